Context: an optimization exercise on an open-source flow, tuned for small area, a short achievable clock period and few clock cycles. The choices shown serve that exercise and are no tape-out recipe.
At most, simulation tests tie the RTL to the original design; equivalence was not proved.
The runs stand in the order in which they began. Some may have run side by side, so a run need not build on the results above it, and the first need not be the original design.
The series may have gaps, and a smaller design here may also do less where the tests do not look.
Only the layout flow was run in runs 6 to 9, 12 to 15 and 20; the RTL was not checked for function there.
Power and IR drop assume default switching activity.

==> flow/design.v <==
`timescale 1ns / 1ns
module source_64bit_mod3(s, f, x, e, clk);
output reg [1:0] s;
output reg f;
input wire [63:0] x;
input wire e;
input wire clk;
always @(posedge clk) begin
	f <= e;
	s <= x % 3;
end
endmodule
==> flow/run.sh <==
#!/bin/bash
# synth_recipe.tcl (not shown) runs the flow's synth.tcl, then flattens the netlist and writes it again
# the make line also repeats each setting of config.mk as NAME=value (left out here)
make -C /OpenROAD-flow-scripts/flow DESIGN_CONFIG=/design/flow/config.mk WORK_HOME=/design/flow/orfs CLKGATE_MAP_FILE= SYNTH_SCRIPT=/design/flow/synth_recipe.tcl finish
==> flow/config.mk <==
export PLATFORM = sky130hd
export DESIGN_NAME = source_64bit_mod3
export DESIGN_NICKNAME = source_64bit_mod3
export VERILOG_FILES = /design/flow/design.v
export SDC_FILE = /design/flow/constraint.sdc
export NUM_CORES = 4
export LEC_CHECK = 0
export CAP_MARGIN = 20
export CORE_AREA = 5 5 85 85
export DIE_AREA = 0 0 90 90
export SLEW_MARGIN = 20
==> flow/constraint.sdc <==
create_clock -name core_clock -period 4.5 [get_ports {clk}]
set_input_delay 0.9000 -clock core_clock [delete_from_list [all_inputs] [get_ports {clk}]]
set_output_delay 0.9000 -clock core_clock [all_outputs]
set_load 0.01 [all_outputs]
==> flow_summary.ini, run 1 <==
[synthesis]
yosysMostFrequentCell = nand2_1
synthDistinctLibCells = 121
yosys.area.top_type_share_pct = 5.624
syn_area_sq_um = 5072
synth_flop_cell = dfxtp_1
synth-seq-area-share_pct = 1.184
synth_simple_gate_area_share_pct = 40.53
synth_xor_area_share_pct = 3.799
syn_nets = 823
yosys.area_share.adder_pct = 0.4933
syn_area_per_cell_sq_um = 6.718
ys_ff_latch = 3
synth_edf_count = 0
ys_warn_count = 1
ys_top_cells_by_area = nand2_1 5.6%, nor2_1 5.1%, nand3_1 3.7%, mux2i_1 3.4%, a21oi_1 3.2%
synth_compound_area_share_pct = 41.66
yosys.area.top_type = nand2_1
synth_top_family_by_area = compound AO/OA/AOI/OAI gates
synthCells = 755
synthMuxAreaShare_pct = 4.835
async_reset_ff_share_pct = 0
ys_top_cells_by_count = 76 x nand2_1, 69 x nor2_1, 38 x nand3_1

[die]
die_w_microns = 90
core.rowCount = 29
start_util_pct = 80.81
io_pins = 69
die_h_microns = 90

[status]
status = stopped before the end
stop_stage = global placement
tool.error = [ERROR GPL-0301] Utilization 104.265 % exceeds 100%.

[placement]
io_buffer_count = 68
-- cell families after synthesis --
family,count (synthesis)
AND/OR/NAND/NOR,378
AO/OA/AOI/OAI,254
buffers and inverters,73
multiplexers,23
XOR/XNOR,22
flip-flops,3
adder cells (fa/ha/maj),2
Testbench counts, summed over its fixed seeds: cycles 1,600.
==> run 2, diff against run 1 <==
==> flow/design.v (replaced) <==
module source_64bit_mod3(s, f, x, e, clk);
output reg [1:0] s;
output reg f;
input wire [63:0] x;
input wire e;
input wire clk;
function [2:0] oh;
  input [1:0] d;
  oh = {d==2'b10, d==2'b01, d[0]==d[1]};
endfunction
function [2:0] ohc;
  input [2:0] a, b;
  ohc = {(a[0]&b[2])|(a[1]&b[1])|(a[2]&b[0]), (a[0]&b[1])|(a[1]&b[0])|(a[2]&b[2]), (a[0]&b[0])|(a[1]&b[2])|(a[2]&b[1])};
endfunction
wire [2:0] w0 = ohc(oh(x[1:0]), oh(x[3:2]));
wire [2:0] w1 = ohc(oh(x[5:4]), oh(x[7:6]));
wire [2:0] w2 = ohc(oh(x[9:8]), oh(x[11:10]));
wire [2:0] w3 = ohc(oh(x[13:12]), oh(x[15:14]));
wire [2:0] w4 = ohc(oh(x[17:16]), oh(x[19:18]));
wire [2:0] w5 = ohc(oh(x[21:20]), oh(x[23:22]));
wire [2:0] w6 = ohc(oh(x[25:24]), oh(x[27:26]));
wire [2:0] w7 = ohc(oh(x[29:28]), oh(x[31:30]));
wire [2:0] w8 = ohc(oh(x[33:32]), oh(x[35:34]));
wire [2:0] w9 = ohc(oh(x[37:36]), oh(x[39:38]));
wire [2:0] w10 = ohc(oh(x[41:40]), oh(x[43:42]));
wire [2:0] w11 = ohc(oh(x[45:44]), oh(x[47:46]));
wire [2:0] w12 = ohc(oh(x[49:48]), oh(x[51:50]));
wire [2:0] w13 = ohc(oh(x[53:52]), oh(x[55:54]));
wire [2:0] w14 = ohc(oh(x[57:56]), oh(x[59:58]));
wire [2:0] w15 = ohc(oh(x[61:60]), oh(x[63:62]));
wire [2:0] w16 = ohc(w0, w1);
wire [2:0] w17 = ohc(w2, w3);
wire [2:0] w18 = ohc(w4, w5);
wire [2:0] w19 = ohc(w6, w7);
wire [2:0] w20 = ohc(w8, w9);
wire [2:0] w21 = ohc(w10, w11);
wire [2:0] w22 = ohc(w12, w13);
wire [2:0] w23 = ohc(w14, w15);
wire [2:0] w24 = ohc(w16, w17);
wire [2:0] w25 = ohc(w18, w19);
wire [2:0] w26 = ohc(w20, w21);
wire [2:0] w27 = ohc(w22, w23);
wire [2:0] w28 = ohc(w24, w25);
wire [2:0] w29 = ohc(w26, w27);
wire [2:0] w30 = ohc(w28, w29);
always @(posedge clk) begin f <= e; s <= {w30[2], w30[1]}; end
endmodule
==> flow_summary.ini, run 2 <==
[critical_path]
crit_fanout = 3
start_kind = input pin
end_kind = register
critPathRequiredTime_ns = 4.59
path_class = input pin to register
arrival_ns = 3.68

[pwr]
finalPower_uw = 458.5
power.density_nw_per_um2 = 151.4
p_leak_uw = 0.001441
irDropWorstVdd_mv = 0.1323

[routing]
drt_iter0_markers = 262
drc = 0
via_count = 2560
viasPerCell = 5.845
first_pass_iters = 8
ant_nets = 0
wire_per_inst_microns = 12.07
drt-total-wl_mm = 5.287

[timing]
min_period_over_period_pct = 79.64
min_period_ns = 3.584
rsz0062_at_grt = no
finalMaxSlewViolations = 0
tightestPinTransition_ns = 0.5141
hold_viol_final = 0
tns_ns = 0
hold-worst-slack_ns = 1.144
setup_viol = 0
max_freq_mhz = 279.0
slew-limit-headroom_pct = 65.73

[die]
core-area_sq_um = 6277
die_area_sq_um = 8100
die_h_microns = 90
die_w_microns = 90
start_util_pct = 35.16
io_pins = 69
core.rowCount = 29

[global_route]
use_met3_pct = 2.671
top_usage_layer = met2
grt_pass1_vias = 2155
grt_start_max_net_pins = 4
grtUsageMet1_pct = 15.34
grt.overflow.total = 0
use_met2_pct = 19.45
antenna_found_initial = 0
grt_first_pass_wirelength_mm = 8.493
grt_usage_pct = 11.39

[clock_tree]
cts.clk_slew.worst_paths_ns = 0.03
root_buffer = clkbuf_8
cts_buffers = 3
htree_num_levels = 1
post_cts_resized = 0
cts_buffer_depth = 2
cts_tree = built
cts_hold_buffers = 0
postCtsSetupBuffers = 0
cts.sinks = 3

[synthesis]
yosys.area.top_type = ha_1
syn_area_per_cell_sq_um = 7.637
yosysMostFrequentCell = inv_1
ys_warn_count = 1
synth_edf_count = 0
synth_xor_area_share_pct = 0
synth_flop_cell = dfxtp_1
synthCells = 289
ys_top_cells_by_area = ha_1 36%, a222oi_1 23%, inv_1 11%, o22ai_1 9.9%, nor2_1 7.3%
synth_simple_gate_area_share_pct = 9.184
synthMuxAreaShare_pct = 0
ys_ff_latch = 3
synth-seq-area-share_pct = 2.721
syn_nets = 419
syn_area_sq_um = 2207
ys_top_cells_by_count = 66 x inv_1, 64 x ha_1, 51 x a222oi_1
yosys.area_share.adder_pct = 36.28
synth_compound_area_share_pct = 40.59
yosys.area.top_type_share_pct = 36.28
synthDistinctLibCells = 13
synth_top_family_by_area = compound AO/OA/AOI/OAI gates
async_reset_ff_share_pct = 0

[run]
drv_cap = 0

[placement]
dpl.hpwl_mm = 4.607
gp_congestion = 0.7296
io_buffer_count = 68

[cells_and_area]
syn2layout_area_growth_pct = 37.25
top_register = s
most-common-layout-cells = 68 x clkdlybuf4s50_1, 66 x inv_1, 64 x ha_1
final_layout_size_suffix_gt1_share_pct = 2.216
finalNetCount = 492
largest_register_ffs = 2
diodes = 0
largestRegisters = s x2, f x1
mostFrequentLayoutCell = clkdlybuf4s50_1

[status]
status = complete, no violations

[hold_path]
hold_depth = 1
hold_class = input pin to register
-- run 2: cell count changes after synthesis, moves of 30 or more --
cell | before | now
nand2_1 | 76 | 6
a21oi_1 | 32 | 0
ha_1 | 2 | 64
nand3_1 | 38 | 0
o21ai_0 | 30 | 0
a222oi_1 | 0 | 51
inv_1 | 28 | 66
nor3_1 | 32 | 0
-- run 2: layer usage --
| layer | vias to the layer above | part of all wire (%) | wire length, microns |
|---|---|---|---|
| met5 | - | 0 | 0 |
| met4 | 0 | 0 | 0 |
| met3 | 0 | 5.2 | 275 |
| met2 | 74 | 47 | 2485 |
| met1 | 1169 | 48 | 2526 |
| li1 | 1317 | - | - |
-- run 2: layout make-up --
type,instances,area [sq um]
fill,619,3248
multi-input combinational,220,1899
clock buffer,4,45.04
tap,77,96.34
sequential,3,60.06
timing repair buffer,68,680.7
inverter,66,247.7
-- run 2: power by group --
| part | internal (uW) | switching [uW] | total (uW) |
|---|---|---|---|
| Combinational | 171 | 181 | 352 |
| Sequential | 29.4 | 0.526 | 29.9 |
| Clock | 60.2 | 16.2 | 76.4 |
| Total | 261 | 198 | 459 |
-- run 2: final timing paths --
path	startpoint	endpoint	slack (ns)
setup / recovery	x[12]	s[0]	0.92
hold / removal	e	f	1.14
-- run 2: cell families after synthesis --
logic type               after synthesis
AND/OR/NAND/NOR                       52
adder cells (fa/ha/maj)               64
buffers and inverters                 66
AO/OA/AOI/OAI                        104
flip-flops                             3
-- run 2: stage by stage --
stage	setup slack (ns)	std cells	util, %	area, sq um
finish	0.9162	438	48.26	3029
global route	0.6821	438	48.26	3029
CTS	0.9239	438	48.26	3029
detailed placement	0.6982	434	47.54	2984
global placement	0.7825	434	47.54	2984
floorplan	1.464	289	-	2207
-- run 2: critical path: stages --
cell and delay [ns]:
clkdlybuf4s50_1 0.48, inv_1 0.05, ha_1 0.31, a222oi_1 0.51
o22ai_1 0.19, o22ai_1 0.19, o221ai_1 0.19, a222oi_1 0.43
inv_1 0.07, a221o_1 0.34
Testbench counts for the RTL of run 2, summed over its fixed seeds: cycles 1,600.
==> run 3, diff against run 2 <==
==> flow/design.v (replaced) <==
module g_nand2(input a,b, output y);
assign y = ~(a & b);
endmodule
module g_nand3(input a,b,c, output y);
assign y = ~(a & b & c);
endmodule
module g_nor2(input a,b, output y);
assign y = ~(a | b);
endmodule
module m_digit(input a1, a0, output h, l);
assign h = a1 & ~a0; assign l = a0 & ~a1;
endmodule
module source_64bit_mod3(s, f, x, e, clk);
output reg [1:0] s;
output reg f;
input wire [63:0] x;
input wire e;
input wire clk;
wire m1_h, m1_l; m_digit u1 (.a1(x[1]), .a0(x[0]), .h(m1_h), .l(m1_l));
wire m2_h, m2_l; m_digit u2 (.a1(x[3]), .a0(x[2]), .h(m2_h), .l(m2_l));
wire m3_h, m3_l; m_digit u3 (.a1(x[5]), .a0(x[4]), .h(m3_h), .l(m3_l));
wire m4_h, m4_l; m_digit u4 (.a1(x[7]), .a0(x[6]), .h(m4_h), .l(m4_l));
wire m5_h, m5_l; m_digit u5 (.a1(x[9]), .a0(x[8]), .h(m5_h), .l(m5_l));
wire m6_h, m6_l; m_digit u6 (.a1(x[11]), .a0(x[10]), .h(m6_h), .l(m6_l));
wire m7_h, m7_l; m_digit u7 (.a1(x[13]), .a0(x[12]), .h(m7_h), .l(m7_l));
wire m8_h, m8_l; m_digit u8 (.a1(x[15]), .a0(x[14]), .h(m8_h), .l(m8_l));
wire m9_h, m9_l; m_digit u9 (.a1(x[17]), .a0(x[16]), .h(m9_h), .l(m9_l));
wire m10_h, m10_l; m_digit u10 (.a1(x[19]), .a0(x[18]), .h(m10_h), .l(m10_l));
wire m11_h, m11_l; m_digit u11 (.a1(x[21]), .a0(x[20]), .h(m11_h), .l(m11_l));
wire m12_h, m12_l; m_digit u12 (.a1(x[23]), .a0(x[22]), .h(m12_h), .l(m12_l));
wire m13_h, m13_l; m_digit u13 (.a1(x[25]), .a0(x[24]), .h(m13_h), .l(m13_l));
wire m14_h, m14_l; m_digit u14 (.a1(x[27]), .a0(x[26]), .h(m14_h), .l(m14_l));
wire m15_h, m15_l; m_digit u15 (.a1(x[29]), .a0(x[28]), .h(m15_h), .l(m15_l));
wire m16_h, m16_l; m_digit u16 (.a1(x[31]), .a0(x[30]), .h(m16_h), .l(m16_l));
wire m17_h, m17_l; m_digit u17 (.a1(x[33]), .a0(x[32]), .h(m17_h), .l(m17_l));
wire m18_h, m18_l; m_digit u18 (.a1(x[35]), .a0(x[34]), .h(m18_h), .l(m18_l));
wire m19_h, m19_l; m_digit u19 (.a1(x[37]), .a0(x[36]), .h(m19_h), .l(m19_l));
wire m20_h, m20_l; m_digit u20 (.a1(x[39]), .a0(x[38]), .h(m20_h), .l(m20_l));
wire m21_h, m21_l; m_digit u21 (.a1(x[41]), .a0(x[40]), .h(m21_h), .l(m21_l));
wire m22_h, m22_l; m_digit u22 (.a1(x[43]), .a0(x[42]), .h(m22_h), .l(m22_l));
wire m23_h, m23_l; m_digit u23 (.a1(x[45]), .a0(x[44]), .h(m23_h), .l(m23_l));
wire m24_h, m24_l; m_digit u24 (.a1(x[47]), .a0(x[46]), .h(m24_h), .l(m24_l));
wire m25_h, m25_l; m_digit u25 (.a1(x[49]), .a0(x[48]), .h(m25_h), .l(m25_l));
wire m26_h, m26_l; m_digit u26 (.a1(x[51]), .a0(x[50]), .h(m26_h), .l(m26_l));
wire m27_h, m27_l; m_digit u27 (.a1(x[53]), .a0(x[52]), .h(m27_h), .l(m27_l));
wire m28_h, m28_l; m_digit u28 (.a1(x[55]), .a0(x[54]), .h(m28_h), .l(m28_l));
wire m29_h, m29_l; m_digit u29 (.a1(x[57]), .a0(x[56]), .h(m29_h), .l(m29_l));
wire m30_h, m30_l; m_digit u30 (.a1(x[59]), .a0(x[58]), .h(m30_h), .l(m30_l));
wire m31_h, m31_l; m_digit u31 (.a1(x[61]), .a0(x[60]), .h(m31_h), .l(m31_l));
wire m32_h, m32_l; m_digit u32 (.a1(x[63]), .a0(x[62]), .h(m32_h), .l(m32_l));
wire n33; g_nor2 u33 (.a(m1_h), .b(m1_l), .y(n33));
wire n34; g_nor2 u34 (.a(m2_h), .b(m2_l), .y(n34));
wire n35; g_nand2 u35 (.a(n33), .b(m2_l), .y(n35));
wire n36; g_nand2 u36 (.a(m1_l), .b(n34), .y(n36));
wire n37; g_nand2 u37 (.a(m1_h), .b(m2_h), .y(n37));
wire n38; g_nand3 u38 (.a(n35), .b(n36), .c(n37), .y(n38));
wire n39; g_nand2 u39 (.a(n33), .b(m2_h), .y(n39));
wire n40; g_nand2 u40 (.a(m1_l), .b(m2_l), .y(n40));
wire n41; g_nand2 u41 (.a(m1_h), .b(n34), .y(n41));
wire n42; g_nand3 u42 (.a(n39), .b(n40), .c(n41), .y(n42));
wire n43; g_nor2 u43 (.a(m3_h), .b(m3_l), .y(n43));
wire n44; g_nor2 u44 (.a(m4_h), .b(m4_l), .y(n44));
wire n45; g_nand2 u45 (.a(n43), .b(m4_l), .y(n45));
wire n46; g_nand2 u46 (.a(m3_l), .b(n44), .y(n46));
wire n47; g_nand2 u47 (.a(m3_h), .b(m4_h), .y(n47));
wire n48; g_nand3 u48 (.a(n45), .b(n46), .c(n47), .y(n48));
wire n49; g_nand2 u49 (.a(n43), .b(m4_h), .y(n49));
wire n50; g_nand2 u50 (.a(m3_l), .b(m4_l), .y(n50));
wire n51; g_nand2 u51 (.a(m3_h), .b(n44), .y(n51));
wire n52; g_nand3 u52 (.a(n49), .b(n50), .c(n51), .y(n52));
wire n53; g_nor2 u53 (.a(m5_h), .b(m5_l), .y(n53));
wire n54; g_nor2 u54 (.a(m6_h), .b(m6_l), .y(n54));
wire n55; g_nand2 u55 (.a(n53), .b(m6_l), .y(n55));
wire n56; g_nand2 u56 (.a(m5_l), .b(n54), .y(n56));
wire n57; g_nand2 u57 (.a(m5_h), .b(m6_h), .y(n57));
wire n58; g_nand3 u58 (.a(n55), .b(n56), .c(n57), .y(n58));
wire n59; g_nand2 u59 (.a(n53), .b(m6_h), .y(n59));
wire n60; g_nand2 u60 (.a(m5_l), .b(m6_l), .y(n60));
wire n61; g_nand2 u61 (.a(m5_h), .b(n54), .y(n61));
wire n62; g_nand3 u62 (.a(n59), .b(n60), .c(n61), .y(n62));
wire n63; g_nor2 u63 (.a(m7_h), .b(m7_l), .y(n63));
wire n64; g_nor2 u64 (.a(m8_h), .b(m8_l), .y(n64));
wire n65; g_nand2 u65 (.a(n63), .b(m8_l), .y(n65));
wire n66; g_nand2 u66 (.a(m7_l), .b(n64), .y(n66));
wire n67; g_nand2 u67 (.a(m7_h), .b(m8_h), .y(n67));
wire n68; g_nand3 u68 (.a(n65), .b(n66), .c(n67), .y(n68));
wire n69; g_nand2 u69 (.a(n63), .b(m8_h), .y(n69));
wire n70; g_nand2 u70 (.a(m7_l), .b(m8_l), .y(n70));
wire n71; g_nand2 u71 (.a(m7_h), .b(n64), .y(n71));
wire n72; g_nand3 u72 (.a(n69), .b(n70), .c(n71), .y(n72));
wire n73; g_nor2 u73 (.a(m9_h), .b(m9_l), .y(n73));
wire n74; g_nor2 u74 (.a(m10_h), .b(m10_l), .y(n74));
wire n75; g_nand2 u75 (.a(n73), .b(m10_l), .y(n75));
wire n76; g_nand2 u76 (.a(m9_l), .b(n74), .y(n76));
wire n77; g_nand2 u77 (.a(m9_h), .b(m10_h), .y(n77));
wire n78; g_nand3 u78 (.a(n75), .b(n76), .c(n77), .y(n78));
wire n79; g_nand2 u79 (.a(n73), .b(m10_h), .y(n79));
wire n80; g_nand2 u80 (.a(m9_l), .b(m10_l), .y(n80));
wire n81; g_nand2 u81 (.a(m9_h), .b(n74), .y(n81));
wire n82; g_nand3 u82 (.a(n79), .b(n80), .c(n81), .y(n82));
wire n83; g_nor2 u83 (.a(m11_h), .b(m11_l), .y(n83));
wire n84; g_nor2 u84 (.a(m12_h), .b(m12_l), .y(n84));
wire n85; g_nand2 u85 (.a(n83), .b(m12_l), .y(n85));
wire n86; g_nand2 u86 (.a(m11_l), .b(n84), .y(n86));
wire n87; g_nand2 u87 (.a(m11_h), .b(m12_h), .y(n87));
wire n88; g_nand3 u88 (.a(n85), .b(n86), .c(n87), .y(n88));
wire n89; g_nand2 u89 (.a(n83), .b(m12_h), .y(n89));
wire n90; g_nand2 u90 (.a(m11_l), .b(m12_l), .y(n90));
wire n91; g_nand2 u91 (.a(m11_h), .b(n84), .y(n91));
wire n92; g_nand3 u92 (.a(n89), .b(n90), .c(n91), .y(n92));
wire n93; g_nor2 u93 (.a(m13_h), .b(m13_l), .y(n93));
wire n94; g_nor2 u94 (.a(m14_h), .b(m14_l), .y(n94));
wire n95; g_nand2 u95 (.a(n93), .b(m14_l), .y(n95));
wire n96; g_nand2 u96 (.a(m13_l), .b(n94), .y(n96));
wire n97; g_nand2 u97 (.a(m13_h), .b(m14_h), .y(n97));
wire n98; g_nand3 u98 (.a(n95), .b(n96), .c(n97), .y(n98));
wire n99; g_nand2 u99 (.a(n93), .b(m14_h), .y(n99));
wire n100; g_nand2 u100 (.a(m13_l), .b(m14_l), .y(n100));
wire n101; g_nand2 u101 (.a(m13_h), .b(n94), .y(n101));
wire n102; g_nand3 u102 (.a(n99), .b(n100), .c(n101), .y(n102));
wire n103; g_nor2 u103 (.a(m15_h), .b(m15_l), .y(n103));
wire n104; g_nor2 u104 (.a(m16_h), .b(m16_l), .y(n104));
wire n105; g_nand2 u105 (.a(n103), .b(m16_l), .y(n105));
wire n106; g_nand2 u106 (.a(m15_l), .b(n104), .y(n106));
wire n107; g_nand2 u107 (.a(m15_h), .b(m16_h), .y(n107));
wire n108; g_nand3 u108 (.a(n105), .b(n106), .c(n107), .y(n108));
wire n109; g_nand2 u109 (.a(n103), .b(m16_h), .y(n109));
wire n110; g_nand2 u110 (.a(m15_l), .b(m16_l), .y(n110));
wire n111; g_nand2 u111 (.a(m15_h), .b(n104), .y(n111));
wire n112; g_nand3 u112 (.a(n109), .b(n110), .c(n111), .y(n112));
wire n113; g_nor2 u113 (.a(m17_h), .b(m17_l), .y(n113));
wire n114; g_nor2 u114 (.a(m18_h), .b(m18_l), .y(n114));
wire n115; g_nand2 u115 (.a(n113), .b(m18_l), .y(n115));
wire n116; g_nand2 u116 (.a(m17_l), .b(n114), .y(n116));
wire n117; g_nand2 u117 (.a(m17_h), .b(m18_h), .y(n117));
wire n118; g_nand3 u118 (.a(n115), .b(n116), .c(n117), .y(n118));
wire n119; g_nand2 u119 (.a(n113), .b(m18_h), .y(n119));
wire n120; g_nand2 u120 (.a(m17_l), .b(m18_l), .y(n120));
wire n121; g_nand2 u121 (.a(m17_h), .b(n114), .y(n121));
wire n122; g_nand3 u122 (.a(n119), .b(n120), .c(n121), .y(n122));
wire n123; g_nor2 u123 (.a(m19_h), .b(m19_l), .y(n123));
wire n124; g_nor2 u124 (.a(m20_h), .b(m20_l), .y(n124));
wire n125; g_nand2 u125 (.a(n123), .b(m20_l), .y(n125));
wire n126; g_nand2 u126 (.a(m19_l), .b(n124), .y(n126));
wire n127; g_nand2 u127 (.a(m19_h), .b(m20_h), .y(n127));
wire n128; g_nand3 u128 (.a(n125), .b(n126), .c(n127), .y(n128));
wire n129; g_nand2 u129 (.a(n123), .b(m20_h), .y(n129));
wire n130; g_nand2 u130 (.a(m19_l), .b(m20_l), .y(n130));
wire n131; g_nand2 u131 (.a(m19_h), .b(n124), .y(n131));
wire n132; g_nand3 u132 (.a(n129), .b(n130), .c(n131), .y(n132));
wire n133; g_nor2 u133 (.a(m21_h), .b(m21_l), .y(n133));
wire n134; g_nor2 u134 (.a(m22_h), .b(m22_l), .y(n134));
wire n135; g_nand2 u135 (.a(n133), .b(m22_l), .y(n135));
wire n136; g_nand2 u136 (.a(m21_l), .b(n134), .y(n136));
wire n137; g_nand2 u137 (.a(m21_h), .b(m22_h), .y(n137));
wire n138; g_nand3 u138 (.a(n135), .b(n136), .c(n137), .y(n138));
wire n139; g_nand2 u139 (.a(n133), .b(m22_h), .y(n139));
wire n140; g_nand2 u140 (.a(m21_l), .b(m22_l), .y(n140));
wire n141; g_nand2 u141 (.a(m21_h), .b(n134), .y(n141));
wire n142; g_nand3 u142 (.a(n139), .b(n140), .c(n141), .y(n142));
wire n143; g_nor2 u143 (.a(m23_h), .b(m23_l), .y(n143));
wire n144; g_nor2 u144 (.a(m24_h), .b(m24_l), .y(n144));
wire n145; g_nand2 u145 (.a(n143), .b(m24_l), .y(n145));
wire n146; g_nand2 u146 (.a(m23_l), .b(n144), .y(n146));
wire n147; g_nand2 u147 (.a(m23_h), .b(m24_h), .y(n147));
wire n148; g_nand3 u148 (.a(n145), .b(n146), .c(n147), .y(n148));
wire n149; g_nand2 u149 (.a(n143), .b(m24_h), .y(n149));
wire n150; g_nand2 u150 (.a(m23_l), .b(m24_l), .y(n150));
wire n151; g_nand2 u151 (.a(m23_h), .b(n144), .y(n151));
wire n152; g_nand3 u152 (.a(n149), .b(n150), .c(n151), .y(n152));
wire n153; g_nor2 u153 (.a(m25_h), .b(m25_l), .y(n153));
wire n154; g_nor2 u154 (.a(m26_h), .b(m26_l), .y(n154));
wire n155; g_nand2 u155 (.a(n153), .b(m26_l), .y(n155));
wire n156; g_nand2 u156 (.a(m25_l), .b(n154), .y(n156));
wire n157; g_nand2 u157 (.a(m25_h), .b(m26_h), .y(n157));
wire n158; g_nand3 u158 (.a(n155), .b(n156), .c(n157), .y(n158));
wire n159; g_nand2 u159 (.a(n153), .b(m26_h), .y(n159));
wire n160; g_nand2 u160 (.a(m25_l), .b(m26_l), .y(n160));
wire n161; g_nand2 u161 (.a(m25_h), .b(n154), .y(n161));
wire n162; g_nand3 u162 (.a(n159), .b(n160), .c(n161), .y(n162));
wire n163; g_nor2 u163 (.a(m27_h), .b(m27_l), .y(n163));
wire n164; g_nor2 u164 (.a(m28_h), .b(m28_l), .y(n164));
wire n165; g_nand2 u165 (.a(n163), .b(m28_l), .y(n165));
wire n166; g_nand2 u166 (.a(m27_l), .b(n164), .y(n166));
wire n167; g_nand2 u167 (.a(m27_h), .b(m28_h), .y(n167));
wire n168; g_nand3 u168 (.a(n165), .b(n166), .c(n167), .y(n168));
wire n169; g_nand2 u169 (.a(n163), .b(m28_h), .y(n169));
wire n170; g_nand2 u170 (.a(m27_l), .b(m28_l), .y(n170));
wire n171; g_nand2 u171 (.a(m27_h), .b(n164), .y(n171));
wire n172; g_nand3 u172 (.a(n169), .b(n170), .c(n171), .y(n172));
wire n173; g_nor2 u173 (.a(m29_h), .b(m29_l), .y(n173));
wire n174; g_nor2 u174 (.a(m30_h), .b(m30_l), .y(n174));
wire n175; g_nand2 u175 (.a(n173), .b(m30_l), .y(n175));
wire n176; g_nand2 u176 (.a(m29_l), .b(n174), .y(n176));
wire n177; g_nand2 u177 (.a(m29_h), .b(m30_h), .y(n177));
wire n178; g_nand3 u178 (.a(n175), .b(n176), .c(n177), .y(n178));
wire n179; g_nand2 u179 (.a(n173), .b(m30_h), .y(n179));
wire n180; g_nand2 u180 (.a(m29_l), .b(m30_l), .y(n180));
wire n181; g_nand2 u181 (.a(m29_h), .b(n174), .y(n181));
wire n182; g_nand3 u182 (.a(n179), .b(n180), .c(n181), .y(n182));
wire n183; g_nor2 u183 (.a(m31_h), .b(m31_l), .y(n183));
wire n184; g_nor2 u184 (.a(m32_h), .b(m32_l), .y(n184));
wire n185; g_nand2 u185 (.a(n183), .b(m32_l), .y(n185));
wire n186; g_nand2 u186 (.a(m31_l), .b(n184), .y(n186));
wire n187; g_nand2 u187 (.a(m31_h), .b(m32_h), .y(n187));
wire n188; g_nand3 u188 (.a(n185), .b(n186), .c(n187), .y(n188));
wire n189; g_nand2 u189 (.a(n183), .b(m32_h), .y(n189));
wire n190; g_nand2 u190 (.a(m31_l), .b(m32_l), .y(n190));
wire n191; g_nand2 u191 (.a(m31_h), .b(n184), .y(n191));
wire n192; g_nand3 u192 (.a(n189), .b(n190), .c(n191), .y(n192));
wire n193; g_nor2 u193 (.a(n42), .b(n38), .y(n193));
wire n194; g_nor2 u194 (.a(n52), .b(n48), .y(n194));
wire n195; g_nand2 u195 (.a(n193), .b(n48), .y(n195));
wire n196; g_nand2 u196 (.a(n38), .b(n194), .y(n196));
wire n197; g_nand2 u197 (.a(n42), .b(n52), .y(n197));
wire n198; g_nand3 u198 (.a(n195), .b(n196), .c(n197), .y(n198));
wire n199; g_nand2 u199 (.a(n193), .b(n52), .y(n199));
wire n200; g_nand2 u200 (.a(n38), .b(n48), .y(n200));
wire n201; g_nand2 u201 (.a(n42), .b(n194), .y(n201));
wire n202; g_nand3 u202 (.a(n199), .b(n200), .c(n201), .y(n202));
wire n203; g_nor2 u203 (.a(n62), .b(n58), .y(n203));
wire n204; g_nor2 u204 (.a(n72), .b(n68), .y(n204));
wire n205; g_nand2 u205 (.a(n203), .b(n68), .y(n205));
wire n206; g_nand2 u206 (.a(n58), .b(n204), .y(n206));
wire n207; g_nand2 u207 (.a(n62), .b(n72), .y(n207));
wire n208; g_nand3 u208 (.a(n205), .b(n206), .c(n207), .y(n208));
wire n209; g_nand2 u209 (.a(n203), .b(n72), .y(n209));
wire n210; g_nand2 u210 (.a(n58), .b(n68), .y(n210));
wire n211; g_nand2 u211 (.a(n62), .b(n204), .y(n211));
wire n212; g_nand3 u212 (.a(n209), .b(n210), .c(n211), .y(n212));
wire n213; g_nor2 u213 (.a(n82), .b(n78), .y(n213));
wire n214; g_nor2 u214 (.a(n92), .b(n88), .y(n214));
wire n215; g_nand2 u215 (.a(n213), .b(n88), .y(n215));
wire n216; g_nand2 u216 (.a(n78), .b(n214), .y(n216));
wire n217; g_nand2 u217 (.a(n82), .b(n92), .y(n217));
wire n218; g_nand3 u218 (.a(n215), .b(n216), .c(n217), .y(n218));
wire n219; g_nand2 u219 (.a(n213), .b(n92), .y(n219));
wire n220; g_nand2 u220 (.a(n78), .b(n88), .y(n220));
wire n221; g_nand2 u221 (.a(n82), .b(n214), .y(n221));
wire n222; g_nand3 u222 (.a(n219), .b(n220), .c(n221), .y(n222));
wire n223; g_nor2 u223 (.a(n102), .b(n98), .y(n223));
wire n224; g_nor2 u224 (.a(n112), .b(n108), .y(n224));
wire n225; g_nand2 u225 (.a(n223), .b(n108), .y(n225));
wire n226; g_nand2 u226 (.a(n98), .b(n224), .y(n226));
wire n227; g_nand2 u227 (.a(n102), .b(n112), .y(n227));
wire n228; g_nand3 u228 (.a(n225), .b(n226), .c(n227), .y(n228));
wire n229; g_nand2 u229 (.a(n223), .b(n112), .y(n229));
wire n230; g_nand2 u230 (.a(n98), .b(n108), .y(n230));
wire n231; g_nand2 u231 (.a(n102), .b(n224), .y(n231));
wire n232; g_nand3 u232 (.a(n229), .b(n230), .c(n231), .y(n232));
wire n233; g_nor2 u233 (.a(n122), .b(n118), .y(n233));
wire n234; g_nor2 u234 (.a(n132), .b(n128), .y(n234));
wire n235; g_nand2 u235 (.a(n233), .b(n128), .y(n235));
wire n236; g_nand2 u236 (.a(n118), .b(n234), .y(n236));
wire n237; g_nand2 u237 (.a(n122), .b(n132), .y(n237));
wire n238; g_nand3 u238 (.a(n235), .b(n236), .c(n237), .y(n238));
wire n239; g_nand2 u239 (.a(n233), .b(n132), .y(n239));
wire n240; g_nand2 u240 (.a(n118), .b(n128), .y(n240));
wire n241; g_nand2 u241 (.a(n122), .b(n234), .y(n241));
wire n242; g_nand3 u242 (.a(n239), .b(n240), .c(n241), .y(n242));
wire n243; g_nor2 u243 (.a(n142), .b(n138), .y(n243));
wire n244; g_nor2 u244 (.a(n152), .b(n148), .y(n244));
wire n245; g_nand2 u245 (.a(n243), .b(n148), .y(n245));
wire n246; g_nand2 u246 (.a(n138), .b(n244), .y(n246));
wire n247; g_nand2 u247 (.a(n142), .b(n152), .y(n247));
wire n248; g_nand3 u248 (.a(n245), .b(n246), .c(n247), .y(n248));
wire n249; g_nand2 u249 (.a(n243), .b(n152), .y(n249));
wire n250; g_nand2 u250 (.a(n138), .b(n148), .y(n250));
wire n251; g_nand2 u251 (.a(n142), .b(n244), .y(n251));
wire n252; g_nand3 u252 (.a(n249), .b(n250), .c(n251), .y(n252));
wire n253; g_nor2 u253 (.a(n162), .b(n158), .y(n253));
wire n254; g_nor2 u254 (.a(n172), .b(n168), .y(n254));
wire n255; g_nand2 u255 (.a(n253), .b(n168), .y(n255));
wire n256; g_nand2 u256 (.a(n158), .b(n254), .y(n256));
wire n257; g_nand2 u257 (.a(n162), .b(n172), .y(n257));
wire n258; g_nand3 u258 (.a(n255), .b(n256), .c(n257), .y(n258));
wire n259; g_nand2 u259 (.a(n253), .b(n172), .y(n259));
wire n260; g_nand2 u260 (.a(n158), .b(n168), .y(n260));
wire n261; g_nand2 u261 (.a(n162), .b(n254), .y(n261));
wire n262; g_nand3 u262 (.a(n259), .b(n260), .c(n261), .y(n262));
wire n263; g_nor2 u263 (.a(n182), .b(n178), .y(n263));
wire n264; g_nor2 u264 (.a(n192), .b(n188), .y(n264));
wire n265; g_nand2 u265 (.a(n263), .b(n188), .y(n265));
wire n266; g_nand2 u266 (.a(n178), .b(n264), .y(n266));
wire n267; g_nand2 u267 (.a(n182), .b(n192), .y(n267));
wire n268; g_nand3 u268 (.a(n265), .b(n266), .c(n267), .y(n268));
wire n269; g_nand2 u269 (.a(n263), .b(n192), .y(n269));
wire n270; g_nand2 u270 (.a(n178), .b(n188), .y(n270));
wire n271; g_nand2 u271 (.a(n182), .b(n264), .y(n271));
wire n272; g_nand3 u272 (.a(n269), .b(n270), .c(n271), .y(n272));
wire n273; g_nor2 u273 (.a(n202), .b(n198), .y(n273));
wire n274; g_nor2 u274 (.a(n212), .b(n208), .y(n274));
wire n275; g_nand2 u275 (.a(n273), .b(n208), .y(n275));
wire n276; g_nand2 u276 (.a(n198), .b(n274), .y(n276));
wire n277; g_nand2 u277 (.a(n202), .b(n212), .y(n277));
wire n278; g_nand3 u278 (.a(n275), .b(n276), .c(n277), .y(n278));
wire n279; g_nand2 u279 (.a(n273), .b(n212), .y(n279));
wire n280; g_nand2 u280 (.a(n198), .b(n208), .y(n280));
wire n281; g_nand2 u281 (.a(n202), .b(n274), .y(n281));
wire n282; g_nand3 u282 (.a(n279), .b(n280), .c(n281), .y(n282));
wire n283; g_nor2 u283 (.a(n222), .b(n218), .y(n283));
wire n284; g_nor2 u284 (.a(n232), .b(n228), .y(n284));
wire n285; g_nand2 u285 (.a(n283), .b(n228), .y(n285));
wire n286; g_nand2 u286 (.a(n218), .b(n284), .y(n286));
wire n287; g_nand2 u287 (.a(n222), .b(n232), .y(n287));
wire n288; g_nand3 u288 (.a(n285), .b(n286), .c(n287), .y(n288));
wire n289; g_nand2 u289 (.a(n283), .b(n232), .y(n289));
wire n290; g_nand2 u290 (.a(n218), .b(n228), .y(n290));
wire n291; g_nand2 u291 (.a(n222), .b(n284), .y(n291));
wire n292; g_nand3 u292 (.a(n289), .b(n290), .c(n291), .y(n292));
wire n293; g_nor2 u293 (.a(n242), .b(n238), .y(n293));
wire n294; g_nor2 u294 (.a(n252), .b(n248), .y(n294));
wire n295; g_nand2 u295 (.a(n293), .b(n248), .y(n295));
wire n296; g_nand2 u296 (.a(n238), .b(n294), .y(n296));
wire n297; g_nand2 u297 (.a(n242), .b(n252), .y(n297));
wire n298; g_nand3 u298 (.a(n295), .b(n296), .c(n297), .y(n298));
wire n299; g_nand2 u299 (.a(n293), .b(n252), .y(n299));
wire n300; g_nand2 u300 (.a(n238), .b(n248), .y(n300));
wire n301; g_nand2 u301 (.a(n242), .b(n294), .y(n301));
wire n302; g_nand3 u302 (.a(n299), .b(n300), .c(n301), .y(n302));
wire n303; g_nor2 u303 (.a(n262), .b(n258), .y(n303));
wire n304; g_nor2 u304 (.a(n272), .b(n268), .y(n304));
wire n305; g_nand2 u305 (.a(n303), .b(n268), .y(n305));
wire n306; g_nand2 u306 (.a(n258), .b(n304), .y(n306));
wire n307; g_nand2 u307 (.a(n262), .b(n272), .y(n307));
wire n308; g_nand3 u308 (.a(n305), .b(n306), .c(n307), .y(n308));
wire n309; g_nand2 u309 (.a(n303), .b(n272), .y(n309));
wire n310; g_nand2 u310 (.a(n258), .b(n268), .y(n310));
wire n311; g_nand2 u311 (.a(n262), .b(n304), .y(n311));
wire n312; g_nand3 u312 (.a(n309), .b(n310), .c(n311), .y(n312));
wire n313; g_nor2 u313 (.a(n282), .b(n278), .y(n313));
wire n314; g_nor2 u314 (.a(n292), .b(n288), .y(n314));
wire n315; g_nand2 u315 (.a(n313), .b(n288), .y(n315));
wire n316; g_nand2 u316 (.a(n278), .b(n314), .y(n316));
wire n317; g_nand2 u317 (.a(n282), .b(n292), .y(n317));
wire n318; g_nand3 u318 (.a(n315), .b(n316), .c(n317), .y(n318));
wire n319; g_nand2 u319 (.a(n313), .b(n292), .y(n319));
wire n320; g_nand2 u320 (.a(n278), .b(n288), .y(n320));
wire n321; g_nand2 u321 (.a(n282), .b(n314), .y(n321));
wire n322; g_nand3 u322 (.a(n319), .b(n320), .c(n321), .y(n322));
wire n323; g_nor2 u323 (.a(n302), .b(n298), .y(n323));
wire n324; g_nor2 u324 (.a(n312), .b(n308), .y(n324));
wire n325; g_nand2 u325 (.a(n323), .b(n308), .y(n325));
wire n326; g_nand2 u326 (.a(n298), .b(n324), .y(n326));
wire n327; g_nand2 u327 (.a(n302), .b(n312), .y(n327));
wire n328; g_nand3 u328 (.a(n325), .b(n326), .c(n327), .y(n328));
wire n329; g_nand2 u329 (.a(n323), .b(n312), .y(n329));
wire n330; g_nand2 u330 (.a(n298), .b(n308), .y(n330));
wire n331; g_nand2 u331 (.a(n302), .b(n324), .y(n331));
wire n332; g_nand3 u332 (.a(n329), .b(n330), .c(n331), .y(n332));
wire n333; g_nor2 u333 (.a(n322), .b(n318), .y(n333));
wire n334; g_nor2 u334 (.a(n332), .b(n328), .y(n334));
wire n335; g_nand2 u335 (.a(n333), .b(n328), .y(n335));
wire n336; g_nand2 u336 (.a(n318), .b(n334), .y(n336));
wire n337; g_nand2 u337 (.a(n322), .b(n332), .y(n337));
wire n338; g_nand3 u338 (.a(n335), .b(n336), .c(n337), .y(n338));
wire n339; g_nand2 u339 (.a(n333), .b(n332), .y(n339));
wire n340; g_nand2 u340 (.a(n318), .b(n328), .y(n340));
wire n341; g_nand2 u341 (.a(n322), .b(n334), .y(n341));
wire n342; g_nand3 u342 (.a(n339), .b(n340), .c(n341), .y(n342));
always @(posedge clk) begin
  f <= e;
  s <= {n342, n338};
end
endmodule
==> flow/flow/run.sh (new file) <==
#!/bin/bash
cat >> config.mk <<'EOC'
export BUFFER_PORTS_ARGS = -buffer_cell sky130_fd_sc_hd__buf_1
EOC
bash standard.sh > standard.log 2>&1
==> flow/standard.sh (new file) <==
#!/bin/bash
# synth_recipe.tcl (not shown) runs the flow's synth.tcl, then flattens the netlist and writes it again
# the make line also repeats each setting of config.mk as NAME=value (left out here)
make -C /OpenROAD-flow-scripts/flow DESIGN_CONFIG=/design/flow/config.mk WORK_HOME=/design/flow/orfs CLKGATE_MAP_FILE= SYNTH_SCRIPT=/design/flow/synth_recipe.tcl "${@:-finish}"
--- a/flow/config.mk
+++ b/flow/config.mk
@@ -9,3 +9,6 @@
 export CORE_AREA = 5 5 85 85
+export CTS_BUF_LIST = sky130_fd_sc_hd__clkbuf_2
 export DIE_AREA = 0 0 90 90
 export SLEW_MARGIN = 20
+export SYNTH_HIERARCHICAL = 1
+export BUFFER_PORTS_ARGS = -buffer_cell sky130_fd_sc_hd__buf_1
removed: flow/run.sh
==> flow_summary.ini, run 3 <==
[die]
start_util_pct = 28.38
die_h_microns = 90
core.rowCount = 29
die_area_sq_um = 8100
die_w_microns = 90
core-area_sq_um = 6277
io_pins = 69

[timing]
setup_viol = 0
slew-limit-headroom_pct = 85.55
tns_ns = 0
finalMaxSlewViolations = 0
tightestPinTransition_ns = 0.2163
min_period_ns = 2.560
rsz0062_at_grt = no
max_freq_mhz = 390.6
min_period_over_period_pct = 56.90
hold_viol_final = 0

[clock_tree]
root_buffer = clkbuf_2
postCtsSetupBuffers = 0
cts_buffer_depth = 2
cts_hold_buffers = 0
cts.sinks = 3
post_cts_resized = 0
htree_num_levels = 1
cts.clk_slew.worst_paths_ns = 0.04
cts_buffers = 3
cts_tree = built

[synthesis]
ys_ff_latch = 3
yosys.area_share.adder_pct = 0
synthMuxAreaShare_pct = 0
ys_warn_count = 7
synth_flop_cell = dfxtp_1
syn_area_per_cell_sq_um = 4.726
async_reset_ff_share_pct = 0
synth_compound_area_share_pct = 0
syn_nets = 443
ys_top_cells_by_area = nand2_1 39%, nand3_1 17%, and2b_2 16%, nor2_1 13%, nor2b_1 11%
ys_top_cells_by_count = 186 x nand2_1, 62 x nand3_1, 62 x nor2_1
syn_area_sq_um = 1782
synth-seq-area-share_pct = 3.371
synth_xor_area_share_pct = 0
yosys.area.top_type = nand2_1
yosys.area.top_type_share_pct = 39.19
synth_edf_count = 0
yosysMostFrequentCell = nand2_1
synthDistinctLibCells = 6
synth_top_family_by_area = simple AND/OR/NAND/NOR gates
synth_simple_gate_area_share_pct = 96.63
synthCells = 377

[cells_and_area]
syn2layout_area_growth_pct = 20.86
diodes = 0
multi_input_area_sq_um = 1722
most-common-layout-cells = 186 x nand2_1, 68 x buf_1, 62 x nand3_1, 62 x nor2_1
largest_register_ffs = 2
final_cells = 526
largestRegisters = s x2, f x1
final_layout_size_suffix_gt1_share_pct = 8.018
mostFrequentLayoutCell = nand2_1
seq_area_sq_um = 60.06
finalNetCount = 516
fillers = 732
top_register = s
fin_area_sq_um = 2153

[routing]
ant_nets = 0
drc = 0
first_pass_iters = 4
drt_iter0_markers = 52
viasPerCell = 4.574
wire_per_inst_microns = 7.772
via_count = 2406
drt-total-wl_mm = 4.088

[pwr]
finalPower_uw = 391.0
power.density_nw_per_um2 = 181.6
p_leak_uw = 0.0009725
irDropWorstVdd_mv = 0.06637

[global_route]
antenna_found_initial = 0
grt_first_pass_wirelength_mm = 7.755
grt_usage_pct = 10.17
grt_pass1_vias = 2186
grt.overflow.total = 0
grt_start_max_net_pins = 4

[critical_path]
end_kind = register
start_kind = input pin
path_delay_family = simple AND/OR/NAND/NOR gates
crit_fanout = 3
path_class = input pin to register
arrival_ns = 2.64
cp_num_buf_inv = 1
slowest_delay_ns = 0.23
critPathRequiredTime_ns = 4.58
path_cells = buf_1 > nor2b_1 > nor2_1 > nand2_1 > nand3_1 > nor2_1 > nand2_1 > nand3_1 > nor2_1 > nand2_1 > nand3_1 > nor2_1 > nand2_1 > nand3_1 > nor2_1 > nand2_1 > nand3_1
crit_slowest_cell = nor2b_1

[placement]
dpl.hpwl_mm = 3.814
dpl_cell_area_sq_um = 2133
io_buffer_count = 68
gp_congestion = 0.6980
placed_cells = 522

[hold_path]
hold_class = input pin to register

[status]
status = complete, no violations

[run]
drv_cap = 0
-- run 3: changes by cell type after synthesis, moves of 35 or more --
cell      previous run  this run
ha_1                64         0
inv_1               66         0
o22ai_1             35         0
nand2_1              6       186
a222oi_1            51         0
nand3_1              0        62
-- run 3: where the power goes --
group | internal [uW] | switching (uW)
Clock | 23.4 | 11.9
Combinational | 121 | 193
Sequential | 37.5 | 3.66
Total | 182 | 209
-- run 3: per-stage QoR --
stage          util (%)  hold slack (ns)  worst slack (ns)
6_report          34.30           0.7969             1.940
3_3_place_gp      33.98           0.9907             1.811
4_1_cts           34.30           0.7832             1.948
3_5_place_dp      33.98           0.9935             1.744
2_1_floorplan         -           0.9277             2.049
5_1_grt           34.30           0.7737             1.538
-- run 3: area by class of cell --
type                       instances  share of cell area, %
clock buffer                       4                 0.9297
multi-input combinational        374                  79.95
sequential                         3                  2.789
timing repair buffer              68                  11.85
tap                               77                  4.474
-- run 3: worst paths after layout --
check | start | endpoint | slack, ns | depth (start not counted)
max | x[53] | s[1] | 1.94 | 17
min | e | f | 0.80 | 1
-- run 3: routing by layer --
layer | up-vias | GRT usage [%] | routed length (microns)
met1 | 1029 | 11.05 | 1726
li1 | 1342 | - | -
met5 | - | 0 | 0
met2 | 35 | 20.24 | 2135
met4 | 0 | 1.985 | 0
met3 | 0 | 1.753 | 226
-- run 3: kinds of logic after synthesis --
| logic type | count (synthesis) |
|---|---|
| and+or+nand+nor | 374 |
| DFF | 3 |
-- run 3: Yosys stat by module, one instance, submodules excluded --
module	times used	cell area (sq um)	cells	flops+latches
m_digit	32	15.01	2	0
g_nor2	62	3.754	1	0
g_nand3	62	5.005	1	0
g_nand2	186	3.754	1	0
source_64bit_mod3	1	60.06	3	3
Testbench counts for the RTL of run 3, summed over its fixed seeds: cycles 1,600.
==> run 4, diff against run 3 <==
==> flow/design.v (replaced) <==
module g_nand2(input a,b, output y);
assign y = ~(a & b);
endmodule
module g_nand3(input a,b,c, output y);
assign y = ~(a & b & c);
endmodule
module g_nor2(input a,b, output y);
assign y = ~(a | b);
endmodule
module g_xor2(input a,b, output y);
assign y = a ^ b;
endmodule
module source_64bit_mod3(s, f, x, e, clk);
output reg [1:0] s;
output reg f;
input wire [63:0] x;
input wire e;
input wire clk;
wire n1; g_xor2 u1 (.a(x[0]), .b(x[2]), .y(n1));
wire n2; g_xor2 u2 (.a(x[1]), .b(x[3]), .y(n2));
wire n3; g_nor2 u3 (.a(x[0]), .b(x[2]), .y(n3));
wire n4; g_nor2 u4 (.a(x[1]), .b(x[3]), .y(n4));
wire n5; g_nand2 u5 (.a(n1), .b(n4), .y(n5));
wire n6; g_nand3 u6 (.a(x[0]), .b(x[2]), .c(n2), .y(n6));
wire n7; g_nand3 u7 (.a(n3), .b(x[1]), .c(x[3]), .y(n7));
wire n8; g_nand3 u8 (.a(n5), .b(n6), .c(n7), .y(n8));
wire n9; g_nand2 u9 (.a(n3), .b(n2), .y(n9));
wire n10; g_nand3 u10 (.a(n1), .b(x[1]), .c(x[3]), .y(n10));
wire n11; g_nand3 u11 (.a(x[0]), .b(x[2]), .c(n4), .y(n11));
wire n12; g_nand3 u12 (.a(n9), .b(n10), .c(n11), .y(n12));
wire n13; g_xor2 u13 (.a(x[4]), .b(x[6]), .y(n13));
wire n14; g_xor2 u14 (.a(x[5]), .b(x[7]), .y(n14));
wire n15; g_nor2 u15 (.a(x[4]), .b(x[6]), .y(n15));
wire n16; g_nor2 u16 (.a(x[5]), .b(x[7]), .y(n16));
wire n17; g_nand2 u17 (.a(n13), .b(n16), .y(n17));
wire n18; g_nand3 u18 (.a(x[4]), .b(x[6]), .c(n14), .y(n18));
wire n19; g_nand3 u19 (.a(n15), .b(x[5]), .c(x[7]), .y(n19));
wire n20; g_nand3 u20 (.a(n17), .b(n18), .c(n19), .y(n20));
wire n21; g_nand2 u21 (.a(n15), .b(n14), .y(n21));
wire n22; g_nand3 u22 (.a(n13), .b(x[5]), .c(x[7]), .y(n22));
wire n23; g_nand3 u23 (.a(x[4]), .b(x[6]), .c(n16), .y(n23));
wire n24; g_nand3 u24 (.a(n21), .b(n22), .c(n23), .y(n24));
wire n25; g_xor2 u25 (.a(x[8]), .b(x[10]), .y(n25));
wire n26; g_xor2 u26 (.a(x[9]), .b(x[11]), .y(n26));
wire n27; g_nor2 u27 (.a(x[8]), .b(x[10]), .y(n27));
wire n28; g_nor2 u28 (.a(x[9]), .b(x[11]), .y(n28));
wire n29; g_nand2 u29 (.a(n25), .b(n28), .y(n29));
wire n30; g_nand3 u30 (.a(x[8]), .b(x[10]), .c(n26), .y(n30));
wire n31; g_nand3 u31 (.a(n27), .b(x[9]), .c(x[11]), .y(n31));
wire n32; g_nand3 u32 (.a(n29), .b(n30), .c(n31), .y(n32));
wire n33; g_nand2 u33 (.a(n27), .b(n26), .y(n33));
wire n34; g_nand3 u34 (.a(n25), .b(x[9]), .c(x[11]), .y(n34));
wire n35; g_nand3 u35 (.a(x[8]), .b(x[10]), .c(n28), .y(n35));
wire n36; g_nand3 u36 (.a(n33), .b(n34), .c(n35), .y(n36));
wire n37; g_xor2 u37 (.a(x[12]), .b(x[14]), .y(n37));
wire n38; g_xor2 u38 (.a(x[13]), .b(x[15]), .y(n38));
wire n39; g_nor2 u39 (.a(x[12]), .b(x[14]), .y(n39));
wire n40; g_nor2 u40 (.a(x[13]), .b(x[15]), .y(n40));
wire n41; g_nand2 u41 (.a(n37), .b(n40), .y(n41));
wire n42; g_nand3 u42 (.a(x[12]), .b(x[14]), .c(n38), .y(n42));
wire n43; g_nand3 u43 (.a(n39), .b(x[13]), .c(x[15]), .y(n43));
wire n44; g_nand3 u44 (.a(n41), .b(n42), .c(n43), .y(n44));
wire n45; g_nand2 u45 (.a(n39), .b(n38), .y(n45));
wire n46; g_nand3 u46 (.a(n37), .b(x[13]), .c(x[15]), .y(n46));
wire n47; g_nand3 u47 (.a(x[12]), .b(x[14]), .c(n40), .y(n47));
wire n48; g_nand3 u48 (.a(n45), .b(n46), .c(n47), .y(n48));
wire n49; g_xor2 u49 (.a(x[16]), .b(x[18]), .y(n49));
wire n50; g_xor2 u50 (.a(x[17]), .b(x[19]), .y(n50));
wire n51; g_nor2 u51 (.a(x[16]), .b(x[18]), .y(n51));
wire n52; g_nor2 u52 (.a(x[17]), .b(x[19]), .y(n52));
wire n53; g_nand2 u53 (.a(n49), .b(n52), .y(n53));
wire n54; g_nand3 u54 (.a(x[16]), .b(x[18]), .c(n50), .y(n54));
wire n55; g_nand3 u55 (.a(n51), .b(x[17]), .c(x[19]), .y(n55));
wire n56; g_nand3 u56 (.a(n53), .b(n54), .c(n55), .y(n56));
wire n57; g_nand2 u57 (.a(n51), .b(n50), .y(n57));
wire n58; g_nand3 u58 (.a(n49), .b(x[17]), .c(x[19]), .y(n58));
wire n59; g_nand3 u59 (.a(x[16]), .b(x[18]), .c(n52), .y(n59));
wire n60; g_nand3 u60 (.a(n57), .b(n58), .c(n59), .y(n60));
wire n61; g_xor2 u61 (.a(x[20]), .b(x[22]), .y(n61));
wire n62; g_xor2 u62 (.a(x[21]), .b(x[23]), .y(n62));
wire n63; g_nor2 u63 (.a(x[20]), .b(x[22]), .y(n63));
wire n64; g_nor2 u64 (.a(x[21]), .b(x[23]), .y(n64));
wire n65; g_nand2 u65 (.a(n61), .b(n64), .y(n65));
wire n66; g_nand3 u66 (.a(x[20]), .b(x[22]), .c(n62), .y(n66));
wire n67; g_nand3 u67 (.a(n63), .b(x[21]), .c(x[23]), .y(n67));
wire n68; g_nand3 u68 (.a(n65), .b(n66), .c(n67), .y(n68));
wire n69; g_nand2 u69 (.a(n63), .b(n62), .y(n69));
wire n70; g_nand3 u70 (.a(n61), .b(x[21]), .c(x[23]), .y(n70));
wire n71; g_nand3 u71 (.a(x[20]), .b(x[22]), .c(n64), .y(n71));
wire n72; g_nand3 u72 (.a(n69), .b(n70), .c(n71), .y(n72));
wire n73; g_xor2 u73 (.a(x[24]), .b(x[26]), .y(n73));
wire n74; g_xor2 u74 (.a(x[25]), .b(x[27]), .y(n74));
wire n75; g_nor2 u75 (.a(x[24]), .b(x[26]), .y(n75));
wire n76; g_nor2 u76 (.a(x[25]), .b(x[27]), .y(n76));
wire n77; g_nand2 u77 (.a(n73), .b(n76), .y(n77));
wire n78; g_nand3 u78 (.a(x[24]), .b(x[26]), .c(n74), .y(n78));
wire n79; g_nand3 u79 (.a(n75), .b(x[25]), .c(x[27]), .y(n79));
wire n80; g_nand3 u80 (.a(n77), .b(n78), .c(n79), .y(n80));
wire n81; g_nand2 u81 (.a(n75), .b(n74), .y(n81));
wire n82; g_nand3 u82 (.a(n73), .b(x[25]), .c(x[27]), .y(n82));
wire n83; g_nand3 u83 (.a(x[24]), .b(x[26]), .c(n76), .y(n83));
wire n84; g_nand3 u84 (.a(n81), .b(n82), .c(n83), .y(n84));
wire n85; g_xor2 u85 (.a(x[28]), .b(x[30]), .y(n85));
wire n86; g_xor2 u86 (.a(x[29]), .b(x[31]), .y(n86));
wire n87; g_nor2 u87 (.a(x[28]), .b(x[30]), .y(n87));
wire n88; g_nor2 u88 (.a(x[29]), .b(x[31]), .y(n88));
wire n89; g_nand2 u89 (.a(n85), .b(n88), .y(n89));
wire n90; g_nand3 u90 (.a(x[28]), .b(x[30]), .c(n86), .y(n90));
wire n91; g_nand3 u91 (.a(n87), .b(x[29]), .c(x[31]), .y(n91));
wire n92; g_nand3 u92 (.a(n89), .b(n90), .c(n91), .y(n92));
wire n93; g_nand2 u93 (.a(n87), .b(n86), .y(n93));
wire n94; g_nand3 u94 (.a(n85), .b(x[29]), .c(x[31]), .y(n94));
wire n95; g_nand3 u95 (.a(x[28]), .b(x[30]), .c(n88), .y(n95));
wire n96; g_nand3 u96 (.a(n93), .b(n94), .c(n95), .y(n96));
wire n97; g_xor2 u97 (.a(x[32]), .b(x[34]), .y(n97));
wire n98; g_xor2 u98 (.a(x[33]), .b(x[35]), .y(n98));
wire n99; g_nor2 u99 (.a(x[32]), .b(x[34]), .y(n99));
wire n100; g_nor2 u100 (.a(x[33]), .b(x[35]), .y(n100));
wire n101; g_nand2 u101 (.a(n97), .b(n100), .y(n101));
wire n102; g_nand3 u102 (.a(x[32]), .b(x[34]), .c(n98), .y(n102));
wire n103; g_nand3 u103 (.a(n99), .b(x[33]), .c(x[35]), .y(n103));
wire n104; g_nand3 u104 (.a(n101), .b(n102), .c(n103), .y(n104));
wire n105; g_nand2 u105 (.a(n99), .b(n98), .y(n105));
wire n106; g_nand3 u106 (.a(n97), .b(x[33]), .c(x[35]), .y(n106));
wire n107; g_nand3 u107 (.a(x[32]), .b(x[34]), .c(n100), .y(n107));
wire n108; g_nand3 u108 (.a(n105), .b(n106), .c(n107), .y(n108));
wire n109; g_xor2 u109 (.a(x[36]), .b(x[38]), .y(n109));
wire n110; g_xor2 u110 (.a(x[37]), .b(x[39]), .y(n110));
wire n111; g_nor2 u111 (.a(x[36]), .b(x[38]), .y(n111));
wire n112; g_nor2 u112 (.a(x[37]), .b(x[39]), .y(n112));
wire n113; g_nand2 u113 (.a(n109), .b(n112), .y(n113));
wire n114; g_nand3 u114 (.a(x[36]), .b(x[38]), .c(n110), .y(n114));
wire n115; g_nand3 u115 (.a(n111), .b(x[37]), .c(x[39]), .y(n115));
wire n116; g_nand3 u116 (.a(n113), .b(n114), .c(n115), .y(n116));
wire n117; g_nand2 u117 (.a(n111), .b(n110), .y(n117));
wire n118; g_nand3 u118 (.a(n109), .b(x[37]), .c(x[39]), .y(n118));
wire n119; g_nand3 u119 (.a(x[36]), .b(x[38]), .c(n112), .y(n119));
wire n120; g_nand3 u120 (.a(n117), .b(n118), .c(n119), .y(n120));
wire n121; g_xor2 u121 (.a(x[40]), .b(x[42]), .y(n121));
wire n122; g_xor2 u122 (.a(x[41]), .b(x[43]), .y(n122));
wire n123; g_nor2 u123 (.a(x[40]), .b(x[42]), .y(n123));
wire n124; g_nor2 u124 (.a(x[41]), .b(x[43]), .y(n124));
wire n125; g_nand2 u125 (.a(n121), .b(n124), .y(n125));
wire n126; g_nand3 u126 (.a(x[40]), .b(x[42]), .c(n122), .y(n126));
wire n127; g_nand3 u127 (.a(n123), .b(x[41]), .c(x[43]), .y(n127));
wire n128; g_nand3 u128 (.a(n125), .b(n126), .c(n127), .y(n128));
wire n129; g_nand2 u129 (.a(n123), .b(n122), .y(n129));
wire n130; g_nand3 u130 (.a(n121), .b(x[41]), .c(x[43]), .y(n130));
wire n131; g_nand3 u131 (.a(x[40]), .b(x[42]), .c(n124), .y(n131));
wire n132; g_nand3 u132 (.a(n129), .b(n130), .c(n131), .y(n132));
wire n133; g_xor2 u133 (.a(x[44]), .b(x[46]), .y(n133));
wire n134; g_xor2 u134 (.a(x[45]), .b(x[47]), .y(n134));
wire n135; g_nor2 u135 (.a(x[44]), .b(x[46]), .y(n135));
wire n136; g_nor2 u136 (.a(x[45]), .b(x[47]), .y(n136));
wire n137; g_nand2 u137 (.a(n133), .b(n136), .y(n137));
wire n138; g_nand3 u138 (.a(x[44]), .b(x[46]), .c(n134), .y(n138));
wire n139; g_nand3 u139 (.a(n135), .b(x[45]), .c(x[47]), .y(n139));
wire n140; g_nand3 u140 (.a(n137), .b(n138), .c(n139), .y(n140));
wire n141; g_nand2 u141 (.a(n135), .b(n134), .y(n141));
wire n142; g_nand3 u142 (.a(n133), .b(x[45]), .c(x[47]), .y(n142));
wire n143; g_nand3 u143 (.a(x[44]), .b(x[46]), .c(n136), .y(n143));
wire n144; g_nand3 u144 (.a(n141), .b(n142), .c(n143), .y(n144));
wire n145; g_xor2 u145 (.a(x[48]), .b(x[50]), .y(n145));
wire n146; g_xor2 u146 (.a(x[49]), .b(x[51]), .y(n146));
wire n147; g_nor2 u147 (.a(x[48]), .b(x[50]), .y(n147));
wire n148; g_nor2 u148 (.a(x[49]), .b(x[51]), .y(n148));
wire n149; g_nand2 u149 (.a(n145), .b(n148), .y(n149));
wire n150; g_nand3 u150 (.a(x[48]), .b(x[50]), .c(n146), .y(n150));
wire n151; g_nand3 u151 (.a(n147), .b(x[49]), .c(x[51]), .y(n151));
wire n152; g_nand3 u152 (.a(n149), .b(n150), .c(n151), .y(n152));
wire n153; g_nand2 u153 (.a(n147), .b(n146), .y(n153));
wire n154; g_nand3 u154 (.a(n145), .b(x[49]), .c(x[51]), .y(n154));
wire n155; g_nand3 u155 (.a(x[48]), .b(x[50]), .c(n148), .y(n155));
wire n156; g_nand3 u156 (.a(n153), .b(n154), .c(n155), .y(n156));
wire n157; g_xor2 u157 (.a(x[52]), .b(x[54]), .y(n157));
wire n158; g_xor2 u158 (.a(x[53]), .b(x[55]), .y(n158));
wire n159; g_nor2 u159 (.a(x[52]), .b(x[54]), .y(n159));
wire n160; g_nor2 u160 (.a(x[53]), .b(x[55]), .y(n160));
wire n161; g_nand2 u161 (.a(n157), .b(n160), .y(n161));
wire n162; g_nand3 u162 (.a(x[52]), .b(x[54]), .c(n158), .y(n162));
wire n163; g_nand3 u163 (.a(n159), .b(x[53]), .c(x[55]), .y(n163));
wire n164; g_nand3 u164 (.a(n161), .b(n162), .c(n163), .y(n164));
wire n165; g_nand2 u165 (.a(n159), .b(n158), .y(n165));
wire n166; g_nand3 u166 (.a(n157), .b(x[53]), .c(x[55]), .y(n166));
wire n167; g_nand3 u167 (.a(x[52]), .b(x[54]), .c(n160), .y(n167));
wire n168; g_nand3 u168 (.a(n165), .b(n166), .c(n167), .y(n168));
wire n169; g_xor2 u169 (.a(x[56]), .b(x[58]), .y(n169));
wire n170; g_xor2 u170 (.a(x[57]), .b(x[59]), .y(n170));
wire n171; g_nor2 u171 (.a(x[56]), .b(x[58]), .y(n171));
wire n172; g_nor2 u172 (.a(x[57]), .b(x[59]), .y(n172));
wire n173; g_nand2 u173 (.a(n169), .b(n172), .y(n173));
wire n174; g_nand3 u174 (.a(x[56]), .b(x[58]), .c(n170), .y(n174));
wire n175; g_nand3 u175 (.a(n171), .b(x[57]), .c(x[59]), .y(n175));
wire n176; g_nand3 u176 (.a(n173), .b(n174), .c(n175), .y(n176));
wire n177; g_nand2 u177 (.a(n171), .b(n170), .y(n177));
wire n178; g_nand3 u178 (.a(n169), .b(x[57]), .c(x[59]), .y(n178));
wire n179; g_nand3 u179 (.a(x[56]), .b(x[58]), .c(n172), .y(n179));
wire n180; g_nand3 u180 (.a(n177), .b(n178), .c(n179), .y(n180));
wire n181; g_xor2 u181 (.a(x[60]), .b(x[62]), .y(n181));
wire n182; g_xor2 u182 (.a(x[61]), .b(x[63]), .y(n182));
wire n183; g_nor2 u183 (.a(x[60]), .b(x[62]), .y(n183));
wire n184; g_nor2 u184 (.a(x[61]), .b(x[63]), .y(n184));
wire n185; g_nand2 u185 (.a(n181), .b(n184), .y(n185));
wire n186; g_nand3 u186 (.a(x[60]), .b(x[62]), .c(n182), .y(n186));
wire n187; g_nand3 u187 (.a(n183), .b(x[61]), .c(x[63]), .y(n187));
wire n188; g_nand3 u188 (.a(n185), .b(n186), .c(n187), .y(n188));
wire n189; g_nand2 u189 (.a(n183), .b(n182), .y(n189));
wire n190; g_nand3 u190 (.a(n181), .b(x[61]), .c(x[63]), .y(n190));
wire n191; g_nand3 u191 (.a(x[60]), .b(x[62]), .c(n184), .y(n191));
wire n192; g_nand3 u192 (.a(n189), .b(n190), .c(n191), .y(n192));
wire n193; g_nor2 u193 (.a(n12), .b(n8), .y(n193));
wire n194; g_nor2 u194 (.a(n24), .b(n20), .y(n194));
wire n195; g_nand2 u195 (.a(n193), .b(n20), .y(n195));
wire n196; g_nand2 u196 (.a(n8), .b(n194), .y(n196));
wire n197; g_nand2 u197 (.a(n12), .b(n24), .y(n197));
wire n198; g_nand3 u198 (.a(n195), .b(n196), .c(n197), .y(n198));
wire n199; g_nand2 u199 (.a(n193), .b(n24), .y(n199));
wire n200; g_nand2 u200 (.a(n8), .b(n20), .y(n200));
wire n201; g_nand2 u201 (.a(n12), .b(n194), .y(n201));
wire n202; g_nand3 u202 (.a(n199), .b(n200), .c(n201), .y(n202));
wire n203; g_nor2 u203 (.a(n36), .b(n32), .y(n203));
wire n204; g_nor2 u204 (.a(n48), .b(n44), .y(n204));
wire n205; g_nand2 u205 (.a(n203), .b(n44), .y(n205));
wire n206; g_nand2 u206 (.a(n32), .b(n204), .y(n206));
wire n207; g_nand2 u207 (.a(n36), .b(n48), .y(n207));
wire n208; g_nand3 u208 (.a(n205), .b(n206), .c(n207), .y(n208));
wire n209; g_nand2 u209 (.a(n203), .b(n48), .y(n209));
wire n210; g_nand2 u210 (.a(n32), .b(n44), .y(n210));
wire n211; g_nand2 u211 (.a(n36), .b(n204), .y(n211));
wire n212; g_nand3 u212 (.a(n209), .b(n210), .c(n211), .y(n212));
wire n213; g_nor2 u213 (.a(n60), .b(n56), .y(n213));
wire n214; g_nor2 u214 (.a(n72), .b(n68), .y(n214));
wire n215; g_nand2 u215 (.a(n213), .b(n68), .y(n215));
wire n216; g_nand2 u216 (.a(n56), .b(n214), .y(n216));
wire n217; g_nand2 u217 (.a(n60), .b(n72), .y(n217));
wire n218; g_nand3 u218 (.a(n215), .b(n216), .c(n217), .y(n218));
wire n219; g_nand2 u219 (.a(n213), .b(n72), .y(n219));
wire n220; g_nand2 u220 (.a(n56), .b(n68), .y(n220));
wire n221; g_nand2 u221 (.a(n60), .b(n214), .y(n221));
wire n222; g_nand3 u222 (.a(n219), .b(n220), .c(n221), .y(n222));
wire n223; g_nor2 u223 (.a(n84), .b(n80), .y(n223));
wire n224; g_nor2 u224 (.a(n96), .b(n92), .y(n224));
wire n225; g_nand2 u225 (.a(n223), .b(n92), .y(n225));
wire n226; g_nand2 u226 (.a(n80), .b(n224), .y(n226));
wire n227; g_nand2 u227 (.a(n84), .b(n96), .y(n227));
wire n228; g_nand3 u228 (.a(n225), .b(n226), .c(n227), .y(n228));
wire n229; g_nand2 u229 (.a(n223), .b(n96), .y(n229));
wire n230; g_nand2 u230 (.a(n80), .b(n92), .y(n230));
wire n231; g_nand2 u231 (.a(n84), .b(n224), .y(n231));
wire n232; g_nand3 u232 (.a(n229), .b(n230), .c(n231), .y(n232));
wire n233; g_nor2 u233 (.a(n108), .b(n104), .y(n233));
wire n234; g_nor2 u234 (.a(n120), .b(n116), .y(n234));
wire n235; g_nand2 u235 (.a(n233), .b(n116), .y(n235));
wire n236; g_nand2 u236 (.a(n104), .b(n234), .y(n236));
wire n237; g_nand2 u237 (.a(n108), .b(n120), .y(n237));
wire n238; g_nand3 u238 (.a(n235), .b(n236), .c(n237), .y(n238));
wire n239; g_nand2 u239 (.a(n233), .b(n120), .y(n239));
wire n240; g_nand2 u240 (.a(n104), .b(n116), .y(n240));
wire n241; g_nand2 u241 (.a(n108), .b(n234), .y(n241));
wire n242; g_nand3 u242 (.a(n239), .b(n240), .c(n241), .y(n242));
wire n243; g_nor2 u243 (.a(n132), .b(n128), .y(n243));
wire n244; g_nor2 u244 (.a(n144), .b(n140), .y(n244));
wire n245; g_nand2 u245 (.a(n243), .b(n140), .y(n245));
wire n246; g_nand2 u246 (.a(n128), .b(n244), .y(n246));
wire n247; g_nand2 u247 (.a(n132), .b(n144), .y(n247));
wire n248; g_nand3 u248 (.a(n245), .b(n246), .c(n247), .y(n248));
wire n249; g_nand2 u249 (.a(n243), .b(n144), .y(n249));
wire n250; g_nand2 u250 (.a(n128), .b(n140), .y(n250));
wire n251; g_nand2 u251 (.a(n132), .b(n244), .y(n251));
wire n252; g_nand3 u252 (.a(n249), .b(n250), .c(n251), .y(n252));
wire n253; g_nor2 u253 (.a(n156), .b(n152), .y(n253));
wire n254; g_nor2 u254 (.a(n168), .b(n164), .y(n254));
wire n255; g_nand2 u255 (.a(n253), .b(n164), .y(n255));
wire n256; g_nand2 u256 (.a(n152), .b(n254), .y(n256));
wire n257; g_nand2 u257 (.a(n156), .b(n168), .y(n257));
wire n258; g_nand3 u258 (.a(n255), .b(n256), .c(n257), .y(n258));
wire n259; g_nand2 u259 (.a(n253), .b(n168), .y(n259));
wire n260; g_nand2 u260 (.a(n152), .b(n164), .y(n260));
wire n261; g_nand2 u261 (.a(n156), .b(n254), .y(n261));
wire n262; g_nand3 u262 (.a(n259), .b(n260), .c(n261), .y(n262));
wire n263; g_nor2 u263 (.a(n180), .b(n176), .y(n263));
wire n264; g_nor2 u264 (.a(n192), .b(n188), .y(n264));
wire n265; g_nand2 u265 (.a(n263), .b(n188), .y(n265));
wire n266; g_nand2 u266 (.a(n176), .b(n264), .y(n266));
wire n267; g_nand2 u267 (.a(n180), .b(n192), .y(n267));
wire n268; g_nand3 u268 (.a(n265), .b(n266), .c(n267), .y(n268));
wire n269; g_nand2 u269 (.a(n263), .b(n192), .y(n269));
wire n270; g_nand2 u270 (.a(n176), .b(n188), .y(n270));
wire n271; g_nand2 u271 (.a(n180), .b(n264), .y(n271));
wire n272; g_nand3 u272 (.a(n269), .b(n270), .c(n271), .y(n272));
wire n273; g_nor2 u273 (.a(n202), .b(n198), .y(n273));
wire n274; g_nor2 u274 (.a(n212), .b(n208), .y(n274));
wire n275; g_nand2 u275 (.a(n273), .b(n274), .y(n275));
wire n276; g_nand2 u276 (.a(n198), .b(n212), .y(n276));
wire n277; g_nand2 u277 (.a(n202), .b(n208), .y(n277));
wire n278; g_nand3 u278 (.a(n275), .b(n276), .c(n277), .y(n278));
wire n279; g_nand2 u279 (.a(n273), .b(n208), .y(n279));
wire n280; g_nand2 u280 (.a(n198), .b(n274), .y(n280));
wire n281; g_nand2 u281 (.a(n202), .b(n212), .y(n281));
wire n282; g_nand3 u282 (.a(n279), .b(n280), .c(n281), .y(n282));
wire n283; g_nand2 u283 (.a(n273), .b(n212), .y(n283));
wire n284; g_nand2 u284 (.a(n198), .b(n208), .y(n284));
wire n285; g_nand2 u285 (.a(n202), .b(n274), .y(n285));
wire n286; g_nand3 u286 (.a(n283), .b(n284), .c(n285), .y(n286));
wire n287; g_nor2 u287 (.a(n222), .b(n218), .y(n287));
wire n288; g_nor2 u288 (.a(n232), .b(n228), .y(n288));
wire n289; g_nand2 u289 (.a(n287), .b(n288), .y(n289));
wire n290; g_nand2 u290 (.a(n218), .b(n232), .y(n290));
wire n291; g_nand2 u291 (.a(n222), .b(n228), .y(n291));
wire n292; g_nand3 u292 (.a(n289), .b(n290), .c(n291), .y(n292));
wire n293; g_nand2 u293 (.a(n287), .b(n228), .y(n293));
wire n294; g_nand2 u294 (.a(n218), .b(n288), .y(n294));
wire n295; g_nand2 u295 (.a(n222), .b(n232), .y(n295));
wire n296; g_nand3 u296 (.a(n293), .b(n294), .c(n295), .y(n296));
wire n297; g_nand2 u297 (.a(n287), .b(n232), .y(n297));
wire n298; g_nand2 u298 (.a(n218), .b(n228), .y(n298));
wire n299; g_nand2 u299 (.a(n222), .b(n288), .y(n299));
wire n300; g_nand3 u300 (.a(n297), .b(n298), .c(n299), .y(n300));
wire n301; g_nor2 u301 (.a(n242), .b(n238), .y(n301));
wire n302; g_nor2 u302 (.a(n252), .b(n248), .y(n302));
wire n303; g_nand2 u303 (.a(n301), .b(n302), .y(n303));
wire n304; g_nand2 u304 (.a(n238), .b(n252), .y(n304));
wire n305; g_nand2 u305 (.a(n242), .b(n248), .y(n305));
wire n306; g_nand3 u306 (.a(n303), .b(n304), .c(n305), .y(n306));
wire n307; g_nand2 u307 (.a(n301), .b(n248), .y(n307));
wire n308; g_nand2 u308 (.a(n238), .b(n302), .y(n308));
wire n309; g_nand2 u309 (.a(n242), .b(n252), .y(n309));
wire n310; g_nand3 u310 (.a(n307), .b(n308), .c(n309), .y(n310));
wire n311; g_nand2 u311 (.a(n301), .b(n252), .y(n311));
wire n312; g_nand2 u312 (.a(n238), .b(n248), .y(n312));
wire n313; g_nand2 u313 (.a(n242), .b(n302), .y(n313));
wire n314; g_nand3 u314 (.a(n311), .b(n312), .c(n313), .y(n314));
wire n315; g_nor2 u315 (.a(n262), .b(n258), .y(n315));
wire n316; g_nor2 u316 (.a(n272), .b(n268), .y(n316));
wire n317; g_nand2 u317 (.a(n315), .b(n316), .y(n317));
wire n318; g_nand2 u318 (.a(n258), .b(n272), .y(n318));
wire n319; g_nand2 u319 (.a(n262), .b(n268), .y(n319));
wire n320; g_nand3 u320 (.a(n317), .b(n318), .c(n319), .y(n320));
wire n321; g_nand2 u321 (.a(n315), .b(n268), .y(n321));
wire n322; g_nand2 u322 (.a(n258), .b(n316), .y(n322));
wire n323; g_nand2 u323 (.a(n262), .b(n272), .y(n323));
wire n324; g_nand3 u324 (.a(n321), .b(n322), .c(n323), .y(n324));
wire n325; g_nand2 u325 (.a(n315), .b(n272), .y(n325));
wire n326; g_nand2 u326 (.a(n258), .b(n268), .y(n326));
wire n327; g_nand2 u327 (.a(n262), .b(n316), .y(n327));
wire n328; g_nand3 u328 (.a(n325), .b(n326), .c(n327), .y(n328));
wire n329; g_nand2 u329 (.a(n278), .b(n292), .y(n329));
wire n330; g_nand2 u330 (.a(n282), .b(n300), .y(n330));
wire n331; g_nand2 u331 (.a(n286), .b(n296), .y(n331));
wire n332; g_nand3 u332 (.a(n329), .b(n330), .c(n331), .y(n332));
wire n333; g_nand2 u333 (.a(n278), .b(n296), .y(n333));
wire n334; g_nand2 u334 (.a(n282), .b(n292), .y(n334));
wire n335; g_nand2 u335 (.a(n286), .b(n300), .y(n335));
wire n336; g_nand3 u336 (.a(n333), .b(n334), .c(n335), .y(n336));
wire n337; g_nand2 u337 (.a(n278), .b(n300), .y(n337));
wire n338; g_nand2 u338 (.a(n282), .b(n296), .y(n338));
wire n339; g_nand2 u339 (.a(n286), .b(n292), .y(n339));
wire n340; g_nand3 u340 (.a(n337), .b(n338), .c(n339), .y(n340));
wire n341; g_nand2 u341 (.a(n306), .b(n320), .y(n341));
wire n342; g_nand2 u342 (.a(n310), .b(n328), .y(n342));
wire n343; g_nand2 u343 (.a(n314), .b(n324), .y(n343));
wire n344; g_nand3 u344 (.a(n341), .b(n342), .c(n343), .y(n344));
wire n345; g_nand2 u345 (.a(n306), .b(n324), .y(n345));
wire n346; g_nand2 u346 (.a(n310), .b(n320), .y(n346));
wire n347; g_nand2 u347 (.a(n314), .b(n328), .y(n347));
wire n348; g_nand3 u348 (.a(n345), .b(n346), .c(n347), .y(n348));
wire n349; g_nand2 u349 (.a(n306), .b(n328), .y(n349));
wire n350; g_nand2 u350 (.a(n310), .b(n324), .y(n350));
wire n351; g_nand2 u351 (.a(n314), .b(n320), .y(n351));
wire n352; g_nand3 u352 (.a(n349), .b(n350), .c(n351), .y(n352));
wire n353; g_nand2 u353 (.a(n332), .b(n348), .y(n353));
wire n354; g_nand2 u354 (.a(n336), .b(n344), .y(n354));
wire n355; g_nand2 u355 (.a(n340), .b(n352), .y(n355));
wire n356; g_nand3 u356 (.a(n353), .b(n354), .c(n355), .y(n356));
wire n357; g_nand2 u357 (.a(n332), .b(n352), .y(n357));
wire n358; g_nand2 u358 (.a(n336), .b(n348), .y(n358));
wire n359; g_nand2 u359 (.a(n340), .b(n344), .y(n359));
wire n360; g_nand3 u360 (.a(n357), .b(n358), .c(n359), .y(n360));
always @(posedge clk) begin
  f <= e;
  s <= {n360, n356};
end
endmodule
--- a/flow/config.mk
+++ b/flow/config.mk
@@ -11,2 +11,3 @@
 export DIE_AREA = 0 0 90 90
+export SETUP_SLACK_MARGIN = 2.5
 export SLEW_MARGIN = 20
==> flow_summary.ini, run 4 <==
[cells_and_area]
largestRegisters = s x2, f x1
top_register = s
fillers = 595
mostFrequentLayoutCell = nand2_2
largest_register_ffs = 2
final_layout_size_suffix_gt1_share_pct = 60.67
seq_area_sq_um = 60.06
diodes = 0
most-common-layout-cells = 69 x nand2_2, 68 x nand2_1, 60 x nand3_1
syn2layout_area_growth_pct = 102.7
multi_input_area_sq_um = 2805
finalNetCount = 512

[placement]
io_buffer_count = 68
gp_congestion = 0.7393
dpl.hpwl_mm = 4.119

[pwr]
finalPower_uw = 750.5
p_leak_uw = 0.001682
power.density_nw_per_um2 = 213.2
irDropWorstVdd_mv = 0.08830

[clock_tree]
cts.sinks = 3
cts.clk_slew.worst_paths_ns = 0.04
htree_num_levels = 1
root_buffer = clkbuf_2
cts_buffers = 3
cts_hold_buffers = 0
cts_buffer_depth = 2
cts_tree = built

[timing]
max_freq_mhz = 452.0
tns_ns = 0
rsz0062_at_grt = yes
hold_viol_final = 0
min_period_over_period_pct = 49.16
setup_viol = 0
tightestPinTransition_ns = 0.1803
finalMaxSlewViolations = 0
slew-limit-headroom_pct = 87.94
min_period_ns = 2.212

[die]
die_area_sq_um = 8100
core-area_sq_um = 6277
io_pins = 69
die_h_microns = 90
start_util_pct = 27.67
core.rowCount = 29
die_w_microns = 90

[synthesis]
synth-seq-area-share_pct = 3.458
async_reset_ff_share_pct = 0
syn_area_sq_um = 1737
yosysMostFrequentCell = nand2_1
ys_warn_count = 7
synth_flop_cell = dfxtp_1
syn_nets = 429
synthDistinctLibCells = 5
yosys.area.top_type = nand3_1
ys_ff_latch = 3
yosys.area.top_type_share_pct = 38.04
synth_edf_count = 0
synthCells = 363
ys_top_cells_by_count = 140 x nand2_1, 132 x nand3_1, 56 x nor2_1
ys_top_cells_by_area = nand3_1 38%, nand2_1 30%, xor2_1 16%, nor2_1 12%, dfxtp_1 3.5%
syn_area_per_cell_sq_um = 4.784

[hold_path]
hold_class = input pin to register
min_to = f
hold_depth = 1
hold_path_startpoint = e

[routing]
wire_per_inst_microns = 10.65
drt_iter0_markers = 70
via_count = 2610
viasPerCell = 5.000
first_pass_iters = 4
drc = 0
ant_nets = 0
drt-total-wl_mm = 5.561

[global_route]
antenna_found_initial = 0
grt_pass1_vias = 2308
grt.overflow.total = 0
grt_first_pass_wirelength_mm = 8.873
grt_start_max_net_pins = 5
grt_usage_pct = 11.61

[critical_path]
arrival_ns = 2.30
start_kind = input pin
path_class = input pin to register
critPathRequiredTime_ns = 4.59
end_kind = register
crit_fanout = 4

[run]
drv_cap = 0

[status]
status = complete, no violations
run 4: cell types whose count changed in the layout (fill, tap and decap cells not counted), moves of 35 or more:
| cell | delta |
|---|---|
| nand2_1 | -118 |
| nand2_2 | +69 |
| buf_2 | +35 |
| nand3_2 | +41 |
| buf_1 | -64 |
run 4: cell families after synthesis:
kind of cell	after synthesis	share of synthesized area (%)
AND/OR/NAND/NOR	328	80.40
XOR/XNOR	32	16.14
flip-flops	3	3.458
run 4: report_power, final:
group	switching [uW]	total, uW	internal, uW
Combinational	401	675	273
Sequential	3.15	39.5	36.4
Clock	13.0	36.4	23.5
Total	417	751	333
run 4: worst max path at each step:
stage / from / endpoint / slack, ns / cells after the start
6_report: x[28] / s[0] / 2.29 / 14
2_1_floorplan: x[46] / s[1] / 2.43 / 13
5_1_grt: x[23] / s[0] / 2.18 / 14
3_5_place_dp: x[63] / s[0] / 2.08 / 14
3_3_place_gp: x[63] / s[0] / 2.10 / 14
4_1_cts: x[52] / s[0] / 2.36 / 14
run 4: cell type report:
type | count | share of cell area (%)
multi-input cells | 360 | 79.67
repair buffers | 78 | 15.32
well taps | 77 | 2.736
flip-flops and latches | 3 | 1.706
clock buffers | 4 | 0.5686
run 4: per-module statistics from Yosys (local to each module, per instance):
module / flip-flops and latches / copies in the design / cell area, sq um
source_64bit_mod3: 3 / 1 / 60.06
g_xor2: 0 / 32 / 8.758
g_nand3: 0 / 132 / 5.005
g_nor2: 0 / 56 / 3.754
g_nand2: 0 / 140 / 3.754
run 4: routing by layer:
metal,GRT usage [%],up-vias,routed length [microns]
met5,0,-,0
met4,1.737,0,23
met3,1.586,2,187
met2,21.71,40,3140
met1,14.21,1194,2209
li1,-,1374,-
run 4: worst max-delay path, cell delays in order:
cell and delay (ns):
buf_2 0.13, xor2_2 0.19, nand3_2 0.10, nand3_4 0.09
nor2_4 0.14, nand2_2 0.09, nand3_4 0.12, nor2_4 0.06
nand2_2 0.08, nand3_4 0.08, nand2_2 0.09, nand3_4 0.08
nand2_2 0.07, nand3_2 0.06
run 4: per-stage QoR:
stage               area (sq um)  std cells  utilization [%]  hold WS, ns  setup slack [ns]
floorplan                   2082        363                -       0.9277             2.428
global placement            2434        508            38.77       0.9927             2.103
detailed placement          2434        508            38.77       0.9948             2.081
CTS                         2644        513            42.12       0.7838             2.362
global route                3521        522            56.09       0.7717             2.179
finish                      3521        522            56.09       0.7937             2.288
run 4: what timing repair did:
item,CTS,global route
setup endpoints to repair,2,2
resized for setup,85,194
pin swaps,67,129
setup buffers,1,9
Testbench counts for the RTL of run 4, summed over its fixed seeds: cycles 1,600.
==> run 5, diff against run 4 <==
--- a/flow/config.mk
+++ b/flow/config.mk
@@ -11,3 +11,2 @@
 export DIE_AREA = 0 0 90 90
-export SETUP_SLACK_MARGIN = 2.5
 export SLEW_MARGIN = 20
==> flow_summary.ini, run 5 <==
[synthesis]
synthDistinctLibCells = 5
syn_area_sq_um = 1737
ys_warn_count = 7
yosys.area.top_type = nand3_1
async_reset_ff_share_pct = 0
yosysMostFrequentCell = nand2_1
synth_simple_gate_area_share_pct = 80.40
synth_compound_area_share_pct = 0
synthMuxAreaShare_pct = 0
synth-seq-area-share_pct = 3.458
synthCells = 363
yosys.area_share.adder_pct = 0
synth_top_family_by_area = simple AND/OR/NAND/NOR gates
synth_edf_count = 0
synth_flop_cell = dfxtp_1
ys_top_cells_by_count = 140 x nand2_1, 132 x nand3_1, 56 x nor2_1
syn_nets = 429
yosys.area.top_type_share_pct = 38.04
synth_xor_area_share_pct = 16.14
ys_top_cells_by_area = nand3_1 38%, nand2_1 30%, xor2_1 16%, nor2_1 12%, dfxtp_1 3.5%
ys_ff_latch = 3
syn_area_per_cell_sq_um = 4.784

[placement]
place_ws_ns = 1.920
gp_congestion = 0.6925
dpl.hpwl_mm = 3.978
dpl_cell_area_sq_um = 2088
io_buffer_count = 68

[routing]
viasPerCell = 4.885
via_count = 2501
first_pass_iters = 5
ant_nets = 0
wire_per_inst_microns = 8.701
drc = 0
drt_iter0_markers = 78
drt-total-wl_mm = 4.455

[pwr]
finalPower_uw = 427.8
power.density_nw_per_um2 = 202.9
p_leak_uw = 0.0009182
irDropWorstVdd_mv = 0.06749

[cells_and_area]
fin_area_sq_um = 2108
largestRegisters = s x2, f x1
finalNetCount = 502
final_layout_size_suffix_gt1_share_pct = 0.9195
seq_area_sq_um = 60.06
syn2layout_area_growth_pct = 21.40
diodes = 0
fillers = 699
post-route-util_pct = 33.59
mostFrequentLayoutCell = nand2_1
multi_input_area_sq_um = 1677
most-common-layout-cells = 140 x nand2_1, 132 x nand3_1, 68 x buf_1
largest_register_ffs = 2
top_register = s

[timing]
min_period_ns = 2.372
min_period_over_period_pct = 52.72
tightestPinTransition_ns = 0.1989
setup_viol = 0
finalMaxSlewViolations = 0
tns_ns = 0
max_freq_mhz = 421.5
rsz0062_at_grt = no
slew-limit-headroom_pct = 86.70
setup_ws_ns = 2.128
hold_viol_final = 0

[clock_tree]
cts_tree = built
cts_buffers = 3
postCtsSetupBuffers = 0
cts.clk_slew.worst_paths_ns = 0.04
root_buffer = clkbuf_2
cts.sinks = 3
cts_hold_buffers = 0
post_cts_resized = 0
cts_buffer_depth = 2
htree_num_levels = 1

[hold_path]
min_to = f
hold_path_startpoint = e
hold_depth = 1
hold_class = input pin to register

[global_route]
antenna_found_initial = 0
grt.overflow.total = 0
grt_start_max_net_pins = 5
grt_first_pass_wirelength_mm = 8.148
grt_usage_pct = 10.69
grt_pass1_vias = 2250

[critical_path]
path_class = input pin to register
critPathLaunch = x[49]
crit_fanout = 4
critPathRequiredTime_ns = 4.64
arrival_ns = 2.51
end_kind = register
start_kind = input pin

[die]
core-area_sq_um = 6277
die_w_microns = 90
die_h_microns = 90
die_area_sq_um = 8100
core.rowCount = 29
start_util_pct = 27.67
io_pins = 69

[run]
drv_cap = 0

[status]
status = complete, no violations
## run 5: cell count changes in the layout (fill, tap and decap cells not counted), sizes merged
cell,before,now
buf,73,68
clkbuf,9,4
## run 5: how the worst max path moves through the flow
| stage | depth (start not counted) | slack, ns | end |
|---|---|---|---|
| after floorplan | 13 | 2.32 | s[0] |
| after global placement | 14 | 2.00 | s[0] |
| after detailed placement | 14 | 1.92 | s[0] |
| after CTS | 14 | 2.13 | s[0] |
| after global routing | 14 | 1.80 | s[1] |
| final | 14 | 2.13 | s[1] |
## run 5: power by group
group	internal, uW	total, uW	switching (uW)
sequential	36.4	39.1	2.79
clock	23.4	36.0	12.6
combinational	122	353	231
total	182	428	246
## run 5: stage by stage
stage	hold WS [ns]	cells
after floorplan	0.9277	363
after global placement	0.9921	508
after detailed placement	0.9968	508
after CTS	0.7824	512
after global routing	0.7837	512
final	0.7940	512
## run 5: cell type report
cell class,instances,share of cell area (%)
Tap cell,77,4.570
Timing Repair Buffer,68,12.11
Multi-Input combinational cell,360,79.53
Clock buffer,4,0.9496
Sequential cell,3,2.849
## run 5: per-layer routing
metal  global-route usage, %  routed length, microns  share of wire, %
met5                       0                       0                 0
met1                   11.64                    1890                42
met2                   21.28                    2339                53
met3                   1.419                     224               5.0
met4                   2.605                       0                 0
## run 5: modules after synthesis, one instance, submodules excluded
module | flip-flops and latches | cells inside
g_nand2 | 0 | 1
g_nand3 | 0 | 1
g_nor2 | 0 | 1
g_xor2 | 0 | 1
source_64bit_mod3 | 3 | 3
## run 5: cells by family (layout without fill, tap and decap cells)
kind of cell              count (synthesis)  count (layout)
DFF                                       3               3
buffers and inverters                     0              72
and+or+nand+nor                         328             328
xor gates and xnor gates                 32              32
## run 5: worst max-delay path, stage by stage
cell and delay (ns):
buf_1 0.17, xor2_1 0.22, nand3_1 0.10, nand3_1 0.12
nor2_1 0.08, nand2_1 0.06, nand3_1 0.13, nor2_1 0.22
nand2_1 0.08, nand3_1 0.13, nand2_1 0.07, nand3_1 0.10
nand2_1 0.06, nand3_1 0.07
==> run 6, diff against run 5 <==
==> flow/design.v (replaced) <==
module g_a22oi(input a1,a2,b1,b2, output y);
assign y = ~((a1 & a2) | (b1 & b2));
endmodule
module g_nand2(input a,b, output y);
assign y = ~(a & b);
endmodule
module g_nand3(input a,b,c, output y);
assign y = ~(a & b & c);
endmodule
module g_nor2(input a,b, output y);
assign y = ~(a | b);
endmodule
module g_o21ai(input a1,a2,b1, output y);
assign y = ~((a1 | a2) & b1);
endmodule
module g_o22ai(input a1,a2,b1,b2, output y);
assign y = ~((a1 | a2) & (b1 | b2));
endmodule
module g_xnor2(input a,b, output y);
assign y = ~(a ^ b);
endmodule
module g_xor2(input a,b, output y);
assign y = a ^ b;
endmodule
module source_64bit_mod3(s, f, x, e, clk);
output reg [1:0] s;
output reg f;
input wire [63:0] x;
input wire e;
input wire clk;
wire n1; g_nand2 u1 (.a(x[3]), .b(x[1]), .y(n1));
wire n2; g_a22oi u2 (.a1(x[3]), .a2(x[1]), .b1(x[2]), .b2(x[0]), .y(n2));
wire n3; g_xnor2 u3 (.a(x[2]), .b(x[0]), .y(n3));
wire n4; g_o21ai u4 (.a1(x[3]), .a2(x[1]), .b1(n3), .y(n4));
wire n5; g_xor2 u5 (.a(n2), .b(n4), .y(n5));
wire n6; g_o22ai u6 (.a1(x[3]), .a2(x[1]), .b1(x[2]), .b2(x[0]), .y(n6));
wire n7; g_nand2 u7 (.a(n1), .b(n3), .y(n7));
wire n8; g_xnor2 u8 (.a(n6), .b(n7), .y(n8));
wire n9; g_nand2 u9 (.a(x[7]), .b(x[5]), .y(n9));
wire n10; g_a22oi u10 (.a1(x[7]), .a2(x[5]), .b1(x[6]), .b2(x[4]), .y(n10));
wire n11; g_xnor2 u11 (.a(x[6]), .b(x[4]), .y(n11));
wire n12; g_o21ai u12 (.a1(x[7]), .a2(x[5]), .b1(n11), .y(n12));
wire n13; g_xor2 u13 (.a(n10), .b(n12), .y(n13));
wire n14; g_o22ai u14 (.a1(x[7]), .a2(x[5]), .b1(x[6]), .b2(x[4]), .y(n14));
wire n15; g_nand2 u15 (.a(n9), .b(n11), .y(n15));
wire n16; g_xnor2 u16 (.a(n14), .b(n15), .y(n16));
wire n17; g_nand2 u17 (.a(x[11]), .b(x[9]), .y(n17));
wire n18; g_a22oi u18 (.a1(x[11]), .a2(x[9]), .b1(x[10]), .b2(x[8]), .y(n18));
wire n19; g_xnor2 u19 (.a(x[10]), .b(x[8]), .y(n19));
wire n20; g_o21ai u20 (.a1(x[11]), .a2(x[9]), .b1(n19), .y(n20));
wire n21; g_xor2 u21 (.a(n18), .b(n20), .y(n21));
wire n22; g_o22ai u22 (.a1(x[11]), .a2(x[9]), .b1(x[10]), .b2(x[8]), .y(n22));
wire n23; g_nand2 u23 (.a(n17), .b(n19), .y(n23));
wire n24; g_xnor2 u24 (.a(n22), .b(n23), .y(n24));
wire n25; g_nand2 u25 (.a(x[15]), .b(x[13]), .y(n25));
wire n26; g_a22oi u26 (.a1(x[15]), .a2(x[13]), .b1(x[14]), .b2(x[12]), .y(n26));
wire n27; g_xnor2 u27 (.a(x[14]), .b(x[12]), .y(n27));
wire n28; g_o21ai u28 (.a1(x[15]), .a2(x[13]), .b1(n27), .y(n28));
wire n29; g_xor2 u29 (.a(n26), .b(n28), .y(n29));
wire n30; g_o22ai u30 (.a1(x[15]), .a2(x[13]), .b1(x[14]), .b2(x[12]), .y(n30));
wire n31; g_nand2 u31 (.a(n25), .b(n27), .y(n31));
wire n32; g_xnor2 u32 (.a(n30), .b(n31), .y(n32));
wire n33; g_nand2 u33 (.a(x[19]), .b(x[17]), .y(n33));
wire n34; g_a22oi u34 (.a1(x[19]), .a2(x[17]), .b1(x[18]), .b2(x[16]), .y(n34));
wire n35; g_xnor2 u35 (.a(x[18]), .b(x[16]), .y(n35));
wire n36; g_o21ai u36 (.a1(x[19]), .a2(x[17]), .b1(n35), .y(n36));
wire n37; g_xor2 u37 (.a(n34), .b(n36), .y(n37));
wire n38; g_o22ai u38 (.a1(x[19]), .a2(x[17]), .b1(x[18]), .b2(x[16]), .y(n38));
wire n39; g_nand2 u39 (.a(n33), .b(n35), .y(n39));
wire n40; g_xnor2 u40 (.a(n38), .b(n39), .y(n40));
wire n41; g_nand2 u41 (.a(x[23]), .b(x[21]), .y(n41));
wire n42; g_a22oi u42 (.a1(x[23]), .a2(x[21]), .b1(x[22]), .b2(x[20]), .y(n42));
wire n43; g_xnor2 u43 (.a(x[22]), .b(x[20]), .y(n43));
wire n44; g_o21ai u44 (.a1(x[23]), .a2(x[21]), .b1(n43), .y(n44));
wire n45; g_xor2 u45 (.a(n42), .b(n44), .y(n45));
wire n46; g_o22ai u46 (.a1(x[23]), .a2(x[21]), .b1(x[22]), .b2(x[20]), .y(n46));
wire n47; g_nand2 u47 (.a(n41), .b(n43), .y(n47));
wire n48; g_xnor2 u48 (.a(n46), .b(n47), .y(n48));
wire n49; g_nand2 u49 (.a(x[27]), .b(x[25]), .y(n49));
wire n50; g_a22oi u50 (.a1(x[27]), .a2(x[25]), .b1(x[26]), .b2(x[24]), .y(n50));
wire n51; g_xnor2 u51 (.a(x[26]), .b(x[24]), .y(n51));
wire n52; g_o21ai u52 (.a1(x[27]), .a2(x[25]), .b1(n51), .y(n52));
wire n53; g_xor2 u53 (.a(n50), .b(n52), .y(n53));
wire n54; g_o22ai u54 (.a1(x[27]), .a2(x[25]), .b1(x[26]), .b2(x[24]), .y(n54));
wire n55; g_nand2 u55 (.a(n49), .b(n51), .y(n55));
wire n56; g_xnor2 u56 (.a(n54), .b(n55), .y(n56));
wire n57; g_nand2 u57 (.a(x[31]), .b(x[29]), .y(n57));
wire n58; g_a22oi u58 (.a1(x[31]), .a2(x[29]), .b1(x[30]), .b2(x[28]), .y(n58));
wire n59; g_xnor2 u59 (.a(x[30]), .b(x[28]), .y(n59));
wire n60; g_o21ai u60 (.a1(x[31]), .a2(x[29]), .b1(n59), .y(n60));
wire n61; g_xor2 u61 (.a(n58), .b(n60), .y(n61));
wire n62; g_o22ai u62 (.a1(x[31]), .a2(x[29]), .b1(x[30]), .b2(x[28]), .y(n62));
wire n63; g_nand2 u63 (.a(n57), .b(n59), .y(n63));
wire n64; g_xnor2 u64 (.a(n62), .b(n63), .y(n64));
wire n65; g_nand2 u65 (.a(x[35]), .b(x[33]), .y(n65));
wire n66; g_a22oi u66 (.a1(x[35]), .a2(x[33]), .b1(x[34]), .b2(x[32]), .y(n66));
wire n67; g_xnor2 u67 (.a(x[34]), .b(x[32]), .y(n67));
wire n68; g_o21ai u68 (.a1(x[35]), .a2(x[33]), .b1(n67), .y(n68));
wire n69; g_xor2 u69 (.a(n66), .b(n68), .y(n69));
wire n70; g_o22ai u70 (.a1(x[35]), .a2(x[33]), .b1(x[34]), .b2(x[32]), .y(n70));
wire n71; g_nand2 u71 (.a(n65), .b(n67), .y(n71));
wire n72; g_xnor2 u72 (.a(n70), .b(n71), .y(n72));
wire n73; g_nand2 u73 (.a(x[39]), .b(x[37]), .y(n73));
wire n74; g_a22oi u74 (.a1(x[39]), .a2(x[37]), .b1(x[38]), .b2(x[36]), .y(n74));
wire n75; g_xnor2 u75 (.a(x[38]), .b(x[36]), .y(n75));
wire n76; g_o21ai u76 (.a1(x[39]), .a2(x[37]), .b1(n75), .y(n76));
wire n77; g_xor2 u77 (.a(n74), .b(n76), .y(n77));
wire n78; g_o22ai u78 (.a1(x[39]), .a2(x[37]), .b1(x[38]), .b2(x[36]), .y(n78));
wire n79; g_nand2 u79 (.a(n73), .b(n75), .y(n79));
wire n80; g_xnor2 u80 (.a(n78), .b(n79), .y(n80));
wire n81; g_nand2 u81 (.a(x[43]), .b(x[41]), .y(n81));
wire n82; g_a22oi u82 (.a1(x[43]), .a2(x[41]), .b1(x[42]), .b2(x[40]), .y(n82));
wire n83; g_xnor2 u83 (.a(x[42]), .b(x[40]), .y(n83));
wire n84; g_o21ai u84 (.a1(x[43]), .a2(x[41]), .b1(n83), .y(n84));
wire n85; g_xor2 u85 (.a(n82), .b(n84), .y(n85));
wire n86; g_o22ai u86 (.a1(x[43]), .a2(x[41]), .b1(x[42]), .b2(x[40]), .y(n86));
wire n87; g_nand2 u87 (.a(n81), .b(n83), .y(n87));
wire n88; g_xnor2 u88 (.a(n86), .b(n87), .y(n88));
wire n89; g_nand2 u89 (.a(x[47]), .b(x[45]), .y(n89));
wire n90; g_a22oi u90 (.a1(x[47]), .a2(x[45]), .b1(x[46]), .b2(x[44]), .y(n90));
wire n91; g_xnor2 u91 (.a(x[46]), .b(x[44]), .y(n91));
wire n92; g_o21ai u92 (.a1(x[47]), .a2(x[45]), .b1(n91), .y(n92));
wire n93; g_xor2 u93 (.a(n90), .b(n92), .y(n93));
wire n94; g_o22ai u94 (.a1(x[47]), .a2(x[45]), .b1(x[46]), .b2(x[44]), .y(n94));
wire n95; g_nand2 u95 (.a(n89), .b(n91), .y(n95));
wire n96; g_xnor2 u96 (.a(n94), .b(n95), .y(n96));
wire n97; g_nand2 u97 (.a(x[51]), .b(x[49]), .y(n97));
wire n98; g_a22oi u98 (.a1(x[51]), .a2(x[49]), .b1(x[50]), .b2(x[48]), .y(n98));
wire n99; g_xnor2 u99 (.a(x[50]), .b(x[48]), .y(n99));
wire n100; g_o21ai u100 (.a1(x[51]), .a2(x[49]), .b1(n99), .y(n100));
wire n101; g_xor2 u101 (.a(n98), .b(n100), .y(n101));
wire n102; g_o22ai u102 (.a1(x[51]), .a2(x[49]), .b1(x[50]), .b2(x[48]), .y(n102));
wire n103; g_nand2 u103 (.a(n97), .b(n99), .y(n103));
wire n104; g_xnor2 u104 (.a(n102), .b(n103), .y(n104));
wire n105; g_nand2 u105 (.a(x[55]), .b(x[53]), .y(n105));
wire n106; g_a22oi u106 (.a1(x[55]), .a2(x[53]), .b1(x[54]), .b2(x[52]), .y(n106));
wire n107; g_xnor2 u107 (.a(x[54]), .b(x[52]), .y(n107));
wire n108; g_o21ai u108 (.a1(x[55]), .a2(x[53]), .b1(n107), .y(n108));
wire n109; g_xor2 u109 (.a(n106), .b(n108), .y(n109));
wire n110; g_o22ai u110 (.a1(x[55]), .a2(x[53]), .b1(x[54]), .b2(x[52]), .y(n110));
wire n111; g_nand2 u111 (.a(n105), .b(n107), .y(n111));
wire n112; g_xnor2 u112 (.a(n110), .b(n111), .y(n112));
wire n113; g_nand2 u113 (.a(x[59]), .b(x[57]), .y(n113));
wire n114; g_a22oi u114 (.a1(x[59]), .a2(x[57]), .b1(x[58]), .b2(x[56]), .y(n114));
wire n115; g_xnor2 u115 (.a(x[58]), .b(x[56]), .y(n115));
wire n116; g_o21ai u116 (.a1(x[59]), .a2(x[57]), .b1(n115), .y(n116));
wire n117; g_xor2 u117 (.a(n114), .b(n116), .y(n117));
wire n118; g_o22ai u118 (.a1(x[59]), .a2(x[57]), .b1(x[58]), .b2(x[56]), .y(n118));
wire n119; g_nand2 u119 (.a(n113), .b(n115), .y(n119));
wire n120; g_xnor2 u120 (.a(n118), .b(n119), .y(n120));
wire n121; g_nand2 u121 (.a(x[63]), .b(x[61]), .y(n121));
wire n122; g_a22oi u122 (.a1(x[63]), .a2(x[61]), .b1(x[62]), .b2(x[60]), .y(n122));
wire n123; g_xnor2 u123 (.a(x[62]), .b(x[60]), .y(n123));
wire n124; g_o21ai u124 (.a1(x[63]), .a2(x[61]), .b1(n123), .y(n124));
wire n125; g_xor2 u125 (.a(n122), .b(n124), .y(n125));
wire n126; g_o22ai u126 (.a1(x[63]), .a2(x[61]), .b1(x[62]), .b2(x[60]), .y(n126));
wire n127; g_nand2 u127 (.a(n121), .b(n123), .y(n127));
wire n128; g_xnor2 u128 (.a(n126), .b(n127), .y(n128));
wire n129; g_nor2 u129 (.a(n5), .b(n8), .y(n129));
wire n130; g_nor2 u130 (.a(n13), .b(n16), .y(n130));
wire n131; g_nand2 u131 (.a(n129), .b(n16), .y(n131));
wire n132; g_nand2 u132 (.a(n8), .b(n130), .y(n132));
wire n133; g_nand2 u133 (.a(n5), .b(n13), .y(n133));
wire n134; g_nand3 u134 (.a(n131), .b(n132), .c(n133), .y(n134));
wire n135; g_nand2 u135 (.a(n129), .b(n13), .y(n135));
wire n136; g_nand2 u136 (.a(n8), .b(n16), .y(n136));
wire n137; g_nand2 u137 (.a(n5), .b(n130), .y(n137));
wire n138; g_nand3 u138 (.a(n135), .b(n136), .c(n137), .y(n138));
wire n139; g_nor2 u139 (.a(n21), .b(n24), .y(n139));
wire n140; g_nor2 u140 (.a(n29), .b(n32), .y(n140));
wire n141; g_nand2 u141 (.a(n139), .b(n32), .y(n141));
wire n142; g_nand2 u142 (.a(n24), .b(n140), .y(n142));
wire n143; g_nand2 u143 (.a(n21), .b(n29), .y(n143));
wire n144; g_nand3 u144 (.a(n141), .b(n142), .c(n143), .y(n144));
wire n145; g_nand2 u145 (.a(n139), .b(n29), .y(n145));
wire n146; g_nand2 u146 (.a(n24), .b(n32), .y(n146));
wire n147; g_nand2 u147 (.a(n21), .b(n140), .y(n147));
wire n148; g_nand3 u148 (.a(n145), .b(n146), .c(n147), .y(n148));
wire n149; g_nor2 u149 (.a(n37), .b(n40), .y(n149));
wire n150; g_nor2 u150 (.a(n45), .b(n48), .y(n150));
wire n151; g_nand2 u151 (.a(n149), .b(n48), .y(n151));
wire n152; g_nand2 u152 (.a(n40), .b(n150), .y(n152));
wire n153; g_nand2 u153 (.a(n37), .b(n45), .y(n153));
wire n154; g_nand3 u154 (.a(n151), .b(n152), .c(n153), .y(n154));
wire n155; g_nand2 u155 (.a(n149), .b(n45), .y(n155));
wire n156; g_nand2 u156 (.a(n40), .b(n48), .y(n156));
wire n157; g_nand2 u157 (.a(n37), .b(n150), .y(n157));
wire n158; g_nand3 u158 (.a(n155), .b(n156), .c(n157), .y(n158));
wire n159; g_nor2 u159 (.a(n53), .b(n56), .y(n159));
wire n160; g_nor2 u160 (.a(n61), .b(n64), .y(n160));
wire n161; g_nand2 u161 (.a(n159), .b(n64), .y(n161));
wire n162; g_nand2 u162 (.a(n56), .b(n160), .y(n162));
wire n163; g_nand2 u163 (.a(n53), .b(n61), .y(n163));
wire n164; g_nand3 u164 (.a(n161), .b(n162), .c(n163), .y(n164));
wire n165; g_nand2 u165 (.a(n159), .b(n61), .y(n165));
wire n166; g_nand2 u166 (.a(n56), .b(n64), .y(n166));
wire n167; g_nand2 u167 (.a(n53), .b(n160), .y(n167));
wire n168; g_nand3 u168 (.a(n165), .b(n166), .c(n167), .y(n168));
wire n169; g_nor2 u169 (.a(n69), .b(n72), .y(n169));
wire n170; g_nor2 u170 (.a(n77), .b(n80), .y(n170));
wire n171; g_nand2 u171 (.a(n169), .b(n80), .y(n171));
wire n172; g_nand2 u172 (.a(n72), .b(n170), .y(n172));
wire n173; g_nand2 u173 (.a(n69), .b(n77), .y(n173));
wire n174; g_nand3 u174 (.a(n171), .b(n172), .c(n173), .y(n174));
wire n175; g_nand2 u175 (.a(n169), .b(n77), .y(n175));
wire n176; g_nand2 u176 (.a(n72), .b(n80), .y(n176));
wire n177; g_nand2 u177 (.a(n69), .b(n170), .y(n177));
wire n178; g_nand3 u178 (.a(n175), .b(n176), .c(n177), .y(n178));
wire n179; g_nor2 u179 (.a(n85), .b(n88), .y(n179));
wire n180; g_nor2 u180 (.a(n93), .b(n96), .y(n180));
wire n181; g_nand2 u181 (.a(n179), .b(n96), .y(n181));
wire n182; g_nand2 u182 (.a(n88), .b(n180), .y(n182));
wire n183; g_nand2 u183 (.a(n85), .b(n93), .y(n183));
wire n184; g_nand3 u184 (.a(n181), .b(n182), .c(n183), .y(n184));
wire n185; g_nand2 u185 (.a(n179), .b(n93), .y(n185));
wire n186; g_nand2 u186 (.a(n88), .b(n96), .y(n186));
wire n187; g_nand2 u187 (.a(n85), .b(n180), .y(n187));
wire n188; g_nand3 u188 (.a(n185), .b(n186), .c(n187), .y(n188));
wire n189; g_nor2 u189 (.a(n101), .b(n104), .y(n189));
wire n190; g_nor2 u190 (.a(n109), .b(n112), .y(n190));
wire n191; g_nand2 u191 (.a(n189), .b(n112), .y(n191));
wire n192; g_nand2 u192 (.a(n104), .b(n190), .y(n192));
wire n193; g_nand2 u193 (.a(n101), .b(n109), .y(n193));
wire n194; g_nand3 u194 (.a(n191), .b(n192), .c(n193), .y(n194));
wire n195; g_nand2 u195 (.a(n189), .b(n109), .y(n195));
wire n196; g_nand2 u196 (.a(n104), .b(n112), .y(n196));
wire n197; g_nand2 u197 (.a(n101), .b(n190), .y(n197));
wire n198; g_nand3 u198 (.a(n195), .b(n196), .c(n197), .y(n198));
wire n199; g_nor2 u199 (.a(n117), .b(n120), .y(n199));
wire n200; g_nor2 u200 (.a(n125), .b(n128), .y(n200));
wire n201; g_nand2 u201 (.a(n199), .b(n128), .y(n201));
wire n202; g_nand2 u202 (.a(n120), .b(n200), .y(n202));
wire n203; g_nand2 u203 (.a(n117), .b(n125), .y(n203));
wire n204; g_nand3 u204 (.a(n201), .b(n202), .c(n203), .y(n204));
wire n205; g_nand2 u205 (.a(n199), .b(n125), .y(n205));
wire n206; g_nand2 u206 (.a(n120), .b(n128), .y(n206));
wire n207; g_nand2 u207 (.a(n117), .b(n200), .y(n207));
wire n208; g_nand3 u208 (.a(n205), .b(n206), .c(n207), .y(n208));
wire n209; g_nor2 u209 (.a(n138), .b(n134), .y(n209));
wire n210; g_nor2 u210 (.a(n148), .b(n144), .y(n210));
wire n211; g_nand2 u211 (.a(n209), .b(n210), .y(n211));
wire n212; g_nand2 u212 (.a(n134), .b(n148), .y(n212));
wire n213; g_nand2 u213 (.a(n138), .b(n144), .y(n213));
wire n214; g_nand3 u214 (.a(n211), .b(n212), .c(n213), .y(n214));
wire n215; g_nand2 u215 (.a(n209), .b(n144), .y(n215));
wire n216; g_nand2 u216 (.a(n134), .b(n210), .y(n216));
wire n217; g_nand2 u217 (.a(n138), .b(n148), .y(n217));
wire n218; g_nand3 u218 (.a(n215), .b(n216), .c(n217), .y(n218));
wire n219; g_nand2 u219 (.a(n209), .b(n148), .y(n219));
wire n220; g_nand2 u220 (.a(n134), .b(n144), .y(n220));
wire n221; g_nand2 u221 (.a(n138), .b(n210), .y(n221));
wire n222; g_nand3 u222 (.a(n219), .b(n220), .c(n221), .y(n222));
wire n223; g_nor2 u223 (.a(n158), .b(n154), .y(n223));
wire n224; g_nor2 u224 (.a(n168), .b(n164), .y(n224));
wire n225; g_nand2 u225 (.a(n223), .b(n224), .y(n225));
wire n226; g_nand2 u226 (.a(n154), .b(n168), .y(n226));
wire n227; g_nand2 u227 (.a(n158), .b(n164), .y(n227));
wire n228; g_nand3 u228 (.a(n225), .b(n226), .c(n227), .y(n228));
wire n229; g_nand2 u229 (.a(n223), .b(n164), .y(n229));
wire n230; g_nand2 u230 (.a(n154), .b(n224), .y(n230));
wire n231; g_nand2 u231 (.a(n158), .b(n168), .y(n231));
wire n232; g_nand3 u232 (.a(n229), .b(n230), .c(n231), .y(n232));
wire n233; g_nand2 u233 (.a(n223), .b(n168), .y(n233));
wire n234; g_nand2 u234 (.a(n154), .b(n164), .y(n234));
wire n235; g_nand2 u235 (.a(n158), .b(n224), .y(n235));
wire n236; g_nand3 u236 (.a(n233), .b(n234), .c(n235), .y(n236));
wire n237; g_nor2 u237 (.a(n178), .b(n174), .y(n237));
wire n238; g_nor2 u238 (.a(n188), .b(n184), .y(n238));
wire n239; g_nand2 u239 (.a(n237), .b(n238), .y(n239));
wire n240; g_nand2 u240 (.a(n174), .b(n188), .y(n240));
wire n241; g_nand2 u241 (.a(n178), .b(n184), .y(n241));
wire n242; g_nand3 u242 (.a(n239), .b(n240), .c(n241), .y(n242));
wire n243; g_nand2 u243 (.a(n237), .b(n184), .y(n243));
wire n244; g_nand2 u244 (.a(n174), .b(n238), .y(n244));
wire n245; g_nand2 u245 (.a(n178), .b(n188), .y(n245));
wire n246; g_nand3 u246 (.a(n243), .b(n244), .c(n245), .y(n246));
wire n247; g_nand2 u247 (.a(n237), .b(n188), .y(n247));
wire n248; g_nand2 u248 (.a(n174), .b(n184), .y(n248));
wire n249; g_nand2 u249 (.a(n178), .b(n238), .y(n249));
wire n250; g_nand3 u250 (.a(n247), .b(n248), .c(n249), .y(n250));
wire n251; g_nor2 u251 (.a(n198), .b(n194), .y(n251));
wire n252; g_nor2 u252 (.a(n208), .b(n204), .y(n252));
wire n253; g_nand2 u253 (.a(n251), .b(n252), .y(n253));
wire n254; g_nand2 u254 (.a(n194), .b(n208), .y(n254));
wire n255; g_nand2 u255 (.a(n198), .b(n204), .y(n255));
wire n256; g_nand3 u256 (.a(n253), .b(n254), .c(n255), .y(n256));
wire n257; g_nand2 u257 (.a(n251), .b(n204), .y(n257));
wire n258; g_nand2 u258 (.a(n194), .b(n252), .y(n258));
wire n259; g_nand2 u259 (.a(n198), .b(n208), .y(n259));
wire n260; g_nand3 u260 (.a(n257), .b(n258), .c(n259), .y(n260));
wire n261; g_nand2 u261 (.a(n251), .b(n208), .y(n261));
wire n262; g_nand2 u262 (.a(n194), .b(n204), .y(n262));
wire n263; g_nand2 u263 (.a(n198), .b(n252), .y(n263));
wire n264; g_nand3 u264 (.a(n261), .b(n262), .c(n263), .y(n264));
wire n265; g_nand2 u265 (.a(n214), .b(n228), .y(n265));
wire n266; g_nand2 u266 (.a(n218), .b(n236), .y(n266));
wire n267; g_nand2 u267 (.a(n222), .b(n232), .y(n267));
wire n268; g_nand3 u268 (.a(n265), .b(n266), .c(n267), .y(n268));
wire n269; g_nand2 u269 (.a(n214), .b(n232), .y(n269));
wire n270; g_nand2 u270 (.a(n218), .b(n228), .y(n270));
wire n271; g_nand2 u271 (.a(n222), .b(n236), .y(n271));
wire n272; g_nand3 u272 (.a(n269), .b(n270), .c(n271), .y(n272));
wire n273; g_nand2 u273 (.a(n214), .b(n236), .y(n273));
wire n274; g_nand2 u274 (.a(n218), .b(n232), .y(n274));
wire n275; g_nand2 u275 (.a(n222), .b(n228), .y(n275));
wire n276; g_nand3 u276 (.a(n273), .b(n274), .c(n275), .y(n276));
wire n277; g_nand2 u277 (.a(n242), .b(n256), .y(n277));
wire n278; g_nand2 u278 (.a(n246), .b(n264), .y(n278));
wire n279; g_nand2 u279 (.a(n250), .b(n260), .y(n279));
wire n280; g_nand3 u280 (.a(n277), .b(n278), .c(n279), .y(n280));
wire n281; g_nand2 u281 (.a(n242), .b(n260), .y(n281));
wire n282; g_nand2 u282 (.a(n246), .b(n256), .y(n282));
wire n283; g_nand2 u283 (.a(n250), .b(n264), .y(n283));
wire n284; g_nand3 u284 (.a(n281), .b(n282), .c(n283), .y(n284));
wire n285; g_nand2 u285 (.a(n242), .b(n264), .y(n285));
wire n286; g_nand2 u286 (.a(n246), .b(n260), .y(n286));
wire n287; g_nand2 u287 (.a(n250), .b(n256), .y(n287));
wire n288; g_nand3 u288 (.a(n285), .b(n286), .c(n287), .y(n288));
wire n289; g_nand2 u289 (.a(n268), .b(n284), .y(n289));
wire n290; g_nand2 u290 (.a(n272), .b(n280), .y(n290));
wire n291; g_nand2 u291 (.a(n276), .b(n288), .y(n291));
wire n292; g_nand3 u292 (.a(n289), .b(n290), .c(n291), .y(n292));
wire n293; g_nand2 u293 (.a(n268), .b(n288), .y(n293));
wire n294; g_nand2 u294 (.a(n272), .b(n284), .y(n294));
wire n295; g_nand2 u295 (.a(n276), .b(n280), .y(n295));
wire n296; g_nand3 u296 (.a(n293), .b(n294), .c(n295), .y(n296));
always @(posedge clk) begin
  f <= e;
  s <= {n296, n292};
end
endmodule
==> flow_summary.ini, run 6 <==
[synthesis]
ys_top_cells_by_count = 140 x nand2_1, 36 x nand3_1, 32 x xnor2_1
ys_top_cells_by_area = nand2_1 32%, xnor2_1 17%, a22oi_2 12%, nand3_1 11%, xor2_1 8.5%
ys_ff_latch = 3
ys_warn_count = 7
synth_edf_count = 0
synth_flop_cell = dfxtp_1
synthCells = 299
synth-seq-area-share_pct = 3.625
synthDistinctLibCells = 9
syn_area_per_cell_sq_um = 5.540
yosys.area.top_type = nand2_1
syn_area_sq_um = 1657
syn_nets = 365
yosys.area.top_type_share_pct = 31.72
async_reset_ff_share_pct = 0
yosysMostFrequentCell = nand2_1

[critical_path]
start_kind = input pin
end_kind = register
crit_cells = 14
arrival_ns = 2.61
cp_num_buf_inv = 1
path_class = input pin to register
critPathCapture = s[0]
critPathLaunch = x[0]
path_delay_family = simple AND/OR/NAND/NOR gates
path_cells = buf_1 > xnor2_1 > nand2_1 > xnor2_1 > nor2_1 > nand2_1 > nand3_1 > nor2_1 > nand2_1 > nand3_1 > nand2_1 > nand3_1 > nand2_1 > nand3_1
critPathRequiredTime_ns = 4.63
crit_slowest_cell = xnor2_1
crit_fanout = 4
crit_path_frequent_cell = nand2_1
slowest_delay_ns = 0.26

[timing]
hold_viol_final = 0
rsz0062_at_grt = no
tightestPinTransition_ns = 0.2738
finalMaxSlewViolations = 0
min_period_over_period_pct = 55.09
tns_ns = 0
slew-limit-headroom_pct = 81.62
setup_viol = 0
max_freq_mhz = 403.4
min_period_ns = 2.479

[pwr]
p_leak_uw = 0.0007694
finalPower_uw = 593.7
clockPowerShare_pct = 6.1
p_int_uw = 253.8
switching_share_pct = 57.26
irDropWorstVdd_mv = 0.1035
power.density_nw_per_um2 = 292.7
switchingPower_uw = 339.9
comb_power_share_pct = 86.9
p_seq_share_pct = 7.0

[cells_and_area]
finalNetCount = 438
fin_area_sq_um = 2028
seq_area_sq_um = 60.06
multi_input_area_sq_um = 1597
largest_register_ffs = 2
largestRegisters = s x2, f x1
syn2layout_area_growth_pct = 22.43
final_layout_size_suffix_gt1_share_pct = 5.391
top_register = s
mostFrequentLayoutCell = nand2_1
fillers = 711
diodes = 0
most-common-layout-cells = 140 x nand2_1, 68 x buf_1, 36 x nand3_1

[placement]
io_buffer_count = 68
dpl_cell_area_sq_um = 2008
gp_congestion = 0.7272
dpl.hpwl_mm = 3.415

[global_route]
grt_first_pass_wirelength_mm = 7.107
grt.overflow.total = 0
grt_usage_pct = 9.398
antenna_found_initial = 0
grt_pass1_vias = 1900
grt_start_max_net_pins = 5

[status]
status = complete, no violations

[die]
start_util_pct = 26.39
core-area_sq_um = 6277
core.rowCount = 29
io_pins = 69
die_w_microns = 90
die_area_sq_um = 8100
die_h_microns = 90

[routing]
first_pass_iters = 4
drt-total-wl_mm = 3.792
viasPerCell = 4.725
drt_iter0_markers = 49
drc = 0
ant_nets = 0
via_count = 2117
wire_per_inst_microns = 8.464

[clock_tree]
post_cts_resized = 0
postCtsSetupBuffers = 0
cts_buffer_depth = 2
htree_num_levels = 1
cts.clk_slew.worst_paths_ns = 0.04
cts_hold_buffers = 0
cts_tree = built
root_buffer = clkbuf_2
cts.sinks = 3
cts_buffers = 3

[hold_path]
hold_class = input pin to register

[run]
drv_cap = 0
==> run 6: cell types whose count changed in the layout (fill, tap and decap cells not counted) <==
cell,before,now
nand3_1,132,36
nor2_1,56,24
xnor2_1,0,32
a22oi_2,0,16
o21ai_1,0,16
o22ai_1,0,16
xor2_1,32,16
==> run 6: metal layers <==
layer  global-route usage (%)  up-vias  routed length (microns)  share of wire, %
met4                    2.233        0                        0                 0
li1                         -     1167                        -                 -
met5                        0        -                        0                 0
met1                    11.31      907                     1711                45
met2                    17.26       43                     1884                50
met3                    1.503        0                      195               5.1
==> run 6: worst min path at each step <==
stage	startpoint	endpoint	cells past startpoint	slack, ns
after floorplan	e	f	0	0.93
after global placement	e	f	1	1.0
after detailed placement	e	f	1	1.0
after CTS	e	f	1	0.78
after global routing	e	f	1	0.77
final	e	f	1	0.80
==> run 6: modules after synthesis (local to each module, per instance), excerpt <==
module             area (sq um)  copies in the design
g_nand2                   3.754                   140
g_o22ai                   6.256                    16
g_nand3                   5.005                    36
source_64bit_mod3         60.06                     1
g_nor2                    3.754                    24
g_xor2                    8.758                    16
g_o21ai                   5.005                    16
g_xnor2                   8.758                    32
==> run 6: kinds of logic (layout without fill, tap and decap cells) <==
group                  after synthesis  count (layout)  synth area share, %
AO/OA/AOI/OAI                       48              48                22.96
XOR/XNOR                            48              48                25.38
buffers and inverters                0              72                    0
flip-flops                           3               3                3.626
AND/OR/NAND/NOR                    200             200                48.04
==> run 6: layout make-up <==
cell class	count	area share [%]
Clock buffer	4	0.9870
Timing Repair Buffer	68	12.58
Tap cell	77	4.750
Multi-Input combinational cell	296	78.72
Sequential cell	3	2.961
==> run 6: power groups by stage <==
| stage | registers, uW | clock network [uW] | logic, uW |
|---|---|---|---|
| 2_1_floorplan | 46.7 | 0 | 397 |
| 3_3_place_gp | 43.3 | 0 | 505 |
| 3_5_place_dp | 42.1 | 0 | 518 |
| 4_1_cts | 41.7 | 38.2 | 520 |
| 5_1_grt | 42.8 | 42.9 | 604 |
| 6_report | 41.5 | 36.0 | 516 |
==> run 6: through the flow <==
stage / util (%) / hold WS (ns) / worst slack, ns / std cells
finish: 32.31 / 0.7981 / 2.021 / 448
floorplan: - / 0.9277 / 2.214 / 299
CTS: 32.31 / 0.7790 / 2.002 / 448
detailed placement: 31.99 / 0.9981 / 1.788 / 444
global route: 32.31 / 0.7714 / 1.679 / 448
global placement: 31.99 / 0.9959 / 1.881 / 444
==> run 7, diff against run 6 <==
==> flow/design.v (replaced) <==
module g_nand2(input a,b, output y);
assign y = ~(a & b);
endmodule
module g_nand3(input a,b,c, output y);
assign y = ~(a & b & c);
endmodule
module g_nor2(input a,b, output y);
assign y = ~(a | b);
endmodule
module g_xor2(input a,b, output y);
assign y = a ^ b;
endmodule
module source_64bit_mod3(s, f, x, e, clk);
output reg [1:0] s;
output reg f;
input wire [63:0] x;
input wire e;
input wire clk;
wire n1; g_xor2 u1 (.a(x[0]), .b(x[2]), .y(n1));
wire n2; g_xor2 u2 (.a(x[1]), .b(x[3]), .y(n2));
wire n3; g_nor2 u3 (.a(x[0]), .b(x[2]), .y(n3));
wire n4; g_nor2 u4 (.a(x[1]), .b(x[3]), .y(n4));
wire n5; g_nand2 u5 (.a(n1), .b(n4), .y(n5));
wire n6; g_nand3 u6 (.a(x[0]), .b(x[2]), .c(n2), .y(n6));
wire n7; g_nand3 u7 (.a(n3), .b(x[1]), .c(x[3]), .y(n7));
wire n8; g_nand3 u8 (.a(n5), .b(n6), .c(n7), .y(n8));
wire n9; g_nand2 u9 (.a(n3), .b(n2), .y(n9));
wire n10; g_nand3 u10 (.a(n1), .b(x[1]), .c(x[3]), .y(n10));
wire n11; g_nand3 u11 (.a(x[0]), .b(x[2]), .c(n4), .y(n11));
wire n12; g_nand3 u12 (.a(n9), .b(n10), .c(n11), .y(n12));
wire n13; g_xor2 u13 (.a(x[4]), .b(x[6]), .y(n13));
wire n14; g_xor2 u14 (.a(x[5]), .b(x[7]), .y(n14));
wire n15; g_nor2 u15 (.a(x[4]), .b(x[6]), .y(n15));
wire n16; g_nor2 u16 (.a(x[5]), .b(x[7]), .y(n16));
wire n17; g_nand2 u17 (.a(n13), .b(n16), .y(n17));
wire n18; g_nand3 u18 (.a(x[4]), .b(x[6]), .c(n14), .y(n18));
wire n19; g_nand3 u19 (.a(n15), .b(x[5]), .c(x[7]), .y(n19));
wire n20; g_nand3 u20 (.a(n17), .b(n18), .c(n19), .y(n20));
wire n21; g_nand2 u21 (.a(n15), .b(n14), .y(n21));
wire n22; g_nand3 u22 (.a(n13), .b(x[5]), .c(x[7]), .y(n22));
wire n23; g_nand3 u23 (.a(x[4]), .b(x[6]), .c(n16), .y(n23));
wire n24; g_nand3 u24 (.a(n21), .b(n22), .c(n23), .y(n24));
wire n25; g_xor2 u25 (.a(x[8]), .b(x[10]), .y(n25));
wire n26; g_xor2 u26 (.a(x[9]), .b(x[11]), .y(n26));
wire n27; g_nor2 u27 (.a(x[8]), .b(x[10]), .y(n27));
wire n28; g_nor2 u28 (.a(x[9]), .b(x[11]), .y(n28));
wire n29; g_nand2 u29 (.a(n25), .b(n28), .y(n29));
wire n30; g_nand3 u30 (.a(x[8]), .b(x[10]), .c(n26), .y(n30));
wire n31; g_nand3 u31 (.a(n27), .b(x[9]), .c(x[11]), .y(n31));
wire n32; g_nand3 u32 (.a(n29), .b(n30), .c(n31), .y(n32));
wire n33; g_nand2 u33 (.a(n27), .b(n26), .y(n33));
wire n34; g_nand3 u34 (.a(n25), .b(x[9]), .c(x[11]), .y(n34));
wire n35; g_nand3 u35 (.a(x[8]), .b(x[10]), .c(n28), .y(n35));
wire n36; g_nand3 u36 (.a(n33), .b(n34), .c(n35), .y(n36));
wire n37; g_xor2 u37 (.a(x[12]), .b(x[14]), .y(n37));
wire n38; g_xor2 u38 (.a(x[13]), .b(x[15]), .y(n38));
wire n39; g_nor2 u39 (.a(x[12]), .b(x[14]), .y(n39));
wire n40; g_nor2 u40 (.a(x[13]), .b(x[15]), .y(n40));
wire n41; g_nand2 u41 (.a(n37), .b(n40), .y(n41));
wire n42; g_nand3 u42 (.a(x[12]), .b(x[14]), .c(n38), .y(n42));
wire n43; g_nand3 u43 (.a(n39), .b(x[13]), .c(x[15]), .y(n43));
wire n44; g_nand3 u44 (.a(n41), .b(n42), .c(n43), .y(n44));
wire n45; g_nand2 u45 (.a(n39), .b(n38), .y(n45));
wire n46; g_nand3 u46 (.a(n37), .b(x[13]), .c(x[15]), .y(n46));
wire n47; g_nand3 u47 (.a(x[12]), .b(x[14]), .c(n40), .y(n47));
wire n48; g_nand3 u48 (.a(n45), .b(n46), .c(n47), .y(n48));
wire n49; g_xor2 u49 (.a(x[16]), .b(x[18]), .y(n49));
wire n50; g_xor2 u50 (.a(x[17]), .b(x[19]), .y(n50));
wire n51; g_nor2 u51 (.a(x[16]), .b(x[18]), .y(n51));
wire n52; g_nor2 u52 (.a(x[17]), .b(x[19]), .y(n52));
wire n53; g_nand2 u53 (.a(n49), .b(n52), .y(n53));
wire n54; g_nand3 u54 (.a(x[16]), .b(x[18]), .c(n50), .y(n54));
wire n55; g_nand3 u55 (.a(n51), .b(x[17]), .c(x[19]), .y(n55));
wire n56; g_nand3 u56 (.a(n53), .b(n54), .c(n55), .y(n56));
wire n57; g_nand2 u57 (.a(n51), .b(n50), .y(n57));
wire n58; g_nand3 u58 (.a(n49), .b(x[17]), .c(x[19]), .y(n58));
wire n59; g_nand3 u59 (.a(x[16]), .b(x[18]), .c(n52), .y(n59));
wire n60; g_nand3 u60 (.a(n57), .b(n58), .c(n59), .y(n60));
wire n61; g_xor2 u61 (.a(x[20]), .b(x[22]), .y(n61));
wire n62; g_xor2 u62 (.a(x[21]), .b(x[23]), .y(n62));
wire n63; g_nor2 u63 (.a(x[20]), .b(x[22]), .y(n63));
wire n64; g_nor2 u64 (.a(x[21]), .b(x[23]), .y(n64));
wire n65; g_nand2 u65 (.a(n61), .b(n64), .y(n65));
wire n66; g_nand3 u66 (.a(x[20]), .b(x[22]), .c(n62), .y(n66));
wire n67; g_nand3 u67 (.a(n63), .b(x[21]), .c(x[23]), .y(n67));
wire n68; g_nand3 u68 (.a(n65), .b(n66), .c(n67), .y(n68));
wire n69; g_nand2 u69 (.a(n63), .b(n62), .y(n69));
wire n70; g_nand3 u70 (.a(n61), .b(x[21]), .c(x[23]), .y(n70));
wire n71; g_nand3 u71 (.a(x[20]), .b(x[22]), .c(n64), .y(n71));
wire n72; g_nand3 u72 (.a(n69), .b(n70), .c(n71), .y(n72));
wire n73; g_xor2 u73 (.a(x[24]), .b(x[26]), .y(n73));
wire n74; g_xor2 u74 (.a(x[25]), .b(x[27]), .y(n74));
wire n75; g_nor2 u75 (.a(x[24]), .b(x[26]), .y(n75));
wire n76; g_nor2 u76 (.a(x[25]), .b(x[27]), .y(n76));
wire n77; g_nand2 u77 (.a(n73), .b(n76), .y(n77));
wire n78; g_nand3 u78 (.a(x[24]), .b(x[26]), .c(n74), .y(n78));
wire n79; g_nand3 u79 (.a(n75), .b(x[25]), .c(x[27]), .y(n79));
wire n80; g_nand3 u80 (.a(n77), .b(n78), .c(n79), .y(n80));
wire n81; g_nand2 u81 (.a(n75), .b(n74), .y(n81));
wire n82; g_nand3 u82 (.a(n73), .b(x[25]), .c(x[27]), .y(n82));
wire n83; g_nand3 u83 (.a(x[24]), .b(x[26]), .c(n76), .y(n83));
wire n84; g_nand3 u84 (.a(n81), .b(n82), .c(n83), .y(n84));
wire n85; g_xor2 u85 (.a(x[28]), .b(x[30]), .y(n85));
wire n86; g_xor2 u86 (.a(x[29]), .b(x[31]), .y(n86));
wire n87; g_nor2 u87 (.a(x[28]), .b(x[30]), .y(n87));
wire n88; g_nor2 u88 (.a(x[29]), .b(x[31]), .y(n88));
wire n89; g_nand2 u89 (.a(n85), .b(n88), .y(n89));
wire n90; g_nand3 u90 (.a(x[28]), .b(x[30]), .c(n86), .y(n90));
wire n91; g_nand3 u91 (.a(n87), .b(x[29]), .c(x[31]), .y(n91));
wire n92; g_nand3 u92 (.a(n89), .b(n90), .c(n91), .y(n92));
wire n93; g_nand2 u93 (.a(n87), .b(n86), .y(n93));
wire n94; g_nand3 u94 (.a(n85), .b(x[29]), .c(x[31]), .y(n94));
wire n95; g_nand3 u95 (.a(x[28]), .b(x[30]), .c(n88), .y(n95));
wire n96; g_nand3 u96 (.a(n93), .b(n94), .c(n95), .y(n96));
wire n97; g_xor2 u97 (.a(x[32]), .b(x[34]), .y(n97));
wire n98; g_xor2 u98 (.a(x[33]), .b(x[35]), .y(n98));
wire n99; g_nor2 u99 (.a(x[32]), .b(x[34]), .y(n99));
wire n100; g_nor2 u100 (.a(x[33]), .b(x[35]), .y(n100));
wire n101; g_nand2 u101 (.a(n97), .b(n100), .y(n101));
wire n102; g_nand3 u102 (.a(x[32]), .b(x[34]), .c(n98), .y(n102));
wire n103; g_nand3 u103 (.a(n99), .b(x[33]), .c(x[35]), .y(n103));
wire n104; g_nand3 u104 (.a(n101), .b(n102), .c(n103), .y(n104));
wire n105; g_nand2 u105 (.a(n99), .b(n98), .y(n105));
wire n106; g_nand3 u106 (.a(n97), .b(x[33]), .c(x[35]), .y(n106));
wire n107; g_nand3 u107 (.a(x[32]), .b(x[34]), .c(n100), .y(n107));
wire n108; g_nand3 u108 (.a(n105), .b(n106), .c(n107), .y(n108));
wire n109; g_xor2 u109 (.a(x[36]), .b(x[38]), .y(n109));
wire n110; g_xor2 u110 (.a(x[37]), .b(x[39]), .y(n110));
wire n111; g_nor2 u111 (.a(x[36]), .b(x[38]), .y(n111));
wire n112; g_nor2 u112 (.a(x[37]), .b(x[39]), .y(n112));
wire n113; g_nand2 u113 (.a(n109), .b(n112), .y(n113));
wire n114; g_nand3 u114 (.a(x[36]), .b(x[38]), .c(n110), .y(n114));
wire n115; g_nand3 u115 (.a(n111), .b(x[37]), .c(x[39]), .y(n115));
wire n116; g_nand3 u116 (.a(n113), .b(n114), .c(n115), .y(n116));
wire n117; g_nand2 u117 (.a(n111), .b(n110), .y(n117));
wire n118; g_nand3 u118 (.a(n109), .b(x[37]), .c(x[39]), .y(n118));
wire n119; g_nand3 u119 (.a(x[36]), .b(x[38]), .c(n112), .y(n119));
wire n120; g_nand3 u120 (.a(n117), .b(n118), .c(n119), .y(n120));
wire n121; g_xor2 u121 (.a(x[40]), .b(x[42]), .y(n121));
wire n122; g_xor2 u122 (.a(x[41]), .b(x[43]), .y(n122));
wire n123; g_nor2 u123 (.a(x[40]), .b(x[42]), .y(n123));
wire n124; g_nor2 u124 (.a(x[41]), .b(x[43]), .y(n124));
wire n125; g_nand2 u125 (.a(n121), .b(n124), .y(n125));
wire n126; g_nand3 u126 (.a(x[40]), .b(x[42]), .c(n122), .y(n126));
wire n127; g_nand3 u127 (.a(n123), .b(x[41]), .c(x[43]), .y(n127));
wire n128; g_nand3 u128 (.a(n125), .b(n126), .c(n127), .y(n128));
wire n129; g_nand2 u129 (.a(n123), .b(n122), .y(n129));
wire n130; g_nand3 u130 (.a(n121), .b(x[41]), .c(x[43]), .y(n130));
wire n131; g_nand3 u131 (.a(x[40]), .b(x[42]), .c(n124), .y(n131));
wire n132; g_nand3 u132 (.a(n129), .b(n130), .c(n131), .y(n132));
wire n133; g_xor2 u133 (.a(x[44]), .b(x[46]), .y(n133));
wire n134; g_xor2 u134 (.a(x[45]), .b(x[47]), .y(n134));
wire n135; g_nor2 u135 (.a(x[44]), .b(x[46]), .y(n135));
wire n136; g_nor2 u136 (.a(x[45]), .b(x[47]), .y(n136));
wire n137; g_nand2 u137 (.a(n133), .b(n136), .y(n137));
wire n138; g_nand3 u138 (.a(x[44]), .b(x[46]), .c(n134), .y(n138));
wire n139; g_nand3 u139 (.a(n135), .b(x[45]), .c(x[47]), .y(n139));
wire n140; g_nand3 u140 (.a(n137), .b(n138), .c(n139), .y(n140));
wire n141; g_nand2 u141 (.a(n135), .b(n134), .y(n141));
wire n142; g_nand3 u142 (.a(n133), .b(x[45]), .c(x[47]), .y(n142));
wire n143; g_nand3 u143 (.a(x[44]), .b(x[46]), .c(n136), .y(n143));
wire n144; g_nand3 u144 (.a(n141), .b(n142), .c(n143), .y(n144));
wire n145; g_xor2 u145 (.a(x[48]), .b(x[50]), .y(n145));
wire n146; g_xor2 u146 (.a(x[49]), .b(x[51]), .y(n146));
wire n147; g_nor2 u147 (.a(x[48]), .b(x[50]), .y(n147));
wire n148; g_nor2 u148 (.a(x[49]), .b(x[51]), .y(n148));
wire n149; g_nand2 u149 (.a(n145), .b(n148), .y(n149));
wire n150; g_nand3 u150 (.a(x[48]), .b(x[50]), .c(n146), .y(n150));
wire n151; g_nand3 u151 (.a(n147), .b(x[49]), .c(x[51]), .y(n151));
wire n152; g_nand3 u152 (.a(n149), .b(n150), .c(n151), .y(n152));
wire n153; g_nand2 u153 (.a(n147), .b(n146), .y(n153));
wire n154; g_nand3 u154 (.a(n145), .b(x[49]), .c(x[51]), .y(n154));
wire n155; g_nand3 u155 (.a(x[48]), .b(x[50]), .c(n148), .y(n155));
wire n156; g_nand3 u156 (.a(n153), .b(n154), .c(n155), .y(n156));
wire n157; g_xor2 u157 (.a(x[52]), .b(x[54]), .y(n157));
wire n158; g_xor2 u158 (.a(x[53]), .b(x[55]), .y(n158));
wire n159; g_nor2 u159 (.a(x[52]), .b(x[54]), .y(n159));
wire n160; g_nor2 u160 (.a(x[53]), .b(x[55]), .y(n160));
wire n161; g_nand2 u161 (.a(n157), .b(n160), .y(n161));
wire n162; g_nand3 u162 (.a(x[52]), .b(x[54]), .c(n158), .y(n162));
wire n163; g_nand3 u163 (.a(n159), .b(x[53]), .c(x[55]), .y(n163));
wire n164; g_nand3 u164 (.a(n161), .b(n162), .c(n163), .y(n164));
wire n165; g_nand2 u165 (.a(n159), .b(n158), .y(n165));
wire n166; g_nand3 u166 (.a(n157), .b(x[53]), .c(x[55]), .y(n166));
wire n167; g_nand3 u167 (.a(x[52]), .b(x[54]), .c(n160), .y(n167));
wire n168; g_nand3 u168 (.a(n165), .b(n166), .c(n167), .y(n168));
wire n169; g_xor2 u169 (.a(x[56]), .b(x[58]), .y(n169));
wire n170; g_xor2 u170 (.a(x[57]), .b(x[59]), .y(n170));
wire n171; g_nor2 u171 (.a(x[56]), .b(x[58]), .y(n171));
wire n172; g_nor2 u172 (.a(x[57]), .b(x[59]), .y(n172));
wire n173; g_nand2 u173 (.a(n169), .b(n172), .y(n173));
wire n174; g_nand3 u174 (.a(x[56]), .b(x[58]), .c(n170), .y(n174));
wire n175; g_nand3 u175 (.a(n171), .b(x[57]), .c(x[59]), .y(n175));
wire n176; g_nand3 u176 (.a(n173), .b(n174), .c(n175), .y(n176));
wire n177; g_nand2 u177 (.a(n171), .b(n170), .y(n177));
wire n178; g_nand3 u178 (.a(n169), .b(x[57]), .c(x[59]), .y(n178));
wire n179; g_nand3 u179 (.a(x[56]), .b(x[58]), .c(n172), .y(n179));
wire n180; g_nand3 u180 (.a(n177), .b(n178), .c(n179), .y(n180));
wire n181; g_xor2 u181 (.a(x[60]), .b(x[62]), .y(n181));
wire n182; g_xor2 u182 (.a(x[61]), .b(x[63]), .y(n182));
wire n183; g_nor2 u183 (.a(x[60]), .b(x[62]), .y(n183));
wire n184; g_nor2 u184 (.a(x[61]), .b(x[63]), .y(n184));
wire n185; g_nand2 u185 (.a(n181), .b(n184), .y(n185));
wire n186; g_nand3 u186 (.a(x[60]), .b(x[62]), .c(n182), .y(n186));
wire n187; g_nand3 u187 (.a(n183), .b(x[61]), .c(x[63]), .y(n187));
wire n188; g_nand3 u188 (.a(n185), .b(n186), .c(n187), .y(n188));
wire n189; g_nand2 u189 (.a(n183), .b(n182), .y(n189));
wire n190; g_nand3 u190 (.a(n181), .b(x[61]), .c(x[63]), .y(n190));
wire n191; g_nand3 u191 (.a(x[60]), .b(x[62]), .c(n184), .y(n191));
wire n192; g_nand3 u192 (.a(n189), .b(n190), .c(n191), .y(n192));
wire n193; g_nor2 u193 (.a(n12), .b(n8), .y(n193));
wire n194; g_nor2 u194 (.a(n24), .b(n20), .y(n194));
wire n195; g_nand2 u195 (.a(n193), .b(n194), .y(n195));
wire n196; g_nand2 u196 (.a(n8), .b(n24), .y(n196));
wire n197; g_nand2 u197 (.a(n12), .b(n20), .y(n197));
wire n198; g_nand3 u198 (.a(n195), .b(n196), .c(n197), .y(n198));
wire n199; g_nand2 u199 (.a(n193), .b(n20), .y(n199));
wire n200; g_nand2 u200 (.a(n8), .b(n194), .y(n200));
wire n201; g_nand2 u201 (.a(n12), .b(n24), .y(n201));
wire n202; g_nand3 u202 (.a(n199), .b(n200), .c(n201), .y(n202));
wire n203; g_nand2 u203 (.a(n193), .b(n24), .y(n203));
wire n204; g_nand2 u204 (.a(n8), .b(n20), .y(n204));
wire n205; g_nand2 u205 (.a(n12), .b(n194), .y(n205));
wire n206; g_nand3 u206 (.a(n203), .b(n204), .c(n205), .y(n206));
wire n207; g_nor2 u207 (.a(n36), .b(n32), .y(n207));
wire n208; g_nor2 u208 (.a(n48), .b(n44), .y(n208));
wire n209; g_nand2 u209 (.a(n207), .b(n208), .y(n209));
wire n210; g_nand2 u210 (.a(n32), .b(n48), .y(n210));
wire n211; g_nand2 u211 (.a(n36), .b(n44), .y(n211));
wire n212; g_nand3 u212 (.a(n209), .b(n210), .c(n211), .y(n212));
wire n213; g_nand2 u213 (.a(n207), .b(n44), .y(n213));
wire n214; g_nand2 u214 (.a(n32), .b(n208), .y(n214));
wire n215; g_nand2 u215 (.a(n36), .b(n48), .y(n215));
wire n216; g_nand3 u216 (.a(n213), .b(n214), .c(n215), .y(n216));
wire n217; g_nand2 u217 (.a(n207), .b(n48), .y(n217));
wire n218; g_nand2 u218 (.a(n32), .b(n44), .y(n218));
wire n219; g_nand2 u219 (.a(n36), .b(n208), .y(n219));
wire n220; g_nand3 u220 (.a(n217), .b(n218), .c(n219), .y(n220));
wire n221; g_nor2 u221 (.a(n60), .b(n56), .y(n221));
wire n222; g_nor2 u222 (.a(n72), .b(n68), .y(n222));
wire n223; g_nand2 u223 (.a(n221), .b(n222), .y(n223));
wire n224; g_nand2 u224 (.a(n56), .b(n72), .y(n224));
wire n225; g_nand2 u225 (.a(n60), .b(n68), .y(n225));
wire n226; g_nand3 u226 (.a(n223), .b(n224), .c(n225), .y(n226));
wire n227; g_nand2 u227 (.a(n221), .b(n68), .y(n227));
wire n228; g_nand2 u228 (.a(n56), .b(n222), .y(n228));
wire n229; g_nand2 u229 (.a(n60), .b(n72), .y(n229));
wire n230; g_nand3 u230 (.a(n227), .b(n228), .c(n229), .y(n230));
wire n231; g_nand2 u231 (.a(n221), .b(n72), .y(n231));
wire n232; g_nand2 u232 (.a(n56), .b(n68), .y(n232));
wire n233; g_nand2 u233 (.a(n60), .b(n222), .y(n233));
wire n234; g_nand3 u234 (.a(n231), .b(n232), .c(n233), .y(n234));
wire n235; g_nor2 u235 (.a(n84), .b(n80), .y(n235));
wire n236; g_nor2 u236 (.a(n96), .b(n92), .y(n236));
wire n237; g_nand2 u237 (.a(n235), .b(n236), .y(n237));
wire n238; g_nand2 u238 (.a(n80), .b(n96), .y(n238));
wire n239; g_nand2 u239 (.a(n84), .b(n92), .y(n239));
wire n240; g_nand3 u240 (.a(n237), .b(n238), .c(n239), .y(n240));
wire n241; g_nand2 u241 (.a(n235), .b(n92), .y(n241));
wire n242; g_nand2 u242 (.a(n80), .b(n236), .y(n242));
wire n243; g_nand2 u243 (.a(n84), .b(n96), .y(n243));
wire n244; g_nand3 u244 (.a(n241), .b(n242), .c(n243), .y(n244));
wire n245; g_nand2 u245 (.a(n235), .b(n96), .y(n245));
wire n246; g_nand2 u246 (.a(n80), .b(n92), .y(n246));
wire n247; g_nand2 u247 (.a(n84), .b(n236), .y(n247));
wire n248; g_nand3 u248 (.a(n245), .b(n246), .c(n247), .y(n248));
wire n249; g_nor2 u249 (.a(n108), .b(n104), .y(n249));
wire n250; g_nor2 u250 (.a(n120), .b(n116), .y(n250));
wire n251; g_nand2 u251 (.a(n249), .b(n250), .y(n251));
wire n252; g_nand2 u252 (.a(n104), .b(n120), .y(n252));
wire n253; g_nand2 u253 (.a(n108), .b(n116), .y(n253));
wire n254; g_nand3 u254 (.a(n251), .b(n252), .c(n253), .y(n254));
wire n255; g_nand2 u255 (.a(n249), .b(n116), .y(n255));
wire n256; g_nand2 u256 (.a(n104), .b(n250), .y(n256));
wire n257; g_nand2 u257 (.a(n108), .b(n120), .y(n257));
wire n258; g_nand3 u258 (.a(n255), .b(n256), .c(n257), .y(n258));
wire n259; g_nand2 u259 (.a(n249), .b(n120), .y(n259));
wire n260; g_nand2 u260 (.a(n104), .b(n116), .y(n260));
wire n261; g_nand2 u261 (.a(n108), .b(n250), .y(n261));
wire n262; g_nand3 u262 (.a(n259), .b(n260), .c(n261), .y(n262));
wire n263; g_nor2 u263 (.a(n132), .b(n128), .y(n263));
wire n264; g_nor2 u264 (.a(n144), .b(n140), .y(n264));
wire n265; g_nand2 u265 (.a(n263), .b(n264), .y(n265));
wire n266; g_nand2 u266 (.a(n128), .b(n144), .y(n266));
wire n267; g_nand2 u267 (.a(n132), .b(n140), .y(n267));
wire n268; g_nand3 u268 (.a(n265), .b(n266), .c(n267), .y(n268));
wire n269; g_nand2 u269 (.a(n263), .b(n140), .y(n269));
wire n270; g_nand2 u270 (.a(n128), .b(n264), .y(n270));
wire n271; g_nand2 u271 (.a(n132), .b(n144), .y(n271));
wire n272; g_nand3 u272 (.a(n269), .b(n270), .c(n271), .y(n272));
wire n273; g_nand2 u273 (.a(n263), .b(n144), .y(n273));
wire n274; g_nand2 u274 (.a(n128), .b(n140), .y(n274));
wire n275; g_nand2 u275 (.a(n132), .b(n264), .y(n275));
wire n276; g_nand3 u276 (.a(n273), .b(n274), .c(n275), .y(n276));
wire n277; g_nor2 u277 (.a(n156), .b(n152), .y(n277));
wire n278; g_nor2 u278 (.a(n168), .b(n164), .y(n278));
wire n279; g_nand2 u279 (.a(n277), .b(n278), .y(n279));
wire n280; g_nand2 u280 (.a(n152), .b(n168), .y(n280));
wire n281; g_nand2 u281 (.a(n156), .b(n164), .y(n281));
wire n282; g_nand3 u282 (.a(n279), .b(n280), .c(n281), .y(n282));
wire n283; g_nand2 u283 (.a(n277), .b(n164), .y(n283));
wire n284; g_nand2 u284 (.a(n152), .b(n278), .y(n284));
wire n285; g_nand2 u285 (.a(n156), .b(n168), .y(n285));
wire n286; g_nand3 u286 (.a(n283), .b(n284), .c(n285), .y(n286));
wire n287; g_nand2 u287 (.a(n277), .b(n168), .y(n287));
wire n288; g_nand2 u288 (.a(n152), .b(n164), .y(n288));
wire n289; g_nand2 u289 (.a(n156), .b(n278), .y(n289));
wire n290; g_nand3 u290 (.a(n287), .b(n288), .c(n289), .y(n290));
wire n291; g_nor2 u291 (.a(n180), .b(n176), .y(n291));
wire n292; g_nor2 u292 (.a(n192), .b(n188), .y(n292));
wire n293; g_nand2 u293 (.a(n291), .b(n292), .y(n293));
wire n294; g_nand2 u294 (.a(n176), .b(n192), .y(n294));
wire n295; g_nand2 u295 (.a(n180), .b(n188), .y(n295));
wire n296; g_nand3 u296 (.a(n293), .b(n294), .c(n295), .y(n296));
wire n297; g_nand2 u297 (.a(n291), .b(n188), .y(n297));
wire n298; g_nand2 u298 (.a(n176), .b(n292), .y(n298));
wire n299; g_nand2 u299 (.a(n180), .b(n192), .y(n299));
wire n300; g_nand3 u300 (.a(n297), .b(n298), .c(n299), .y(n300));
wire n301; g_nand2 u301 (.a(n291), .b(n192), .y(n301));
wire n302; g_nand2 u302 (.a(n176), .b(n188), .y(n302));
wire n303; g_nand2 u303 (.a(n180), .b(n292), .y(n303));
wire n304; g_nand3 u304 (.a(n301), .b(n302), .c(n303), .y(n304));
wire n305; g_nand2 u305 (.a(n198), .b(n212), .y(n305));
wire n306; g_nand2 u306 (.a(n202), .b(n220), .y(n306));
wire n307; g_nand2 u307 (.a(n206), .b(n216), .y(n307));
wire n308; g_nand3 u308 (.a(n305), .b(n306), .c(n307), .y(n308));
wire n309; g_nand2 u309 (.a(n198), .b(n216), .y(n309));
wire n310; g_nand2 u310 (.a(n202), .b(n212), .y(n310));
wire n311; g_nand2 u311 (.a(n206), .b(n220), .y(n311));
wire n312; g_nand3 u312 (.a(n309), .b(n310), .c(n311), .y(n312));
wire n313; g_nand2 u313 (.a(n198), .b(n220), .y(n313));
wire n314; g_nand2 u314 (.a(n202), .b(n216), .y(n314));
wire n315; g_nand2 u315 (.a(n206), .b(n212), .y(n315));
wire n316; g_nand3 u316 (.a(n313), .b(n314), .c(n315), .y(n316));
wire n317; g_nand2 u317 (.a(n226), .b(n240), .y(n317));
wire n318; g_nand2 u318 (.a(n230), .b(n248), .y(n318));
wire n319; g_nand2 u319 (.a(n234), .b(n244), .y(n319));
wire n320; g_nand3 u320 (.a(n317), .b(n318), .c(n319), .y(n320));
wire n321; g_nand2 u321 (.a(n226), .b(n244), .y(n321));
wire n322; g_nand2 u322 (.a(n230), .b(n240), .y(n322));
wire n323; g_nand2 u323 (.a(n234), .b(n248), .y(n323));
wire n324; g_nand3 u324 (.a(n321), .b(n322), .c(n323), .y(n324));
wire n325; g_nand2 u325 (.a(n226), .b(n248), .y(n325));
wire n326; g_nand2 u326 (.a(n230), .b(n244), .y(n326));
wire n327; g_nand2 u327 (.a(n234), .b(n240), .y(n327));
wire n328; g_nand3 u328 (.a(n325), .b(n326), .c(n327), .y(n328));
wire n329; g_nand2 u329 (.a(n254), .b(n268), .y(n329));
wire n330; g_nand2 u330 (.a(n258), .b(n276), .y(n330));
wire n331; g_nand2 u331 (.a(n262), .b(n272), .y(n331));
wire n332; g_nand3 u332 (.a(n329), .b(n330), .c(n331), .y(n332));
wire n333; g_nand2 u333 (.a(n254), .b(n272), .y(n333));
wire n334; g_nand2 u334 (.a(n258), .b(n268), .y(n334));
wire n335; g_nand2 u335 (.a(n262), .b(n276), .y(n335));
wire n336; g_nand3 u336 (.a(n333), .b(n334), .c(n335), .y(n336));
wire n337; g_nand2 u337 (.a(n254), .b(n276), .y(n337));
wire n338; g_nand2 u338 (.a(n258), .b(n272), .y(n338));
wire n339; g_nand2 u339 (.a(n262), .b(n268), .y(n339));
wire n340; g_nand3 u340 (.a(n337), .b(n338), .c(n339), .y(n340));
wire n341; g_nand2 u341 (.a(n282), .b(n296), .y(n341));
wire n342; g_nand2 u342 (.a(n286), .b(n304), .y(n342));
wire n343; g_nand2 u343 (.a(n290), .b(n300), .y(n343));
wire n344; g_nand3 u344 (.a(n341), .b(n342), .c(n343), .y(n344));
wire n345; g_nand2 u345 (.a(n282), .b(n300), .y(n345));
wire n346; g_nand2 u346 (.a(n286), .b(n296), .y(n346));
wire n347; g_nand2 u347 (.a(n290), .b(n304), .y(n347));
wire n348; g_nand3 u348 (.a(n345), .b(n346), .c(n347), .y(n348));
wire n349; g_nand2 u349 (.a(n282), .b(n304), .y(n349));
wire n350; g_nand2 u350 (.a(n286), .b(n300), .y(n350));
wire n351; g_nand2 u351 (.a(n290), .b(n296), .y(n351));
wire n352; g_nand3 u352 (.a(n349), .b(n350), .c(n351), .y(n352));
wire n353; g_nand2 u353 (.a(n308), .b(n320), .y(n353));
wire n354; g_nand2 u354 (.a(n312), .b(n328), .y(n354));
wire n355; g_nand2 u355 (.a(n316), .b(n324), .y(n355));
wire n356; g_nand3 u356 (.a(n353), .b(n354), .c(n355), .y(n356));
wire n357; g_nand2 u357 (.a(n308), .b(n324), .y(n357));
wire n358; g_nand2 u358 (.a(n312), .b(n320), .y(n358));
wire n359; g_nand2 u359 (.a(n316), .b(n328), .y(n359));
wire n360; g_nand3 u360 (.a(n357), .b(n358), .c(n359), .y(n360));
wire n361; g_nand2 u361 (.a(n308), .b(n328), .y(n361));
wire n362; g_nand2 u362 (.a(n312), .b(n324), .y(n362));
wire n363; g_nand2 u363 (.a(n316), .b(n320), .y(n363));
wire n364; g_nand3 u364 (.a(n361), .b(n362), .c(n363), .y(n364));
wire n365; g_nand2 u365 (.a(n332), .b(n344), .y(n365));
wire n366; g_nand2 u366 (.a(n336), .b(n352), .y(n366));
wire n367; g_nand2 u367 (.a(n340), .b(n348), .y(n367));
wire n368; g_nand3 u368 (.a(n365), .b(n366), .c(n367), .y(n368));
wire n369; g_nand2 u369 (.a(n332), .b(n348), .y(n369));
wire n370; g_nand2 u370 (.a(n336), .b(n344), .y(n370));
wire n371; g_nand2 u371 (.a(n340), .b(n352), .y(n371));
wire n372; g_nand3 u372 (.a(n369), .b(n370), .c(n371), .y(n372));
wire n373; g_nand2 u373 (.a(n332), .b(n352), .y(n373));
wire n374; g_nand2 u374 (.a(n336), .b(n348), .y(n374));
wire n375; g_nand2 u375 (.a(n340), .b(n344), .y(n375));
wire n376; g_nand3 u376 (.a(n373), .b(n374), .c(n375), .y(n376));
wire n377; g_nand2 u377 (.a(n356), .b(n372), .y(n377));
wire n378; g_nand2 u378 (.a(n360), .b(n368), .y(n378));
wire n379; g_nand2 u379 (.a(n364), .b(n376), .y(n379));
wire n380; g_nand3 u380 (.a(n377), .b(n378), .c(n379), .y(n380));
wire n381; g_nand2 u381 (.a(n356), .b(n376), .y(n381));
wire n382; g_nand2 u382 (.a(n360), .b(n372), .y(n382));
wire n383; g_nand2 u383 (.a(n364), .b(n368), .y(n383));
wire n384; g_nand3 u384 (.a(n381), .b(n382), .c(n383), .y(n384));
always @(posedge clk) begin
  f <= e;
  s <= {n384, n380};
end
endmodule
==> flow_summary.ini, run 7 <==
[routing]
via_count = 2668
drc = 0
drt_iter0_markers = 118
first_pass_iters = 4
drt-total-wl_mm = 4.890
viasPerCell = 4.978
wire_per_inst_microns = 9.123
ant_nets = 0

[critical_path]
start_kind = input pin
end_kind = register
path_class = input pin to register
crit_fanout = 4
arrival_ns = 2.38
critPathRequiredTime_ns = 4.57

[timing]
hold_viol_final = 0
max_freq_mhz = 432.6
tns_ns = 0
slew-limit-headroom_pct = 85.97
setup_ws_ns = 2.189
setup_viol = 0
tightestPinTransition_ns = 0.2097
min_period_over_period_pct = 51.37
min_period_ns = 2.311
rsz0062_at_grt = no
finalMaxSlewViolations = 0

[clock_tree]
htree_num_levels = 1
cts_hold_buffers = 0
post_cts_resized = 0
cts.sinks = 3
root_buffer = clkbuf_2
cts.clk_slew.worst_paths_ns = 0.04
cts_buffers = 3
cts_buffer_depth = 2
cts_tree = built
postCtsSetupBuffers = 0

[global_route]
grt_first_pass_wirelength_mm = 8.638
grt_pass1_vias = 2325
antenna_found_initial = 0
grt_usage_pct = 11.22
grt.overflow.total = 0
grt_start_max_net_pins = 5

[die]
core-area_sq_um = 6277
start_util_pct = 29.26
io_pins = 69
die_w_microns = 90
core.rowCount = 29
die_area_sq_um = 8100
die_h_microns = 90

[status]
status = complete, no violations

[cells_and_area]
seq_area_sq_um = 60.06
post-route-util_pct = 35.18
mostFrequentLayoutCell = nand2_1
largestRegisters = s x2, f x1
largest_register_ffs = 2
final_layout_size_suffix_gt1_share_pct = 0.8715
multi_input_area_sq_um = 1777
diodes = 0
top_register = s
most-common-layout-cells = 164 x nand2_1, 140 x nand3_1, 68 x buf_1
syn2layout_area_growth_pct = 20.23
fillers = 711
finalNetCount = 526

[synthesis]
ys_top_cells_by_count = 164 x nand2_1, 140 x nand3_1, 48 x nor2_1
syn_nets = 453
synth_edf_count = 0
synth-seq-area-share_pct = 3.270
syn_area_sq_um = 1837
syn_area_per_cell_sq_um = 4.746
ys_top_cells_by_area = nand3_1 38%, nand2_1 34%, xor2_1 15%, nor2_1 9.8%, dfxtp_1 3.3%
synthDistinctLibCells = 5
synthCells = 387
ys_warn_count = 7
yosys.area.top_type = nand3_1
yosysMostFrequentCell = nand2_1
synth_flop_cell = dfxtp_1
async_reset_ff_share_pct = 0
ys_ff_latch = 3
yosys.area.top_type_share_pct = 38.15

[placement]
io_buffer_count = 68
place_ws_ns = 1.991
gp_congestion = 0.7186
dpl.hpwl_mm = 4.328

[hold_path]
min_to = f
hold_path_startpoint = e
hold_class = input pin to register
hold_depth = 1

[run]
drv_cap = 0

[pwr]
finalPower_uw = 416.7
p_leak_uw = 0.0009664
irDropWorstVdd_mv = 0.05869
power.density_nw_per_um2 = 188.7
==> run 7: changes by cell type in the layout (fill, tap and decap cells not counted), moves of 24 or more <==
cell / previous run / this run
xnor2_1: 32 / 0
nand3_1: 36 / 140
nor2_1: 24 / 48
nand2_1: 140 / 164
==> run 7: modules after synthesis (local to each module, per instance) <==
module | flip-flops and latches | times used | area, sq um | cells inside
g_nand2 | 0 | 164 | 3.754 | 1
g_nand3 | 0 | 140 | 5.005 | 1
g_nor2 | 0 | 48 | 3.754 | 1
g_xor2 | 0 | 32 | 8.758 | 1
source_64bit_mod3 | 3 | 1 | 60.06 | 3
==> run 7: area by class of cell <==
cell class | instances | area share [%]
clock buffers | 4 | 0.9065
multi-input cells | 384 | 80.45
repair buffers | 68 | 11.56
well taps | 77 | 4.363
flip-flops and latches | 3 | 2.720
==> run 7: stage by stage <==
step	area (sq um)	cells	hold WS (ns)
finish	2208	536	0.7964
floorplan	1837	387	0.9277
detailed placement	2188	532	0.9935
global placement	2188	532	0.9933
global route	2208	536	0.7763
CTS	2208	536	0.7842
==> run 7: how the worst max path moves through the flow <==
| stage | slack (ns) | startpoint | end | cells after the start |
|---|---|---|---|---|
| after global placement | 2.07 | x[48] | s[0] | 13 |
| after global routing | 1.90 | x[19] | s[1] | 13 |
| after detailed placement | 1.99 | x[17] | s[1] | 13 |
| final | 2.19 | x[35] | s[1] | 13 |
| after floorplan | 2.42 | x[3] | s[0] | 12 |
| after CTS | 2.20 | x[17] | s[1] | 13 |
==> run 7: logic make-up (layout without fill, tap and decap cells) <==
group	after synthesis	after routing	synth area share [%]
flops	3	3	3.270
xor+xnor	32	32	15.26
simple gates	352	352	81.47
buf+inv	0	72	0
==> run 7: power by group <==
| group | internal (uW) | total [uW] | switching (uW) | leakage [uW] |
|---|---|---|---|---|
| logic | 117 | 345 | 228 | 0.000925 |
| clock network | 23.4 | 35.3 | 11.9 | 0.0000166 |
| registers | 34.2 | 36.4 | 2.23 | 0.0000250 |
| total | 175 | 417 | 242 | 0.000966 |
==> run 7: critical path, cell delays in order <==
cell,delay (ns)
buf_1,0.17
xor2_1,0.22
nand3_1,0.11
nand3_1,0.15
nor2_1,0.10
nand2_1,0.07
nand3_1,0.12
nand2_1,0.10
nand3_1,0.11
nand2_1,0.10
nand3_1,0.10
nand2_1,0.07
nand3_1,0.08
==> run 7: routing by layer <==
layer	up-vias	global-route usage, %	share of wire, %
met5	-	0	0
met4	0	1.613	0
met3	0	0.9182	4.1
met2	47	22.13	52
met1	1166	13.20	44
li1	1455	-	-
==> run 8, diff against run 7 <==
--- a/flow/design.v
+++ b/flow/design.v
@@ -212,195 +212,153 @@
 wire n194; g_nor2 u194 (.a(n24), .b(n20), .y(n194));
-wire n195; g_nand2 u195 (.a(n193), .b(n194), .y(n195));
-wire n196; g_nand2 u196 (.a(n8), .b(n24), .y(n196));
-wire n197; g_nand2 u197 (.a(n12), .b(n20), .y(n197));
+wire n195; g_nand2 u195 (.a(n193), .b(n20), .y(n195));
+wire n196; g_nand2 u196 (.a(n8), .b(n194), .y(n196));
+wire n197; g_nand2 u197 (.a(n12), .b(n24), .y(n197));
 wire n198; g_nand3 u198 (.a(n195), .b(n196), .c(n197), .y(n198));
-wire n199; g_nand2 u199 (.a(n193), .b(n20), .y(n199));
-wire n200; g_nand2 u200 (.a(n8), .b(n194), .y(n200));
-wire n201; g_nand2 u201 (.a(n12), .b(n24), .y(n201));
+wire n199; g_nand2 u199 (.a(n193), .b(n24), .y(n199));
+wire n200; g_nand2 u200 (.a(n8), .b(n20), .y(n200));
+wire n201; g_nand2 u201 (.a(n12), .b(n194), .y(n201));
 wire n202; g_nand3 u202 (.a(n199), .b(n200), .c(n201), .y(n202));
-wire n203; g_nand2 u203 (.a(n193), .b(n24), .y(n203));
-wire n204; g_nand2 u204 (.a(n8), .b(n20), .y(n204));
-wire n205; g_nand2 u205 (.a(n12), .b(n194), .y(n205));
-wire n206; g_nand3 u206 (.a(n203), .b(n204), .c(n205), .y(n206));
-wire n207; g_nor2 u207 (.a(n36), .b(n32), .y(n207));
-wire n208; g_nor2 u208 (.a(n48), .b(n44), .y(n208));
-wire n209; g_nand2 u209 (.a(n207), .b(n208), .y(n209));
-wire n210; g_nand2 u210 (.a(n32), .b(n48), .y(n210));
-wire n211; g_nand2 u211 (.a(n36), .b(n44), .y(n211));
+wire n203; g_nor2 u203 (.a(n36), .b(n32), .y(n203));
+wire n204; g_nor2 u204 (.a(n48), .b(n44), .y(n204));
+wire n205; g_nand2 u205 (.a(n203), .b(n44), .y(n205));
+wire n206; g_nand2 u206 (.a(n32), .b(n204), .y(n206));
+wire n207; g_nand2 u207 (.a(n36), .b(n48), .y(n207));
+wire n208; g_nand3 u208 (.a(n205), .b(n206), .c(n207), .y(n208));
+wire n209; g_nand2 u209 (.a(n203), .b(n48), .y(n209));
+wire n210; g_nand2 u210 (.a(n32), .b(n44), .y(n210));
+wire n211; g_nand2 u211 (.a(n36), .b(n204), .y(n211));
 wire n212; g_nand3 u212 (.a(n209), .b(n210), .c(n211), .y(n212));
-wire n213; g_nand2 u213 (.a(n207), .b(n44), .y(n213));
-wire n214; g_nand2 u214 (.a(n32), .b(n208), .y(n214));
-wire n215; g_nand2 u215 (.a(n36), .b(n48), .y(n215));
-wire n216; g_nand3 u216 (.a(n213), .b(n214), .c(n215), .y(n216));
-wire n217; g_nand2 u217 (.a(n207), .b(n48), .y(n217));
-wire n218; g_nand2 u218 (.a(n32), .b(n44), .y(n218));
-wire n219; g_nand2 u219 (.a(n36), .b(n208), .y(n219));
-wire n220; g_nand3 u220 (.a(n217), .b(n218), .c(n219), .y(n220));
-wire n221; g_nor2 u221 (.a(n60), .b(n56), .y(n221));
-wire n222; g_nor2 u222 (.a(n72), .b(n68), .y(n222));
-wire n223; g_nand2 u223 (.a(n221), .b(n222), .y(n223));
-wire n224; g_nand2 u224 (.a(n56), .b(n72), .y(n224));
-wire n225; g_nand2 u225 (.a(n60), .b(n68), .y(n225));
-wire n226; g_nand3 u226 (.a(n223), .b(n224), .c(n225), .y(n226));
-wire n227; g_nand2 u227 (.a(n221), .b(n68), .y(n227));
-wire n228; g_nand2 u228 (.a(n56), .b(n222), .y(n228));
-wire n229; g_nand2 u229 (.a(n60), .b(n72), .y(n229));
-wire n230; g_nand3 u230 (.a(n227), .b(n228), .c(n229), .y(n230));
-wire n231; g_nand2 u231 (.a(n221), .b(n72), .y(n231));
-wire n232; g_nand2 u232 (.a(n56), .b(n68), .y(n232));
-wire n233; g_nand2 u233 (.a(n60), .b(n222), .y(n233));
-wire n234; g_nand3 u234 (.a(n231), .b(n232), .c(n233), .y(n234));
-wire n235; g_nor2 u235 (.a(n84), .b(n80), .y(n235));
-wire n236; g_nor2 u236 (.a(n96), .b(n92), .y(n236));
-wire n237; g_nand2 u237 (.a(n235), .b(n236), .y(n237));
-wire n238; g_nand2 u238 (.a(n80), .b(n96), .y(n238));
-wire n239; g_nand2 u239 (.a(n84), .b(n92), .y(n239));
-wire n240; g_nand3 u240 (.a(n237), .b(n238), .c(n239), .y(n240));
-wire n241; g_nand2 u241 (.a(n235), .b(n92), .y(n241));
-wire n242; g_nand2 u242 (.a(n80), .b(n236), .y(n242));
-wire n243; g_nand2 u243 (.a(n84), .b(n96), .y(n243));
-wire n244; g_nand3 u244 (.a(n241), .b(n242), .c(n243), .y(n244));
-wire n245; g_nand2 u245 (.a(n235), .b(n96), .y(n245));
-wire n246; g_nand2 u246 (.a(n80), .b(n92), .y(n246));
-wire n247; g_nand2 u247 (.a(n84), .b(n236), .y(n247));
+wire n213; g_nor2 u213 (.a(n60), .b(n56), .y(n213));
+wire n214; g_nor2 u214 (.a(n72), .b(n68), .y(n214));
+wire n215; g_nand2 u215 (.a(n213), .b(n68), .y(n215));
+wire n216; g_nand2 u216 (.a(n56), .b(n214), .y(n216));
+wire n217; g_nand2 u217 (.a(n60), .b(n72), .y(n217));
+wire n218; g_nand3 u218 (.a(n215), .b(n216), .c(n217), .y(n218));
+wire n219; g_nand2 u219 (.a(n213), .b(n72), .y(n219));
+wire n220; g_nand2 u220 (.a(n56), .b(n68), .y(n220));
+wire n221; g_nand2 u221 (.a(n60), .b(n214), .y(n221));
+wire n222; g_nand3 u222 (.a(n219), .b(n220), .c(n221), .y(n222));
+wire n223; g_nor2 u223 (.a(n84), .b(n80), .y(n223));
+wire n224; g_nor2 u224 (.a(n96), .b(n92), .y(n224));
+wire n225; g_nand2 u225 (.a(n223), .b(n92), .y(n225));
+wire n226; g_nand2 u226 (.a(n80), .b(n224), .y(n226));
+wire n227; g_nand2 u227 (.a(n84), .b(n96), .y(n227));
+wire n228; g_nand3 u228 (.a(n225), .b(n226), .c(n227), .y(n228));
+wire n229; g_nand2 u229 (.a(n223), .b(n96), .y(n229));
+wire n230; g_nand2 u230 (.a(n80), .b(n92), .y(n230));
+wire n231; g_nand2 u231 (.a(n84), .b(n224), .y(n231));
+wire n232; g_nand3 u232 (.a(n229), .b(n230), .c(n231), .y(n232));
+wire n233; g_nor2 u233 (.a(n108), .b(n104), .y(n233));
+wire n234; g_nor2 u234 (.a(n120), .b(n116), .y(n234));
+wire n235; g_nand2 u235 (.a(n233), .b(n116), .y(n235));
+wire n236; g_nand2 u236 (.a(n104), .b(n234), .y(n236));
+wire n237; g_nand2 u237 (.a(n108), .b(n120), .y(n237));
+wire n238; g_nand3 u238 (.a(n235), .b(n236), .c(n237), .y(n238));
+wire n239; g_nand2 u239 (.a(n233), .b(n120), .y(n239));
+wire n240; g_nand2 u240 (.a(n104), .b(n116), .y(n240));
+wire n241; g_nand2 u241 (.a(n108), .b(n234), .y(n241));
+wire n242; g_nand3 u242 (.a(n239), .b(n240), .c(n241), .y(n242));
+wire n243; g_nor2 u243 (.a(n132), .b(n128), .y(n243));
+wire n244; g_nor2 u244 (.a(n144), .b(n140), .y(n244));
+wire n245; g_nand2 u245 (.a(n243), .b(n140), .y(n245));
+wire n246; g_nand2 u246 (.a(n128), .b(n244), .y(n246));
+wire n247; g_nand2 u247 (.a(n132), .b(n144), .y(n247));
 wire n248; g_nand3 u248 (.a(n245), .b(n246), .c(n247), .y(n248));
-wire n249; g_nor2 u249 (.a(n108), .b(n104), .y(n249));
-wire n250; g_nor2 u250 (.a(n120), .b(n116), .y(n250));
-wire n251; g_nand2 u251 (.a(n249), .b(n250), .y(n251));
-wire n252; g_nand2 u252 (.a(n104), .b(n120), .y(n252));
-wire n253; g_nand2 u253 (.a(n108), .b(n116), .y(n253));
-wire n254; g_nand3 u254 (.a(n251), .b(n252), .c(n253), .y(n254));
-wire n255; g_nand2 u255 (.a(n249), .b(n116), .y(n255));
-wire n256; g_nand2 u256 (.a(n104), .b(n250), .y(n256));
-wire n257; g_nand2 u257 (.a(n108), .b(n120), .y(n257));
+wire n249; g_nand2 u249 (.a(n243), .b(n144), .y(n249));
+wire n250; g_nand2 u250 (.a(n128), .b(n140), .y(n250));
+wire n251; g_nand2 u251 (.a(n132), .b(n244), .y(n251));
+wire n252; g_nand3 u252 (.a(n249), .b(n250), .c(n251), .y(n252));
+wire n253; g_nor2 u253 (.a(n156), .b(n152), .y(n253));
+wire n254; g_nor2 u254 (.a(n168), .b(n164), .y(n254));
+wire n255; g_nand2 u255 (.a(n253), .b(n164), .y(n255));
+wire n256; g_nand2 u256 (.a(n152), .b(n254), .y(n256));
+wire n257; g_nand2 u257 (.a(n156), .b(n168), .y(n257));
 wire n258; g_nand3 u258 (.a(n255), .b(n256), .c(n257), .y(n258));
-wire n259; g_nand2 u259 (.a(n249), .b(n120), .y(n259));
-wire n260; g_nand2 u260 (.a(n104), .b(n116), .y(n260));
-wire n261; g_nand2 u261 (.a(n108), .b(n250), .y(n261));
+wire n259; g_nand2 u259 (.a(n253), .b(n168), .y(n259));
+wire n260; g_nand2 u260 (.a(n152), .b(n164), .y(n260));
+wire n261; g_nand2 u261 (.a(n156), .b(n254), .y(n261));
 wire n262; g_nand3 u262 (.a(n259), .b(n260), .c(n261), .y(n262));
-wire n263; g_nor2 u263 (.a(n132), .b(n128), .y(n263));
-wire n264; g_nor2 u264 (.a(n144), .b(n140), .y(n264));
-wire n265; g_nand2 u265 (.a(n263), .b(n264), .y(n265));
-wire n266; g_nand2 u266 (.a(n128), .b(n144), .y(n266));
-wire n267; g_nand2 u267 (.a(n132), .b(n140), .y(n267));
+wire n263; g_nor2 u263 (.a(n180), .b(n176), .y(n263));
+wire n264; g_nor2 u264 (.a(n192), .b(n188), .y(n264));
+wire n265; g_nand2 u265 (.a(n263), .b(n188), .y(n265));
+wire n266; g_nand2 u266 (.a(n176), .b(n264), .y(n266));
+wire n267; g_nand2 u267 (.a(n180), .b(n192), .y(n267));
 wire n268; g_nand3 u268 (.a(n265), .b(n266), .c(n267), .y(n268));
-wire n269; g_nand2 u269 (.a(n263), .b(n140), .y(n269));
-wire n270; g_nand2 u270 (.a(n128), .b(n264), .y(n270));
-wire n271; g_nand2 u271 (.a(n132), .b(n144), .y(n271));
+wire n269; g_nand2 u269 (.a(n263), .b(n192), .y(n269));
+wire n270; g_nand2 u270 (.a(n176), .b(n188), .y(n270));
+wire n271; g_nand2 u271 (.a(n180), .b(n264), .y(n271));
 wire n272; g_nand3 u272 (.a(n269), .b(n270), .c(n271), .y(n272));
-wire n273; g_nand2 u273 (.a(n263), .b(n144), .y(n273));
-wire n274; g_nand2 u274 (.a(n128), .b(n140), .y(n274));
-wire n275; g_nand2 u275 (.a(n132), .b(n264), .y(n275));
-wire n276; g_nand3 u276 (.a(n273), .b(n274), .c(n275), .y(n276));
-wire n277; g_nor2 u277 (.a(n156), .b(n152), .y(n277));
-wire n278; g_nor2 u278 (.a(n168), .b(n164), .y(n278));
-wire n279; g_nand2 u279 (.a(n277), .b(n278), .y(n279));
-wire n280; g_nand2 u280 (.a(n152), .b(n168), .y(n280));
-wire n281; g_nand2 u281 (.a(n156), .b(n164), .y(n281));
+wire n273; g_nor2 u273 (.a(n202), .b(n198), .y(n273));
+wire n274; g_nor2 u274 (.a(n212), .b(n208), .y(n274));
+wire n275; g_nand2 u275 (.a(n273), .b(n208), .y(n275));
+wire n276; g_nand2 u276 (.a(n198), .b(n274), .y(n276));
+wire n277; g_nand2 u277 (.a(n202), .b(n212), .y(n277));
+wire n278; g_nand3 u278 (.a(n275), .b(n276), .c(n277), .y(n278));
+wire n279; g_nand2 u279 (.a(n273), .b(n212), .y(n279));
+wire n280; g_nand2 u280 (.a(n198), .b(n208), .y(n280));
+wire n281; g_nand2 u281 (.a(n202), .b(n274), .y(n281));
 wire n282; g_nand3 u282 (.a(n279), .b(n280), .c(n281), .y(n282));
-wire n283; g_nand2 u283 (.a(n277), .b(n164), .y(n283));
-wire n284; g_nand2 u284 (.a(n152), .b(n278), .y(n284));
-wire n285; g_nand2 u285 (.a(n156), .b(n168), .y(n285));
-wire n286; g_nand3 u286 (.a(n283), .b(n284), .c(n285), .y(n286));
-wire n287; g_nand2 u287 (.a(n277), .b(n168), .y(n287));
-wire n288; g_nand2 u288 (.a(n152), .b(n164), .y(n288));
-wire n289; g_nand2 u289 (.a(n156), .b(n278), .y(n289));
-wire n290; g_nand3 u290 (.a(n287), .b(n288), .c(n289), .y(n290));
-wire n291; g_nor2 u291 (.a(n180), .b(n176), .y(n291));
-wire n292; g_nor2 u292 (.a(n192), .b(n188), .y(n292));
-wire n293; g_nand2 u293 (.a(n291), .b(n292), .y(n293));
-wire n294; g_nand2 u294 (.a(n176), .b(n192), .y(n294));
-wire n295; g_nand2 u295 (.a(n180), .b(n188), .y(n295));
-wire n296; g_nand3 u296 (.a(n293), .b(n294), .c(n295), .y(n296));
-wire n297; g_nand2 u297 (.a(n291), .b(n188), .y(n297));
-wire n298; g_nand2 u298 (.a(n176), .b(n292), .y(n298));
-wire n299; g_nand2 u299 (.a(n180), .b(n192), .y(n299));
-wire n300; g_nand3 u300 (.a(n297), .b(n298), .c(n299), .y(n300));
-wire n301; g_nand2 u301 (.a(n291), .b(n192), .y(n301));
-wire n302; g_nand2 u302 (.a(n176), .b(n188), .y(n302));
-wire n303; g_nand2 u303 (.a(n180), .b(n292), .y(n303));
-wire n304; g_nand3 u304 (.a(n301), .b(n302), .c(n303), .y(n304));
-wire n305; g_nand2 u305 (.a(n198), .b(n212), .y(n305));
-wire n306; g_nand2 u306 (.a(n202), .b(n220), .y(n306));
-wire n307; g_nand2 u307 (.a(n206), .b(n216), .y(n307));
+wire n283; g_nor2 u283 (.a(n222), .b(n218), .y(n283));
+wire n284; g_nor2 u284 (.a(n232), .b(n228), .y(n284));
+wire n285; g_nand2 u285 (.a(n283), .b(n228), .y(n285));
+wire n286; g_nand2 u286 (.a(n218), .b(n284), .y(n286));
+wire n287; g_nand2 u287 (.a(n222), .b(n232), .y(n287));
+wire n288; g_nand3 u288 (.a(n285), .b(n286), .c(n287), .y(n288));
+wire n289; g_nand2 u289 (.a(n283), .b(n232), .y(n289));
+wire n290; g_nand2 u290 (.a(n218), .b(n228), .y(n290));
+wire n291; g_nand2 u291 (.a(n222), .b(n284), .y(n291));
+wire n292; g_nand3 u292 (.a(n289), .b(n290), .c(n291), .y(n292));
+wire n293; g_nor2 u293 (.a(n242), .b(n238), .y(n293));
+wire n294; g_nor2 u294 (.a(n252), .b(n248), .y(n294));
+wire n295; g_nand2 u295 (.a(n293), .b(n248), .y(n295));
+wire n296; g_nand2 u296 (.a(n238), .b(n294), .y(n296));
+wire n297; g_nand2 u297 (.a(n242), .b(n252), .y(n297));
+wire n298; g_nand3 u298 (.a(n295), .b(n296), .c(n297), .y(n298));
+wire n299; g_nand2 u299 (.a(n293), .b(n252), .y(n299));
+wire n300; g_nand2 u300 (.a(n238), .b(n248), .y(n300));
+wire n301; g_nand2 u301 (.a(n242), .b(n294), .y(n301));
+wire n302; g_nand3 u302 (.a(n299), .b(n300), .c(n301), .y(n302));
+wire n303; g_nor2 u303 (.a(n262), .b(n258), .y(n303));
+wire n304; g_nor2 u304 (.a(n272), .b(n268), .y(n304));
+wire n305; g_nand2 u305 (.a(n303), .b(n268), .y(n305));
+wire n306; g_nand2 u306 (.a(n258), .b(n304), .y(n306));
+wire n307; g_nand2 u307 (.a(n262), .b(n272), .y(n307));
 wire n308; g_nand3 u308 (.a(n305), .b(n306), .c(n307), .y(n308));
-wire n309; g_nand2 u309 (.a(n198), .b(n216), .y(n309));
-wire n310; g_nand2 u310 (.a(n202), .b(n212), .y(n310));
-wire n311; g_nand2 u311 (.a(n206), .b(n220), .y(n311));
+wire n309; g_nand2 u309 (.a(n303), .b(n272), .y(n309));
+wire n310; g_nand2 u310 (.a(n258), .b(n268), .y(n310));
+wire n311; g_nand2 u311 (.a(n262), .b(n304), .y(n311));
 wire n312; g_nand3 u312 (.a(n309), .b(n310), .c(n311), .y(n312));
-wire n313; g_nand2 u313 (.a(n198), .b(n220), .y(n313));
-wire n314; g_nand2 u314 (.a(n202), .b(n216), .y(n314));
-wire n315; g_nand2 u315 (.a(n206), .b(n212), .y(n315));
-wire n316; g_nand3 u316 (.a(n313), .b(n314), .c(n315), .y(n316));
-wire n317; g_nand2 u317 (.a(n226), .b(n240), .y(n317));
-wire n318; g_nand2 u318 (.a(n230), .b(n248), .y(n318));
-wire n319; g_nand2 u319 (.a(n234), .b(n244), .y(n319));
-wire n320; g_nand3 u320 (.a(n317), .b(n318), .c(n319), .y(n320));
-wire n321; g_nand2 u321 (.a(n226), .b(n244), .y(n321));
-wire n322; g_nand2 u322 (.a(n230), .b(n240), .y(n322));
-wire n323; g_nand2 u323 (.a(n234), .b(n248), .y(n323));
-wire n324; g_nand3 u324 (.a(n321), .b(n322), .c(n323), .y(n324));
-wire n325; g_nand2 u325 (.a(n226), .b(n248), .y(n325));
-wire n326; g_nand2 u326 (.a(n230), .b(n244), .y(n326));
-wire n327; g_nand2 u327 (.a(n234), .b(n240), .y(n327));
+wire n313; g_nor2 u313 (.a(n282), .b(n278), .y(n313));
+wire n314; g_nor2 u314 (.a(n292), .b(n288), .y(n314));
+wire n315; g_nand2 u315 (.a(n313), .b(n288), .y(n315));
+wire n316; g_nand2 u316 (.a(n278), .b(n314), .y(n316));
+wire n317; g_nand2 u317 (.a(n282), .b(n292), .y(n317));
+wire n318; g_nand3 u318 (.a(n315), .b(n316), .c(n317), .y(n318));
+wire n319; g_nand2 u319 (.a(n313), .b(n292), .y(n319));
+wire n320; g_nand2 u320 (.a(n278), .b(n288), .y(n320));
+wire n321; g_nand2 u321 (.a(n282), .b(n314), .y(n321));
+wire n322; g_nand3 u322 (.a(n319), .b(n320), .c(n321), .y(n322));
+wire n323; g_nor2 u323 (.a(n302), .b(n298), .y(n323));
+wire n324; g_nor2 u324 (.a(n312), .b(n308), .y(n324));
+wire n325; g_nand2 u325 (.a(n323), .b(n308), .y(n325));
+wire n326; g_nand2 u326 (.a(n298), .b(n324), .y(n326));
+wire n327; g_nand2 u327 (.a(n302), .b(n312), .y(n327));
 wire n328; g_nand3 u328 (.a(n325), .b(n326), .c(n327), .y(n328));
-wire n329; g_nand2 u329 (.a(n254), .b(n268), .y(n329));
-wire n330; g_nand2 u330 (.a(n258), .b(n276), .y(n330));
-wire n331; g_nand2 u331 (.a(n262), .b(n272), .y(n331));
+wire n329; g_nand2 u329 (.a(n323), .b(n312), .y(n329));
+wire n330; g_nand2 u330 (.a(n298), .b(n308), .y(n330));
+wire n331; g_nand2 u331 (.a(n302), .b(n324), .y(n331));
 wire n332; g_nand3 u332 (.a(n329), .b(n330), .c(n331), .y(n332));
-wire n333; g_nand2 u333 (.a(n254), .b(n272), .y(n333));
-wire n334; g_nand2 u334 (.a(n258), .b(n268), .y(n334));
-wire n335; g_nand2 u335 (.a(n262), .b(n276), .y(n335));
-wire n336; g_nand3 u336 (.a(n333), .b(n334), .c(n335), .y(n336));
-wire n337; g_nand2 u337 (.a(n254), .b(n276), .y(n337));
-wire n338; g_nand2 u338 (.a(n258), .b(n272), .y(n338));
-wire n339; g_nand2 u339 (.a(n262), .b(n268), .y(n339));
-wire n340; g_nand3 u340 (.a(n337), .b(n338), .c(n339), .y(n340));
-wire n341; g_nand2 u341 (.a(n282), .b(n296), .y(n341));
-wire n342; g_nand2 u342 (.a(n286), .b(n304), .y(n342));
-wire n343; g_nand2 u343 (.a(n290), .b(n300), .y(n343));
-wire n344; g_nand3 u344 (.a(n341), .b(n342), .c(n343), .y(n344));
-wire n345; g_nand2 u345 (.a(n282), .b(n300), .y(n345));
-wire n346; g_nand2 u346 (.a(n286), .b(n296), .y(n346));
-wire n347; g_nand2 u347 (.a(n290), .b(n304), .y(n347));
-wire n348; g_nand3 u348 (.a(n345), .b(n346), .c(n347), .y(n348));
-wire n349; g_nand2 u349 (.a(n282), .b(n304), .y(n349));
-wire n350; g_nand2 u350 (.a(n286), .b(n300), .y(n350));
-wire n351; g_nand2 u351 (.a(n290), .b(n296), .y(n351));
-wire n352; g_nand3 u352 (.a(n349), .b(n350), .c(n351), .y(n352));
-wire n353; g_nand2 u353 (.a(n308), .b(n320), .y(n353));
-wire n354; g_nand2 u354 (.a(n312), .b(n328), .y(n354));
-wire n355; g_nand2 u355 (.a(n316), .b(n324), .y(n355));
-wire n356; g_nand3 u356 (.a(n353), .b(n354), .c(n355), .y(n356));
-wire n357; g_nand2 u357 (.a(n308), .b(n324), .y(n357));
-wire n358; g_nand2 u358 (.a(n312), .b(n320), .y(n358));
-wire n359; g_nand2 u359 (.a(n316), .b(n328), .y(n359));
-wire n360; g_nand3 u360 (.a(n357), .b(n358), .c(n359), .y(n360));
-wire n361; g_nand2 u361 (.a(n308), .b(n328), .y(n361));
-wire n362; g_nand2 u362 (.a(n312), .b(n324), .y(n362));
-wire n363; g_nand2 u363 (.a(n316), .b(n320), .y(n363));
-wire n364; g_nand3 u364 (.a(n361), .b(n362), .c(n363), .y(n364));
-wire n365; g_nand2 u365 (.a(n332), .b(n344), .y(n365));
-wire n366; g_nand2 u366 (.a(n336), .b(n352), .y(n366));
-wire n367; g_nand2 u367 (.a(n340), .b(n348), .y(n367));
-wire n368; g_nand3 u368 (.a(n365), .b(n366), .c(n367), .y(n368));
-wire n369; g_nand2 u369 (.a(n332), .b(n348), .y(n369));
-wire n370; g_nand2 u370 (.a(n336), .b(n344), .y(n370));
-wire n371; g_nand2 u371 (.a(n340), .b(n352), .y(n371));
-wire n372; g_nand3 u372 (.a(n369), .b(n370), .c(n371), .y(n372));
-wire n373; g_nand2 u373 (.a(n332), .b(n352), .y(n373));
-wire n374; g_nand2 u374 (.a(n336), .b(n348), .y(n374));
-wire n375; g_nand2 u375 (.a(n340), .b(n344), .y(n375));
-wire n376; g_nand3 u376 (.a(n373), .b(n374), .c(n375), .y(n376));
-wire n377; g_nand2 u377 (.a(n356), .b(n372), .y(n377));
-wire n378; g_nand2 u378 (.a(n360), .b(n368), .y(n378));
-wire n379; g_nand2 u379 (.a(n364), .b(n376), .y(n379));
-wire n380; g_nand3 u380 (.a(n377), .b(n378), .c(n379), .y(n380));
-wire n381; g_nand2 u381 (.a(n356), .b(n376), .y(n381));
-wire n382; g_nand2 u382 (.a(n360), .b(n372), .y(n382));
-wire n383; g_nand2 u383 (.a(n364), .b(n368), .y(n383));
-wire n384; g_nand3 u384 (.a(n381), .b(n382), .c(n383), .y(n384));
+wire n333; g_nor2 u333 (.a(n322), .b(n318), .y(n333));
+wire n334; g_nor2 u334 (.a(n332), .b(n328), .y(n334));
+wire n335; g_nand2 u335 (.a(n333), .b(n328), .y(n335));
+wire n336; g_nand2 u336 (.a(n318), .b(n334), .y(n336));
+wire n337; g_nand2 u337 (.a(n322), .b(n332), .y(n337));
+wire n338; g_nand3 u338 (.a(n335), .b(n336), .c(n337), .y(n338));
+wire n339; g_nand2 u339 (.a(n333), .b(n332), .y(n339));
+wire n340; g_nand2 u340 (.a(n318), .b(n328), .y(n340));
+wire n341; g_nand2 u341 (.a(n322), .b(n334), .y(n341));
+wire n342; g_nand3 u342 (.a(n339), .b(n340), .c(n341), .y(n342));
 always @(posedge clk) begin
   f <= e;
-  s <= {n384, n380};
+  s <= {n342, n338};
 end
==> flow_summary.ini, run 8 <==
[status]
status = complete, no violations

[routing]
drc = 0
ant_nets = 0
viasPerCell = 4.844
drt-total-wl_mm = 4.282
wire_per_inst_microns = 8.668
via_count = 2393
drt_iter0_markers = 79
first_pass_iters = 4

[clock_tree]
cts_tree = built
cts_buffers = 3
postCtsSetupBuffers = 0
cts.clk_slew.worst_paths_ns = 0.04
htree_num_levels = 1
cts.sinks = 3
post_cts_resized = 0
root_buffer = clkbuf_2
cts_hold_buffers = 0
cts_buffer_depth = 2

[synthesis]
yosysMostFrequentCell = nand3_1
syn_nets = 411
synthCells = 345
async_reset_ff_share_pct = 0
synth-seq-area-share_pct = 3.614
syn_area_per_cell_sq_um = 4.816
yosys.area.top_type = nand3_1
syn_area_sq_um = 1662
ys_ff_latch = 3
synthDistinctLibCells = 5
yosys.area.top_type_share_pct = 37.95
ys_top_cells_by_area = nand3_1 38%, nand2_1 28%, xor2_1 17%, nor2_1 14%, dfxtp_1 3.6%
ys_warn_count = 7
synth_edf_count = 0
synth_flop_cell = dfxtp_1
ys_top_cells_by_count = 126 x nand3_1, 122 x nand2_1, 62 x nor2_1

[critical_path]
crit_fanout = 4
crit_path_frequent_cell = nand3_1
path_class = input pin to register
end_kind = register
critPathRequiredTime_ns = 4.64
crit_slowest_cell = xor2_1
path_delay_family = simple AND/OR/NAND/NOR gates
arrival_ns = 2.66
slowest_delay_ns = 0.21
start_kind = input pin
path_cells = buf_1 > xor2_1 > nand3_1 > nand3_1 > nor2_1 > nand2_1 > nand3_1 > nor2_1 > nand2_1 > nand3_1 > nor2_1 > nand2_1 > nand3_1 > nor2_1 > nand2_1 > nand3_1
cp_num_buf_inv = 1

[timing]
finalMaxSlewViolations = 0
setup_ws_ns = 1.980
hold_viol_final = 0
max_freq_mhz = 396.9
setup_viol = 0
min_period_ns = 2.520
tns_ns = 0
min_period_over_period_pct = 55.99
rsz0062_at_grt = no
slew-limit-headroom_pct = 86.50
tightestPinTransition_ns = 0.2025

[cells_and_area]
seq_area_sq_um = 60.06
fin_area_sq_um = 2033
finalNetCount = 484
most-common-layout-cells = 126 x nand3_1, 122 x nand2_1, 68 x buf_1
diodes = 0
top_register = s
post-route-util_pct = 32.39
largestRegisters = s x2, f x1
syn2layout_area_growth_pct = 22.36
mostFrequentLayoutCell = nand3_1
largest_register_ffs = 2
final_layout_size_suffix_gt1_share_pct = 0.9592
fillers = 725
multi_input_area_sq_um = 1602

[global_route]
grt_start_max_net_pins = 5
antenna_found_initial = 0
grt_first_pass_wirelength_mm = 7.617
grt_usage_pct = 10.10
grt_pass1_vias = 2129
grt.overflow.total = 0

[run]
drv_cap = 0

[die]
die_h_microns = 90
die_area_sq_um = 8100
core.rowCount = 29
die_w_microns = 90
io_pins = 69
core-area_sq_um = 6277
start_util_pct = 26.47

[placement]
dpl_cell_area_sq_um = 2013
place_ws_ns = 1.752
dpl.hpwl_mm = 3.837
io_buffer_count = 68
gp_congestion = 0.7049

[hold_path]
hold_class = input pin to register

[pwr]
irDropWorstVdd_mv = 0.08399
p_leak_uw = 0.0008803
power.density_nw_per_um2 = 204.7
[run 8: final cells by class]
cell class	instances	area share [%]
Clock buffer	4	0.9846
Timing Repair Buffer	68	12.55
Multi-Input combinational cell	342	78.77
Tap cell	77	4.738
Sequential cell	3	2.954
[run 8: metal layers]
layer  share of wire [%]  wire [microns]  vias up  GRT usage, %
li1                    -               -     1320             -
met1                  44            1895     1029         11.19
met2                  51            2184       40         19.82
met3                 3.8             164        4         1.169
met4                0.89              38        0         2.854
met5                   0               0        -             0
[run 8: final timing paths]
kind	startpoint	endpoint	slack (ns)	cells after the start
min	e	f	0.79	1
max	x[0]	s[0]	1.98	16
[run 8: Yosys stat by module, one instance, submodules excluded]
module | cells inside | flip-flops and latches | copies in the design
g_xor2 | 1 | 0 | 32
g_nor2 | 1 | 0 | 62
source_64bit_mod3 | 3 | 3 | 1
g_nand3 | 1 | 0 | 126
g_nand2 | 1 | 0 | 122
[run 8: power by group]
| group | switching (uW) | internal (uW) |
|---|---|---|
| Clock | 13.4 | 23.4 |
| Sequential | 3.38 | 37.6 |
| Combinational | 219 | 119 |
[run 8: stage by stage]
step	total power (uW)	std cells	hold WS, ns
2_1_floorplan	288.9	345	0.9277
3_3_place_gp	372.2	490	0.9922
3_5_place_dp	383.1	490	1.001
4_1_cts	422.8	494	0.7781
5_1_grt	481.5	494	0.7880
6_report	416.2	494	0.7916
[run 8: logic make-up (layout without fill, tap and decap cells)]
logic type | after synthesis | after routing | share of synthesized area, %
buf+inv | 0 | 72 | 0
flops | 3 | 3 | 3.615
xor+xnor | 32 | 32 | 16.87
simple gates | 310 | 310 | 79.52
==> run 9, diff against run 8 <==
--- a/flow/design.v
+++ b/flow/design.v
@@ -332,33 +332,39 @@
 wire n314; g_nor2 u314 (.a(n292), .b(n288), .y(n314));
-wire n315; g_nand2 u315 (.a(n313), .b(n288), .y(n315));
-wire n316; g_nand2 u316 (.a(n278), .b(n314), .y(n316));
-wire n317; g_nand2 u317 (.a(n282), .b(n292), .y(n317));
+wire n315; g_nand2 u315 (.a(n313), .b(n314), .y(n315));
+wire n316; g_nand2 u316 (.a(n278), .b(n292), .y(n316));
+wire n317; g_nand2 u317 (.a(n282), .b(n288), .y(n317));
 wire n318; g_nand3 u318 (.a(n315), .b(n316), .c(n317), .y(n318));
-wire n319; g_nand2 u319 (.a(n313), .b(n292), .y(n319));
-wire n320; g_nand2 u320 (.a(n278), .b(n288), .y(n320));
-wire n321; g_nand2 u321 (.a(n282), .b(n314), .y(n321));
+wire n319; g_nand2 u319 (.a(n313), .b(n288), .y(n319));
+wire n320; g_nand2 u320 (.a(n278), .b(n314), .y(n320));
+wire n321; g_nand2 u321 (.a(n282), .b(n292), .y(n321));
 wire n322; g_nand3 u322 (.a(n319), .b(n320), .c(n321), .y(n322));
-wire n323; g_nor2 u323 (.a(n302), .b(n298), .y(n323));
-wire n324; g_nor2 u324 (.a(n312), .b(n308), .y(n324));
-wire n325; g_nand2 u325 (.a(n323), .b(n308), .y(n325));
-wire n326; g_nand2 u326 (.a(n298), .b(n324), .y(n326));
-wire n327; g_nand2 u327 (.a(n302), .b(n312), .y(n327));
-wire n328; g_nand3 u328 (.a(n325), .b(n326), .c(n327), .y(n328));
-wire n329; g_nand2 u329 (.a(n323), .b(n312), .y(n329));
-wire n330; g_nand2 u330 (.a(n298), .b(n308), .y(n330));
-wire n331; g_nand2 u331 (.a(n302), .b(n324), .y(n331));
+wire n323; g_nand2 u323 (.a(n313), .b(n292), .y(n323));
+wire n324; g_nand2 u324 (.a(n278), .b(n288), .y(n324));
+wire n325; g_nand2 u325 (.a(n282), .b(n314), .y(n325));
+wire n326; g_nand3 u326 (.a(n323), .b(n324), .c(n325), .y(n326));
+wire n327; g_nor2 u327 (.a(n302), .b(n298), .y(n327));
+wire n328; g_nor2 u328 (.a(n312), .b(n308), .y(n328));
+wire n329; g_nand2 u329 (.a(n327), .b(n328), .y(n329));
+wire n330; g_nand2 u330 (.a(n298), .b(n312), .y(n330));
+wire n331; g_nand2 u331 (.a(n302), .b(n308), .y(n331));
 wire n332; g_nand3 u332 (.a(n329), .b(n330), .c(n331), .y(n332));
-wire n333; g_nor2 u333 (.a(n322), .b(n318), .y(n333));
-wire n334; g_nor2 u334 (.a(n332), .b(n328), .y(n334));
-wire n335; g_nand2 u335 (.a(n333), .b(n328), .y(n335));
-wire n336; g_nand2 u336 (.a(n318), .b(n334), .y(n336));
-wire n337; g_nand2 u337 (.a(n322), .b(n332), .y(n337));
-wire n338; g_nand3 u338 (.a(n335), .b(n336), .c(n337), .y(n338));
-wire n339; g_nand2 u339 (.a(n333), .b(n332), .y(n339));
-wire n340; g_nand2 u340 (.a(n318), .b(n328), .y(n340));
-wire n341; g_nand2 u341 (.a(n322), .b(n334), .y(n341));
-wire n342; g_nand3 u342 (.a(n339), .b(n340), .c(n341), .y(n342));
+wire n333; g_nand2 u333 (.a(n327), .b(n308), .y(n333));
+wire n334; g_nand2 u334 (.a(n298), .b(n328), .y(n334));
+wire n335; g_nand2 u335 (.a(n302), .b(n312), .y(n335));
+wire n336; g_nand3 u336 (.a(n333), .b(n334), .c(n335), .y(n336));
+wire n337; g_nand2 u337 (.a(n327), .b(n312), .y(n337));
+wire n338; g_nand2 u338 (.a(n298), .b(n308), .y(n338));
+wire n339; g_nand2 u339 (.a(n302), .b(n328), .y(n339));
+wire n340; g_nand3 u340 (.a(n337), .b(n338), .c(n339), .y(n340));
+wire n341; g_nand2 u341 (.a(n318), .b(n336), .y(n341));
+wire n342; g_nand2 u342 (.a(n322), .b(n332), .y(n342));
+wire n343; g_nand2 u343 (.a(n326), .b(n340), .y(n343));
+wire n344; g_nand3 u344 (.a(n341), .b(n342), .c(n343), .y(n344));
+wire n345; g_nand2 u345 (.a(n318), .b(n340), .y(n345));
+wire n346; g_nand2 u346 (.a(n322), .b(n336), .y(n346));
+wire n347; g_nand2 u347 (.a(n326), .b(n332), .y(n347));
+wire n348; g_nand3 u348 (.a(n345), .b(n346), .c(n347), .y(n348));
 always @(posedge clk) begin
   f <= e;
-  s <= {n342, n338};
+  s <= {n348, n344};
 end
==> flow_summary.ini, run 9 <==
[clock_tree]
cts.sinks = 3
cts.clk_slew.worst_paths_ns = 0.04
htree_num_levels = 1
root_buffer = clkbuf_2
cts_tree = built
cts_buffer_depth = 2
post_cts_resized = 0
cts_hold_buffers = 0
postCtsSetupBuffers = 0
cts_buffers = 3

[pwr]
p_seq_share_pct = 9.6
p_int_uw = 182.5
switching_share_pct = 57.50
p_leak_uw = 0.0008932
irDropWorstVdd_mv = 0.06466
comb_power_share_pct = 82.0
power.density_nw_per_um2 = 208.6
switchingPower_uw = 246.9
clockPowerShare_pct = 8.4

[die]
core-area_sq_um = 6277
io_pins = 69
core.rowCount = 29
die_h_microns = 90
die_w_microns = 90
die_area_sq_um = 8100
start_util_pct = 26.87

[synthesis]
synth-seq-area-share_pct = 3.561
yosys.area_share.adder_pct = 0
synthDistinctLibCells = 5
ys_ff_latch = 3
ys_warn_count = 7
yosys.area.top_type = nand3_1
synthCells = 351
synth_xor_area_share_pct = 16.62
synth_simple_gate_area_share_pct = 79.82
synthMuxAreaShare_pct = 0
syn_nets = 417
synth_flop_cell = dfxtp_1
syn_area_per_cell_sq_um = 4.805
ys_top_cells_by_count = 128 x nand2_1, 128 x nand3_1, 60 x nor2_1
syn_area_sq_um = 1687
synth_edf_count = 0
async_reset_ff_share_pct = 0
ys_top_cells_by_area = nand3_1 38%, nand2_1 28%, xor2_1 17%, nor2_1 13%, dfxtp_1 3.6%
synth_compound_area_share_pct = 0
synth_top_family_by_area = simple AND/OR/NAND/NOR gates
yosys.area.top_type_share_pct = 37.98

[routing]
wire_per_inst_microns = 8.852
drt-total-wl_mm = 4.426
first_pass_iters = 4
ant_nets = 0
via_count = 2416
drt_iter0_markers = 72
drc = 0
viasPerCell = 4.832

[placement]
gp_congestion = 0.7550
io_buffer_count = 68
dpl.hpwl_mm = 3.921
placed_cells = 496

[cells_and_area]
top_register = s
final_layout_size_suffix_gt1_share_pct = 0.9456
most-common-layout-cells = 128 x nand3_1, 128 x nand2_1, 68 x buf_1
final_cells = 500
syn2layout_area_growth_pct = 22.03
finalNetCount = 490
largest_register_ffs = 2
fillers = 705
largestRegisters = s x2, f x1
diodes = 0

[timing]
min_period_over_period_pct = 55.49
setup_viol = 0
rsz0062_at_grt = no
min_period_ns = 2.497
max_freq_mhz = 400.5
hold_viol_final = 0
slew-limit-headroom_pct = 85.66
finalMaxSlewViolations = 0
tns_ns = 0
tightestPinTransition_ns = 0.2143

[global_route]
grt_first_pass_wirelength_mm = 7.838
grt_usage_pct = 10.31
antenna_found_initial = 0
grt_pass1_vias = 2077
grt.overflow.total = 0
grt_start_max_net_pins = 5

[critical_path]
start_kind = input pin
crit_fanout = 4
path_class = input pin to register
critPathRequiredTime_ns = 4.58
arrival_ns = 2.57
end_kind = register

[hold_path]
hold_class = input pin to register
hold_depth = 1

[status]
status = complete, no violations

[run]
drv_cap = 0
==> run 9: cell count changes after synthesis, sizes merged <==
cell   previous run  this run
nand3           126       128
nand2           122       128
nor2             62        60
==> run 9: cells by family after synthesis <==
group	after synthesis
and+or+nand+nor	316
xor gates and xnor gates	32
DFF	3
==> run 9: metal layers <==
layer  part of all wire (%)  wire (microns)  GRT usage [%]
met4                   0.34              15          2.109
met5                      0               0              0
met2                     48            2134          18.84
met3                    5.3             236          1.252
met1                     46            2039          12.84
==> run 9: area by class of cell <==
| class | count | area [sq um] | area share (%) |
|---|---|---|---|
| timing repair buffer | 68 | 255.2 | 12.40 |
| multi-input combinational | 348 | 1627 | 79.03 |
| sequential | 3 | 60.06 | 2.918 |
| clock buffer | 4 | 20.02 | 0.9726 |
| tap | 77 | 96.34 | 4.681 |
==> run 9: critical path, cell delays in order <==
cell and delay, ns:
buf_1 0.17, xor2_1 0.24, nand3_1 0.10, nand3_1 0.13
nor2_1 0.07, nand2_1 0.06, nand3_1 0.12, nor2_1 0.15
nand2_1 0.07, nand3_1 0.15, nor2_1 0.10, nand2_1 0.08
nand3_1 0.09, nand2_1 0.07, nand3_1 0.08
==> run 9: worst paths after layout <==
check | slack, ns | start | end
min | 0.79 | e | f
max | 2.00 | x[38] | s[1]
==> run 9: power by group through the flow <==
| stage | Clock, uW | Combinational, uW | Sequential [uW] |
|---|---|---|---|
| 2_1_floorplan | 0 | 250 | 44.7 |
| 3_3_place_gp | 0 | 338 | 43.2 |
| 3_5_place_dp | 0 | 352 | 42.5 |
| 4_1_cts | 37.8 | 353 | 42.2 |
| 5_1_grt | 39.5 | 410 | 42.0 |
| 6_report | 36.0 | 352 | 41.2 |
==> run 9: per-stage QoR <==
| stage | setup WS, ns | area (sq um) | power [uW] | util (%) | hold slack (ns) |
|---|---|---|---|---|---|
| 2_1_floorplan | 2.242 | 1687 | 295.2 | - | 0.9277 |
| 3_3_place_gp | 1.902 | 2038 | 380.8 | 32.47 | 0.9908 |
| 3_5_place_dp | 1.812 | 2038 | 394.1 | 32.47 | 0.9935 |
| 4_1_cts | 2.022 | 2058 | 432.7 | 32.79 | 0.7812 |
| 5_1_grt | 1.701 | 2058 | 491.8 | 32.79 | 0.7822 |
| 6_report | 2.003 | 2058 | 429.3 | 32.79 | 0.7937 |
==> run 9: Yosys stat by module, one instance, submodules excluded <==
module | area (sq um) | cells inside | flops+latches
g_nor2 | 3.754 | 1 | 0
g_xor2 | 8.758 | 1 | 0
g_nand3 | 5.005 | 1 | 0
source_64bit_mod3 | 60.06 | 3 | 3
g_nand2 | 3.754 | 1 | 0
==> run 10, diff against run 9 <==
==> flow/design.v (replaced) <==
module g_a211oi(input a1,a2,b1,c1, output y);
assign y = ~((a1 & a2) | b1 | c1);
endmodule
module g_a21oi(input a1,a2,b1, output y);
assign y = ~((a1 & a2) | b1);
endmodule
module g_nand2(input a,b, output y);
assign y = ~(a & b);
endmodule
module g_nand3(input a,b,c, output y);
assign y = ~(a & b & c);
endmodule
module g_nor2(input a,b, output y);
assign y = ~(a | b);
endmodule
module g_o21a(input a1,a2,b1, output y);
assign y = (a1 | a2) & b1;
endmodule
module g_o22ai(input a1,a2,b1,b2, output y);
assign y = ~((a1 | a2) & (b1 | b2));
endmodule
module source_64bit_mod3(s, f, x, e, clk);
output reg [1:0] s;
output reg f;
input wire [63:0] x;
input wire e;
input wire clk;
wire n1; g_nand2 u1 (.a(x[2]), .b(x[0]), .y(n1));
wire n2; g_nor2 u2 (.a(x[3]), .b(n1), .y(n2));
wire n3; g_nor2 u3 (.a(x[2]), .b(x[0]), .y(n3));
wire n4; g_a21oi u4 (.a1(x[3]), .a2(n3), .b1(n2), .y(n4));
wire n5; g_nand2 u5 (.a(x[1]), .b(n4), .y(n5));
wire n6; g_a211oi u6 (.a1(x[3]), .a2(n1), .b1(n2), .c1(n3), .y(n6));
wire n7; g_o22ai u7 (.a1(x[1]), .a2(n4), .b1(n5), .b2(n6), .y(n7));
wire n8; g_o21a u8 (.a1(x[1]), .a2(n6), .b1(n5), .y(n8));
wire n9; g_nand2 u9 (.a(x[6]), .b(x[4]), .y(n9));
wire n10; g_nor2 u10 (.a(x[7]), .b(n9), .y(n10));
wire n11; g_nor2 u11 (.a(x[6]), .b(x[4]), .y(n11));
wire n12; g_a21oi u12 (.a1(x[7]), .a2(n11), .b1(n10), .y(n12));
wire n13; g_nand2 u13 (.a(x[5]), .b(n12), .y(n13));
wire n14; g_a211oi u14 (.a1(x[7]), .a2(n9), .b1(n10), .c1(n11), .y(n14));
wire n15; g_o22ai u15 (.a1(x[5]), .a2(n12), .b1(n13), .b2(n14), .y(n15));
wire n16; g_o21a u16 (.a1(x[5]), .a2(n14), .b1(n13), .y(n16));
wire n17; g_nand2 u17 (.a(x[10]), .b(x[8]), .y(n17));
wire n18; g_nor2 u18 (.a(x[11]), .b(n17), .y(n18));
wire n19; g_nor2 u19 (.a(x[10]), .b(x[8]), .y(n19));
wire n20; g_a21oi u20 (.a1(x[11]), .a2(n19), .b1(n18), .y(n20));
wire n21; g_nand2 u21 (.a(x[9]), .b(n20), .y(n21));
wire n22; g_a211oi u22 (.a1(x[11]), .a2(n17), .b1(n18), .c1(n19), .y(n22));
wire n23; g_o22ai u23 (.a1(x[9]), .a2(n20), .b1(n21), .b2(n22), .y(n23));
wire n24; g_o21a u24 (.a1(x[9]), .a2(n22), .b1(n21), .y(n24));
wire n25; g_nand2 u25 (.a(x[14]), .b(x[12]), .y(n25));
wire n26; g_nor2 u26 (.a(x[15]), .b(n25), .y(n26));
wire n27; g_nor2 u27 (.a(x[14]), .b(x[12]), .y(n27));
wire n28; g_a21oi u28 (.a1(x[15]), .a2(n27), .b1(n26), .y(n28));
wire n29; g_nand2 u29 (.a(x[13]), .b(n28), .y(n29));
wire n30; g_a211oi u30 (.a1(x[15]), .a2(n25), .b1(n26), .c1(n27), .y(n30));
wire n31; g_o22ai u31 (.a1(x[13]), .a2(n28), .b1(n29), .b2(n30), .y(n31));
wire n32; g_o21a u32 (.a1(x[13]), .a2(n30), .b1(n29), .y(n32));
wire n33; g_nand2 u33 (.a(x[18]), .b(x[16]), .y(n33));
wire n34; g_nor2 u34 (.a(x[19]), .b(n33), .y(n34));
wire n35; g_nor2 u35 (.a(x[18]), .b(x[16]), .y(n35));
wire n36; g_a21oi u36 (.a1(x[19]), .a2(n35), .b1(n34), .y(n36));
wire n37; g_nand2 u37 (.a(x[17]), .b(n36), .y(n37));
wire n38; g_a211oi u38 (.a1(x[19]), .a2(n33), .b1(n34), .c1(n35), .y(n38));
wire n39; g_o22ai u39 (.a1(x[17]), .a2(n36), .b1(n37), .b2(n38), .y(n39));
wire n40; g_o21a u40 (.a1(x[17]), .a2(n38), .b1(n37), .y(n40));
wire n41; g_nand2 u41 (.a(x[22]), .b(x[20]), .y(n41));
wire n42; g_nor2 u42 (.a(x[23]), .b(n41), .y(n42));
wire n43; g_nor2 u43 (.a(x[22]), .b(x[20]), .y(n43));
wire n44; g_a21oi u44 (.a1(x[23]), .a2(n43), .b1(n42), .y(n44));
wire n45; g_nand2 u45 (.a(x[21]), .b(n44), .y(n45));
wire n46; g_a211oi u46 (.a1(x[23]), .a2(n41), .b1(n42), .c1(n43), .y(n46));
wire n47; g_o22ai u47 (.a1(x[21]), .a2(n44), .b1(n45), .b2(n46), .y(n47));
wire n48; g_o21a u48 (.a1(x[21]), .a2(n46), .b1(n45), .y(n48));
wire n49; g_nand2 u49 (.a(x[26]), .b(x[24]), .y(n49));
wire n50; g_nor2 u50 (.a(x[27]), .b(n49), .y(n50));
wire n51; g_nor2 u51 (.a(x[26]), .b(x[24]), .y(n51));
wire n52; g_a21oi u52 (.a1(x[27]), .a2(n51), .b1(n50), .y(n52));
wire n53; g_nand2 u53 (.a(x[25]), .b(n52), .y(n53));
wire n54; g_a211oi u54 (.a1(x[27]), .a2(n49), .b1(n50), .c1(n51), .y(n54));
wire n55; g_o22ai u55 (.a1(x[25]), .a2(n52), .b1(n53), .b2(n54), .y(n55));
wire n56; g_o21a u56 (.a1(x[25]), .a2(n54), .b1(n53), .y(n56));
wire n57; g_nand2 u57 (.a(x[30]), .b(x[28]), .y(n57));
wire n58; g_nor2 u58 (.a(x[31]), .b(n57), .y(n58));
wire n59; g_nor2 u59 (.a(x[30]), .b(x[28]), .y(n59));
wire n60; g_a21oi u60 (.a1(x[31]), .a2(n59), .b1(n58), .y(n60));
wire n61; g_nand2 u61 (.a(x[29]), .b(n60), .y(n61));
wire n62; g_a211oi u62 (.a1(x[31]), .a2(n57), .b1(n58), .c1(n59), .y(n62));
wire n63; g_o22ai u63 (.a1(x[29]), .a2(n60), .b1(n61), .b2(n62), .y(n63));
wire n64; g_o21a u64 (.a1(x[29]), .a2(n62), .b1(n61), .y(n64));
wire n65; g_nand2 u65 (.a(x[34]), .b(x[32]), .y(n65));
wire n66; g_nor2 u66 (.a(x[35]), .b(n65), .y(n66));
wire n67; g_nor2 u67 (.a(x[34]), .b(x[32]), .y(n67));
wire n68; g_a21oi u68 (.a1(x[35]), .a2(n67), .b1(n66), .y(n68));
wire n69; g_nand2 u69 (.a(x[33]), .b(n68), .y(n69));
wire n70; g_a211oi u70 (.a1(x[35]), .a2(n65), .b1(n66), .c1(n67), .y(n70));
wire n71; g_o22ai u71 (.a1(x[33]), .a2(n68), .b1(n69), .b2(n70), .y(n71));
wire n72; g_o21a u72 (.a1(x[33]), .a2(n70), .b1(n69), .y(n72));
wire n73; g_nand2 u73 (.a(x[38]), .b(x[36]), .y(n73));
wire n74; g_nor2 u74 (.a(x[39]), .b(n73), .y(n74));
wire n75; g_nor2 u75 (.a(x[38]), .b(x[36]), .y(n75));
wire n76; g_a21oi u76 (.a1(x[39]), .a2(n75), .b1(n74), .y(n76));
wire n77; g_nand2 u77 (.a(x[37]), .b(n76), .y(n77));
wire n78; g_a211oi u78 (.a1(x[39]), .a2(n73), .b1(n74), .c1(n75), .y(n78));
wire n79; g_o22ai u79 (.a1(x[37]), .a2(n76), .b1(n77), .b2(n78), .y(n79));
wire n80; g_o21a u80 (.a1(x[37]), .a2(n78), .b1(n77), .y(n80));
wire n81; g_nand2 u81 (.a(x[42]), .b(x[40]), .y(n81));
wire n82; g_nor2 u82 (.a(x[43]), .b(n81), .y(n82));
wire n83; g_nor2 u83 (.a(x[42]), .b(x[40]), .y(n83));
wire n84; g_a21oi u84 (.a1(x[43]), .a2(n83), .b1(n82), .y(n84));
wire n85; g_nand2 u85 (.a(x[41]), .b(n84), .y(n85));
wire n86; g_a211oi u86 (.a1(x[43]), .a2(n81), .b1(n82), .c1(n83), .y(n86));
wire n87; g_o22ai u87 (.a1(x[41]), .a2(n84), .b1(n85), .b2(n86), .y(n87));
wire n88; g_o21a u88 (.a1(x[41]), .a2(n86), .b1(n85), .y(n88));
wire n89; g_nand2 u89 (.a(x[46]), .b(x[44]), .y(n89));
wire n90; g_nor2 u90 (.a(x[47]), .b(n89), .y(n90));
wire n91; g_nor2 u91 (.a(x[46]), .b(x[44]), .y(n91));
wire n92; g_a21oi u92 (.a1(x[47]), .a2(n91), .b1(n90), .y(n92));
wire n93; g_nand2 u93 (.a(x[45]), .b(n92), .y(n93));
wire n94; g_a211oi u94 (.a1(x[47]), .a2(n89), .b1(n90), .c1(n91), .y(n94));
wire n95; g_o22ai u95 (.a1(x[45]), .a2(n92), .b1(n93), .b2(n94), .y(n95));
wire n96; g_o21a u96 (.a1(x[45]), .a2(n94), .b1(n93), .y(n96));
wire n97; g_nand2 u97 (.a(x[50]), .b(x[48]), .y(n97));
wire n98; g_nor2 u98 (.a(x[51]), .b(n97), .y(n98));
wire n99; g_nor2 u99 (.a(x[50]), .b(x[48]), .y(n99));
wire n100; g_a21oi u100 (.a1(x[51]), .a2(n99), .b1(n98), .y(n100));
wire n101; g_nand2 u101 (.a(x[49]), .b(n100), .y(n101));
wire n102; g_a211oi u102 (.a1(x[51]), .a2(n97), .b1(n98), .c1(n99), .y(n102));
wire n103; g_o22ai u103 (.a1(x[49]), .a2(n100), .b1(n101), .b2(n102), .y(n103));
wire n104; g_o21a u104 (.a1(x[49]), .a2(n102), .b1(n101), .y(n104));
wire n105; g_nand2 u105 (.a(x[54]), .b(x[52]), .y(n105));
wire n106; g_nor2 u106 (.a(x[55]), .b(n105), .y(n106));
wire n107; g_nor2 u107 (.a(x[54]), .b(x[52]), .y(n107));
wire n108; g_a21oi u108 (.a1(x[55]), .a2(n107), .b1(n106), .y(n108));
wire n109; g_nand2 u109 (.a(x[53]), .b(n108), .y(n109));
wire n110; g_a211oi u110 (.a1(x[55]), .a2(n105), .b1(n106), .c1(n107), .y(n110));
wire n111; g_o22ai u111 (.a1(x[53]), .a2(n108), .b1(n109), .b2(n110), .y(n111));
wire n112; g_o21a u112 (.a1(x[53]), .a2(n110), .b1(n109), .y(n112));
wire n113; g_nand2 u113 (.a(x[58]), .b(x[56]), .y(n113));
wire n114; g_nor2 u114 (.a(x[59]), .b(n113), .y(n114));
wire n115; g_nor2 u115 (.a(x[58]), .b(x[56]), .y(n115));
wire n116; g_a21oi u116 (.a1(x[59]), .a2(n115), .b1(n114), .y(n116));
wire n117; g_nand2 u117 (.a(x[57]), .b(n116), .y(n117));
wire n118; g_a211oi u118 (.a1(x[59]), .a2(n113), .b1(n114), .c1(n115), .y(n118));
wire n119; g_o22ai u119 (.a1(x[57]), .a2(n116), .b1(n117), .b2(n118), .y(n119));
wire n120; g_o21a u120 (.a1(x[57]), .a2(n118), .b1(n117), .y(n120));
wire n121; g_nand2 u121 (.a(x[62]), .b(x[60]), .y(n121));
wire n122; g_nor2 u122 (.a(x[63]), .b(n121), .y(n122));
wire n123; g_nor2 u123 (.a(x[62]), .b(x[60]), .y(n123));
wire n124; g_a21oi u124 (.a1(x[63]), .a2(n123), .b1(n122), .y(n124));
wire n125; g_nand2 u125 (.a(x[61]), .b(n124), .y(n125));
wire n126; g_a211oi u126 (.a1(x[63]), .a2(n121), .b1(n122), .c1(n123), .y(n126));
wire n127; g_o22ai u127 (.a1(x[61]), .a2(n124), .b1(n125), .b2(n126), .y(n127));
wire n128; g_o21a u128 (.a1(x[61]), .a2(n126), .b1(n125), .y(n128));
wire n129; g_nor2 u129 (.a(n7), .b(n8), .y(n129));
wire n130; g_nor2 u130 (.a(n15), .b(n16), .y(n130));
wire n131; g_nand2 u131 (.a(n129), .b(n16), .y(n131));
wire n132; g_nand2 u132 (.a(n8), .b(n130), .y(n132));
wire n133; g_nand2 u133 (.a(n7), .b(n15), .y(n133));
wire n134; g_nand3 u134 (.a(n131), .b(n132), .c(n133), .y(n134));
wire n135; g_nand2 u135 (.a(n129), .b(n15), .y(n135));
wire n136; g_nand2 u136 (.a(n8), .b(n16), .y(n136));
wire n137; g_nand2 u137 (.a(n7), .b(n130), .y(n137));
wire n138; g_nand3 u138 (.a(n135), .b(n136), .c(n137), .y(n138));
wire n139; g_nor2 u139 (.a(n23), .b(n24), .y(n139));
wire n140; g_nor2 u140 (.a(n31), .b(n32), .y(n140));
wire n141; g_nand2 u141 (.a(n139), .b(n32), .y(n141));
wire n142; g_nand2 u142 (.a(n24), .b(n140), .y(n142));
wire n143; g_nand2 u143 (.a(n23), .b(n31), .y(n143));
wire n144; g_nand3 u144 (.a(n141), .b(n142), .c(n143), .y(n144));
wire n145; g_nand2 u145 (.a(n139), .b(n31), .y(n145));
wire n146; g_nand2 u146 (.a(n24), .b(n32), .y(n146));
wire n147; g_nand2 u147 (.a(n23), .b(n140), .y(n147));
wire n148; g_nand3 u148 (.a(n145), .b(n146), .c(n147), .y(n148));
wire n149; g_nor2 u149 (.a(n39), .b(n40), .y(n149));
wire n150; g_nor2 u150 (.a(n47), .b(n48), .y(n150));
wire n151; g_nand2 u151 (.a(n149), .b(n48), .y(n151));
wire n152; g_nand2 u152 (.a(n40), .b(n150), .y(n152));
wire n153; g_nand2 u153 (.a(n39), .b(n47), .y(n153));
wire n154; g_nand3 u154 (.a(n151), .b(n152), .c(n153), .y(n154));
wire n155; g_nand2 u155 (.a(n149), .b(n47), .y(n155));
wire n156; g_nand2 u156 (.a(n40), .b(n48), .y(n156));
wire n157; g_nand2 u157 (.a(n39), .b(n150), .y(n157));
wire n158; g_nand3 u158 (.a(n155), .b(n156), .c(n157), .y(n158));
wire n159; g_nor2 u159 (.a(n55), .b(n56), .y(n159));
wire n160; g_nor2 u160 (.a(n63), .b(n64), .y(n160));
wire n161; g_nand2 u161 (.a(n159), .b(n64), .y(n161));
wire n162; g_nand2 u162 (.a(n56), .b(n160), .y(n162));
wire n163; g_nand2 u163 (.a(n55), .b(n63), .y(n163));
wire n164; g_nand3 u164 (.a(n161), .b(n162), .c(n163), .y(n164));
wire n165; g_nand2 u165 (.a(n159), .b(n63), .y(n165));
wire n166; g_nand2 u166 (.a(n56), .b(n64), .y(n166));
wire n167; g_nand2 u167 (.a(n55), .b(n160), .y(n167));
wire n168; g_nand3 u168 (.a(n165), .b(n166), .c(n167), .y(n168));
wire n169; g_nor2 u169 (.a(n71), .b(n72), .y(n169));
wire n170; g_nor2 u170 (.a(n79), .b(n80), .y(n170));
wire n171; g_nand2 u171 (.a(n169), .b(n80), .y(n171));
wire n172; g_nand2 u172 (.a(n72), .b(n170), .y(n172));
wire n173; g_nand2 u173 (.a(n71), .b(n79), .y(n173));
wire n174; g_nand3 u174 (.a(n171), .b(n172), .c(n173), .y(n174));
wire n175; g_nand2 u175 (.a(n169), .b(n79), .y(n175));
wire n176; g_nand2 u176 (.a(n72), .b(n80), .y(n176));
wire n177; g_nand2 u177 (.a(n71), .b(n170), .y(n177));
wire n178; g_nand3 u178 (.a(n175), .b(n176), .c(n177), .y(n178));
wire n179; g_nor2 u179 (.a(n87), .b(n88), .y(n179));
wire n180; g_nor2 u180 (.a(n95), .b(n96), .y(n180));
wire n181; g_nand2 u181 (.a(n179), .b(n96), .y(n181));
wire n182; g_nand2 u182 (.a(n88), .b(n180), .y(n182));
wire n183; g_nand2 u183 (.a(n87), .b(n95), .y(n183));
wire n184; g_nand3 u184 (.a(n181), .b(n182), .c(n183), .y(n184));
wire n185; g_nand2 u185 (.a(n179), .b(n95), .y(n185));
wire n186; g_nand2 u186 (.a(n88), .b(n96), .y(n186));
wire n187; g_nand2 u187 (.a(n87), .b(n180), .y(n187));
wire n188; g_nand3 u188 (.a(n185), .b(n186), .c(n187), .y(n188));
wire n189; g_nor2 u189 (.a(n103), .b(n104), .y(n189));
wire n190; g_nor2 u190 (.a(n111), .b(n112), .y(n190));
wire n191; g_nand2 u191 (.a(n189), .b(n112), .y(n191));
wire n192; g_nand2 u192 (.a(n104), .b(n190), .y(n192));
wire n193; g_nand2 u193 (.a(n103), .b(n111), .y(n193));
wire n194; g_nand3 u194 (.a(n191), .b(n192), .c(n193), .y(n194));
wire n195; g_nand2 u195 (.a(n189), .b(n111), .y(n195));
wire n196; g_nand2 u196 (.a(n104), .b(n112), .y(n196));
wire n197; g_nand2 u197 (.a(n103), .b(n190), .y(n197));
wire n198; g_nand3 u198 (.a(n195), .b(n196), .c(n197), .y(n198));
wire n199; g_nor2 u199 (.a(n119), .b(n120), .y(n199));
wire n200; g_nor2 u200 (.a(n127), .b(n128), .y(n200));
wire n201; g_nand2 u201 (.a(n199), .b(n128), .y(n201));
wire n202; g_nand2 u202 (.a(n120), .b(n200), .y(n202));
wire n203; g_nand2 u203 (.a(n119), .b(n127), .y(n203));
wire n204; g_nand3 u204 (.a(n201), .b(n202), .c(n203), .y(n204));
wire n205; g_nand2 u205 (.a(n199), .b(n127), .y(n205));
wire n206; g_nand2 u206 (.a(n120), .b(n128), .y(n206));
wire n207; g_nand2 u207 (.a(n119), .b(n200), .y(n207));
wire n208; g_nand3 u208 (.a(n205), .b(n206), .c(n207), .y(n208));
wire n209; g_nor2 u209 (.a(n138), .b(n134), .y(n209));
wire n210; g_nor2 u210 (.a(n148), .b(n144), .y(n210));
wire n211; g_nand2 u211 (.a(n209), .b(n210), .y(n211));
wire n212; g_nand2 u212 (.a(n134), .b(n148), .y(n212));
wire n213; g_nand2 u213 (.a(n138), .b(n144), .y(n213));
wire n214; g_nand3 u214 (.a(n211), .b(n212), .c(n213), .y(n214));
wire n215; g_nand2 u215 (.a(n209), .b(n144), .y(n215));
wire n216; g_nand2 u216 (.a(n134), .b(n210), .y(n216));
wire n217; g_nand2 u217 (.a(n138), .b(n148), .y(n217));
wire n218; g_nand3 u218 (.a(n215), .b(n216), .c(n217), .y(n218));
wire n219; g_nand2 u219 (.a(n209), .b(n148), .y(n219));
wire n220; g_nand2 u220 (.a(n134), .b(n144), .y(n220));
wire n221; g_nand2 u221 (.a(n138), .b(n210), .y(n221));
wire n222; g_nand3 u222 (.a(n219), .b(n220), .c(n221), .y(n222));
wire n223; g_nor2 u223 (.a(n158), .b(n154), .y(n223));
wire n224; g_nor2 u224 (.a(n168), .b(n164), .y(n224));
wire n225; g_nand2 u225 (.a(n223), .b(n224), .y(n225));
wire n226; g_nand2 u226 (.a(n154), .b(n168), .y(n226));
wire n227; g_nand2 u227 (.a(n158), .b(n164), .y(n227));
wire n228; g_nand3 u228 (.a(n225), .b(n226), .c(n227), .y(n228));
wire n229; g_nand2 u229 (.a(n223), .b(n164), .y(n229));
wire n230; g_nand2 u230 (.a(n154), .b(n224), .y(n230));
wire n231; g_nand2 u231 (.a(n158), .b(n168), .y(n231));
wire n232; g_nand3 u232 (.a(n229), .b(n230), .c(n231), .y(n232));
wire n233; g_nand2 u233 (.a(n223), .b(n168), .y(n233));
wire n234; g_nand2 u234 (.a(n154), .b(n164), .y(n234));
wire n235; g_nand2 u235 (.a(n158), .b(n224), .y(n235));
wire n236; g_nand3 u236 (.a(n233), .b(n234), .c(n235), .y(n236));
wire n237; g_nor2 u237 (.a(n178), .b(n174), .y(n237));
wire n238; g_nor2 u238 (.a(n188), .b(n184), .y(n238));
wire n239; g_nand2 u239 (.a(n237), .b(n238), .y(n239));
wire n240; g_nand2 u240 (.a(n174), .b(n188), .y(n240));
wire n241; g_nand2 u241 (.a(n178), .b(n184), .y(n241));
wire n242; g_nand3 u242 (.a(n239), .b(n240), .c(n241), .y(n242));
wire n243; g_nand2 u243 (.a(n237), .b(n184), .y(n243));
wire n244; g_nand2 u244 (.a(n174), .b(n238), .y(n244));
wire n245; g_nand2 u245 (.a(n178), .b(n188), .y(n245));
wire n246; g_nand3 u246 (.a(n243), .b(n244), .c(n245), .y(n246));
wire n247; g_nand2 u247 (.a(n237), .b(n188), .y(n247));
wire n248; g_nand2 u248 (.a(n174), .b(n184), .y(n248));
wire n249; g_nand2 u249 (.a(n178), .b(n238), .y(n249));
wire n250; g_nand3 u250 (.a(n247), .b(n248), .c(n249), .y(n250));
wire n251; g_nor2 u251 (.a(n198), .b(n194), .y(n251));
wire n252; g_nor2 u252 (.a(n208), .b(n204), .y(n252));
wire n253; g_nand2 u253 (.a(n251), .b(n252), .y(n253));
wire n254; g_nand2 u254 (.a(n194), .b(n208), .y(n254));
wire n255; g_nand2 u255 (.a(n198), .b(n204), .y(n255));
wire n256; g_nand3 u256 (.a(n253), .b(n254), .c(n255), .y(n256));
wire n257; g_nand2 u257 (.a(n251), .b(n204), .y(n257));
wire n258; g_nand2 u258 (.a(n194), .b(n252), .y(n258));
wire n259; g_nand2 u259 (.a(n198), .b(n208), .y(n259));
wire n260; g_nand3 u260 (.a(n257), .b(n258), .c(n259), .y(n260));
wire n261; g_nand2 u261 (.a(n251), .b(n208), .y(n261));
wire n262; g_nand2 u262 (.a(n194), .b(n204), .y(n262));
wire n263; g_nand2 u263 (.a(n198), .b(n252), .y(n263));
wire n264; g_nand3 u264 (.a(n261), .b(n262), .c(n263), .y(n264));
wire n265; g_nand2 u265 (.a(n214), .b(n228), .y(n265));
wire n266; g_nand2 u266 (.a(n218), .b(n236), .y(n266));
wire n267; g_nand2 u267 (.a(n222), .b(n232), .y(n267));
wire n268; g_nand3 u268 (.a(n265), .b(n266), .c(n267), .y(n268));
wire n269; g_nand2 u269 (.a(n214), .b(n232), .y(n269));
wire n270; g_nand2 u270 (.a(n218), .b(n228), .y(n270));
wire n271; g_nand2 u271 (.a(n222), .b(n236), .y(n271));
wire n272; g_nand3 u272 (.a(n269), .b(n270), .c(n271), .y(n272));
wire n273; g_nand2 u273 (.a(n214), .b(n236), .y(n273));
wire n274; g_nand2 u274 (.a(n218), .b(n232), .y(n274));
wire n275; g_nand2 u275 (.a(n222), .b(n228), .y(n275));
wire n276; g_nand3 u276 (.a(n273), .b(n274), .c(n275), .y(n276));
wire n277; g_nand2 u277 (.a(n242), .b(n256), .y(n277));
wire n278; g_nand2 u278 (.a(n246), .b(n264), .y(n278));
wire n279; g_nand2 u279 (.a(n250), .b(n260), .y(n279));
wire n280; g_nand3 u280 (.a(n277), .b(n278), .c(n279), .y(n280));
wire n281; g_nand2 u281 (.a(n242), .b(n260), .y(n281));
wire n282; g_nand2 u282 (.a(n246), .b(n256), .y(n282));
wire n283; g_nand2 u283 (.a(n250), .b(n264), .y(n283));
wire n284; g_nand3 u284 (.a(n281), .b(n282), .c(n283), .y(n284));
wire n285; g_nand2 u285 (.a(n242), .b(n264), .y(n285));
wire n286; g_nand2 u286 (.a(n246), .b(n260), .y(n286));
wire n287; g_nand2 u287 (.a(n250), .b(n256), .y(n287));
wire n288; g_nand3 u288 (.a(n285), .b(n286), .c(n287), .y(n288));
wire n289; g_nand2 u289 (.a(n268), .b(n284), .y(n289));
wire n290; g_nand2 u290 (.a(n272), .b(n280), .y(n290));
wire n291; g_nand2 u291 (.a(n276), .b(n288), .y(n291));
wire n292; g_nand3 u292 (.a(n289), .b(n290), .c(n291), .y(n292));
wire n293; g_nand2 u293 (.a(n268), .b(n288), .y(n293));
wire n294; g_nand2 u294 (.a(n272), .b(n284), .y(n294));
wire n295; g_nand2 u295 (.a(n276), .b(n280), .y(n295));
wire n296; g_nand3 u296 (.a(n293), .b(n294), .c(n295), .y(n296));
always @(posedge clk) begin
  f <= e;
  s <= {n296, n292};
end
endmodule
==> flow_summary.ini, run 10 <==
[critical_path]
crit_slowest_cell = o22ai_1
end_kind = register
path_delay_family = simple AND/OR/NAND/NOR gates
slowest_delay_ns = 0.27
critPathRequiredTime_ns = 4.63
path_cells = buf_1 > nand2_1 > nor2_1 > a21oi_2 > o22ai_1 > nor2_1 > nand2_1 > nand3_1 > nor2_1 > nand2_1 > nand3_1 > nand2_1 > nand3_1 > nand2_1 > nand3_1
critPathLaunch = x[50]
crit_fanout = 4
critPathCapture = s[1]
crit_cells = 15
cp_num_buf_inv = 1
path_class = input pin to register
start_kind = input pin
arrival_ns = 2.67
crit_path_frequent_cell = nand2_1

[die]
die_h_microns = 90
die_area_sq_um = 8100
io_pins = 69
start_util_pct = 24.48
die_w_microns = 90
core-area_sq_um = 6277
core.rowCount = 29

[routing]
drt_iter0_markers = 65
ant_nets = 0
viasPerCell = 4.864
via_count = 2179
first_pass_iters = 5
drt-total-wl_mm = 3.946
drc = 0
wire_per_inst_microns = 8.808

[clock_tree]
post_cts_resized = 0
cts_hold_buffers = 0
root_buffer = clkbuf_2
htree_num_levels = 1
postCtsSetupBuffers = 0
cts_tree = built
cts.sinks = 3
cts_buffers = 3
cts_buffer_depth = 2
cts.clk_slew.worst_paths_ns = 0.04

[cells_and_area]
finalNetCount = 438
largestRegisters = s x2, f x1
diodes = 0
final_layout_size_suffix_gt1_share_pct = 9.704
largest_register_ffs = 2
post-route-util_pct = 30.40
mostFrequentLayoutCell = nand2_1
top_register = s
most-common-layout-cells = 140 x nand2_1, 68 x buf_1, 56 x nor2_1
fillers = 703
syn2layout_area_growth_pct = 24.19

[synthesis]
yosysMostFrequentCell = nand2_1
async_reset_ff_share_pct = 0
syn_nets = 365
synth_flop_cell = dfxtp_1
ys_ff_latch = 3
syn_area_sq_um = 1536
synth_top_family_by_area = simple AND/OR/NAND/NOR gates
synthCells = 299
synth_compound_area_share_pct = 36.48
yosys.area.top_type = nand2_1
ys_warn_count = 7
ys_top_cells_by_area = nand2_1 34%, nor2_1 14%, a211oi_2 13%, nand3_1 12%, a21oi_2 9.1%
yosys.area.top_type_share_pct = 34.20
syn_area_per_cell_sq_um = 5.139
yosys.area_share.adder_pct = 0
synth-seq-area-share_pct = 3.909
ys_top_cells_by_count = 140 x nand2_1, 56 x nor2_1, 36 x nand3_1
synthDistinctLibCells = 8
synthMuxAreaShare_pct = 0
synth_edf_count = 0
synth_simple_gate_area_share_pct = 59.61
synth_xor_area_share_pct = 0

[timing]
hold_viol_final = 0
tns_ns = 0
setup_viol = 0
max_freq_mhz = 394.8
rsz0062_at_grt = no
min_period_over_period_pct = 56.29
tightestPinTransition_ns = 0.2927
slew-limit-headroom_pct = 80.49
min_period_ns = 2.533
finalMaxSlewViolations = 0

[hold_path]
hold_path_startpoint = e
hold_class = input pin to register

[placement]
io_buffer_count = 68
dpl.hpwl_mm = 3.542
gp_congestion = 0.7290

[global_route]
grt.overflow.total = 0
grt_usage_pct = 9.136
grt_pass1_vias = 1918
grt_first_pass_wirelength_mm = 6.962
antenna_found_initial = 0
grt_start_max_net_pins = 5

[pwr]
power.density_nw_per_um2 = 213.3
irDropWorstVdd_mv = 0.08074
p_leak_uw = 0.0007384

[run]
drv_cap = 0

[status]
status = complete, no violations
run 10: cell types whose count changed in the layout (fill, tap and decap cells not counted), sizes merged:
cell    before  now
a211oi       0   16
a21oi        0   16
nand3      128   36
nor2        60   56
nand2      128  140
xor2        32    0
o22ai        0   16
o21a         0   16
run 10: cells by family after synthesis:
family | count (synthesis)
DFF | 3
AOI/OAI and AO/OA | 64
and+or+nand+nor | 232
run 10: metrics by stage:
step	total power, uW	worst slack [ns]	std cells	area, sq um	hold slack (ns)
6_report	406.9	1.967	448	1908	0.7956
5_1_grt	463.7	1.685	448	1908	0.7848
4_1_cts	409.4	1.994	448	1908	0.7815
3_5_place_dp	371.1	1.789	444	1888	0.9962
3_3_place_gp	356.7	1.881	444	1888	0.9914
2_1_floorplan	288.3	2.143	299	1536	0.9277
run 10: how the worst min path moves through the flow:
stage | slack [ns] | to | depth (start not counted)
CTS | 0.78 | f | 1
floorplan | 0.93 | f | 0
global route | 0.78 | f | 1
global placement | 0.99 | f | 1
detailed placement | 1.0 | f | 1
finish | 0.80 | f | 1
run 10: cell type report:
type                            instances  area [sq um]  share of cell area (%)
Tap cell                               77         96.34                   5.049
Clock buffer                            4         20.02                   1.049
Multi-Input combinational cell        296          1476                   77.38
Sequential cell                         3         60.06                   3.148
Timing Repair Buffer                   68         255.2                   13.38
run 10: power by group:
group / internal (uW) / switching, uW / leakage, uW / total (uW)
logic: 121 / 210 / 0.000697 / 331
registers: 36.9 / 3.62 / 0.0000252 / 40.5
clock network: 23.4 / 12.0 / 0.0000166 / 35.4
total: 181 / 226 / 0.000738 / 407
run 10: Yosys stat by module, one instance, submodules excluded:
module | flops+latches | area [sq um] | cells inside
g_a211oi | 0 | 12.51 | 1
g_nor2 | 0 | 3.754 | 1
g_o22ai | 0 | 6.256 | 1
g_nand2 | 0 | 3.754 | 1
g_nand3 | 0 | 5.005 | 1
g_a21oi | 0 | 8.758 | 1
g_o21a | 0 | 7.507 | 1
source_64bit_mod3 | 3 | 60.06 | 3
run 10: layer usage:
metal  GRT usage (%)  vias up  wire, microns
met2           17.80       51           1981
met4           2.357        0             45
met3          0.5843        8            189
li1                -     1193              -
met1           10.59      927           1729
met5               0        -              0
Testbench counts for the RTL of run 10, summed over its fixed seeds: cycles 1,600.
==> run 11, diff against run 10 <==
==> flow/flow/run.sh (replaced) <==
#!/bin/bash
HERE=$(pwd)
cat >> config.mk <<EOC
export BUFFER_PORTS_ARGS = -buffer_cell sky130_fd_sc_hd__buf_1
export POST_FLOORPLAN_TCL = $HERE/flow/downsize.tcl
EOC
bash standard.sh > standard.log 2>&1
==> flow/flow/downsize.tcl (new file) <==
# After floorplan: put every logic gate that synthesis upsized back to its _1 size.
# Timing repair later in the flow still upsizes whatever it needs to.
set db [ord::get_db]
set block [[$db getChip] getBlock]
set n 0
foreach inst [$block getInsts] {
  set name [[$inst getMaster] getName]
  if {[regexp {^(sky130_fd_sc_hd__(a21oi|a211oi|a22oi|o21ai|o22ai|o21a|nand2|nand3|nor2|nor3|xor2|xnor2))_[248]$} $name -> base]} {
    set new [$db findMaster ${base}_1]
    if {$new ne "NULL" && $new ne ""} {
      $inst swapMaster $new
      incr n
    }
  }
}
puts "downsize.tcl: resized $n instances to drive strength 1"
--- a/flow/config.mk
+++ b/flow/config.mk
@@ -14 +14,2 @@
 export BUFFER_PORTS_ARGS = -buffer_cell sky130_fd_sc_hd__buf_1
+export POST_FLOORPLAN_TCL = /design/flow/flow/downsize.tcl
==> flow_summary.ini, run 11 <==
[synthesis]
ys_top_cells_by_count = 140 x nand2_1, 56 x nor2_1, 36 x nand3_1
synth_xor_area_share_pct = 0
synth_edf_count = 0
yosys.area.top_type_share_pct = 34.20
synth_top_family_by_area = simple AND/OR/NAND/NOR gates
synth_simple_gate_area_share_pct = 59.61
syn_nets = 365
synth_flop_cell = dfxtp_1
yosys.area.top_type = nand2_1
synthCells = 299
syn_area_per_cell_sq_um = 5.139
ys_ff_latch = 3
synth_compound_area_share_pct = 36.48
yosysMostFrequentCell = nand2_1
syn_area_sq_um = 1536
synthDistinctLibCells = 8
ys_warn_count = 7
synth-seq-area-share_pct = 3.909
yosys.area_share.adder_pct = 0
async_reset_ff_share_pct = 0
ys_top_cells_by_area = nand2_1 34%, nor2_1 14%, a211oi_2 13%, nand3_1 12%, a21oi_2 9.1%
synthMuxAreaShare_pct = 0

[routing]
ant_nets = 0
drt-total-wl_mm = 3.707
first_pass_iters = 4
drt_iter0_markers = 44
wire_per_inst_microns = 8.275
via_count = 2121
viasPerCell = 4.734
drc = 0

[cells_and_area]
final_layout_size_suffix_gt1_share_pct = 1.078
syn2layout_area_growth_pct = 15.07
top_register = s
mostFrequentLayoutCell = nand2_1
post-route-util_pct = 28.16
largest_register_ffs = 2
largestRegisters = s x2, f x1
finalNetCount = 438
diodes = 0
most-common-layout-cells = 140 x nand2_1, 68 x buf_1, 56 x nor2_1

[die]
die_w_microns = 90
core.rowCount = 29
die_area_sq_um = 8100
io_pins = 69
core-area_sq_um = 6277
die_h_microns = 90
start_util_pct = 24.48

[placement]
gp_congestion = 0.7296
io_buffer_count = 68
dpl.hpwl_mm = 3.355

[clock_tree]
cts_hold_buffers = 0
postCtsSetupBuffers = 0
cts.sinks = 3
htree_num_levels = 1
cts_buffer_depth = 2
cts_tree = built
root_buffer = clkbuf_2
cts.clk_slew.worst_paths_ns = 0.04
post_cts_resized = 0
cts_buffers = 3

[critical_path]
path_class = input pin to register
path_cells = buf_1 > nand2_1 > nor2_1 > a211oi_1 > o22ai_1 > nor2_1 > nand2_1 > nand3_1 > nor2_1 > nand2_1 > nand3_1 > nand2_1 > nand3_1 > nand2_1 > nand3_1
crit_fanout = 4
crit_path_frequent_cell = nand2_1
start_kind = input pin
crit_slowest_cell = a211oi_1
slowest_delay_ns = 0.26
end_kind = register
arrival_ns = 2.58
critPathRequiredTime_ns = 4.58

[pwr]
p_int_uw = 174.4
p_seq_share_pct = 9.9
clockPowerShare_pct = 9.3
switching_share_pct = 55.22
power.density_nw_per_um2 = 220.3
switchingPower_uw = 215.1
p_leak_uw = 0.0007079
comb_power_share_pct = 80.8
irDropWorstVdd_mv = 0.06545

[timing]
max_freq_mhz = 400.0
hold_viol_final = 0
slew-limit-headroom_pct = 79.50
finalMaxSlewViolations = 0
min_period_over_period_pct = 55.56
tightestPinTransition_ns = 0.3057
tns_ns = 0
min_period_ns = 2.500
rsz0062_at_grt = no
setup_viol = 0

[hold_path]
hold_class = input pin to register
hold_depth = 1

[global_route]
antenna_found_initial = 0
grt_first_pass_wirelength_mm = 6.182
grt_start_max_net_pins = 5
grt_usage_pct = 8.154
grt_pass1_vias = 1725
grt.overflow.total = 0

[run]
drv_cap = 0

[status]
status = complete, no violations
-- run 11: cell counts after synthesis --
No cell type changed its count.
-- run 11: critical path: cells and delay by family --
| family | cells | cell delay (ns) |
|---|---|---|
| AOI/OAI and AO/OA | 2 | 0.44 |
| and+or+nand+nor | 12 | 1.15 |
| buffers and inverters | 1 | 0.08 |
-- run 11: metrics by stage --
stage	total power, uW	hold WS [ns]	cell area, sq um	instances	worst slack (ns)
after CTS	393.7	0.7922	1768	448	1.995
after global placement	339.7	0.9910	1748	444	1.917
after global routing	446.7	0.8029	1768	448	1.575
after detailed placement	356.1	0.9965	1748	444	1.797
after floorplan	288.3	0.9277	1536	299	2.143
final	389.5	0.7928	1768	448	2.000
-- run 11: per-layer routing --
layer  up-vias  GRT usage, %  routed length, microns
met5         -             0                       0
li1       1194             -                       -
met4         0         1.737                       0
met2        32         16.83                    1927
met1       895         8.696                    1618
met3         0        0.7513                     161
-- run 11: cell families after synthesis --
group,after synthesis
AO/OA/AOI/OAI,64
flip-flops,3
AND/OR/NAND/NOR,232
-- run 11: final timing paths --
path	slack (ns)	end	start
max	2.00	s[0]	x[26]
min	0.79	f	e
-- run 11: area by class of cell --
| class | instances | area (sq um) |
|---|---|---|
| clock buffer | 4 | 20.02 |
| tap | 77 | 96.34 |
| sequential | 3 | 60.06 |
| multi-input combinational | 296 | 1336 |
| timing repair buffer | 68 | 255.2 |
| fill | 725 | 4509 |
-- run 11: power groups by stage --
stage	Clock [uW]	Combinational, uW	Sequential, uW
floorplan	0	244	44.4
global placement	0	300	39.9
detailed placement	0	317	39.5
CTS	37.0	318	39.1
global route	39.3	368	39.8
finish	36.2	315	38.7
-- run 11: Yosys stat by module, one instance, submodules excluded, a selection --
module	copies in the design	cells inside	cell area, sq um	flip-flops and latches
g_nor2	56	1	3.754	0
source_64bit_mod3	1	3	60.06	3
g_a211oi	16	1	12.51	0
g_a21oi	16	1	8.758	0
g_nand3	36	1	5.005	0
g_o21a	16	1	7.507	0
==> run 12, diff against run 11 <==
--- a/flow/design.v
+++ b/flow/design.v
@@ -237,91 +237,73 @@
 wire n210; g_nor2 u210 (.a(n148), .b(n144), .y(n210));
-wire n211; g_nand2 u211 (.a(n209), .b(n210), .y(n211));
-wire n212; g_nand2 u212 (.a(n134), .b(n148), .y(n212));
-wire n213; g_nand2 u213 (.a(n138), .b(n144), .y(n213));
+wire n211; g_nand2 u211 (.a(n209), .b(n144), .y(n211));
+wire n212; g_nand2 u212 (.a(n134), .b(n210), .y(n212));
+wire n213; g_nand2 u213 (.a(n138), .b(n148), .y(n213));
 wire n214; g_nand3 u214 (.a(n211), .b(n212), .c(n213), .y(n214));
-wire n215; g_nand2 u215 (.a(n209), .b(n144), .y(n215));
-wire n216; g_nand2 u216 (.a(n134), .b(n210), .y(n216));
-wire n217; g_nand2 u217 (.a(n138), .b(n148), .y(n217));
+wire n215; g_nand2 u215 (.a(n209), .b(n148), .y(n215));
+wire n216; g_nand2 u216 (.a(n134), .b(n144), .y(n216));
+wire n217; g_nand2 u217 (.a(n138), .b(n210), .y(n217));
 wire n218; g_nand3 u218 (.a(n215), .b(n216), .c(n217), .y(n218));
-wire n219; g_nand2 u219 (.a(n209), .b(n148), .y(n219));
-wire n220; g_nand2 u220 (.a(n134), .b(n144), .y(n220));
-wire n221; g_nand2 u221 (.a(n138), .b(n210), .y(n221));
-wire n222; g_nand3 u222 (.a(n219), .b(n220), .c(n221), .y(n222));
-wire n223; g_nor2 u223 (.a(n158), .b(n154), .y(n223));
-wire n224; g_nor2 u224 (.a(n168), .b(n164), .y(n224));
-wire n225; g_nand2 u225 (.a(n223), .b(n224), .y(n225));
-wire n226; g_nand2 u226 (.a(n154), .b(n168), .y(n226));
-wire n227; g_nand2 u227 (.a(n158), .b(n164), .y(n227));
+wire n219; g_nor2 u219 (.a(n158), .b(n154), .y(n219));
+wire n220; g_nor2 u220 (.a(n168), .b(n164), .y(n220));
+wire n221; g_nand2 u221 (.a(n219), .b(n164), .y(n221));
+wire n222; g_nand2 u222 (.a(n154), .b(n220), .y(n222));
+wire n223; g_nand2 u223 (.a(n158), .b(n168), .y(n223));
+wire n224; g_nand3 u224 (.a(n221), .b(n222), .c(n223), .y(n224));
+wire n225; g_nand2 u225 (.a(n219), .b(n168), .y(n225));
+wire n226; g_nand2 u226 (.a(n154), .b(n164), .y(n226));
+wire n227; g_nand2 u227 (.a(n158), .b(n220), .y(n227));
 wire n228; g_nand3 u228 (.a(n225), .b(n226), .c(n227), .y(n228));
-wire n229; g_nand2 u229 (.a(n223), .b(n164), .y(n229));
-wire n230; g_nand2 u230 (.a(n154), .b(n224), .y(n230));
-wire n231; g_nand2 u231 (.a(n158), .b(n168), .y(n231));
-wire n232; g_nand3 u232 (.a(n229), .b(n230), .c(n231), .y(n232));
-wire n233; g_nand2 u233 (.a(n223), .b(n168), .y(n233));
-wire n234; g_nand2 u234 (.a(n154), .b(n164), .y(n234));
-wire n235; g_nand2 u235 (.a(n158), .b(n224), .y(n235));
-wire n236; g_nand3 u236 (.a(n233), .b(n234), .c(n235), .y(n236));
-wire n237; g_nor2 u237 (.a(n178), .b(n174), .y(n237));
-wire n238; g_nor2 u238 (.a(n188), .b(n184), .y(n238));
-wire n239; g_nand2 u239 (.a(n237), .b(n238), .y(n239));
-wire n240; g_nand2 u240 (.a(n174), .b(n188), .y(n240));
-wire n241; g_nand2 u241 (.a(n178), .b(n184), .y(n241));
-wire n242; g_nand3 u242 (.a(n239), .b(n240), .c(n241), .y(n242));
-wire n243; g_nand2 u243 (.a(n237), .b(n184), .y(n243));
-wire n244; g_nand2 u244 (.a(n174), .b(n238), .y(n244));
-wire n245; g_nand2 u245 (.a(n178), .b(n188), .y(n245));
-wire n246; g_nand3 u246 (.a(n243), .b(n244), .c(n245), .y(n246));
-wire n247; g_nand2 u247 (.a(n237), .b(n188), .y(n247));
-wire n248; g_nand2 u248 (.a(n174), .b(n184), .y(n248));
-wire n249; g_nand2 u249 (.a(n178), .b(n238), .y(n249));
-wire n250; g_nand3 u250 (.a(n247), .b(n248), .c(n249), .y(n250));
-wire n251; g_nor2 u251 (.a(n198), .b(n194), .y(n251));
-wire n252; g_nor2 u252 (.a(n208), .b(n204), .y(n252));
-wire n253; g_nand2 u253 (.a(n251), .b(n252), .y(n253));
-wire n254; g_nand2 u254 (.a(n194), .b(n208), .y(n254));
-wire n255; g_nand2 u255 (.a(n198), .b(n204), .y(n255));
-wire n256; g_nand3 u256 (.a(n253), .b(n254), .c(n255), .y(n256));
-wire n257; g_nand2 u257 (.a(n251), .b(n204), .y(n257));
-wire n258; g_nand2 u258 (.a(n194), .b(n252), .y(n258));
-wire n259; g_nand2 u259 (.a(n198), .b(n208), .y(n259));
-wire n260; g_nand3 u260 (.a(n257), .b(n258), .c(n259), .y(n260));
-wire n261; g_nand2 u261 (.a(n251), .b(n208), .y(n261));
-wire n262; g_nand2 u262 (.a(n194), .b(n204), .y(n262));
-wire n263; g_nand2 u263 (.a(n198), .b(n252), .y(n263));
+wire n229; g_nor2 u229 (.a(n178), .b(n174), .y(n229));
+wire n230; g_nor2 u230 (.a(n188), .b(n184), .y(n230));
+wire n231; g_nand2 u231 (.a(n229), .b(n184), .y(n231));
+wire n232; g_nand2 u232 (.a(n174), .b(n230), .y(n232));
+wire n233; g_nand2 u233 (.a(n178), .b(n188), .y(n233));
+wire n234; g_nand3 u234 (.a(n231), .b(n232), .c(n233), .y(n234));
+wire n235; g_nand2 u235 (.a(n229), .b(n188), .y(n235));
+wire n236; g_nand2 u236 (.a(n174), .b(n184), .y(n236));
+wire n237; g_nand2 u237 (.a(n178), .b(n230), .y(n237));
+wire n238; g_nand3 u238 (.a(n235), .b(n236), .c(n237), .y(n238));
+wire n239; g_nor2 u239 (.a(n198), .b(n194), .y(n239));
+wire n240; g_nor2 u240 (.a(n208), .b(n204), .y(n240));
+wire n241; g_nand2 u241 (.a(n239), .b(n204), .y(n241));
+wire n242; g_nand2 u242 (.a(n194), .b(n240), .y(n242));
+wire n243; g_nand2 u243 (.a(n198), .b(n208), .y(n243));
+wire n244; g_nand3 u244 (.a(n241), .b(n242), .c(n243), .y(n244));
+wire n245; g_nand2 u245 (.a(n239), .b(n208), .y(n245));
+wire n246; g_nand2 u246 (.a(n194), .b(n204), .y(n246));
+wire n247; g_nand2 u247 (.a(n198), .b(n240), .y(n247));
+wire n248; g_nand3 u248 (.a(n245), .b(n246), .c(n247), .y(n248));
+wire n249; g_nor2 u249 (.a(n218), .b(n214), .y(n249));
+wire n250; g_nor2 u250 (.a(n228), .b(n224), .y(n250));
+wire n251; g_nand2 u251 (.a(n249), .b(n224), .y(n251));
+wire n252; g_nand2 u252 (.a(n214), .b(n250), .y(n252));
+wire n253; g_nand2 u253 (.a(n218), .b(n228), .y(n253));
+wire n254; g_nand3 u254 (.a(n251), .b(n252), .c(n253), .y(n254));
+wire n255; g_nand2 u255 (.a(n249), .b(n228), .y(n255));
+wire n256; g_nand2 u256 (.a(n214), .b(n224), .y(n256));
+wire n257; g_nand2 u257 (.a(n218), .b(n250), .y(n257));
+wire n258; g_nand3 u258 (.a(n255), .b(n256), .c(n257), .y(n258));
+wire n259; g_nor2 u259 (.a(n238), .b(n234), .y(n259));
+wire n260; g_nor2 u260 (.a(n248), .b(n244), .y(n260));
+wire n261; g_nand2 u261 (.a(n259), .b(n244), .y(n261));
+wire n262; g_nand2 u262 (.a(n234), .b(n260), .y(n262));
+wire n263; g_nand2 u263 (.a(n238), .b(n248), .y(n263));
 wire n264; g_nand3 u264 (.a(n261), .b(n262), .c(n263), .y(n264));
-wire n265; g_nand2 u265 (.a(n214), .b(n228), .y(n265));
-wire n266; g_nand2 u266 (.a(n218), .b(n236), .y(n266));
-wire n267; g_nand2 u267 (.a(n222), .b(n232), .y(n267));
+wire n265; g_nand2 u265 (.a(n259), .b(n248), .y(n265));
+wire n266; g_nand2 u266 (.a(n234), .b(n244), .y(n266));
+wire n267; g_nand2 u267 (.a(n238), .b(n260), .y(n267));
 wire n268; g_nand3 u268 (.a(n265), .b(n266), .c(n267), .y(n268));
-wire n269; g_nand2 u269 (.a(n214), .b(n232), .y(n269));
-wire n270; g_nand2 u270 (.a(n218), .b(n228), .y(n270));
-wire n271; g_nand2 u271 (.a(n222), .b(n236), .y(n271));
-wire n272; g_nand3 u272 (.a(n269), .b(n270), .c(n271), .y(n272));
-wire n273; g_nand2 u273 (.a(n214), .b(n236), .y(n273));
-wire n274; g_nand2 u274 (.a(n218), .b(n232), .y(n274));
-wire n275; g_nand2 u275 (.a(n222), .b(n228), .y(n275));
-wire n276; g_nand3 u276 (.a(n273), .b(n274), .c(n275), .y(n276));
-wire n277; g_nand2 u277 (.a(n242), .b(n256), .y(n277));
-wire n278; g_nand2 u278 (.a(n246), .b(n264), .y(n278));
-wire n279; g_nand2 u279 (.a(n250), .b(n260), .y(n279));
-wire n280; g_nand3 u280 (.a(n277), .b(n278), .c(n279), .y(n280));
-wire n281; g_nand2 u281 (.a(n242), .b(n260), .y(n281));
-wire n282; g_nand2 u282 (.a(n246), .b(n256), .y(n282));
-wire n283; g_nand2 u283 (.a(n250), .b(n264), .y(n283));
-wire n284; g_nand3 u284 (.a(n281), .b(n282), .c(n283), .y(n284));
-wire n285; g_nand2 u285 (.a(n242), .b(n264), .y(n285));
-wire n286; g_nand2 u286 (.a(n246), .b(n260), .y(n286));
-wire n287; g_nand2 u287 (.a(n250), .b(n256), .y(n287));
-wire n288; g_nand3 u288 (.a(n285), .b(n286), .c(n287), .y(n288));
-wire n289; g_nand2 u289 (.a(n268), .b(n284), .y(n289));
-wire n290; g_nand2 u290 (.a(n272), .b(n280), .y(n290));
-wire n291; g_nand2 u291 (.a(n276), .b(n288), .y(n291));
-wire n292; g_nand3 u292 (.a(n289), .b(n290), .c(n291), .y(n292));
-wire n293; g_nand2 u293 (.a(n268), .b(n288), .y(n293));
-wire n294; g_nand2 u294 (.a(n272), .b(n284), .y(n294));
-wire n295; g_nand2 u295 (.a(n276), .b(n280), .y(n295));
-wire n296; g_nand3 u296 (.a(n293), .b(n294), .c(n295), .y(n296));
+wire n269; g_nor2 u269 (.a(n258), .b(n254), .y(n269));
+wire n270; g_nor2 u270 (.a(n268), .b(n264), .y(n270));
+wire n271; g_nand2 u271 (.a(n269), .b(n264), .y(n271));
+wire n272; g_nand2 u272 (.a(n254), .b(n270), .y(n272));
+wire n273; g_nand2 u273 (.a(n258), .b(n268), .y(n273));
+wire n274; g_nand3 u274 (.a(n271), .b(n272), .c(n273), .y(n274));
+wire n275; g_nand2 u275 (.a(n269), .b(n268), .y(n275));
+wire n276; g_nand2 u276 (.a(n254), .b(n264), .y(n276));
+wire n277; g_nand2 u277 (.a(n258), .b(n270), .y(n277));
+wire n278; g_nand3 u278 (.a(n275), .b(n276), .c(n277), .y(n278));
 always @(posedge clk) begin
   f <= e;
-  s <= {n296, n292};
+  s <= {n278, n274};
 end
==> flow_summary.ini, run 12 <==
[die]
io_pins = 69
die_w_microns = 90
core.rowCount = 29
die_area_sq_um = 8100
start_util_pct = 23.28
core-area_sq_um = 6277
die_h_microns = 90

[timing]
tightestPinTransition_ns = 0.3031
slew-limit-headroom_pct = 79.67
tns_ns = 0
min_period_ns = 2.673
finalMaxSlewViolations = 0
rsz0062_at_grt = no
hold_viol_final = 0
min_period_over_period_pct = 59.40
setup_viol = 0
max_freq_mhz = 374.1

[synthesis]
synth_simple_gate_area_share_pct = 57.53
syn_area_per_cell_sq_um = 5.201
synth_flop_cell = dfxtp_1
synth_xor_area_share_pct = 0
synth_edf_count = 0
synth_top_family_by_area = simple AND/OR/NAND/NOR gates
synthMuxAreaShare_pct = 0
ys_warn_count = 7
ys_top_cells_by_area = nand2_1 31%, nor2_1 16%, a211oi_2 14%, nand3_1 10%, a21oi_2 9.6%
synthCells = 281
syn_nets = 347
synthDistinctLibCells = 8
yosys.area.top_type = nand2_1
yosys.area.top_type_share_pct = 31.34
ys_ff_latch = 3
synth_compound_area_share_pct = 38.36
yosysMostFrequentCell = nand2_1
yosys.area_share.adder_pct = 0
syn_area_sq_um = 1461
synth-seq-area-share_pct = 4.110
ys_top_cells_by_count = 122 x nand2_1, 62 x nor2_1, 30 x nand3_1
async_reset_ff_share_pct = 0

[cells_and_area]
seq_area_sq_um = 60.06
top_register = s
multi_input_area_sq_um = 1261
diodes = 0
syn2layout_area_growth_pct = 15.84
mostFrequentLayoutCell = nand2_1
largest_register_ffs = 2
final_layout_size_suffix_gt1_share_pct = 1.133
largestRegisters = s x2, f x1
fillers = 720
most-common-layout-cells = 122 x nand2_1, 68 x buf_1, 62 x nor2_1
fin_area_sq_um = 1693
finalNetCount = 420

[critical_path]
path_cells = buf_1 > nand2_1 > nor2_1 > a21oi_1 > nand2_1 > o22ai_1 > nor2_1 > nand2_1 > nand3_1 > nor2_1 > nand2_1 > nand3_1 > nor2_1 > nand2_1 > nand3_1 > nor2_1 > nand2_1 > nand3_1
crit_cells = 18
path_class = input pin to register
end_kind = register
slowest_delay_ns = 0.21
crit_slowest_cell = o22ai_1
critPathLaunch = x[2]
crit_fanout = 3
path_delay_family = simple AND/OR/NAND/NOR gates
arrival_ns = 2.81
start_kind = input pin
critPathRequiredTime_ns = 4.63
cp_num_buf_inv = 1
crit_path_frequent_cell = nand2_1
critPathCapture = s[0]

[routing]
via_count = 2053
wire_per_inst_microns = 8.160
first_pass_iters = 4
viasPerCell = 4.774
drt_iter0_markers = 31
drt-total-wl_mm = 3.509
ant_nets = 0
drc = 0

[clock_tree]
post_cts_resized = 0
cts_buffers = 3
htree_num_levels = 1
cts.clk_slew.worst_paths_ns = 0.04
cts_hold_buffers = 0
root_buffer = clkbuf_2
cts_buffer_depth = 2
cts_tree = built
postCtsSetupBuffers = 0
cts.sinks = 3

[placement]
gp_congestion = 0.7064
dpl_cell_area_sq_um = 1673
dpl.hpwl_mm = 3.207
io_buffer_count = 68

[global_route]
grt_first_pass_wirelength_mm = 6.334
grt_usage_pct = 8.430
grt.overflow.total = 0
top_usage_layer = met2
antenna_found_initial = 0
use_met3_pct = 1.085
use_met2_pct = 17.38
grt_start_max_net_pins = 4
grtUsageMet1_pct = 8.496
grt_pass1_vias = 1814

[pwr]
finalPower_uw = 375.7
irDropWorstVdd_mv = 0.06015
power.density_nw_per_um2 = 221.9
p_leak_uw = 0.0006691

[hold_path]
hold_class = input pin to register

[status]
status = complete, no violations

[run]
drv_cap = 0
-- run 12: changes by cell type after synthesis, sizes merged --
cell / delta
nand2: -18
nand3: -6
nor2: +6
-- run 12: area by class of cell --
class	count	area share [%]
well taps	77	5.691
flip-flops and latches	3	3.548
repair buffers	68	15.08
multi-input cells	278	74.50
clock buffers	4	1.183
-- run 12: cell families after synthesis --
family	after synthesis
AOI/OAI and AO/OA	64
DFF	3
and+or+nand+nor	214
-- run 12: per-layer routing --
layer | share of wire (%) | wire length [microns]
met1 | 41 | 1424
met5 | 0 | 0
met4 | 0.34 | 12
met3 | 5.0 | 174
met2 | 54 | 1898
-- run 12: report_power, final --
group          switching (uW)  internal [uW]  total, uW
combinational             190            111        301
sequential               2.01           37.3       39.3
clock                    12.4           23.4       35.8
-- run 12: how the worst min path moves through the flow --
stage	from	endpoint	slack, ns	cells after the start
6_report	e	f	0.80	1
5_1_grt	e	f	0.78	1
4_1_cts	e	f	0.79	1
3_5_place_dp	e	f	1.0	1
3_3_place_gp	e	f	0.99	1
2_1_floorplan	e	f	0.93	0
-- run 12: per-module statistics from Yosys, one instance, submodules excluded --
module             cells  flip-flops and latches  area [sq um]
g_a211oi               1                       0         12.51
g_nand3                1                       0         5.005
source_64bit_mod3      3                       3         60.06
g_nor2                 1                       0         3.754
g_o21a                 1                       0         7.507
g_nand2                1                       0         3.754
g_o22ai                1                       0         6.256
g_a21oi                1                       0         8.758
-- run 12: metrics by stage --
| stage | std cells | setup WS, ns | utilization, % | hold slack (ns) |
|---|---|---|---|---|
| after floorplan | 281 | 1.989 | - | 0.9277 |
| after global placement | 426 | 1.756 | 26.65 | 0.9910 |
| after detailed placement | 426 | 1.636 | 26.65 | 0.9956 |
| after CTS | 430 | 1.842 | 26.97 | 0.7879 |
| after global routing | 430 | 1.490 | 26.97 | 0.7820 |
| final | 430 | 1.827 | 26.97 | 0.7973 |
==> run 13, diff against run 12 <==
--- a/flow/design.v
+++ b/flow/design.v
@@ -157,153 +157,195 @@
 wire n130; g_nor2 u130 (.a(n15), .b(n16), .y(n130));
-wire n131; g_nand2 u131 (.a(n129), .b(n16), .y(n131));
-wire n132; g_nand2 u132 (.a(n8), .b(n130), .y(n132));
-wire n133; g_nand2 u133 (.a(n7), .b(n15), .y(n133));
+wire n131; g_nand2 u131 (.a(n129), .b(n130), .y(n131));
+wire n132; g_nand2 u132 (.a(n8), .b(n15), .y(n132));
+wire n133; g_nand2 u133 (.a(n7), .b(n16), .y(n133));
 wire n134; g_nand3 u134 (.a(n131), .b(n132), .c(n133), .y(n134));
-wire n135; g_nand2 u135 (.a(n129), .b(n15), .y(n135));
-wire n136; g_nand2 u136 (.a(n8), .b(n16), .y(n136));
-wire n137; g_nand2 u137 (.a(n7), .b(n130), .y(n137));
+wire n135; g_nand2 u135 (.a(n129), .b(n16), .y(n135));
+wire n136; g_nand2 u136 (.a(n8), .b(n130), .y(n136));
+wire n137; g_nand2 u137 (.a(n7), .b(n15), .y(n137));
 wire n138; g_nand3 u138 (.a(n135), .b(n136), .c(n137), .y(n138));
-wire n139; g_nor2 u139 (.a(n23), .b(n24), .y(n139));
-wire n140; g_nor2 u140 (.a(n31), .b(n32), .y(n140));
-wire n141; g_nand2 u141 (.a(n139), .b(n32), .y(n141));
-wire n142; g_nand2 u142 (.a(n24), .b(n140), .y(n142));
-wire n143; g_nand2 u143 (.a(n23), .b(n31), .y(n143));
-wire n144; g_nand3 u144 (.a(n141), .b(n142), .c(n143), .y(n144));
-wire n145; g_nand2 u145 (.a(n139), .b(n31), .y(n145));
-wire n146; g_nand2 u146 (.a(n24), .b(n32), .y(n146));
-wire n147; g_nand2 u147 (.a(n23), .b(n140), .y(n147));
+wire n139; g_nand2 u139 (.a(n129), .b(n15), .y(n139));
+wire n140; g_nand2 u140 (.a(n8), .b(n16), .y(n140));
+wire n141; g_nand2 u141 (.a(n7), .b(n130), .y(n141));
+wire n142; g_nand3 u142 (.a(n139), .b(n140), .c(n141), .y(n142));
+wire n143; g_nor2 u143 (.a(n23), .b(n24), .y(n143));
+wire n144; g_nor2 u144 (.a(n31), .b(n32), .y(n144));
+wire n145; g_nand2 u145 (.a(n143), .b(n144), .y(n145));
+wire n146; g_nand2 u146 (.a(n24), .b(n31), .y(n146));
+wire n147; g_nand2 u147 (.a(n23), .b(n32), .y(n147));
 wire n148; g_nand3 u148 (.a(n145), .b(n146), .c(n147), .y(n148));
-wire n149; g_nor2 u149 (.a(n39), .b(n40), .y(n149));
-wire n150; g_nor2 u150 (.a(n47), .b(n48), .y(n150));
-wire n151; g_nand2 u151 (.a(n149), .b(n48), .y(n151));
-wire n152; g_nand2 u152 (.a(n40), .b(n150), .y(n152));
-wire n153; g_nand2 u153 (.a(n39), .b(n47), .y(n153));
-wire n154; g_nand3 u154 (.a(n151), .b(n152), .c(n153), .y(n154));
-wire n155; g_nand2 u155 (.a(n149), .b(n47), .y(n155));
-wire n156; g_nand2 u156 (.a(n40), .b(n48), .y(n156));
-wire n157; g_nand2 u157 (.a(n39), .b(n150), .y(n157));
-wire n158; g_nand3 u158 (.a(n155), .b(n156), .c(n157), .y(n158));
-wire n159; g_nor2 u159 (.a(n55), .b(n56), .y(n159));
-wire n160; g_nor2 u160 (.a(n63), .b(n64), .y(n160));
-wire n161; g_nand2 u161 (.a(n159), .b(n64), .y(n161));
-wire n162; g_nand2 u162 (.a(n56), .b(n160), .y(n162));
-wire n163; g_nand2 u163 (.a(n55), .b(n63), .y(n163));
-wire n164; g_nand3 u164 (.a(n161), .b(n162), .c(n163), .y(n164));
-wire n165; g_nand2 u165 (.a(n159), .b(n63), .y(n165));
-wire n166; g_nand2 u166 (.a(n56), .b(n64), .y(n166));
-wire n167; g_nand2 u167 (.a(n55), .b(n160), .y(n167));
-wire n168; g_nand3 u168 (.a(n165), .b(n166), .c(n167), .y(n168));
-wire n169; g_nor2 u169 (.a(n71), .b(n72), .y(n169));
-wire n170; g_nor2 u170 (.a(n79), .b(n80), .y(n170));
-wire n171; g_nand2 u171 (.a(n169), .b(n80), .y(n171));
-wire n172; g_nand2 u172 (.a(n72), .b(n170), .y(n172));
-wire n173; g_nand2 u173 (.a(n71), .b(n79), .y(n173));
-wire n174; g_nand3 u174 (.a(n171), .b(n172), .c(n173), .y(n174));
-wire n175; g_nand2 u175 (.a(n169), .b(n79), .y(n175));
-wire n176; g_nand2 u176 (.a(n72), .b(n80), .y(n176));
-wire n177; g_nand2 u177 (.a(n71), .b(n170), .y(n177));
-wire n178; g_nand3 u178 (.a(n175), .b(n176), .c(n177), .y(n178));
-wire n179; g_nor2 u179 (.a(n87), .b(n88), .y(n179));
-wire n180; g_nor2 u180 (.a(n95), .b(n96), .y(n180));
-wire n181; g_nand2 u181 (.a(n179), .b(n96), .y(n181));
-wire n182; g_nand2 u182 (.a(n88), .b(n180), .y(n182));
-wire n183; g_nand2 u183 (.a(n87), .b(n95), .y(n183));
+wire n149; g_nand2 u149 (.a(n143), .b(n32), .y(n149));
+wire n150; g_nand2 u150 (.a(n24), .b(n144), .y(n150));
+wire n151; g_nand2 u151 (.a(n23), .b(n31), .y(n151));
+wire n152; g_nand3 u152 (.a(n149), .b(n150), .c(n151), .y(n152));
+wire n153; g_nand2 u153 (.a(n143), .b(n31), .y(n153));
+wire n154; g_nand2 u154 (.a(n24), .b(n32), .y(n154));
+wire n155; g_nand2 u155 (.a(n23), .b(n144), .y(n155));
+wire n156; g_nand3 u156 (.a(n153), .b(n154), .c(n155), .y(n156));
+wire n157; g_nor2 u157 (.a(n39), .b(n40), .y(n157));
+wire n158; g_nor2 u158 (.a(n47), .b(n48), .y(n158));
+wire n159; g_nand2 u159 (.a(n157), .b(n158), .y(n159));
+wire n160; g_nand2 u160 (.a(n40), .b(n47), .y(n160));
+wire n161; g_nand2 u161 (.a(n39), .b(n48), .y(n161));
+wire n162; g_nand3 u162 (.a(n159), .b(n160), .c(n161), .y(n162));
+wire n163; g_nand2 u163 (.a(n157), .b(n48), .y(n163));
+wire n164; g_nand2 u164 (.a(n40), .b(n158), .y(n164));
+wire n165; g_nand2 u165 (.a(n39), .b(n47), .y(n165));
+wire n166; g_nand3 u166 (.a(n163), .b(n164), .c(n165), .y(n166));
+wire n167; g_nand2 u167 (.a(n157), .b(n47), .y(n167));
+wire n168; g_nand2 u168 (.a(n40), .b(n48), .y(n168));
+wire n169; g_nand2 u169 (.a(n39), .b(n158), .y(n169));
+wire n170; g_nand3 u170 (.a(n167), .b(n168), .c(n169), .y(n170));
+wire n171; g_nor2 u171 (.a(n55), .b(n56), .y(n171));
+wire n172; g_nor2 u172 (.a(n63), .b(n64), .y(n172));
+wire n173; g_nand2 u173 (.a(n171), .b(n172), .y(n173));
+wire n174; g_nand2 u174 (.a(n56), .b(n63), .y(n174));
+wire n175; g_nand2 u175 (.a(n55), .b(n64), .y(n175));
+wire n176; g_nand3 u176 (.a(n173), .b(n174), .c(n175), .y(n176));
+wire n177; g_nand2 u177 (.a(n171), .b(n64), .y(n177));
+wire n178; g_nand2 u178 (.a(n56), .b(n172), .y(n178));
+wire n179; g_nand2 u179 (.a(n55), .b(n63), .y(n179));
+wire n180; g_nand3 u180 (.a(n177), .b(n178), .c(n179), .y(n180));
+wire n181; g_nand2 u181 (.a(n171), .b(n63), .y(n181));
+wire n182; g_nand2 u182 (.a(n56), .b(n64), .y(n182));
+wire n183; g_nand2 u183 (.a(n55), .b(n172), .y(n183));
 wire n184; g_nand3 u184 (.a(n181), .b(n182), .c(n183), .y(n184));
-wire n185; g_nand2 u185 (.a(n179), .b(n95), .y(n185));
-wire n186; g_nand2 u186 (.a(n88), .b(n96), .y(n186));
-wire n187; g_nand2 u187 (.a(n87), .b(n180), .y(n187));
-wire n188; g_nand3 u188 (.a(n185), .b(n186), .c(n187), .y(n188));
-wire n189; g_nor2 u189 (.a(n103), .b(n104), .y(n189));
-wire n190; g_nor2 u190 (.a(n111), .b(n112), .y(n190));
-wire n191; g_nand2 u191 (.a(n189), .b(n112), .y(n191));
-wire n192; g_nand2 u192 (.a(n104), .b(n190), .y(n192));
-wire n193; g_nand2 u193 (.a(n103), .b(n111), .y(n193));
+wire n185; g_nor2 u185 (.a(n71), .b(n72), .y(n185));
+wire n186; g_nor2 u186 (.a(n79), .b(n80), .y(n186));
+wire n187; g_nand2 u187 (.a(n185), .b(n186), .y(n187));
+wire n188; g_nand2 u188 (.a(n72), .b(n79), .y(n188));
+wire n189; g_nand2 u189 (.a(n71), .b(n80), .y(n189));
+wire n190; g_nand3 u190 (.a(n187), .b(n188), .c(n189), .y(n190));
+wire n191; g_nand2 u191 (.a(n185), .b(n80), .y(n191));
+wire n192; g_nand2 u192 (.a(n72), .b(n186), .y(n192));
+wire n193; g_nand2 u193 (.a(n71), .b(n79), .y(n193));
 wire n194; g_nand3 u194 (.a(n191), .b(n192), .c(n193), .y(n194));
-wire n195; g_nand2 u195 (.a(n189), .b(n111), .y(n195));
-wire n196; g_nand2 u196 (.a(n104), .b(n112), .y(n196));
-wire n197; g_nand2 u197 (.a(n103), .b(n190), .y(n197));
+wire n195; g_nand2 u195 (.a(n185), .b(n79), .y(n195));
+wire n196; g_nand2 u196 (.a(n72), .b(n80), .y(n196));
+wire n197; g_nand2 u197 (.a(n71), .b(n186), .y(n197));
 wire n198; g_nand3 u198 (.a(n195), .b(n196), .c(n197), .y(n198));
-wire n199; g_nor2 u199 (.a(n119), .b(n120), .y(n199));
-wire n200; g_nor2 u200 (.a(n127), .b(n128), .y(n200));
-wire n201; g_nand2 u201 (.a(n199), .b(n128), .y(n201));
-wire n202; g_nand2 u202 (.a(n120), .b(n200), .y(n202));
-wire n203; g_nand2 u203 (.a(n119), .b(n127), .y(n203));
+wire n199; g_nor2 u199 (.a(n87), .b(n88), .y(n199));
+wire n200; g_nor2 u200 (.a(n95), .b(n96), .y(n200));
+wire n201; g_nand2 u201 (.a(n199), .b(n200), .y(n201));
+wire n202; g_nand2 u202 (.a(n88), .b(n95), .y(n202));
+wire n203; g_nand2 u203 (.a(n87), .b(n96), .y(n203));
 wire n204; g_nand3 u204 (.a(n201), .b(n202), .c(n203), .y(n204));
-wire n205; g_nand2 u205 (.a(n199), .b(n127), .y(n205));
-wire n206; g_nand2 u206 (.a(n120), .b(n128), .y(n206));
-wire n207; g_nand2 u207 (.a(n119), .b(n200), .y(n207));
+wire n205; g_nand2 u205 (.a(n199), .b(n96), .y(n205));
+wire n206; g_nand2 u206 (.a(n88), .b(n200), .y(n206));
+wire n207; g_nand2 u207 (.a(n87), .b(n95), .y(n207));
 wire n208; g_nand3 u208 (.a(n205), .b(n206), .c(n207), .y(n208));
-wire n209; g_nor2 u209 (.a(n138), .b(n134), .y(n209));
-wire n210; g_nor2 u210 (.a(n148), .b(n144), .y(n210));
-wire n211; g_nand2 u211 (.a(n209), .b(n144), .y(n211));
-wire n212; g_nand2 u212 (.a(n134), .b(n210), .y(n212));
-wire n213; g_nand2 u213 (.a(n138), .b(n148), .y(n213));
-wire n214; g_nand3 u214 (.a(n211), .b(n212), .c(n213), .y(n214));
-wire n215; g_nand2 u215 (.a(n209), .b(n148), .y(n215));
-wire n216; g_nand2 u216 (.a(n134), .b(n144), .y(n216));
-wire n217; g_nand2 u217 (.a(n138), .b(n210), .y(n217));
+wire n209; g_nand2 u209 (.a(n199), .b(n95), .y(n209));
+wire n210; g_nand2 u210 (.a(n88), .b(n96), .y(n210));
+wire n211; g_nand2 u211 (.a(n87), .b(n200), .y(n211));
+wire n212; g_nand3 u212 (.a(n209), .b(n210), .c(n211), .y(n212));
+wire n213; g_nor2 u213 (.a(n103), .b(n104), .y(n213));
+wire n214; g_nor2 u214 (.a(n111), .b(n112), .y(n214));
+wire n215; g_nand2 u215 (.a(n213), .b(n214), .y(n215));
+wire n216; g_nand2 u216 (.a(n104), .b(n111), .y(n216));
+wire n217; g_nand2 u217 (.a(n103), .b(n112), .y(n217));
 wire n218; g_nand3 u218 (.a(n215), .b(n216), .c(n217), .y(n218));
-wire n219; g_nor2 u219 (.a(n158), .b(n154), .y(n219));
-wire n220; g_nor2 u220 (.a(n168), .b(n164), .y(n220));
-wire n221; g_nand2 u221 (.a(n219), .b(n164), .y(n221));
-wire n222; g_nand2 u222 (.a(n154), .b(n220), .y(n222));
-wire n223; g_nand2 u223 (.a(n158), .b(n168), .y(n223));
-wire n224; g_nand3 u224 (.a(n221), .b(n222), .c(n223), .y(n224));
-wire n225; g_nand2 u225 (.a(n219), .b(n168), .y(n225));
-wire n226; g_nand2 u226 (.a(n154), .b(n164), .y(n226));
-wire n227; g_nand2 u227 (.a(n158), .b(n220), .y(n227));
-wire n228; g_nand3 u228 (.a(n225), .b(n226), .c(n227), .y(n228));
-wire n229; g_nor2 u229 (.a(n178), .b(n174), .y(n229));
-wire n230; g_nor2 u230 (.a(n188), .b(n184), .y(n230));
-wire n231; g_nand2 u231 (.a(n229), .b(n184), .y(n231));
-wire n232; g_nand2 u232 (.a(n174), .b(n230), .y(n232));
-wire n233; g_nand2 u233 (.a(n178), .b(n188), .y(n233));
-wire n234; g_nand3 u234 (.a(n231), .b(n232), .c(n233), .y(n234));
-wire n235; g_nand2 u235 (.a(n229), .b(n188), .y(n235));
-wire n236; g_nand2 u236 (.a(n174), .b(n184), .y(n236));
-wire n237; g_nand2 u237 (.a(n178), .b(n230), .y(n237));
-wire n238; g_nand3 u238 (.a(n235), .b(n236), .c(n237), .y(n238));
-wire n239; g_nor2 u239 (.a(n198), .b(n194), .y(n239));
-wire n240; g_nor2 u240 (.a(n208), .b(n204), .y(n240));
-wire n241; g_nand2 u241 (.a(n239), .b(n204), .y(n241));
-wire n242; g_nand2 u242 (.a(n194), .b(n240), .y(n242));
-wire n243; g_nand2 u243 (.a(n198), .b(n208), .y(n243));
+wire n219; g_nand2 u219 (.a(n213), .b(n112), .y(n219));
+wire n220; g_nand2 u220 (.a(n104), .b(n214), .y(n220));
+wire n221; g_nand2 u221 (.a(n103), .b(n111), .y(n221));
+wire n222; g_nand3 u222 (.a(n219), .b(n220), .c(n221), .y(n222));
+wire n223; g_nand2 u223 (.a(n213), .b(n111), .y(n223));
+wire n224; g_nand2 u224 (.a(n104), .b(n112), .y(n224));
+wire n225; g_nand2 u225 (.a(n103), .b(n214), .y(n225));
+wire n226; g_nand3 u226 (.a(n223), .b(n224), .c(n225), .y(n226));
+wire n227; g_nor2 u227 (.a(n119), .b(n120), .y(n227));
+wire n228; g_nor2 u228 (.a(n127), .b(n128), .y(n228));
+wire n229; g_nand2 u229 (.a(n227), .b(n228), .y(n229));
+wire n230; g_nand2 u230 (.a(n120), .b(n127), .y(n230));
+wire n231; g_nand2 u231 (.a(n119), .b(n128), .y(n231));
+wire n232; g_nand3 u232 (.a(n229), .b(n230), .c(n231), .y(n232));
+wire n233; g_nand2 u233 (.a(n227), .b(n128), .y(n233));
+wire n234; g_nand2 u234 (.a(n120), .b(n228), .y(n234));
+wire n235; g_nand2 u235 (.a(n119), .b(n127), .y(n235));
+wire n236; g_nand3 u236 (.a(n233), .b(n234), .c(n235), .y(n236));
+wire n237; g_nand2 u237 (.a(n227), .b(n127), .y(n237));
+wire n238; g_nand2 u238 (.a(n120), .b(n128), .y(n238));
+wire n239; g_nand2 u239 (.a(n119), .b(n228), .y(n239));
+wire n240; g_nand3 u240 (.a(n237), .b(n238), .c(n239), .y(n240));
+wire n241; g_nand2 u241 (.a(n134), .b(n148), .y(n241));
+wire n242; g_nand2 u242 (.a(n138), .b(n156), .y(n242));
+wire n243; g_nand2 u243 (.a(n142), .b(n152), .y(n243));
 wire n244; g_nand3 u244 (.a(n241), .b(n242), .c(n243), .y(n244));
-wire n245; g_nand2 u245 (.a(n239), .b(n208), .y(n245));
-wire n246; g_nand2 u246 (.a(n194), .b(n204), .y(n246));
-wire n247; g_nand2 u247 (.a(n198), .b(n240), .y(n247));
+wire n245; g_nand2 u245 (.a(n134), .b(n152), .y(n245));
+wire n246; g_nand2 u246 (.a(n138), .b(n148), .y(n246));
+wire n247; g_nand2 u247 (.a(n142), .b(n156), .y(n247));
 wire n248; g_nand3 u248 (.a(n245), .b(n246), .c(n247), .y(n248));
-wire n249; g_nor2 u249 (.a(n218), .b(n214), .y(n249));
-wire n250; g_nor2 u250 (.a(n228), .b(n224), .y(n250));
-wire n251; g_nand2 u251 (.a(n249), .b(n224), .y(n251));
-wire n252; g_nand2 u252 (.a(n214), .b(n250), .y(n252));
-wire n253; g_nand2 u253 (.a(n218), .b(n228), .y(n253));
-wire n254; g_nand3 u254 (.a(n251), .b(n252), .c(n253), .y(n254));
-wire n255; g_nand2 u255 (.a(n249), .b(n228), .y(n255));
-wire n256; g_nand2 u256 (.a(n214), .b(n224), .y(n256));
-wire n257; g_nand2 u257 (.a(n218), .b(n250), .y(n257));
-wire n258; g_nand3 u258 (.a(n255), .b(n256), .c(n257), .y(n258));
-wire n259; g_nor2 u259 (.a(n238), .b(n234), .y(n259));
-wire n260; g_nor2 u260 (.a(n248), .b(n244), .y(n260));
-wire n261; g_nand2 u261 (.a(n259), .b(n244), .y(n261));
-wire n262; g_nand2 u262 (.a(n234), .b(n260), .y(n262));
-wire n263; g_nand2 u263 (.a(n238), .b(n248), .y(n263));
+wire n249; g_nand2 u249 (.a(n134), .b(n156), .y(n249));
+wire n250; g_nand2 u250 (.a(n138), .b(n152), .y(n250));
+wire n251; g_nand2 u251 (.a(n142), .b(n148), .y(n251));
+wire n252; g_nand3 u252 (.a(n249), .b(n250), .c(n251), .y(n252));
+wire n253; g_nand2 u253 (.a(n162), .b(n176), .y(n253));
+wire n254; g_nand2 u254 (.a(n166), .b(n184), .y(n254));
+wire n255; g_nand2 u255 (.a(n170), .b(n180), .y(n255));
+wire n256; g_nand3 u256 (.a(n253), .b(n254), .c(n255), .y(n256));
+wire n257; g_nand2 u257 (.a(n162), .b(n180), .y(n257));
+wire n258; g_nand2 u258 (.a(n166), .b(n176), .y(n258));
+wire n259; g_nand2 u259 (.a(n170), .b(n184), .y(n259));
+wire n260; g_nand3 u260 (.a(n257), .b(n258), .c(n259), .y(n260));
+wire n261; g_nand2 u261 (.a(n162), .b(n184), .y(n261));
+wire n262; g_nand2 u262 (.a(n166), .b(n180), .y(n262));
+wire n263; g_nand2 u263 (.a(n170), .b(n176), .y(n263));
 wire n264; g_nand3 u264 (.a(n261), .b(n262), .c(n263), .y(n264));
-wire n265; g_nand2 u265 (.a(n259), .b(n248), .y(n265));
-wire n266; g_nand2 u266 (.a(n234), .b(n244), .y(n266));
-wire n267; g_nand2 u267 (.a(n238), .b(n260), .y(n267));
+wire n265; g_nand2 u265 (.a(n190), .b(n204), .y(n265));
+wire n266; g_nand2 u266 (.a(n194), .b(n212), .y(n266));
+wire n267; g_nand2 u267 (.a(n198), .b(n208), .y(n267));
 wire n268; g_nand3 u268 (.a(n265), .b(n266), .c(n267), .y(n268));
-wire n269; g_nor2 u269 (.a(n258), .b(n254), .y(n269));
-wire n270; g_nor2 u270 (.a(n268), .b(n264), .y(n270));
-wire n271; g_nand2 u271 (.a(n269), .b(n264), .y(n271));
-wire n272; g_nand2 u272 (.a(n254), .b(n270), .y(n272));
-wire n273; g_nand2 u273 (.a(n258), .b(n268), .y(n273));
-wire n274; g_nand3 u274 (.a(n271), .b(n272), .c(n273), .y(n274));
-wire n275; g_nand2 u275 (.a(n269), .b(n268), .y(n275));
-wire n276; g_nand2 u276 (.a(n254), .b(n264), .y(n276));
-wire n277; g_nand2 u277 (.a(n258), .b(n270), .y(n277));
-wire n278; g_nand3 u278 (.a(n275), .b(n276), .c(n277), .y(n278));
+wire n269; g_nand2 u269 (.a(n190), .b(n208), .y(n269));
+wire n270; g_nand2 u270 (.a(n194), .b(n204), .y(n270));
+wire n271; g_nand2 u271 (.a(n198), .b(n212), .y(n271));
+wire n272; g_nand3 u272 (.a(n269), .b(n270), .c(n271), .y(n272));
+wire n273; g_nand2 u273 (.a(n190), .b(n212), .y(n273));
+wire n274; g_nand2 u274 (.a(n194), .b(n208), .y(n274));
+wire n275; g_nand2 u275 (.a(n198), .b(n204), .y(n275));
+wire n276; g_nand3 u276 (.a(n273), .b(n274), .c(n275), .y(n276));
+wire n277; g_nand2 u277 (.a(n218), .b(n232), .y(n277));
+wire n278; g_nand2 u278 (.a(n222), .b(n240), .y(n278));
+wire n279; g_nand2 u279 (.a(n226), .b(n236), .y(n279));
+wire n280; g_nand3 u280 (.a(n277), .b(n278), .c(n279), .y(n280));
+wire n281; g_nand2 u281 (.a(n218), .b(n236), .y(n281));
+wire n282; g_nand2 u282 (.a(n222), .b(n232), .y(n282));
+wire n283; g_nand2 u283 (.a(n226), .b(n240), .y(n283));
+wire n284; g_nand3 u284 (.a(n281), .b(n282), .c(n283), .y(n284));
+wire n285; g_nand2 u285 (.a(n218), .b(n240), .y(n285));
+wire n286; g_nand2 u286 (.a(n222), .b(n236), .y(n286));
+wire n287; g_nand2 u287 (.a(n226), .b(n232), .y(n287));
+wire n288; g_nand3 u288 (.a(n285), .b(n286), .c(n287), .y(n288));
+wire n289; g_nand2 u289 (.a(n244), .b(n256), .y(n289));
+wire n290; g_nand2 u290 (.a(n248), .b(n264), .y(n290));
+wire n291; g_nand2 u291 (.a(n252), .b(n260), .y(n291));
+wire n292; g_nand3 u292 (.a(n289), .b(n290), .c(n291), .y(n292));
+wire n293; g_nand2 u293 (.a(n244), .b(n260), .y(n293));
+wire n294; g_nand2 u294 (.a(n248), .b(n256), .y(n294));
+wire n295; g_nand2 u295 (.a(n252), .b(n264), .y(n295));
+wire n296; g_nand3 u296 (.a(n293), .b(n294), .c(n295), .y(n296));
+wire n297; g_nand2 u297 (.a(n244), .b(n264), .y(n297));
+wire n298; g_nand2 u298 (.a(n248), .b(n260), .y(n298));
+wire n299; g_nand2 u299 (.a(n252), .b(n256), .y(n299));
+wire n300; g_nand3 u300 (.a(n297), .b(n298), .c(n299), .y(n300));
+wire n301; g_nand2 u301 (.a(n268), .b(n280), .y(n301));
+wire n302; g_nand2 u302 (.a(n272), .b(n288), .y(n302));
+wire n303; g_nand2 u303 (.a(n276), .b(n284), .y(n303));
+wire n304; g_nand3 u304 (.a(n301), .b(n302), .c(n303), .y(n304));
+wire n305; g_nand2 u305 (.a(n268), .b(n284), .y(n305));
+wire n306; g_nand2 u306 (.a(n272), .b(n280), .y(n306));
+wire n307; g_nand2 u307 (.a(n276), .b(n288), .y(n307));
+wire n308; g_nand3 u308 (.a(n305), .b(n306), .c(n307), .y(n308));
+wire n309; g_nand2 u309 (.a(n268), .b(n288), .y(n309));
+wire n310; g_nand2 u310 (.a(n272), .b(n284), .y(n310));
+wire n311; g_nand2 u311 (.a(n276), .b(n280), .y(n311));
+wire n312; g_nand3 u312 (.a(n309), .b(n310), .c(n311), .y(n312));
+wire n313; g_nand2 u313 (.a(n292), .b(n308), .y(n313));
+wire n314; g_nand2 u314 (.a(n296), .b(n304), .y(n314));
+wire n315; g_nand2 u315 (.a(n300), .b(n312), .y(n315));
+wire n316; g_nand3 u316 (.a(n313), .b(n314), .c(n315), .y(n316));
+wire n317; g_nand2 u317 (.a(n292), .b(n312), .y(n317));
+wire n318; g_nand2 u318 (.a(n296), .b(n308), .y(n318));
+wire n319; g_nand2 u319 (.a(n300), .b(n304), .y(n319));
+wire n320; g_nand3 u320 (.a(n317), .b(n318), .c(n319), .y(n320));
 always @(posedge clk) begin
   f <= e;
-  s <= {n278, n274};
+  s <= {n320, n316};
 end
==> flow_summary.ini, run 13 <==
[cells_and_area]
seq_area_sq_um = 60.06
finalNetCount = 462
multi_input_area_sq_um = 1436
most-common-layout-cells = 164 x nand2_1, 68 x buf_1, 48 x nor2_1
diodes = 0
top_register = s
syn2layout_area_growth_pct = 14.14
mostFrequentLayoutCell = nand2_1
largestRegisters = s x2, f x1
final_layout_size_suffix_gt1_share_pct = 1.013
fillers = 712
final_cells = 472
largest_register_ffs = 2

[critical_path]
start_kind = input pin
arrival_ns = 2.52
end_kind = register
critPathRequiredTime_ns = 4.58
crit_fanout = 4
path_class = input pin to register

[synthesis]
syn_area_sq_um = 1637
yosys.area.top_type = nand2_1
ys_ff_latch = 3
yosys.area.top_type_share_pct = 37.61
synth_flop_cell = dfxtp_1
synthCells = 323
ys_warn_count = 7
synth_edf_count = 0
async_reset_ff_share_pct = 0
synth-seq-area-share_pct = 3.670
yosysMostFrequentCell = nand2_1
ys_top_cells_by_count = 164 x nand2_1, 48 x nor2_1, 44 x nand3_1
synthDistinctLibCells = 8
syn_nets = 389
syn_area_per_cell_sq_um = 5.067
ys_top_cells_by_area = nand2_1 38%, nand3_1 13%, a211oi_2 12%, nor2_1 11%, a21oi_2 8.6%

[timing]
min_period_ns = 2.446
finalMaxSlewViolations = 0
setup_viol = 0
max_freq_mhz = 408.9
hold_viol_final = 0
slew-limit-headroom_pct = 75.72
tns_ns = 0
min_period_over_period_pct = 54.35
tightestPinTransition_ns = 0.3642
rsz0062_at_grt = no

[placement]
placed_cells = 468
io_buffer_count = 68
gp_congestion = 0.6794
dpl.hpwl_mm = 3.722

[global_route]
grt_pass1_vias = 1860
antenna_found_initial = 0
grt_start_max_net_pins = 5
grt.overflow.total = 0
grt_usage_pct = 9.498
grt_first_pass_wirelength_mm = 7.065

[die]
die_w_microns = 90
start_util_pct = 26.07
die_h_microns = 90
io_pins = 69
core.rowCount = 29
core-area_sq_um = 6277
die_area_sq_um = 8100

[clock_tree]
root_buffer = clkbuf_2
cts_buffers = 3
cts.clk_slew.worst_paths_ns = 0.04
post_cts_resized = 0
cts_buffer_depth = 2
cts_tree = built
cts.sinks = 3
cts_hold_buffers = 0
htree_num_levels = 1
postCtsSetupBuffers = 0

[pwr]
p_int_uw = 173.4
power.density_nw_per_um2 = 209.3
p_seq_share_pct = 9.8
comb_power_share_pct = 81.1
p_leak_uw = 0.0007587
switching_share_pct = 55.65
clockPowerShare_pct = 9.1
switchingPower_uw = 217.6
irDropWorstVdd_mv = 0.05965

[hold_path]
hold_class = input pin to register
hold_depth = 1
hold_path_startpoint = e
min_to = f

[routing]
drt-total-wl_mm = 4.202
drc = 0
wire_per_inst_microns = 8.903
viasPerCell = 4.900
via_count = 2313
first_pass_iters = 4
ant_nets = 0
drt_iter0_markers = 82

[status]
status = complete, no violations

[run]
drv_cap = 0
run 13: cell count changes after synthesis, sizes merged:
cell / change
nand2: +42
nand3: +14
nor2: -14
run 13: layout make-up:
cell class	instances	area share [%]
multi-input cells	320	76.89
repair buffers	68	13.66
well taps	77	5.157
flip-flops and latches	3	3.215
clock buffers	4	1.072
run 13: routing by layer:
metal / routed length, microns / vias to the layer above / GRT usage (%)
met4: 14 / 0 / 2.481
li1: - / 1268 / -
met3: 219 / 2 / 1.419
met5: 0 / - / 0
met2: 2111 / 53 / 17.80
met1: 1856 / 990 / 11.09
run 13: worst max path at each step:
stage                     endpoint  start  slack, ns  cells after the start
after floorplan               s[0]   x[2]       2.21                     13
final                         s[0]  x[50]       2.05                     15
after global routing          s[0]   x[6]       1.75                     15
after CTS                     s[0]   x[6]       2.05                     15
after detailed placement      s[0]   x[6]       1.85                     15
after global placement        s[0]   x[6]       1.96                     15
run 13: stage by stage:
step | power [uW] | util, % | hold slack (ns) | setup WS [ns] | area [sq um]
after floorplan | 287.5 | - | 0.9277 | 2.205 | 1637
after global placement | 341.6 | 29.44 | 0.9917 | 1.957 | 1848
after detailed placement | 356.7 | 29.44 | 0.9948 | 1.852 | 1848
after CTS | 395.2 | 29.76 | 0.7847 | 2.052 | 1868
after global routing | 450.0 | 29.76 | 0.7927 | 1.750 | 1868
final | 391.0 | 29.76 | 0.7988 | 2.054 | 1868
run 13: cell families after synthesis:
family	Yosys count	share of synthesized area, %
AOI/OAI and AO/OA	64	34.25
DFF	3	3.670
and+or+nand+nor	256	62.08
run 13: power by group through the flow:
| stage | sequential, uW | clock, uW | combinational, uW |
|---|---|---|---|
| floorplan | 43.5 | 0 | 244 |
| global placement | 39.5 | 0 | 302 |
| detailed placement | 39.1 | 0 | 318 |
| CTS | 38.7 | 37.6 | 319 |
| global route | 39.4 | 41.4 | 369 |
| finish | 38.5 | 35.5 | 317 |
run 13: Yosys stat by module (local to each module, per instance):
module	times used	cells inside	area, sq um	flops+latches
g_o21a	16	1	7.507	0
g_a211oi	16	1	12.51	0
g_nor2	48	1	3.754	0
g_o22ai	16	1	6.256	0
g_nand2	164	1	3.754	0
g_a21oi	16	1	8.758	0
source_64bit_mod3	1	3	60.06	3
g_nand3	44	1	5.005	0
run 13: worst max-delay path: stages:
cell and delay (ns):
buf_1 0.08, nand2_1 0.08, nor2_1 0.06, a21oi_1 0.16, nand2_1 0.09, o22ai_1 0.26, nor2_1 0.11, nand2_1 0.10
nand3_1 0.12, nand2_1 0.11, nand3_1 0.12, nand2_1 0.09, nand3_1 0.10, nand2_1 0.07, nand3_1 0.07
==> run 14, diff against run 13 <==
==> flow/design.v (replaced) <==
module g_a211oi(input a1,a2,b1,c1, output y);
assign y = ~((a1 & a2) | b1 | c1);
endmodule
module g_a21oi(input a1,a2,b1, output y);
assign y = ~((a1 & a2) | b1);
endmodule
module g_nand2(input a,b, output y);
assign y = ~(a & b);
endmodule
module g_nand3(input a,b,c, output y);
assign y = ~(a & b & c);
endmodule
module g_nor2(input a,b, output y);
assign y = ~(a | b);
endmodule
module g_o21a(input a1,a2,b1, output y);
assign y = (a1 | a2) & b1;
endmodule
module g_o22ai(input a1,a2,b1,b2, output y);
assign y = ~((a1 | a2) & (b1 | b2));
endmodule
module source_64bit_mod3(s, f, x, e, clk);
output [1:0] s;
output reg f;
input wire [63:0] x;
input wire e;
input wire clk;
wire n1; g_nand2 u1 (.a(x[2]), .b(x[0]), .y(n1));
wire n2; g_nor2 u2 (.a(x[3]), .b(n1), .y(n2));
wire n3; g_nor2 u3 (.a(x[2]), .b(x[0]), .y(n3));
wire n4; g_a21oi u4 (.a1(x[3]), .a2(n3), .b1(n2), .y(n4));
wire n5; g_nand2 u5 (.a(x[1]), .b(n4), .y(n5));
wire n6; g_a211oi u6 (.a1(x[3]), .a2(n1), .b1(n2), .c1(n3), .y(n6));
wire n7; g_o22ai u7 (.a1(x[1]), .a2(n4), .b1(n5), .b2(n6), .y(n7));
wire n8; g_o21a u8 (.a1(x[1]), .a2(n6), .b1(n5), .y(n8));
wire n9; g_nand2 u9 (.a(x[6]), .b(x[4]), .y(n9));
wire n10; g_nor2 u10 (.a(x[7]), .b(n9), .y(n10));
wire n11; g_nor2 u11 (.a(x[6]), .b(x[4]), .y(n11));
wire n12; g_a21oi u12 (.a1(x[7]), .a2(n11), .b1(n10), .y(n12));
wire n13; g_nand2 u13 (.a(x[5]), .b(n12), .y(n13));
wire n14; g_a211oi u14 (.a1(x[7]), .a2(n9), .b1(n10), .c1(n11), .y(n14));
wire n15; g_o22ai u15 (.a1(x[5]), .a2(n12), .b1(n13), .b2(n14), .y(n15));
wire n16; g_o21a u16 (.a1(x[5]), .a2(n14), .b1(n13), .y(n16));
wire n17; g_nand2 u17 (.a(x[10]), .b(x[8]), .y(n17));
wire n18; g_nor2 u18 (.a(x[11]), .b(n17), .y(n18));
wire n19; g_nor2 u19 (.a(x[10]), .b(x[8]), .y(n19));
wire n20; g_a21oi u20 (.a1(x[11]), .a2(n19), .b1(n18), .y(n20));
wire n21; g_nand2 u21 (.a(x[9]), .b(n20), .y(n21));
wire n22; g_a211oi u22 (.a1(x[11]), .a2(n17), .b1(n18), .c1(n19), .y(n22));
wire n23; g_o22ai u23 (.a1(x[9]), .a2(n20), .b1(n21), .b2(n22), .y(n23));
wire n24; g_o21a u24 (.a1(x[9]), .a2(n22), .b1(n21), .y(n24));
wire n25; g_nand2 u25 (.a(x[14]), .b(x[12]), .y(n25));
wire n26; g_nor2 u26 (.a(x[15]), .b(n25), .y(n26));
wire n27; g_nor2 u27 (.a(x[14]), .b(x[12]), .y(n27));
wire n28; g_a21oi u28 (.a1(x[15]), .a2(n27), .b1(n26), .y(n28));
wire n29; g_nand2 u29 (.a(x[13]), .b(n28), .y(n29));
wire n30; g_a211oi u30 (.a1(x[15]), .a2(n25), .b1(n26), .c1(n27), .y(n30));
wire n31; g_o22ai u31 (.a1(x[13]), .a2(n28), .b1(n29), .b2(n30), .y(n31));
wire n32; g_o21a u32 (.a1(x[13]), .a2(n30), .b1(n29), .y(n32));
wire n33; g_nand2 u33 (.a(x[18]), .b(x[16]), .y(n33));
wire n34; g_nor2 u34 (.a(x[19]), .b(n33), .y(n34));
wire n35; g_nor2 u35 (.a(x[18]), .b(x[16]), .y(n35));
wire n36; g_a21oi u36 (.a1(x[19]), .a2(n35), .b1(n34), .y(n36));
wire n37; g_nand2 u37 (.a(x[17]), .b(n36), .y(n37));
wire n38; g_a211oi u38 (.a1(x[19]), .a2(n33), .b1(n34), .c1(n35), .y(n38));
wire n39; g_o22ai u39 (.a1(x[17]), .a2(n36), .b1(n37), .b2(n38), .y(n39));
wire n40; g_o21a u40 (.a1(x[17]), .a2(n38), .b1(n37), .y(n40));
wire n41; g_nand2 u41 (.a(x[22]), .b(x[20]), .y(n41));
wire n42; g_nor2 u42 (.a(x[23]), .b(n41), .y(n42));
wire n43; g_nor2 u43 (.a(x[22]), .b(x[20]), .y(n43));
wire n44; g_a21oi u44 (.a1(x[23]), .a2(n43), .b1(n42), .y(n44));
wire n45; g_nand2 u45 (.a(x[21]), .b(n44), .y(n45));
wire n46; g_a211oi u46 (.a1(x[23]), .a2(n41), .b1(n42), .c1(n43), .y(n46));
wire n47; g_o22ai u47 (.a1(x[21]), .a2(n44), .b1(n45), .b2(n46), .y(n47));
wire n48; g_o21a u48 (.a1(x[21]), .a2(n46), .b1(n45), .y(n48));
wire n49; g_nand2 u49 (.a(x[26]), .b(x[24]), .y(n49));
wire n50; g_nor2 u50 (.a(x[27]), .b(n49), .y(n50));
wire n51; g_nor2 u51 (.a(x[26]), .b(x[24]), .y(n51));
wire n52; g_a21oi u52 (.a1(x[27]), .a2(n51), .b1(n50), .y(n52));
wire n53; g_nand2 u53 (.a(x[25]), .b(n52), .y(n53));
wire n54; g_a211oi u54 (.a1(x[27]), .a2(n49), .b1(n50), .c1(n51), .y(n54));
wire n55; g_o22ai u55 (.a1(x[25]), .a2(n52), .b1(n53), .b2(n54), .y(n55));
wire n56; g_o21a u56 (.a1(x[25]), .a2(n54), .b1(n53), .y(n56));
wire n57; g_nand2 u57 (.a(x[30]), .b(x[28]), .y(n57));
wire n58; g_nor2 u58 (.a(x[31]), .b(n57), .y(n58));
wire n59; g_nor2 u59 (.a(x[30]), .b(x[28]), .y(n59));
wire n60; g_a21oi u60 (.a1(x[31]), .a2(n59), .b1(n58), .y(n60));
wire n61; g_nand2 u61 (.a(x[29]), .b(n60), .y(n61));
wire n62; g_a211oi u62 (.a1(x[31]), .a2(n57), .b1(n58), .c1(n59), .y(n62));
wire n63; g_o22ai u63 (.a1(x[29]), .a2(n60), .b1(n61), .b2(n62), .y(n63));
wire n64; g_o21a u64 (.a1(x[29]), .a2(n62), .b1(n61), .y(n64));
wire n65; g_nand2 u65 (.a(x[34]), .b(x[32]), .y(n65));
wire n66; g_nor2 u66 (.a(x[35]), .b(n65), .y(n66));
wire n67; g_nor2 u67 (.a(x[34]), .b(x[32]), .y(n67));
wire n68; g_a21oi u68 (.a1(x[35]), .a2(n67), .b1(n66), .y(n68));
wire n69; g_nand2 u69 (.a(x[33]), .b(n68), .y(n69));
wire n70; g_a211oi u70 (.a1(x[35]), .a2(n65), .b1(n66), .c1(n67), .y(n70));
wire n71; g_o22ai u71 (.a1(x[33]), .a2(n68), .b1(n69), .b2(n70), .y(n71));
wire n72; g_o21a u72 (.a1(x[33]), .a2(n70), .b1(n69), .y(n72));
wire n73; g_nand2 u73 (.a(x[38]), .b(x[36]), .y(n73));
wire n74; g_nor2 u74 (.a(x[39]), .b(n73), .y(n74));
wire n75; g_nor2 u75 (.a(x[38]), .b(x[36]), .y(n75));
wire n76; g_a21oi u76 (.a1(x[39]), .a2(n75), .b1(n74), .y(n76));
wire n77; g_nand2 u77 (.a(x[37]), .b(n76), .y(n77));
wire n78; g_a211oi u78 (.a1(x[39]), .a2(n73), .b1(n74), .c1(n75), .y(n78));
wire n79; g_o22ai u79 (.a1(x[37]), .a2(n76), .b1(n77), .b2(n78), .y(n79));
wire n80; g_o21a u80 (.a1(x[37]), .a2(n78), .b1(n77), .y(n80));
wire n81; g_nand2 u81 (.a(x[42]), .b(x[40]), .y(n81));
wire n82; g_nor2 u82 (.a(x[43]), .b(n81), .y(n82));
wire n83; g_nor2 u83 (.a(x[42]), .b(x[40]), .y(n83));
wire n84; g_a21oi u84 (.a1(x[43]), .a2(n83), .b1(n82), .y(n84));
wire n85; g_nand2 u85 (.a(x[41]), .b(n84), .y(n85));
wire n86; g_a211oi u86 (.a1(x[43]), .a2(n81), .b1(n82), .c1(n83), .y(n86));
wire n87; g_o22ai u87 (.a1(x[41]), .a2(n84), .b1(n85), .b2(n86), .y(n87));
wire n88; g_o21a u88 (.a1(x[41]), .a2(n86), .b1(n85), .y(n88));
wire n89; g_nand2 u89 (.a(x[46]), .b(x[44]), .y(n89));
wire n90; g_nor2 u90 (.a(x[47]), .b(n89), .y(n90));
wire n91; g_nor2 u91 (.a(x[46]), .b(x[44]), .y(n91));
wire n92; g_a21oi u92 (.a1(x[47]), .a2(n91), .b1(n90), .y(n92));
wire n93; g_nand2 u93 (.a(x[45]), .b(n92), .y(n93));
wire n94; g_a211oi u94 (.a1(x[47]), .a2(n89), .b1(n90), .c1(n91), .y(n94));
wire n95; g_o22ai u95 (.a1(x[45]), .a2(n92), .b1(n93), .b2(n94), .y(n95));
wire n96; g_o21a u96 (.a1(x[45]), .a2(n94), .b1(n93), .y(n96));
wire n97; g_nand2 u97 (.a(x[50]), .b(x[48]), .y(n97));
wire n98; g_nor2 u98 (.a(x[51]), .b(n97), .y(n98));
wire n99; g_nor2 u99 (.a(x[50]), .b(x[48]), .y(n99));
wire n100; g_a21oi u100 (.a1(x[51]), .a2(n99), .b1(n98), .y(n100));
wire n101; g_nand2 u101 (.a(x[49]), .b(n100), .y(n101));
wire n102; g_a211oi u102 (.a1(x[51]), .a2(n97), .b1(n98), .c1(n99), .y(n102));
wire n103; g_o22ai u103 (.a1(x[49]), .a2(n100), .b1(n101), .b2(n102), .y(n103));
wire n104; g_o21a u104 (.a1(x[49]), .a2(n102), .b1(n101), .y(n104));
wire n105; g_nand2 u105 (.a(x[54]), .b(x[52]), .y(n105));
wire n106; g_nor2 u106 (.a(x[55]), .b(n105), .y(n106));
wire n107; g_nor2 u107 (.a(x[54]), .b(x[52]), .y(n107));
wire n108; g_a21oi u108 (.a1(x[55]), .a2(n107), .b1(n106), .y(n108));
wire n109; g_nand2 u109 (.a(x[53]), .b(n108), .y(n109));
wire n110; g_a211oi u110 (.a1(x[55]), .a2(n105), .b1(n106), .c1(n107), .y(n110));
wire n111; g_o22ai u111 (.a1(x[53]), .a2(n108), .b1(n109), .b2(n110), .y(n111));
wire n112; g_o21a u112 (.a1(x[53]), .a2(n110), .b1(n109), .y(n112));
wire n113; g_nand2 u113 (.a(x[58]), .b(x[56]), .y(n113));
wire n114; g_nor2 u114 (.a(x[59]), .b(n113), .y(n114));
wire n115; g_nor2 u115 (.a(x[58]), .b(x[56]), .y(n115));
wire n116; g_a21oi u116 (.a1(x[59]), .a2(n115), .b1(n114), .y(n116));
wire n117; g_nand2 u117 (.a(x[57]), .b(n116), .y(n117));
wire n118; g_a211oi u118 (.a1(x[59]), .a2(n113), .b1(n114), .c1(n115), .y(n118));
wire n119; g_o22ai u119 (.a1(x[57]), .a2(n116), .b1(n117), .b2(n118), .y(n119));
wire n120; g_o21a u120 (.a1(x[57]), .a2(n118), .b1(n117), .y(n120));
wire n121; g_nand2 u121 (.a(x[62]), .b(x[60]), .y(n121));
wire n122; g_nor2 u122 (.a(x[63]), .b(n121), .y(n122));
wire n123; g_nor2 u123 (.a(x[62]), .b(x[60]), .y(n123));
wire n124; g_a21oi u124 (.a1(x[63]), .a2(n123), .b1(n122), .y(n124));
wire n125; g_nand2 u125 (.a(x[61]), .b(n124), .y(n125));
wire n126; g_a211oi u126 (.a1(x[63]), .a2(n121), .b1(n122), .c1(n123), .y(n126));
wire n127; g_o22ai u127 (.a1(x[61]), .a2(n124), .b1(n125), .b2(n126), .y(n127));
wire n128; g_o21a u128 (.a1(x[61]), .a2(n126), .b1(n125), .y(n128));
wire n129; g_nor2 u129 (.a(n7), .b(n8), .y(n129));
wire n130; g_nor2 u130 (.a(n15), .b(n16), .y(n130));
wire n131; g_nand2 u131 (.a(n129), .b(n16), .y(n131));
wire n132; g_nand2 u132 (.a(n8), .b(n130), .y(n132));
wire n133; g_nand2 u133 (.a(n7), .b(n15), .y(n133));
wire n134; g_nand3 u134 (.a(n131), .b(n132), .c(n133), .y(n134));
wire n135; g_nand2 u135 (.a(n129), .b(n15), .y(n135));
wire n136; g_nand2 u136 (.a(n8), .b(n16), .y(n136));
wire n137; g_nand2 u137 (.a(n7), .b(n130), .y(n137));
wire n138; g_nand3 u138 (.a(n135), .b(n136), .c(n137), .y(n138));
wire n139; g_nor2 u139 (.a(n23), .b(n24), .y(n139));
wire n140; g_nor2 u140 (.a(n31), .b(n32), .y(n140));
wire n141; g_nand2 u141 (.a(n139), .b(n32), .y(n141));
wire n142; g_nand2 u142 (.a(n24), .b(n140), .y(n142));
wire n143; g_nand2 u143 (.a(n23), .b(n31), .y(n143));
wire n144; g_nand3 u144 (.a(n141), .b(n142), .c(n143), .y(n144));
wire n145; g_nand2 u145 (.a(n139), .b(n31), .y(n145));
wire n146; g_nand2 u146 (.a(n24), .b(n32), .y(n146));
wire n147; g_nand2 u147 (.a(n23), .b(n140), .y(n147));
wire n148; g_nand3 u148 (.a(n145), .b(n146), .c(n147), .y(n148));
wire n149; g_nor2 u149 (.a(n39), .b(n40), .y(n149));
wire n150; g_nor2 u150 (.a(n47), .b(n48), .y(n150));
wire n151; g_nand2 u151 (.a(n149), .b(n48), .y(n151));
wire n152; g_nand2 u152 (.a(n40), .b(n150), .y(n152));
wire n153; g_nand2 u153 (.a(n39), .b(n47), .y(n153));
wire n154; g_nand3 u154 (.a(n151), .b(n152), .c(n153), .y(n154));
wire n155; g_nand2 u155 (.a(n149), .b(n47), .y(n155));
wire n156; g_nand2 u156 (.a(n40), .b(n48), .y(n156));
wire n157; g_nand2 u157 (.a(n39), .b(n150), .y(n157));
wire n158; g_nand3 u158 (.a(n155), .b(n156), .c(n157), .y(n158));
wire n159; g_nor2 u159 (.a(n55), .b(n56), .y(n159));
wire n160; g_nor2 u160 (.a(n63), .b(n64), .y(n160));
wire n161; g_nand2 u161 (.a(n159), .b(n64), .y(n161));
wire n162; g_nand2 u162 (.a(n56), .b(n160), .y(n162));
wire n163; g_nand2 u163 (.a(n55), .b(n63), .y(n163));
wire n164; g_nand3 u164 (.a(n161), .b(n162), .c(n163), .y(n164));
wire n165; g_nand2 u165 (.a(n159), .b(n63), .y(n165));
wire n166; g_nand2 u166 (.a(n56), .b(n64), .y(n166));
wire n167; g_nand2 u167 (.a(n55), .b(n160), .y(n167));
wire n168; g_nand3 u168 (.a(n165), .b(n166), .c(n167), .y(n168));
wire n169; g_nor2 u169 (.a(n71), .b(n72), .y(n169));
wire n170; g_nor2 u170 (.a(n79), .b(n80), .y(n170));
wire n171; g_nand2 u171 (.a(n169), .b(n80), .y(n171));
wire n172; g_nand2 u172 (.a(n72), .b(n170), .y(n172));
wire n173; g_nand2 u173 (.a(n71), .b(n79), .y(n173));
wire n174; g_nand3 u174 (.a(n171), .b(n172), .c(n173), .y(n174));
wire n175; g_nand2 u175 (.a(n169), .b(n79), .y(n175));
wire n176; g_nand2 u176 (.a(n72), .b(n80), .y(n176));
wire n177; g_nand2 u177 (.a(n71), .b(n170), .y(n177));
wire n178; g_nand3 u178 (.a(n175), .b(n176), .c(n177), .y(n178));
wire n179; g_nor2 u179 (.a(n87), .b(n88), .y(n179));
wire n180; g_nor2 u180 (.a(n95), .b(n96), .y(n180));
wire n181; g_nand2 u181 (.a(n179), .b(n96), .y(n181));
wire n182; g_nand2 u182 (.a(n88), .b(n180), .y(n182));
wire n183; g_nand2 u183 (.a(n87), .b(n95), .y(n183));
wire n184; g_nand3 u184 (.a(n181), .b(n182), .c(n183), .y(n184));
wire n185; g_nand2 u185 (.a(n179), .b(n95), .y(n185));
wire n186; g_nand2 u186 (.a(n88), .b(n96), .y(n186));
wire n187; g_nand2 u187 (.a(n87), .b(n180), .y(n187));
wire n188; g_nand3 u188 (.a(n185), .b(n186), .c(n187), .y(n188));
wire n189; g_nor2 u189 (.a(n103), .b(n104), .y(n189));
wire n190; g_nor2 u190 (.a(n111), .b(n112), .y(n190));
wire n191; g_nand2 u191 (.a(n189), .b(n112), .y(n191));
wire n192; g_nand2 u192 (.a(n104), .b(n190), .y(n192));
wire n193; g_nand2 u193 (.a(n103), .b(n111), .y(n193));
wire n194; g_nand3 u194 (.a(n191), .b(n192), .c(n193), .y(n194));
wire n195; g_nand2 u195 (.a(n189), .b(n111), .y(n195));
wire n196; g_nand2 u196 (.a(n104), .b(n112), .y(n196));
wire n197; g_nand2 u197 (.a(n103), .b(n190), .y(n197));
wire n198; g_nand3 u198 (.a(n195), .b(n196), .c(n197), .y(n198));
wire n199; g_nor2 u199 (.a(n119), .b(n120), .y(n199));
wire n200; g_nor2 u200 (.a(n127), .b(n128), .y(n200));
wire n201; g_nand2 u201 (.a(n199), .b(n128), .y(n201));
wire n202; g_nand2 u202 (.a(n120), .b(n200), .y(n202));
wire n203; g_nand2 u203 (.a(n119), .b(n127), .y(n203));
wire n204; g_nand3 u204 (.a(n201), .b(n202), .c(n203), .y(n204));
wire n205; g_nand2 u205 (.a(n199), .b(n127), .y(n205));
wire n206; g_nand2 u206 (.a(n120), .b(n128), .y(n206));
wire n207; g_nand2 u207 (.a(n119), .b(n200), .y(n207));
wire n208; g_nand3 u208 (.a(n205), .b(n206), .c(n207), .y(n208));
wire n209; g_nor2 u209 (.a(n138), .b(n134), .y(n209));
wire n210; g_nor2 u210 (.a(n148), .b(n144), .y(n210));
wire n211; g_nand2 u211 (.a(n209), .b(n210), .y(n211));
wire n212; g_nand2 u212 (.a(n134), .b(n148), .y(n212));
wire n213; g_nand2 u213 (.a(n138), .b(n144), .y(n213));
wire n214; g_nand3 u214 (.a(n211), .b(n212), .c(n213), .y(n214));
wire n215; g_nand2 u215 (.a(n209), .b(n144), .y(n215));
wire n216; g_nand2 u216 (.a(n134), .b(n210), .y(n216));
wire n217; g_nand2 u217 (.a(n138), .b(n148), .y(n217));
wire n218; g_nand3 u218 (.a(n215), .b(n216), .c(n217), .y(n218));
wire n219; g_nand2 u219 (.a(n209), .b(n148), .y(n219));
wire n220; g_nand2 u220 (.a(n134), .b(n144), .y(n220));
wire n221; g_nand2 u221 (.a(n138), .b(n210), .y(n221));
wire n222; g_nand3 u222 (.a(n219), .b(n220), .c(n221), .y(n222));
wire n223; g_nor2 u223 (.a(n158), .b(n154), .y(n223));
wire n224; g_nor2 u224 (.a(n168), .b(n164), .y(n224));
wire n225; g_nand2 u225 (.a(n223), .b(n224), .y(n225));
wire n226; g_nand2 u226 (.a(n154), .b(n168), .y(n226));
wire n227; g_nand2 u227 (.a(n158), .b(n164), .y(n227));
wire n228; g_nand3 u228 (.a(n225), .b(n226), .c(n227), .y(n228));
wire n229; g_nand2 u229 (.a(n223), .b(n164), .y(n229));
wire n230; g_nand2 u230 (.a(n154), .b(n224), .y(n230));
wire n231; g_nand2 u231 (.a(n158), .b(n168), .y(n231));
wire n232; g_nand3 u232 (.a(n229), .b(n230), .c(n231), .y(n232));
wire n233; g_nand2 u233 (.a(n223), .b(n168), .y(n233));
wire n234; g_nand2 u234 (.a(n154), .b(n164), .y(n234));
wire n235; g_nand2 u235 (.a(n158), .b(n224), .y(n235));
wire n236; g_nand3 u236 (.a(n233), .b(n234), .c(n235), .y(n236));
wire n237; g_nor2 u237 (.a(n178), .b(n174), .y(n237));
wire n238; g_nor2 u238 (.a(n188), .b(n184), .y(n238));
wire n239; g_nand2 u239 (.a(n237), .b(n238), .y(n239));
wire n240; g_nand2 u240 (.a(n174), .b(n188), .y(n240));
wire n241; g_nand2 u241 (.a(n178), .b(n184), .y(n241));
wire n242; g_nand3 u242 (.a(n239), .b(n240), .c(n241), .y(n242));
wire n243; g_nand2 u243 (.a(n237), .b(n184), .y(n243));
wire n244; g_nand2 u244 (.a(n174), .b(n238), .y(n244));
wire n245; g_nand2 u245 (.a(n178), .b(n188), .y(n245));
wire n246; g_nand3 u246 (.a(n243), .b(n244), .c(n245), .y(n246));
wire n247; g_nand2 u247 (.a(n237), .b(n188), .y(n247));
wire n248; g_nand2 u248 (.a(n174), .b(n184), .y(n248));
wire n249; g_nand2 u249 (.a(n178), .b(n238), .y(n249));
wire n250; g_nand3 u250 (.a(n247), .b(n248), .c(n249), .y(n250));
wire n251; g_nor2 u251 (.a(n198), .b(n194), .y(n251));
wire n252; g_nor2 u252 (.a(n208), .b(n204), .y(n252));
wire n253; g_nand2 u253 (.a(n251), .b(n252), .y(n253));
wire n254; g_nand2 u254 (.a(n194), .b(n208), .y(n254));
wire n255; g_nand2 u255 (.a(n198), .b(n204), .y(n255));
wire n256; g_nand3 u256 (.a(n253), .b(n254), .c(n255), .y(n256));
wire n257; g_nand2 u257 (.a(n251), .b(n204), .y(n257));
wire n258; g_nand2 u258 (.a(n194), .b(n252), .y(n258));
wire n259; g_nand2 u259 (.a(n198), .b(n208), .y(n259));
wire n260; g_nand3 u260 (.a(n257), .b(n258), .c(n259), .y(n260));
wire n261; g_nand2 u261 (.a(n251), .b(n208), .y(n261));
wire n262; g_nand2 u262 (.a(n194), .b(n204), .y(n262));
wire n263; g_nand2 u263 (.a(n198), .b(n252), .y(n263));
wire n264; g_nand3 u264 (.a(n261), .b(n262), .c(n263), .y(n264));
wire n265; g_nand2 u265 (.a(n214), .b(n232), .y(n265));
wire n266; g_nand2 u266 (.a(n218), .b(n228), .y(n266));
wire n267; g_nand2 u267 (.a(n222), .b(n236), .y(n267));
wire n268; g_nand3 u268 (.a(n265), .b(n266), .c(n267), .y(n268));
wire n269; g_nand2 u269 (.a(n214), .b(n236), .y(n269));
wire n270; g_nand2 u270 (.a(n218), .b(n232), .y(n270));
wire n271; g_nand2 u271 (.a(n222), .b(n228), .y(n271));
wire n272; g_nand3 u272 (.a(n269), .b(n270), .c(n271), .y(n272));
wire n273; g_nand2 u273 (.a(n242), .b(n260), .y(n273));
wire n274; g_nand2 u274 (.a(n246), .b(n256), .y(n274));
wire n275; g_nand2 u275 (.a(n250), .b(n264), .y(n275));
wire n276; g_nand3 u276 (.a(n273), .b(n274), .c(n275), .y(n276));
wire n277; g_nand2 u277 (.a(n242), .b(n264), .y(n277));
wire n278; g_nand2 u278 (.a(n246), .b(n260), .y(n278));
wire n279; g_nand2 u279 (.a(n250), .b(n256), .y(n279));
wire n280; g_nand3 u280 (.a(n277), .b(n278), .c(n279), .y(n280));
reg [3:0] r;
always @(posedge clk) begin
  f <= e;
  r <= {n276, n280, n268, n272};
end
wire n281; g_nor2 u281 (.a(r[0]), .b(r[1]), .y(n281));
wire n282; g_nor2 u282 (.a(r[2]), .b(r[3]), .y(n282));
wire n283; g_nand2 u283 (.a(n281), .b(r[3]), .y(n283));
wire n284; g_nand2 u284 (.a(r[1]), .b(n282), .y(n284));
wire n285; g_nand2 u285 (.a(r[0]), .b(r[2]), .y(n285));
wire n286; g_nand3 u286 (.a(n283), .b(n284), .c(n285), .y(n286));
wire n287; g_nand2 u287 (.a(n281), .b(r[2]), .y(n287));
wire n288; g_nand2 u288 (.a(r[1]), .b(r[3]), .y(n288));
wire n289; g_nand2 u289 (.a(r[0]), .b(n282), .y(n289));
wire n290; g_nand3 u290 (.a(n287), .b(n288), .c(n289), .y(n290));
assign s = {n290, n286};
endmodule
==> flow_summary.ini, run 14 <==
[global_route]
grt_start_max_net_pins = 5
grt_pass1_vias = 1855
grtUsageMet1_pct = 10.86
antenna_found_initial = 0
grt_usage_pct = 9.072
use_met3_pct = 2.337
grt_first_pass_wirelength_mm = 6.734
top_usage_layer = met2
grt.overflow.total = 0
use_met2_pct = 16.04

[synthesis]
yosysMostFrequentCell = nand2_1
ys_warn_count = 7
yosys.area.top_type = nand2_1
syn_area_sq_um = 1567
synth_flop_cell = dfxtp_1
syn_area_per_cell_sq_um = 5.274
yosys.area.top_type_share_pct = 32.11
synth-seq-area-share_pct = 6.390
synthCells = 297
synth_edf_count = 0
synthDistinctLibCells = 9
ys_top_cells_by_area = nand2_1 32%, nor2_1 14%, a211oi_2 13%, nand3_1 11%, a21oi_2 8.9%
async_reset_ff_share_pct = 0
ys_top_cells_by_count = 134 x nand2_1, 58 x nor2_1, 34 x nand3_1
syn_nets = 363
ys_ff_latch = 5

[timing]
tightestPinTransition_ns = 0.3239
setup_viol = 0
setup_ws_ns = 2.213
hold_viol_final = 0
tns_ns = 0
rsz0062_at_grt = no
slew-limit-headroom_pct = 78.28
finalMaxSlewViolations = 0
max_freq_mhz = 437.3
min_period_ns = 2.287
min_period_over_period_pct = 50.82

[cells_and_area]
largestRegisters = r x4, f x1
syn2layout_area_growth_pct = 13.82
finalNetCount = 434
diodes = 0
mostFrequentLayoutCell = nand2_1
final_layout_size_suffix_gt1_share_pct = 1.090
top_register = r
post-route-util_pct = 28.40
largest_register_ffs = 4
most-common-layout-cells = 134 x nand2_1, 68 x buf_1, 58 x nor2_1

[clock_tree]
cts_buffers = 3
cts.clk_slew.worst_paths_ns = 0.05
htree_num_levels = 1
root_buffer = clkbuf_2
cts.sinks = 5
postCtsSetupBuffers = 0
cts_hold_buffers = 0
cts_tree = built
post_cts_resized = 0
cts_buffer_depth = 2

[die]
die_w_microns = 90
core-area_sq_um = 6277
start_util_pct = 24.96
io_pins = 69
die_h_microns = 90
die_area_sq_um = 8100
core.rowCount = 29

[critical_path]
crit_fanout = 4
slowest_delay_ns = 0.23
path_delay_family = simple AND/OR/NAND/NOR gates
crit_slowest_cell = o22ai_1
critPathRequiredTime_ns = 4.65
path_cells = buf_1 > nand2_1 > nor2_1 > a21oi_1 > nand2_1 > o22ai_1 > nor2_1 > nand2_1 > nand3_1 > nor2_1 > nand2_1 > nand3_1 > nand2_1 > nand3_1
start_kind = input pin
arrival_ns = 2.44
crit_path_frequent_cell = nand2_1
cp_num_buf_inv = 1
path_class = input pin to register
end_kind = register

[hold_path]
hold_class = input pin to register

[pwr]
power.density_nw_per_um2 = 235.8
p_seq_share_pct = 18.3
clockPowerShare_pct = 9.6
switchingPower_uw = 220.1
irDropWorstVdd_mv = 0.1533
comb_power_share_pct = 72.2
p_int_uw = 200.4
p_leak_uw = 0.0007118
finalPower_uw = 420.5
switching_share_pct = 52.35

[routing]
drc = 0
ant_nets = 0
drt-total-wl_mm = 3.780
drt_iter0_markers = 86
first_pass_iters = 4
viasPerCell = 4.800
wire_per_inst_microns = 8.514
via_count = 2131

[status]
status = complete, no violations

[placement]
io_buffer_count = 68
place_ws_ns = 2.002
gp_congestion = 0.7240
dpl.hpwl_mm = 3.339

[run]
drv_cap = 0
-- run 14: cell count changes in the layout (fill, tap and decap cells not counted), sizes merged --
cell / previous run / this run
nor2: 48 / 58
nand3: 44 / 34
dfxtp: 3 / 5
nand2: 164 / 134
-- run 14: area by class of cell --
type	count	area (sq um)
Tap cell	77	96.34
Timing Repair Buffer	68	255.2
Clock buffer	4	20.02
Fill cell	726	4494
Multi-Input combinational cell	290	1311
Sequential cell	5	100.1
-- run 14: Yosys stat by module, one instance, submodules excluded --
module	cells inside	area [sq um]	flip-flops and latches	copies in the design
g_o21a	1	7.507	0	16
g_a211oi	1	12.51	0	16
source_64bit_mod3	7	115.1	5	1
g_nand3	1	5.005	0	34
g_nand2	1	3.754	0	134
g_nor2	1	3.754	0	58
g_o22ai	1	6.256	0	16
g_a21oi	1	8.758	0	16
-- run 14: final timing paths --
kind | start | endpoint | slack, ns | cells past startpoint
setup / recovery | x[30] | r[0] | 2.21 | 14
hold / removal | e | f | 0.79 | 1
-- run 14: power by group through the flow --
stage	sequential, uW	clock, uW	combinational [uW]
2_1_floorplan	74.2	0	258
3_3_place_gp	77.3	0	290
3_5_place_dp	78.0	0	304
4_1_cts	77.1	42.7	305
5_1_grt	80.8	46.2	355
6_report	76.8	40.3	303
-- run 14: metrics by stage --
step / cells / hold WS (ns) / cell area [sq um]
after floorplan: 297 / 0.9277 / 1567
after global placement: 440 / 0.9959 / 1763
after detailed placement: 440 / 1.014 / 1763
after CTS: 444 / 0.7831 / 1783
after global routing: 444 / 0.7879 / 1783
final: 444 / 0.7931 / 1783
-- run 14: kinds of logic (layout without fill, tap and decap cells) --
kind of cell           count (synthesis)  after routing  synth area share (%)
AND/OR/NAND/NOR                      226            226                 56.87
AO/OA/AOI/OAI                         64             64                 35.78
flip-flops                             5              5                 6.390
buffers and inverters                  2             72                0.9582
-- run 14: metal layers --
layer	share of wire, %	routed length (microns)	up-vias
li1	-	-	1178
met1	45	1700	897
met2	47	1765	54
met3	7.5	284	2
met4	0.79	30	0
met5	0	0	-
==> run 15, diff against run 14 <==
--- a/flow/design.v
+++ b/flow/design.v
@@ -237,88 +237,76 @@
 wire n210; g_nor2 u210 (.a(n148), .b(n144), .y(n210));
-wire n211; g_nand2 u211 (.a(n209), .b(n210), .y(n211));
-wire n212; g_nand2 u212 (.a(n134), .b(n148), .y(n212));
-wire n213; g_nand2 u213 (.a(n138), .b(n144), .y(n213));
+wire n211; g_nand2 u211 (.a(n209), .b(n144), .y(n211));
+wire n212; g_nand2 u212 (.a(n134), .b(n210), .y(n212));
+wire n213; g_nand2 u213 (.a(n138), .b(n148), .y(n213));
 wire n214; g_nand3 u214 (.a(n211), .b(n212), .c(n213), .y(n214));
-wire n215; g_nand2 u215 (.a(n209), .b(n144), .y(n215));
-wire n216; g_nand2 u216 (.a(n134), .b(n210), .y(n216));
-wire n217; g_nand2 u217 (.a(n138), .b(n148), .y(n217));
+wire n215; g_nand2 u215 (.a(n209), .b(n148), .y(n215));
+wire n216; g_nand2 u216 (.a(n134), .b(n144), .y(n216));
+wire n217; g_nand2 u217 (.a(n138), .b(n210), .y(n217));
 wire n218; g_nand3 u218 (.a(n215), .b(n216), .c(n217), .y(n218));
-wire n219; g_nand2 u219 (.a(n209), .b(n148), .y(n219));
-wire n220; g_nand2 u220 (.a(n134), .b(n144), .y(n220));
-wire n221; g_nand2 u221 (.a(n138), .b(n210), .y(n221));
-wire n222; g_nand3 u222 (.a(n219), .b(n220), .c(n221), .y(n222));
-wire n223; g_nor2 u223 (.a(n158), .b(n154), .y(n223));
-wire n224; g_nor2 u224 (.a(n168), .b(n164), .y(n224));
-wire n225; g_nand2 u225 (.a(n223), .b(n224), .y(n225));
-wire n226; g_nand2 u226 (.a(n154), .b(n168), .y(n226));
-wire n227; g_nand2 u227 (.a(n158), .b(n164), .y(n227));
+wire n219; g_nor2 u219 (.a(n158), .b(n154), .y(n219));
+wire n220; g_nor2 u220 (.a(n168), .b(n164), .y(n220));
+wire n221; g_nand2 u221 (.a(n219), .b(n164), .y(n221));
+wire n222; g_nand2 u222 (.a(n154), .b(n220), .y(n222));
+wire n223; g_nand2 u223 (.a(n158), .b(n168), .y(n223));
+wire n224; g_nand3 u224 (.a(n221), .b(n222), .c(n223), .y(n224));
+wire n225; g_nand2 u225 (.a(n219), .b(n168), .y(n225));
+wire n226; g_nand2 u226 (.a(n154), .b(n164), .y(n226));
+wire n227; g_nand2 u227 (.a(n158), .b(n220), .y(n227));
 wire n228; g_nand3 u228 (.a(n225), .b(n226), .c(n227), .y(n228));
-wire n229; g_nand2 u229 (.a(n223), .b(n164), .y(n229));
-wire n230; g_nand2 u230 (.a(n154), .b(n224), .y(n230));
-wire n231; g_nand2 u231 (.a(n158), .b(n168), .y(n231));
-wire n232; g_nand3 u232 (.a(n229), .b(n230), .c(n231), .y(n232));
-wire n233; g_nand2 u233 (.a(n223), .b(n168), .y(n233));
-wire n234; g_nand2 u234 (.a(n154), .b(n164), .y(n234));
-wire n235; g_nand2 u235 (.a(n158), .b(n224), .y(n235));
-wire n236; g_nand3 u236 (.a(n233), .b(n234), .c(n235), .y(n236));
-wire n237; g_nor2 u237 (.a(n178), .b(n174), .y(n237));
-wire n238; g_nor2 u238 (.a(n188), .b(n184), .y(n238));
-wire n239; g_nand2 u239 (.a(n237), .b(n238), .y(n239));
-wire n240; g_nand2 u240 (.a(n174), .b(n188), .y(n240));
-wire n241; g_nand2 u241 (.a(n178), .b(n184), .y(n241));
-wire n242; g_nand3 u242 (.a(n239), .b(n240), .c(n241), .y(n242));
-wire n243; g_nand2 u243 (.a(n237), .b(n184), .y(n243));
-wire n244; g_nand2 u244 (.a(n174), .b(n238), .y(n244));
-wire n245; g_nand2 u245 (.a(n178), .b(n188), .y(n245));
-wire n246; g_nand3 u246 (.a(n243), .b(n244), .c(n245), .y(n246));
-wire n247; g_nand2 u247 (.a(n237), .b(n188), .y(n247));
-wire n248; g_nand2 u248 (.a(n174), .b(n184), .y(n248));
-wire n249; g_nand2 u249 (.a(n178), .b(n238), .y(n249));
-wire n250; g_nand3 u250 (.a(n247), .b(n248), .c(n249), .y(n250));
-wire n251; g_nor2 u251 (.a(n198), .b(n194), .y(n251));
-wire n252; g_nor2 u252 (.a(n208), .b(n204), .y(n252));
-wire n253; g_nand2 u253 (.a(n251), .b(n252), .y(n253));
-wire n254; g_nand2 u254 (.a(n194), .b(n208), .y(n254));
-wire n255; g_nand2 u255 (.a(n198), .b(n204), .y(n255));
-wire n256; g_nand3 u256 (.a(n253), .b(n254), .c(n255), .y(n256));
-wire n257; g_nand2 u257 (.a(n251), .b(n204), .y(n257));
-wire n258; g_nand2 u258 (.a(n194), .b(n252), .y(n258));
-wire n259; g_nand2 u259 (.a(n198), .b(n208), .y(n259));
-wire n260; g_nand3 u260 (.a(n257), .b(n258), .c(n259), .y(n260));
-wire n261; g_nand2 u261 (.a(n251), .b(n208), .y(n261));
-wire n262; g_nand2 u262 (.a(n194), .b(n204), .y(n262));
-wire n263; g_nand2 u263 (.a(n198), .b(n252), .y(n263));
-wire n264; g_nand3 u264 (.a(n261), .b(n262), .c(n263), .y(n264));
-wire n265; g_nand2 u265 (.a(n214), .b(n232), .y(n265));
-wire n266; g_nand2 u266 (.a(n218), .b(n228), .y(n266));
-wire n267; g_nand2 u267 (.a(n222), .b(n236), .y(n267));
-wire n268; g_nand3 u268 (.a(n265), .b(n266), .c(n267), .y(n268));
-wire n269; g_nand2 u269 (.a(n214), .b(n236), .y(n269));
-wire n270; g_nand2 u270 (.a(n218), .b(n232), .y(n270));
-wire n271; g_nand2 u271 (.a(n222), .b(n228), .y(n271));
-wire n272; g_nand3 u272 (.a(n269), .b(n270), .c(n271), .y(n272));
-wire n273; g_nand2 u273 (.a(n242), .b(n260), .y(n273));
-wire n274; g_nand2 u274 (.a(n246), .b(n256), .y(n274));
-wire n275; g_nand2 u275 (.a(n250), .b(n264), .y(n275));
-wire n276; g_nand3 u276 (.a(n273), .b(n274), .c(n275), .y(n276));
-wire n277; g_nand2 u277 (.a(n242), .b(n264), .y(n277));
-wire n278; g_nand2 u278 (.a(n246), .b(n260), .y(n278));
-wire n279; g_nand2 u279 (.a(n250), .b(n256), .y(n279));
-wire n280; g_nand3 u280 (.a(n277), .b(n278), .c(n279), .y(n280));
-reg [3:0] r;
+wire n229; g_nor2 u229 (.a(n178), .b(n174), .y(n229));
+wire n230; g_nor2 u230 (.a(n188), .b(n184), .y(n230));
+wire n231; g_nand2 u231 (.a(n229), .b(n184), .y(n231));
+wire n232; g_nand2 u232 (.a(n174), .b(n230), .y(n232));
+wire n233; g_nand2 u233 (.a(n178), .b(n188), .y(n233));
+wire n234; g_nand3 u234 (.a(n231), .b(n232), .c(n233), .y(n234));
+wire n235; g_nand2 u235 (.a(n229), .b(n188), .y(n235));
+wire n236; g_nand2 u236 (.a(n174), .b(n184), .y(n236));
+wire n237; g_nand2 u237 (.a(n178), .b(n230), .y(n237));
+wire n238; g_nand3 u238 (.a(n235), .b(n236), .c(n237), .y(n238));
+wire n239; g_nor2 u239 (.a(n198), .b(n194), .y(n239));
+wire n240; g_nor2 u240 (.a(n208), .b(n204), .y(n240));
+wire n241; g_nand2 u241 (.a(n239), .b(n204), .y(n241));
+wire n242; g_nand2 u242 (.a(n194), .b(n240), .y(n242));
+wire n243; g_nand2 u243 (.a(n198), .b(n208), .y(n243));
+wire n244; g_nand3 u244 (.a(n241), .b(n242), .c(n243), .y(n244));
+wire n245; g_nand2 u245 (.a(n239), .b(n208), .y(n245));
+wire n246; g_nand2 u246 (.a(n194), .b(n204), .y(n246));
+wire n247; g_nand2 u247 (.a(n198), .b(n240), .y(n247));
+wire n248; g_nand3 u248 (.a(n245), .b(n246), .c(n247), .y(n248));
+reg [7:0] r;
 always @(posedge clk) begin
   f <= e;
-  r <= {n276, n280, n268, n272};
+  r <= {n244, n248, n234, n238, n224, n228, n214, n218};
 end
-wire n281; g_nor2 u281 (.a(r[0]), .b(r[1]), .y(n281));
-wire n282; g_nor2 u282 (.a(r[2]), .b(r[3]), .y(n282));
-wire n283; g_nand2 u283 (.a(n281), .b(r[3]), .y(n283));
-wire n284; g_nand2 u284 (.a(r[1]), .b(n282), .y(n284));
-wire n285; g_nand2 u285 (.a(r[0]), .b(r[2]), .y(n285));
-wire n286; g_nand3 u286 (.a(n283), .b(n284), .c(n285), .y(n286));
-wire n287; g_nand2 u287 (.a(n281), .b(r[2]), .y(n287));
-wire n288; g_nand2 u288 (.a(r[1]), .b(r[3]), .y(n288));
-wire n289; g_nand2 u289 (.a(r[0]), .b(n282), .y(n289));
-wire n290; g_nand3 u290 (.a(n287), .b(n288), .c(n289), .y(n290));
-assign s = {n290, n286};
+wire n249; g_nor2 u249 (.a(r[0]), .b(r[1]), .y(n249));
+wire n250; g_nor2 u250 (.a(r[2]), .b(r[3]), .y(n250));
+wire n251; g_nand2 u251 (.a(n249), .b(r[3]), .y(n251));
+wire n252; g_nand2 u252 (.a(r[1]), .b(n250), .y(n252));
+wire n253; g_nand2 u253 (.a(r[0]), .b(r[2]), .y(n253));
+wire n254; g_nand3 u254 (.a(n251), .b(n252), .c(n253), .y(n254));
+wire n255; g_nand2 u255 (.a(n249), .b(r[2]), .y(n255));
+wire n256; g_nand2 u256 (.a(r[1]), .b(r[3]), .y(n256));
+wire n257; g_nand2 u257 (.a(r[0]), .b(n250), .y(n257));
+wire n258; g_nand3 u258 (.a(n255), .b(n256), .c(n257), .y(n258));
+wire n259; g_nor2 u259 (.a(r[4]), .b(r[5]), .y(n259));
+wire n260; g_nor2 u260 (.a(r[6]), .b(r[7]), .y(n260));
+wire n261; g_nand2 u261 (.a(n259), .b(r[7]), .y(n261));
+wire n262; g_nand2 u262 (.a(r[5]), .b(n260), .y(n262));
+wire n263; g_nand2 u263 (.a(r[4]), .b(r[6]), .y(n263));
+wire n264; g_nand3 u264 (.a(n261), .b(n262), .c(n263), .y(n264));
+wire n265; g_nand2 u265 (.a(n259), .b(r[6]), .y(n265));
+wire n266; g_nand2 u266 (.a(r[5]), .b(r[7]), .y(n266));
+wire n267; g_nand2 u267 (.a(r[4]), .b(n260), .y(n267));
+wire n268; g_nand3 u268 (.a(n265), .b(n266), .c(n267), .y(n268));
+wire n269; g_nor2 u269 (.a(n258), .b(n254), .y(n269));
+wire n270; g_nor2 u270 (.a(n268), .b(n264), .y(n270));
+wire n271; g_nand2 u271 (.a(n269), .b(n264), .y(n271));
+wire n272; g_nand2 u272 (.a(n254), .b(n270), .y(n272));
+wire n273; g_nand2 u273 (.a(n258), .b(n268), .y(n273));
+wire n274; g_nand3 u274 (.a(n271), .b(n272), .c(n273), .y(n274));
+wire n275; g_nand2 u275 (.a(n269), .b(n268), .y(n275));
+wire n276; g_nand2 u276 (.a(n254), .b(n264), .y(n276));
+wire n277; g_nand2 u277 (.a(n258), .b(n270), .y(n277));
+wire n278; g_nand3 u278 (.a(n275), .b(n276), .c(n277), .y(n278));
+assign s = {n278, n274};
 endmodule
==> flow_summary.ini, run 15 <==
[status]
status = complete, no violations

[synthesis]
synth_flop_cell = dfxtp_1
synth_top_family_by_area = simple AND/OR/NAND/NOR gates
yosys.area.top_type_share_pct = 28.68
yosys.area.top_type = nand2_1
synth_compound_area_share_pct = 35.11
yosys.area_share.adder_pct = 0
yosysMostFrequentCell = nand2_1
syn_area_sq_um = 1597
synthDistinctLibCells = 9
ys_top_cells_by_count = 122 x nand2_1, 62 x nor2_1, 30 x nand3_1
synth_edf_count = 0
synth-seq-area-share_pct = 11.29
synthMuxAreaShare_pct = 0
ys_warn_count = 7
syn_area_per_cell_sq_um = 5.524
async_reset_ff_share_pct = 0
synth_simple_gate_area_share_pct = 52.66
synthCells = 289
synth_xor_area_share_pct = 0
ys_ff_latch = 9
syn_nets = 355
ys_top_cells_by_area = nand2_1 29%, nor2_1 15%, a211oi_2 13%, dfxtp_1 11%, nand3_1 9.4%

[critical_path]
start_kind = register
arrival_ns = 1.35
cp_num_buf_inv = 1
crit_fanout = 3
path_delay_family = simple AND/OR/NAND/NOR gates
path_cells = nor2_1 > nand2_1 > nand3_1 > nor2_1 > nand2_1 > nand3_1 > buf_1
critPathRequiredTime_ns = 3.60
path_class = register to primary output
end_kind = primary output
crit_slowest_cell = dfxtp_1
slowest_delay_ns = 0.38

[global_route]
top_usage_layer = met2
grt_first_pass_wirelength_mm = 6.582
grt.overflow.total = 0
grt_start_max_net_pins = 6
grt_usage_pct = 8.921
use_met3_pct = 2.337
grt_pass1_vias = 1844
grtUsageMet1_pct = 9.774
antenna_found_initial = 0
use_met2_pct = 17.07

[routing]
ant_nets = 0
first_pass_iters = 4
drt-total-wl_mm = 3.653
drc = 0
via_count = 2060
viasPerCell = 4.725
drt_iter0_markers = 51
wire_per_inst_microns = 8.378

[clock_tree]
postCtsSetupBuffers = 0
htree_num_levels = 1
cts_buffers = 3
post_cts_resized = 0
cts_buffer_depth = 2
cts.sinks = 9
cts.clk_slew.worst_paths_ns = 0.10
cts_hold_buffers = 0
cts_tree = built
root_buffer = clkbuf_2

[placement]
gp_congestion = 0.7124
dpl.hpwl_mm = 3.288
dpl_cell_area_sq_um = 1793
io_buffer_count = 68

[pwr]
p_leak_uw = 0.0007195
irDropWorstVdd_mv = 0.1022
finalPower_uw = 480.0
power.density_nw_per_um2 = 264.8

[timing]
rsz0062_at_grt = no
hold_viol_final = 0
setup_viol = 0
tns_ns = 0
finalMaxSlewViolations = 0
max_freq_mhz = 443.7
min_period_ns = 2.254
slew-limit-headroom_pct = 80.49
tightestPinTransition_ns = 0.2909
min_period_over_period_pct = 50.09

[hold_path]
hold_path_startpoint = e
hold_depth = 1
min_to = f
hold_class = input pin to register

[cells_and_area]
post-route-util_pct = 28.88
fin_area_sq_um = 1813
largestRegisters = r x8, f x1
mostFrequentLayoutCell = nand2_1
final_layout_size_suffix_gt1_share_pct = 1.114
finalNetCount = 426
top_register = r
syn2layout_area_growth_pct = 13.56
largest_register_ffs = 8
diodes = 0
fillers = 726
most-common-layout-cells = 122 x nand2_1, 68 x buf_1, 62 x nor2_1

[die]
die_w_microns = 90
die_area_sq_um = 8100
core.rowCount = 29
core-area_sq_um = 6277
die_h_microns = 90
start_util_pct = 25.43
io_pins = 69

[run]
drv_cap = 0
==> run 15: worst max path at each step <==
stage	start	endpoint	slack, ns	cells after the start
after floorplan	x[2]	r[1]	2.51	10
after global placement	x[28]	r[2]	2.31	11
after detailed placement	x[10]	r[0]	2.24	12
after CTS	r[4]	s[1]	2.22	7
after global routing	r[1]	s[0]	2.09	7
final	r[4]	s[1]	2.25	7
==> run 15: layer usage <==
metal	routed length [microns]	vias up
li1	-	1148
met1	1590	871
met2	1863	37
met3	178	4
met4	20	0
met5	0	-
==> run 15: cell families after synthesis <==
family          after synthesis
simple gates                214
compound gates               64
flops                         9
buf+inv                       2
==> run 15: metrics by stage <==
stage | setup slack (ns) | hold slack (ns) | instances
2_1_floorplan | 2.510 | 0.9277 | 289
3_3_place_gp | 2.314 | 0.9917 | 432
3_5_place_dp | 2.245 | 0.9964 | 432
4_1_cts | 2.217 | 0.7169 | 436
5_1_grt | 2.085 | 0.7281 | 436
6_report | 2.246 | 0.7308 | 436
==> run 15: area by class of cell <==
class	instances	area [sq um]	area share, %
clock buffer	4	20.02	1.104
multi-input combinational	278	1261	69.57
sequential	9	180.2	9.938
timing repair buffer	68	255.2	14.08
tap	77	96.34	5.314
==> run 15: where the power goes <==
group	leakage (uW)	internal, uW	switching, uW	total (uW)
Combinational	0.000627	115	188	303
Clock	0.0000166	23.6	30.0	53.6
Sequential	0.0000757	105	19.0	124
==> run 15: per-module statistics from Yosys, one instance, submodules excluded <==
| module | flip-flops and latches | times used | area (sq um) |
|---|---|---|---|
| g_a211oi | 0 | 16 | 12.51 |
| g_nand3 | 0 | 30 | 5.005 |
| g_nand2 | 0 | 122 | 3.754 |
| g_nor2 | 0 | 62 | 3.754 |
| g_o22ai | 0 | 16 | 6.256 |
| g_o21a | 0 | 16 | 7.507 |
| source_64bit_mod3 | 9 | 1 | 195.2 |
| g_a21oi | 0 | 16 | 8.758 |
==> run 16, diff against run 15 <==
--- a/flow/design.v
+++ b/flow/design.v
@@ -282,31 +282,37 @@
 wire n250; g_nor2 u250 (.a(r[2]), .b(r[3]), .y(n250));
-wire n251; g_nand2 u251 (.a(n249), .b(r[3]), .y(n251));
-wire n252; g_nand2 u252 (.a(r[1]), .b(n250), .y(n252));
-wire n253; g_nand2 u253 (.a(r[0]), .b(r[2]), .y(n253));
+wire n251; g_nand2 u251 (.a(n249), .b(n250), .y(n251));
+wire n252; g_nand2 u252 (.a(r[1]), .b(r[2]), .y(n252));
+wire n253; g_nand2 u253 (.a(r[0]), .b(r[3]), .y(n253));
 wire n254; g_nand3 u254 (.a(n251), .b(n252), .c(n253), .y(n254));
-wire n255; g_nand2 u255 (.a(n249), .b(r[2]), .y(n255));
-wire n256; g_nand2 u256 (.a(r[1]), .b(r[3]), .y(n256));
-wire n257; g_nand2 u257 (.a(r[0]), .b(n250), .y(n257));
+wire n255; g_nand2 u255 (.a(n249), .b(r[3]), .y(n255));
+wire n256; g_nand2 u256 (.a(r[1]), .b(n250), .y(n256));
+wire n257; g_nand2 u257 (.a(r[0]), .b(r[2]), .y(n257));
 wire n258; g_nand3 u258 (.a(n255), .b(n256), .c(n257), .y(n258));
-wire n259; g_nor2 u259 (.a(r[4]), .b(r[5]), .y(n259));
-wire n260; g_nor2 u260 (.a(r[6]), .b(r[7]), .y(n260));
-wire n261; g_nand2 u261 (.a(n259), .b(r[7]), .y(n261));
-wire n262; g_nand2 u262 (.a(r[5]), .b(n260), .y(n262));
-wire n263; g_nand2 u263 (.a(r[4]), .b(r[6]), .y(n263));
-wire n264; g_nand3 u264 (.a(n261), .b(n262), .c(n263), .y(n264));
-wire n265; g_nand2 u265 (.a(n259), .b(r[6]), .y(n265));
-wire n266; g_nand2 u266 (.a(r[5]), .b(r[7]), .y(n266));
-wire n267; g_nand2 u267 (.a(r[4]), .b(n260), .y(n267));
+wire n259; g_nand2 u259 (.a(n249), .b(r[2]), .y(n259));
+wire n260; g_nand2 u260 (.a(r[1]), .b(r[3]), .y(n260));
+wire n261; g_nand2 u261 (.a(r[0]), .b(n250), .y(n261));
+wire n262; g_nand3 u262 (.a(n259), .b(n260), .c(n261), .y(n262));
+wire n263; g_nor2 u263 (.a(r[4]), .b(r[5]), .y(n263));
+wire n264; g_nor2 u264 (.a(r[6]), .b(r[7]), .y(n264));
+wire n265; g_nand2 u265 (.a(n263), .b(n264), .y(n265));
+wire n266; g_nand2 u266 (.a(r[5]), .b(r[6]), .y(n266));
+wire n267; g_nand2 u267 (.a(r[4]), .b(r[7]), .y(n267));
 wire n268; g_nand3 u268 (.a(n265), .b(n266), .c(n267), .y(n268));
-wire n269; g_nor2 u269 (.a(n258), .b(n254), .y(n269));
-wire n270; g_nor2 u270 (.a(n268), .b(n264), .y(n270));
-wire n271; g_nand2 u271 (.a(n269), .b(n264), .y(n271));
-wire n272; g_nand2 u272 (.a(n254), .b(n270), .y(n272));
-wire n273; g_nand2 u273 (.a(n258), .b(n268), .y(n273));
-wire n274; g_nand3 u274 (.a(n271), .b(n272), .c(n273), .y(n274));
-wire n275; g_nand2 u275 (.a(n269), .b(n268), .y(n275));
-wire n276; g_nand2 u276 (.a(n254), .b(n264), .y(n276));
-wire n277; g_nand2 u277 (.a(n258), .b(n270), .y(n277));
-wire n278; g_nand3 u278 (.a(n275), .b(n276), .c(n277), .y(n278));
-assign s = {n278, n274};
+wire n269; g_nand2 u269 (.a(n263), .b(r[7]), .y(n269));
+wire n270; g_nand2 u270 (.a(r[5]), .b(n264), .y(n270));
+wire n271; g_nand2 u271 (.a(r[4]), .b(r[6]), .y(n271));
+wire n272; g_nand3 u272 (.a(n269), .b(n270), .c(n271), .y(n272));
+wire n273; g_nand2 u273 (.a(n263), .b(r[6]), .y(n273));
+wire n274; g_nand2 u274 (.a(r[5]), .b(r[7]), .y(n274));
+wire n275; g_nand2 u275 (.a(r[4]), .b(n264), .y(n275));
+wire n276; g_nand3 u276 (.a(n273), .b(n274), .c(n275), .y(n276));
+wire n277; g_nand2 u277 (.a(n254), .b(n272), .y(n277));
+wire n278; g_nand2 u278 (.a(n258), .b(n268), .y(n278));
+wire n279; g_nand2 u279 (.a(n262), .b(n276), .y(n279));
+wire n280; g_nand3 u280 (.a(n277), .b(n278), .c(n279), .y(n280));
+wire n281; g_nand2 u281 (.a(n254), .b(n276), .y(n281));
+wire n282; g_nand2 u282 (.a(n258), .b(n272), .y(n282));
+wire n283; g_nand2 u283 (.a(n262), .b(n268), .y(n283));
+wire n284; g_nand3 u284 (.a(n281), .b(n282), .c(n283), .y(n284));
+assign s = {n284, n280};
 endmodule
==> flow_summary.ini, run 16 <==
[cells_and_area]
diodes = 0
fillers = 688
syn2layout_area_growth_pct = 13.35
finalNetCount = 432
final_layout_size_suffix_gt1_share_pct = 1.096
largest_register_ffs = 8
largestRegisters = r x8, f x1
multi_input_area_sq_um = 1286
post-route-util_pct = 29.28
seq_area_sq_um = 180.2
mostFrequentLayoutCell = nand2_1
top_register = r
most-common-layout-cells = 128 x nand2_1, 68 x buf_1, 60 x nor2_1
fin_area_sq_um = 1838

[synthesis]
yosysMostFrequentCell = nand2_1
synth-seq-area-share_pct = 11.11
syn_nets = 361
ys_warn_count = 7
synth_edf_count = 0
synthCells = 295
synth_flop_cell = dfxtp_1
syn_area_sq_um = 1622
synthDistinctLibCells = 9
async_reset_ff_share_pct = 0
syn_area_per_cell_sq_um = 5.497
yosys.area.top_type = nand2_1
ys_top_cells_by_count = 128 x nand2_1, 60 x nor2_1, 32 x nand3_1
ys_ff_latch = 9
ys_top_cells_by_area = nand2_1 30%, nor2_1 14%, a211oi_2 12%, dfxtp_1 11%, nand3_1 9.9%
yosys.area.top_type_share_pct = 29.63

[routing]
via_count = 2113
first_pass_iters = 4
wire_per_inst_microns = 8.597
drt_iter0_markers = 46
viasPerCell = 4.781
drt-total-wl_mm = 3.800
drc = 0
ant_nets = 0

[die]
io_pins = 69
die_w_microns = 90
core-area_sq_um = 6277
die_area_sq_um = 8100
start_util_pct = 25.83
die_h_microns = 90
core.rowCount = 29

[pwr]
switchingPower_uw = 239.9
comb_power_share_pct = 62.7
p_seq_share_pct = 26.7
irDropWorstVdd_mv = 0.1063
clockPowerShare_pct = 10.6
p_leak_uw = 0.0007325
finalPower_uw = 485.2
power.density_nw_per_um2 = 264.0
p_int_uw = 245.3
switching_share_pct = 49.45

[timing]
slew-limit-headroom_pct = 78.81
setup_viol = 0
tns_ns = 0
setup_ws_ns = 2.326
finalMaxSlewViolations = 0
rsz0062_at_grt = no
min_period_over_period_pct = 48.32
tightestPinTransition_ns = 0.3160
min_period_ns = 2.174
max_freq_mhz = 459.9
hold_viol_final = 0

[clock_tree]
cts_buffers = 3
post_cts_resized = 0
postCtsSetupBuffers = 0
cts.clk_slew.worst_paths_ns = 0.11
cts_tree = built
htree_num_levels = 1
root_buffer = clkbuf_2
cts_buffer_depth = 2
cts_hold_buffers = 0
cts.sinks = 9

[global_route]
antenna_found_initial = 0
grt_usage_pct = 8.663
grt_start_max_net_pins = 6
grt_pass1_vias = 1785
grt_first_pass_wirelength_mm = 6.361
grt.overflow.total = 0

[critical_path]
start_kind = register
crit_slowest_cell = dfxtp_1
slowest_delay_ns = 0.36
critPathRequiredTime_ns = 3.60
end_kind = primary output
path_class = register to primary output
path_cells = nor2_1 > nand2_1 > nand3_1 > nand2_1 > nand3_1 > buf_1
arrival_ns = 1.27
crit_fanout = 4

[run]
drv_cap = 0

[placement]
io_buffer_count = 68
dpl_cell_area_sq_um = 1818
dpl.hpwl_mm = 3.352
place_ws_ns = 2.222
gp_congestion = 0.6913

[hold_path]
hold_class = input pin to register

[status]
status = complete, no violations
==> run 16: changes by cell type after synthesis, sizes merged <==
cell | before | now
nand3 | 30 | 32
nor2 | 62 | 60
nand2 | 122 | 128
==> run 16: layout make-up <==
cell class                      count  share of cell area (%)
Clock buffer                        4                   1.089
Tap cell                           77                   5.242
Sequential cell                     9                   9.803
Timing Repair Buffer               68                   13.89
Multi-Input combinational cell    284                   69.98
==> run 16: modules after synthesis, one instance, submodules excluded, excerpt <==
module	cells inside	cell area (sq um)	times used	flops+latches
g_a211oi	1	12.51	16	0
g_nand3	1	5.005	32	0
g_o21a	1	7.507	16	0
g_o22ai	1	6.256	16	0
g_nand2	1	3.754	128	0
g_nor2	1	3.754	60	0
g_a21oi	1	8.758	16	0
==> run 16: power groups by stage <==
stage          clock (uW)  combinational, uW  sequential, uW
6_report             51.6                304             129
2_1_floorplan           0                261             125
5_1_grt              61.0                354             134
3_5_place_dp            0                305             131
3_3_place_gp            0                289             131
4_1_cts              54.9                307             129
==> run 16: worst max-delay path, delay by kind of cell (launching register included) <==
kind / cells / cell delay, ns
flops: 1 / 0.36
buf+inv: 1 / 0.16
simple gates: 5 / 0.51
==> run 16: per-stage QoR <==
step	hold slack [ns]	std cells
2_1_floorplan	0.9277	295
3_3_place_gp	0.9911	438
3_5_place_dp	0.9935	438
4_1_cts	0.7246	442
5_1_grt	0.7173	442
6_report	0.7392	442
==> run 16: cells by family (layout without fill, tap and decap cells) <==
group,after synthesis,count (layout),share of synthesized area (%)
AND/OR/NAND/NOR,220,220,53.40
AO/OA/AOI/OAI,64,64,34.57
flip-flops,9,9,11.11
buffers and inverters,2,72,0.9257
==> run 16: path summary, 6_finish.rpt <==
kind / from / end / slack, ns / cells after the start
worst max-delay path: r[5] / s[0] / 2.33 / 6
worst min-delay path: e / f / 0.74 / 1
==> run 16: layer usage <==
layer / up-vias / track usage, % / wire length [microns]
li1: 1165 / - / -
met1: 911 / 9.073 / 1595
met2: 35 / 17.44 / 2029
met3: 2 / 1.002 / 148
met4: 0 / 2.854 / 27
met5: - / 0 / 0
Testbench counts for the RTL of run 16, summed over its fixed seeds: cycles 1,600.
==> run 17, diff against run 16 <==
--- a/flow/config.mk
+++ b/flow/config.mk
@@ -11,2 +11,3 @@
 export DIE_AREA = 0 0 90 90
+export SETUP_SLACK_MARGIN = 2.4
 export SLEW_MARGIN = 20
==> flow_summary.ini, run 17 <==
[critical_path]
slowest_delay_ns = 0.38
path_cells = nor2_4 > nand2_1 > nand3_2 > nand2_1 > nand3_1 > buf_2
path_class = register to primary output
end_kind = primary output
start_kind = register
critPathCapture = s[1]
critPathRequiredTime_ns = 3.60
crit_fanout = 4
critPathLaunch = r[5]
crit_path_frequent_cell = nand2_1
crit_slowest_cell = dfxtp_4
arrival_ns = 1.15

[timing]
min_period_ns = 2.054
setup_ws_ns = 2.446
slew-limit-headroom_pct = 82.37
tns_ns = 0
finalMaxSlewViolations = 0
hold_viol_final = 0
setup_viol = 0
max_freq_mhz = 486.8
tightestPinTransition_ns = 0.2644
min_period_over_period_pct = 45.65
rsz0062_at_grt = yes

[cells_and_area]
diodes = 0
mostFrequentLayoutCell = nand2_1
syn2layout_area_growth_pct = 38.19
final_cells = 443
post-route-util_pct = 35.70
largestRegisters = r x8, f x1
finalNetCount = 433
final_layout_size_suffix_gt1_share_pct = 26.78
top_register = r
largest_register_ffs = 8
most-common-layout-cells = 124 x nand2_1, 65 x buf_1, 38 x nor2_1

[status]
status = complete, no violations

[global_route]
grt_pass1_vias = 1803
grt_start_max_net_pins = 6
antenna_found_initial = 0
grt_first_pass_wirelength_mm = 6.410
grt_usage_pct = 8.714
grt.overflow.total = 0

[die]
core.rowCount = 29
core-area_sq_um = 6277
die_h_microns = 90
die_area_sq_um = 8100
io_pins = 69
die_w_microns = 90
start_util_pct = 25.83

[routing]
drt_iter0_markers = 26
viasPerCell = 4.932
first_pass_iters = 5
via_count = 2185
ant_nets = 0
wire_per_inst_microns = 9.806
drc = 0
drt-total-wl_mm = 4.344

[pwr]
switching_share_pct = 48.88
p_seq_share_pct = 25.3
power.density_nw_per_um2 = 268.2
clockPowerShare_pct = 8.6
p_int_uw = 307.3
irDropWorstVdd_mv = 0.1318
p_leak_uw = 0.0008668
switchingPower_uw = 293.8
comb_power_share_pct = 66.0

[synthesis]
yosys.area_share.adder_pct = 0
ys_top_cells_by_count = 128 x nand2_1, 60 x nor2_1, 32 x nand3_1
synthMuxAreaShare_pct = 0
ys_warn_count = 7
synth_edf_count = 0
syn_area_per_cell_sq_um = 5.497
ys_top_cells_by_area = nand2_1 30%, nor2_1 14%, a211oi_2 12%, dfxtp_1 11%, nand3_1 9.9%
syn_nets = 361
synth_simple_gate_area_share_pct = 53.40
synth_compound_area_share_pct = 34.57
synth_top_family_by_area = simple AND/OR/NAND/NOR gates
yosys.area.top_type = nand2_1
synth_flop_cell = dfxtp_1
syn_area_sq_um = 1622
async_reset_ff_share_pct = 0
synth-seq-area-share_pct = 11.11
synth_xor_area_share_pct = 0
synthDistinctLibCells = 9
ys_ff_latch = 9
yosys.area.top_type_share_pct = 29.63
yosysMostFrequentCell = nand2_1
synthCells = 295

[clock_tree]
htree_num_levels = 1
cts.sinks = 9
root_buffer = clkbuf_2
cts_buffers = 3
cts.clk_slew.worst_paths_ns = 0.11
cts_hold_buffers = 0
cts_tree = built
cts_buffer_depth = 2

[placement]
dpl.hpwl_mm = 3.352
gp_congestion = 0.6913
placed_cells = 438
io_buffer_count = 68
place_ws_ns = 2.222

[hold_path]
hold_class = input pin to register

[run]
drv_cap = 0
[run 17: timing repair]
action	4_1_cts	5_1_grt
gates resized for setup	8	94
endpoints found under the setup margin	2	10
buffers inserted	0	1
pin swaps	0	12
[run 17: cell families after synthesis]
logic type | after synthesis
buffers and inverters | 2
and+or+nand+nor | 220
DFF | 9
AOI/OAI and AO/OA | 64
[run 17: stage by stage]
| stage | power (uW) | hold slack, ns | instance area, sq um |
|---|---|---|---|
| CTS | 503.4 | 0.7246 | 1853 |
| finish | 601.1 | 0.7377 | 2241 |
| detailed placement | 436.6 | 0.9935 | 1818 |
| global route | 663.9 | 0.7184 | 2241 |
| floorplan | 386.5 | 0.9277 | 1622 |
| global placement | 420.7 | 0.9911 | 1818 |
[run 17: power by group through the flow]
stage	Sequential, uW	Combinational [uW]	Clock, uW
6_report	152	397	51.9
5_1_grt	158	445	60.7
4_1_cts	135	314	54.9
3_5_place_dp	131	305	0
3_3_place_gp	131	289	0
2_1_floorplan	125	261	0
[run 17: per-module statistics from Yosys (local to each module, per instance)]
module	cell area [sq um]	cells
g_a211oi	12.51	1
g_a21oi	8.758	1
g_nand2	3.754	1
g_nand3	5.005	1
g_nor2	3.754	1
g_o21a	7.507	1
g_o22ai	6.256	1
source_64bit_mod3	195.2	11
[run 17: per-layer routing]
metal | vias to the layer above | routed length, microns | global-route usage (%)
li1 | 1167 | - | -
met1 | 981 | 1643 | 8.972
met2 | 35 | 2522 | 17.62
met3 | 2 | 150 | 1.169
met4 | 0 | 27 | 2.854
met5 | - | 0 | 0
[run 17: how the worst min path moves through the flow]
stage / from / end / slack, ns / cells after the start
2_1_floorplan: e / f / 0.93 / 0
3_3_place_gp: e / f / 0.99 / 1
3_5_place_dp: e / f / 0.99 / 1
4_1_cts: e / f / 0.72 / 1
5_1_grt: e / f / 0.72 / 1
6_report: e / f / 0.74 / 1
[run 17: area by class of cell]
type | count | area (sq um)
Fill cell | 689 | 4036
Multi-Input combinational cell | 284 | 1652
Timing Repair Buffer | 69 | 272.8
Sequential cell | 9 | 200.2
Tap cell | 77 | 96.34
Clock buffer | 4 | 20.02
[run 17: worst max-delay path: cells and delay by family, from the launching register on]
family	cells	cell delay (ns)
buffers and inverters	1	0.13
and+or+nand+nor	5	0.40
DFF	1	0.38
==> run 18, diff against run 17 <==
--- a/flow/config.mk
+++ b/flow/config.mk
@@ -8,6 +8,5 @@
 export CAP_MARGIN = 20
-export CORE_AREA = 5 5 85 85
+export CORE_AREA = 4 4 56 56
 export CTS_BUF_LIST = sky130_fd_sc_hd__clkbuf_2
-export DIE_AREA = 0 0 90 90
-export SETUP_SLACK_MARGIN = 2.4
+export DIE_AREA = 0 0 60 60
 export SLEW_MARGIN = 20
==> flow_summary.ini, run 18 <==
[die]
core-area_sq_um = 2522
die_area_sq_um = 3600
core.rowCount = 18
start_util_pct = 64.29
die_w_microns = 60
io_pins = 69
die_h_microns = 60

[hold_path]
hold_depth = 1
hold_class = input pin to register
hold_path_startpoint = e
min_to = f

[clock_tree]
cts_hold_buffers = 0
cts.clk_slew.worst_paths_ns = 0.09
postCtsSetupBuffers = 0
cts_buffers = 3
cts.sinks = 9
cts_tree = built
cts_buffer_depth = 2
post_cts_resized = 0
htree_num_levels = 1
root_buffer = clkbuf_2

[pwr]
irDropWorstVdd_mv = 0.2227
power.density_nw_per_um2 = 269.7
finalPower_uw = 479.8
p_leak_uw = 0.0007325

[timing]
min_period_over_period_pct = 47.69
finalMaxSlewViolations = 0
tns_ns = 0
min_period_ns = 2.146
setup_viol = 0
setup_ws_ns = 2.354
tightestPinTransition_ns = 0.3011
hold_viol_final = 0
rsz0062_at_grt = no
slew-limit-headroom_pct = 79.80
max_freq_mhz = 466.0
hold-worst-slack_ns = 0.7469

[placement]
gp_congestion = 0.7668
io_buffer_count = 68
dpl.hpwl_mm = 2.895
place_ws_ns = 2.265

[global_route]
grt.overflow.total = 0
antenna_found_initial = 0
grt_pass1_vias = 1743
grt_start_max_net_pins = 6
grt_first_pass_wirelength_mm = 5.968
grt_usage_pct = 19.89

[synthesis]
syn_area_sq_um = 1622
ys_top_cells_by_area = nand2_1 30%, nor2_1 14%, a211oi_2 12%, dfxtp_1 11%, nand3_1 9.9%
ys_top_cells_by_count = 128 x nand2_1, 60 x nor2_1, 32 x nand3_1
synthCells = 295
syn_area_per_cell_sq_um = 5.497
synthDistinctLibCells = 9
ys_warn_count = 7
synth_edf_count = 0
syn_nets = 361
async_reset_ff_share_pct = 0
yosys.area.top_type = nand2_1
yosysMostFrequentCell = nand2_1
ys_ff_latch = 9
synth-seq-area-share_pct = 11.11
yosys.area.top_type_share_pct = 29.63
synth_flop_cell = dfxtp_1

[cells_and_area]
seq_area_sq_um = 180.2
top_register = r
largest_register_ffs = 8
mostFrequentLayoutCell = nand2_1
multi_input_area_sq_um = 1286
fillers = 252
syn2layout_area_growth_pct = 9.722
largestRegisters = r x8, f x1
finalNetCount = 432
diodes = 0
final_layout_size_suffix_gt1_share_pct = 1.096
most-common-layout-cells = 128 x nand2_1, 68 x buf_1, 60 x nor2_1

[routing]
first_pass_iters = 5
drt_iter0_markers = 48
wire_per_inst_microns = 8.354
viasPerCell = 5.344
drc = 0
drt-total-wl_mm = 3.300
ant_nets = 0
via_count = 2111

[critical_path]
critPathLaunch = r[3]
end_kind = primary output
path_class = register to primary output
start_kind = register
crit_fanout = 4
arrival_ns = 1.25
critPathRequiredTime_ns = 3.60

[status]
status = complete, no violations

[run]
drv_cap = 0
==> run 18: cell counts after synthesis <==
Identical to the previous run, type by type.
==> run 18: cell families after synthesis <==
group                  count (synthesis)  share of synthesized area, %
flip-flops                             9                         11.11
AND/OR/NAND/NOR                      220                         53.40
AO/OA/AOI/OAI                         64                         34.57
buffers and inverters                  2                        0.9257
==> run 18: worst max path at each step <==
stage / end / slack (ns) / cells after the start
6_report: s[0] / 2.35 / 6
5_1_grt: s[1] / 2.16 / 6
4_1_cts: s[1] / 2.34 / 6
3_5_place_dp: r[6] / 2.27 / 11
3_3_place_gp: r[2] / 2.30 / 11
2_1_floorplan: r[1] / 2.51 / 10
==> run 18: area by class of cell <==
cell class                      count  share of cell area, %
Multi-Input combinational cell    284                  72.29
Timing Repair Buffer               68                  14.35
Sequential cell                     9                  10.13
Tap cell                           30                  2.110
Clock buffer                        4                  1.125
==> run 18: modules after synthesis (local to each module, per instance), excerpt <==
module,flops+latches,copies in the design
g_o22ai,0,16
g_o21a,0,16
g_nor2,0,60
g_nand2,0,128
source_64bit_mod3,9,1
g_a211oi,0,16
g_nand3,0,32
==> run 18: through the flow <==
step | cells | utilization [%] | area, sq um
after detailed placement | 391 | 69.74 | 1759
after global routing | 395 | 70.54 | 1779
after floorplan | 295 | - | 1622
final | 395 | 70.54 | 1779
after CTS | 395 | 70.54 | 1779
after global placement | 391 | 69.74 | 1759
==> run 18: power by group <==
| part | leakage, uW | switching, uW | internal (uW) |
|---|---|---|---|
| clock | 0.0000166 | 27.3 | 23.6 |
| combinational | 0.000640 | 182 | 117 |
| sequential | 0.0000757 | 25.2 | 105 |
==> run 18: critical path, stage by stage, from the launching register on <==
cell and delay [ns]:
dfxtp_1 0.35, nor2_1 0.18, nand2_1 0.07, nand3_1 0.11, nand2_1 0.06, nand3_1 0.07
buf_1 0.16
==> run 18: metal layers <==
metal / vias to the layer above / wire, microns / track usage [%]
li1: 1174 / - / -
met5: - / 0 / 0
met4: 0 / 25 / 2.848
met3: 2 / 223 / 3.240
met2: 53 / 1539 / 37.65
met1: 882 / 1511 / 23.54
==> run 19, diff against run 18 <==
--- a/flow/flow/run.sh
+++ b/flow/flow/run.sh
@@ -5,2 +5,3 @@
 export POST_FLOORPLAN_TCL = $HERE/flow/downsize.tcl
+export POST_GLOBAL_PLACE_TCL = $HERE/flow/obuf.tcl
 EOC
==> flow/flow/obuf.tcl (new file) <==
# After global placement: give the output ports a buf_2 instead of buf_1.
set db [ord::get_db]
set block [[$db getChip] getBlock]
set new [$db findMaster sky130_fd_sc_hd__buf_2]
set n 0
foreach inst [$block getInsts] {
  if {[string match "output*" [$inst getName]] && [[$inst getMaster] getName] eq "sky130_fd_sc_hd__buf_1"} {
    $inst swapMaster $new
    incr n
  }
}
puts "obuf.tcl: $n output buffers set to buf_2"
--- a/flow/config.mk
+++ b/flow/config.mk
@@ -8,5 +8,5 @@
 export CAP_MARGIN = 20
-export CORE_AREA = 4 4 56 56
+export CORE_AREA = 4 4 62 62
 export CTS_BUF_LIST = sky130_fd_sc_hd__clkbuf_2
-export DIE_AREA = 0 0 60 60
+export DIE_AREA = 0 0 66 66
 export SLEW_MARGIN = 20
@@ -15 +15,2 @@
 export POST_FLOORPLAN_TCL = /design/flow/flow/downsize.tcl
+export POST_GLOBAL_PLACE_TCL = /design/flow/flow/obuf.tcl
==> flow_summary.ini, run 19 <==
[critical_path]
arrival_ns = 1.23
path_cells = nor2_1 > nand2_1 > nand3_1 > nand2_1 > nand3_1 > buf_2
path_delay_family = simple AND/OR/NAND/NOR gates
crit_fanout = 4
crit_slowest_cell = dfxtp_1
start_kind = register
path_class = register to primary output
slowest_delay_ns = 0.35
end_kind = primary output
cp_num_buf_inv = 1
critPathRequiredTime_ns = 3.60

[timing]
hold-worst-slack_ns = 0.7455
max_freq_mhz = 469.0
setup_ws_ns = 2.368
min_period_ns = 2.132
slew-limit-headroom_pct = 80.10
tightestPinTransition_ns = 0.2968
hold_viol_final = 0
setup_viol = 0
finalMaxSlewViolations = 0
min_period_over_period_pct = 47.38
rsz0062_at_grt = no
tns_ns = 0

[clock_tree]
cts_hold_buffers = 0
post_cts_resized = 0
root_buffer = clkbuf_2
cts_buffers = 3
htree_num_levels = 1
postCtsSetupBuffers = 0
cts.clk_slew.worst_paths_ns = 0.09
cts_tree = built
cts.sinks = 9
cts_buffer_depth = 2

[run]
drv_cap = 0

[placement]
dpl.hpwl_mm = 2.871
place_ws_ns = 2.276
io_buffer_count = 68
placed_cells = 405

[cells_and_area]
final_layout_size_suffix_gt1_share_pct = 1.918
final_cells = 409
largestRegisters = r x8, f x1
largest_register_ffs = 8
finalNetCount = 432
syn2layout_area_growth_pct = 11.03
most-common-layout-cells = 128 x nand2_1, 65 x buf_1, 60 x nor2_1
mostFrequentLayoutCell = nand2_1
diodes = 0
top_register = r
fillers = 340

[synthesis]
synth_xor_area_share_pct = 0
syn_area_per_cell_sq_um = 5.497
synthCells = 295
synth_compound_area_share_pct = 34.57
yosys.area.top_type = nand2_1
yosysMostFrequentCell = nand2_1
ys_top_cells_by_count = 128 x nand2_1, 60 x nor2_1, 32 x nand3_1
ys_top_cells_by_area = nand2_1 30%, nor2_1 14%, a211oi_2 12%, dfxtp_1 11%, nand3_1 9.9%
async_reset_ff_share_pct = 0
syn_area_sq_um = 1622
syn_nets = 361
ys_warn_count = 7
synth_flop_cell = dfxtp_1
synth_simple_gate_area_share_pct = 53.40
synthDistinctLibCells = 9
ys_ff_latch = 9
yosys.area.top_type_share_pct = 29.63
synth_edf_count = 0
yosys.area_share.adder_pct = 0
synth-seq-area-share_pct = 11.11
synthMuxAreaShare_pct = 0
synth_top_family_by_area = simple AND/OR/NAND/NOR gates

[routing]
drt-total-wl_mm = 3.265
drt_iter0_markers = 59
viasPerCell = 5.029
drc = 0
first_pass_iters = 4
via_count = 2057
ant_nets = 0
wire_per_inst_microns = 7.983

[die]
core.rowCount = 20
io_pins = 69
die_h_microns = 66
start_util_pct = 51.84
die_w_microns = 66
die_area_sq_um = 4356
core-area_sq_um = 3128

[status]
status = complete, no violations

[pwr]
finalPower_uw = 481.9
p_leak_uw = 0.0007417
irDropWorstVdd_mv = 0.1444
power.density_nw_per_um2 = 267.7

[global_route]
grt_first_pass_wirelength_mm = 5.878
grt_pass1_vias = 1657
antenna_found_initial = 0
grt_usage_pct = 15.95
grt_start_max_net_pins = 6
grt.overflow.total = 0

[hold_path]
min_to = f
hold_path_startpoint = e
hold_depth = 1
hold_class = input pin to register
==> run 19: cells by family (layout without fill, tap and decap cells) <==
logic type	Yosys count	after routing
AOI/OAI and AO/OA	64	64
buffers and inverters	2	72
DFF	9	9
and+or+nand+nor	220	220
==> run 19: worst max path at each step <==
stage	from	slack (ns)	to	depth (start not counted)
finish	r[5]	2.37	s[1]	6
global route	r[5]	2.19	s[1]	6
CTS	r[7]	2.36	s[1]	6
detailed placement	x[50]	2.28	r[6]	11
global placement	x[50]	2.29	r[7]	11
floorplan	x[2]	2.51	r[1]	10
==> run 19: layout make-up <==
type                            instances  area [sq um]  area share, %
Timing Repair Buffer                   68         259.0          14.38
Clock buffer                            4         20.02          1.112
Tap cell                               44         55.05          3.058
Multi-Input combinational cell        284          1286          71.44
Sequential cell                         9         180.2          10.01
==> run 19: routing by layer <==
| metal | track usage (%) | vias to the layer above | share of wire (%) |
|---|---|---|---|
| met1 | 19.88 | 845 | 48 |
| met5 | 0 | - | 0 |
| met4 | 1.523 | 0 | 0 |
| li1 | - | 1172 | - |
| met3 | 4.252 | 0 | 7.2 |
| met2 | 28.29 | 40 | 45 |
==> run 19: modules after synthesis, one instance, submodules excluded <==
module / area [sq um] / times used
g_a211oi: 12.51 / 16
g_a21oi: 8.758 / 16
g_nand2: 3.754 / 128
g_nand3: 5.005 / 32
g_nor2: 3.754 / 60
g_o21a: 7.507 / 16
g_o22ai: 6.256 / 16
source_64bit_mod3: 195.2 / 1
==> run 19: stage by stage <==
stage | area (sq um) | util [%]
6_report | 1800 | 57.56
2_1_floorplan | 1622 | -
5_1_grt | 1800 | 57.56
3_3_place_gp | 1777 | 56.80
4_1_cts | 1800 | 57.56
3_5_place_dp | 1780 | 56.92
==> run 19: where the power goes <==
part | leakage (uW) | switching (uW) | internal [uW]
Clock | 0.0000166 | 26.7 | 23.6
Combinational | 0.000649 | 181 | 122
Sequential | 0.0000757 | 24.1 | 105
==> run 20, diff against run 19 <==
--- a/flow/design.v
+++ b/flow/design.v
@@ -237,82 +237,94 @@
 wire n210; g_nor2 u210 (.a(n148), .b(n144), .y(n210));
-wire n211; g_nand2 u211 (.a(n209), .b(n144), .y(n211));
-wire n212; g_nand2 u212 (.a(n134), .b(n210), .y(n212));
-wire n213; g_nand2 u213 (.a(n138), .b(n148), .y(n213));
+wire n211; g_nand2 u211 (.a(n209), .b(n210), .y(n211));
+wire n212; g_nand2 u212 (.a(n134), .b(n148), .y(n212));
+wire n213; g_nand2 u213 (.a(n138), .b(n144), .y(n213));
 wire n214; g_nand3 u214 (.a(n211), .b(n212), .c(n213), .y(n214));
-wire n215; g_nand2 u215 (.a(n209), .b(n148), .y(n215));
-wire n216; g_nand2 u216 (.a(n134), .b(n144), .y(n216));
-wire n217; g_nand2 u217 (.a(n138), .b(n210), .y(n217));
+wire n215; g_nand2 u215 (.a(n209), .b(n144), .y(n215));
+wire n216; g_nand2 u216 (.a(n134), .b(n210), .y(n216));
+wire n217; g_nand2 u217 (.a(n138), .b(n148), .y(n217));
 wire n218; g_nand3 u218 (.a(n215), .b(n216), .c(n217), .y(n218));
-wire n219; g_nor2 u219 (.a(n158), .b(n154), .y(n219));
-wire n220; g_nor2 u220 (.a(n168), .b(n164), .y(n220));
-wire n221; g_nand2 u221 (.a(n219), .b(n164), .y(n221));
-wire n222; g_nand2 u222 (.a(n154), .b(n220), .y(n222));
-wire n223; g_nand2 u223 (.a(n158), .b(n168), .y(n223));
-wire n224; g_nand3 u224 (.a(n221), .b(n222), .c(n223), .y(n224));
-wire n225; g_nand2 u225 (.a(n219), .b(n168), .y(n225));
-wire n226; g_nand2 u226 (.a(n154), .b(n164), .y(n226));
-wire n227; g_nand2 u227 (.a(n158), .b(n220), .y(n227));
+wire n219; g_nand2 u219 (.a(n209), .b(n148), .y(n219));
+wire n220; g_nand2 u220 (.a(n134), .b(n144), .y(n220));
+wire n221; g_nand2 u221 (.a(n138), .b(n210), .y(n221));
+wire n222; g_nand3 u222 (.a(n219), .b(n220), .c(n221), .y(n222));
+wire n223; g_nor2 u223 (.a(n158), .b(n154), .y(n223));
+wire n224; g_nor2 u224 (.a(n168), .b(n164), .y(n224));
+wire n225; g_nand2 u225 (.a(n223), .b(n224), .y(n225));
+wire n226; g_nand2 u226 (.a(n154), .b(n168), .y(n226));
+wire n227; g_nand2 u227 (.a(n158), .b(n164), .y(n227));
 wire n228; g_nand3 u228 (.a(n225), .b(n226), .c(n227), .y(n228));
-wire n229; g_nor2 u229 (.a(n178), .b(n174), .y(n229));
-wire n230; g_nor2 u230 (.a(n188), .b(n184), .y(n230));
-wire n231; g_nand2 u231 (.a(n229), .b(n184), .y(n231));
-wire n232; g_nand2 u232 (.a(n174), .b(n230), .y(n232));
-wire n233; g_nand2 u233 (.a(n178), .b(n188), .y(n233));
-wire n234; g_nand3 u234 (.a(n231), .b(n232), .c(n233), .y(n234));
-wire n235; g_nand2 u235 (.a(n229), .b(n188), .y(n235));
-wire n236; g_nand2 u236 (.a(n174), .b(n184), .y(n236));
-wire n237; g_nand2 u237 (.a(n178), .b(n230), .y(n237));
-wire n238; g_nand3 u238 (.a(n235), .b(n236), .c(n237), .y(n238));
-wire n239; g_nor2 u239 (.a(n198), .b(n194), .y(n239));
-wire n240; g_nor2 u240 (.a(n208), .b(n204), .y(n240));
-wire n241; g_nand2 u241 (.a(n239), .b(n204), .y(n241));
-wire n242; g_nand2 u242 (.a(n194), .b(n240), .y(n242));
-wire n243; g_nand2 u243 (.a(n198), .b(n208), .y(n243));
-wire n244; g_nand3 u244 (.a(n241), .b(n242), .c(n243), .y(n244));
-wire n245; g_nand2 u245 (.a(n239), .b(n208), .y(n245));
-wire n246; g_nand2 u246 (.a(n194), .b(n204), .y(n246));
-wire n247; g_nand2 u247 (.a(n198), .b(n240), .y(n247));
-wire n248; g_nand3 u248 (.a(n245), .b(n246), .c(n247), .y(n248));
-reg [7:0] r;
+wire n229; g_nand2 u229 (.a(n223), .b(n164), .y(n229));
+wire n230; g_nand2 u230 (.a(n154), .b(n224), .y(n230));
+wire n231; g_nand2 u231 (.a(n158), .b(n168), .y(n231));
+wire n232; g_nand3 u232 (.a(n229), .b(n230), .c(n231), .y(n232));
+wire n233; g_nand2 u233 (.a(n223), .b(n168), .y(n233));
+wire n234; g_nand2 u234 (.a(n154), .b(n164), .y(n234));
+wire n235; g_nand2 u235 (.a(n158), .b(n224), .y(n235));
+wire n236; g_nand3 u236 (.a(n233), .b(n234), .c(n235), .y(n236));
+wire n237; g_nor2 u237 (.a(n178), .b(n174), .y(n237));
+wire n238; g_nor2 u238 (.a(n188), .b(n184), .y(n238));
+wire n239; g_nand2 u239 (.a(n237), .b(n238), .y(n239));
+wire n240; g_nand2 u240 (.a(n174), .b(n188), .y(n240));
+wire n241; g_nand2 u241 (.a(n178), .b(n184), .y(n241));
+wire n242; g_nand3 u242 (.a(n239), .b(n240), .c(n241), .y(n242));
+wire n243; g_nand2 u243 (.a(n237), .b(n184), .y(n243));
+wire n244; g_nand2 u244 (.a(n174), .b(n238), .y(n244));
+wire n245; g_nand2 u245 (.a(n178), .b(n188), .y(n245));
+wire n246; g_nand3 u246 (.a(n243), .b(n244), .c(n245), .y(n246));
+wire n247; g_nand2 u247 (.a(n237), .b(n188), .y(n247));
+wire n248; g_nand2 u248 (.a(n174), .b(n184), .y(n248));
+wire n249; g_nand2 u249 (.a(n178), .b(n238), .y(n249));
+wire n250; g_nand3 u250 (.a(n247), .b(n248), .c(n249), .y(n250));
+wire n251; g_nor2 u251 (.a(n198), .b(n194), .y(n251));
+wire n252; g_nor2 u252 (.a(n208), .b(n204), .y(n252));
+wire n253; g_nand2 u253 (.a(n251), .b(n252), .y(n253));
+wire n254; g_nand2 u254 (.a(n194), .b(n208), .y(n254));
+wire n255; g_nand2 u255 (.a(n198), .b(n204), .y(n255));
+wire n256; g_nand3 u256 (.a(n253), .b(n254), .c(n255), .y(n256));
+wire n257; g_nand2 u257 (.a(n251), .b(n204), .y(n257));
+wire n258; g_nand2 u258 (.a(n194), .b(n252), .y(n258));
+wire n259; g_nand2 u259 (.a(n198), .b(n208), .y(n259));
+wire n260; g_nand3 u260 (.a(n257), .b(n258), .c(n259), .y(n260));
+wire n261; g_nand2 u261 (.a(n251), .b(n208), .y(n261));
+wire n262; g_nand2 u262 (.a(n194), .b(n204), .y(n262));
+wire n263; g_nand2 u263 (.a(n198), .b(n252), .y(n263));
+wire n264; g_nand3 u264 (.a(n261), .b(n262), .c(n263), .y(n264));
+reg [11:0] r;
 always @(posedge clk) begin
   f <= e;
-  r <= {n244, n248, n234, n238, n224, n228, n214, n218};
+  r <= {n256, n260, n264, n242, n246, n250, n228, n232, n236, n214, n218, n222};
 end
-wire n249; g_nor2 u249 (.a(r[0]), .b(r[1]), .y(n249));
-wire n250; g_nor2 u250 (.a(r[2]), .b(r[3]), .y(n250));
-wire n251; g_nand2 u251 (.a(n249), .b(n250), .y(n251));
-wire n252; g_nand2 u252 (.a(r[1]), .b(r[2]), .y(n252));
-wire n253; g_nand2 u253 (.a(r[0]), .b(r[3]), .y(n253));
-wire n254; g_nand3 u254 (.a(n251), .b(n252), .c(n253), .y(n254));
-wire n255; g_nand2 u255 (.a(n249), .b(r[3]), .y(n255));
-wire n256; g_nand2 u256 (.a(r[1]), .b(n250), .y(n256));
-wire n257; g_nand2 u257 (.a(r[0]), .b(r[2]), .y(n257));
-wire n258; g_nand3 u258 (.a(n255), .b(n256), .c(n257), .y(n258));
-wire n259; g_nand2 u259 (.a(n249), .b(r[2]), .y(n259));
-wire n260; g_nand2 u260 (.a(r[1]), .b(r[3]), .y(n260));
-wire n261; g_nand2 u261 (.a(r[0]), .b(n250), .y(n261));
-wire n262; g_nand3 u262 (.a(n259), .b(n260), .c(n261), .y(n262));
-wire n263; g_nor2 u263 (.a(r[4]), .b(r[5]), .y(n263));
-wire n264; g_nor2 u264 (.a(r[6]), .b(r[7]), .y(n264));
-wire n265; g_nand2 u265 (.a(n263), .b(n264), .y(n265));
-wire n266; g_nand2 u266 (.a(r[5]), .b(r[6]), .y(n266));
-wire n267; g_nand2 u267 (.a(r[4]), .b(r[7]), .y(n267));
+wire n265; g_nand2 u265 (.a(r[2]), .b(r[5]), .y(n265));
+wire n266; g_nand2 u266 (.a(r[1]), .b(r[3]), .y(n266));
+wire n267; g_nand2 u267 (.a(r[0]), .b(r[4]), .y(n267));
 wire n268; g_nand3 u268 (.a(n265), .b(n266), .c(n267), .y(n268));
-wire n269; g_nand2 u269 (.a(n263), .b(r[7]), .y(n269));
-wire n270; g_nand2 u270 (.a(r[5]), .b(n264), .y(n270));
-wire n271; g_nand2 u271 (.a(r[4]), .b(r[6]), .y(n271));
+wire n269; g_nand2 u269 (.a(r[2]), .b(r[4]), .y(n269));
+wire n270; g_nand2 u270 (.a(r[1]), .b(r[5]), .y(n270));
+wire n271; g_nand2 u271 (.a(r[0]), .b(r[3]), .y(n271));
 wire n272; g_nand3 u272 (.a(n269), .b(n270), .c(n271), .y(n272));
-wire n273; g_nand2 u273 (.a(n263), .b(r[6]), .y(n273));
-wire n274; g_nand2 u274 (.a(r[5]), .b(r[7]), .y(n274));
-wire n275; g_nand2 u275 (.a(r[4]), .b(n264), .y(n275));
+wire n273; g_nand2 u273 (.a(r[2]), .b(r[3]), .y(n273));
+wire n274; g_nand2 u274 (.a(r[1]), .b(r[4]), .y(n274));
+wire n275; g_nand2 u275 (.a(r[0]), .b(r[5]), .y(n275));
 wire n276; g_nand3 u276 (.a(n273), .b(n274), .c(n275), .y(n276));
-wire n277; g_nand2 u277 (.a(n254), .b(n272), .y(n277));
-wire n278; g_nand2 u278 (.a(n258), .b(n268), .y(n278));
-wire n279; g_nand2 u279 (.a(n262), .b(n276), .y(n279));
+wire n277; g_nand2 u277 (.a(r[8]), .b(r[11]), .y(n277));
+wire n278; g_nand2 u278 (.a(r[7]), .b(r[9]), .y(n278));
+wire n279; g_nand2 u279 (.a(r[6]), .b(r[10]), .y(n279));
 wire n280; g_nand3 u280 (.a(n277), .b(n278), .c(n279), .y(n280));
-wire n281; g_nand2 u281 (.a(n254), .b(n276), .y(n281));
-wire n282; g_nand2 u282 (.a(n258), .b(n272), .y(n282));
-wire n283; g_nand2 u283 (.a(n262), .b(n268), .y(n283));
+wire n281; g_nand2 u281 (.a(r[8]), .b(r[10]), .y(n281));
+wire n282; g_nand2 u282 (.a(r[7]), .b(r[11]), .y(n282));
+wire n283; g_nand2 u283 (.a(r[6]), .b(r[9]), .y(n283));
 wire n284; g_nand3 u284 (.a(n281), .b(n282), .c(n283), .y(n284));
-assign s = {n284, n280};
+wire n285; g_nand2 u285 (.a(r[8]), .b(r[9]), .y(n285));
+wire n286; g_nand2 u286 (.a(r[7]), .b(r[10]), .y(n286));
+wire n287; g_nand2 u287 (.a(r[6]), .b(r[11]), .y(n287));
+wire n288; g_nand3 u288 (.a(n285), .b(n286), .c(n287), .y(n288));
+wire n289; g_nand2 u289 (.a(n268), .b(n284), .y(n289));
+wire n290; g_nand2 u290 (.a(n272), .b(n280), .y(n290));
+wire n291; g_nand2 u291 (.a(n276), .b(n288), .y(n291));
+wire n292; g_nand3 u292 (.a(n289), .b(n290), .c(n291), .y(n292));
+wire n293; g_nand2 u293 (.a(n268), .b(n288), .y(n293));
+wire n294; g_nand2 u294 (.a(n272), .b(n284), .y(n294));
+wire n295; g_nand2 u295 (.a(n276), .b(n280), .y(n295));
+wire n296; g_nand3 u296 (.a(n293), .b(n294), .c(n295), .y(n296));
+assign s = {n296, n292};
 endmodule
--- a/flow/flow/run.sh
+++ b/flow/flow/run.sh
@@ -5,3 +5,2 @@
 export POST_FLOORPLAN_TCL = $HERE/flow/downsize.tcl
-export POST_GLOBAL_PLACE_TCL = $HERE/flow/obuf.tcl
 EOC
--- a/flow/config.mk
+++ b/flow/config.mk
@@ -15,2 +15 @@
 export POST_FLOORPLAN_TCL = /design/flow/flow/downsize.tcl
-export POST_GLOBAL_PLACE_TCL = /design/flow/flow/obuf.tcl
removed: flow/flow/obuf.tcl
==> flow_summary.ini, run 20 <==
[critical_path]
start_kind = input pin
path_cells = buf_1 > nand2_1 > nor2_1 > a21oi_1 > nand2_1 > o22ai_1 > nor2_1 > nand2_1 > nand3_1 > nor2_1 > nand2_1 > nand3_1
crit_slowest_cell = o22ai_1
critPathCapture = r[9]
path_class = input pin to register
crit_fanout = 4
critPathRequiredTime_ns = 4.71
crit_cells = 12
critPathLaunch = x[50]
path_delay_family = simple AND/OR/NAND/NOR gates
cp_num_buf_inv = 1
crit_path_frequent_cell = nand2_1
end_kind = register
slowest_delay_ns = 0.24
arrival_ns = 2.28

[global_route]
grt_first_pass_wirelength_mm = 5.823
grt_pass1_vias = 1632
grt_start_max_net_pins = 8
antenna_found_initial = 0
grt.overflow.total = 0
grt_usage_pct = 15.91

[routing]
wire_per_inst_microns = 8.101
via_count = 2168
drc = 0
ant_nets = 0
viasPerCell = 5.101
drt_iter0_markers = 66
drt-total-wl_mm = 3.443
first_pass_iters = 4

[pwr]
irDropWorstVdd_mv = 0.1911
p_leak_uw = 0.0007920
power.density_nw_per_um2 = 280.7

[die]
core-area_sq_um = 3128
core.rowCount = 20
io_pins = 69
die_h_microns = 66
die_w_microns = 66
die_area_sq_um = 4356
start_util_pct = 56.00

[timing]
min_period_ns = 2.068
finalMaxSlewViolations = 0
min_period_over_period_pct = 45.95
max_freq_mhz = 483.6
tns_ns = 0
hold_viol_final = 0
tightestPinTransition_ns = 0.3051
setup_viol = 0
rsz0062_at_grt = no
slew-limit-headroom_pct = 79.54
setup_ws_ns = 2.432

[placement]
io_buffer_count = 68
dpl_cell_area_sq_um = 1907
place_ws_ns = 2.180
placed_cells = 421
dpl.hpwl_mm = 2.973
gp_congestion = 0.7029

[synthesis]
synth_flop_cell = dfxtp_1
synth_top_family_by_area = simple AND/OR/NAND/NOR gates
syn_nets = 377
synth-seq-area-share_pct = 14.86
ys_top_cells_by_area = nand2_1 30%, dfxtp_1 15%, nor2_1 12%, a211oi_2 11%, nand3_1 10%
synth_compound_area_share_pct = 32.00
async_reset_ff_share_pct = 0
yosys.area.top_type_share_pct = 30.00
synthCells = 311
syn_area_sq_um = 1752
synthDistinctLibCells = 9
ys_ff_latch = 13
yosys.area.top_type = nand2_1
yosysMostFrequentCell = nand2_1
synth_edf_count = 0
synth_simple_gate_area_share_pct = 52.29
ys_top_cells_by_count = 140 x nand2_1, 56 x nor2_1, 36 x nand3_1
ys_warn_count = 7
syn_area_per_cell_sq_um = 5.632
synthMuxAreaShare_pct = 0
yosys.area_share.adder_pct = 0
synth_xor_area_share_pct = 0

[clock_tree]
cts_hold_buffers = 0
cts_buffers = 3
post_cts_resized = 0
root_buffer = clkbuf_2
htree_num_levels = 1
cts.sinks = 13
cts.clk_slew.worst_paths_ns = 0.11
cts_tree = built
postCtsSetupBuffers = 0
cts_buffer_depth = 2

[cells_and_area]
seq_area_sq_um = 260.3
mostFrequentLayoutCell = nand2_1
most-common-layout-cells = 140 x nand2_1, 68 x buf_1, 56 x nor2_1
final_layout_size_suffix_gt1_share_pct = 1.050
diodes = 0
final_cells = 425
fin_area_sq_um = 1927
fillers = 333
multi_input_area_sq_um = 1336
top_register = r
syn2layout_area_growth_pct = 10.00
finalNetCount = 448
largest_register_ffs = 12
largestRegisters = r x12, f x1

[run]
drv_cap = 0

[status]
status = complete, no violations

[hold_path]
hold_depth = 1
hold_class = input pin to register
-- run 20: changes by cell type in the layout (fill, tap and decap cells not counted), sizes merged --
cell,delta
dfxtp,+4
nand2,+12
nand3,+4
nor2,-4
-- run 20: cells by family after synthesis --
group / Yosys count
compound gates: 64
simple gates: 232
flops: 13
buf+inv: 2
-- run 20: worst min path at each step --
stage,to,start,slack [ns]
global route,f,e,0.70
CTS,f,e,0.71
floorplan,f,e,0.93
detailed placement,f,e,1.0
finish,f,e,0.71
global placement,f,e,1.00
-- run 20: layout make-up --
| cell class | instances | share of cell area [%] |
|---|---|---|
| tap | 44 | 2.857 |
| timing repair buffer | 68 | 13.25 |
| clock buffer | 4 | 1.039 |
| multi-input combinational | 296 | 69.35 |
| sequential | 13 | 13.51 |
-- run 20: report_power, final --
group	internal [uW]	total [uW]	switching, uW
Clock	23.6	58.8	35.2
Sequential	153	182	28.9
Combinational	117	300	183
Total	293	541	248
-- run 20: per-stage QoR --
stage,total power (uW),hold WS [ns],util [%]
floorplan,436.7,0.9277,-
global placement,479.7,1.002,60.96
detailed placement,484.0,0.9960,60.96
CTS,543.4,0.7093,61.60
global route,603.1,0.7048,61.60
finish,540.9,0.7149,61.60
-- run 20: routing by layer --
layer | vias up | global-route usage, % | routed length (microns)
li1 | 1219 | - | -
met1 | 899 | 20.90 | 1662
met2 | 48 | 26.78 | 1507
met3 | 2 | 3.912 | 264
met4 | 0 | 2.284 | 8
met5 | - | 0 | 0
-- run 20: modules after synthesis (local to each module, per instance), excerpt --
module	cells inside	area [sq um]	flip-flops and latches	copies in the design
g_nor2	1	3.754	0	56
g_nand3	1	5.005	0	36
source_64bit_mod3	15	275.3	13	1
g_nand2	1	3.754	0	140
g_o21a	1	7.507	0	16
g_a211oi	1	12.51	0	16
g_o22ai	1	6.256	0	16
==> run 21, diff against run 20 <==
==> flow/design.v: back to that of run 16 <==
==> flow_summary.ini, run 21 <==
[cells_and_area]
most-common-layout-cells = 128 x nand2_1, 68 x buf_1, 60 x nor2_1
top_register = r
final_layout_size_suffix_gt1_share_pct = 1.096
syn2layout_area_growth_pct = 10.80
post-route-util_pct = 57.44
largestRegisters = r x8, f x1
largest_register_ffs = 8
finalNetCount = 432
mostFrequentLayoutCell = nand2_1
diodes = 0

[synthesis]
ys_top_cells_by_area = nand2_1 30%, nor2_1 14%, a211oi_2 12%, dfxtp_1 11%, nand3_1 9.9%
synth-seq-area-share_pct = 11.11
yosys.area.top_type_share_pct = 29.63
ys_warn_count = 7
synth_edf_count = 0
syn_nets = 361
synthDistinctLibCells = 9
synth_flop_cell = dfxtp_1
ys_top_cells_by_count = 128 x nand2_1, 60 x nor2_1, 32 x nand3_1
async_reset_ff_share_pct = 0
yosysMostFrequentCell = nand2_1
ys_ff_latch = 9
syn_area_sq_um = 1622
yosys.area.top_type = nand2_1
synthCells = 295
syn_area_per_cell_sq_um = 5.497

[routing]
drt_iter0_markers = 54
via_count = 2070
drc = 0
wire_per_inst_microns = 8.005
ant_nets = 0
viasPerCell = 5.061
drt-total-wl_mm = 3.274
first_pass_iters = 4

[clock_tree]
cts_hold_buffers = 0
cts_buffers = 3
post_cts_resized = 0
cts.sinks = 9
cts.clk_slew.worst_paths_ns = 0.08
cts_tree = built
cts_buffer_depth = 2
root_buffer = clkbuf_2
postCtsSetupBuffers = 0
htree_num_levels = 1

[status]
status = complete, no violations

[global_route]
antenna_found_initial = 0
grt.overflow.total = 0
grt_start_max_net_pins = 6
grt_usage_pct = 15.59
grt_pass1_vias = 1641
grt_first_pass_wirelength_mm = 5.789

[critical_path]
path_delay_family = simple AND/OR/NAND/NOR gates
crit_slowest_cell = dfxtp_1
critPathRequiredTime_ns = 3.60
crit_fanout = 4
arrival_ns = 1.24
cp_num_buf_inv = 1
slowest_delay_ns = 0.35
path_class = register to primary output
start_kind = register
end_kind = primary output
path_cells = nor2_1 > nand2_1 > nand3_1 > nand2_1 > nand3_1 > buf_1

[die]
core-area_sq_um = 3128
io_pins = 69
die_w_microns = 66
start_util_pct = 51.84
core.rowCount = 20
die_h_microns = 66
die_area_sq_um = 4356

[pwr]
switchingPower_uw = 230.5
p_leak_uw = 0.0007325
comb_power_share_pct = 62.8
p_int_uw = 245.3
clockPowerShare_pct = 10.3
irDropWorstVdd_mv = 0.1464
switching_share_pct = 48.45
power.density_nw_per_um2 = 264.8
p_seq_share_pct = 27.0

[timing]
max_freq_mhz = 466.9
finalMaxSlewViolations = 0
setup_viol = 0
hold_viol_final = 0
min_period_ns = 2.142
tns_ns = 0
tightestPinTransition_ns = 0.2898
min_period_over_period_pct = 47.59
rsz0062_at_grt = no
slew-limit-headroom_pct = 80.57

[run]
drv_cap = 0

[placement]
dpl.hpwl_mm = 2.898
gp_congestion = 0.6984
io_buffer_count = 68

[hold_path]
hold_class = input pin to register
[run 21: final cells by class]
cell class | count | area (sq um)
fillers | 332 | 1331
repair buffers | 68 | 255.2
clock buffers | 4 | 20.02
well taps | 44 | 55.05
flip-flops and latches | 9 | 180.2
multi-input cells | 284 | 1286
[run 21: modules after synthesis, one instance, submodules excluded]
| module | flip-flops and latches | times used | cell area [sq um] |
|---|---|---|---|
| g_a21oi | 0 | 16 | 8.758 |
| g_a211oi | 0 | 16 | 12.51 |
| g_o22ai | 0 | 16 | 6.256 |
| g_o21a | 0 | 16 | 7.507 |
| source_64bit_mod3 | 9 | 1 | 195.2 |
| g_nor2 | 0 | 60 | 3.754 |
| g_nand2 | 0 | 128 | 3.754 |
| g_nand3 | 0 | 32 | 5.005 |
[run 21: worst paths after layout]
| path | from | depth (start not counted) | to |
|---|---|---|---|
| worst max-delay path | r[7] | 6 | s[1] |
| worst min-delay path | e | 1 | f |
[run 21: cells by family after synthesis]
family,after synthesis,share of synthesized area [%]
DFF,9,11.11
buffers and inverters,2,0.9257
and+or+nand+nor,220,53.40
AOI/OAI and AO/OA,64,34.57
[run 21: through the flow]
stage	instance area (sq um)	cells	hold slack (ns)	power, uW	setup slack, ns
finish	1797	409	0.7588	475.8	2.358
global route	1797	409	0.7423	544.7	2.136
CTS	1797	409	0.7472	481.3	2.338
detailed placement	1777	405	1.003	430.1	2.277
global placement	1777	405	0.9952	427.7	2.289
floorplan	1622	295	0.9277	386.5	2.510
[run 21: power by group through the flow]
stage | clock [uW] | sequential (uW) | combinational (uW)
floorplan | 0 | 125 | 261
global route | 56.2 | 133 | 356
global placement | 0 | 131 | 297
detailed placement | 0 | 131 | 299
finish | 48.8 | 128 | 299
CTS | 51.9 | 129 | 301
[run 21: per-layer routing]
layer	GRT usage, %	vias to the layer above	wire, microns
met5	0	-	0
met4	0	0	0
met3	4.082	0	252
met2	28.29	44	1480
met1	19.55	850	1542
li1	-	1176	-
Testbench counts for the RTL of run 21, summed over its fixed seeds: cycles 1,600.
==> run 22, diff against run 21 <==
--- a/flow/config.mk
+++ b/flow/config.mk
@@ -11,2 +11,3 @@
 export DIE_AREA = 0 0 66 66
+export PLACE_DENSITY = 0.85
 export SLEW_MARGIN = 20
==> flow_summary.ini, run 22 <==
[status]
status = complete, no violations

[routing]
first_pass_iters = 4
drt_iter0_markers = 75
drt-total-wl_mm = 3.276
viasPerCell = 5.056
wire_per_inst_microns = 8.010
via_count = 2068
drc = 0
ant_nets = 0

[timing]
hold_viol_final = 0
tns_ns = 0
setup_viol = 0
finalMaxSlewViolations = 0
tightestPinTransition_ns = 0.3182
max_freq_mhz = 462.4
min_period_over_period_pct = 48.06
rsz0062_at_grt = no
slew-limit-headroom_pct = 78.66
setup_ws_ns = 2.337
min_period_ns = 2.163

[clock_tree]
htree_num_levels = 1
cts_buffers = 3
cts_tree = built
post_cts_resized = 0
root_buffer = clkbuf_2
cts_buffer_depth = 2
cts_hold_buffers = 0
cts.clk_slew.worst_paths_ns = 0.10
cts.sinks = 9
postCtsSetupBuffers = 0

[run]
drv_cap = 0

[global_route]
grt_usage_pct = 15.00
grt_first_pass_wirelength_mm = 5.644
grt.overflow.total = 0
grt_pass1_vias = 1607
grt_start_max_net_pins = 6
antenna_found_initial = 0

[critical_path]
end_kind = primary output
arrival_ns = 1.26
slowest_delay_ns = 0.35
critPathRequiredTime_ns = 3.60
crit_fanout = 4
path_cells = nor2_1 > nand2_1 > nand3_1 > nand2_1 > nand3_1 > buf_1
path_class = register to primary output
start_kind = register
crit_slowest_cell = dfxtp_1
path_delay_family = simple AND/OR/NAND/NOR gates
cp_num_buf_inv = 1

[pwr]
p_leak_uw = 0.0007325
clockPowerShare_pct = 10.5
p_int_uw = 245.3
switchingPower_uw = 233.7
comb_power_share_pct = 62.5
p_seq_share_pct = 27.0
switching_share_pct = 48.78
power.density_nw_per_um2 = 266.6
irDropWorstVdd_mv = 0.1563
finalPower_uw = 479.0

[cells_and_area]
top_register = r
final_layout_size_suffix_gt1_share_pct = 1.096
syn2layout_area_growth_pct = 10.80
finalNetCount = 432
mostFrequentLayoutCell = nand2_1
fillers = 310
most-common-layout-cells = 128 x nand2_1, 68 x buf_1, 60 x nor2_1
largest_register_ffs = 8
largestRegisters = r x8, f x1
diodes = 0

[die]
core-area_sq_um = 3128
die_h_microns = 66
io_pins = 69
die_area_sq_um = 4356
core.rowCount = 20
start_util_pct = 51.84
die_w_microns = 66

[synthesis]
yosys.area.top_type = nand2_1
synthDistinctLibCells = 9
yosysMostFrequentCell = nand2_1
ys_warn_count = 7
syn_area_per_cell_sq_um = 5.497
syn_area_sq_um = 1622
syn_nets = 361
synth_flop_cell = dfxtp_1
ys_top_cells_by_count = 128 x nand2_1, 60 x nor2_1, 32 x nand3_1
synthCells = 295
yosys.area.top_type_share_pct = 29.63
synth-seq-area-share_pct = 11.11
synth_edf_count = 0
ys_ff_latch = 9
ys_top_cells_by_area = nand2_1 30%, nor2_1 14%, a211oi_2 12%, dfxtp_1 11%, nand3_1 9.9%
async_reset_ff_share_pct = 0

[placement]
io_buffer_count = 68
dpl.hpwl_mm = 2.867
place_ws_ns = 2.268
gp_congestion = 0.7340

[hold_path]
hold_class = input pin to register
hold_depth = 1
min_to = f
hold_path_startpoint = e
-- run 22: cell counts in the layout (fill, tap and decap cells not counted) --
No cell type changed its count.
-- run 22: cell type report --
type	count	area (sq um)	share of cell area (%)
multi-input cells	284	1286	71.59
repair buffers	68	255.2	14.21
flip-flops and latches	9	180.2	10.03
well taps	44	55.05	3.064
clock buffers	4	20.02	1.114
-- run 22: cells by family after synthesis --
group	after synthesis	share of synthesized area [%]
simple gates	220	53.40
compound gates	64	34.57
buf+inv	2	0.9257
flops	9	11.11
-- run 22: Yosys stat by module, one instance, submodules excluded --
module	cell area, sq um	flops+latches	cells	copies in the design
g_nand2	3.754	0	1	128
g_o21a	7.507	0	1	16
g_o22ai	6.256	0	1	16
g_a211oi	12.51	0	1	16
source_64bit_mod3	195.2	9	11	1
g_nand3	5.005	0	1	32
g_nor2	3.754	0	1	60
g_a21oi	8.758	0	1	16
-- run 22: per-layer routing --
layer  vias up  track usage, %  wire length, microns
li1       1174               -                     -
met1       852           19.49                  1585
met2        42           27.03                  1474
met3         0           2.551                   217
met4         0          0.7614                     0
met5         -               0                     0
-- run 22: stage by stage --
stage               std cells  hold WS (ns)  util, %  instance area [sq um]
floorplan                 295        0.9277        -                   1622
global placement          405        0.9932    56.80                   1777
detailed placement        405        0.9960    56.80                   1777
CTS                       409        0.7412    57.44                   1797
global route              409        0.7344    57.44                   1797
finish                    409        0.7469    57.44                   1797
-- run 22: worst max path at each step --
| stage | startpoint | endpoint | cells past startpoint |
|---|---|---|---|
| 2_1_floorplan | x[2] | r[1] | 10 |
| 3_3_place_gp | x[50] | r[7] | 11 |
| 3_5_place_dp | x[22] | r[3] | 11 |
| 4_1_cts | r[3] | s[1] | 6 |
| 5_1_grt | r[3] | s[0] | 6 |
| 6_report | r[3] | s[0] | 6 |
-- run 22: power groups by stage --
stage               sequential (uW)  clock [uW]  combinational (uW)
floorplan                       125           0                 261
global placement                129           0                 290
detailed placement              131           0                 299
CTS                             129        52.0                 300
global route                    133        55.8                 356
finish                          129        50.3                 300

==> separate check: timing with driven ports <==
In the flow no input, the clock included, has a driving cell. The finished layouts below were timed again as built, in two steps. Step 1 sets driving cells, clkbuf_16 on the clock port and buf_2 on the other inputs (assumed; they add their load-dependent delay and slew). Step 2 adds t to the input delays and takes it off the output delays; t is the mean of the earliest and latest rising clock arrival at the registers after step 1. Input paths then give back, and output paths get back, about the clock's delay inside the block. Three values: ideal, step 1, step 2; two values: the first two.
| run | t, ns | setup slack, ns | worst hold slack (ns) |
|---|---|---|---|
| run 2 | 0.234 | 0.916 / 0.908 / 0.674 | 1.144 / 1.147 / 1.381 |
| run 3 | 0.207 | 1.940 / 1.931 / 1.724 | 0.797 / 0.813 / 1.020 |
| run 4 | 0.212 | 2.288 / 2.280 / 2.068 | 0.794 / 0.803 / 1.015 |
| run 5 | 0.212 | 2.128 / 2.118 / 1.906 | 0.794 / 0.806 / 1.018 |
| run 6 | 0.212 | 2.021 / 2.016 / 1.803 | 0.798 / 0.814 / 1.027 |
| run 7 | 0.206 | 2.189 / 2.179 / 1.973 | 0.796 / 0.807 / 1.013 |
| run 8 | 0.217 | 1.980 / 1.976 / 1.759 | 0.792 / 0.797 / 1.014 |
| run 9 | 0.212 | 2.003 / 1.993 / 1.781 | 0.794 / 0.803 / 1.015 |
| run 10 | 0.208 | 1.967 / 1.960 / 1.751 | 0.796 / 0.803 / 1.011 |
| run 11 | 0.210 | 2.000 / 1.986 / 1.776 | 0.793 / 0.801 / 1.011 |
| run 12 | 0.207 | 1.827 / 1.820 / 1.613 | 0.797 / 0.809 / 1.016 |
| run 13 | 0.208 | 2.054 / 2.045 / 1.837 | 0.799 / 0.806 / 1.014 |
| run 14 | 0.229 | 2.213 / 2.214 / 1.985 | 0.793 / 0.819 / 1.047 |
| run 15 | 0.272 | 2.246 / 2.222 / 2.232 | 0.731 / 0.730 / 1.002 |
| run 16 | 0.254 | 2.326 / 2.305 / 2.201 | 0.739 / 0.744 / 0.998 |
| run 17 | 0.255 | 2.446 / 2.425 / 2.246 | 0.738 / 0.742 / 0.997 |
| run 18 | 0.257 | 2.354 / 2.335 / 2.247 | 0.747 / 0.751 / 1.007 |
| run 19 | 0.255 | 2.368 / 2.349 / 2.264 | 0.746 / 0.753 / 1.008 |
| run 20 | 0.282 | 2.432 / 2.428 / 2.146 | 0.715 / 0.721 / 1.003 |
| run 21 | 0.248 | 2.358 / 2.339 / 2.262 | 0.759 / 0.763 / 1.011 |
| run 22 | 0.247 | 2.337 / 2.319 / 2.240 | 0.747 / 0.751 / 0.998 |
After both steps every run listed still meets setup and hold. For run 20, which loses most, drivers alone change the setup slack by -0.004 ns; drivers and shift together by -0.286 ns.
